From an optimization exercise on the open Yosys and OpenROAD flow, aimed at small area; shortcuts taken in it are not production practice. At most, simulation tests tie the RTL to the original design; equivalence was not proved. Runs are listed by start time; runs that overlapped did not see each other's results, and the first one shown may already differ from the original design. Some runs may be left out. An edit can pass the tests and still lose a function that they never use. Function not checked in runs 2 and 8: the RTL went through the layout flow alone. Power and IR drop assume default switching activity.

==> flow/run.sh <==
#!/bin/bash
# synth_recipe.tcl (not shown) runs the flow's synth.tcl, then flattens the netlist and writes it again
# the make line also repeats each setting of config.mk as NAME=value (left out here)
make -C /OpenROAD-flow-scripts/flow DESIGN_CONFIG=/design/flow/config.mk WORK_HOME=/design/flow/orfs CLKGATE_MAP_FILE= SYNTH_SCRIPT=/design/flow/synth_recipe.tcl finish
==> flow/config.mk <==
export PLATFORM = sky130hd
export DESIGN_NAME = Too_Much_Cake
export DESIGN_NICKNAME = Too_Much_Cake
export VERILOG_FILES = /design/flow/design.v
export SDC_FILE = /design/flow/constraint.sdc
export NUM_CORES = 4
export LEC_CHECK = 0
export CAP_MARGIN = 20
export CORE_MARGIN = 2
export CORE_UTILIZATION = 40
export SLEW_MARGIN = 20
==> flow/constraint.sdc <==
create_clock -name core_clock -period 10.0 [get_ports {clk}]
set_input_delay 2.0000 -clock core_clock [delete_from_list [all_inputs] [get_ports {clk}]]
set_output_delay 2.0000 -clock core_clock [all_outputs]
set_load 0.01 [all_outputs]
==> flow/design.v <==
module Lab_4_1(a,b,c,d,o1,o2,o3,o4,o5,o6,o7);
input a,b,c,d;
output o1,o2,o3,o4,o5,o6,o7;
assign o1 = (!((!a&b&d) | (a&!b&!c) | (a&!d) | (c&b) | (!b&!d) | (!a&c)));
assign o2 = (!((!a&!b) | (!b&!d) | (!a&c&d) | (!a&!c&!d) | (a&!c&d)));
assign o3 = (!((!a&!c) | (!a&d) | (!a&b) | (!c&d) | (a&!b)));
assign o4 = (!((!a&!b&c) | (!a&!b&!d) | (b&c&!d) | (!b&c&d) | (b&!c&d) | (a&!c&!d)));
assign o5 = (!((!b&!d) | (a&b) | (c&!d) | (a&c)));
assign o6 = (!((!a&b&!c) | (b&!d) | (a&c) | (a&!b) | (!c&!d)));
assign o7 = (!((!a&b&!c) | (!a&!b&c) | (c&!d) | (a&d) | (a&!b)));
endmodule 
module VGA_Controller(clk, rst, xLength, yLength, ScreenArea, hsync, vsync, blank_n);
input clk, rst;
output reg [9:0]xLength, yLength; 
output reg ScreenArea;  
output hsync, vsync, blank_n;
reg p_hSync, p_vSync; 
localparam [9:0] porchHF = 10'd640;  
localparam [9:0] syncH = 10'd655; 
localparam [9:0] porchHB = 10'd747;  
localparam [9:0] maxH = 10'd793;  
localparam [9:0] porchVF = 10'd480;  
localparam [9:0] syncV = 10'd490;  
localparam [9:0] porchVB = 10'd492;  
localparam [9:0] maxV = 10'd525;  
always@(posedge clk)
	begin
		if(rst == 1'b1)
			xLength <= 10'd0;
		else if(xLength == maxH)
			xLength <= 10'd0;
		else
			xLength <= xLength + 10'd1;
	end
always@(posedge clk)
	begin
		if(rst == 1'b1)
			yLength <= 10'd0;
		else if(xLength == maxH)
			begin
				if(yLength == maxV)
					yLength <= 10'd0;
				else
					yLength <= yLength + 10'd1;
			end
	end
always@(posedge clk)  
	begin
		ScreenArea <= ((xLength < porchHF) && (yLength < porchVF)); 
	end
always@(posedge clk)  
	begin
		p_hSync <= ((xLength >= syncH) && (xLength < porchHB)); 
		p_vSync <= ((yLength >= syncV) && (yLength < porchVB)); 
	end
assign vsync = ~p_vSync; 
assign hsync = ~p_hSync;
assign blank_n = ScreenArea;
endmodule
module Guy(clk, rst, up, down, left, right, update, xLength, yLength, Guy);
input clk, rst;
input up, down, left, right, update;
input [9:0] xLength;
input [9:0] yLength;
output Guy;
reg Guy;
wire rst;
reg [9:0] GuyX;
reg [8:0] GuyY;
wire [9:0] xLength;
wire [9:0] yLength;
always@(posedge clk)
	begin
		Guy <= (xLength > GuyX && xLength < (GuyX+10'd15)) && (yLength > GuyY && yLength < (GuyY+10'd15));
	end	
reg [2:0]S;
reg [2:0]NS;
parameter Go_up = 3'd0,
		Go_down = 3'd1,
		Go_left = 3'd2,
		Go_right = 3'd3,
		Stay = 3'hF;
always @(posedge clk) if (rst == 1'b1 || update == 1'b1)
begin
	if (rst ==1'b1)
		S <= Stay;
	else
		S <= NS;
end
always@(*)
		case(S)
			Go_up:
				begin
					if (up == 1'b0)
						NS = Go_up;
					else
						NS = Stay;
				end
			Go_down:
				begin
					if (down == 1'b0)
						NS = Go_down;
					else
						NS = Stay;
				end
			Go_left:
				begin
					if (left == 1'b0)
						NS = Go_left;
					else
						NS = Stay;
				end
			Go_right:
				begin
					if (right == 1'b0)
						NS = Go_right;
					else
						NS = Stay;
				end
			Stay:
				begin
					if (up == 1'b0)
						NS = Go_up;
					else if (down == 1'b0)
						NS = Go_down;
					else if (left == 1'b0)
						NS = Go_left;
					else if (right == 1'b0)
						NS = Go_right;
					else
						NS = Stay;
				end
			default:
				NS = Stay;
		endcase
always @(posedge clk) if (rst == 1'b1 || update == 1'b1)
		begin
			if (rst == 1'b1)
				begin
					GuyX <= 10'd305;
					GuyY <= 9'd200;
				end
			else
				case(S)
					Go_up:
						GuyY <= (GuyY-9'd3);
					Go_down:
						GuyY <= (GuyY+9'd3);
					Go_left:
						GuyX <= (GuyX-10'd3);
					Go_right:
						GuyX <= (GuyX+10'd3);
					Stay:
						begin
							GuyY <= GuyY;
							GuyX <= GuyX;
						end
				endcase
		end
endmodule 
module Apple(clk, update, rst, xLength, yLength, apple);
input clk, update, rst;
input [9:0] xLength;
input [9:0] yLength;
output reg [4:0] apple;
always @(posedge clk)
	begin
		apple[2] <= (xLength >= 10'd205 && xLength < 10'd220) && (yLength >= 10'd400 && yLength < 10'd415);
		apple[1] <= (xLength >= 10'd135 && xLength < 10'd150) && (yLength >= 10'd300 && yLength < 10'd315);
		apple[0] <= (xLength >= 10'd35  && xLength < 10'd50 ) && (yLength >= 10'd80  && yLength < 10'd95 );
		apple[3] <= (xLength >= 10'd440 && xLength < 10'd455) && (yLength >= 10'd290 && yLength < 10'd305);
		apple[4] <= (xLength >= 10'd600 && xLength < 10'd615) && (yLength >= 10'd50  && yLength < 10'd65 );
	end
endmodule
module Truck (clk,update,rst,xLength,yLength,truck);	
input clk,rst,update;
input [9:0]xLength;
input [9:0]yLength;
wire [9:0] xLength;
wire [9:0] yLength;
output [14:0]truck;
assign truck[0] = slot0;
assign truck[1] = slot1;
assign truck[2] = slot2;
assign truck[3] = slot3;
assign truck[4] = slot4;
assign truck[5] = slot5;
assign truck[6] = slot6;
assign truck[7] = slot7;
assign truck[8] = slot8;
assign truck[9] = slot9;
assign truck[10] = slot10;
assign truck[11] = slot11;
assign truck[12] = slot12;
assign truck[13] = slot13;
assign truck[14] = slot14;
reg slot0;
reg slot1;
reg slot2;
reg slot3;
reg slot4;
reg slot5;
reg slot6;
reg slot7;
reg slot8;
reg slot9;
reg slot10;
reg slot11;
reg slot12;
reg slot13;
reg slot14;
reg [9:0] slot0X;
reg [9:0] slot1X;
reg [9:0] slot2X;
reg [9:0] slot3X;
reg [9:0] slot4X;
reg [9:0] slot5X;
reg [9:0] slot6X;
reg [9:0] slot7X;
reg [9:0] slot8X;
reg [9:0] slot9X;
reg [9:0] slot10X;
reg [9:0] slot11X;
reg [9:0] slot12X;
reg [9:0] slot13X;
reg [9:0] slot14X;
reg [8:0] slot0Y;
reg [8:0] slot1Y;
reg [8:0] slot2Y;
reg [8:0] slot3Y;
reg [8:0] slot4Y;
reg [8:0] slot5Y;
reg [8:0] slot6Y;
reg [8:0] slot7Y;
reg [8:0] slot8Y;
reg [8:0] slot9Y;
reg [8:0] slot10Y;
reg [8:0] slot11Y;
reg [8:0] slot12Y;
reg [8:0] slot13Y;
reg [8:0] slot14Y;
always@(posedge clk) 
	begin	 
		slot0 <= (xLength > slot0X && xLength < (slot0X+10'd30)) && (yLength > slot0Y && yLength < (slot0Y+10'd30));
		slot1 <= (xLength > slot1X && xLength < (slot1X+10'd30)) && (yLength > slot1Y && yLength < (slot1Y+10'd30));
		slot2 <= (xLength > slot2X && xLength < (slot2X+10'd30)) && (yLength > slot2Y && yLength < (slot2Y+10'd30));
		slot3 <= (xLength > slot3X && xLength < (slot3X+10'd30)) && (yLength > slot3Y && yLength < (slot3Y+10'd30));
		slot4 <= (xLength > slot4X && xLength < (slot4X+10'd30)) && (yLength > slot4Y && yLength < (slot4Y+10'd30));
		slot5 <= (xLength > slot5X && xLength < (slot5X+10'd30)) && (yLength > slot5Y && yLength < (slot5Y+10'd30));
		slot6 <= (xLength > slot6X && xLength < (slot6X+10'd30)) && (yLength > slot6Y && yLength < (slot6Y+10'd30));
		slot7 <= (xLength > slot7X && xLength < (slot7X+10'd30)) && (yLength > slot7Y && yLength < (slot7Y+10'd30));
		slot8 <= (xLength > slot8X && xLength < (slot8X+10'd30)) && (yLength > slot8Y && yLength < (slot8Y+10'd30));
		slot9 <= (xLength > slot9X && xLength < (slot9X+10'd30)) && (yLength > slot9Y && yLength < (slot9Y+10'd30));
		slot10 <= (xLength > slot10X && xLength < (slot10X+10'd30)) && (yLength > slot10Y && yLength < (slot10Y+10'd30));
		slot11 <= (xLength > slot11X && xLength < (slot11X+10'd30)) && (yLength > slot11Y && yLength < (slot11Y+10'd30));
		slot12 <= (xLength > slot12X && xLength < (slot12X+10'd30)) && (yLength > slot12Y && yLength < (slot12Y+10'd30));
		slot13 <= (xLength > slot13X && xLength < (slot13X+10'd30)) && (yLength > slot13Y && yLength < (slot13Y+10'd30));
		slot14 <= (xLength > slot14X && xLength < (slot14X+10'd30)) && (yLength > slot14Y && yLength < (slot14Y+10'd30));
	end
	always @(posedge clk) if (rst == 1'b1 || update == 1'b1)
	begin
		if (rst == 1'b1)
			begin  
				slot0X <= 10'd60;
				slot0Y <= 9'd0;
				slot1X <= 10'd95;
				slot1Y <= 9'd450;
				slot2X <= 10'd130;
				slot2Y <= 9'd450;
				slot3X <= 10'd165;
				slot3Y <= 9'd0;
				slot4X <= 10'd200;
				slot4Y <= 9'd0;
				slot5X <= 10'd235;
				slot5Y <= 9'd450;
				slot6X <= 10'd270;
				slot6Y <= 9'd450;
				slot7X <= 10'd330;
				slot7Y <= 9'd450;
				slot8X <= 10'd365;
				slot8Y <= 9'd0;
				slot9X <= 10'd400;
				slot9Y <= 9'd0;
				slot10X <= 10'd435;
				slot10Y <= 9'd450;
				slot11X <= 10'd470;
				slot11Y <= 9'd450;
				slot12X <= 10'd505;
				slot12Y <= 9'd0;
				slot13X <= 10'd540;
				slot13Y <= 9'd0;
				slot14X <= 10'd575;
				slot14Y <= 9'd450;
			end
		else
			begin
				slot0X <= 10'd60;
				slot0Y <= 9'd0;
				slot1X <= 10'd95;
				slot1Y <= 9'd450;
				slot2X <= 10'd130;
				slot2Y <= 9'd450;
				slot3X <= 10'd165;
				slot3Y <= 9'd0;
				slot4X <= 10'd200;
				slot4Y <= 9'd0;
				slot5X <= 10'd235;
				slot5Y <= 9'd450;
				slot6X <= 10'd270;
				slot6Y <= 9'd450;
				slot7X <= 10'd330;
				slot7Y <= 9'd450;
				slot8X <= 10'd365;
				slot8Y <= 9'd0;
				slot9X <= 10'd400;
				slot9Y <= 9'd0;
				slot10X <= 10'd435;
				slot10Y <= 9'd450;
				slot11X <= 10'd470;
				slot11Y <= 9'd450;
				slot12X <= 10'd505;
				slot12Y <= 9'd0;
				slot13X <= 10'd540;
				slot13Y <= 9'd0;
				slot14X <= 10'd575;
				slot14Y <= 9'd450;
			end
	end	
endmodule 
module Easy (clk,update,rst,xLength,yLength,cake);	
input clk,rst,update;
input [9:0]xLength;
input [9:0]yLength;
wire [9:0] xLength;
wire [9:0] yLength;
output [100:0]cake;
assign cake[0] = truck1c0;
assign cake[1] = truck1c1;
assign cake[2] = truck1c2;
assign cake[3] = truck1c3;
assign cake[4] = truck1c4;
assign cake[5] = truck1c5;
assign cake[6] = truck2c0;
assign cake[7] = truck2c1;
assign cake[8] = truck2c2;
assign cake[9] = truck2c3;
assign cake[10] = truck2c4;
assign cake[11] = truck2c5;
assign cake[12] = 1'b0;
assign cake[13] = 1'b0;
assign cake[14] = 1'b0;
assign cake[15] = 1'b0;
assign cake[16] = 1'b0;
assign cake[17] = 1'b0;
assign cake[18] = truck4c0;
assign cake[19] = truck4c1;
assign cake[20] = truck4c2;
assign cake[21] = truck4c3;
assign cake[22] = truck4c4;
assign cake[23] = truck4c5;
assign cake[24] = 1'b0;
assign cake[25] = 1'b0;
assign cake[26] = 1'b0;
assign cake[27] = 1'b0;
assign cake[28] = 1'b0;
assign cake[29] = 1'b0;
assign cake[30] = truck6c0;
assign cake[31] = truck6c1;
assign cake[32] = truck6c2;
assign cake[33] = truck6c3;
assign cake[34] = truck6c4;
assign cake[35] = truck6c5;
assign cake[36] = truck6c6;
assign cake[37] = truck6c7;
assign cake[38] = truck7c0;
assign cake[39] = truck7c1;
assign cake[40] = truck7c2;
assign cake[41] = truck7c3;
assign cake[42] = truck7c4;
assign cake[43] = truck7c5;
assign cake[44] = 1'b0;
assign cake[45] = 1'b0;
assign cake[46] = 1'b0;
assign cake[47] = 1'b0;
assign cake[48] = 1'b0;
assign cake[49] = 1'b0;
assign cake[50] = truck9c0;
assign cake[51] = truck9c1;
assign cake[52] = truck9c2;
assign cake[53] = truck9c3;
assign cake[54] = truck9c4;
assign cake[55] = truck9c5;
assign cake[56] = 1'b0;
assign cake[57] = 1'b0;
assign cake[58] = 1'b0;
assign cake[59] = 1'b0;
assign cake[60] = 1'b0;
assign cake[61] = 1'b0;
assign cake[62] = truck11c0;
assign cake[63] = truck11c1;
assign cake[64] = truck11c2;
assign cake[65] = truck11c3;
assign cake[66] = truck11c4;
assign cake[67] = truck11c5;
assign cake[68] = 1'b0;
assign cake[69] = 1'b0;
assign cake[70] = 1'b0;
assign cake[71] = 1'b0;
assign cake[72] = 1'b0;
assign cake[73] = 1'b0;
assign cake[74] = 1'b0;
assign cake[75] = truck13c0;
assign cake[76] = truck13c1;
assign cake[77] = truck13c2;
assign cake[78] = truck13c3;
assign cake[79] = truck13c4;
assign cake[80] = truck13c5;
assign cake[81] = truck14c0;
assign cake[82] = truck14c1;
assign cake[83] = truck14c2;
assign cake[84] = truck14c3;
assign cake[85] = truck14c4;
assign cake[86] = truck14c5;
assign cake[87] = truck14c6;
assign cake[88] = 1'b0;
assign cake[89] = 1'b0;
assign cake[90] = 1'b0;
assign cake[91] = 1'b0;
assign cake[92] = 1'b0;
assign cake[93] = 1'b0;
assign cake[94] = 1'b0;
assign cake[95] = truck16c0;
assign cake[96] = truck16c1;
assign cake[97] = truck16c2;
assign cake[98] = truck16c3;
assign cake[99] = truck16c4;
assign cake[100] = truck16c5;
reg truck1c0;
reg truck1c1;
reg truck1c2;
reg truck1c3;
reg truck1c4;
reg truck1c5;
reg truck2c0;
reg truck2c1;
reg truck2c2;
reg truck2c3;
reg truck2c4;
reg truck2c5;
reg truck4c0;
reg truck4c1;
reg truck4c2;
reg truck4c3;
reg truck4c4;
reg truck4c5;
reg truck6c0;
reg truck6c1;
reg truck6c2;
reg truck6c3;
reg truck6c4;
reg truck6c5;
reg truck6c6;
reg truck6c7;
reg truck7c0;
reg truck7c1;
reg truck7c2;
reg truck7c3;
reg truck7c4;
reg truck7c5;
reg truck9c0;
reg truck9c1;
reg truck9c2;
reg truck9c3;
reg truck9c4;
reg truck9c5;
reg truck11c0;
reg truck11c1;
reg truck11c2;
reg truck11c3;
reg truck11c4;
reg truck11c5;
reg truck13c0;
reg truck13c1;
reg truck13c2;
reg truck13c3;
reg truck13c4;
reg truck13c5;
reg truck14c0;
reg truck14c1;
reg truck14c2;
reg truck14c3;
reg truck14c4;
reg truck14c5;
reg truck14c6;
reg truck16c0;
reg truck16c1;
reg truck16c2;
reg truck16c3;
reg truck16c4;
reg truck16c5;
reg [9:0] truck1c0X;
reg [9:0] truck1c1X;
reg [9:0] truck1c2X;
reg [9:0] truck1c3X;
reg [9:0] truck1c4X;
reg [9:0] truck1c5X;
reg [9:0] truck2c0X;
reg [9:0] truck2c1X;
reg [9:0] truck2c2X;
reg [9:0] truck2c3X;
reg [9:0] truck2c4X;
reg [9:0] truck2c5X;
reg [9:0] truck4c0X;
reg [9:0] truck4c1X;
reg [9:0] truck4c2X;
reg [9:0] truck4c3X;
reg [9:0] truck4c4X;
reg [9:0] truck4c5X;
reg [9:0] truck6c0X;
reg [9:0] truck6c1X;
reg [9:0] truck6c2X;
reg [9:0] truck6c3X;
reg [9:0] truck6c4X;
reg [9:0] truck6c5X;
reg [9:0] truck6c6X;
reg [9:0] truck6c7X;
reg [9:0] truck7c0X;
reg [9:0] truck7c1X;
reg [9:0] truck7c2X;
reg [9:0] truck7c3X;
reg [9:0] truck7c4X;
reg [9:0] truck7c5X;
reg [9:0] truck9c0X;
reg [9:0] truck9c1X;
reg [9:0] truck9c2X;
reg [9:0] truck9c3X;
reg [9:0] truck9c4X;
reg [9:0] truck9c5X;
reg [9:0] truck11c0X;
reg [9:0] truck11c1X;
reg [9:0] truck11c2X;
reg [9:0] truck11c3X;
reg [9:0] truck11c4X;
reg [9:0] truck11c5X;
reg [9:0] truck13c0X;
reg [9:0] truck13c1X;
reg [9:0] truck13c2X;
reg [9:0] truck13c3X;
reg [9:0] truck13c4X;
reg [9:0] truck13c5X;
reg [9:0] truck14c0X;
reg [9:0] truck14c1X;
reg [9:0] truck14c2X;
reg [9:0] truck14c3X;
reg [9:0] truck14c4X;
reg [9:0] truck14c5X;
reg [9:0] truck14c6X;
reg [9:0] truck16c0X;
reg [9:0] truck16c1X;
reg [9:0] truck16c2X;
reg [9:0] truck16c3X;
reg [9:0] truck16c4X;
reg [9:0] truck16c5X;
reg [8:0] truck1c0Y;
reg [8:0] truck1c1Y;
reg [8:0] truck1c2Y;
reg [8:0] truck1c3Y;
reg [8:0] truck1c4Y;
reg [8:0] truck1c5Y;
reg [8:0] truck2c0Y;
reg [8:0] truck2c1Y;
reg [8:0] truck2c2Y;
reg [8:0] truck2c3Y;
reg [8:0] truck2c4Y;
reg [8:0] truck2c5Y;
reg [8:0] truck4c0Y;
reg [8:0] truck4c1Y;
reg [8:0] truck4c2Y;
reg [8:0] truck4c3Y;
reg [8:0] truck4c4Y;
reg [8:0] truck4c5Y;
reg [8:0] truck6c0Y;
reg [8:0] truck6c1Y;
reg [8:0] truck6c2Y;
reg [8:0] truck6c3Y;
reg [8:0] truck6c4Y;
reg [8:0] truck6c5Y;
reg [8:0] truck6c6Y;
reg [8:0] truck6c7Y;
reg [8:0] truck7c0Y;
reg [8:0] truck7c1Y;
reg [8:0] truck7c2Y;
reg [8:0] truck7c3Y;
reg [8:0] truck7c4Y;
reg [8:0] truck7c5Y;
reg [8:0] truck9c0Y;
reg [8:0] truck9c1Y;
reg [8:0] truck9c2Y;
reg [8:0] truck9c3Y;
reg [8:0] truck9c4Y;
reg [8:0] truck9c5Y;
reg [8:0] truck11c0Y;
reg [8:0] truck11c1Y;
reg [8:0] truck11c2Y;
reg [8:0] truck11c3Y;
reg [8:0] truck11c4Y;
reg [8:0] truck11c5Y;
reg [8:0] truck13c0Y;
reg [8:0] truck13c1Y;
reg [8:0] truck13c2Y;
reg [8:0] truck13c3Y;
reg [8:0] truck13c4Y;
reg [8:0] truck13c5Y;
reg [8:0] truck14c0Y;
reg [8:0] truck14c1Y;
reg [8:0] truck14c2Y;
reg [8:0] truck14c3Y;
reg [8:0] truck14c4Y;
reg [8:0] truck14c5Y;
reg [8:0] truck14c6Y;
reg [8:0] truck16c0Y;
reg [8:0] truck16c1Y;
reg [8:0] truck16c2Y;
reg [8:0] truck16c3Y;
reg [8:0] truck16c4Y;
reg [8:0] truck16c5Y;
always@(posedge clk) 
	begin	
		truck1c0 <= (xLength > truck1c0X && xLength < (truck1c0X+10'd20)) && (yLength > truck1c0Y && yLength < (truck1c0Y+10'd20));
		truck1c1 <= (xLength > truck1c1X && xLength < (truck1c1X+10'd20)) && (yLength > truck1c1Y && yLength < (truck1c1Y+10'd20));
		truck1c2 <= (xLength > truck1c2X && xLength < (truck1c2X+10'd20)) && (yLength > truck1c2Y && yLength < (truck1c2Y+10'd20));
		truck1c3 <= (xLength > truck1c3X && xLength < (truck1c3X+10'd20)) && (yLength > truck1c3Y && yLength < (truck1c3Y+10'd20));
		truck1c4 <= (xLength > truck1c4X && xLength < (truck1c4X+10'd20)) && (yLength > truck1c4Y && yLength < (truck1c4Y+10'd20));
		truck1c5 <= (xLength > truck1c5X && xLength < (truck1c5X+10'd20)) && (yLength > truck1c5Y && yLength < (truck1c5Y+10'd20));
		truck2c0 <= (xLength > truck2c0X && xLength < (truck2c0X+10'd20)) && (yLength > truck2c0Y && yLength < (truck2c0Y+10'd20));
		truck2c1 <= (xLength > truck2c1X && xLength < (truck2c1X+10'd20)) && (yLength > truck2c1Y && yLength < (truck2c1Y+10'd20));
		truck2c2 <= (xLength > truck2c2X && xLength < (truck2c2X+10'd20)) && (yLength > truck2c2Y && yLength < (truck2c2Y+10'd20));
		truck2c3 <= (xLength > truck2c3X && xLength < (truck2c3X+10'd20)) && (yLength > truck2c3Y && yLength < (truck2c3Y+10'd20));
		truck2c4 <= (xLength > truck2c4X && xLength < (truck2c4X+10'd20)) && (yLength > truck2c4Y && yLength < (truck2c4Y+10'd20));
		truck2c5 <= (xLength > truck2c5X && xLength < (truck2c5X+10'd20)) && (yLength > truck2c5Y && yLength < (truck2c5Y+10'd20));
		truck4c0 <= (xLength > truck4c0X && xLength < (truck4c0X+10'd20)) && (yLength > truck4c0Y && yLength < (truck4c0Y+10'd20));
		truck4c1 <= (xLength > truck4c1X && xLength < (truck4c1X+10'd20)) && (yLength > truck4c1Y && yLength < (truck4c1Y+10'd20));
		truck4c2 <= (xLength > truck4c2X && xLength < (truck4c2X+10'd20)) && (yLength > truck4c2Y && yLength < (truck4c2Y+10'd20));
		truck4c3 <= (xLength > truck4c3X && xLength < (truck4c3X+10'd20)) && (yLength > truck4c3Y && yLength < (truck4c3Y+10'd20));
		truck4c4 <= (xLength > truck4c4X && xLength < (truck4c4X+10'd20)) && (yLength > truck4c4Y && yLength < (truck4c4Y+10'd20));
		truck4c5 <= (xLength > truck4c5X && xLength < (truck4c5X+10'd20)) && (yLength > truck4c5Y && yLength < (truck4c5Y+10'd20));
		truck6c0 <= (xLength > truck6c0X && xLength < (truck6c0X+10'd20)) && (yLength > truck6c0Y && yLength < (truck6c0Y+10'd20));
		truck6c1 <= (xLength > truck6c1X && xLength < (truck6c1X+10'd20)) && (yLength > truck6c1Y && yLength < (truck6c1Y+10'd20));
		truck6c2 <= (xLength > truck6c2X && xLength < (truck6c2X+10'd20)) && (yLength > truck6c2Y && yLength < (truck6c2Y+10'd20));
		truck6c3 <= (xLength > truck6c3X && xLength < (truck6c3X+10'd20)) && (yLength > truck6c3Y && yLength < (truck6c3Y+10'd20));
		truck6c4 <= (xLength > truck6c4X && xLength < (truck6c4X+10'd20)) && (yLength > truck6c4Y && yLength < (truck6c4Y+10'd20));
		truck6c5 <= (xLength > truck6c5X && xLength < (truck6c5X+10'd20)) && (yLength > truck6c5Y && yLength < (truck6c5Y+10'd20));
		truck6c6 <= (xLength > truck6c6X && xLength < (truck6c6X+10'd20)) && (yLength > truck6c6Y && yLength < (truck6c6Y+10'd20));
		truck6c7 <= (xLength > truck6c7X && xLength < (truck6c7X+10'd20)) && (yLength > truck6c7Y && yLength < (truck6c7Y+10'd20));
		truck7c0 <= (xLength > truck7c0X && xLength < (truck7c0X+10'd20)) && (yLength > truck7c0Y && yLength < (truck7c0Y+10'd20));
		truck7c1 <= (xLength > truck7c1X && xLength < (truck7c1X+10'd20)) && (yLength > truck7c1Y && yLength < (truck7c1Y+10'd20));
		truck7c2 <= (xLength > truck7c2X && xLength < (truck7c2X+10'd20)) && (yLength > truck7c2Y && yLength < (truck7c2Y+10'd20));
		truck7c3 <= (xLength > truck7c3X && xLength < (truck7c3X+10'd20)) && (yLength > truck7c3Y && yLength < (truck7c3Y+10'd20));
		truck7c4 <= (xLength > truck7c4X && xLength < (truck7c4X+10'd20)) && (yLength > truck7c4Y && yLength < (truck7c4Y+10'd20));
		truck7c5 <= (xLength > truck7c5X && xLength < (truck7c5X+10'd20)) && (yLength > truck7c5Y && yLength < (truck7c5Y+10'd20));
		truck9c0 <= (xLength > truck9c0X && xLength < (truck9c0X+10'd20)) && (yLength > truck9c0Y && yLength < (truck9c0Y+10'd20));
		truck9c1 <= (xLength > truck9c1X && xLength < (truck9c1X+10'd20)) && (yLength > truck9c1Y && yLength < (truck9c1Y+10'd20));
		truck9c2 <= (xLength > truck9c2X && xLength < (truck9c2X+10'd20)) && (yLength > truck9c2Y && yLength < (truck9c2Y+10'd20));
		truck9c3 <= (xLength > truck9c3X && xLength < (truck9c3X+10'd20)) && (yLength > truck9c3Y && yLength < (truck9c3Y+10'd20));
		truck9c4 <= (xLength > truck9c4X && xLength < (truck9c4X+10'd20)) && (yLength > truck9c4Y && yLength < (truck9c4Y+10'd20));
		truck9c5 <= (xLength > truck9c5X && xLength < (truck9c5X+10'd20)) && (yLength > truck9c5Y && yLength < (truck9c5Y+10'd20));
		truck11c0 <= (xLength > truck11c0X && xLength < (truck11c0X+10'd20)) && (yLength > truck11c0Y && yLength < (truck11c0Y+10'd20));
		truck11c1 <= (xLength > truck11c1X && xLength < (truck11c1X+10'd20)) && (yLength > truck11c1Y && yLength < (truck11c1Y+10'd20));
		truck11c2 <= (xLength > truck11c2X && xLength < (truck11c2X+10'd20)) && (yLength > truck11c2Y && yLength < (truck11c2Y+10'd20));
		truck11c3 <= (xLength > truck11c3X && xLength < (truck11c3X+10'd20)) && (yLength > truck11c3Y && yLength < (truck11c3Y+10'd20));
		truck11c4 <= (xLength > truck11c4X && xLength < (truck11c4X+10'd20)) && (yLength > truck11c4Y && yLength < (truck11c4Y+10'd20));
		truck11c5 <= (xLength > truck11c5X && xLength < (truck11c5X+10'd20)) && (yLength > truck11c5Y && yLength < (truck11c5Y+10'd20));
		truck13c0 <= (xLength > truck13c0X && xLength < (truck13c0X+10'd20)) && (yLength > truck13c0Y && yLength < (truck13c0Y+10'd20));
		truck13c1 <= (xLength > truck13c1X && xLength < (truck13c1X+10'd20)) && (yLength > truck13c1Y && yLength < (truck13c1Y+10'd20));
		truck13c2 <= (xLength > truck13c2X && xLength < (truck13c2X+10'd20)) && (yLength > truck13c2Y && yLength < (truck13c2Y+10'd20));
		truck13c3 <= (xLength > truck13c3X && xLength < (truck13c3X+10'd20)) && (yLength > truck13c3Y && yLength < (truck13c3Y+10'd20));
		truck13c4 <= (xLength > truck13c4X && xLength < (truck13c4X+10'd20)) && (yLength > truck13c4Y && yLength < (truck13c4Y+10'd20));
		truck13c5 <= (xLength > truck13c5X && xLength < (truck13c5X+10'd20)) && (yLength > truck13c5Y && yLength < (truck13c5Y+10'd20));
		truck14c0 <= (xLength > truck14c0X && xLength < (truck14c0X+10'd20)) && (yLength > truck14c0Y && yLength < (truck14c0Y+10'd20));
		truck14c1 <= (xLength > truck14c1X && xLength < (truck14c1X+10'd20)) && (yLength > truck14c1Y && yLength < (truck14c1Y+10'd20));
		truck14c2 <= (xLength > truck14c2X && xLength < (truck14c2X+10'd20)) && (yLength > truck14c2Y && yLength < (truck14c2Y+10'd20));
		truck14c3 <= (xLength > truck14c3X && xLength < (truck14c3X+10'd20)) && (yLength > truck14c3Y && yLength < (truck14c3Y+10'd20));
		truck14c4 <= (xLength > truck14c4X && xLength < (truck14c4X+10'd20)) && (yLength > truck14c4Y && yLength < (truck14c4Y+10'd20));
		truck14c5 <= (xLength > truck14c5X && xLength < (truck14c5X+10'd20)) && (yLength > truck14c5Y && yLength < (truck14c5Y+10'd20));
		truck14c6 <= (xLength > truck14c6X && xLength < (truck14c6X+10'd20)) && (yLength > truck14c6Y && yLength < (truck14c6Y+10'd20));
		truck16c0 <= (xLength > truck16c0X && xLength < (truck16c0X+10'd20)) && (yLength > truck16c0Y && yLength < (truck16c0Y+10'd20));
		truck16c1 <= (xLength > truck16c1X && xLength < (truck16c1X+10'd20)) && (yLength > truck16c1Y && yLength < (truck16c1Y+10'd20));
		truck16c2 <= (xLength > truck16c2X && xLength < (truck16c2X+10'd20)) && (yLength > truck16c2Y && yLength < (truck16c2Y+10'd20));
		truck16c3 <= (xLength > truck16c3X && xLength < (truck16c3X+10'd20)) && (yLength > truck16c3Y && yLength < (truck16c3Y+10'd20));
		truck16c4 <= (xLength > truck16c4X && xLength < (truck16c4X+10'd20)) && (yLength > truck16c4Y && yLength < (truck16c4Y+10'd20));
		truck16c5 <= (xLength > truck16c5X && xLength < (truck16c5X+10'd20)) && (yLength > truck16c5Y && yLength < (truck16c5Y+10'd20));
	end
always @(posedge clk) if (rst == 1'b1 || update == 1'b1)
	begin
		if (rst == 1'b1)
			begin  
				truck1c0X <= 10'd65;
				truck1c0Y <= 9'd70;
				truck1c1X <= 10'd65;
				truck1c1Y <= 9'd150;
				truck1c2X <= 10'd65;
				truck1c2Y <= 9'd200;
				truck1c3X <= 10'd65;
				truck1c3Y <= 9'd290;
				truck1c4X <= 10'd65;
				truck1c4Y <= 9'd370;
				truck1c5X <= 10'd65;
				truck1c5Y <= 9'd450;
			end
		else if (truck1c0Y >= 9'd480)
			truck1c0Y <= 9'd0;
		else if (truck1c1Y >= 9'd480)
			truck1c1Y <= 9'd0;
		else if (truck1c2Y >= 9'd480)
			truck1c2Y <= 9'd0;
		else if (truck1c3Y >= 9'd480)
			truck1c3Y <= 9'd0;
		else if (truck1c4Y >= 9'd480)
			truck1c4Y <= 9'd0;
		else if (truck1c5Y >= 9'd480)
			truck1c5Y <= 9'd0;
		else
			begin  
				truck1c0Y <= truck1c0Y + 9'd1;
				truck1c1Y <= truck1c1Y + 9'd1;
				truck1c2Y <= truck1c2Y + 9'd1;
				truck1c3Y <= truck1c3Y + 9'd1;
				truck1c4Y <= truck1c4Y + 9'd1;
				truck1c5Y <= truck1c5Y + 9'd1;	
			end
	end
always @(posedge clk) if (rst == 1'b1 || update == 1'b1)
	begin
		if (rst == 1'b1)
			begin  
				truck2c0X <= 10'd100;
				truck2c0Y <= 9'd50;
				truck2c1X <= 10'd100;
				truck2c1Y <= 9'd150;
				truck2c2X <= 10'd100;
				truck2c2Y <= 9'd220;
				truck2c3X <= 10'd100;
				truck2c3Y <= 9'd290;
				truck2c4X <= 10'd100;
				truck2c4Y <= 9'd340;
				truck2c5X <= 10'd100;
				truck2c5Y <= 9'd440;
			end
		else if (truck2c0Y == 9'd0)
			truck2c0Y <= 9'd480;
		else if (truck2c1Y == 9'd0)
			truck2c1Y <= 9'd480;
		else if (truck2c2Y == 9'd0)
			truck2c2Y <= 9'd480;
		else if (truck2c3Y == 9'd0)
			truck2c3Y <= 9'd480;
		else if (truck2c4Y == 9'd0)
			truck2c4Y <= 9'd480;
		else if (truck2c5Y == 9'd0)
			truck2c5Y <= 9'd480;
		else
			begin  
				truck2c0Y <= truck2c0Y - 9'd1;
				truck2c1Y <= truck2c1Y - 9'd1;
				truck2c2Y <= truck2c2Y - 9'd1;
				truck2c3Y <= truck2c3Y - 9'd1;
				truck2c4Y <= truck2c4Y - 9'd1;
				truck2c5Y <= truck2c5Y - 9'd1;	
			end
	end
always @(posedge clk) if (rst == 1'b1 || update == 1'b1)
	begin
		if (rst == 1'b1)
			begin  
				truck4c0X <= 10'd170;
				truck4c0Y <= 9'd16;
				truck4c1X <= 10'd170;
				truck4c1Y <= 9'd69;
				truck4c2X <= 10'd170;
				truck4c2Y <= 9'd145;
				truck4c3X <= 10'd170;
				truck4c3Y <= 9'd215;
				truck4c4X <= 10'd170;
				truck4c4Y <= 9'd375;
				truck4c5X <= 10'd170;
				truck4c5Y <= 9'd420;
			end
		else if (truck4c0Y >= 9'd480)
			truck4c0Y <= 9'd0;
		else if (truck4c1Y >= 9'd480)
			truck4c1Y <= 9'd0;
		else if (truck4c2Y >= 9'd480)
			truck4c2Y <= 9'd0;
		else if (truck4c3Y >= 9'd480)
			truck4c3Y <= 9'd0;
		else if (truck4c4Y >= 9'd480)
			truck4c4Y <= 9'd0;
		else if (truck4c5Y >= 9'd480)
			truck4c5Y <= 9'd0;
		else
			begin  
				truck4c0Y <= truck4c0Y + 9'd1;
				truck4c1Y <= truck4c1Y + 9'd1;
				truck4c2Y <= truck4c2Y + 9'd1;
				truck4c3Y <= truck4c3Y + 9'd1;
				truck4c4Y <= truck4c4Y + 9'd1;
				truck4c5Y <= truck4c5Y + 9'd1;	
			end
	end
always @(posedge clk) if (rst == 1'b1 || update == 1'b1)
	begin
		if (rst == 1'b1)
			begin  
				truck6c0X <= 10'd240;
				truck6c0Y <= 9'd25;
				truck6c1X <= 10'd240;
				truck6c1Y <= 9'd75;
				truck6c2X <= 10'd240;
				truck6c2Y <= 9'd180;
				truck6c3X <= 10'd240;
				truck6c3Y <= 9'd210;
				truck6c4X <= 10'd240;
				truck6c4Y <= 9'd350;
				truck6c5X <= 10'd240;
				truck6c5Y <= 9'd375;
				truck6c6X <= 10'd240;
				truck6c6Y <= 9'd415;
				truck6c7X <= 10'd240;
				truck6c7Y <= 9'd460;
			end
		else if (truck6c0Y == 9'd0)
			truck6c0Y <= 9'd480;
		else if (truck6c1Y == 9'd0)
			truck6c1Y <= 9'd480;
		else if (truck6c2Y == 9'd0)
			truck6c2Y <= 9'd480;
		else if (truck6c3Y == 9'd0)
			truck6c3Y <= 9'd480;
		else if (truck6c4Y == 9'd0)
			truck6c4Y <= 9'd480;
		else if (truck6c5Y == 9'd0)
			truck6c5Y <= 9'd480;
		else if (truck6c6Y == 9'd0)
			truck6c6Y <= 9'd480;
		else if (truck6c7Y == 9'd0)
			truck6c7Y <= 9'd480;
		else
			begin  
				truck6c0Y <= truck6c0Y - 9'd2;
				truck6c1Y <= truck6c1Y - 9'd2;
				truck6c2Y <= truck6c2Y - 9'd2;
				truck6c3Y <= truck6c3Y - 9'd2;
				truck6c4Y <= truck6c4Y - 9'd2;
				truck6c5Y <= truck6c5Y - 9'd2;
				truck6c6Y <= truck6c6Y - 9'd2;
				truck6c7Y <= truck6c7Y - 9'd2;	
			end
	end
always @(posedge clk) if (rst == 1'b1 || update == 1'b1)
	begin
		if (rst == 1'b1)
			begin  
				truck7c0X <= 10'd275;
				truck7c0Y <= 9'd55;
				truck7c1X <= 10'd275;
				truck7c1Y <= 9'd155;
				truck7c2X <= 10'd275;
				truck7c2Y <= 9'd225;
				truck7c3X <= 10'd275;
				truck7c3Y <= 9'd296;
				truck7c4X <= 10'd275;
				truck7c4Y <= 9'd348;
				truck7c5X <= 10'd275;
				truck7c5Y <= 9'd451;
			end
		else if (truck7c0Y == 9'd0)
			truck7c0Y <= 9'd480;
		else if (truck7c1Y == 9'd0)
			truck7c1Y <= 9'd480;
		else if (truck7c2Y == 9'd0)
			truck7c2Y <= 9'd480;
		else if (truck7c3Y == 9'd0)
			truck7c3Y <= 9'd480;
		else if (truck7c4Y == 9'd0)
			truck7c4Y <= 9'd480;
		else if (truck7c5Y == 9'd0)
			truck7c5Y <= 9'd480;
		else
			begin  
				truck7c0Y <= truck7c0Y - 9'd1;
				truck7c1Y <= truck7c1Y - 9'd1;
				truck7c2Y <= truck7c2Y - 9'd1;
				truck7c3Y <= truck7c3Y - 9'd1;
				truck7c4Y <= truck7c4Y - 9'd1;
				truck7c5Y <= truck7c5Y - 9'd1;	
			end
	end
always @(posedge clk) if (rst == 1'b1 || update == 1'b1)
	begin
		if (rst == 1'b1)
			begin  
				truck9c0X <= 10'd335;
				truck9c0Y <= 9'd70;
				truck9c1X <= 10'd335;
				truck9c1Y <= 9'd160;
				truck9c2X <= 10'd335;
				truck9c2Y <= 9'd220;
				truck9c3X <= 10'd335;
				truck9c3Y <= 9'd255;
				truck9c4X <= 10'd335;
				truck9c4Y <= 9'd315;
				truck9c5X <= 10'd335;
				truck9c5Y <= 9'd420;
			end
		else if (truck9c0Y == 9'd0)
			truck9c0Y <= 9'd480;
		else if (truck9c1Y == 9'd0)
			truck9c1Y <= 9'd480;
		else if (truck9c2Y == 9'd0)
			truck9c2Y <= 9'd480;
		else if (truck9c3Y == 9'd0)
			truck9c3Y <= 9'd480;
		else if (truck9c4Y == 9'd0)
			truck9c4Y <= 9'd480;
		else if (truck9c5Y == 9'd0)
			truck9c5Y <= 9'd480;
		else
			begin  
				truck9c0Y <= truck9c0Y - 9'd1;
				truck9c1Y <= truck9c1Y - 9'd1;
				truck9c2Y <= truck9c2Y - 9'd1;
				truck9c3Y <= truck9c3Y - 9'd1;
				truck9c4Y <= truck9c4Y - 9'd1;
				truck9c5Y <= truck9c5Y - 9'd1;	
			end
	end
always @(posedge clk) if (rst == 1'b1 || update == 1'b1)
	begin
		if (rst == 1'b1)
			begin  
				truck11c0X <= 10'd405;
				truck11c0Y <= 9'd60;
				truck11c1X <= 10'd405;
				truck11c1Y <= 9'd190;
				truck11c2X <= 10'd405;
				truck11c2Y <= 9'd235;
				truck11c3X <= 10'd405;
				truck11c3Y <= 9'd280;
				truck11c4X <= 10'd405;
				truck11c4Y <= 9'd370;
				truck11c5X <= 10'd405;
				truck11c5Y <= 9'd445;
			end
		else if (truck11c0Y >= 9'd480)
			truck11c0Y <= 9'd0;
		else if (truck11c1Y >= 9'd480)
			truck11c1Y <= 9'd0;
		else if (truck11c2Y >= 9'd480)
			truck11c2Y <= 9'd0;
		else if (truck11c3Y >= 9'd480)
			truck11c3Y <= 9'd0;
		else if (truck11c4Y >= 9'd480)
			truck11c4Y <= 9'd0;
		else if (truck11c5Y >= 9'd480)
			truck11c5Y <= 9'd0;
		else
			begin  
				truck11c0Y <= truck11c0Y + 9'd1;
				truck11c1Y <= truck11c1Y + 9'd1;
				truck11c2Y <= truck11c2Y + 9'd1;
				truck11c3Y <= truck11c3Y + 9'd1;
				truck11c4Y <= truck11c4Y + 9'd1;
				truck11c5Y <= truck11c5Y + 9'd1;	
			end
	end		
always @(posedge clk) if (rst == 1'b1 || update == 1'b1)
	begin
		if (rst == 1'b1)
			begin  
				truck13c0X <= 10'd475;
				truck13c0Y <= 9'd50;
				truck13c1X <= 10'd475;
				truck13c1Y <= 9'd160;
				truck13c2X <= 10'd475;
				truck13c2Y <= 9'd220;
				truck13c3X <= 10'd475;
				truck13c3Y <= 9'd255;
				truck13c4X <= 10'd475;
				truck13c4Y <= 9'd335;
				truck13c5X <= 10'd475;
				truck13c5Y <= 9'd430;
			end
		else if (truck13c0Y == 9'd0)
			truck13c0Y <= 9'd480;
		else if (truck13c1Y == 9'd0)
			truck13c1Y <= 9'd480;
		else if (truck13c2Y == 9'd0)
			truck13c2Y <= 9'd480;
		else if (truck13c3Y == 9'd0)
			truck13c3Y <= 9'd480;
		else if (truck13c4Y == 9'd0)
			truck13c4Y <= 9'd480;
		else if (truck13c5Y == 9'd0)
			truck13c5Y <= 9'd480;
		else
			begin  
				truck13c0Y <= truck13c0Y - 9'd1;
				truck13c1Y <= truck13c1Y - 9'd1;
				truck13c2Y <= truck13c2Y - 9'd1;
				truck13c3Y <= truck13c3Y - 9'd1;
				truck13c4Y <= truck13c4Y - 9'd1;
				truck13c5Y <= truck13c5Y - 9'd1;	
			end
	end	
always @(posedge clk) if (rst == 1'b1 || update == 1'b1)
	begin
		if (rst == 1'b1)
			begin  
				truck14c0X <= 10'd510;
				truck14c0Y <= 9'd20;
				truck14c1X <= 10'd510;
				truck14c1Y <= 9'd100;
				truck14c2X <= 10'd510;
				truck14c2Y <= 9'd200;
				truck14c3X <= 10'd510;
				truck14c3Y <= 9'd255;
				truck14c4X <= 10'd510;
				truck14c4Y <= 9'd330;
				truck14c5X <= 10'd510;
				truck14c5Y <= 9'd400;
				truck14c6X <= 10'd510;
				truck14c6Y <= 9'd430;
			end
		else if (truck14c0Y >= 9'd480)
			truck14c0Y <= 9'd0;
		else if (truck14c1Y >= 9'd480)
			truck14c1Y <= 9'd0;
		else if (truck14c2Y >= 9'd480)
			truck14c2Y <= 9'd0;
		else if (truck14c3Y >= 9'd480)
			truck14c3Y <= 9'd0;
		else if (truck14c4Y >= 9'd480)
			truck14c4Y <= 9'd0;
		else if (truck14c5Y >= 9'd480)
			truck14c5Y <= 9'd0;
		else if (truck14c6Y >= 9'd480)
			truck14c6Y <= 9'd0;
		else
			begin  
				truck14c0Y <= truck14c0Y + 9'd1;
				truck14c1Y <= truck14c1Y + 9'd1;
				truck14c2Y <= truck14c2Y + 9'd1;
				truck14c3Y <= truck14c3Y + 9'd1;
				truck14c4Y <= truck14c4Y + 9'd1;
				truck14c5Y <= truck14c5Y + 9'd1;
				truck14c6Y <= truck14c6Y + 9'd1;		
			end
	end	
always @(posedge clk) if (rst == 1'b1 || update == 1'b1)
	begin
		if (rst == 1'b1)
			begin  
				truck16c0X <= 10'd580;
				truck16c0Y <= 9'd100;
				truck16c1X <= 10'd580;
				truck16c1Y <= 9'd150;
				truck16c2X <= 10'd580;
				truck16c2Y <= 9'd220;
				truck16c3X <= 10'd580;
				truck16c3Y <= 9'd300;
				truck16c4X <= 10'd580;
				truck16c4Y <= 9'd340;
				truck16c5X <= 10'd580;
				truck16c5Y <= 9'd430;
			end
		else if (truck16c0Y == 9'd0)
			truck16c0Y <= 9'd480;
		else if (truck16c1Y == 9'd0)
			truck16c1Y <= 9'd480;
		else if (truck16c2Y == 9'd0)
			truck16c2Y <= 9'd480;
		else if (truck16c3Y == 9'd0)
			truck16c3Y <= 9'd480;
		else if (truck16c4Y == 9'd0)
			truck16c4Y <= 9'd480;
		else if (truck16c5Y == 9'd0)
			truck16c5Y <= 9'd480;
		else
			begin  
				truck16c0Y <= truck16c0Y - 9'd1;
				truck16c1Y <= truck16c1Y - 9'd1;
				truck16c2Y <= truck16c2Y - 9'd1;
				truck16c3Y <= truck16c3Y - 9'd1;
				truck16c4Y <= truck16c4Y - 9'd1;
				truck16c5Y <= truck16c5Y - 9'd1;	
			end
	end	
endmodule 
module Hard (clk,update,rst,xLength,yLength,cake);	
input clk,rst,update;
input [9:0]xLength;
input [9:0]yLength;
wire [9:0] xLength;
wire [9:0] yLength;
output [100:0]cake;
assign cake[0] = truck1c0;
assign cake[1] = truck1c1;
assign cake[2] = truck1c2;
assign cake[3] = truck1c3;
assign cake[4] = truck1c4;
assign cake[5] = truck1c5;
assign cake[6] = truck2c0;
assign cake[7] = truck2c1;
assign cake[8] = truck2c2;
assign cake[9] = truck2c3;
assign cake[10] = truck2c4;
assign cake[11] = truck2c5;
assign cake[12] = truck3c0;
assign cake[13] = truck3c1;
assign cake[14] = truck3c2;
assign cake[15] = truck3c3;
assign cake[16] = truck3c4;
assign cake[17] = truck3c5;
assign cake[18] = truck4c0;
assign cake[19] = truck4c1;
assign cake[20] = truck4c2;
assign cake[21] = truck4c3;
assign cake[22] = truck4c4;
assign cake[23] = truck4c5;
assign cake[24] = truck5c0;
assign cake[25] = truck5c1;
assign cake[26] = truck5c2;
assign cake[27] = truck5c3;
assign cake[28] = truck5c4;
assign cake[29] = truck5c5;
assign cake[30] = truck6c0;
assign cake[31] = truck6c1;
assign cake[32] = truck6c2;
assign cake[33] = truck6c3;
assign cake[34] = truck6c4;
assign cake[35] = truck6c5;
assign cake[36] = truck6c6;
assign cake[37] = truck6c7;
assign cake[38] = truck7c0;
assign cake[39] = truck7c1;
assign cake[40] = truck7c2;
assign cake[41] = truck7c3;
assign cake[42] = truck7c4;
assign cake[43] = truck7c5;
assign cake[44] = 1'b0;
assign cake[45] = 1'b0;
assign cake[46] = 1'b0;
assign cake[47] = 1'b0;
assign cake[48] = 1'b0;
assign cake[49] = 1'b0;
assign cake[50] = truck9c0;
assign cake[51] = truck9c1;
assign cake[52] = truck9c2;
assign cake[53] = truck9c3;
assign cake[54] = truck9c4;
assign cake[55] = truck9c5;
assign cake[56] = truck10c0;
assign cake[57] = truck10c1;
assign cake[58] = truck10c2;
assign cake[59] = truck10c3;
assign cake[60] = truck10c4;
assign cake[61] = truck10c5;
assign cake[62] = truck11c0;
assign cake[63] = truck11c1;
assign cake[64] = truck11c2;
assign cake[65] = truck11c3;
assign cake[66] = truck11c4;
assign cake[67] = truck11c5;
assign cake[68] = truck12c0;
assign cake[69] = truck12c1;
assign cake[70] = truck12c2;
assign cake[71] = truck12c3;
assign cake[72] = truck12c4;
assign cake[73] = truck12c5;
assign cake[74] = truck12c6;
assign cake[75] = truck13c0;
assign cake[76] = truck13c1;
assign cake[77] = truck13c2;
assign cake[78] = truck13c3;
assign cake[79] = truck13c4;
assign cake[80] = truck13c5;
assign cake[81] = truck14c0;
assign cake[82] = truck14c1;
assign cake[83] = truck14c2;
assign cake[84] = truck14c3;
assign cake[85] = truck14c4;
assign cake[86] = truck14c5;
assign cake[87] = truck14c6;
assign cake[88] = truck15c0;
assign cake[89] = truck15c1;
assign cake[90] = truck15c2;
assign cake[91] = truck15c3;
assign cake[92] = truck15c4;
assign cake[93] = truck15c5;
assign cake[94] = truck15c6;
assign cake[95] = truck16c0;
assign cake[96] = truck16c1;
assign cake[97] = truck16c2;
assign cake[98] = truck16c3;
assign cake[99] = truck16c4;
assign cake[100] = truck16c5;
reg truck1c0;
reg truck1c1;
reg truck1c2;
reg truck1c3;
reg truck1c4;
reg truck1c5;
reg truck2c0;
reg truck2c1;
reg truck2c2;
reg truck2c3;
reg truck2c4;
reg truck2c5;
reg truck3c0;
reg truck3c1;
reg truck3c2;
reg truck3c3;
reg truck3c4;
reg truck3c5;
reg truck4c0;
reg truck4c1;
reg truck4c2;
reg truck4c3;
reg truck4c4;
reg truck4c5;
reg truck5c0;
reg truck5c1;
reg truck5c2;
reg truck5c3;
reg truck5c4;
reg truck5c5;
reg truck6c0;
reg truck6c1;
reg truck6c2;
reg truck6c3;
reg truck6c4;
reg truck6c5;
reg truck6c6;
reg truck6c7;
reg truck7c0;
reg truck7c1;
reg truck7c2;
reg truck7c3;
reg truck7c4;
reg truck7c5;
reg truck9c0;
reg truck9c1;
reg truck9c2;
reg truck9c3;
reg truck9c4;
reg truck9c5;
reg truck10c0;
reg truck10c1;
reg truck10c2;
reg truck10c3;
reg truck10c4;
reg truck10c5;
reg truck11c0;
reg truck11c1;
reg truck11c2;
reg truck11c3;
reg truck11c4;
reg truck11c5;
reg truck12c0;
reg truck12c1;
reg truck12c2;
reg truck12c3;
reg truck12c4;
reg truck12c5;
reg truck12c6;
reg truck13c0;
reg truck13c1;
reg truck13c2;
reg truck13c3;
reg truck13c4;
reg truck13c5;
reg truck14c0;
reg truck14c1;
reg truck14c2;
reg truck14c3;
reg truck14c4;
reg truck14c5;
reg truck14c6;
reg truck15c0;
reg truck15c1;
reg truck15c2;
reg truck15c3;
reg truck15c4;
reg truck15c5;
reg truck15c6;
reg truck16c0;
reg truck16c1;
reg truck16c2;
reg truck16c3;
reg truck16c4;
reg truck16c5;
reg [9:0] truck1c0X;
reg [9:0] truck1c1X;
reg [9:0] truck1c2X;
reg [9:0] truck1c3X;
reg [9:0] truck1c4X;
reg [9:0] truck1c5X;
reg [9:0] truck2c0X;
reg [9:0] truck2c1X;
reg [9:0] truck2c2X;
reg [9:0] truck2c3X;
reg [9:0] truck2c4X;
reg [9:0] truck2c5X;
reg [9:0] truck3c0X;
reg [9:0] truck3c1X;
reg [9:0] truck3c2X;
reg [9:0] truck3c3X;
reg [9:0] truck3c4X;
reg [9:0] truck3c5X;
reg [9:0] truck4c0X;
reg [9:0] truck4c1X;
reg [9:0] truck4c2X;
reg [9:0] truck4c3X;
reg [9:0] truck4c4X;
reg [9:0] truck4c5X;
reg [9:0] truck5c0X;
reg [9:0] truck5c1X;
reg [9:0] truck5c2X;
reg [9:0] truck5c3X;
reg [9:0] truck5c4X;
reg [9:0] truck5c5X;
reg [9:0] truck6c0X;
reg [9:0] truck6c1X;
reg [9:0] truck6c2X;
reg [9:0] truck6c3X;
reg [9:0] truck6c4X;
reg [9:0] truck6c5X;
reg [9:0] truck6c6X;
reg [9:0] truck6c7X;
reg [9:0] truck7c0X;
reg [9:0] truck7c1X;
reg [9:0] truck7c2X;
reg [9:0] truck7c3X;
reg [9:0] truck7c4X;
reg [9:0] truck7c5X;
reg [9:0] truck9c0X;
reg [9:0] truck9c1X;
reg [9:0] truck9c2X;
reg [9:0] truck9c3X;
reg [9:0] truck9c4X;
reg [9:0] truck9c5X;
reg [9:0] truck10c0X;
reg [9:0] truck10c1X;
reg [9:0] truck10c2X;
reg [9:0] truck10c3X;
reg [9:0] truck10c4X;
reg [9:0] truck10c5X;
reg [9:0] truck11c0X;
reg [9:0] truck11c1X;
reg [9:0] truck11c2X;
reg [9:0] truck11c3X;
reg [9:0] truck11c4X;
reg [9:0] truck11c5X;
reg [9:0] truck12c0X;
reg [9:0] truck12c1X;
reg [9:0] truck12c2X;
reg [9:0] truck12c3X;
reg [9:0] truck12c4X;
reg [9:0] truck12c5X;
reg [9:0] truck12c6X;
reg [9:0] truck13c0X;
reg [9:0] truck13c1X;
reg [9:0] truck13c2X;
reg [9:0] truck13c3X;
reg [9:0] truck13c4X;
reg [9:0] truck13c5X;
reg [9:0] truck14c0X;
reg [9:0] truck14c1X;
reg [9:0] truck14c2X;
reg [9:0] truck14c3X;
reg [9:0] truck14c4X;
reg [9:0] truck14c5X;
reg [9:0] truck14c6X;
reg [9:0] truck15c0X;
reg [9:0] truck15c1X;
reg [9:0] truck15c2X;
reg [9:0] truck15c3X;
reg [9:0] truck15c4X;
reg [9:0] truck15c5X;
reg [9:0] truck15c6X;
reg [9:0] truck16c0X;
reg [9:0] truck16c1X;
reg [9:0] truck16c2X;
reg [9:0] truck16c3X;
reg [9:0] truck16c4X;
reg [9:0] truck16c5X;
reg [8:0] truck1c0Y;
reg [8:0] truck1c1Y;
reg [8:0] truck1c2Y;
reg [8:0] truck1c3Y;
reg [8:0] truck1c4Y;
reg [8:0] truck1c5Y;
reg [8:0] truck2c0Y;
reg [8:0] truck2c1Y;
reg [8:0] truck2c2Y;
reg [8:0] truck2c3Y;
reg [8:0] truck2c4Y;
reg [8:0] truck2c5Y;
reg [8:0] truck3c0Y;
reg [8:0] truck3c1Y;
reg [8:0] truck3c2Y;
reg [8:0] truck3c3Y;
reg [8:0] truck3c4Y;
reg [8:0] truck3c5Y;
reg [8:0] truck4c0Y;
reg [8:0] truck4c1Y;
reg [8:0] truck4c2Y;
reg [8:0] truck4c3Y;
reg [8:0] truck4c4Y;
reg [8:0] truck4c5Y;
reg [8:0] truck5c0Y;
reg [8:0] truck5c1Y;
reg [8:0] truck5c2Y;
reg [8:0] truck5c3Y;
reg [8:0] truck5c4Y;
reg [8:0] truck5c5Y;
reg [8:0] truck6c0Y;
reg [8:0] truck6c1Y;
reg [8:0] truck6c2Y;
reg [8:0] truck6c3Y;
reg [8:0] truck6c4Y;
reg [8:0] truck6c5Y;
reg [8:0] truck6c6Y;
reg [8:0] truck6c7Y;
reg [8:0] truck7c0Y;
reg [8:0] truck7c1Y;
reg [8:0] truck7c2Y;
reg [8:0] truck7c3Y;
reg [8:0] truck7c4Y;
reg [8:0] truck7c5Y;
reg [8:0] truck9c0Y;
reg [8:0] truck9c1Y;
reg [8:0] truck9c2Y;
reg [8:0] truck9c3Y;
reg [8:0] truck9c4Y;
reg [8:0] truck9c5Y;
reg [8:0] truck10c0Y;
reg [8:0] truck10c1Y;
reg [8:0] truck10c2Y;
reg [8:0] truck10c3Y;
reg [8:0] truck10c4Y;
reg [8:0] truck10c5Y;
reg [8:0] truck11c0Y;
reg [8:0] truck11c1Y;
reg [8:0] truck11c2Y;
reg [8:0] truck11c3Y;
reg [8:0] truck11c4Y;
reg [8:0] truck11c5Y;
reg [8:0] truck12c0Y;
reg [8:0] truck12c1Y;
reg [8:0] truck12c2Y;
reg [8:0] truck12c3Y;
reg [8:0] truck12c4Y;
reg [8:0] truck12c5Y;
reg [8:0] truck12c6Y;
reg [8:0] truck13c0Y;
reg [8:0] truck13c1Y;
reg [8:0] truck13c2Y;
reg [8:0] truck13c3Y;
reg [8:0] truck13c4Y;
reg [8:0] truck13c5Y;
reg [8:0] truck14c0Y;
reg [8:0] truck14c1Y;
reg [8:0] truck14c2Y;
reg [8:0] truck14c3Y;
reg [8:0] truck14c4Y;
reg [8:0] truck14c5Y;
reg [8:0] truck14c6Y;
reg [8:0] truck15c0Y;
reg [8:0] truck15c1Y;
reg [8:0] truck15c2Y;
reg [8:0] truck15c3Y;
reg [8:0] truck15c4Y;
reg [8:0] truck15c5Y;
reg [8:0] truck15c6Y;
reg [8:0] truck16c0Y;
reg [8:0] truck16c1Y;
reg [8:0] truck16c2Y;
reg [8:0] truck16c3Y;
reg [8:0] truck16c4Y;
reg [8:0] truck16c5Y;
always@(posedge clk) 
	begin	
		truck1c0 <= (xLength > truck1c0X && xLength < (truck1c0X+10'd20)) && (yLength > truck1c0Y && yLength < (truck1c0Y+10'd20));
		truck1c1 <= (xLength > truck1c1X && xLength < (truck1c1X+10'd20)) && (yLength > truck1c1Y && yLength < (truck1c1Y+10'd20));
		truck1c2 <= (xLength > truck1c2X && xLength < (truck1c2X+10'd20)) && (yLength > truck1c2Y && yLength < (truck1c2Y+10'd20));
		truck1c3 <= (xLength > truck1c3X && xLength < (truck1c3X+10'd20)) && (yLength > truck1c3Y && yLength < (truck1c3Y+10'd20));
		truck1c4 <= (xLength > truck1c4X && xLength < (truck1c4X+10'd20)) && (yLength > truck1c4Y && yLength < (truck1c4Y+10'd20));
		truck1c5 <= (xLength > truck1c5X && xLength < (truck1c5X+10'd20)) && (yLength > truck1c5Y && yLength < (truck1c5Y+10'd20));
		truck2c0 <= (xLength > truck2c0X && xLength < (truck2c0X+10'd20)) && (yLength > truck2c0Y && yLength < (truck2c0Y+10'd20));
		truck2c1 <= (xLength > truck2c1X && xLength < (truck2c1X+10'd20)) && (yLength > truck2c1Y && yLength < (truck2c1Y+10'd20));
		truck2c2 <= (xLength > truck2c2X && xLength < (truck2c2X+10'd20)) && (yLength > truck2c2Y && yLength < (truck2c2Y+10'd20));
		truck2c3 <= (xLength > truck2c3X && xLength < (truck2c3X+10'd20)) && (yLength > truck2c3Y && yLength < (truck2c3Y+10'd20));
		truck2c4 <= (xLength > truck2c4X && xLength < (truck2c4X+10'd20)) && (yLength > truck2c4Y && yLength < (truck2c4Y+10'd20));
		truck2c5 <= (xLength > truck2c5X && xLength < (truck2c5X+10'd20)) && (yLength > truck2c5Y && yLength < (truck2c5Y+10'd20));
		truck3c0 <= (xLength > truck3c0X && xLength < (truck3c0X+10'd20)) && (yLength > truck3c0Y && yLength < (truck3c0Y+10'd20));
		truck3c1 <= (xLength > truck3c1X && xLength < (truck3c1X+10'd20)) && (yLength > truck3c1Y && yLength < (truck3c1Y+10'd20));
		truck3c2 <= (xLength > truck3c2X && xLength < (truck3c2X+10'd20)) && (yLength > truck3c2Y && yLength < (truck3c2Y+10'd20));
		truck3c3 <= (xLength > truck3c3X && xLength < (truck3c3X+10'd20)) && (yLength > truck3c3Y && yLength < (truck3c3Y+10'd20));
		truck3c4 <= (xLength > truck3c4X && xLength < (truck3c4X+10'd20)) && (yLength > truck3c4Y && yLength < (truck3c4Y+10'd20));
		truck3c5 <= (xLength > truck3c5X && xLength < (truck3c5X+10'd20)) && (yLength > truck3c5Y && yLength < (truck3c5Y+10'd20));
		truck4c0 <= (xLength > truck4c0X && xLength < (truck4c0X+10'd20)) && (yLength > truck4c0Y && yLength < (truck4c0Y+10'd20));
		truck4c1 <= (xLength > truck4c1X && xLength < (truck4c1X+10'd20)) && (yLength > truck4c1Y && yLength < (truck4c1Y+10'd20));
		truck4c2 <= (xLength > truck4c2X && xLength < (truck4c2X+10'd20)) && (yLength > truck4c2Y && yLength < (truck4c2Y+10'd20));
		truck4c3 <= (xLength > truck4c3X && xLength < (truck4c3X+10'd20)) && (yLength > truck4c3Y && yLength < (truck4c3Y+10'd20));
		truck4c4 <= (xLength > truck4c4X && xLength < (truck4c4X+10'd20)) && (yLength > truck4c4Y && yLength < (truck4c4Y+10'd20));
		truck4c5 <= (xLength > truck4c5X && xLength < (truck4c5X+10'd20)) && (yLength > truck4c5Y && yLength < (truck4c5Y+10'd20));
		truck5c0 <= (xLength > truck5c0X && xLength < (truck5c0X+10'd20)) && (yLength > truck5c0Y && yLength < (truck5c0Y+10'd20));
		truck5c1 <= (xLength > truck5c1X && xLength < (truck5c1X+10'd20)) && (yLength > truck5c1Y && yLength < (truck5c1Y+10'd20));
		truck5c2 <= (xLength > truck5c2X && xLength < (truck5c2X+10'd20)) && (yLength > truck5c2Y && yLength < (truck5c2Y+10'd20));
		truck5c3 <= (xLength > truck5c3X && xLength < (truck5c3X+10'd20)) && (yLength > truck5c3Y && yLength < (truck5c3Y+10'd20));
		truck5c4 <= (xLength > truck5c4X && xLength < (truck5c4X+10'd20)) && (yLength > truck5c4Y && yLength < (truck5c4Y+10'd20));
		truck5c5 <= (xLength > truck5c5X && xLength < (truck5c5X+10'd20)) && (yLength > truck5c5Y && yLength < (truck5c5Y+10'd20));
		truck6c0 <= (xLength > truck6c0X && xLength < (truck6c0X+10'd20)) && (yLength > truck6c0Y && yLength < (truck6c0Y+10'd20));
		truck6c1 <= (xLength > truck6c1X && xLength < (truck6c1X+10'd20)) && (yLength > truck6c1Y && yLength < (truck6c1Y+10'd20));
		truck6c2 <= (xLength > truck6c2X && xLength < (truck6c2X+10'd20)) && (yLength > truck6c2Y && yLength < (truck6c2Y+10'd20));
		truck6c3 <= (xLength > truck6c3X && xLength < (truck6c3X+10'd20)) && (yLength > truck6c3Y && yLength < (truck6c3Y+10'd20));
		truck6c4 <= (xLength > truck6c4X && xLength < (truck6c4X+10'd20)) && (yLength > truck6c4Y && yLength < (truck6c4Y+10'd20));
		truck6c5 <= (xLength > truck6c5X && xLength < (truck6c5X+10'd20)) && (yLength > truck6c5Y && yLength < (truck6c5Y+10'd20));
		truck6c6 <= (xLength > truck6c6X && xLength < (truck6c6X+10'd20)) && (yLength > truck6c6Y && yLength < (truck6c6Y+10'd20));
		truck6c7 <= (xLength > truck6c7X && xLength < (truck6c7X+10'd20)) && (yLength > truck6c7Y && yLength < (truck6c7Y+10'd20));
		truck7c0 <= (xLength > truck7c0X && xLength < (truck7c0X+10'd20)) && (yLength > truck7c0Y && yLength < (truck7c0Y+10'd20));
		truck7c1 <= (xLength > truck7c1X && xLength < (truck7c1X+10'd20)) && (yLength > truck7c1Y && yLength < (truck7c1Y+10'd20));
		truck7c2 <= (xLength > truck7c2X && xLength < (truck7c2X+10'd20)) && (yLength > truck7c2Y && yLength < (truck7c2Y+10'd20));
		truck7c3 <= (xLength > truck7c3X && xLength < (truck7c3X+10'd20)) && (yLength > truck7c3Y && yLength < (truck7c3Y+10'd20));
		truck7c4 <= (xLength > truck7c4X && xLength < (truck7c4X+10'd20)) && (yLength > truck7c4Y && yLength < (truck7c4Y+10'd20));
		truck7c5 <= (xLength > truck7c5X && xLength < (truck7c5X+10'd20)) && (yLength > truck7c5Y && yLength < (truck7c5Y+10'd20));
		truck9c0 <= (xLength > truck9c0X && xLength < (truck9c0X+10'd20)) && (yLength > truck9c0Y && yLength < (truck9c0Y+10'd20));
		truck9c1 <= (xLength > truck9c1X && xLength < (truck9c1X+10'd20)) && (yLength > truck9c1Y && yLength < (truck9c1Y+10'd20));
		truck9c2 <= (xLength > truck9c2X && xLength < (truck9c2X+10'd20)) && (yLength > truck9c2Y && yLength < (truck9c2Y+10'd20));
		truck9c3 <= (xLength > truck9c3X && xLength < (truck9c3X+10'd20)) && (yLength > truck9c3Y && yLength < (truck9c3Y+10'd20));
		truck9c4 <= (xLength > truck9c4X && xLength < (truck9c4X+10'd20)) && (yLength > truck9c4Y && yLength < (truck9c4Y+10'd20));
		truck9c5 <= (xLength > truck9c5X && xLength < (truck9c5X+10'd20)) && (yLength > truck9c5Y && yLength < (truck9c5Y+10'd20));
		truck10c0 <= (xLength > truck10c0X && xLength < (truck10c0X+10'd20)) && (yLength > truck10c0Y && yLength < (truck10c0Y+10'd20));
		truck10c1 <= (xLength > truck10c1X && xLength < (truck10c1X+10'd20)) && (yLength > truck10c1Y && yLength < (truck10c1Y+10'd20));
		truck10c2 <= (xLength > truck10c2X && xLength < (truck10c2X+10'd20)) && (yLength > truck10c2Y && yLength < (truck10c2Y+10'd20));
		truck10c3 <= (xLength > truck10c3X && xLength < (truck10c3X+10'd20)) && (yLength > truck10c3Y && yLength < (truck10c3Y+10'd20));
		truck10c4 <= (xLength > truck10c4X && xLength < (truck10c4X+10'd20)) && (yLength > truck10c4Y && yLength < (truck10c4Y+10'd20));
		truck10c5 <= (xLength > truck10c5X && xLength < (truck10c5X+10'd20)) && (yLength > truck10c5Y && yLength < (truck10c5Y+10'd20));
		truck11c0 <= (xLength > truck11c0X && xLength < (truck11c0X+10'd20)) && (yLength > truck11c0Y && yLength < (truck11c0Y+10'd20));
		truck11c1 <= (xLength > truck11c1X && xLength < (truck11c1X+10'd20)) && (yLength > truck11c1Y && yLength < (truck11c1Y+10'd20));
		truck11c2 <= (xLength > truck11c2X && xLength < (truck11c2X+10'd20)) && (yLength > truck11c2Y && yLength < (truck11c2Y+10'd20));
		truck11c3 <= (xLength > truck11c3X && xLength < (truck11c3X+10'd20)) && (yLength > truck11c3Y && yLength < (truck11c3Y+10'd20));
		truck11c4 <= (xLength > truck11c4X && xLength < (truck11c4X+10'd20)) && (yLength > truck11c4Y && yLength < (truck11c4Y+10'd20));
		truck11c5 <= (xLength > truck11c5X && xLength < (truck11c5X+10'd20)) && (yLength > truck11c5Y && yLength < (truck11c5Y+10'd20));
		truck12c0 <= (xLength > truck12c0X && xLength < (truck12c0X+10'd20)) && (yLength > truck12c0Y && yLength < (truck12c0Y+10'd20));
		truck12c1 <= (xLength > truck12c1X && xLength < (truck12c1X+10'd20)) && (yLength > truck12c1Y && yLength < (truck12c1Y+10'd20));
		truck12c2 <= (xLength > truck12c2X && xLength < (truck12c2X+10'd20)) && (yLength > truck12c2Y && yLength < (truck12c2Y+10'd20));
		truck12c3 <= (xLength > truck12c3X && xLength < (truck12c3X+10'd20)) && (yLength > truck12c3Y && yLength < (truck12c3Y+10'd20));
		truck12c4 <= (xLength > truck12c4X && xLength < (truck12c4X+10'd20)) && (yLength > truck12c4Y && yLength < (truck12c4Y+10'd20));
		truck12c5 <= (xLength > truck12c5X && xLength < (truck12c5X+10'd20)) && (yLength > truck12c5Y && yLength < (truck12c5Y+10'd20));
		truck12c6 <= (xLength > truck12c6X && xLength < (truck12c6X+10'd20)) && (yLength > truck12c6Y && yLength < (truck12c6Y+10'd20));
		truck13c0 <= (xLength > truck13c0X && xLength < (truck13c0X+10'd20)) && (yLength > truck13c0Y && yLength < (truck13c0Y+10'd20));
		truck13c1 <= (xLength > truck13c1X && xLength < (truck13c1X+10'd20)) && (yLength > truck13c1Y && yLength < (truck13c1Y+10'd20));
		truck13c2 <= (xLength > truck13c2X && xLength < (truck13c2X+10'd20)) && (yLength > truck13c2Y && yLength < (truck13c2Y+10'd20));
		truck13c3 <= (xLength > truck13c3X && xLength < (truck13c3X+10'd20)) && (yLength > truck13c3Y && yLength < (truck13c3Y+10'd20));
		truck13c4 <= (xLength > truck13c4X && xLength < (truck13c4X+10'd20)) && (yLength > truck13c4Y && yLength < (truck13c4Y+10'd20));
		truck13c5 <= (xLength > truck13c5X && xLength < (truck13c5X+10'd20)) && (yLength > truck13c5Y && yLength < (truck13c5Y+10'd20));
		truck14c0 <= (xLength > truck14c0X && xLength < (truck14c0X+10'd20)) && (yLength > truck14c0Y && yLength < (truck14c0Y+10'd20));
		truck14c1 <= (xLength > truck14c1X && xLength < (truck14c1X+10'd20)) && (yLength > truck14c1Y && yLength < (truck14c1Y+10'd20));
		truck14c2 <= (xLength > truck14c2X && xLength < (truck14c2X+10'd20)) && (yLength > truck14c2Y && yLength < (truck14c2Y+10'd20));
		truck14c3 <= (xLength > truck14c3X && xLength < (truck14c3X+10'd20)) && (yLength > truck14c3Y && yLength < (truck14c3Y+10'd20));
		truck14c4 <= (xLength > truck14c4X && xLength < (truck14c4X+10'd20)) && (yLength > truck14c4Y && yLength < (truck14c4Y+10'd20));
		truck14c5 <= (xLength > truck14c5X && xLength < (truck14c5X+10'd20)) && (yLength > truck14c5Y && yLength < (truck14c5Y+10'd20));
		truck14c6 <= (xLength > truck14c6X && xLength < (truck14c6X+10'd20)) && (yLength > truck14c6Y && yLength < (truck14c6Y+10'd20));
		truck15c0 <= (xLength > truck15c0X && xLength < (truck15c0X+10'd20)) && (yLength > truck15c0Y && yLength < (truck15c0Y+10'd20));
		truck15c1 <= (xLength > truck15c1X && xLength < (truck15c1X+10'd20)) && (yLength > truck15c1Y && yLength < (truck15c1Y+10'd20));
		truck15c2 <= (xLength > truck15c2X && xLength < (truck15c2X+10'd20)) && (yLength > truck15c2Y && yLength < (truck15c2Y+10'd20));
		truck15c3 <= (xLength > truck15c3X && xLength < (truck15c3X+10'd20)) && (yLength > truck15c3Y && yLength < (truck15c3Y+10'd20));
		truck15c4 <= (xLength > truck15c4X && xLength < (truck15c4X+10'd20)) && (yLength > truck15c4Y && yLength < (truck15c4Y+10'd20));
		truck15c5 <= (xLength > truck15c5X && xLength < (truck15c5X+10'd20)) && (yLength > truck15c5Y && yLength < (truck15c5Y+10'd20));
		truck15c6 <= (xLength > truck15c6X && xLength < (truck15c6X+10'd20)) && (yLength > truck15c6Y && yLength < (truck15c6Y+10'd20));
		truck16c0 <= (xLength > truck16c0X && xLength < (truck16c0X+10'd20)) && (yLength > truck16c0Y && yLength < (truck16c0Y+10'd20));
		truck16c1 <= (xLength > truck16c1X && xLength < (truck16c1X+10'd20)) && (yLength > truck16c1Y && yLength < (truck16c1Y+10'd20));
		truck16c2 <= (xLength > truck16c2X && xLength < (truck16c2X+10'd20)) && (yLength > truck16c2Y && yLength < (truck16c2Y+10'd20));
		truck16c3 <= (xLength > truck16c3X && xLength < (truck16c3X+10'd20)) && (yLength > truck16c3Y && yLength < (truck16c3Y+10'd20));
		truck16c4 <= (xLength > truck16c4X && xLength < (truck16c4X+10'd20)) && (yLength > truck16c4Y && yLength < (truck16c4Y+10'd20));
		truck16c5 <= (xLength > truck16c5X && xLength < (truck16c5X+10'd20)) && (yLength > truck16c5Y && yLength < (truck16c5Y+10'd20));
	end
always @(posedge clk) if (rst == 1'b1 || update == 1'b1)
	begin
		if (rst == 1'b1)
			begin  
				truck1c0X <= 10'd65;
				truck1c0Y <= 9'd70;
				truck1c1X <= 10'd65;
				truck1c1Y <= 9'd150;
				truck1c2X <= 10'd65;
				truck1c2Y <= 9'd200;
				truck1c3X <= 10'd65;
				truck1c3Y <= 9'd290;
				truck1c4X <= 10'd65;
				truck1c4Y <= 9'd370;
				truck1c5X <= 10'd65;
				truck1c5Y <= 9'd450;
			end
		else if (truck1c0Y >= 9'd480)
			truck1c0Y <= 9'd0;
		else if (truck1c1Y >= 9'd480)
			truck1c1Y <= 9'd0;
		else if (truck1c2Y >= 9'd480)
			truck1c2Y <= 9'd0;
		else if (truck1c3Y >= 9'd480)
			truck1c3Y <= 9'd0;
		else if (truck1c4Y >= 9'd480)
			truck1c4Y <= 9'd0;
		else if (truck1c5Y >= 9'd480)
			truck1c5Y <= 9'd0;
		else
			begin  
				truck1c0Y <= truck1c0Y + 9'd1;
				truck1c1Y <= truck1c1Y + 9'd1;
				truck1c2Y <= truck1c2Y + 9'd1;
				truck1c3Y <= truck1c3Y + 9'd1;
				truck1c4Y <= truck1c4Y + 9'd1;
				truck1c5Y <= truck1c5Y + 9'd1;	
			end
	end
always @(posedge clk) if (rst == 1'b1 || update == 1'b1)
	begin
		if (rst == 1'b1)
			begin  
				truck2c0X <= 10'd100;
				truck2c0Y <= 9'd50;
				truck2c1X <= 10'd100;
				truck2c1Y <= 9'd150;
				truck2c2X <= 10'd100;
				truck2c2Y <= 9'd220;
				truck2c3X <= 10'd100;
				truck2c3Y <= 9'd290;
				truck2c4X <= 10'd100;
				truck2c4Y <= 9'd340;
				truck2c5X <= 10'd100;
				truck2c5Y <= 9'd440;
			end
		else if (truck2c0Y == 9'd0)
			truck2c0Y <= 9'd480;
		else if (truck2c1Y == 9'd0)
			truck2c1Y <= 9'd480;
		else if (truck2c2Y == 9'd0)
			truck2c2Y <= 9'd480;
		else if (truck2c3Y == 9'd0)
			truck2c3Y <= 9'd480;
		else if (truck2c4Y == 9'd0)
			truck2c4Y <= 9'd480;
		else if (truck2c5Y == 9'd0)
			truck2c5Y <= 9'd480;
		else
			begin  
				truck2c0Y <= truck2c0Y - 9'd1;
				truck2c1Y <= truck2c1Y - 9'd1;
				truck2c2Y <= truck2c2Y - 9'd1;
				truck2c3Y <= truck2c3Y - 9'd1;
				truck2c4Y <= truck2c4Y - 9'd1;
				truck2c5Y <= truck2c5Y - 9'd1;	
			end
	end
always @(posedge clk) if (rst == 1'b1 || update == 1'b1)
	begin
		if (rst == 1'b1)
			begin  
				truck3c0X <= 10'd135;
				truck3c0Y <= 9'd20;
				truck3c1X <= 10'd135;
				truck3c1Y <= 9'd90;
				truck3c2X <= 10'd135;
				truck3c2Y <= 9'd160;
				truck3c3X <= 10'd135;
				truck3c3Y <= 9'd190;
				truck3c4X <= 10'd135;
				truck3c4Y <= 9'd300;
				truck3c5X <= 10'd135;
				truck3c5Y <= 9'd410;
			end
		else if (truck3c0Y == 9'd0)
			truck3c0Y <= 9'd480;
		else if (truck3c1Y == 9'd0)
			truck3c1Y <= 9'd480;
		else if (truck3c2Y == 9'd0)
			truck3c2Y <= 9'd480;
		else if (truck3c3Y == 9'd0)
			truck3c3Y <= 9'd480;
		else if (truck3c4Y == 9'd0)
			truck3c4Y <= 9'd480;
		else if (truck3c5Y == 9'd0)
			truck3c5Y <= 9'd480;
		else
			begin  
				truck3c0Y <= truck3c0Y - 9'd2;
				truck3c1Y <= truck3c1Y - 9'd2;
				truck3c2Y <= truck3c2Y - 9'd2;
				truck3c3Y <= truck3c3Y - 9'd2;
				truck3c4Y <= truck3c4Y - 9'd2;
				truck3c5Y <= truck3c5Y - 9'd2;	
			end
	end
always @(posedge clk) if (rst == 1'b1 || update == 1'b1)
	begin
		if (rst == 1'b1)
			begin  
				truck4c0X <= 10'd170;
				truck4c0Y <= 9'd16;
				truck4c1X <= 10'd170;
				truck4c1Y <= 9'd69;
				truck4c2X <= 10'd170;
				truck4c2Y <= 9'd145;
				truck4c3X <= 10'd170;
				truck4c3Y <= 9'd215;
				truck4c4X <= 10'd170;
				truck4c4Y <= 9'd375;
				truck4c5X <= 10'd170;
				truck4c5Y <= 9'd420;
			end
		else if (truck4c0Y >= 9'd480)
			truck4c0Y <= 9'd0;
		else if (truck4c1Y >= 9'd480)
			truck4c1Y <= 9'd0;
		else if (truck4c2Y >= 9'd480)
			truck4c2Y <= 9'd0;
		else if (truck4c3Y >= 9'd480)
			truck4c3Y <= 9'd0;
		else if (truck4c4Y >= 9'd480)
			truck4c4Y <= 9'd0;
		else if (truck4c5Y >= 9'd480)
			truck4c5Y <= 9'd0;
		else
			begin  
				truck4c0Y <= truck4c0Y + 9'd1;
				truck4c1Y <= truck4c1Y + 9'd1;
				truck4c2Y <= truck4c2Y + 9'd1;
				truck4c3Y <= truck4c3Y + 9'd1;
				truck4c4Y <= truck4c4Y + 9'd1;
				truck4c5Y <= truck4c5Y + 9'd1;	
			end
	end
always @(posedge clk) if (rst == 1'b1 || update == 1'b1)
	begin
		if (rst == 1'b1)
			begin  
				truck5c0X <= 10'd205;
				truck5c0Y <= 9'd20;
				truck5c1X <= 10'd205;
				truck5c1Y <= 9'd60;
				truck5c2X <= 10'd205;
				truck5c2Y <= 9'd120;
				truck5c3X <= 10'd205;
				truck5c3Y <= 9'd190;
				truck5c4X <= 10'd205;
				truck5c4Y <= 9'd350;
				truck5c5X <= 10'd205;
				truck5c5Y <= 9'd460;
			end
		else if (truck5c0Y >= 9'd480)
			truck5c0Y <= 9'd0;
		else if (truck5c1Y >= 9'd480)
			truck5c1Y <= 9'd0;
		else if (truck5c2Y >= 9'd480)
			truck5c2Y <= 9'd0;
		else if (truck5c3Y >= 9'd480)
			truck5c3Y <= 9'd0;
		else if (truck5c4Y >= 9'd480)
			truck5c4Y <= 9'd0;
		else if (truck5c5Y >= 9'd480)
			truck5c5Y <= 9'd0;
		else
			begin  
				truck5c0Y <= truck5c0Y + 9'd1;
				truck5c1Y <= truck5c1Y + 9'd1;
				truck5c2Y <= truck5c2Y + 9'd1;
				truck5c3Y <= truck5c3Y + 9'd1;
				truck5c4Y <= truck5c4Y + 9'd1;
				truck5c5Y <= truck5c5Y + 9'd1;	
			end
	end
always @(posedge clk) if (rst == 1'b1 || update == 1'b1)
	begin
		if (rst == 1'b1)
			begin  
				truck6c0X <= 10'd240;
				truck6c0Y <= 9'd25;
				truck6c1X <= 10'd240;
				truck6c1Y <= 9'd75;
				truck6c2X <= 10'd240;
				truck6c2Y <= 9'd180;
				truck6c3X <= 10'd240;
				truck6c3Y <= 9'd210;
				truck6c4X <= 10'd240;
				truck6c4Y <= 9'd350;
				truck6c5X <= 10'd240;
				truck6c5Y <= 9'd375;
				truck6c6X <= 10'd240;
				truck6c6Y <= 9'd415;
				truck6c7X <= 10'd240;
				truck6c7Y <= 9'd460;
			end
		else if (truck6c0Y == 9'd0)
			truck6c0Y <= 9'd480;
		else if (truck6c1Y == 9'd0)
			truck6c1Y <= 9'd480;
		else if (truck6c2Y == 9'd0)
			truck6c2Y <= 9'd480;
		else if (truck6c3Y == 9'd0)
			truck6c3Y <= 9'd480;
		else if (truck6c4Y == 9'd0)
			truck6c4Y <= 9'd480;
		else if (truck6c5Y == 9'd0)
			truck6c5Y <= 9'd480;
		else if (truck6c6Y == 9'd0)
			truck6c6Y <= 9'd480;
		else if (truck6c7Y == 9'd0)
			truck6c7Y <= 9'd480;
		else
			begin  
				truck6c0Y <= truck6c0Y - 9'd2;
				truck6c1Y <= truck6c1Y - 9'd2;
				truck6c2Y <= truck6c2Y - 9'd2;
				truck6c3Y <= truck6c3Y - 9'd2;
				truck6c4Y <= truck6c4Y - 9'd2;
				truck6c5Y <= truck6c5Y - 9'd2;
				truck6c6Y <= truck6c6Y - 9'd2;
				truck6c7Y <= truck6c7Y - 9'd2;	
			end
	end
always @(posedge clk) if (rst == 1'b1 || update == 1'b1)
	begin
		if (rst == 1'b1)
			begin  
				truck7c0X <= 10'd275;
				truck7c0Y <= 9'd55;
				truck7c1X <= 10'd275;
				truck7c1Y <= 9'd155;
				truck7c2X <= 10'd275;
				truck7c2Y <= 9'd225;
				truck7c3X <= 10'd275;
				truck7c3Y <= 9'd296;
				truck7c4X <= 10'd275;
				truck7c4Y <= 9'd348;
				truck7c5X <= 10'd275;
				truck7c5Y <= 9'd451;
			end
		else if (truck7c0Y == 9'd0)
			truck7c0Y <= 9'd480;
		else if (truck7c1Y == 9'd0)
			truck7c1Y <= 9'd480;
		else if (truck7c2Y == 9'd0)
			truck7c2Y <= 9'd480;
		else if (truck7c3Y == 9'd0)
			truck7c3Y <= 9'd480;
		else if (truck7c4Y == 9'd0)
			truck7c4Y <= 9'd480;
		else if (truck7c5Y == 9'd0)
			truck7c5Y <= 9'd480;
		else
			begin  
				truck7c0Y <= truck7c0Y - 9'd1;
				truck7c1Y <= truck7c1Y - 9'd1;
				truck7c2Y <= truck7c2Y - 9'd1;
				truck7c3Y <= truck7c3Y - 9'd1;
				truck7c4Y <= truck7c4Y - 9'd1;
				truck7c5Y <= truck7c5Y - 9'd1;	
			end
	end
always @(posedge clk) if (rst == 1'b1 || update == 1'b1)
	begin
		if (rst == 1'b1)
			begin  
				truck9c0X <= 10'd335;
				truck9c0Y <= 9'd70;
				truck9c1X <= 10'd335;
				truck9c1Y <= 9'd160;
				truck9c2X <= 10'd335;
				truck9c2Y <= 9'd220;
				truck9c3X <= 10'd335;
				truck9c3Y <= 9'd255;
				truck9c4X <= 10'd335;
				truck9c4Y <= 9'd315;
				truck9c5X <= 10'd335;
				truck9c5Y <= 9'd420;
			end
		else if (truck9c0Y == 9'd0)
			truck9c0Y <= 9'd480;
		else if (truck9c1Y == 9'd0)
			truck9c1Y <= 9'd480;
		else if (truck9c2Y == 9'd0)
			truck9c2Y <= 9'd480;
		else if (truck9c3Y == 9'd0)
			truck9c3Y <= 9'd480;
		else if (truck9c4Y == 9'd0)
			truck9c4Y <= 9'd480;
		else if (truck9c5Y == 9'd0)
			truck9c5Y <= 9'd480;
		else
			begin  
				truck9c0Y <= truck9c0Y - 9'd1;
				truck9c1Y <= truck9c1Y - 9'd1;
				truck9c2Y <= truck9c2Y - 9'd1;
				truck9c3Y <= truck9c3Y - 9'd1;
				truck9c4Y <= truck9c4Y - 9'd1;
				truck9c5Y <= truck9c5Y - 9'd1;	
			end
	end
always @(posedge clk) if (rst == 1'b1 || update == 1'b1)
	begin
		if (rst == 1'b1)
			begin  
				truck10c0X <= 10'd370;
				truck10c0Y <= 9'd90;
				truck10c1X <= 10'd370;
				truck10c1Y <= 9'd150;
				truck10c2X <= 10'd370;
				truck10c2Y <= 9'd190;
				truck10c3X <= 10'd370;
				truck10c3Y <= 9'd240;
				truck10c4X <= 10'd370;
				truck10c4Y <= 9'd325;
				truck10c5X <= 10'd370;
				truck10c5Y <= 9'd410;
			end
		else if (truck10c0Y >= 9'd480)
			truck10c0Y <= 9'd0;
		else if (truck10c1Y >= 9'd480)
			truck10c1Y <= 9'd0;
		else if (truck10c2Y >= 9'd480)
			truck10c2Y <= 9'd0;
		else if (truck10c3Y >= 9'd480)
			truck10c3Y <= 9'd0;
		else if (truck10c4Y >= 9'd480)
			truck10c4Y <= 9'd0;
		else if (truck10c5Y >= 9'd480)
			truck10c5Y <= 9'd0;
		else
			begin  
				truck10c0Y <= truck10c0Y + 9'd1;
				truck10c1Y <= truck10c1Y + 9'd1;
				truck10c2Y <= truck10c2Y + 9'd1;
				truck10c3Y <= truck10c3Y + 9'd1;
				truck10c4Y <= truck10c4Y + 9'd1;
				truck10c5Y <= truck10c5Y + 9'd1;	
			end
	end	
always @(posedge clk) if (rst == 1'b1 || update == 1'b1)
	begin
		if (rst == 1'b1)
			begin  
				truck11c0X <= 10'd405;
				truck11c0Y <= 9'd60;
				truck11c1X <= 10'd405;
				truck11c1Y <= 9'd190;
				truck11c2X <= 10'd405;
				truck11c2Y <= 9'd235;
				truck11c3X <= 10'd405;
				truck11c3Y <= 9'd280;
				truck11c4X <= 10'd405;
				truck11c4Y <= 9'd370;
				truck11c5X <= 10'd405;
				truck11c5Y <= 9'd445;
			end
		else if (truck11c0Y >= 9'd480)
			truck11c0Y <= 9'd0;
		else if (truck11c1Y >= 9'd480)
			truck11c1Y <= 9'd0;
		else if (truck11c2Y >= 9'd480)
			truck11c2Y <= 9'd0;
		else if (truck11c3Y >= 9'd480)
			truck11c3Y <= 9'd0;
		else if (truck11c4Y >= 9'd480)
			truck11c4Y <= 9'd0;
		else if (truck11c5Y >= 9'd480)
			truck11c5Y <= 9'd0;
		else
			begin  
				truck11c0Y <= truck11c0Y + 9'd1;
				truck11c1Y <= truck11c1Y + 9'd1;
				truck11c2Y <= truck11c2Y + 9'd1;
				truck11c3Y <= truck11c3Y + 9'd1;
				truck11c4Y <= truck11c4Y + 9'd1;
				truck11c5Y <= truck11c5Y + 9'd1;	
			end
	end		
always @(posedge clk) if (rst == 1'b1 || update == 1'b1)
	begin
		if (rst == 1'b1)
			begin  
				truck12c0X <= 10'd440;
				truck12c0Y <= 9'd20;
				truck12c1X <= 10'd440;
				truck12c1Y <= 9'd100;
				truck12c2X <= 10'd440;
				truck12c2Y <= 9'd200;
				truck12c3X <= 10'd440;
				truck12c3Y <= 9'd255;
				truck12c4X <= 10'd440;
				truck12c4Y <= 9'd330;
				truck12c5X <= 10'd440;
				truck12c5Y <= 9'd400;
				truck12c6X <= 10'd440;
				truck12c6Y <= 9'd430;
			end
		else if (truck12c0Y == 9'd0)
			truck12c0Y <= 9'd480;
		else if (truck12c1Y == 9'd0)
			truck12c1Y <= 9'd480;
		else if (truck12c2Y == 9'd0)
			truck12c2Y <= 9'd480;
		else if (truck12c3Y == 9'd0)
			truck12c3Y <= 9'd480;
		else if (truck12c4Y == 9'd0)
			truck12c4Y <= 9'd480;
		else if (truck12c5Y == 9'd0)
			truck12c5Y <= 9'd480;
		else if (truck12c6Y == 9'd0)
			truck12c6Y <= 9'd480;
		else
			begin  
				truck12c0Y <= truck12c0Y - 9'd2;
				truck12c1Y <= truck12c1Y - 9'd2;
				truck12c2Y <= truck12c2Y - 9'd2;
				truck12c3Y <= truck12c3Y - 9'd2;
				truck12c4Y <= truck12c4Y - 9'd2;
				truck12c5Y <= truck12c5Y - 9'd2;
				truck12c6Y <= truck12c6Y - 9'd2;		
			end
	end	
always @(posedge clk) if (rst == 1'b1 || update == 1'b1)
	begin
		if (rst == 1'b1)
			begin  
				truck13c0X <= 10'd475;
				truck13c0Y <= 9'd50;
				truck13c1X <= 10'd475;
				truck13c1Y <= 9'd160;
				truck13c2X <= 10'd475;
				truck13c2Y <= 9'd220;
				truck13c3X <= 10'd475;
				truck13c3Y <= 9'd255;
				truck13c4X <= 10'd475;
				truck13c4Y <= 9'd335;
				truck13c5X <= 10'd475;
				truck13c5Y <= 9'd430;
			end
		else if (truck13c0Y == 9'd0)
			truck13c0Y <= 9'd480;
		else if (truck13c1Y == 9'd0)
			truck13c1Y <= 9'd480;
		else if (truck13c2Y == 9'd0)
			truck13c2Y <= 9'd480;
		else if (truck13c3Y == 9'd0)
			truck13c3Y <= 9'd480;
		else if (truck13c4Y == 9'd0)
			truck13c4Y <= 9'd480;
		else if (truck13c5Y == 9'd0)
			truck13c5Y <= 9'd480;
		else
			begin  
				truck13c0Y <= truck13c0Y - 9'd1;
				truck13c1Y <= truck13c1Y - 9'd1;
				truck13c2Y <= truck13c2Y - 9'd1;
				truck13c3Y <= truck13c3Y - 9'd1;
				truck13c4Y <= truck13c4Y - 9'd1;
				truck13c5Y <= truck13c5Y - 9'd1;	
			end
	end	
always @(posedge clk) if (rst == 1'b1 || update == 1'b1)
	begin
		if (rst == 1'b1)
			begin  
				truck14c0X <= 10'd510;
				truck14c0Y <= 9'd20;
				truck14c1X <= 10'd510;
				truck14c1Y <= 9'd100;
				truck14c2X <= 10'd510;
				truck14c2Y <= 9'd200;
				truck14c3X <= 10'd510;
				truck14c3Y <= 9'd255;
				truck14c4X <= 10'd510;
				truck14c4Y <= 9'd330;
				truck14c5X <= 10'd510;
				truck14c5Y <= 9'd400;
				truck14c6X <= 10'd510;
				truck14c6Y <= 9'd430;
			end
		else if (truck14c0Y >= 9'd480)
			truck14c0Y <= 9'd0;
		else if (truck14c1Y >= 9'd480)
			truck14c1Y <= 9'd0;
		else if (truck14c2Y >= 9'd480)
			truck14c2Y <= 9'd0;
		else if (truck14c3Y >= 9'd480)
			truck14c3Y <= 9'd0;
		else if (truck14c4Y >= 9'd480)
			truck14c4Y <= 9'd0;
		else if (truck14c5Y >= 9'd480)
			truck14c5Y <= 9'd0;
		else if (truck14c6Y >= 9'd480)
			truck14c6Y <= 9'd0;
		else
			begin  
				truck14c0Y <= truck14c0Y + 9'd1;
				truck14c1Y <= truck14c1Y + 9'd1;
				truck14c2Y <= truck14c2Y + 9'd1;
				truck14c3Y <= truck14c3Y + 9'd1;
				truck14c4Y <= truck14c4Y + 9'd1;
				truck14c5Y <= truck14c5Y + 9'd1;
				truck14c6Y <= truck14c6Y + 9'd1;		
			end
	end	
always @(posedge clk) if (rst == 1'b1 || update == 1'b1)
	begin
		if (rst == 1'b1)
			begin  
				truck15c0X <= 10'd545;
				truck15c0Y <= 9'd30;
				truck15c1X <= 10'd545;
				truck15c1Y <= 9'd120;
				truck15c2X <= 10'd545;
				truck15c2Y <= 9'd220;
				truck15c3X <= 10'd545;
				truck15c3Y <= 9'd255;
				truck15c4X <= 10'd545;
				truck15c4Y <= 9'd350;
				truck15c5X <= 10'd545;
				truck15c5Y <= 9'd410;
				truck15c6X <= 10'd545;
				truck15c6Y <= 9'd440;
			end
		else if (truck15c0Y >= 9'd480)
			truck15c0Y <= 9'd0;
		else if (truck15c1Y >= 9'd480)
			truck15c1Y <= 9'd0;
		else if (truck15c2Y >= 9'd480)
			truck15c2Y <= 9'd0;
		else if (truck15c3Y >= 9'd480)
			truck15c3Y <= 9'd0;
		else if (truck15c4Y >= 9'd480)
			truck15c4Y <= 9'd0;
		else if (truck15c5Y >= 9'd480)
			truck15c5Y <= 9'd0;
		else if (truck15c6Y >= 9'd480)
			truck15c6Y <= 9'd0;
		else
			begin  
				truck15c0Y <= truck15c0Y + 9'd1;
				truck15c1Y <= truck15c1Y + 9'd1;
				truck15c2Y <= truck15c2Y + 9'd1;
				truck15c3Y <= truck15c3Y + 9'd1;
				truck15c4Y <= truck15c4Y + 9'd1;
				truck15c5Y <= truck15c5Y + 9'd1;
				truck15c6Y <= truck15c6Y + 9'd1;		
			end
	end	
always @(posedge clk) if (rst == 1'b1 || update == 1'b1)
	begin
		if (rst == 1'b1)
			begin  
				truck16c0X <= 10'd580;
				truck16c0Y <= 9'd100;
				truck16c1X <= 10'd580;
				truck16c1Y <= 9'd150;
				truck16c2X <= 10'd580;
				truck16c2Y <= 9'd220;
				truck16c3X <= 10'd580;
				truck16c3Y <= 9'd300;
				truck16c4X <= 10'd580;
				truck16c4Y <= 9'd340;
				truck16c5X <= 10'd580;
				truck16c5Y <= 9'd430;
			end
		else if (truck16c0Y == 9'd0)
			truck16c0Y <= 9'd480;
		else if (truck16c1Y == 9'd0)
			truck16c1Y <= 9'd480;
		else if (truck16c2Y == 9'd0)
			truck16c2Y <= 9'd480;
		else if (truck16c3Y == 9'd0)
			truck16c3Y <= 9'd480;
		else if (truck16c4Y == 9'd0)
			truck16c4Y <= 9'd480;
		else if (truck16c5Y == 9'd0)
			truck16c5Y <= 9'd480;
		else
			begin  
				truck16c0Y <= truck16c0Y - 9'd1;
				truck16c1Y <= truck16c1Y - 9'd1;
				truck16c2Y <= truck16c2Y - 9'd1;
				truck16c3Y <= truck16c3Y - 9'd1;
				truck16c4Y <= truck16c4Y - 9'd1;
				truck16c5Y <= truck16c5Y - 9'd1;	
			end
	end	
endmodule 
module collision (clk,rst,Guy,cake,border,apple,xLength,yLength,win,game_over, score); 
input clk, rst, Guy, border;  
input [4:0] apple;
input [100:0]cake;
input [9:0]xLength;
input [9:0]yLength;
output win, game_over;  
output [3:0] score;  
wire Guy;
wire [4:0] apple;
wire border;
wire [100:0]cake;
wire [9:0] xLength;
wire [9:0] yLength;
reg game_over; 
reg win;
reg [3:0] score;
wire [4:0]eat; 
wire hit;  
assign eat[0] = (Guy && apple[0]);
assign eat[1] = (Guy && apple[1]);
assign eat[2] = (Guy && apple[2]);
assign eat[3] = (Guy && apple[3]);
assign eat[4] = (Guy && apple[4]);
assign hit = (Guy && border) || (Guy && (cake[0] || cake[1] || cake[2] || cake[3] || cake[4] || cake[5] || cake[6] || cake[7] || cake[8] || cake[9] || cake[10] || cake [11] || cake[12] || cake[13] || cake[14] || cake[15] || cake[16] || cake[17] || cake[18] || cake[19] || cake[20] || cake[21] || cake[22] || cake[23] || cake[24] || cake[25] || cake[26] || cake[27] || cake[28] || cake[29] || cake[30] || cake[31] || cake[32] || cake[33] || cake[34] || cake[35] || cake[36] || cake[37] || cake[38] || cake[39] || cake[40] || cake[41] || cake[42] || cake[43] || cake[44] || cake[45] || cake[46] || cake[47] || cake[48] || cake[49] || cake[50] || cake[51] || cake[52] || cake[53] || cake[54] || cake[55] || cake [56] || cake[57] || cake[58] || cake[59] || cake[60] || cake[61] || cake[62] || cake[63] || cake[64] || cake[65] || cake[66] || cake[67] || cake[68] || cake[69] || cake[70] || cake[71] || cake[72] || cake[73] || cake[74] || cake[75] || cake[76] || cake[77] || cake[78] || cake[79] || cake[80] || cake[81] || cake[82] || cake[83] || cake[84] || cake[85] || cake[86] || cake[87] || cake[88] || cake[89] || cake[90] || cake[91] || cake[92] || cake[93] || cake[94] || cake[95] || cake[96] || cake[97] || cake[98] || cake[99] || cake[100] ));
localparam alive1 = 3'd0,
				alive2 = 3'd1,
				alive3 = 3'd2,
				alive4 = 3'd3,
				alive5 = 3'd4,
				winner = 3'd5,
				loser = 3'd6;
reg [2:0]S;
reg [2:0]NS;
always @(posedge clk)
	begin
		if (rst == 1'b1)
			begin
			S <= alive1;
			end
		else
			begin
			S <= NS;
			end
	end
always @(*) 
	case (S)
		alive1: 
			begin
				if (hit == 1'b1)
					NS = loser;
				else if(eat[2] == 1'b1)
					NS = alive2;
				else
					NS = alive1;
			end
			alive2: 
			begin
				if (hit == 1'b1)
					NS = loser;
				else if(eat[1] == 1'b1)
					NS = alive3;
				else
					NS = alive2;
			end
			alive3: 
			begin
				if (hit == 1'b1)
					NS = loser;
				else if(eat[0] == 1'b1)
					NS = alive4;
				else
					NS = alive3;
			end
			alive4: 
			begin
				if (hit == 1'b1)
					NS = loser;
				else if(eat[3] == 1'b1)
					NS = alive5;
				else
					NS = alive4;
			end
			alive5: 
			begin
				if (hit == 1'b1)
					NS = loser;
				else if(eat[4] == 1'b1)
					NS = winner;
				else
					NS = alive5;
			end
		winner:	 
			NS = winner;
		loser:   
			NS = loser;
		default:
			NS = S;
	endcase
always @(posedge clk) 
	begin
		if (rst == 1'b1)
			begin
				win <= 1'b0;
				game_over <= 1'b0;
				score <= 4'b0001;
			end
		else
			begin
				case (S)
					alive1:
						begin
							win <= 1'b0;
							game_over <= 1'b0;
							score <= 4'b0001;
						end
					alive2:
						begin
							win <= 1'b0;
							game_over <= 1'b0;
							score <= 4'b0010;
						end
					alive3:
						begin
							win <= 1'b0;
							game_over <= 1'b0;
							score <= 4'b0011;
						end
					alive4:
						begin
							win <= 1'b0;
							game_over <= 1'b0;
							score <= 4'b0100;
						end
					alive5:
						begin
							win <= 1'b0;
							game_over <= 1'b0;
							score <= 4'b0101;
						end
					winner:
						begin
						win <= 1'b1;
						score <= 4'b0000;
						end
					loser:
						begin
						game_over <= 1'b1;
						score <= 4'b0000;
						end
				endcase
			end
	end
endmodule
module text(clk,rst,xLength,yLength,game_over_text,win_text,level_num1_text,level_num2_text, apple1_text, apple2_text, apple3_text, apple4_text, apple5_text); 
input clk,rst;
input [9:0]xLength;
input [9:0] yLength;
wire [9:0] xLength;
wire [9:0] yLength;
output game_over_text;
output win_text;
output level_num1_text;
output level_num2_text;
wire game_over_text;
assign game_over_text = (go1 || go2 || go3 || go4 || go5 || go6 || go7 || go8 || go9 || go10);
reg [9:0] game_overX;
reg [8:0] game_overY;
reg go1, go2, go3, go4, go5;
reg go6, go7, go8, go9, go10;
always@(posedge clk) 
	begin	
			if (rst == 1'b1)
				begin
					game_overX = 10'd100;
					game_overY = 9'd200;
				end
			else
				begin
					go1 <= ((yLength >= (game_overY + 9'd0))  && (yLength < (game_overY + 9'd10)))  &&  ( ( (xLength >= (game_overX + 10'd0)) && (xLength < (game_overX + 10'd50)) ) || ( (xLength >= (game_overX + 10'd70)) && (xLength < (game_overX + 10'd100)) ) || ( (xLength >= (game_overX + 10'd130)) && (xLength < (game_overX + 10'd160)) ) || ( (xLength >= (game_overX + 10'd190)) && (xLength < (game_overX + 10'd200)) ) || ( (xLength >= (game_overX + 10'd230)) && (xLength < (game_overX + 10'd240)) ) || ( (xLength >= (game_overX + 10'd250)) && (xLength < (game_overX + 10'd260)) ) || ( (xLength >= (game_overX + 10'd290)) && (xLength < (game_overX + 10'd300)) ) || ( (xLength >= (game_overX + 10'd320)) && (xLength < (game_overX + 10'd360)) ) || ( (xLength >= (game_overX + 10'd370)) && (xLength < (game_overX + 10'd380)) ) || ( (xLength >= (game_overX + 10'd410)) && (xLength < (game_overX + 10'd420)) ));
					go2 <= ((yLength >= (game_overY + 9'd10)) && (yLength < (game_overY + 9'd20)))  &&  ( ( (xLength >= (game_overX + 10'd20)) && (xLength < (game_overX + 10'd30)) ) || ( (xLength >= (game_overX + 10'd60)) && (xLength < (game_overX + 10'd70)) ) || ( (xLength >= (game_overX + 10'd100)) && (xLength < (game_overX + 10'd110)) ) || ( (xLength >= (game_overX + 10'd120)) && (xLength < (game_overX + 10'd130)) ) || ( (xLength >= (game_overX + 10'd160)) && (xLength < (game_overX + 10'd170)) ) || ( (xLength >= (game_overX + 10'd190)) && (xLength < (game_overX + 10'd210)) ) || ( (xLength >= (game_overX + 10'd220)) && (xLength < (game_overX + 10'd240)) ) || ( (xLength >= (game_overX + 10'd250)) && (xLength < (game_overX + 10'd260)) ) || ( (xLength >= (game_overX + 10'd290)) && (xLength < (game_overX + 10'd300)) ) || ( (xLength >= (game_overX + 10'd310)) && (xLength < (game_overX + 10'd320)) ) || ( (xLength >= (game_overX + 10'd370)) && (xLength < (game_overX + 10'd380)) ) || ( (xLength >= (game_overX + 10'd410)) && (xLength < (game_overX + 10'd420)) ));
					go3 <= ((yLength >= (game_overY + 9'd20)) && (yLength < (game_overY + 9'd30)))  &&  ( ( (xLength >= (game_overX + 10'd20)) && (xLength < (game_overX + 10'd30)) ) || ( (xLength >= (game_overX + 10'd60)) && (xLength < (game_overX + 10'd70)) ) || ( (xLength >= (game_overX + 10'd100)) && (xLength < (game_overX + 10'd110)) ) || ( (xLength >= (game_overX + 10'd120)) && (xLength < (game_overX + 10'd130)) ) || ( (xLength >= (game_overX + 10'd160)) && (xLength < (game_overX + 10'd170)) ) || ( (xLength >= (game_overX + 10'd190)) && (xLength < (game_overX + 10'd200)) ) || ( (xLength >= (game_overX + 10'd210)) && (xLength < (game_overX + 10'd220)) ) || ( (xLength >= (game_overX + 10'd230)) && (xLength < (game_overX + 10'd240)) ) || ( (xLength >= (game_overX + 10'd250)) && (xLength < (game_overX + 10'd260)) ) || ( (xLength >= (game_overX + 10'd290)) && (xLength < (game_overX + 10'd300)) ) || ( (xLength >= (game_overX + 10'd310)) && (xLength < (game_overX + 10'd320)) ) || ( (xLength >= (game_overX + 10'd370)) && (xLength < (game_overX + 10'd420)) ));
					go4 <= ((yLength >= (game_overY + 9'd30)) && (yLength < (game_overY + 9'd40)))  &&  ( ( (xLength >= (game_overX + 10'd20)) && (xLength < (game_overX + 10'd30)) ) || ( (xLength >= (game_overX + 10'd60)) && (xLength < (game_overX + 10'd70)) ) || ( (xLength >= (game_overX + 10'd100)) && (xLength < (game_overX + 10'd110)) ) || ( (xLength >= (game_overX + 10'd120)) && (xLength < (game_overX + 10'd130)) ) || ( (xLength >= (game_overX + 10'd160)) && (xLength < (game_overX + 10'd170)) ) || ( (xLength >= (game_overX + 10'd190)) && (xLength < (game_overX + 10'd200)) ) || ( (xLength >= (game_overX + 10'd230)) && (xLength < (game_overX + 10'd240)) ) || ( (xLength >= (game_overX + 10'd250)) && (xLength < (game_overX + 10'd260)) ) || ( (xLength >= (game_overX + 10'd290)) && (xLength < (game_overX + 10'd300)) ) || ( (xLength >= (game_overX + 10'd310)) && (xLength < (game_overX + 10'd320)) ) || ( (xLength >= (game_overX + 10'd370)) && (xLength < (game_overX + 10'd380)) ) || ( (xLength >= (game_overX + 10'd410)) && (xLength < (game_overX + 10'd420)) ));
					go5 <= ((yLength >= (game_overY + 9'd40)) && (yLength < (game_overY + 9'd50)))  &&  ( ( (xLength >= (game_overX + 10'd20)) && (xLength < (game_overX + 10'd30)) ) || ( (xLength >= (game_overX + 10'd70)) && (xLength < (game_overX + 10'd100)) ) || ( (xLength >= (game_overX + 10'd130)) && (xLength < (game_overX + 10'd160)) ) || ( (xLength >= (game_overX + 10'd190)) && (xLength < (game_overX + 10'd200)) ) || ( (xLength >= (game_overX + 10'd230)) && (xLength < (game_overX + 10'd240)) ) || ( (xLength >= (game_overX + 10'd260)) && (xLength < (game_overX + 10'd290)) ) || ( (xLength >= (game_overX + 10'd320)) && (xLength < (game_overX + 10'd360)) ) || ( (xLength >= (game_overX + 10'd370)) && (xLength < (game_overX + 10'd380)) ) || ( (xLength >= (game_overX + 10'd410)) && (xLength < (game_overX + 10'd420)) ));
					go6 <= ((yLength >= (game_overY + 9'd60))  && (yLength < (game_overY + 9'd70)))  &&  ( ( (xLength >= (game_overX + 10'd105)) && (xLength < (game_overX + 10'd145)) ) || ( (xLength >= (game_overX + 10'd175)) && (xLength < (game_overX + 10'd185)) ) || ( (xLength >= (game_overX + 10'd215)) && (xLength < (game_overX + 10'd225)) ) || ( (xLength >= (game_overX + 10'd255)) && (xLength < (game_overX + 10'd265)) ) || ( (xLength >= (game_overX + 10'd275)) && (xLength < (game_overX + 10'd325)) ) );
					go7 <= ((yLength >= (game_overY + 9'd70))  && (yLength < (game_overY + 9'd80)))  &&  ( ( (xLength >= (game_overX + 10'd95)) && (xLength < (game_overX + 10'd105)) ) || ( (xLength >= (game_overX + 10'd165)) && (xLength < (game_overX + 10'd175)) ) || ( (xLength >= (game_overX + 10'd185)) && (xLength < (game_overX + 10'd195)) ) || ( (xLength >= (game_overX + 10'd215)) && (xLength < (game_overX + 10'd225)) ) || ( (xLength >= (game_overX + 10'd245)) && (xLength < (game_overX + 10'd255)) ) || ( (xLength >= (game_overX + 10'd275)) && (xLength < (game_overX + 10'd285)) ));
					go8 <= ((yLength >= (game_overY + 9'd80))  && (yLength < (game_overY + 9'd90)))  &&  ( ( (xLength >= (game_overX + 10'd95)) && (xLength < (game_overX + 10'd105)) ) || ( (xLength >= (game_overX + 10'd155)) && (xLength < (game_overX + 10'd205)) ) || ( (xLength >= (game_overX + 10'd215)) && (xLength < (game_overX + 10'd245)) ) || ( (xLength >= (game_overX + 10'd275)) && (xLength < (game_overX + 10'd305)) ));
					go9 <= ((yLength >= (game_overY + 9'd90))  && (yLength < (game_overY + 9'd100))) &&  ( ( (xLength >= (game_overX + 10'd95)) && (xLength < (game_overX + 10'd105)) ) || ( (xLength >= (game_overX + 10'd155)) && (xLength < (game_overX + 10'd165)) ) || ( (xLength >= (game_overX + 10'd195)) && (xLength < (game_overX + 10'd205)) ) || ( (xLength >= (game_overX + 10'd215)) && (xLength < (game_overX + 10'd225)) ) || ( (xLength >= (game_overX + 10'd245)) && (xLength < (game_overX + 10'd255)) ) || ( (xLength >= (game_overX + 10'd275)) && (xLength < (game_overX + 10'd285)) ));
					go10 <= ((yLength >= (game_overY + 9'd100)) && (yLength < (game_overY + 9'd110))) &&  ( ( (xLength >= (game_overX + 10'd105)) && (xLength < (game_overX + 10'd145)) ) || ( (xLength >= (game_overX + 10'd155)) && (xLength < (game_overX + 10'd165)) ) || ( (xLength >= (game_overX + 10'd195)) && (xLength < (game_overX + 10'd205)) ) || ( (xLength >= (game_overX + 10'd215)) && (xLength < (game_overX + 10'd225)) ) || ( (xLength >= (game_overX + 10'd255)) && (xLength < (game_overX + 10'd265)) ) || ( (xLength >= (game_overX + 10'd275)) && (xLength < (game_overX + 10'd325)) ));
				end
	end
wire win_text;
assign win_text = (win1 || win2 || win3 || win4 || win5);
reg [9:0] wt_X;
reg [8:0] wt_Y;
reg win1, win2, win3, win4, win5;
always @(posedge clk)
	begin
		if (rst == 1'b1)
			begin
				wt_X = 10'd230;
				wt_Y = 9'd230;
			end
		else
			begin
			win1 <= ((yLength >= (wt_Y + 9'd0))  && (yLength < (wt_Y + 9'd10)))  && ( ( (xLength >= (wt_X + 10'd0)) && (xLength < (wt_X + 10'd10)) ) || ( (xLength >= (wt_X + 10'd40)) && (xLength < (wt_X + 10'd50)) ) || ( (xLength >= (wt_X + 10'd60)) && (xLength < (wt_X + 10'd90)) ) || ( (xLength >= (wt_X + 10'd110)) && (xLength < (wt_X + 10'd150)) ) || ((xLength >= (wt_X + 10'd160)) && (xLength < (wt_X + 10'd210)) ) );
			win2 <= ((yLength >= (wt_Y + 9'd10)) && (yLength < (wt_Y + 9'd20)))  && ( ( (xLength >= (wt_X + 10'd0)) && (xLength < (wt_X + 10'd20)) ) || ( (xLength >= (wt_X + 10'd40)) && (xLength < (wt_X + 10'd50)) ) || ( (xLength >= (wt_X + 10'd70)) && (xLength < (wt_X + 10'd80)) ) || ( (xLength >= (wt_X + 10'd100)) && (xLength < (wt_X + 10'd110)) ) || ((xLength >= (wt_X + 10'd160)) && (xLength < (wt_X + 10'd170)) ) );
			win3 <= ((yLength >= (wt_Y + 9'd20)) && (yLength < (wt_Y + 9'd30)))  && ( ( (xLength >= (wt_X + 10'd0)) && (xLength < (wt_X + 10'd10)) ) || ( (xLength >= (wt_X + 10'd20)) && (xLength < (wt_X + 10'd30)) ) || ( (xLength >= (wt_X + 10'd40)) && (xLength < (wt_X + 10'd50)) ) || ( (xLength >= (wt_X + 10'd70)) && (xLength < (wt_X + 10'd80)) ) || ( (xLength >= (wt_X + 10'd100)) && (xLength < (wt_X + 10'd110)) ) || ((xLength >= (wt_X + 10'd160)) && (xLength < (wt_X + 10'd190)) ));
			win4 <= ((yLength >= (wt_Y + 9'd30)) && (yLength < (wt_Y + 9'd40)))  && ( ( (xLength >= (wt_X + 10'd0)) && (xLength < (wt_X + 10'd10)) ) || ( (xLength >= (wt_X + 10'd30)) && (xLength < (wt_X + 10'd50)) ) || ( (xLength >= (wt_X + 10'd70)) && (xLength < (wt_X + 10'd80)) ) || ( (xLength >= (wt_X + 10'd100)) && (xLength < (wt_X + 10'd110)) ) || ((xLength >= (wt_X + 10'd160)) && (xLength < (wt_X + 10'd170)) ) );
			win5 <= ((yLength >= (wt_Y + 9'd40)) && (yLength < (wt_Y + 9'd50)))  && ( ( (xLength >= (wt_X + 10'd0)) && (xLength < (wt_X + 10'd10)) ) || ( (xLength >= (wt_X + 10'd40)) && (xLength < (wt_X + 10'd50)) ) || ( (xLength >= (wt_X + 10'd60)) && (xLength < (wt_X + 10'd90)) ) || ( (xLength >= (wt_X + 10'd110)) && (xLength < (wt_X + 10'd150)) ) || ((xLength >= (wt_X + 10'd160)) && (xLength < (wt_X + 10'd210)) ) );
			end
	end
wire level_num1_text;
wire level_num2_text;
reg [9:0] level_X;
reg [8:0] level_Y;
assign level_num1_text = (lvone1 || lvone2 || lvone3 || lvone4 || lvone5);
assign level_num2_text = (lvtwo1 || lvtwo2 || lvtwo3 || lvtwo4 || lvtwo5);
reg lvone1, lvone2, lvone3, lvone4, lvone5;
reg lvtwo1, lvtwo2, lvtwo3, lvtwo4, lvtwo5;
always @(posedge clk)
	begin
		level_X = 10'd15;
		level_Y = 9'd3;
		lvone1 <= ((yLength >= (level_Y + 9'd0))  && (yLength < (level_Y + 9'd2)))  && ( ( (xLength >= (level_X + 10'd0)) && (xLength < (level_X + 10'd10)) )  || ( (xLength >= (level_X + 10'd16)) && (xLength < (level_X + 10'd18)) ) || ( (xLength >= (level_X + 10'd24)) && (xLength < (level_X + 10'd34)) ) || ( (xLength >= (level_X + 10'd36)) && (xLength < (level_X + 10'd38)) ) || ( (xLength >= (level_X + 10'd44)) && (xLength < (level_X + 10'd46)) ));
		lvone2 <= ((yLength >= (level_Y + 9'd2))  && (yLength < (level_Y + 9'd4)))  && ( ( (xLength >= (level_X + 10'd0)) && (xLength < (level_X + 10'd2)) )  || ( (xLength >= (level_X + 10'd14)) && (xLength < (level_X + 10'd16)) ) || ( (xLength >= (level_X + 10'd18)) && (xLength < (level_X + 10'd20)) ) || ( (xLength >= (level_X + 10'd24)) && (xLength < (level_X + 10'd26)) ) || ( (xLength >= (level_X + 10'd36)) && (xLength < (level_X + 10'd38)) ) || ( (xLength >= (level_X + 10'd44)) && (xLength < (level_X + 10'd46)) ) );
		lvone3 <= ((yLength >= (level_Y + 9'd4))  && (yLength < (level_Y + 9'd6)))  && ( ( (xLength >= (level_X + 10'd0)) && (xLength < (level_X + 10'd6)) )  || ( (xLength >= (level_X + 10'd12)) && (xLength < (level_X + 10'd22)) ) || ( (xLength >= (level_X + 10'd24)) && (xLength < (level_X + 10'd34)) ) || ( (xLength >= (level_X + 10'd38)) && (xLength < (level_X + 10'd40)) ) || ( (xLength >= (level_X + 10'd42)) && (xLength < (level_X + 10'd44)) ));
		lvone4 <= ((yLength >= (level_Y + 9'd6))  && (yLength < (level_Y + 9'd8)))  && ( ( (xLength >= (level_X + 10'd0)) && (xLength < (level_X + 10'd2)) )  || ( (xLength >= (level_X + 10'd12)) && (xLength < (level_X + 10'd14)) ) || ( (xLength >= (level_X + 10'd20)) && (xLength < (level_X + 10'd22)) ) || ( (xLength >= (level_X + 10'd32)) && (xLength < (level_X + 10'd34)) ) || ( (xLength >= (level_X + 10'd40)) && (xLength < (level_X + 10'd42)) ));
		lvone5 <= ((yLength >= (level_Y + 9'd8))  && (yLength < (level_Y + 9'd10))) && ( ( (xLength >= (level_X + 10'd0)) && (xLength < (level_X + 10'd10)) ) || ( (xLength >= (level_X + 10'd12)) && (xLength < (level_X + 10'd14)) ) || ( (xLength >= (level_X + 10'd20)) && (xLength < (level_X + 10'd22)) ) || ( (xLength >= (level_X + 10'd24)) && (xLength < (level_X + 10'd34)) ) || ( (xLength >= (level_X + 10'd40)) && (xLength < (level_X + 10'd42)) )  );
		lvtwo1 <= ((yLength >= (level_Y + 9'd0))  && (yLength < (level_Y + 9'd2)))  && ( ( (xLength >= (level_X + 10'd0)) && (xLength < (level_X + 10'd2)) )  || ( (xLength >= (level_X + 10'd8)) && (xLength < (level_X + 10'd10)) ) || ( (xLength >= (level_X + 10'd16)) && (xLength < (level_X + 10'd18)) ) || ( (xLength >= (level_X + 10'd26)) && (xLength < (level_X + 10'd32)) ) || ( (xLength >= (level_X + 10'd36)) && (xLength < (level_X + 10'd44)) ));
		lvtwo2 <= ((yLength >= (level_Y + 9'd2))  && (yLength < (level_Y + 9'd4)))  && ( ( (xLength >= (level_X + 10'd0)) && (xLength < (level_X + 10'd2)) )  || ( (xLength >= (level_X + 10'd8)) && (xLength < (level_X + 10'd10)) ) || ( (xLength >= (level_X + 10'd14)) && (xLength < (level_X + 10'd16)) ) || ( (xLength >= (level_X + 10'd18)) && (xLength < (level_X + 10'd20)) ) || ( (xLength >= (level_X + 10'd24)) && (xLength < (level_X + 10'd26)) ) || ( (xLength >= (level_X + 10'd32)) && (xLength < (level_X + 10'd34)) ) || ( (xLength >= (level_X + 10'd36)) && (xLength < (level_X + 10'd38)) ) || ( (xLength >= (level_X + 10'd44)) && (xLength < (level_X + 10'd46)) ));
		lvtwo3 <= ((yLength >= (level_Y + 9'd4))  && (yLength < (level_Y + 9'd6)))  && ( ( (xLength >= (level_X + 10'd0)) && (xLength < (level_X + 10'd10)) )  || ( (xLength >= (level_X + 10'd12)) && (xLength < (level_X + 10'd22)) ) || ( (xLength >= (level_X + 10'd24)) && (xLength < (level_X + 10'd34)) ) || ( (xLength >= (level_X + 10'd36)) && (xLength < (level_X + 10'd38)) ) || ( (xLength >= (level_X + 10'd44)) && (xLength < (level_X + 10'd46)) ));
		lvtwo4 <= ((yLength >= (level_Y + 9'd6))  && (yLength < (level_Y + 9'd8)))  && ( ( (xLength >= (level_X + 10'd0)) && (xLength < (level_X + 10'd2)) )  || ( (xLength >= (level_X + 10'd8)) && (xLength < (level_X + 10'd10)) ) || ( (xLength >= (level_X + 10'd12)) && (xLength < (level_X + 10'd14)) ) || ( (xLength >= (level_X + 10'd20)) && (xLength < (level_X + 10'd22)) ) || ( (xLength >= (level_X + 10'd24)) && (xLength < (level_X + 10'd26)) ) || ( (xLength >= (level_X + 10'd30)) && (xLength < (level_X + 10'd32)) ) || ( (xLength >= (level_X + 10'd36)) && (xLength < (level_X + 10'd38)) ) || ( (xLength >= (level_X + 10'd44)) && (xLength < (level_X + 10'd46)) ));
		lvtwo5 <= ((yLength >= (level_Y + 9'd8))  && (yLength < (level_Y + 9'd10))) && ( ( (xLength >= (level_X + 10'd0)) && (xLength < (level_X + 10'd2)) ) || ( (xLength >= (level_X + 10'd8)) && (xLength < (level_X + 10'd10)) ) || ( (xLength >= (level_X + 10'd12)) && (xLength < (level_X + 10'd14)) ) || ( (xLength >= (level_X + 10'd20)) && (xLength < (level_X + 10'd22)) ) || ( (xLength >= (level_X + 10'd24)) && (xLength < (level_X + 10'd26)) )  || ( (xLength >= (level_X + 10'd32)) && (xLength < (level_X + 10'd34)) ) || ( (xLength >= (level_X + 10'd36)) && (xLength < (level_X + 10'd44)) ));
		end
output apple1_text;
output apple2_text;
output apple3_text;
output apple4_text;
output apple5_text;
wire apple1_text;
wire apple2_text;
wire apple3_text;
wire apple4_text;
wire apple5_text;
reg [9:0] apple1_X;
reg [8:0] apple1_Y;
reg [9:0] apple2_X;
reg [8:0] apple2_Y;
reg [9:0] apple3_X;
reg [8:0] apple3_Y;
reg [9:0] apple4_X;
reg [8:0] apple4_Y;
reg [9:0] apple5_X;
reg [8:0] apple5_Y;
assign apple1_text = (app11 || app12 || app13 || app14 || app15);
assign apple2_text = (app21 || app22 || app23 || app24 || app25);
assign apple3_text = (app31 || app32 || app33 || app34 || app35);
assign apple4_text = (app41 || app42 || app43 || app44 || app45);
assign apple5_text = (app51 || app52 || app53 || app54 || app55);
reg app11, app12, app13, app14, app15;
reg app21, app22, app23, app24, app25;
reg app31, app32, app33, app34, app35;
reg app41, app42, app43, app44, app45;
reg app51, app52, app53, app54, app55;
always @(posedge clk)
	begin
		apple1_X = 10'd205;
		apple1_Y = 9'd400;
		app11 <= ((yLength >= (apple1_Y + 9'd2))  && (yLength < (apple1_Y + 9'd4)))  && ( ( (xLength >= (apple1_X + 10'd4)) && (xLength < (apple1_X + 10'd8)) )  );
		app12 <= ((yLength >= (apple1_Y + 9'd4))  && (yLength < (apple1_Y + 9'd6)))  && ( ( (xLength >= (apple1_X + 10'd6)) && (xLength < (apple1_X + 10'd8)) ) );
		app13 <= ((yLength >= (apple1_Y + 9'd6))  && (yLength < (apple1_Y + 9'd8)))  && ( ( (xLength >= (apple1_X + 10'd6)) && (xLength < (apple1_X + 10'd8)) ) );
		app14 <= ((yLength >= (apple1_Y + 9'd8))  && (yLength < (apple1_Y + 9'd10)))  && ( ( (xLength >= (apple1_X + 10'd6)) && (xLength < (apple1_X + 10'd8)) ) );
		app15 <= ((yLength >= (apple1_Y + 9'd10))  && (yLength < (apple1_Y + 9'd12))) && ( ( (xLength >= (apple1_X + 10'd4)) && (xLength < (apple1_X + 10'd10)) ));
		apple2_X = 10'd135;
		apple2_Y = 9'd300;
		app21 <= ((yLength >= (apple2_Y + 9'd2))  && (yLength < (apple2_Y + 9'd4)))  && ( ( (xLength >= (apple2_X + 10'd2)) && (xLength < (apple2_X + 10'd10)) )  );
		app22 <= ((yLength >= (apple2_Y + 9'd4))  && (yLength < (apple2_Y + 9'd6)))  && ( ( (xLength >= (apple2_X + 10'd10)) && (xLength < (apple2_X + 10'd12)) ) );
		app23 <= ((yLength >= (apple2_Y + 9'd6))  && (yLength < (apple2_Y + 9'd8)))  && ( ( (xLength >= (apple2_X + 10'd4)) && (xLength < (apple2_X + 10'd10)) ) );
		app24 <= ((yLength >= (apple2_Y + 9'd8))  && (yLength < (apple2_Y + 9'd10)))  && ( ( (xLength >= (apple2_X + 10'd2)) && (xLength < (apple2_X + 10'd4)) ) );
		app25 <= ((yLength >= (apple2_Y + 9'd10))  && (yLength < (apple2_Y + 9'd12))) && ( ( (xLength >= (apple2_X + 10'd2)) && (xLength < (apple2_X + 10'd12)) ));
		apple3_X = 10'd35;
		apple3_Y = 9'd80;
		app31 <= ((yLength >= (apple3_Y + 9'd2))  && (yLength < (apple3_Y + 9'd4)))  && ( ( (xLength >= (apple3_X + 10'd2)) && (xLength < (apple3_X + 10'd10)) )  );
		app32 <= ((yLength >= (apple3_Y + 9'd4))  && (yLength < (apple3_Y + 9'd6)))  && ( ( (xLength >= (apple3_X + 10'd10)) && (xLength < (apple3_X + 10'd12)) ) );
		app33 <= ((yLength >= (apple3_Y + 9'd6))  && (yLength < (apple3_Y + 9'd8)))  && ( ( (xLength >= (apple3_X + 10'd6)) && (xLength < (apple3_X + 10'd10)) ) );
		app34 <= ((yLength >= (apple3_Y + 9'd8))  && (yLength < (apple3_Y + 9'd10)))  && ( ( (xLength >= (apple3_X + 10'd10)) && (xLength < (apple3_X + 10'd12)) ) );
		app35 <= ((yLength >= (apple3_Y + 9'd10))  && (yLength < (apple3_Y + 9'd12))) && ( ( (xLength >= (apple3_X + 10'd2)) && (xLength < (apple3_X + 10'd10)) ));
		apple4_X = 10'd440;
		apple4_Y = 9'd290;
		app41 <= ((yLength >= (apple4_Y + 9'd2))  && (yLength < (apple4_Y + 9'd4)))  && ( ( (xLength >= (apple4_X + 10'd2)) && (xLength < (apple4_X + 10'd4)) )  || ( (xLength >= (apple4_X + 10'd10)) && (xLength < (apple4_X + 10'd12)) ) );
		app42 <= ((yLength >= (apple4_Y + 9'd4))  && (yLength < (apple4_Y + 9'd6)))  && ( ( (xLength >= (apple4_X + 10'd2)) && (xLength < (apple4_X + 10'd4)) ) || ( (xLength >= (apple4_X + 10'd10)) && (xLength < (apple4_X + 10'd12)) ) );
		app43 <= ((yLength >= (apple4_Y + 9'd6))  && (yLength < (apple4_Y + 9'd8)))  && ( ( (xLength >= (apple4_X + 10'd4)) && (xLength < (apple4_X + 10'd12)) ) );
		app44 <= ((yLength >= (apple4_Y + 9'd8))  && (yLength < (apple4_Y + 9'd10)))  && ( ( (xLength >= (apple4_X + 10'd10)) && (xLength < (apple4_X + 10'd12)) ) );
		app45 <= ((yLength >= (apple4_Y + 9'd10))  && (yLength < (apple4_Y + 9'd12))) && ( ( (xLength >= (apple4_X + 10'd10)) && (xLength < (apple4_X + 10'd12)) ));
		apple5_X = 10'd600;
		apple5_Y = 9'd50;
		app51 <= ((yLength >= (apple5_Y + 9'd2))  && (yLength < (apple5_Y + 9'd4)))  && ( ( (xLength >= (apple5_X + 10'd2)) && (xLength < (apple5_X + 10'd12)) )  );
		app52 <= ((yLength >= (apple5_Y + 9'd4))  && (yLength < (apple5_Y + 9'd6)))  && ( ( (xLength >= (apple5_X + 10'd2)) && (xLength < (apple5_X + 10'd4)) ) );
		app53 <= ((yLength >= (apple5_Y + 9'd6))  && (yLength < (apple5_Y + 9'd8)))  && ( ( (xLength >= (apple5_X + 10'd2)) && (xLength < (apple5_X + 10'd10)) ) );
		app54 <= ((yLength >= (apple5_Y + 9'd8))  && (yLength < (apple5_Y + 9'd10)))  && ( ( (xLength >= (apple5_X + 10'd10)) && (xLength < (apple5_X + 10'd12)) ) );
		app55 <= ((yLength >= (apple5_Y + 9'd10))  && (yLength < (apple5_Y + 9'd12))) && ( ( (xLength >= (apple5_X + 10'd2)) && (xLength < (apple5_X + 10'd10)) ));
	end
endmodule
module Too_Much_Cake(clk, rst, tick, up, down, left, right, VGA_R, VGA_G, VGA_B, hsync, vsync, blank_n, difficulty, o1,o2,o3,o4,o5,o6,o7);
input clk, rst;
input tick;
input difficulty;
input up, down, left, right;
output hsync, vsync, blank_n;
output o1,o2,o3,o4,o5,o6,o7;
wire update = tick;
Guy Guy1(clk, rst, up, down, left, right, update, xLength, yLength, Guy);
wire Guy;
Apple app(clk,update,rst,xLength,yLength,apple);
wire [4:0] apple;
Truck tru(clk,update,rst,xLength,yLength,truck);
wire [14:0] truck;
Easy Cake1(clk,update,rst,xLength,yLength,cake1);
Hard Cake2(clk,update,rst,xLength,yLength,cake2);
wire [100:0]cake1;
wire [100:0]cake2;
reg [100:0]cake;
always @(posedge clk)
		begin
			if (difficulty == 1'b0)
				cake <= cake1;
			else
				cake <=cake2;
		end
collision WL(clk,rst,Guy,cake,border,apple,xLength,yLength,win,game_over, score); 
wire game_over;
wire win;
wire [3:0] score;
Lab_4_1 Lab4(score[3],score[2],score[1],score[0],o1,o2,o3,o4,o5,o6,o7);
reg border;
always @(posedge clk)
	begin
		border <= (((xLength >= 0) && (xLength < 15) || (xLength >= 630) && (xLength < 641)) || ((yLength >= 0) && (yLength < 15) || (yLength >= 465) && (yLength < 481)));
	end
wire game_over_text;
wire win_text;
wire level_num1_text;
wire level_num2_text;
wire apple1_text;
wire apple2_text;
wire apple3_text;
wire apple4_text;
wire apple5_text;
text txt(clk,rst,xLength,yLength,game_over_text,win_text,level_num1_text,level_num2_text, apple1_text, apple2_text, apple3_text, apple4_text, apple5_text);
wire [9:0] xLength; 
wire [9:0] yLength;
wire ScreenArea;
VGA_Controller VGA(clk, rst, xLength, yLength, ScreenArea, hsync, vsync, blank_n);
output reg [7:0]VGA_R, VGA_G, VGA_B;
reg R;
reg G;
reg B;
always @(posedge clk)
	begin
		if (game_over == 1'b0)
			begin
				if (win == 1'b0)
					begin
						if (difficulty == 1'b0)
							begin
								R <= (((border && !level_num1_text) || (apple && !apple1_text && !apple2_text && !apple3_text && !apple4_text && !apple5_text)  ||Guy || cake[0] || cake[1] || cake[2] || cake[3] || cake[4] || cake[5] || cake[6] || cake[7] || cake[8] || cake[9] || cake[10] || cake[11] || cake[12] || cake[13] || cake[14] || cake[15] || cake[16] || cake[17] || cake[18] || cake[19] || cake[20] || cake[21] || cake[22] || cake[23] || cake[24] || cake[25] || cake[26] || cake[27] || cake[28] || cake[29] || cake[30] || cake[31] || cake[32] || cake[33] || cake[34] || cake[35] || cake[36] || cake[37] || cake[38] || cake[39] || cake[40] || cake[41] || cake[42] || cake[43] || cake[44] || cake[45] || cake[46] || cake[47] || cake[48] || cake[49] || cake[50] || cake[51] || cake[52] || cake[53] || cake[54] || cake[55] || cake[56] || cake[57] || cake[58] || cake[59] || cake[60] || cake[61] || cake[62] || cake[63] || cake[64] || cake[65] || cake[66] || cake[67] || cake[68] || cake[69] || cake[70] || cake[71] || cake[72] || cake[73] || cake[74] || cake[75] || cake[76] || cake[77] || cake[78] || cake[79] || cake[80] || cake[81] || cake[82] || cake[83] || cake[84] || cake[85] || cake[86] || cake[87] || cake[88] || cake[89] || cake[90] || cake[91] || cake[92] || cake[93] || cake[94] || cake[95] || cake[96] || cake[97] || cake[98] || cake[99] || cake[100]));
								G <= (((border && !level_num1_text) || cake[0] || cake[1] || cake[2] || cake[3] || cake[4] || cake[5] || cake[6] || cake[7] || cake[8] || cake[9] || cake[10] || cake[11] || cake[12] || cake[13] || cake[14] || cake[15] || cake[16] || cake[17] || cake[18] || cake[19] || cake[20] || cake[21] || cake[22] || cake[23] || cake[24] || cake[25] || cake[26] || cake[27] || cake[28] || cake[29] || cake[30] || cake[31] || cake[32] || cake[33] || cake[34] || cake[35] || cake[36] || cake[37] || cake[38] || cake[39] || cake[40] || cake[41] || cake[42] || cake[43] || cake[44] || cake[45] || cake[46] || cake[47] || cake[48] || cake[49] || cake[50] || cake[51] || cake[52] || cake[53] || cake[54] || cake[55] || cake[56] || cake[57] || cake[58] || cake[59] || cake[60] || cake[61] || cake[62] || cake[63] || cake[64] || cake[65] || cake[66] || cake[67] || cake[68] || cake[69] || cake[70] || cake[71] || cake[72] || cake[73] || cake[74] || cake[75] || cake[76] || cake[77] || cake[78] || cake[79] || cake[80] || cake[81] || cake[82] || cake[83] || cake[84] || cake[85] || cake[86] || cake[87] || cake[88] || cake[89] || cake[90] || cake[91] || cake[92] || cake[93] || cake[94] || cake[95] || cake[96] || cake[97] || cake[98] || cake[99] || cake[100] || truck[0] || truck[1] || truck[2] || truck[3] || truck[4] || truck[5] || truck[6] || truck[7] || truck[8] || truck[9] || truck[10] || truck[11] || truck[12] || truck[13] || truck[14]));
								B <= (((border && !level_num1_text) || Guy));
							end
						else
							begin
								R <= (((border && !level_num2_text) || (apple && !apple1_text && !apple2_text && !apple3_text && !apple4_text && !apple5_text) || Guy || cake[0] || cake[1] || cake[2] || cake[3] || cake[4] || cake[5] || cake[6] || cake[7] || cake[8] || cake[9] || cake[10] || cake[11] || cake[12] || cake[13] || cake[14] || cake[15] || cake[16] || cake[17] || cake[18] || cake[19] || cake[20] || cake[21] || cake[22] || cake[23] || cake[24] || cake[25] || cake[26] || cake[27] || cake[28] || cake[29] || cake[30] || cake[31] || cake[32] || cake[33] || cake[34] || cake[35] || cake[36] || cake[37] || cake[38] || cake[39] || cake[40] || cake[41] || cake[42] || cake[43] || cake[44] || cake[45] || cake[46] || cake[47] || cake[48] || cake[49] || cake[50] || cake[51] || cake[52] || cake[53] || cake[54] || cake[55] || cake[56] || cake[57] || cake[58] || cake[59] || cake[60] || cake[61] || cake[62] || cake[63] || cake[64] || cake[65] || cake[66] || cake[67] || cake[68] || cake[69] || cake[70] || cake[71] || cake[72] || cake[73] || cake[74] || cake[75] || cake[76] || cake[77] || cake[78] || cake[79] || cake[80] || cake[81] || cake[82] || cake[83] || cake[84] || cake[85] || cake[86] || cake[87] || cake[88] || cake[89] || cake[90] || cake[91] || cake[92] || cake[93] || cake[94] || cake[95] || cake[96] || cake[97] || cake[98] || cake[99] || cake[100]));
								G <= (((border && !level_num2_text) || cake[0] || cake[1] || cake[2] || cake[3] || cake[4] || cake[5] || cake[6] || cake[7] || cake[8] || cake[9] || cake[10] || cake[11] || cake[12] || cake[13] || cake[14] || cake[15] || cake[16] || cake[17] || cake[18] || cake[19] || cake[20] || cake[21] || cake[22] || cake[23] || cake[24] || cake[25] || cake[26] || cake[27] || cake[28] || cake[29] || cake[30] || cake[31] || cake[32] || cake[33] || cake[34] || cake[35] || cake[36] || cake[37] || cake[38] || cake[39] || cake[40] || cake[41] || cake[42] || cake[43] || cake[44] || cake[45] || cake[46] || cake[47] || cake[48] || cake[49] || cake[50] || cake[51] || cake[52] || cake[53] || cake[54] || cake[55] || cake[56] || cake[57] || cake[58] || cake[59] || cake[60] || cake[61] || cake[62] || cake[63] || cake[64] || cake[65] || cake[66] || cake[67] || cake[68] || cake[69] || cake[70] || cake[71] || cake[72] || cake[73] || cake[74] || cake[75] || cake[76] || cake[77] || cake[78] || cake[79] || cake[80] || cake[81] || cake[82] || cake[83] || cake[84] || cake[85] || cake[86] || cake[87] || cake[88] || cake[89] || cake[90] || cake[91] || cake[92] || cake[93] || cake[94] || cake[95] || cake[96] || cake[97] || cake[98] || cake[99] || cake[100] || truck[0] || truck[1] || truck[2] || truck[3] || truck[4] || truck[5] || truck[6] || truck[7] || truck[8] || truck[9] || truck[10] || truck[11] || truck[12] || truck[13] || truck[14]));
								B <= (((border && !level_num2_text) || Guy));
							end
					end
				else
					begin
						R <= 1'b0;
						G <= win_text;
						B <= 1'b0;
					end
			end
		else
			begin
				R <= game_over_text;
				G <= 1'b0;
				B <= 1'b0;
			end
	end
always@(posedge clk)
	begin
		VGA_R <= {8{R}};
		VGA_G <= {8{G}};
		VGA_B <= {8{B}};
	end 
endmodule
==> flow_metrics.tcl, run 1 <==
set metrics [dict create \
    netlist_top_cells_area "edfxtp_1 (26%), ha_1 (25%), xnor2_1 (7.8%)" \
    holdPathEnd "VGA_B[0]" \
    drtIter0Drc 9154 \
    hp-class "register to register" \
    place_congestion 0.942 \
    worstSkewPairLatency_ns 0.94 \
    reg2regPathDepth 10 \
    grt_max_degree 114 \
    rows 237 \
    rrSetupSlack_ns 5.95 \
    synth_area_per_cell_um2 9.03 \
    tritoncts "built" \
    synth_xor_area_share_pct 8.76 \
    slew_headroom_pct 18.5 \
    grt_pass1_vias 131000 \
    cp-end-kind "primary output" \
    numCtsBuffers 220 \
    grt_setup_unrepaired "no" \
    power_density_mw_per_mm2 159 \
    drt-wirelength-per-cell_um 18.3 \
    die_y_um 652 \
    tightest_slew_ns 1.21 \
    drt_pass1_iterations 7 \
    ys_warn_count 10 \
    port_buffers 41 \
    initial_core_util_pct 40.2 \
    dieArea_mm2 0.425 \
    status "complete, no violations" \
    yosys.area_share.simple_pct 16.2 \
    cts_max_level 4 \
    hold_viol 0 \
    max_freq_mhz 215 \
    async_flop_share_pct 0 \
    via_per_inst 5.54 \
    synth.area.mux_share_pct 0.483 \
    setup_viol 0 \
    routed_wl_um 444000 \
    core-area_mm2 0.417 \
    yosysSeqAreaShare_pct 30.2 \
    clk_pin_slew_ns 0.06 \
    cts_resized 0 \
    synth_top_cell_by_area "edfxtp_1" \
    synth-compound-area-share_pct 14.5 \
    crit_type "register to primary output" \
    clk_path_buf_depth 4 \
    ir_worst_vdd_v 0.000127 \
    maxCapViolations 0 \
    clock_sinks 1804 \
    arrival_ns 2.64 \
    dpl.hpwl_um 303000 \
    required_ns 8.00 \
    cts_setup_buffers 0 \
    ctsHoldBuffers 0 \
    cts-root-buf "clkbuf_16" \
    synthCells 18600 \
    grt_pass1_wl_um 713000 \
    fp.dieW_um 652 \
    synth_top_family_by_area "adder cells" \
    power.leakage_nw 80.7 \
    final_util_pct 43.7 \
    area_growth_pct 8.68 \
    vias 134000 \
    fin_tns_setup_ns 0 \
    drc 0 \
    period_share_pct 46.4 \
    final_layout_size_suffix_gt1_share_pct 3.59 \
    slew_viol_final 0 \
    fin_crit_ns 4.64 \
    power_mw 29.0 \
    synth_edf_count 1457 \
    worstHoldPathCells 0 \
    holdCritStartpoint "B" \
    ys_types 89 \
    synth_seq_cells 1804 \
    r2r_start "VGA.yLength[6]" \
    skew_ns 0.0617 \
    io_pins 42 \
    cp_max_fo 7 \
    fin_cells 24300 \
    synth_fa_ha_area_share_pct 24.9 \
    worstReg2RegEnd "Cake1.truck7c2" \
    final_antenna_net_count 0 \
    synth_top_area_share_pct 26.1 \
    worstSetupStartpointType "register" \
    antenna_found_initial 7 \
    nets 21900 \
    gr-usage-all-layers_pct 20.3 \
    synthFlopType "edfxtp_1" \
    syn_area_mm2 0.168 \
    grt-ovfl-total 0 \
    dp_cells 23800 \
]
metrics by stage:
| stage | instance area (µm²) | hold WS [ns] | setup slack (ns) |
|---|---|---|---|
| final | 182000 | 0.325 | 5.36 |
| after global routing | 182000 | 0.328 | 5.20 |
| after CTS | 182000 | 0.326 | 5.25 |
| after detailed placement | 175000 | 0.312 | 4.72 |
| after global placement | 175000 | 0.312 | 4.78 |
| after floorplan | 168000 | 0.310 | 0.890 |
per-layer routing:
layer | global-route usage, % | share of wire, %
met5 | 0 | 0.0059
met1 | 28.0 | 48
met2 | 33.6 | 45
met4 | 5.53 | 2.8
met3 | 1.95 | 4.2
layout make-up:
type	count	area, µm²
Antenna cell	2	5.00
Clock buffer	280	6060
Clock inverter	127	1460
Fill cell	40500	235000
Inverter	1739	6550
Multi-Input combinational cell	14600	109000
Sequential cell	1804	50700
Tap cell	5497	6880
Timing Repair Buffer	178	1770
kinds of logic after synthesis:
kind of cell               after synthesis
AOI/OAI and AO/OA                     4010
adders and majority gates             3342
xor gates and xnor gates              1680
DFF                                   1804
muxes                                   73
buffers and inverters                 2158
and+or+nand+nor                       5520
cell usage after synthesis (22+ instances only):
cell type / n
or4_1: 31
or2_2: 56
o21ai_0: 1245
dfxtp_1: 347
or3_1: 99
a2111oi_0: 150
o21bai_1: 121
buf_4: 23
a211oi_1: 109
mux2_2: 64
a211o_1: 24
buf_1: 22
ha_1: 3340
nor4b_1: 34
a31oi_1: 67
xnor2_1: 1489
nand3_1: 458
clkbuf_1: 336
and4_1: 122
nor3_1: 740
nand2b_1: 159
nor2b_1: 266
nand4_1: 448
a311oi_1: 36
o311ai_0: 90
inv_1: 1726
a21oi_1: 1260
nor4_1: 214
a21o_1: 292
o31ai_1: 86
nand2_1: 1142
o211ai_1: 59
o2111ai_1: 82
edfxtp_1: 1457
a2bb2oi_1: 39
o21a_1: 163
and2_1: 58
a21boi_0: 86
and3_1: 90
nor2_1: 1458
buf_2: 37
nand3b_1: 92
xor2_1: 191
registers in the layout (all words and copies together), names as in the netlist, 10 cells and up:
name and count:
cake 95, VGA.xLength 10, VGA.yLength 10, Guy1.GuyX 10
placed cells by master, fill, tap and decap left out, drive strengths merged, types with 110 or more instances in the layout:
master   Yosys  layout
nor4       222     222
o21ai     1252    1252
xor2       191     191
inv       1726    1733
nor2      1463    1463
a21o       292     292
a21oi     1262    1262
edfxtp    1457    1457
nor2b      266     266
clkbuf     336     282
a211oi     110     110
o21a       163     163
dfxtp      347     347
nand3      458     458
nand4      448     448
ha        3340    3340
a2111oi    151     151
xnor2     1489    1489
nand2     1144    1144
and4       122     122
nor3       742     742
buf         83     138
o21bai     121     121
nand2b     159     159
power breakdown:
| part | leakage (nW) | internal (mW) | switching [mW] |
|---|---|---|---|
| clock | 3.65 | 5.00 | 3.46 |
| sequential | 16.7 | 9.69 | 1.44 |
| combinational | 60.3 | 3.97 | 5.42 |
how the worst max path moves through the flow:
stage,from,to,cells after the start
6_report,WL.score[1],o4,6
5_1_grt,WL.score[1],o4,6
4_1_cts,WL.score[1],o4,6
3_5_place_dp,rst,Cake2.truck4c2Y[0],6
3_3_place_gp,rst,Cake2.truck11c3Y[3],7
2_1_floorplan,VGA.yLength[4],txt.win3,7
worst max-delay path, cell delays in order, from the launching register on:
cell             delay, ns
dfxtp_1               0.44
inv_1                 0.11
ha_1                  0.22
nand2b_1              0.14
o31a_1                0.11
nor2_1                0.13
clkdlybuf4s50_1       0.56
==> inputs of run 2 (changes only) <==
==> flow/design.v (replaced) <==
module Lab_4_1(a,b,c,d,o1,o2,o3,o4,o5,o6,o7);
input a,b,c,d;
output o1,o2,o3,o4,o5,o6,o7;
assign o1 = (!((!a&b&d) | (a&!b&!c) | (a&!d) | (c&b) | (!b&!d) | (!a&c)));
assign o2 = (!((!a&!b) | (!b&!d) | (!a&c&d) | (!a&!c&!d) | (a&!c&d)));
assign o3 = (!((!a&!c) | (!a&d) | (!a&b) | (!c&d) | (a&!b)));
assign o4 = (!((!a&!b&c) | (!a&!b&!d) | (b&c&!d) | (!b&c&d) | (b&!c&d) | (a&!c&!d)));
assign o5 = (!((!b&!d) | (a&b) | (c&!d) | (a&c)));
assign o6 = (!((!a&b&!c) | (b&!d) | (a&c) | (a&!b) | (!c&!d)));
assign o7 = (!((!a&b&!c) | (!a&!b&c) | (c&!d) | (a&d) | (a&!b)));
endmodule 
module VGA_Controller(clk, rst, xLength, yLength, ScreenArea, hsync, vsync, blank_n);
input clk, rst;
output reg [9:0]xLength, yLength; 
output reg ScreenArea;  
output hsync, vsync, blank_n;
reg p_hSync, p_vSync; 
localparam [9:0] porchHF = 10'd640;  
localparam [9:0] syncH = 10'd655; 
localparam [9:0] porchHB = 10'd747;  
localparam [9:0] maxH = 10'd793;  
localparam [9:0] porchVF = 10'd480;  
localparam [9:0] syncV = 10'd490;  
localparam [9:0] porchVB = 10'd492;  
localparam [9:0] maxV = 10'd525;  
always@(posedge clk)
	begin
		if(rst == 1'b1)
			xLength <= 10'd0;
		else if(xLength == maxH)
			xLength <= 10'd0;
		else
			xLength <= xLength + 10'd1;
	end
always@(posedge clk)
	begin
		if(rst == 1'b1)
			yLength <= 10'd0;
		else if(xLength == maxH)
			begin
				if(yLength == maxV)
					yLength <= 10'd0;
				else
					yLength <= yLength + 10'd1;
			end
	end
always@(posedge clk)  
	begin
		ScreenArea <= ((xLength < porchHF) && (yLength < porchVF)); 
	end
always@(posedge clk)  
	begin
		p_hSync <= ((xLength >= syncH) && (xLength < porchHB)); 
		p_vSync <= ((yLength >= syncV) && (yLength < porchVB)); 
	end
assign vsync = ~p_vSync; 
assign hsync = ~p_hSync;
assign blank_n = ScreenArea;
endmodule
module Guy(clk, rst, up, down, left, right, update, xLength, yLength, Guy);
input clk, rst;
input up, down, left, right, update;
input [9:0] xLength;
input [9:0] yLength;
output reg Guy;
reg [9:0] GuyX;
reg [8:0] GuyY;
wire [10:0] dx = {1'b0, xLength} - {1'b0, GuyX};
wire [9:0] dy = yLength - {1'b0, GuyY};
always@(posedge clk)
	begin
		Guy <= (dx >= 11'd1 && dx <= 11'd14) && (dy >= 10'd1 && dy <= 10'd14);
	end
reg [2:0]S;
reg [2:0]NS;
parameter Go_up = 3'd0,
		Go_down = 3'd1,
		Go_left = 3'd2,
		Go_right = 3'd3,
		Stay = 3'd7;
always @(posedge clk) if (rst == 1'b1 || update == 1'b1)
begin
	if (rst ==1'b1)
		S <= Stay;
	else
		S <= NS;
end
always@(*)
		case(S)
			Go_up:    NS = (up == 1'b0) ? Go_up : Stay;
			Go_down:  NS = (down == 1'b0) ? Go_down : Stay;
			Go_left:  NS = (left == 1'b0) ? Go_left : Stay;
			Go_right: NS = (right == 1'b0) ? Go_right : Stay;
			Stay:
				begin
					if (up == 1'b0)
						NS = Go_up;
					else if (down == 1'b0)
						NS = Go_down;
					else if (left == 1'b0)
						NS = Go_left;
					else if (right == 1'b0)
						NS = Go_right;
					else
						NS = Stay;
				end
			default:
				NS = Stay;
		endcase
wire moving = (S[2] == 1'b0);
wire vertical = (S[1] == 1'b0);
wire [9:0] pos = vertical ? {1'b0, GuyY} : GuyX;
wire [9:0] moved = pos + (S[0] ? 10'd3 : 10'h3FD);
always @(posedge clk) if (rst == 1'b1 || update == 1'b1)
		begin
			if (rst == 1'b1)
				begin
					GuyX <= 10'd305;
					GuyY <= 9'd200;
				end
			else if (moving)
				begin
					if (vertical)
						GuyY <= moved[8:0];
					else
						GuyX <= moved;
				end
		end
endmodule
module Apple(clk, xLength, yLength, apple, apple_shown);
input clk;
input [9:0] xLength;
input [9:0] yLength;
output reg [4:0] apple;
output reg apple_shown;
wire [9:0] x = xLength;
wire [9:0] y = yLength;
wire [4:0] a;
assign a[2] = (x >= 10'd205 && x < 10'd220) && (y >= 10'd400 && y < 10'd415);
assign a[1] = (x >= 10'd135 && x < 10'd150) && (y >= 10'd300 && y < 10'd315);
assign a[0] = (x >= 10'd35  && x < 10'd50 ) && (y >= 10'd80  && y < 10'd95 );
assign a[3] = (x >= 10'd440 && x < 10'd455) && (y >= 10'd290 && y < 10'd305);
assign a[4] = (x >= 10'd600 && x < 10'd615) && (y >= 10'd50  && y < 10'd65 );
wire n1 = ((y >= 10'd402 && y < 10'd404) && (x >= 10'd209 && x < 10'd213)) ||
          ((y >= 10'd404 && y < 10'd410) && (x >= 10'd211 && x < 10'd213)) ||
          ((y >= 10'd410 && y < 10'd412) && (x >= 10'd209 && x < 10'd215));
wire n2 = ((y >= 10'd302 && y < 10'd304) && (x >= 10'd137 && x < 10'd145)) ||
          ((y >= 10'd304 && y < 10'd306) && (x >= 10'd145 && x < 10'd147)) ||
          ((y >= 10'd306 && y < 10'd308) && (x >= 10'd139 && x < 10'd145)) ||
          ((y >= 10'd308 && y < 10'd310) && (x >= 10'd137 && x < 10'd139)) ||
          ((y >= 10'd310 && y < 10'd312) && (x >= 10'd137 && x < 10'd147));
wire n3 = ((y >= 10'd82 && y < 10'd84) && (x >= 10'd37 && x < 10'd45)) ||
          ((y >= 10'd84 && y < 10'd86) && (x >= 10'd45 && x < 10'd47)) ||
          ((y >= 10'd86 && y < 10'd88) && (x >= 10'd41 && x < 10'd45)) ||
          ((y >= 10'd88 && y < 10'd90) && (x >= 10'd45 && x < 10'd47)) ||
          ((y >= 10'd90 && y < 10'd92) && (x >= 10'd37 && x < 10'd45));
wire n4 = ((y >= 10'd292 && y < 10'd296) && ((x >= 10'd442 && x < 10'd444) || (x >= 10'd450 && x < 10'd452))) ||
          ((y >= 10'd296 && y < 10'd298) && (x >= 10'd444 && x < 10'd452)) ||
          ((y >= 10'd298 && y < 10'd302) && (x >= 10'd450 && x < 10'd452));
wire n5 = ((y >= 10'd52 && y < 10'd54) && (x >= 10'd602 && x < 10'd612)) ||
          ((y >= 10'd54 && y < 10'd56) && (x >= 10'd602 && x < 10'd604)) ||
          ((y >= 10'd56 && y < 10'd58) && (x >= 10'd602 && x < 10'd610)) ||
          ((y >= 10'd58 && y < 10'd60) && (x >= 10'd610 && x < 10'd612)) ||
          ((y >= 10'd60 && y < 10'd62) && (x >= 10'd602 && x < 10'd610));
always @(posedge clk)
	begin
		apple <= a;
		apple_shown <= (|a) && !(n1 || n2 || n3 || n4 || n5);
	end
endmodule
module Truck(clk, xLength, yLength, truck);
input clk;
input [9:0] xLength;
input [9:0] yLength;
output reg truck;
wire [9:0] x = xLength;
wire [9:0] y = yLength;
wire top = (x > 10'd60  && x < 10'd90 ) || (x > 10'd165 && x < 10'd195) || (x > 10'd200 && x < 10'd230) ||
           (x > 10'd365 && x < 10'd395) || (x > 10'd400 && x < 10'd430) || (x > 10'd505 && x < 10'd535) ||
           (x > 10'd540 && x < 10'd570);
wire bot = (x > 10'd95  && x < 10'd125) || (x > 10'd130 && x < 10'd160) || (x > 10'd235 && x < 10'd265) ||
           (x > 10'd270 && x < 10'd300) || (x > 10'd330 && x < 10'd360) || (x > 10'd435 && x < 10'd465) ||
           (x > 10'd470 && x < 10'd500) || (x > 10'd575 && x < 10'd605);
always @(posedge clk)
	truck <= (top && y > 10'd0 && y < 10'd30) || (bot && y > 10'd450 && y < 10'd480);
endmodule
module Easy(clk, rst, update, xLength, yLength, hit, hard_only);
input clk, rst, update;
input [9:0] xLength;
input [9:0] yLength;
output reg hit;        
output reg hard_only;  
reg [8:0] n486, n487;
reg [7:0] n246, n244;
reg [7:0] a6, a12;
wire rec6 = (n244 == 8'd90) || (n244 == 8'd106) || (n244 == 8'd177) || (n244 == 8'd233);  
wire rec12 = (n246 == 8'd10) || (n246 == 8'd51) || (n246 == 8'd102) || (n246 == 8'd168) || (n246 == 8'd204) || (n246 == 8'd220);
wire [8:0] n486_nx = rst ? 9'd0 : !update ? n486 : (n486 == 9'd485) ? 9'd0 : n486 + 9'd1;
wire [8:0] n487_nx = rst ? 9'd0 : !update ? n487 : (n487 == 9'd486) ? 9'd0 : n487 + 9'd1;
wire [7:0] n246_nx = rst ? 8'd0 : !update ? n246 : (n246 == 8'd245) ? 8'd0 : n246 + 8'd1;
wire [7:0] n244_nx = rst ? 8'd0 : !update ? n244 : (n244 == 8'd243) ? 8'd0 : n244 + 8'd1;
wire [7:0] a6_nx = rst ? 8'd0 : (update && !rec6) ? a6 + 8'd1 : a6;
wire [7:0] a12_nx = rst ? 8'd0 : (update && !rec12) ? a12 + 8'd1 : a12;
always @(posedge clk) begin
	n486 <= n486_nx;
	n487 <= n487_nx;
	n246 <= n246_nx;
	n244 <= n244_nx;
	a6 <= a6_nx;
	a12 <= a12_nx;
end
reg [3:0] kn; reg inln;
always @(*) begin
	kn = 4'd0; inln = 1'b0;
	if (xLength >= 10'd65 && xLength <= 10'd83) begin kn = 4'd0; inln = 1'b1; end
	if (xLength >= 10'd100 && xLength <= 10'd118) begin kn = 4'd1; inln = 1'b1; end
	if (xLength >= 10'd135 && xLength <= 10'd153) begin kn = 4'd2; inln = 1'b1; end
	if (xLength >= 10'd170 && xLength <= 10'd188) begin kn = 4'd3; inln = 1'b1; end
	if (xLength >= 10'd205 && xLength <= 10'd223) begin kn = 4'd4; inln = 1'b1; end
	if (xLength >= 10'd240 && xLength <= 10'd258) begin kn = 4'd5; inln = 1'b1; end
	if (xLength >= 10'd275 && xLength <= 10'd293) begin kn = 4'd6; inln = 1'b1; end
	if (xLength >= 10'd335 && xLength <= 10'd353) begin kn = 4'd8; inln = 1'b1; end
	if (xLength >= 10'd370 && xLength <= 10'd388) begin kn = 4'd9; inln = 1'b1; end
	if (xLength >= 10'd405 && xLength <= 10'd423) begin kn = 4'd10; inln = 1'b1; end
	if (xLength >= 10'd440 && xLength <= 10'd458) begin kn = 4'd11; inln = 1'b1; end
	if (xLength >= 10'd475 && xLength <= 10'd493) begin kn = 4'd12; inln = 1'b1; end
	if (xLength >= 10'd510 && xLength <= 10'd528) begin kn = 4'd13; inln = 1'b1; end
	if (xLength >= 10'd545 && xLength <= 10'd563) begin kn = 4'd14; inln = 1'b1; end
	if (xLength >= 10'd580 && xLength <= 10'd598) begin kn = 4'd15; inln = 1'b1; end
end
reg [8:0] nn;
reg [8:0] r0, r1, r2, r3, r4, r5, r6;
always @(*) begin
	case (kn)
		4'd0: begin nn = n486_nx; r0 = 9'd30; r1 = 9'd111; r2 = 9'd192; r3 = 9'd283; r4 = 9'd334; r5 = 9'd415; r6 = 9'd511; end
		4'd1: begin nn = n486_nx; r0 = 9'd50; r1 = 9'd151; r2 = 9'd222; r3 = 9'd293; r4 = 9'd344; r5 = 9'd445; r6 = 9'd511; end
		4'd2: begin nn = {1'b0,n246_nx}; r0 = 9'd10; r1 = 9'd46; r2 = 9'd82; r3 = 9'd98; r4 = 9'd154; r5 = 9'd210; r6 = 9'd511; end
		4'd3: begin nn = n486_nx; r0 = 9'd60; r1 = 9'd106; r2 = 9'd267; r3 = 9'd338; r4 = 9'd415; r5 = 9'd469; r6 = 9'd511; end
		4'd4: begin nn = n486_nx; r0 = 9'd20; r1 = 9'd131; r2 = 9'd292; r3 = 9'd363; r4 = 9'd424; r5 = 9'd465; r6 = 9'd511; end
		4'd5: begin nn = {1'b0,n244_nx}; r0 = 9'd90; r1 = 9'd106; r2 = 9'd177; r3 = 9'd233; r4 = 9'd511; r5 = 9'd511; r6 = 9'd511; end
		4'd6: begin nn = n486_nx; r0 = 9'd55; r1 = 9'd156; r2 = 9'd227; r3 = 9'd299; r4 = 9'd352; r5 = 9'd456; r6 = 9'd511; end
		4'd8: begin nn = n486_nx; r0 = 9'd70; r1 = 9'd161; r2 = 9'd222; r3 = 9'd258; r4 = 9'd319; r5 = 9'd425; r6 = 9'd511; end
		4'd9: begin nn = n486_nx; r0 = 9'd70; r1 = 9'd156; r2 = 9'd242; r3 = 9'd293; r4 = 9'd334; r5 = 9'd395; r6 = 9'd511; end
		4'd10: begin nn = n486_nx; r0 = 9'd35; r1 = 9'd111; r2 = 9'd202; r3 = 9'd248; r4 = 9'd294; r5 = 9'd425; r6 = 9'd511; end
		4'd11: begin nn = {1'b0,n246_nx}; r0 = 9'd10; r1 = 9'd51; r2 = 9'd102; r3 = 9'd168; r4 = 9'd204; r5 = 9'd220; r6 = 9'd511; end
		4'd12: begin nn = n486_nx; r0 = 9'd50; r1 = 9'd161; r2 = 9'd222; r3 = 9'd258; r4 = 9'd339; r5 = 9'd435; r6 = 9'd511; end
		4'd13: begin nn = n487_nx; r0 = 9'd50; r1 = 9'd81; r2 = 9'd152; r3 = 9'd228; r4 = 9'd284; r5 = 9'd385; r6 = 9'd466; end
		4'd14: begin nn = n487_nx; r0 = 9'd40; r1 = 9'd71; r2 = 9'd132; r3 = 9'd228; r4 = 9'd264; r5 = 9'd365; r6 = 9'd456; end
		4'd15: begin nn = n486_nx; r0 = 9'd100; r1 = 9'd151; r2 = 9'd222; r3 = 9'd303; r4 = 9'd344; r5 = 9'd435; r6 = 9'd511; end
		default: begin nn = 9'd0; r0 = 9'd511; r1 = 9'd511; r2 = 9'd511; r3 = 9'd511; r4 = 9'd511; r5 = 9'd511; r6 = 9'd511; end
	endcase
end
reg [3:0] k;
reg inl;
reg [6:0] b;  
always @(posedge clk) begin
	k <= kn;
	inl <= inln;
	b <= {nn > r6, nn > r5, nn > r4, nn > r3, nn > r2, nn > r1, nn > r0};
end
reg [8:0] n; reg [1:0] typ; reg ho; reg [6:0] sv;
reg [9:0] c0, c1, c2, c3, c4, c5, c6;
always @(*) begin
	case (k)
		4'd0: begin n = n486; typ = 2'd0; ho = 1'b0; sv = 7'b0111111; c0 = 10'd450; c1 = 10'd370; c2 = 10'd290; c3 = 10'd200; c4 = 10'd150; c5 = 10'd70; c6 = 10'd0; end
		4'd1: begin n = n486; typ = 2'd1; ho = 1'b0; sv = 7'b0111111; c0 = 10'd50; c1 = 10'd150; c2 = 10'd220; c3 = 10'd290; c4 = 10'd340; c5 = 10'd440; c6 = 10'd0; end
		4'd2: begin n = {1'b0,n246}; typ = 2'd2; ho = 1'b1; sv = 7'b0111111; c0 = 10'd20; c1 = 10'd90; c2 = 10'd160; c3 = 10'd190; c4 = 10'd300; c5 = 10'd410; c6 = 10'd0; end
		4'd3: begin n = n486; typ = 2'd0; ho = 1'b0; sv = 7'b0111111; c0 = 10'd420; c1 = 10'd375; c2 = 10'd215; c3 = 10'd145; c4 = 10'd69; c5 = 10'd16; c6 = 10'd0; end
		4'd4: begin n = n486; typ = 2'd0; ho = 1'b1; sv = 7'b0111111; c0 = 10'd460; c1 = 10'd350; c2 = 10'd190; c3 = 10'd120; c4 = 10'd60; c5 = 10'd20; c6 = 10'd0; end
		4'd5: begin n = {1'b0,n244}; typ = 2'd2; ho = 1'b0; sv = 7'b0001111; c0 = 10'd180; c1 = 10'd210; c2 = 10'd350; c3 = 10'd460; c4 = 10'd0; c5 = 10'd0; c6 = 10'd0; end
		4'd6: begin n = n486; typ = 2'd1; ho = 1'b0; sv = 7'b0111111; c0 = 10'd55; c1 = 10'd155; c2 = 10'd225; c3 = 10'd296; c4 = 10'd348; c5 = 10'd451; c6 = 10'd0; end
		4'd8: begin n = n486; typ = 2'd1; ho = 1'b0; sv = 7'b0111111; c0 = 10'd70; c1 = 10'd160; c2 = 10'd220; c3 = 10'd255; c4 = 10'd315; c5 = 10'd420; c6 = 10'd0; end
		4'd9: begin n = n486; typ = 2'd0; ho = 1'b1; sv = 7'b0111111; c0 = 10'd410; c1 = 10'd325; c2 = 10'd240; c3 = 10'd190; c4 = 10'd150; c5 = 10'd90; c6 = 10'd0; end
		4'd10: begin n = n486; typ = 2'd0; ho = 1'b0; sv = 7'b0111111; c0 = 10'd445; c1 = 10'd370; c2 = 10'd280; c3 = 10'd235; c4 = 10'd190; c5 = 10'd60; c6 = 10'd0; end
		4'd11: begin n = {1'b0,n246}; typ = 2'd2; ho = 1'b1; sv = 7'b0111111; c0 = 10'd20; c1 = 10'd100; c2 = 10'd200; c3 = 10'd330; c4 = 10'd400; c5 = 10'd430; c6 = 10'd0; end
		4'd12: begin n = n486; typ = 2'd1; ho = 1'b0; sv = 7'b0111111; c0 = 10'd50; c1 = 10'd160; c2 = 10'd220; c3 = 10'd255; c4 = 10'd335; c5 = 10'd430; c6 = 10'd0; end
		4'd13: begin n = n487; typ = 2'd0; ho = 1'b0; sv = 7'b1111111; c0 = 10'd430; c1 = 10'd400; c2 = 10'd330; c3 = 10'd255; c4 = 10'd200; c5 = 10'd100; c6 = 10'd20; end
		4'd14: begin n = n487; typ = 2'd0; ho = 1'b1; sv = 7'b1111111; c0 = 10'd440; c1 = 10'd410; c2 = 10'd350; c3 = 10'd255; c4 = 10'd220; c5 = 10'd120; c6 = 10'd30; end
		4'd15: begin n = n486; typ = 2'd1; ho = 1'b0; sv = 7'b0111111; c0 = 10'd100; c1 = 10'd150; c2 = 10'd220; c3 = 10'd300; c4 = 10'd340; c5 = 10'd430; c6 = 10'd0; end
		default: begin n = 9'd0; typ = 2'd0; ho = 1'b0; sv = 7'b0; c0 = 10'd0; c1 = 10'd0; c2 = 10'd0; c3 = 10'd0; c4 = 10'd0; c5 = 10'd0; c6 = 10'd0; end
	endcase
end
wire [2:0] m;
assign m[2] = b[3];
assign m[1] = b[1] && !b[3] || b[5];
assign m[0] = b[0] && !b[1] || b[2] && !b[3] || b[4] && !b[5] || b[6];
wire [9:0] u = {1'b0, n} - {7'b0, m};  
wire [9:0] v = (typ == 2'd0) ? yLength - u : (typ == 2'd1) ? yLength + u : yLength + {u[8:0], 1'b0};
wire [6:0] sh;
wire [9:0] d0 = v - c0;
assign sh[0] = sv[0] && (!b[0] ? (d0 >= 10'd1 && d0 <= 10'd19) : (typ == 2'd0) ? (d0 >= 10'd545 && d0 <= 10'd563) : (d0 >= 10'd481 && d0 <= 10'd499));
wire [9:0] d1 = v - c1;
assign sh[1] = sv[1] && (!b[1] ? (d1 >= 10'd1 && d1 <= 10'd19) : (typ == 2'd0) ? (d1 >= 10'd545 && d1 <= 10'd563) : (d1 >= 10'd481 && d1 <= 10'd499));
wire [9:0] d2 = v - c2;
assign sh[2] = sv[2] && (!b[2] ? (d2 >= 10'd1 && d2 <= 10'd19) : (typ == 2'd0) ? (d2 >= 10'd545 && d2 <= 10'd563) : (d2 >= 10'd481 && d2 <= 10'd499));
wire [9:0] d3 = v - c3;
assign sh[3] = sv[3] && (!b[3] ? (d3 >= 10'd1 && d3 <= 10'd19) : (typ == 2'd0) ? (d3 >= 10'd545 && d3 <= 10'd563) : (d3 >= 10'd481 && d3 <= 10'd499));
wire [9:0] d4 = v - c4;
assign sh[4] = sv[4] && (!b[4] ? (d4 >= 10'd1 && d4 <= 10'd19) : (typ == 2'd0) ? (d4 >= 10'd545 && d4 <= 10'd563) : (d4 >= 10'd481 && d4 <= 10'd499));
wire [9:0] d5 = v - c5;
assign sh[5] = sv[5] && (!b[5] ? (d5 >= 10'd1 && d5 <= 10'd19) : (typ == 2'd0) ? (d5 >= 10'd545 && d5 <= 10'd563) : (d5 >= 10'd481 && d5 <= 10'd499));
wire [9:0] d6 = v - c6;
assign sh[6] = sv[6] && (!b[6] ? (d6 >= 10'd1 && d6 <= 10'd19) : (typ == 2'd0) ? (d6 >= 10'd545 && d6 <= 10'd563) : (d6 >= 10'd481 && d6 <= 10'd499));
wire [10:0] z6 = {1'b0, yLength} + {2'b0, a6, 1'b0};
wire [10:0] z12 = {1'b0, yLength} + {2'b0, a12, 1'b0};
wire oh5 = (k == 4'd5) && ((z6[8:0] > 9'd25 && z6[8:0] < 9'd45 && z6[10:9] == ((a6 > 8'd12) ? 2'd1 : 2'd0)) || (z6[8:0] > 9'd75 && z6[8:0] < 9'd95 && z6[10:9] == ((a6 > 8'd37) ? 2'd1 : 2'd0)) || (z6[8:0] > 9'd375 && z6[8:0] < 9'd395 && z6[10:9] == ((a6 > 8'd187) ? 2'd1 : 2'd0)) || (z6[8:0] > 9'd415 && z6[8:0] < 9'd435 && z6[10:9] == ((a6 > 8'd207) ? 2'd1 : 2'd0)));
wire oh11 = (k == 4'd11) && ((z12[8:0] > 9'd255 && z12[8:0] < 9'd275 && z12[10:9] == ((a12 > 8'd127) ? 2'd1 : 2'd0)));
always @(posedge clk) begin
	hit <= inl && ((|sh) || oh5 || oh11);
	hard_only <= ho;
end
endmodule
module collision (clk,rst,Guy,cake,border,apple,win,game_over, score); 
input clk, rst, Guy, border;  
input [4:0] apple;
input cake;  
output win, game_over;  
output [3:0] score;  
wire Guy;
wire [4:0] apple;
wire border;
wire cake;
wire [4:0]eat; 
wire hit;  
assign eat[0] = (Guy && apple[0]);
assign eat[1] = (Guy && apple[1]);
assign eat[2] = (Guy && apple[2]);
assign eat[3] = (Guy && apple[3]);
assign eat[4] = (Guy && apple[4]);
assign hit = (Guy && border) || (Guy && cake);
localparam alive1 = 3'd0,
				alive2 = 3'd1,
				alive3 = 3'd2,
				alive4 = 3'd3,
				alive5 = 3'd4,
				winner = 3'd5,
				loser = 3'd6;
reg [2:0]S;
reg [2:0]NS;
always @(posedge clk)
	begin
		if (rst == 1'b1)
			begin
			S <= alive1;
			end
		else
			begin
			S <= NS;
			end
	end
always @(*) 
	case (S)
		alive1: 
			begin
				if (hit == 1'b1)
					NS = loser;
				else if(eat[2] == 1'b1)
					NS = alive2;
				else
					NS = alive1;
			end
			alive2: 
			begin
				if (hit == 1'b1)
					NS = loser;
				else if(eat[1] == 1'b1)
					NS = alive3;
				else
					NS = alive2;
			end
			alive3: 
			begin
				if (hit == 1'b1)
					NS = loser;
				else if(eat[0] == 1'b1)
					NS = alive4;
				else
					NS = alive3;
			end
			alive4: 
			begin
				if (hit == 1'b1)
					NS = loser;
				else if(eat[3] == 1'b1)
					NS = alive5;
				else
					NS = alive4;
			end
			alive5: 
			begin
				if (hit == 1'b1)
					NS = loser;
				else if(eat[4] == 1'b1)
					NS = winner;
				else
					NS = alive5;
			end
		winner:	 
			NS = winner;
		loser:   
			NS = loser;
		default:
			NS = S;
	endcase
reg [2:0] S_d;
always @(posedge clk)
	begin
		if (rst == 1'b1)
			S_d <= alive1;
		else
			S_d <= S;
	end
assign win = (S_d == winner);
assign game_over = (S_d == loser);
assign score = (S_d == alive1) ? 4'b0001 :
               (S_d == alive2) ? 4'b0010 :
               (S_d == alive3) ? 4'b0011 :
               (S_d == alive4) ? 4'b0100 :
               (S_d == alive5) ? 4'b0101 : 4'b0000;
endmodule
module text(clk, xLength, yLength, game_over_text, win_text, level_num1_text, level_num2_text);
input clk;
input [9:0] xLength;
input [9:0] yLength;
output reg game_over_text, win_text, level_num1_text, level_num2_text;
wire go1 = ((yLength >= 10'd200)  && (yLength < 10'd210))  &&  ( ( (xLength >= 10'd100) && (xLength < 10'd150) ) || ( (xLength >= 10'd170) && (xLength < 10'd200) ) || ( (xLength >= 10'd230) && (xLength < 10'd260) ) || ( (xLength >= 10'd290) && (xLength < 10'd300) ) || ( (xLength >= 10'd330) && (xLength < 10'd340) ) || ( (xLength >= 10'd350) && (xLength < 10'd360) ) || ( (xLength >= 10'd390) && (xLength < 10'd400) ) || ( (xLength >= 10'd420) && (xLength < 10'd460) ) || ( (xLength >= 10'd470) && (xLength < 10'd480) ) || ( (xLength >= 10'd510) && (xLength < 10'd520) ));
wire go2 = ((yLength >= 10'd210) && (yLength < 10'd220))  &&  ( ( (xLength >= 10'd120) && (xLength < 10'd130) ) || ( (xLength >= 10'd160) && (xLength < 10'd170) ) || ( (xLength >= 10'd200) && (xLength < 10'd210) ) || ( (xLength >= 10'd220) && (xLength < 10'd230) ) || ( (xLength >= 10'd260) && (xLength < 10'd270) ) || ( (xLength >= 10'd290) && (xLength < 10'd310) ) || ( (xLength >= 10'd320) && (xLength < 10'd340) ) || ( (xLength >= 10'd350) && (xLength < 10'd360) ) || ( (xLength >= 10'd390) && (xLength < 10'd400) ) || ( (xLength >= 10'd410) && (xLength < 10'd420) ) || ( (xLength >= 10'd470) && (xLength < 10'd480) ) || ( (xLength >= 10'd510) && (xLength < 10'd520) ));
wire go3 = ((yLength >= 10'd220) && (yLength < 10'd230))  &&  ( ( (xLength >= 10'd120) && (xLength < 10'd130) ) || ( (xLength >= 10'd160) && (xLength < 10'd170) ) || ( (xLength >= 10'd200) && (xLength < 10'd210) ) || ( (xLength >= 10'd220) && (xLength < 10'd230) ) || ( (xLength >= 10'd260) && (xLength < 10'd270) ) || ( (xLength >= 10'd290) && (xLength < 10'd300) ) || ( (xLength >= 10'd310) && (xLength < 10'd320) ) || ( (xLength >= 10'd330) && (xLength < 10'd340) ) || ( (xLength >= 10'd350) && (xLength < 10'd360) ) || ( (xLength >= 10'd390) && (xLength < 10'd400) ) || ( (xLength >= 10'd410) && (xLength < 10'd420) ) || ( (xLength >= 10'd470) && (xLength < 10'd520) ));
wire go4 = ((yLength >= 10'd230) && (yLength < 10'd240))  &&  ( ( (xLength >= 10'd120) && (xLength < 10'd130) ) || ( (xLength >= 10'd160) && (xLength < 10'd170) ) || ( (xLength >= 10'd200) && (xLength < 10'd210) ) || ( (xLength >= 10'd220) && (xLength < 10'd230) ) || ( (xLength >= 10'd260) && (xLength < 10'd270) ) || ( (xLength >= 10'd290) && (xLength < 10'd300) ) || ( (xLength >= 10'd330) && (xLength < 10'd340) ) || ( (xLength >= 10'd350) && (xLength < 10'd360) ) || ( (xLength >= 10'd390) && (xLength < 10'd400) ) || ( (xLength >= 10'd410) && (xLength < 10'd420) ) || ( (xLength >= 10'd470) && (xLength < 10'd480) ) || ( (xLength >= 10'd510) && (xLength < 10'd520) ));
wire go5 = ((yLength >= 10'd240) && (yLength < 10'd250))  &&  ( ( (xLength >= 10'd120) && (xLength < 10'd130) ) || ( (xLength >= 10'd170) && (xLength < 10'd200) ) || ( (xLength >= 10'd230) && (xLength < 10'd260) ) || ( (xLength >= 10'd290) && (xLength < 10'd300) ) || ( (xLength >= 10'd330) && (xLength < 10'd340) ) || ( (xLength >= 10'd360) && (xLength < 10'd390) ) || ( (xLength >= 10'd420) && (xLength < 10'd460) ) || ( (xLength >= 10'd470) && (xLength < 10'd480) ) || ( (xLength >= 10'd510) && (xLength < 10'd520) ));
wire go6 = ((yLength >= 10'd260)  && (yLength < 10'd270))  &&  ( ( (xLength >= 10'd205) && (xLength < 10'd245) ) || ( (xLength >= 10'd275) && (xLength < 10'd285) ) || ( (xLength >= 10'd315) && (xLength < 10'd325) ) || ( (xLength >= 10'd355) && (xLength < 10'd365) ) || ( (xLength >= 10'd375) && (xLength < 10'd425) ) );
wire go7 = ((yLength >= 10'd270)  && (yLength < 10'd280))  &&  ( ( (xLength >= 10'd195) && (xLength < 10'd205) ) || ( (xLength >= 10'd265) && (xLength < 10'd275) ) || ( (xLength >= 10'd285) && (xLength < 10'd295) ) || ( (xLength >= 10'd315) && (xLength < 10'd325) ) || ( (xLength >= 10'd345) && (xLength < 10'd355) ) || ( (xLength >= 10'd375) && (xLength < 10'd385) ));
wire go8 = ((yLength >= 10'd280)  && (yLength < 10'd290))  &&  ( ( (xLength >= 10'd195) && (xLength < 10'd205) ) || ( (xLength >= 10'd255) && (xLength < 10'd305) ) || ( (xLength >= 10'd315) && (xLength < 10'd345) ) || ( (xLength >= 10'd375) && (xLength < 10'd405) ));
wire go9 = ((yLength >= 10'd290)  && (yLength < 10'd300)) &&  ( ( (xLength >= 10'd195) && (xLength < 10'd205) ) || ( (xLength >= 10'd255) && (xLength < 10'd265) ) || ( (xLength >= 10'd295) && (xLength < 10'd305) ) || ( (xLength >= 10'd315) && (xLength < 10'd325) ) || ( (xLength >= 10'd345) && (xLength < 10'd355) ) || ( (xLength >= 10'd375) && (xLength < 10'd385) ));
wire go10 = ((yLength >= 10'd300) && (yLength < 10'd310)) &&  ( ( (xLength >= 10'd205) && (xLength < 10'd245) ) || ( (xLength >= 10'd255) && (xLength < 10'd265) ) || ( (xLength >= 10'd295) && (xLength < 10'd305) ) || ( (xLength >= 10'd315) && (xLength < 10'd325) ) || ( (xLength >= 10'd355) && (xLength < 10'd365) ) || ( (xLength >= 10'd375) && (xLength < 10'd425) ));
wire win1 = ((yLength >= 10'd230)  && (yLength < 10'd240))  && ( ( (xLength >= 10'd230) && (xLength < 10'd240) ) || ( (xLength >= 10'd270) && (xLength < 10'd280) ) || ( (xLength >= 10'd290) && (xLength < 10'd320) ) || ( (xLength >= 10'd340) && (xLength < 10'd380) ) || ((xLength >= 10'd390) && (xLength < 10'd440) ) );
wire win2 = ((yLength >= 10'd240) && (yLength < 10'd250))  && ( ( (xLength >= 10'd230) && (xLength < 10'd250) ) || ( (xLength >= 10'd270) && (xLength < 10'd280) ) || ( (xLength >= 10'd300) && (xLength < 10'd310) ) || ( (xLength >= 10'd330) && (xLength < 10'd340) ) || ((xLength >= 10'd390) && (xLength < 10'd400) ) );
wire win3 = ((yLength >= 10'd250) && (yLength < 10'd260))  && ( ( (xLength >= 10'd230) && (xLength < 10'd240) ) || ( (xLength >= 10'd250) && (xLength < 10'd260) ) || ( (xLength >= 10'd270) && (xLength < 10'd280) ) || ( (xLength >= 10'd300) && (xLength < 10'd310) ) || ( (xLength >= 10'd330) && (xLength < 10'd340) ) || ((xLength >= 10'd390) && (xLength < 10'd420) ));
wire win4 = ((yLength >= 10'd260) && (yLength < 10'd270))  && ( ( (xLength >= 10'd230) && (xLength < 10'd240) ) || ( (xLength >= 10'd260) && (xLength < 10'd280) ) || ( (xLength >= 10'd300) && (xLength < 10'd310) ) || ( (xLength >= 10'd330) && (xLength < 10'd340) ) || ((xLength >= 10'd390) && (xLength < 10'd400) ) );
wire win5 = ((yLength >= 10'd270) && (yLength < 10'd280))  && ( ( (xLength >= 10'd230) && (xLength < 10'd240) ) || ( (xLength >= 10'd270) && (xLength < 10'd280) ) || ( (xLength >= 10'd290) && (xLength < 10'd320) ) || ( (xLength >= 10'd340) && (xLength < 10'd380) ) || ((xLength >= 10'd390) && (xLength < 10'd440) ) );
wire lvone1 = ((yLength >= 10'd3)  && (yLength < 10'd5))  && ( ( (xLength >= 10'd15) && (xLength < 10'd25) )  || ( (xLength >= 10'd31) && (xLength < 10'd33) ) || ( (xLength >= 10'd39) && (xLength < 10'd49) ) || ( (xLength >= 10'd51) && (xLength < 10'd53) ) || ( (xLength >= 10'd59) && (xLength < 10'd61) ));
wire lvone2 = ((yLength >= 10'd5)  && (yLength < 10'd7))  && ( ( (xLength >= 10'd15) && (xLength < 10'd17) )  || ( (xLength >= 10'd29) && (xLength < 10'd31) ) || ( (xLength >= 10'd33) && (xLength < 10'd35) ) || ( (xLength >= 10'd39) && (xLength < 10'd41) ) || ( (xLength >= 10'd51) && (xLength < 10'd53) ) || ( (xLength >= 10'd59) && (xLength < 10'd61) ) );
wire lvone3 = ((yLength >= 10'd7)  && (yLength < 10'd9))  && ( ( (xLength >= 10'd15) && (xLength < 10'd21) )  || ( (xLength >= 10'd27) && (xLength < 10'd37) ) || ( (xLength >= 10'd39) && (xLength < 10'd49) ) || ( (xLength >= 10'd53) && (xLength < 10'd55) ) || ( (xLength >= 10'd57) && (xLength < 10'd59) ));
wire lvone4 = ((yLength >= 10'd9)  && (yLength < 10'd11))  && ( ( (xLength >= 10'd15) && (xLength < 10'd17) )  || ( (xLength >= 10'd27) && (xLength < 10'd29) ) || ( (xLength >= 10'd35) && (xLength < 10'd37) ) || ( (xLength >= 10'd47) && (xLength < 10'd49) ) || ( (xLength >= 10'd55) && (xLength < 10'd57) ));
wire lvone5 = ((yLength >= 10'd11)  && (yLength < 10'd13)) && ( ( (xLength >= 10'd15) && (xLength < 10'd25) ) || ( (xLength >= 10'd27) && (xLength < 10'd29) ) || ( (xLength >= 10'd35) && (xLength < 10'd37) ) || ( (xLength >= 10'd39) && (xLength < 10'd49) ) || ( (xLength >= 10'd55) && (xLength < 10'd57) )  );
wire lvtwo1 = ((yLength >= 10'd3)  && (yLength < 10'd5))  && ( ( (xLength >= 10'd15) && (xLength < 10'd17) )  || ( (xLength >= 10'd23) && (xLength < 10'd25) ) || ( (xLength >= 10'd31) && (xLength < 10'd33) ) || ( (xLength >= 10'd41) && (xLength < 10'd47) ) || ( (xLength >= 10'd51) && (xLength < 10'd59) ));
wire lvtwo2 = ((yLength >= 10'd5)  && (yLength < 10'd7))  && ( ( (xLength >= 10'd15) && (xLength < 10'd17) )  || ( (xLength >= 10'd23) && (xLength < 10'd25) ) || ( (xLength >= 10'd29) && (xLength < 10'd31) ) || ( (xLength >= 10'd33) && (xLength < 10'd35) ) || ( (xLength >= 10'd39) && (xLength < 10'd41) ) || ( (xLength >= 10'd47) && (xLength < 10'd49) ) || ( (xLength >= 10'd51) && (xLength < 10'd53) ) || ( (xLength >= 10'd59) && (xLength < 10'd61) ));
wire lvtwo3 = ((yLength >= 10'd7)  && (yLength < 10'd9))  && ( ( (xLength >= 10'd15) && (xLength < 10'd25) )  || ( (xLength >= 10'd27) && (xLength < 10'd37) ) || ( (xLength >= 10'd39) && (xLength < 10'd49) ) || ( (xLength >= 10'd51) && (xLength < 10'd53) ) || ( (xLength >= 10'd59) && (xLength < 10'd61) ));
wire lvtwo4 = ((yLength >= 10'd9)  && (yLength < 10'd11))  && ( ( (xLength >= 10'd15) && (xLength < 10'd17) )  || ( (xLength >= 10'd23) && (xLength < 10'd25) ) || ( (xLength >= 10'd27) && (xLength < 10'd29) ) || ( (xLength >= 10'd35) && (xLength < 10'd37) ) || ( (xLength >= 10'd39) && (xLength < 10'd41) ) || ( (xLength >= 10'd45) && (xLength < 10'd47) ) || ( (xLength >= 10'd51) && (xLength < 10'd53) ) || ( (xLength >= 10'd59) && (xLength < 10'd61) ));
wire lvtwo5 = ((yLength >= 10'd11)  && (yLength < 10'd13)) && ( ( (xLength >= 10'd15) && (xLength < 10'd17) ) || ( (xLength >= 10'd23) && (xLength < 10'd25) ) || ( (xLength >= 10'd27) && (xLength < 10'd29) ) || ( (xLength >= 10'd35) && (xLength < 10'd37) ) || ( (xLength >= 10'd39) && (xLength < 10'd41) )  || ( (xLength >= 10'd47) && (xLength < 10'd49) ) || ( (xLength >= 10'd51) && (xLength < 10'd59) ));
always @(posedge clk)
	begin
		game_over_text <= go1 || go2 || go3 || go4 || go5 || go6 || go7 || go8 || go9 || go10;
		win_text <= win1 || win2 || win3 || win4 || win5;
		level_num1_text <= lvone1 || lvone2 || lvone3 || lvone4 || lvone5;
		level_num2_text <= lvtwo1 || lvtwo2 || lvtwo3 || lvtwo4 || lvtwo5;
	end
endmodule
module Too_Much_Cake(clk, rst, tick, up, down, left, right, VGA_R, VGA_G, VGA_B, hsync, vsync, blank_n, difficulty, o1,o2,o3,o4,o5,o6,o7);
input clk, rst;
input tick;
input difficulty;
input up, down, left, right;
output hsync, vsync, blank_n;
output o1,o2,o3,o4,o5,o6,o7;
output [7:0] VGA_R, VGA_G, VGA_B;
wire update = tick;
wire [9:0] xLength;
wire [9:0] yLength;
wire ScreenArea;
VGA_Controller VGA(clk, rst, xLength, yLength, ScreenArea, hsync, vsync, blank_n);
wire Guy;
Guy Guy1(clk, rst, up, down, left, right, update, xLength, yLength, Guy);
wire [4:0] apple;
wire apple_shown;
Apple app(clk, xLength, yLength, apple, apple_shown);
wire truck;
Truck tru(clk, xLength, yLength, truck);
wire lane_hit, lane_hard_only;
Easy Cakes(clk, rst, update, xLength, yLength, lane_hit, lane_hard_only);
reg cake;
always @(posedge clk)
	cake <= lane_hit && (difficulty || !lane_hard_only);
reg border;
always @(posedge clk)
	border <= (xLength < 15) || (xLength >= 630 && xLength < 641) || (yLength < 15) || (yLength >= 465 && yLength < 481);
wire game_over;
wire win;
wire [3:0] score;
collision WL(clk, rst, Guy, cake, border, apple, win, game_over, score);
Lab_4_1 Lab4(score[3],score[2],score[1],score[0],o1,o2,o3,o4,o5,o6,o7);
wire game_over_text, win_text, level_num1_text, level_num2_text;
text txt(clk, xLength, yLength, game_over_text, win_text, level_num1_text, level_num2_text);
reg R, G, B;
wire edge_ = border && !(difficulty ? level_num2_text : level_num1_text);
always @(posedge clk)
	begin
		if (game_over)
			begin
				R <= game_over_text;
				G <= 1'b0;
				B <= 1'b0;
			end
		else if (win)
			begin
				R <= 1'b0;
				G <= win_text;
				B <= 1'b0;
			end
		else
			begin
				R <= edge_ || apple_shown || Guy || cake;
				G <= edge_ || cake || truck;
				B <= edge_ || Guy;
			end
	end
reg r_q, g_q, b_q;
always @(posedge clk)
	begin
		r_q <= R;
		g_q <= G;
		b_q <= B;
	end
assign VGA_R = {8{r_q}};
assign VGA_G = {8{g_q}};
assign VGA_B = {8{b_q}};
endmodule
--- a/flow/config.mk
+++ b/flow/config.mk
@@ -7,5 +7,6 @@
 export LEC_CHECK = 0
 export CAP_MARGIN = 20
 export CORE_MARGIN = 2
-export CORE_UTILIZATION = 40
+export CORE_UTILIZATION = 45
+export GPL_TIMING_DRIVEN = 0
 export SLEW_MARGIN = 20
==> run 2 against run 1 <==
Effect of this change:
- global-route usage grew 15 points
- synthesized area decreased by 89%
- routed wire length shrank 82%
- worst setup slack got worse by 3.8 ns
- synthesized cell count fell by 86%
- first-iteration DRC count shrank 75%
- die area down 90%
- utilization rose by 5.9 points
- critical path type is now register to register
- via count is 84% lower
- maximum frequency shrank 45%
- sequential power decreased by 95%
- largest cell class unchanged
- highest routed layer is now met4
==> flow_metrics.tcl, run 2 <==
set metrics [dict create \
    area_growth_pct 9.17 \
    ir_worst_vdd_v 0.000126 \
    worstReg2RegEnd "Cakes.hit" \
    maxCapViolations 0 \
    initial_core_util_pct 45.4 \
    cp_top_family "compound AO/OA/AOI/OAI gates" \
    core-area_mm2 0.0418 \
    synthCells 2648 \
    cts_setup_buffers 0 \
    period_share_pct 84.1 \
    worstSetupStartpointType "register" \
    status "complete, no violations" \
    routed_wl_um 78500 \
    reg2regPathDepth 29 \
    rrSetupSlack_ns 1.59 \
    via_per_inst 6.46 \
    worstSkewPairLatency_ns 0.46 \
    whs_ns 0.328 \
    async_flop_share_pct 0 \
    antenna_found_initial 1 \
    synth_area_per_cell_um2 7.16 \
    largest_registers "Guy1.GuyX (10), VGA.xLength (10), VGA.yLength (10)" \
    final_util_pct 49.6 \
    drc 0 \
    power_density_mw_per_mm2 103 \
    yosysSeqAreaShare_pct 15.4 \
    ys_types 92 \
    drt-wirelength-per-cell_um 24.0 \
    power_mw 2.13 \
    arrival_ns 8.76 \
    clk_pin_slew_ns 0.06 \
    path_depth 29 \
    grt_setup_unrepaired "no" \
    synth_top_cell_by_area "ha_1" \
    netlist_top_cells_area "ha_1 (14%), dfxtp_1 (12%), nor2_1 (6.3%)" \
    grt_max_degree 17 \
    max_freq_mhz 119 \
    path_buf_inv 2 \
    slew_headroom_pct 17.1 \
    cp-end-kind "register" \
    cts-root-buf "clkbuf_16" \
    cpPeakStageDelay_ns 0.80 \
    final_cell_mix "nor2_1 (316), nand2_1 (225), ha_1 (219)" \
    drt_pass1_iterations 7 \
    final_antenna_net_count 0 \
    grt_pass1_vias 20400 \
    crit_start "Cakes.k[3]" \
    tightest_slew_ns 1.23 \
    synth_top_area_share_pct 14.4 \
    fin_tns_setup_ns 0 \
    fin_crit_ns 8.41 \
    crit_type "register to register" \
    ys_warn_count 8 \
    fp.dieW_um 209 \
    drtIter0Drc 2307 \
    slew_viol_final 0 \
    final_layout_size_suffix_gt1_share_pct 4.44 \
    setup_viol 0 \
    critPathCapture "Cakes.hit" \
    syn_area_mm2 0.0190 \
    yosysMostFrequentCell "nor2_1" \
    tritoncts "built" \
    slowest_stage "a22oi_1" \
    die_y_um 209 \
    required_ns 10.34 \
    synth_edf_count 22 \
    grt_pass1_wl_um 120000 \
    r2r_start "Cakes.k[3]" \
    synth_commonest_cells "nor2_1 (316), nand2_1 (225), ha_1 (219), a21oi_1 (201), o21ai_0 (169)" \
    power.leakage_nw 8.52 \
    gr-usage-all-layers_pct 35.6 \
    synthFlopType "dfxtp_1" \
    cts_max_level 4 \
    postPlaceCellArea_mm2 0.0201 \
    hold_viol 0 \
    synth_seq_cells 135 \
    dpl.hpwl_um 61300 \
    skew_ns 0.0124 \
    clk_path_buf_depth 2 \
    hp-class "register to register" \
    port_buffers 40 \
    post-route-cell-area_mm2 0.0207 \
    rows 75 \
    clock_sinks 135 \
    grt-ovfl-total 0 \
    cp_max_fo 10 \
    numCtsBuffers 17 \
    vias 21100 \
    nets 2956 \
    place_congestion 1.14 \
    io_pins 42 \
    cts_resized 0 \
    ctsHoldBuffers 0 \
    dieArea_mm2 0.0438 \
    layout_commonest_cell "nor2_1" \
]
==> run 2: cell count changes after synthesis, sizes merged, moves of 1060 or more <==
cell    delta
edfxtp  -1435
a21oi   -1060
nor2    -1146
o21ai   -1081
inv     -1594
xnor2   -1400
ha      -3121
==> run 2: cell families after synthesis <==
logic type | after synthesis | synth area share, %
mux | 22 | 1.19
simple gates | 1052 | 27.2
fa+ha+maj | 238 | 16.3
flops | 135 | 15.4
compound gates | 758 | 26.2
other cells | 1 | 0.0198
xor+xnor | 158 | 7.30
buf+inv | 284 | 6.33
==> run 2: metal layers <==
layer  global-route usage (%)  routed length [µm]  vias up
li1                         -                   -     9752
met1                     45.3               32500     9918
met2                     56.2               34400     1109
met3                     6.66                6530      310
met4                     21.4                5110        0
met5                        0                   0        -
==> run 2: cell type report <==
type / count / area (µm²)
clock inverter: 10 / 120
sequential: 135 / 2920
multi-input combinational: 2231 / 14900
antenna: 2 / 5.00
fill: 4253 / 21100
timing repair buffer: 44 / 435
inverter: 136 / 510
buffer: 148 / 689
clock buffer: 22 / 454
tap: 539 / 674
==> run 2: metrics by stage <==
| step | cells | setup WS (ns) |
|---|---|---|
| 6_report | 3267 | 1.59 |
| 5_1_grt | 3265 | 1.09 |
| 4_1_cts | 3265 | 1.72 |
| 3_5_place_dp | 3233 | 1.78 |
| 3_3_place_gp | 3229 | 1.19 |
| 2_1_floorplan | 2650 | 3.07 |
==> run 2: where the power goes <==
part | switching, mW | internal (mW) | total, mW
clock network | 0.266 | 0.375 | 0.641
logic | 0.522 | 0.353 | 0.875
registers | 0.0252 | 0.585 | 0.610
total | 0.814 | 1.31 | 2.13
==> run 2: how the worst min path moves through the flow <==
stage,startpoint,to,slack (ns),depth (start not counted)
3_3_place_gp,G,g_q,0.31,0
6_report,B,b_q,0.33,0
3_5_place_dp,G,g_q,0.32,0
2_1_floorplan,B,b_q,0.31,0
4_1_cts,G,g_q,0.33,0
5_1_grt,B,b_q,0.34,0
==> inputs of run 3 (changes only) <==
--- a/flow/design.v
+++ b/flow/design.v
@@ -192,22 +192,20 @@
 output reg hard_only;  
 reg [8:0] n486, n487;
 reg [7:0] n246, n244;
-reg [7:0] a6, a12;
-wire rec6 = (n244 == 8'd90) || (n244 == 8'd106) || (n244 == 8'd177) || (n244 == 8'd233);  
-wire rec12 = (n246 == 8'd10) || (n246 == 8'd51) || (n246 == 8'd102) || (n246 == 8'd168) || (n246 == 8'd204) || (n246 == 8'd220);
+reg [3:0] q6, q12;
 wire [8:0] n486_nx = rst ? 9'd0 : !update ? n486 : (n486 == 9'd485) ? 9'd0 : n486 + 9'd1;
 wire [8:0] n487_nx = rst ? 9'd0 : !update ? n487 : (n487 == 9'd486) ? 9'd0 : n487 + 9'd1;
 wire [7:0] n246_nx = rst ? 8'd0 : !update ? n246 : (n246 == 8'd245) ? 8'd0 : n246 + 8'd1;
 wire [7:0] n244_nx = rst ? 8'd0 : !update ? n244 : (n244 == 8'd243) ? 8'd0 : n244 + 8'd1;
-wire [7:0] a6_nx = rst ? 8'd0 : (update && !rec6) ? a6 + 8'd1 : a6;
-wire [7:0] a12_nx = rst ? 8'd0 : (update && !rec12) ? a12 + 8'd1 : a12;
+wire [3:0] q6_nx = rst ? 4'd0 : (update && n244 == 8'd243) ? q6 + 4'd1 : q6;
+wire [3:0] q12_nx = rst ? 4'd0 : (update && n246 == 8'd245) ? q12 + 4'd1 : q12;
 always @(posedge clk) begin
 	n486 <= n486_nx;
 	n487 <= n487_nx;
 	n246 <= n246_nx;
 	n244 <= n244_nx;
-	a6 <= a6_nx;
-	a12 <= a12_nx;
+	q6 <= q6_nx;
+	q12 <= q12_nx;
 end
 reg [3:0] kn; reg inln;
 always @(*) begin
@@ -301,10 +299,26 @@
 assign sh[5] = sv[5] && (!b[5] ? (d5 >= 10'd1 && d5 <= 10'd19) : (typ == 2'd0) ? (d5 >= 10'd545 && d5 <= 10'd563) : (d5 >= 10'd481 && d5 <= 10'd499));
 wire [9:0] d6 = v - c6;
 assign sh[6] = sv[6] && (!b[6] ? (d6 >= 10'd1 && d6 <= 10'd19) : (typ == 2'd0) ? (d6 >= 10'd545 && d6 <= 10'd563) : (d6 >= 10'd481 && d6 <= 10'd499));
-wire [10:0] z6 = {1'b0, yLength} + {2'b0, a6, 1'b0};
-wire [10:0] z12 = {1'b0, yLength} + {2'b0, a12, 1'b0};
-wire oh5 = (k == 4'd5) && ((z6[8:0] > 9'd25 && z6[8:0] < 9'd45 && z6[10:9] == ((a6 > 8'd12) ? 2'd1 : 2'd0)) || (z6[8:0] > 9'd75 && z6[8:0] < 9'd95 && z6[10:9] == ((a6 > 8'd37) ? 2'd1 : 2'd0)) || (z6[8:0] > 9'd375 && z6[8:0] < 9'd395 && z6[10:9] == ((a6 > 8'd187) ? 2'd1 : 2'd0)) || (z6[8:0] > 9'd415 && z6[8:0] < 9'd435 && z6[10:9] == ((a6 > 8'd207) ? 2'd1 : 2'd0)));
-wire oh11 = (k == 4'd11) && ((z12[8:0] > 9'd255 && z12[8:0] < 9'd275 && z12[10:9] == ((a12 > 8'd127) ? 2'd1 : 2'd0)));
+wire [8:0] z = v[8:0] - {((k == 4'd5) ? q6 : q12), 5'b0};
+wire top = (yLength <= 10'd18);
+wire bot = (yLength >= 10'd513);
+wire [4:0] wo25 = z[4:0] - 5'd25;
+wire go25 = (wo25 > yLength[4:0]);
+wire ho25 = (z > 9'd25) && (z < 9'd45) && !(top && go25 || bot && !go25);
+wire [4:0] wo75 = z[4:0] - 5'd11;
+wire go75 = (wo75 > yLength[4:0]);
+wire ho75 = (z > 9'd75) && (z < 9'd95) && !(top && go75 || bot && !go75);
+wire [4:0] wo375 = z[4:0] - 5'd23;
+wire go375 = (wo375 > yLength[4:0]);
+wire ho375 = (z > 9'd375) && (z < 9'd395) && !(top && go375 || bot && !go375);
+wire [4:0] wo415 = z[4:0] - 5'd31;
+wire go415 = (wo415 > yLength[4:0]);
+wire ho415 = (z > 9'd415) && (z < 9'd435) && !(top && go415 || bot && !go415);
+wire oh5 = (k == 4'd5) && (ho25 || ho75 || ho375 || ho415);
+wire [4:0] wo255 = z[4:0] - 5'd31;
+wire go255 = (wo255 > yLength[4:0]);
+wire ho255 = (z > 9'd255) && (z < 9'd275) && !(top && go255 || bot && !go255);
+wire oh11 = (k == 4'd11) && (ho255);
 always @(posedge clk) begin
 	hit <= inl && ((|sh) || oh5 || oh11);
 	hard_only <= ho;
==> run 3 against run 2 <==
Effect of this change:
- still clean on timing, DRC and antenna
- utilization grew 0.58 points
- clock power is 9.7% higher
- design area decreased by 0.41%
- critical path type unchanged
- largest power group unchanged
==> flow_metrics.tcl, run 3 <==
set metrics [dict create \
    clock_sinks 127 \
    async_flop_share_pct 0 \
    antenna_found_initial 0 \
    status "complete, no violations" \
    synth_top_cell_by_area "ha_1" \
    grt_pass1_vias 20200 \
    cp_max_fo 11 \
    netlist_top_cells_area "ha_1 (14%), dfxtp_1 (11%), nor2_1 (5.6%)" \
    reg2regPathDepth 33 \
    syn_area_mm2 0.0188 \
    setup_viol 0 \
    initial_core_util_pct 45.8 \
    num_antenna_cells 0 \
    fin_crit_ns 9.35 \
    ir_worst_vdd_v 0.000142 \
    drt_pass1_iterations 6 \
    worst_slack_ns 0.645 \
    ys_types 89 \
    period_share_pct 93.5 \
    skew_ns 0.0193 \
    synth_top_area_share_pct 14.4 \
    cpPeakStageDelay_ns 0.60 \
    pre_cts_ws_ns 0.325 \
    postPlaceCellArea_mm2 0.0199 \
    tightest_slew_ns 1.26 \
    hp-class "register to register" \
    rows 74 \
    synth_area_per_cell_um2 7.12 \
    worstHoldPathCells 0 \
    drc 0 \
    nets 2952 \
    synth_edf_count 22 \
    required_ns 10.25 \
    path_depth 33 \
    slew_headroom_pct 15.6 \
    routed_wl_um 80500 \
    synth_commonest_cells "nor2_1 (282), nand2_1 (272), ha_1 (217), a21oi_1 (202), o21ai_0 (162)" \
    power_density_mw_per_mm2 112 \
    grt_max_degree 17 \
    hold_viol 0 \
    power.leakage_nw 8.51 \
    crit_type "register to register" \
    io_pins 42 \
    vias 21500 \
    arrival_ns 9.60 \
    numCtsBuffers 17 \
    cp_top_family "compound AO/OA/AOI/OAI gates" \
    port_buffers 39 \
    die_y_um 209 \
    synthCells 2646 \
    drt-wirelength-per-cell_um 24.7 \
    final_util_pct 50.2 \
    slew_viol_final 0 \
    fp.dieW_um 209 \
    cp-end-kind "register" \
    yosysMostFrequentCell "nor2_1" \
    worstSetupStartpointType "register" \
    fin_tns_setup_ns 0 \
    tritoncts "built" \
    dpl.hpwl_um 63000 \
    place_congestion 1.06 \
    yosysSeqAreaShare_pct 14.7 \
    ys_warn_count 8 \
    cts-root-buf "clkbuf_16" \
    gr-usage-all-layers_pct 36.1 \
    via_per_inst 6.59 \
    core-area_mm2 0.0411 \
    largest_registers "Guy1.GuyX (10), VGA.xLength (10), VGA.yLength (10)" \
    drtIter0Drc 2812 \
    grt_pass1_wl_um 121000 \
    final_antenna_net_count 0 \
    fin_cells 3257 \
    post-route-cell-area_mm2 0.0206 \
    final_layout_size_suffix_gt1_share_pct 4.66 \
    final_cell_mix "nor2_1 (281), nand2_1 (272), ha_1 (217)" \
    grt-ovfl-total 0 \
    slowest_stage "xnor2_1" \
    path_buf_inv 8 \
    area_growth_pct 9.49 \
    dp_cells 3223 \
    clk_path_buf_depth 2 \
    layout_commonest_cell "nor2_1" \
    maxCapViolations 0 \
    clk_pin_slew_ns 0.07 \
    grt_setup_unrepaired "no" \
    synth_seq_cells 127 \
    synthFlopType "dfxtp_1" \
    worstSkewPairLatency_ns 0.45 \
    dieArea_mm2 0.0435 \
    cts_max_level 4 \
    max_freq_mhz 107 \
]
run 3: path summary, 6_finish.rpt:
| check | end | startpoint | slack (ns) |
|---|---|---|---|
| min reg2reg | b_q | B | 0.33 |
| max reg2reg | Cakes.hit | Cakes.k[2] | 0.65 |
| min | b_q | B | 0.33 |
| max | Cakes.hit | Cakes.k[2] | 0.65 |
run 3: logic make-up (layout without fill, tap and decap cells):
kind of cell / Yosys count / in the layout / share of synthesized area, %
AND/OR/NAND/NOR: 1089 / 1089 / 28.6
AO/OA/AOI/OAI: 748 / 748 / 26.1
buffers and inverters: 272 / 349 / 6.02
adder cells (fa/ha/maj): 233 / 233 / 16.1
XOR/XNOR: 146 / 146 / 6.86
flip-flops: 127 / 127 / 14.7
multiplexers: 30 / 30 / 1.63
other: 1 / 3 / 0.0199
run 3: what timing repair did:
item                       in CTS  in global routing
setup endpoints to repair       0                  1
gates resized for setup         0                  3
buffers inserted                0                  3
hold buffers                    0                  0
run 3: through the flow:
| stage | total power, mW | hold slack (ns) |
|---|---|---|
| after global placement | 1.54 | 0.318 |
| after detailed placement | 1.58 | 0.318 |
| after CTS | 2.28 | 0.333 |
| after floorplan | 1.34 | 0.310 |
| after global routing | 2.43 | 0.342 |
| final | 2.30 | 0.328 |
run 3: area by class of cell:
type | count | area [µm²]
clock buffer | 17 | 425
buffer | 149 | 672
tap | 532 | 666
timing repair buffer | 46 | 438
clock inverter | 15 | 213
inverter | 122 | 462
multi-input combinational | 2249 | 15000
fill | 4139 | 20500
sequential | 127 | 2760
run 3: power breakdown:
group | total (mW) | internal, mW | switching [mW]
clock network | 0.703 | 0.408 | 0.295
registers | 0.571 | 0.550 | 0.0205
logic | 1.03 | 0.420 | 0.609
run 3: per-layer routing:
metal  vias to the layer above  track usage [%]  routed length [µm]
met4                         0             19.7                4870
li1                       9777                -                   -
met2                      1217             57.7               35400
met1                     10200             46.4               33300
met5                         -                0                   0
met3                       268             5.89                6970
==> inputs of run 4 (changes only) <==
--- a/flow/design.v
+++ b/flow/design.v
@@ -227,25 +227,25 @@
 	if (xLength >= 10'd580 && xLength <= 10'd598) begin kn = 4'd15; inln = 1'b1; end
 end
 reg [8:0] nn;
-reg [8:0] r0, r1, r2, r3, r4, r5, r6;
+reg [8:0] r0, r1, r2, r3, r4, r5;
 always @(*) begin
 	case (kn)
-		4'd0: begin nn = n486_nx; r0 = 9'd30; r1 = 9'd111; r2 = 9'd192; r3 = 9'd283; r4 = 9'd334; r5 = 9'd415; r6 = 9'd511; end
-		4'd1: begin nn = n486_nx; r0 = 9'd50; r1 = 9'd151; r2 = 9'd222; r3 = 9'd293; r4 = 9'd344; r5 = 9'd445; r6 = 9'd511; end
-		4'd2: begin nn = {1'b0,n246_nx}; r0 = 9'd10; r1 = 9'd46; r2 = 9'd82; r3 = 9'd98; r4 = 9'd154; r5 = 9'd210; r6 = 9'd511; end
-		4'd3: begin nn = n486_nx; r0 = 9'd60; r1 = 9'd106; r2 = 9'd267; r3 = 9'd338; r4 = 9'd415; r5 = 9'd469; r6 = 9'd511; end
-		4'd4: begin nn = n486_nx; r0 = 9'd20; r1 = 9'd131; r2 = 9'd292; r3 = 9'd363; r4 = 9'd424; r5 = 9'd465; r6 = 9'd511; end
-		4'd5: begin nn = {1'b0,n244_nx}; r0 = 9'd90; r1 = 9'd106; r2 = 9'd177; r3 = 9'd233; r4 = 9'd511; r5 = 9'd511; r6 = 9'd511; end
-		4'd6: begin nn = n486_nx; r0 = 9'd55; r1 = 9'd156; r2 = 9'd227; r3 = 9'd299; r4 = 9'd352; r5 = 9'd456; r6 = 9'd511; end
-		4'd8: begin nn = n486_nx; r0 = 9'd70; r1 = 9'd161; r2 = 9'd222; r3 = 9'd258; r4 = 9'd319; r5 = 9'd425; r6 = 9'd511; end
-		4'd9: begin nn = n486_nx; r0 = 9'd70; r1 = 9'd156; r2 = 9'd242; r3 = 9'd293; r4 = 9'd334; r5 = 9'd395; r6 = 9'd511; end
-		4'd10: begin nn = n486_nx; r0 = 9'd35; r1 = 9'd111; r2 = 9'd202; r3 = 9'd248; r4 = 9'd294; r5 = 9'd425; r6 = 9'd511; end
-		4'd11: begin nn = {1'b0,n246_nx}; r0 = 9'd10; r1 = 9'd51; r2 = 9'd102; r3 = 9'd168; r4 = 9'd204; r5 = 9'd220; r6 = 9'd511; end
-		4'd12: begin nn = n486_nx; r0 = 9'd50; r1 = 9'd161; r2 = 9'd222; r3 = 9'd258; r4 = 9'd339; r5 = 9'd435; r6 = 9'd511; end
-		4'd13: begin nn = n487_nx; r0 = 9'd50; r1 = 9'd81; r2 = 9'd152; r3 = 9'd228; r4 = 9'd284; r5 = 9'd385; r6 = 9'd466; end
-		4'd14: begin nn = n487_nx; r0 = 9'd40; r1 = 9'd71; r2 = 9'd132; r3 = 9'd228; r4 = 9'd264; r5 = 9'd365; r6 = 9'd456; end
-		4'd15: begin nn = n486_nx; r0 = 9'd100; r1 = 9'd151; r2 = 9'd222; r3 = 9'd303; r4 = 9'd344; r5 = 9'd435; r6 = 9'd511; end
-		default: begin nn = 9'd0; r0 = 9'd511; r1 = 9'd511; r2 = 9'd511; r3 = 9'd511; r4 = 9'd511; r5 = 9'd511; r6 = 9'd511; end
+		4'd0: begin nn = n486_nx; r0 = 9'd30; r1 = 9'd111; r2 = 9'd192; r3 = 9'd283; r4 = 9'd334; r5 = 9'd415; end
+		4'd1: begin nn = n486_nx; r0 = 9'd50; r1 = 9'd151; r2 = 9'd222; r3 = 9'd293; r4 = 9'd344; r5 = 9'd445; end
+		4'd2: begin nn = {1'b0,n246_nx}; r0 = 9'd10; r1 = 9'd46; r2 = 9'd82; r3 = 9'd98; r4 = 9'd154; r5 = 9'd210; end
+		4'd3: begin nn = n486_nx; r0 = 9'd60; r1 = 9'd106; r2 = 9'd267; r3 = 9'd338; r4 = 9'd415; r5 = 9'd469; end
+		4'd4: begin nn = n486_nx; r0 = 9'd20; r1 = 9'd131; r2 = 9'd292; r3 = 9'd363; r4 = 9'd424; r5 = 9'd465; end
+		4'd5: begin nn = {1'b0,n244_nx}; r0 = 9'd90; r1 = 9'd106; r2 = 9'd177; r3 = 9'd233; r4 = 9'd511; r5 = 9'd511; end
+		4'd6: begin nn = n486_nx; r0 = 9'd55; r1 = 9'd156; r2 = 9'd227; r3 = 9'd299; r4 = 9'd352; r5 = 9'd456; end
+		4'd8: begin nn = n486_nx; r0 = 9'd70; r1 = 9'd161; r2 = 9'd222; r3 = 9'd258; r4 = 9'd319; r5 = 9'd425; end
+		4'd9: begin nn = n486_nx; r0 = 9'd70; r1 = 9'd156; r2 = 9'd242; r3 = 9'd293; r4 = 9'd334; r5 = 9'd395; end
+		4'd10: begin nn = n486_nx; r0 = 9'd35; r1 = 9'd111; r2 = 9'd202; r3 = 9'd248; r4 = 9'd294; r5 = 9'd425; end
+		4'd11: begin nn = {1'b0,n246_nx}; r0 = 9'd10; r1 = 9'd51; r2 = 9'd102; r3 = 9'd168; r4 = 9'd204; r5 = 9'd220; end
+		4'd12: begin nn = n486_nx; r0 = 9'd50; r1 = 9'd161; r2 = 9'd222; r3 = 9'd258; r4 = 9'd339; r5 = 9'd435; end
+		4'd13: begin nn = n487_nx; r0 = 9'd50; r1 = 9'd81; r2 = 9'd152; r3 = 9'd228; r4 = 9'd284; r5 = 9'd385; end
+		4'd14: begin nn = n487_nx; r0 = 9'd40; r1 = 9'd71; r2 = 9'd132; r3 = 9'd228; r4 = 9'd264; r5 = 9'd365; end
+		4'd15: begin nn = n486_nx; r0 = 9'd100; r1 = 9'd151; r2 = 9'd222; r3 = 9'd303; r4 = 9'd344; r5 = 9'd435; end
+		default: begin nn = 9'd0; r0 = 9'd511; r1 = 9'd511; r2 = 9'd511; r3 = 9'd511; r4 = 9'd511; r5 = 9'd511; end
 	endcase
 end
 reg [3:0] k;
@@ -254,28 +254,28 @@
 always @(posedge clk) begin
 	k <= kn;
 	inl <= inln;
-	b <= {nn > r6, nn > r5, nn > r4, nn > r3, nn > r2, nn > r1, nn > r0};
+	b <= {(kn == 4'd13 && n487_nx > 9'd466) || (kn == 4'd14 && n487_nx > 9'd456), nn > r5, nn > r4, nn > r3, nn > r2, nn > r1, nn > r0};
 end
-reg [8:0] n; reg [1:0] typ; reg ho; reg [6:0] sv;
-reg [9:0] c0, c1, c2, c3, c4, c5, c6;
+reg [8:0] n; reg [1:0] typ; reg ho; reg [5:0] sv;
+reg [9:0] c0, c1, c2, c3, c4, c5;
 always @(*) begin
 	case (k)
-		4'd0: begin n = n486; typ = 2'd0; ho = 1'b0; sv = 7'b0111111; c0 = 10'd450; c1 = 10'd370; c2 = 10'd290; c3 = 10'd200; c4 = 10'd150; c5 = 10'd70; c6 = 10'd0; end
-		4'd1: begin n = n486; typ = 2'd1; ho = 1'b0; sv = 7'b0111111; c0 = 10'd50; c1 = 10'd150; c2 = 10'd220; c3 = 10'd290; c4 = 10'd340; c5 = 10'd440; c6 = 10'd0; end
-		4'd2: begin n = {1'b0,n246}; typ = 2'd2; ho = 1'b1; sv = 7'b0111111; c0 = 10'd20; c1 = 10'd90; c2 = 10'd160; c3 = 10'd190; c4 = 10'd300; c5 = 10'd410; c6 = 10'd0; end
-		4'd3: begin n = n486; typ = 2'd0; ho = 1'b0; sv = 7'b0111111; c0 = 10'd420; c1 = 10'd375; c2 = 10'd215; c3 = 10'd145; c4 = 10'd69; c5 = 10'd16; c6 = 10'd0; end
-		4'd4: begin n = n486; typ = 2'd0; ho = 1'b1; sv = 7'b0111111; c0 = 10'd460; c1 = 10'd350; c2 = 10'd190; c3 = 10'd120; c4 = 10'd60; c5 = 10'd20; c6 = 10'd0; end
-		4'd5: begin n = {1'b0,n244}; typ = 2'd2; ho = 1'b0; sv = 7'b0001111; c0 = 10'd180; c1 = 10'd210; c2 = 10'd350; c3 = 10'd460; c4 = 10'd0; c5 = 10'd0; c6 = 10'd0; end
-		4'd6: begin n = n486; typ = 2'd1; ho = 1'b0; sv = 7'b0111111; c0 = 10'd55; c1 = 10'd155; c2 = 10'd225; c3 = 10'd296; c4 = 10'd348; c5 = 10'd451; c6 = 10'd0; end
-		4'd8: begin n = n486; typ = 2'd1; ho = 1'b0; sv = 7'b0111111; c0 = 10'd70; c1 = 10'd160; c2 = 10'd220; c3 = 10'd255; c4 = 10'd315; c5 = 10'd420; c6 = 10'd0; end
-		4'd9: begin n = n486; typ = 2'd0; ho = 1'b1; sv = 7'b0111111; c0 = 10'd410; c1 = 10'd325; c2 = 10'd240; c3 = 10'd190; c4 = 10'd150; c5 = 10'd90; c6 = 10'd0; end
-		4'd10: begin n = n486; typ = 2'd0; ho = 1'b0; sv = 7'b0111111; c0 = 10'd445; c1 = 10'd370; c2 = 10'd280; c3 = 10'd235; c4 = 10'd190; c5 = 10'd60; c6 = 10'd0; end
-		4'd11: begin n = {1'b0,n246}; typ = 2'd2; ho = 1'b1; sv = 7'b0111111; c0 = 10'd20; c1 = 10'd100; c2 = 10'd200; c3 = 10'd330; c4 = 10'd400; c5 = 10'd430; c6 = 10'd0; end
-		4'd12: begin n = n486; typ = 2'd1; ho = 1'b0; sv = 7'b0111111; c0 = 10'd50; c1 = 10'd160; c2 = 10'd220; c3 = 10'd255; c4 = 10'd335; c5 = 10'd430; c6 = 10'd0; end
-		4'd13: begin n = n487; typ = 2'd0; ho = 1'b0; sv = 7'b1111111; c0 = 10'd430; c1 = 10'd400; c2 = 10'd330; c3 = 10'd255; c4 = 10'd200; c5 = 10'd100; c6 = 10'd20; end
-		4'd14: begin n = n487; typ = 2'd0; ho = 1'b1; sv = 7'b1111111; c0 = 10'd440; c1 = 10'd410; c2 = 10'd350; c3 = 10'd255; c4 = 10'd220; c5 = 10'd120; c6 = 10'd30; end
-		4'd15: begin n = n486; typ = 2'd1; ho = 1'b0; sv = 7'b0111111; c0 = 10'd100; c1 = 10'd150; c2 = 10'd220; c3 = 10'd300; c4 = 10'd340; c5 = 10'd430; c6 = 10'd0; end
-		default: begin n = 9'd0; typ = 2'd0; ho = 1'b0; sv = 7'b0; c0 = 10'd0; c1 = 10'd0; c2 = 10'd0; c3 = 10'd0; c4 = 10'd0; c5 = 10'd0; c6 = 10'd0; end
+		4'd0: begin n = n486; typ = 2'd0; ho = 1'b0; sv = 6'b111111; c0 = 10'd450; c1 = 10'd370; c2 = 10'd290; c3 = 10'd200; c4 = 10'd150; c5 = 10'd70; end
+		4'd1: begin n = n486; typ = 2'd1; ho = 1'b0; sv = 6'b111111; c0 = 10'd50; c1 = 10'd150; c2 = 10'd220; c3 = 10'd290; c4 = 10'd340; c5 = 10'd440; end
+		4'd2: begin n = {1'b0,n246}; typ = 2'd2; ho = 1'b1; sv = 6'b111111; c0 = 10'd20; c1 = 10'd90; c2 = 10'd160; c3 = 10'd190; c4 = 10'd300; c5 = 10'd410; end
+		4'd3: begin n = n486; typ = 2'd0; ho = 1'b0; sv = 6'b111111; c0 = 10'd420; c1 = 10'd375; c2 = 10'd215; c3 = 10'd145; c4 = 10'd69; c5 = 10'd16; end
+		4'd4: begin n = n486; typ = 2'd0; ho = 1'b1; sv = 6'b111111; c0 = 10'd460; c1 = 10'd350; c2 = 10'd190; c3 = 10'd120; c4 = 10'd60; c5 = 10'd20; end
+		4'd5: begin n = {1'b0,n244}; typ = 2'd2; ho = 1'b0; sv = 6'b001111; c0 = 10'd180; c1 = 10'd210; c2 = 10'd350; c3 = 10'd460; c4 = 10'd0; c5 = 10'd0; end
+		4'd6: begin n = n486; typ = 2'd1; ho = 1'b0; sv = 6'b111111; c0 = 10'd55; c1 = 10'd155; c2 = 10'd225; c3 = 10'd296; c4 = 10'd348; c5 = 10'd451; end
+		4'd8: begin n = n486; typ = 2'd1; ho = 1'b0; sv = 6'b111111; c0 = 10'd70; c1 = 10'd160; c2 = 10'd220; c3 = 10'd255; c4 = 10'd315; c5 = 10'd420; end
+		4'd9: begin n = n486; typ = 2'd0; ho = 1'b1; sv = 6'b111111; c0 = 10'd410; c1 = 10'd325; c2 = 10'd240; c3 = 10'd190; c4 = 10'd150; c5 = 10'd90; end
+		4'd10: begin n = n486; typ = 2'd0; ho = 1'b0; sv = 6'b111111; c0 = 10'd445; c1 = 10'd370; c2 = 10'd280; c3 = 10'd235; c4 = 10'd190; c5 = 10'd60; end
+		4'd11: begin n = {1'b0,n246}; typ = 2'd2; ho = 1'b1; sv = 6'b111111; c0 = 10'd20; c1 = 10'd100; c2 = 10'd200; c3 = 10'd330; c4 = 10'd400; c5 = 10'd430; end
+		4'd12: begin n = n486; typ = 2'd1; ho = 1'b0; sv = 6'b111111; c0 = 10'd50; c1 = 10'd160; c2 = 10'd220; c3 = 10'd255; c4 = 10'd335; c5 = 10'd430; end
+		4'd13: begin n = n487; typ = 2'd0; ho = 1'b0; sv = 6'b111111; c0 = 10'd430; c1 = 10'd400; c2 = 10'd330; c3 = 10'd255; c4 = 10'd200; c5 = 10'd100; end
+		4'd14: begin n = n487; typ = 2'd0; ho = 1'b1; sv = 6'b111111; c0 = 10'd440; c1 = 10'd410; c2 = 10'd350; c3 = 10'd255; c4 = 10'd220; c5 = 10'd120; end
+		4'd15: begin n = n486; typ = 2'd1; ho = 1'b0; sv = 6'b111111; c0 = 10'd100; c1 = 10'd150; c2 = 10'd220; c3 = 10'd300; c4 = 10'd340; c5 = 10'd430; end
+		default: begin n = 9'd0; typ = 2'd0; ho = 1'b0; sv = 6'b0; c0 = 10'd0; c1 = 10'd0; c2 = 10'd0; c3 = 10'd0; c4 = 10'd0; c5 = 10'd0; end
 	endcase
 end
 wire [2:0] m;
@@ -297,28 +297,11 @@
 assign sh[4] = sv[4] && (!b[4] ? (d4 >= 10'd1 && d4 <= 10'd19) : (typ == 2'd0) ? (d4 >= 10'd545 && d4 <= 10'd563) : (d4 >= 10'd481 && d4 <= 10'd499));
 wire [9:0] d5 = v - c5;
 assign sh[5] = sv[5] && (!b[5] ? (d5 >= 10'd1 && d5 <= 10'd19) : (typ == 2'd0) ? (d5 >= 10'd545 && d5 <= 10'd563) : (d5 >= 10'd481 && d5 <= 10'd499));
-wire [9:0] d6 = v - c6;
-assign sh[6] = sv[6] && (!b[6] ? (d6 >= 10'd1 && d6 <= 10'd19) : (typ == 2'd0) ? (d6 >= 10'd545 && d6 <= 10'd563) : (d6 >= 10'd481 && d6 <= 10'd499));
-wire [8:0] z = v[8:0] - {((k == 4'd5) ? q6 : q12), 5'b0};
-wire top = (yLength <= 10'd18);
-wire bot = (yLength >= 10'd513);
-wire [4:0] wo25 = z[4:0] - 5'd25;
-wire go25 = (wo25 > yLength[4:0]);
-wire ho25 = (z > 9'd25) && (z < 9'd45) && !(top && go25 || bot && !go25);
-wire [4:0] wo75 = z[4:0] - 5'd11;
-wire go75 = (wo75 > yLength[4:0]);
-wire ho75 = (z > 9'd75) && (z < 9'd95) && !(top && go75 || bot && !go75);
-wire [4:0] wo375 = z[4:0] - 5'd23;
-wire go375 = (wo375 > yLength[4:0]);
-wire ho375 = (z > 9'd375) && (z < 9'd395) && !(top && go375 || bot && !go375);
-wire [4:0] wo415 = z[4:0] - 5'd31;
-wire go415 = (wo415 > yLength[4:0]);
-wire ho415 = (z > 9'd415) && (z < 9'd435) && !(top && go415 || bot && !go415);
-wire oh5 = (k == 4'd5) && (ho25 || ho75 || ho375 || ho415);
-wire [4:0] wo255 = z[4:0] - 5'd31;
-wire go255 = (wo255 > yLength[4:0]);
-wire ho255 = (z > 9'd255) && (z < 9'd275) && !(top && go255 || bot && !go255);
-wire oh11 = (k == 4'd11) && (ho255);
+assign sh[6] = ((k == 4'd13) && (b[6] ? (v >= 10'd565 && v <= 10'd583) : (v >= 10'd21 && v <= 10'd39))) || ((k == 4'd14) && (b[6] ? (v >= 10'd575 && v <= 10'd593) : (v >= 10'd31 && v <= 10'd49)));
+wire [7:0] eh = u[7:0] - {((k == 4'd5) ? q6 : q12), 4'b0};  
+wire [9:0] z = yLength + {1'b0, eh, 1'b0};
+wire oh5 = (k == 4'd5) && ((z[8:0] > 9'd25 && z[8:0] < 9'd45 && z[9] == (eh > 8'd12)) || (z[8:0] > 9'd75 && z[8:0] < 9'd95 && z[9] == (eh > 8'd37)) || (z[8:0] > 9'd375 && z[8:0] < 9'd395 && z[9] == (eh > 8'd187)) || (z[8:0] > 9'd415 && z[8:0] < 9'd435 && z[9] == (eh > 8'd207)));
+wire oh11 = (k == 4'd11) && ((z[8:0] > 9'd255 && z[8:0] < 9'd275 && z[9] == (eh > 8'd127)));
 always @(posedge clk) begin
 	hit <= inl && ((|sh) || oh5 || oh11);
 	hard_only <= ho;
--- a/flow/config.mk
+++ b/flow/config.mk
@@ -7,6 +7,9 @@
 export LEC_CHECK = 0
 export CAP_MARGIN = 20
 export CORE_MARGIN = 2
-export CORE_UTILIZATION = 45
+export CORE_UTILIZATION = 50
+export CTS_BUF_LIST = sky130_fd_sc_hd__clkbuf_8 sky130_fd_sc_hd__clkbuf_16
+export CTS_CLUSTER_DIAMETER = 120
+export CTS_CLUSTER_SIZE = 30
 export GPL_TIMING_DRIVEN = 0
 export SLEW_MARGIN = 20
==> run 4 against run 3 <==
Effect of this change:
- cell count shrank 8.0%
- clock-buffer cell count stayed put
- largest power group unchanged
- sequential power hardly changed
- utilization grew 5.5 points
- total power shrank 12%
- critical path type unchanged
- synthesized cell count is 7.0% lower
- largest cell class unchanged
- non-clock buffer count fell by 17
==> flow_metrics.tcl, run 4 <==
set metrics [dict create \
    cp-end-kind "register" \
    holdCritStartpoint "R" \
    reg2regPathDepth 28 \
    grt_pass1_wl_um 113000 \
    layout_commonest_cell "nor2_1" \
    slew_headroom_pct 16.3 \
    period_share_pct 81.4 \
    largest_registers "Guy1.GuyX (10), VGA.xLength (10), VGA.yLength (10)" \
    fin_tns_setup_ns 0 \
    async_flop_share_pct 0 \
    required_ns 10.37 \
    whs_ns 0.328 \
    multiInputGateArea_mm2 0.0138 \
    grt_pass1_vias 19100 \
    synth_area_per_cell_um2 7.12 \
    final_cell_mix "nor2_1 (295), nand2_1 (248), ha_1 (195)" \
    grt_max_degree 17 \
    routed_wl_um 75800 \
    ir_worst_vdd_v 0.000106 \
    dpl.hpwl_um 58400 \
    power_density_mw_per_mm2 106 \
    ys_types 86 \
    drt_pass1_iterations 6 \
    netlist_top_cells_area "ha_1 (14%), dfxtp_1 (12%), nor2_1 (6.3%)" \
    initial_core_util_pct 50.7 \
    clk_pin_slew_ns 0.07 \
    gr-usage-all-layers_pct 40.6 \
    hold_viol 0 \
    setup_viol 0 \
    power.leakage_nw 7.90 \
    maxCapViolations 0 \
    dieArea_mm2 0.0366 \
    cp_top_family "compound AO/OA/AOI/OAI gates" \
    fp.dieW_um 191 \
    cts_max_level 4 \
    status "complete, no violations" \
    core-area_mm2 0.0345 \
    grt-ovfl-total 0 \
    area_growth_pct 9.68 \
    antenna_found_initial 2 \
    nets 2746 \
    syn_area_mm2 0.0175 \
    drc 0 \
    slowest_stage "or4b_2" \
    path_buf_inv 5 \
    cts-root-buf "clkbuf_16" \
    rrSetupSlack_ns 1.86 \
    tritoncts "built" \
    cts_resized 0 \
    yosysMostFrequentCell "nor2_1" \
    drt-wirelength-per-cell_um 25.3 \
    arrival_ns 8.51 \
    vias 20500 \
    num_antenna_cells 0 \
    worstSetupStartpointType "register" \
    final_layout_size_suffix_gt1_share_pct 5.35 \
    power_mw 2.03 \
    synthCells 2461 \
    place_congestion 1.09 \
    clk_path_buf_depth 2 \
    worstReg2RegEnd "Cakes.hit" \
    synth_seq_cells 127 \
    holdPathEnd "r_q" \
    cpPeakStageDelay_ns 0.60 \
    fin_crit_ns 8.14 \
    cp_max_fo 10 \
    port_buffers 40 \
    synth_edf_count 22 \
    drtIter0Drc 2919 \
    ctsHoldBuffers 0 \
    seq_area_mm2 0.00276 \
    ys_warn_count 8 \
    skew_ns 0.0193 \
    crit_type "register to register" \
    die_y_um 191 \
    slew_viol_final 0 \
    final_antenna_net_count 0 \
    worstSkewPairLatency_ns 0.46 \
    rows 68 \
    io_pins 42 \
    cts_setup_buffers 0 \
    hp-class "register to register" \
    synthFlopType "dfxtp_1" \
    worstHoldPathCells 0 \
    synth_top_cell_by_area "ha_1" \
    yosysSeqAreaShare_pct 15.8 \
    numCtsBuffers 17 \
    max_freq_mhz 123 \
    tightest_slew_ns 1.24 \
    synth_top_area_share_pct 13.9 \
    via_per_inst 6.84 \
    clock_sinks 127 \
    nFillCells 3322 \
    r2r_start "Cakes.k[3]" \
    synth_commonest_cells "nor2_1 (295), nand2_1 (248), ha_1 (195), a21oi_1 (192), o21ai_0 (164)" \
    grt_setup_unrepaired "no" \
]
[run 4: cell families after synthesis]
kind of cell	Yosys count	synth area share, %
simple gates	1014	28.1
fa+ha+maj	210	15.6
flops	127	15.8
buf+inv	243	5.96
xor+xnor	154	7.78
compound gates	683	25.1
other cells	1	0.0214
mux	29	1.70
[run 4: layer usage]
layer | part of all wire (%) | GRT usage, % | wire length, µm
met5 | 0 | 0 | 0
met1 | 39 | 51.2 | 29400
met4 | 6.7 | 24.1 | 5050
met2 | 43 | 63.9 | 32700
met3 | 11 | 8.33 | 8650
[run 4: worst max path at each step]
| stage | startpoint | end | slack (ns) | cells past startpoint |
|---|---|---|---|---|
| after floorplan | Cakes.k[1] | Cakes.hit | 3.56 | 27 |
| after global placement | Cakes.k[3] | Cakes.hit | 1.65 | 27 |
| after detailed placement | Cakes.k[3] | Cakes.hit | 2.16 | 28 |
| after CTS | Cakes.k[3] | Cakes.hit | 2.12 | 28 |
| after global routing | Cakes.k[3] | Cakes.hit | 1.50 | 28 |
| final | Cakes.k[3] | Cakes.hit | 1.86 | 28 |
[run 4: where the power goes]
group	switching [mW]	total, mW	internal, mW
logic	0.465	0.793	0.327
registers	0.0236	0.574	0.551
clock network	0.286	0.661	0.375
[run 4: final cells by class]
class	count	area share, %
inverters	112	2.19
clock buffers	17	2.21
repair buffers	47	2.37
plain buffers	131	3.24
multi-input cells	2093	71.7
clock inverters	15	0.905
flip-flops and latches	127	14.4
well taps	455	2.96
[run 4: worst reg2reg max path: cells and delay by family, from the launching register on]
family | cells | cell delay (ns)
compound gates | 12 | 3.02
xor+xnor | 2 | 0.66
fa+ha+maj | 3 | 0.96
buf+inv | 5 | 1.55
flops | 1 | 0.43
mux | 1 | 0.16
simple gates | 5 | 1.26
[run 4: stage by stage]
stage	util [%]	area (µm²)	setup WS (ns)	cells
2_1_floorplan	-	17500	3.56	2463
3_3_place_gp	53.5	18500	1.65	2958
3_5_place_dp	53.8	18600	2.16	2964
4_1_cts	55.5	19200	2.12	2996
5_1_grt	55.6	19200	1.50	2997
6_report	55.6	19200	1.86	2997
==> inputs of run 5 (changes only) <==
--- a/flow/config.mk
+++ b/flow/config.mk
@@ -8,8 +8,6 @@
 export CAP_MARGIN = 20
 export CORE_MARGIN = 2
 export CORE_UTILIZATION = 50
-export CTS_BUF_LIST = sky130_fd_sc_hd__clkbuf_8 sky130_fd_sc_hd__clkbuf_16
-export CTS_CLUSTER_DIAMETER = 120
-export CTS_CLUSTER_SIZE = 30
+export CTS_BUF_LIST = sky130_fd_sc_hd__clkbuf_4 sky130_fd_sc_hd__clkbuf_8
 export GPL_TIMING_DRIVEN = 0
 export SLEW_MARGIN = 20
==> run 5 against run 4 <==
Effect of this change:
- still clean
- critical path type unchanged
- sequential share of layout area is 0.14 points higher
- worst setup slack worse by 0.028 ns
- maximum frequency is 0.35% lower
- flip-flop and latch count stayed put
- clock power is 26% lower
==> flow_metrics.tcl, run 5 <==
set metrics [dict create \
    status "complete, no violations" \
    yosysSeqAreaShare_pct 15.8 \
    fin_crit_ns 8.17 \
    worstReg2RegEnd "Cakes.hit" \
    grt_setup_unrepaired "no" \
    drt-wirelength-per-cell_um 25.2 \
    nets 2747 \
    ctsHoldBuffers 0 \
    ys_warn_count 8 \
    cpPeakStageDelay_ns 0.60 \
    seq_area_mm2 0.00276 \
    cts_max_level 4 \
    async_flop_share_pct 0 \
    initial_core_util_pct 50.7 \
    final_antenna_net_count 0 \
    grt_pass1_wl_um 112000 \
    crit_start "Cakes.k[3]" \
    gr-usage-all-layers_pct 40.3 \
    p_clk_share_pct 26.4 \
    worstHoldPathCells 0 \
    arrival_ns 8.58 \
    clock_sinks 127 \
    multiInputGateArea_mm2 0.0138 \
    rrSetupSlack_ns 1.83 \
    dp_cells 2964 \
    synth_top_area_share_pct 13.9 \
    drt_pass1_iterations 8 \
    die_y_um 191 \
    io_pins 42 \
    grt-ovfl-total 0 \
    cts_setup_buffers 0 \
    synth_seq_cells 127 \
    drc 0 \
    worst_slack_ns 1.83 \
    tightest_slew_ns 1.18 \
    fin_cells 2999 \
    p_seq_share_pct 30.9 \
    hold_viol 0 \
    max_freq_mhz 122 \
    area_growth_pct 8.61 \
    maxCapViolations 0 \
    place_congestion 1.09 \
    slew_viol_final 0 \
    dieArea_mm2 0.0366 \
    via_per_inst 6.82 \
    antenna_found_initial 2 \
    pre_cts_ws_ns 2.16 \
    cts_resized 0 \
    worstSetupStartpointType "register" \
    synthFlopType "dfxtp_1" \
    rows 68 \
    core-area_mm2 0.0345 \
    final_util_pct 55.1 \
    skew_ns 0.0329 \
    numCtsBuffers 17 \
    worstSkewPairLatency_ns 0.50 \
    power.leakage_nw 7.82 \
    clk_path_buf_depth 2 \
    crit_type "register to register" \
    switching_share_pct 40.4 \
    synthCells 2461 \
    holdCritStartpoint "G" \
    routed_wl_um 75500 \
    p_sw_uw 749 \
    p_int_mw 1.11 \
    required_ns 10.41 \
    whs_ns 0.333 \
    final_cell_mix "nor2_1 (295), nand2_1 (248), ha_1 (195)" \
    cts-root-buf "clkbuf_8" \
    ys_types 86 \
    drtIter0Drc 2700 \
    reg2regPathDepth 28 \
    period_share_pct 81.7 \
    power_mw 1.86 \
    fin_tns_setup_ns 0 \
    synth_commonest_cells "nor2_1 (295), nand2_1 (248), ha_1 (195), a21oi_1 (192), o21ai_0 (164)" \
    cp-end-kind "register" \
    clk_pin_slew_ns 0.09 \
    grt_pass1_vias 19000 \
    largest_registers "Guy1.GuyX (10), VGA.xLength (10), VGA.yLength (10)" \
    dpl.hpwl_um 58400 \
    postPlaceCellArea_mm2 0.0186 \
    yosysMostFrequentCell "nor2_1" \
    grt_max_degree 17 \
    tritoncts "built" \
    synth_edf_count 22 \
    synth_area_per_cell_um2 7.12 \
    nFillCells 3343 \
    netlist_top_cells_area "ha_1 (14%), dfxtp_1 (12%), nor2_1 (6.3%)" \
    syn_area_mm2 0.0175 \
    hp-class "register to register" \
    layout_commonest_cell "nor2_1" \
    setup_viol 0 \
    r2r_start "Cakes.k[3]" \
    vias 20400 \
    post-route-cell-area_mm2 0.0190 \
    combPwrFrac_pct 42.7 \
    ir_worst_vdd_v 0.0000748 \
    power_density_mw_per_mm2 97.5 \
    slew_headroom_pct 20.7 \
    port_buffers 40 \
    final_layout_size_suffix_gt1_share_pct 5.35 \
    cp_max_fo 10 \
    holdPathEnd "g_q" \
    synth_top_cell_by_area "ha_1" \
    fp.dieW_um 191 \
    slowest_stage "or4b_2" \
]
-- run 5: cell counts after synthesis --
Identical to the previous run, type by type.
-- run 5: final cells by class --
type                       instances  area share [%]
sequential                       127            14.5
antenna                            1          0.0132
timing repair buffer              48            2.42
tap                              455            2.99
multi-input combinational       2093            72.4
clock buffer                      17            1.23
inverter                         112            2.21
buffer                           131            3.27
clock inverter                    15           0.914
-- run 5: power groups by stage --
stage / registers [mW] / clock network [mW] / logic (mW)
final: 0.573 / 0.490 / 0.792
after global routing: 0.577 / 0.507 / 0.866
after CTS: 0.573 / 0.487 / 0.771
after detailed placement: 0.583 / 0 / 0.765
after global placement: 0.583 / 0 / 0.720
after floorplan: 0.573 / 0 / 0.593
-- run 5: how the worst max path moves through the flow --
stage / endpoint / cells after the start / slack [ns]
floorplan: Cakes.hit / 27 / 3.56
detailed placement: Cakes.hit / 28 / 2.16
global placement: Cakes.hit / 27 / 1.65
finish: Cakes.hit / 28 / 1.83
CTS: Cakes.hit / 28 / 2.11
global route: Cakes.hit / 28 / 1.45
-- run 5: critical path: cells and delay by family (launching register included) --
family                     cells  cell delay, ns
xor gates and xnor gates       2            0.64
buffers and inverters          5            1.54
and+or+nand+nor                5            1.27
AOI/OAI and AO/OA             12            3.04
adders and majority gates      3            0.96
muxes                          1            0.15
DFF                            1            0.45
-- run 5: logic make-up (layout without fill, tap and decap cells) --
group	after synthesis	count (layout)	synth area share (%)
simple gates	1014	1014	28.1
other cells	1	4	0.0214
flops	127	127	15.8
compound gates	683	683	25.1
xor+xnor	154	154	7.78
fa+ha+maj	210	210	15.6
buf+inv	243	323	5.96
mux	29	29	1.70
-- run 5: per-layer routing --
metal / share of wire [%] / global-route usage (%)
met1: 39 / 51.0
met2: 44 / 63.4
met3: 11 / 8.41
met4: 6.3 / 23.7
met5: 0 / 0
==> inputs of run 6 (changes only) <==
--- a/flow/config.mk
+++ b/flow/config.mk
@@ -9,5 +9,5 @@
 export CORE_MARGIN = 2
 export CORE_UTILIZATION = 50
 export CTS_BUF_LIST = sky130_fd_sc_hd__clkbuf_4 sky130_fd_sc_hd__clkbuf_8
-export GPL_TIMING_DRIVEN = 0
+export GPL_TIMING_DRIVEN = 1
 export SLEW_MARGIN = 20
==> run 6 against run 5 <==
Effect of this change:
- die area is the same
- clock skew shrank 0.010 ns
- cell count decreased by 3.2%
- via count shrank 4.7%
- flip-flop and latch count is the same
- worst setup slack improved by 0.36 ns
- largest power group unchanged
- clock-buffer cell count is the same
- still clean on timing, DRC and antenna
- synthesized cell count stayed put
- combinational power fell by 2%
- highest routed layer unchanged
- synthesized area stayed put
==> flow_metrics.tcl, run 6 <==
set metrics [dict create \
    grt_pass1_wl_um 105000 \
    synth.area.mux_share_pct 1.70 \
    final_layout_size_suffix_gt1_share_pct 5.07 \
    vias 19500 \
    power_mw 1.80 \
    worstReg2RegEnd "Cakes.hit" \
    required_ns 10.44 \
    nets 2652 \
    period_share_pct 78.1 \
    cpPeakStageDelay_ns 0.81 \
    crit_type "register to register" \
    cp_max_fo 40 \
    cts_setup_buffers 0 \
    port_buffers 41 \
    pre_cts_ws_ns 2.40 \
    place_congestion 1.04 \
    holdCritStartpoint "B" \
    skew_ns 0.0227 \
    syn_area_mm2 0.0175 \
    clock_sinks 127 \
    worstSkewPairLatency_ns 0.50 \
    synth_xor_area_share_pct 7.78 \
    synthCells 2461 \
    largest_registers "Guy1.GuyX (10), VGA.xLength (10), VGA.yLength (10)" \
    setup_viol 0 \
    cts_resized 0 \
    synth_top_cell_by_area "ha_1" \
    arrival_ns 8.24 \
    holdPathEnd "b_q" \
    initial_core_util_pct 50.7 \
    final_cell_mix "nor2_1 (295), nand2_1 (248), ha_1 (195)" \
    drt_pass1_iterations 8 \
    hold_viol 0 \
    yosys.area_share.simple_pct 28.1 \
    reg2regPathDepth 26 \
    ctsHoldBuffers 0 \
    ys_warn_count 8 \
    clk_pin_slew_ns 0.09 \
    cts_max_level 4 \
    ys_types 86 \
    grt-ovfl-total 0 \
    grt_setup_unrepaired "no" \
    slew_viol_final 0 \
    synth_area_per_cell_um2 7.12 \
    drt-wirelength-per-cell_um 23.7 \
    status "complete, no violations" \
    routed_wl_um 68700 \
    grt_pass1_vias 17900 \
    synth_top_area_share_pct 13.9 \
    cp_top_family "compound AO/OA/AOI/OAI gates" \
    ir_worst_vdd_v 0.0000724 \
    power.leakage_nw 7.68 \
    gr-usage-all-layers_pct 37.0 \
    area_growth_pct 6.09 \
    nFillCells 3419 \
    r2r_start "Cakes.k[0]" \
    fin_tns_setup_ns 0 \
    rrSetupSlack_ns 2.19 \
    io_pins 42 \
    slowest_stage "a22oi_1" \
    netlist_top_cells_area "ha_1 (14%), dfxtp_1 (12%), nor2_1 (6.3%)" \
    synth-compound-area-share_pct 25.1 \
    synth_fa_ha_area_share_pct 15.6 \
    max_freq_mhz 128 \
    antenna_found_initial 0 \
    tritoncts "built" \
    cp-end-kind "register" \
    dpl.hpwl_um 52000 \
    tightest_slew_ns 1.21 \
    layout_commonest_cell "nor2_1" \
    via_per_inst 6.71 \
    num_antenna_cells 0 \
    drtIter0Drc 3057 \
    die_y_um 191 \
    synth_seq_cells 127 \
    synth_commonest_cells "nor2_1 (295), nand2_1 (248), ha_1 (195), a21oi_1 (192), o21ai_0 (164)" \
    maxCapViolations 0 \
    rows 68 \
    hp-class "register to register" \
    core-area_mm2 0.0345 \
    async_flop_share_pct 0 \
    numCtsBuffers 17 \
    synthFlopType "dfxtp_1" \
    path_buf_inv 3 \
    clk_path_buf_depth 2 \
    yosysMostFrequentCell "nor2_1" \
    fin_crit_ns 7.81 \
    synth_edf_count 22 \
    drc 0 \
    worstHoldPathCells 0 \
    yosysSeqAreaShare_pct 15.8 \
    power_density_mw_per_mm2 96.9 \
    dieArea_mm2 0.0366 \
    fp.dieW_um 191 \
    synth_top_family_by_area "simple AND/OR/NAND/NOR gates" \
    worst_slack_ns 2.19 \
    fin_cells 2903 \
    worstSetupStartpointType "register" \
    final_antenna_net_count 0 \
    cts-root-buf "clkbuf_8" \
    slew_headroom_pct 18.9 \
    dp_cells 2871 \
    grt_max_degree 53 \
]
[run 6: worst max path at each step]
stage                     from   endpoint  slack [ns]  cells after the start
global route        Cakes.k[0]  Cakes.hit        1.59                     26
finish              Cakes.k[0]  Cakes.hit        2.19                     26
global placement    Cakes.k[0]  Cakes.hit        2.69                     26
detailed placement  Cakes.k[0]  Cakes.hit        2.40                     27
floorplan           Cakes.k[1]  Cakes.hit        3.56                     27
CTS                 Cakes.k[0]  Cakes.hit        2.37                     26
[run 6: worst reg2reg max path: stages (launching register included)]
cell and delay, ns:
dfxtp_2 0.62, buf_4 0.45, nand2_1 0.24, o22ai_2 0.43, a22oi_1 0.19, o21ai_0 0.21, ha_1 0.31, a21o_1 0.18
a21oi_1 0.30, xor2_1 0.43, inv_1 0.16, ha_1 0.37, inv_1 0.07, a21o_1 0.20, a221oi_1 0.39, o21ai_0 0.13
a21o_1 0.20, a22oi_1 0.81, ha_1 0.39, a21oi_1 0.20, xnor2_1 0.12, nor3b_1 0.26, or4b_2 0.60, a21boi_0 0.19
mux2i_1 0.09, nand4_1 0.11, o2bb2ai_1 0.11
[run 6: cells by family (layout without fill, tap and decap cells)]
logic type | after synthesis | after routing
DFF | 127 | 127
other | 1 | 3
buffers and inverters | 243 | 228
and+or+nand+nor | 1014 | 1014
AOI/OAI and AO/OA | 683 | 683
xor gates and xnor gates | 154 | 154
muxes | 29 | 29
adders and majority gates | 210 | 210
[run 6: routing by layer]
metal	up-vias	share of wire [%]	GRT usage (%)
met5	-	0	0
met4	0	5.3	18.2
met3	246	9.0	4.96
met2	1184	44	58.6
met1	9179	42	49.5
li1	8881	-	-
[run 6: area by class of cell]
| cell class | count | area, µm² | area share, % |
|---|---|---|---|
| Multi-Input combinational cell | 2093 | 13700 | 73.9 |
| Sequential cell | 127 | 2770 | 14.9 |
| Timing Repair Buffer | 84 | 733 | 3.94 |
| Tap cell | 455 | 569 | 3.06 |
| Inverter | 112 | 420 | 2.26 |
| Clock buffer | 17 | 234 | 1.26 |
| Clock inverter | 15 | 138 | 0.740 |
[run 6: stage by stage]
step                      util [%]  area, µm²  hold WS [ns]
after floorplan                  -      17500         0.310
after global placement        52.7      18200         0.311
after detailed placement      52.7      18200         0.317
after CTS                     53.8      18600         0.338
after global routing          53.8      18600         0.348
final                         53.8      18600         0.334
[run 6: power breakdown]
part / total (mW) / internal, mW / switching (mW)
clock: 0.458 / 0.199 / 0.259
combinational: 0.774 / 0.323 / 0.451
sequential: 0.569 / 0.550 / 0.0191
==> inputs of run 7 (changes only) <==
--- a/flow/config.mk
+++ b/flow/config.mk
@@ -5,9 +5,9 @@
 export SDC_FILE = /design/flow/constraint.sdc
 export NUM_CORES = 4
 export LEC_CHECK = 0
-export CAP_MARGIN = 20
+export CAP_MARGIN = 10
 export CORE_MARGIN = 2
 export CORE_UTILIZATION = 50
 export CTS_BUF_LIST = sky130_fd_sc_hd__clkbuf_4 sky130_fd_sc_hd__clkbuf_8
 export GPL_TIMING_DRIVEN = 1
-export SLEW_MARGIN = 20
+export SLEW_MARGIN = 10
==> run 7 against run 6 <==
Effect of this change:
- utilization unchanged
- die area unchanged
- via count unchanged
- clock-buffer cell count unchanged
- sequential power hardly changed
- cell count unchanged
- combinational power about the same
- non-clock buffer count unchanged
==> flow_metrics.tcl, run 7 <==
set metrics [dict create \
    status "complete, no violations" \
    dp_cells 2871 \
    p_seq_share_pct 31.6 \
    cp-end-kind "register" \
    tritoncts "built" \
    synthFlopType "dfxtp_1" \
    fin_tns_setup_ns 0 \
    hp-class "register to register" \
    drc 0 \
    final_util_pct 53.8 \
    rrSetupSlack_ns 2.19 \
    nFillCells 3419 \
    fin_crit_ns 7.81 \
    fin_cells 2903 \
    largest_registers "Guy1.GuyX (10), VGA.xLength (10), VGA.yLength (10)" \
    cts-root-buf "clkbuf_8" \
    syn_area_mm2 0.0175 \
    clock_sinks 127 \
    yosysMostFrequentCell "nor2_1" \
    maxCapViolations 0 \
    switching_share_pct 40.5 \
    synth_seq_cells 127 \
    drtIter0Drc 3057 \
    synth_area_per_cell_um2 7.12 \
    crit_type "register to register" \
    synthCells 2461 \
    p_clk_share_pct 25.4 \
    num_antenna_cells 0 \
    cts_resized 0 \
    core-area_mm2 0.0345 \
    p_int_mw 1.07 \
    via_per_inst 6.71 \
    synth_top_area_share_pct 13.9 \
    period_share_pct 78.1 \
    worstSkewPairLatency_ns 0.50 \
    grt_setup_unrepaired "no" \
    tightest_slew_ns 1.21 \
    vias 19500 \
    layout_commonest_cell "nor2_1" \
    worstReg2RegEnd "Cakes.hit" \
    worstSetupStartpointType "register" \
    holdPathEnd "b_q" \
    r2r_start "Cakes.k[0]" \
    final_cell_mix "nor2_1 (295), nand2_1 (248), ha_1 (195)" \
    numCtsBuffers 17 \
    grt_pass1_vias 17900 \
    cts_max_level 4 \
    yosysSeqAreaShare_pct 15.8 \
    clk_path_buf_depth 2 \
    drt_pass1_iterations 8 \
    cts_setup_buffers 0 \
    place_congestion 1.04 \
    slew_viol_final 0 \
    synth_edf_count 22 \
    worstHoldPathCells 0 \
    required_ns 10.44 \
    async_flop_share_pct 0 \
    slew_headroom_pct 18.9 \
    p_sw_uw 730 \
    dieArea_mm2 0.0366 \
    setup_viol 0 \
    max_freq_mhz 128 \
    grt-ovfl-total 0 \
    arrival_ns 8.24 \
    synth_commonest_cells "nor2_1 (295), nand2_1 (248), ha_1 (195), a21oi_1 (192), o21ai_0 (164)" \
    antenna_found_initial 0 \
    ys_types 86 \
    clk_pin_slew_ns 0.09 \
    holdCritStartpoint "B" \
    skew_ns 0.0227 \
    grt_max_degree 53 \
    io_pins 42 \
    ctsHoldBuffers 0 \
    final_layout_size_suffix_gt1_share_pct 5.07 \
    routed_wl_um 68700 \
    nets 2652 \
    combPwrFrac_pct 43.0 \
    fp.dieW_um 191 \
    cp_max_fo 40 \
    final_antenna_net_count 0 \
    power.leakage_nw 7.68 \
    dpl.hpwl_um 52000 \
    ys_warn_count 8 \
    power_density_mw_per_mm2 96.9 \
    die_y_um 191 \
    port_buffers 41 \
    area_growth_pct 6.09 \
    drt-wirelength-per-cell_um 23.7 \
    grt_pass1_wl_um 105000 \
    reg2regPathDepth 26 \
    ir_worst_vdd_v 0.0000724 \
    netlist_top_cells_area "ha_1 (14%), dfxtp_1 (12%), nor2_1 (6.3%)" \
    initial_core_util_pct 50.7 \
    gr-usage-all-layers_pct 37.0 \
    synth_top_cell_by_area "ha_1" \
    rows 68 \
    hold_viol 0 \
]
run 7: cell counts in the layout (fill, tap and decap cells not counted):
No cell type changed its count.
run 7: routing by layer:
layer,GRT usage (%),vias to the layer above,routed length (µm)
met5,0,-,0
met4,18.2,0,3630
met3,4.96,246,6190
met2,58.6,1184,30100
met1,49.5,9179,28800
li1,-,8881,-
run 7: power groups by stage:
stage	clock network, mW	logic (mW)	registers [mW]
final	0.458	0.774	0.569
after global routing	0.481	0.848	0.573
after CTS	0.460	0.761	0.569
after detailed placement	0	0.757	0.581
after global placement	0	0.729	0.580
after floorplan	0	0.593	0.573
run 7: kinds of logic (layout without fill, tap and decap cells):
logic type	count (synthesis)	after routing	share of synthesized area, %
mux	29	29	1.70
compound gates	683	683	25.1
simple gates	1014	1014	28.1
buf+inv	243	228	5.96
other cells	1	3	0.0214
fa+ha+maj	210	210	15.6
xor+xnor	154	154	7.78
flops	127	127	15.8
run 7: worst max-delay path: stages (launching register included):
cell and delay (ns):
dfxtp_2 0.62, buf_4 0.44, nand2_1 0.23, o22ai_2 0.43
a22oi_1 0.18, o21ai_0 0.21, ha_1 0.31, a21o_1 0.18
a21oi_1 0.30, xor2_1 0.43, inv_1 0.16, ha_1 0.37
inv_1 0.07, a21o_1 0.20, a221oi_1 0.39, o21ai_0 0.13
a21o_1 0.20, a22oi_1 0.81, ha_1 0.39, a21oi_1 0.20
xnor2_1 0.12, nor3b_1 0.26, or4b_2 0.60, a21boi_0 0.19
mux2i_1 0.09, nand4_1 0.11, o2bb2ai_1 0.11
run 7: metrics by stage:
step | power [mW] | hold WS, ns | setup WS, ns | cell area [µm²]
floorplan | 1.17 | 0.310 | 3.56 | 17500
global placement | 1.31 | 0.311 | 2.69 | 18200
detailed placement | 1.34 | 0.317 | 2.40 | 18200
CTS | 1.79 | 0.338 | 2.37 | 18600
global route | 1.90 | 0.348 | 1.59 | 18600
finish | 1.80 | 0.334 | 2.19 | 18600
run 7: how the worst max path moves through the flow:
| stage | cells after the start | endpoint | startpoint |
|---|---|---|---|
| floorplan | 27 | Cakes.hit | Cakes.k[1] |
| global placement | 26 | Cakes.hit | Cakes.k[0] |
| detailed placement | 27 | Cakes.hit | Cakes.k[0] |
| CTS | 26 | Cakes.hit | Cakes.k[0] |
| global route | 26 | Cakes.hit | Cakes.k[0] |
| finish | 26 | Cakes.hit | Cakes.k[0] |
run 7: final cells by class:
| cell class | instances | area, µm² | area share [%] |
|---|---|---|---|
| multi-input combinational | 2093 | 13700 | 73.9 |
| sequential | 127 | 2770 | 14.9 |
| timing repair buffer | 84 | 733 | 3.94 |
| tap | 455 | 569 | 3.06 |
| inverter | 112 | 420 | 2.26 |
| clock buffer | 17 | 234 | 1.26 |
| clock inverter | 15 | 138 | 0.740 |
==> inputs of run 8 (changes only) <==
--- a/flow/design.v
+++ b/flow/design.v
@@ -131,58 +131,54 @@
 input clk;
 input [9:0] xLength;
 input [9:0] yLength;
-output reg [4:0] apple;
-output reg apple_shown;
+output [4:0] apple;
+output apple_shown;
 wire [9:0] x = xLength;
 wire [9:0] y = yLength;
 wire [4:0] a;
-assign a[2] = (x >= 10'd205 && x < 10'd220) && (y >= 10'd400 && y < 10'd415);
-assign a[1] = (x >= 10'd135 && x < 10'd150) && (y >= 10'd300 && y < 10'd315);
-assign a[0] = (x >= 10'd35  && x < 10'd50 ) && (y >= 10'd80  && y < 10'd95 );
-assign a[3] = (x >= 10'd440 && x < 10'd455) && (y >= 10'd290 && y < 10'd305);
-assign a[4] = (x >= 10'd600 && x < 10'd615) && (y >= 10'd50  && y < 10'd65 );
-wire n1 = ((y >= 10'd402 && y < 10'd404) && (x >= 10'd209 && x < 10'd213)) ||
-          ((y >= 10'd404 && y < 10'd410) && (x >= 10'd211 && x < 10'd213)) ||
-          ((y >= 10'd410 && y < 10'd412) && (x >= 10'd209 && x < 10'd215));
-wire n2 = ((y >= 10'd302 && y < 10'd304) && (x >= 10'd137 && x < 10'd145)) ||
-          ((y >= 10'd304 && y < 10'd306) && (x >= 10'd145 && x < 10'd147)) ||
-          ((y >= 10'd306 && y < 10'd308) && (x >= 10'd139 && x < 10'd145)) ||
-          ((y >= 10'd308 && y < 10'd310) && (x >= 10'd137 && x < 10'd139)) ||
-          ((y >= 10'd310 && y < 10'd312) && (x >= 10'd137 && x < 10'd147));
-wire n3 = ((y >= 10'd82 && y < 10'd84) && (x >= 10'd37 && x < 10'd45)) ||
-          ((y >= 10'd84 && y < 10'd86) && (x >= 10'd45 && x < 10'd47)) ||
-          ((y >= 10'd86 && y < 10'd88) && (x >= 10'd41 && x < 10'd45)) ||
-          ((y >= 10'd88 && y < 10'd90) && (x >= 10'd45 && x < 10'd47)) ||
-          ((y >= 10'd90 && y < 10'd92) && (x >= 10'd37 && x < 10'd45));
-wire n4 = ((y >= 10'd292 && y < 10'd296) && ((x >= 10'd442 && x < 10'd444) || (x >= 10'd450 && x < 10'd452))) ||
-          ((y >= 10'd296 && y < 10'd298) && (x >= 10'd444 && x < 10'd452)) ||
-          ((y >= 10'd298 && y < 10'd302) && (x >= 10'd450 && x < 10'd452));
-wire n5 = ((y >= 10'd52 && y < 10'd54) && (x >= 10'd602 && x < 10'd612)) ||
-          ((y >= 10'd54 && y < 10'd56) && (x >= 10'd602 && x < 10'd604)) ||
-          ((y >= 10'd56 && y < 10'd58) && (x >= 10'd602 && x < 10'd610)) ||
-          ((y >= 10'd58 && y < 10'd60) && (x >= 10'd610 && x < 10'd612)) ||
-          ((y >= 10'd60 && y < 10'd62) && (x >= 10'd602 && x < 10'd610));
-always @(posedge clk)
-	begin
-		apple <= a;
-		apple_shown <= (|a) && !(n1 || n2 || n3 || n4 || n5);
-	end
+assign a[2] = (x >= 10'd206 && x < 10'd221) && (y >= 10'd400 && y < 10'd415);
+assign a[1] = (x >= 10'd136 && x < 10'd151) && (y >= 10'd300 && y < 10'd315);
+assign a[0] = (x >= 10'd36  && x < 10'd51 ) && (y >= 10'd80  && y < 10'd95 );
+assign a[3] = (x >= 10'd441 && x < 10'd456) && (y >= 10'd290 && y < 10'd305);
+assign a[4] = (x >= 10'd601 && x < 10'd616) && (y >= 10'd50  && y < 10'd65 );
+wire n1 = ((y >= 10'd402 && y < 10'd404) && (x >= 10'd210 && x < 10'd214)) ||
+          ((y >= 10'd404 && y < 10'd410) && (x >= 10'd212 && x < 10'd214)) ||
+          ((y >= 10'd410 && y < 10'd412) && (x >= 10'd210 && x < 10'd216));
+wire n2 = ((y >= 10'd302 && y < 10'd304) && (x >= 10'd138 && x < 10'd146)) ||
+          ((y >= 10'd304 && y < 10'd306) && (x >= 10'd146 && x < 10'd148)) ||
+          ((y >= 10'd306 && y < 10'd308) && (x >= 10'd140 && x < 10'd146)) ||
+          ((y >= 10'd308 && y < 10'd310) && (x >= 10'd138 && x < 10'd140)) ||
+          ((y >= 10'd310 && y < 10'd312) && (x >= 10'd138 && x < 10'd148));
+wire n3 = ((y >= 10'd82 && y < 10'd84) && (x >= 10'd38 && x < 10'd46)) ||
+          ((y >= 10'd84 && y < 10'd86) && (x >= 10'd46 && x < 10'd48)) ||
+          ((y >= 10'd86 && y < 10'd88) && (x >= 10'd42 && x < 10'd46)) ||
+          ((y >= 10'd88 && y < 10'd90) && (x >= 10'd46 && x < 10'd48)) ||
+          ((y >= 10'd90 && y < 10'd92) && (x >= 10'd38 && x < 10'd46));
+wire n4 = ((y >= 10'd292 && y < 10'd296) && ((x >= 10'd443 && x < 10'd445) || (x >= 10'd451 && x < 10'd453))) ||
+          ((y >= 10'd296 && y < 10'd298) && (x >= 10'd445 && x < 10'd453)) ||
+          ((y >= 10'd298 && y < 10'd302) && (x >= 10'd451 && x < 10'd453));
+wire n5 = ((y >= 10'd52 && y < 10'd54) && (x >= 10'd603 && x < 10'd613)) ||
+          ((y >= 10'd54 && y < 10'd56) && (x >= 10'd603 && x < 10'd605)) ||
+          ((y >= 10'd56 && y < 10'd58) && (x >= 10'd603 && x < 10'd611)) ||
+          ((y >= 10'd58 && y < 10'd60) && (x >= 10'd611 && x < 10'd613)) ||
+          ((y >= 10'd60 && y < 10'd62) && (x >= 10'd603 && x < 10'd611));
+assign apple = a;
+assign apple_shown = (|a) && !(n1 || n2 || n3 || n4 || n5);
 endmodule
 module Truck(clk, xLength, yLength, truck);
 input clk;
 input [9:0] xLength;
 input [9:0] yLength;
-output reg truck;
+output truck;
 wire [9:0] x = xLength;
 wire [9:0] y = yLength;
-wire top = (x > 10'd60  && x < 10'd90 ) || (x > 10'd165 && x < 10'd195) || (x > 10'd200 && x < 10'd230) ||
-           (x > 10'd365 && x < 10'd395) || (x > 10'd400 && x < 10'd430) || (x > 10'd505 && x < 10'd535) ||
-           (x > 10'd540 && x < 10'd570);
-wire bot = (x > 10'd95  && x < 10'd125) || (x > 10'd130 && x < 10'd160) || (x > 10'd235 && x < 10'd265) ||
-           (x > 10'd270 && x < 10'd300) || (x > 10'd330 && x < 10'd360) || (x > 10'd435 && x < 10'd465) ||
-           (x > 10'd470 && x < 10'd500) || (x > 10'd575 && x < 10'd605);
-always @(posedge clk)
-	truck <= (top && y > 10'd0 && y < 10'd30) || (bot && y > 10'd450 && y < 10'd480);
+wire top = (x > 10'd61  && x < 10'd91 ) || (x > 10'd166 && x < 10'd196) || (x > 10'd201 && x < 10'd231) ||
+           (x > 10'd366 && x < 10'd396) || (x > 10'd401 && x < 10'd431) || (x > 10'd506 && x < 10'd536) ||
+           (x > 10'd541 && x < 10'd571);
+wire bot = (x > 10'd96  && x < 10'd126) || (x > 10'd131 && x < 10'd161) || (x > 10'd236 && x < 10'd266) ||
+           (x > 10'd271 && x < 10'd301) || (x > 10'd331 && x < 10'd361) || (x > 10'd436 && x < 10'd466) ||
+           (x > 10'd471 && x < 10'd501) || (x > 10'd576 && x < 10'd606);
+assign truck = (top && y > 10'd0 && y < 10'd30) || (bot && y > 10'd450 && y < 10'd480);
 endmodule
 module Easy(clk, rst, update, xLength, yLength, hit, hard_only);
 input clk, rst, update;
@@ -419,39 +415,36 @@
 input clk;
 input [9:0] xLength;
 input [9:0] yLength;
-output reg game_over_text, win_text, level_num1_text, level_num2_text;
-wire go1 = ((yLength >= 10'd200)  && (yLength < 10'd210))  &&  ( ( (xLength >= 10'd100) && (xLength < 10'd150) ) || ( (xLength >= 10'd170) && (xLength < 10'd200) ) || ( (xLength >= 10'd230) && (xLength < 10'd260) ) || ( (xLength >= 10'd290) && (xLength < 10'd300) ) || ( (xLength >= 10'd330) && (xLength < 10'd340) ) || ( (xLength >= 10'd350) && (xLength < 10'd360) ) || ( (xLength >= 10'd390) && (xLength < 10'd400) ) || ( (xLength >= 10'd420) && (xLength < 10'd460) ) || ( (xLength >= 10'd470) && (xLength < 10'd480) ) || ( (xLength >= 10'd510) && (xLength < 10'd520) ));
-wire go2 = ((yLength >= 10'd210) && (yLength < 10'd220))  &&  ( ( (xLength >= 10'd120) && (xLength < 10'd130) ) || ( (xLength >= 10'd160) && (xLength < 10'd170) ) || ( (xLength >= 10'd200) && (xLength < 10'd210) ) || ( (xLength >= 10'd220) && (xLength < 10'd230) ) || ( (xLength >= 10'd260) && (xLength < 10'd270) ) || ( (xLength >= 10'd290) && (xLength < 10'd310) ) || ( (xLength >= 10'd320) && (xLength < 10'd340) ) || ( (xLength >= 10'd350) && (xLength < 10'd360) ) || ( (xLength >= 10'd390) && (xLength < 10'd400) ) || ( (xLength >= 10'd410) && (xLength < 10'd420) ) || ( (xLength >= 10'd470) && (xLength < 10'd480) ) || ( (xLength >= 10'd510) && (xLength < 10'd520) ));
-wire go3 = ((yLength >= 10'd220) && (yLength < 10'd230))  &&  ( ( (xLength >= 10'd120) && (xLength < 10'd130) ) || ( (xLength >= 10'd160) && (xLength < 10'd170) ) || ( (xLength >= 10'd200) && (xLength < 10'd210) ) || ( (xLength >= 10'd220) && (xLength < 10'd230) ) || ( (xLength >= 10'd260) && (xLength < 10'd270) ) || ( (xLength >= 10'd290) && (xLength < 10'd300) ) || ( (xLength >= 10'd310) && (xLength < 10'd320) ) || ( (xLength >= 10'd330) && (xLength < 10'd340) ) || ( (xLength >= 10'd350) && (xLength < 10'd360) ) || ( (xLength >= 10'd390) && (xLength < 10'd400) ) || ( (xLength >= 10'd410) && (xLength < 10'd420) ) || ( (xLength >= 10'd470) && (xLength < 10'd520) ));
-wire go4 = ((yLength >= 10'd230) && (yLength < 10'd240))  &&  ( ( (xLength >= 10'd120) && (xLength < 10'd130) ) || ( (xLength >= 10'd160) && (xLength < 10'd170) ) || ( (xLength >= 10'd200) && (xLength < 10'd210) ) || ( (xLength >= 10'd220) && (xLength < 10'd230) ) || ( (xLength >= 10'd260) && (xLength < 10'd270) ) || ( (xLength >= 10'd290) && (xLength < 10'd300) ) || ( (xLength >= 10'd330) && (xLength < 10'd340) ) || ( (xLength >= 10'd350) && (xLength < 10'd360) ) || ( (xLength >= 10'd390) && (xLength < 10'd400) ) || ( (xLength >= 10'd410) && (xLength < 10'd420) ) || ( (xLength >= 10'd470) && (xLength < 10'd480) ) || ( (xLength >= 10'd510) && (xLength < 10'd520) ));
-wire go5 = ((yLength >= 10'd240) && (yLength < 10'd250))  &&  ( ( (xLength >= 10'd120) && (xLength < 10'd130) ) || ( (xLength >= 10'd170) && (xLength < 10'd200) ) || ( (xLength >= 10'd230) && (xLength < 10'd260) ) || ( (xLength >= 10'd290) && (xLength < 10'd300) ) || ( (xLength >= 10'd330) && (xLength < 10'd340) ) || ( (xLength >= 10'd360) && (xLength < 10'd390) ) || ( (xLength >= 10'd420) && (xLength < 10'd460) ) || ( (xLength >= 10'd470) && (xLength < 10'd480) ) || ( (xLength >= 10'd510) && (xLength < 10'd520) ));
-wire go6 = ((yLength >= 10'd260)  && (yLength < 10'd270))  &&  ( ( (xLength >= 10'd205) && (xLength < 10'd245) ) || ( (xLength >= 10'd275) && (xLength < 10'd285) ) || ( (xLength >= 10'd315) && (xLength < 10'd325) ) || ( (xLength >= 10'd355) && (xLength < 10'd365) ) || ( (xLength >= 10'd375) && (xLength < 10'd425) ) );
-wire go7 = ((yLength >= 10'd270)  && (yLength < 10'd280))  &&  ( ( (xLength >= 10'd195) && (xLength < 10'd205) ) || ( (xLength >= 10'd265) && (xLength < 10'd275) ) || ( (xLength >= 10'd285) && (xLength < 10'd295) ) || ( (xLength >= 10'd315) && (xLength < 10'd325) ) || ( (xLength >= 10'd345) && (xLength < 10'd355) ) || ( (xLength >= 10'd375) && (xLength < 10'd385) ));
-wire go8 = ((yLength >= 10'd280)  && (yLength < 10'd290))  &&  ( ( (xLength >= 10'd195) && (xLength < 10'd205) ) || ( (xLength >= 10'd255) && (xLength < 10'd305) ) || ( (xLength >= 10'd315) && (xLength < 10'd345) ) || ( (xLength >= 10'd375) && (xLength < 10'd405) ));
-wire go9 = ((yLength >= 10'd290)  && (yLength < 10'd300)) &&  ( ( (xLength >= 10'd195) && (xLength < 10'd205) ) || ( (xLength >= 10'd255) && (xLength < 10'd265) ) || ( (xLength >= 10'd295) && (xLength < 10'd305) ) || ( (xLength >= 10'd315) && (xLength < 10'd325) ) || ( (xLength >= 10'd345) && (xLength < 10'd355) ) || ( (xLength >= 10'd375) && (xLength < 10'd385) ));
-wire go10 = ((yLength >= 10'd300) && (yLength < 10'd310)) &&  ( ( (xLength >= 10'd205) && (xLength < 10'd245) ) || ( (xLength >= 10'd255) && (xLength < 10'd265) ) || ( (xLength >= 10'd295) && (xLength < 10'd305) ) || ( (xLength >= 10'd315) && (xLength < 10'd325) ) || ( (xLength >= 10'd355) && (xLength < 10'd365) ) || ( (xLength >= 10'd375) && (xLength < 10'd425) ));
-wire win1 = ((yLength >= 10'd230)  && (yLength < 10'd240))  && ( ( (xLength >= 10'd230) && (xLength < 10'd240) ) || ( (xLength >= 10'd270) && (xLength < 10'd280) ) || ( (xLength >= 10'd290) && (xLength < 10'd320) ) || ( (xLength >= 10'd340) && (xLength < 10'd380) ) || ((xLength >= 10'd390) && (xLength < 10'd440) ) );
-wire win2 = ((yLength >= 10'd240) && (yLength < 10'd250))  && ( ( (xLength >= 10'd230) && (xLength < 10'd250) ) || ( (xLength >= 10'd270) && (xLength < 10'd280) ) || ( (xLength >= 10'd300) && (xLength < 10'd310) ) || ( (xLength >= 10'd330) && (xLength < 10'd340) ) || ((xLength >= 10'd390) && (xLength < 10'd400) ) );
-wire win3 = ((yLength >= 10'd250) && (yLength < 10'd260))  && ( ( (xLength >= 10'd230) && (xLength < 10'd240) ) || ( (xLength >= 10'd250) && (xLength < 10'd260) ) || ( (xLength >= 10'd270) && (xLength < 10'd280) ) || ( (xLength >= 10'd300) && (xLength < 10'd310) ) || ( (xLength >= 10'd330) && (xLength < 10'd340) ) || ((xLength >= 10'd390) && (xLength < 10'd420) ));
-wire win4 = ((yLength >= 10'd260) && (yLength < 10'd270))  && ( ( (xLength >= 10'd230) && (xLength < 10'd240) ) || ( (xLength >= 10'd260) && (xLength < 10'd280) ) || ( (xLength >= 10'd300) && (xLength < 10'd310) ) || ( (xLength >= 10'd330) && (xLength < 10'd340) ) || ((xLength >= 10'd390) && (xLength < 10'd400) ) );
-wire win5 = ((yLength >= 10'd270) && (yLength < 10'd280))  && ( ( (xLength >= 10'd230) && (xLength < 10'd240) ) || ( (xLength >= 10'd270) && (xLength < 10'd280) ) || ( (xLength >= 10'd290) && (xLength < 10'd320) ) || ( (xLength >= 10'd340) && (xLength < 10'd380) ) || ((xLength >= 10'd390) && (xLength < 10'd440) ) );
-wire lvone1 = ((yLength >= 10'd3)  && (yLength < 10'd5))  && ( ( (xLength >= 10'd15) && (xLength < 10'd25) )  || ( (xLength >= 10'd31) && (xLength < 10'd33) ) || ( (xLength >= 10'd39) && (xLength < 10'd49) ) || ( (xLength >= 10'd51) && (xLength < 10'd53) ) || ( (xLength >= 10'd59) && (xLength < 10'd61) ));
-wire lvone2 = ((yLength >= 10'd5)  && (yLength < 10'd7))  && ( ( (xLength >= 10'd15) && (xLength < 10'd17) )  || ( (xLength >= 10'd29) && (xLength < 10'd31) ) || ( (xLength >= 10'd33) && (xLength < 10'd35) ) || ( (xLength >= 10'd39) && (xLength < 10'd41) ) || ( (xLength >= 10'd51) && (xLength < 10'd53) ) || ( (xLength >= 10'd59) && (xLength < 10'd61) ) );
-wire lvone3 = ((yLength >= 10'd7)  && (yLength < 10'd9))  && ( ( (xLength >= 10'd15) && (xLength < 10'd21) )  || ( (xLength >= 10'd27) && (xLength < 10'd37) ) || ( (xLength >= 10'd39) && (xLength < 10'd49) ) || ( (xLength >= 10'd53) && (xLength < 10'd55) ) || ( (xLength >= 10'd57) && (xLength < 10'd59) ));
-wire lvone4 = ((yLength >= 10'd9)  && (yLength < 10'd11))  && ( ( (xLength >= 10'd15) && (xLength < 10'd17) )  || ( (xLength >= 10'd27) && (xLength < 10'd29) ) || ( (xLength >= 10'd35) && (xLength < 10'd37) ) || ( (xLength >= 10'd47) && (xLength < 10'd49) ) || ( (xLength >= 10'd55) && (xLength < 10'd57) ));
-wire lvone5 = ((yLength >= 10'd11)  && (yLength < 10'd13)) && ( ( (xLength >= 10'd15) && (xLength < 10'd25) ) || ( (xLength >= 10'd27) && (xLength < 10'd29) ) || ( (xLength >= 10'd35) && (xLength < 10'd37) ) || ( (xLength >= 10'd39) && (xLength < 10'd49) ) || ( (xLength >= 10'd55) && (xLength < 10'd57) )  );
-wire lvtwo1 = ((yLength >= 10'd3)  && (yLength < 10'd5))  && ( ( (xLength >= 10'd15) && (xLength < 10'd17) )  || ( (xLength >= 10'd23) && (xLength < 10'd25) ) || ( (xLength >= 10'd31) && (xLength < 10'd33) ) || ( (xLength >= 10'd41) && (xLength < 10'd47) ) || ( (xLength >= 10'd51) && (xLength < 10'd59) ));
-wire lvtwo2 = ((yLength >= 10'd5)  && (yLength < 10'd7))  && ( ( (xLength >= 10'd15) && (xLength < 10'd17) )  || ( (xLength >= 10'd23) && (xLength < 10'd25) ) || ( (xLength >= 10'd29) && (xLength < 10'd31) ) || ( (xLength >= 10'd33) && (xLength < 10'd35) ) || ( (xLength >= 10'd39) && (xLength < 10'd41) ) || ( (xLength >= 10'd47) && (xLength < 10'd49) ) || ( (xLength >= 10'd51) && (xLength < 10'd53) ) || ( (xLength >= 10'd59) && (xLength < 10'd61) ));
-wire lvtwo3 = ((yLength >= 10'd7)  && (yLength < 10'd9))  && ( ( (xLength >= 10'd15) && (xLength < 10'd25) )  || ( (xLength >= 10'd27) && (xLength < 10'd37) ) || ( (xLength >= 10'd39) && (xLength < 10'd49) ) || ( (xLength >= 10'd51) && (xLength < 10'd53) ) || ( (xLength >= 10'd59) && (xLength < 10'd61) ));
-wire lvtwo4 = ((yLength >= 10'd9)  && (yLength < 10'd11))  && ( ( (xLength >= 10'd15) && (xLength < 10'd17) )  || ( (xLength >= 10'd23) && (xLength < 10'd25) ) || ( (xLength >= 10'd27) && (xLength < 10'd29) ) || ( (xLength >= 10'd35) && (xLength < 10'd37) ) || ( (xLength >= 10'd39) && (xLength < 10'd41) ) || ( (xLength >= 10'd45) && (xLength < 10'd47) ) || ( (xLength >= 10'd51) && (xLength < 10'd53) ) || ( (xLength >= 10'd59) && (xLength < 10'd61) ));
-wire lvtwo5 = ((yLength >= 10'd11)  && (yLength < 10'd13)) && ( ( (xLength >= 10'd15) && (xLength < 10'd17) ) || ( (xLength >= 10'd23) && (xLength < 10'd25) ) || ( (xLength >= 10'd27) && (xLength < 10'd29) ) || ( (xLength >= 10'd35) && (xLength < 10'd37) ) || ( (xLength >= 10'd39) && (xLength < 10'd41) )  || ( (xLength >= 10'd47) && (xLength < 10'd49) ) || ( (xLength >= 10'd51) && (xLength < 10'd59) ));
-always @(posedge clk)
-	begin
-		game_over_text <= go1 || go2 || go3 || go4 || go5 || go6 || go7 || go8 || go9 || go10;
-		win_text <= win1 || win2 || win3 || win4 || win5;
-		level_num1_text <= lvone1 || lvone2 || lvone3 || lvone4 || lvone5;
-		level_num2_text <= lvtwo1 || lvtwo2 || lvtwo3 || lvtwo4 || lvtwo5;
-	end
+output game_over_text, win_text, level_num1_text, level_num2_text;
+wire go1 = ((yLength >= 10'd200)  && (yLength < 10'd210))  &&  ( ( (xLength >= 10'd101) && (xLength < 10'd151) ) || ( (xLength >= 10'd171) && (xLength < 10'd201) ) || ( (xLength >= 10'd231) && (xLength < 10'd261) ) || ( (xLength >= 10'd291) && (xLength < 10'd301) ) || ( (xLength >= 10'd331) && (xLength < 10'd341) ) || ( (xLength >= 10'd351) && (xLength < 10'd361) ) || ( (xLength >= 10'd391) && (xLength < 10'd401) ) || ( (xLength >= 10'd421) && (xLength < 10'd461) ) || ( (xLength >= 10'd471) && (xLength < 10'd481) ) || ( (xLength >= 10'd511) && (xLength < 10'd521) ));
+wire go2 = ((yLength >= 10'd210) && (yLength < 10'd220))  &&  ( ( (xLength >= 10'd121) && (xLength < 10'd131) ) || ( (xLength >= 10'd161) && (xLength < 10'd171) ) || ( (xLength >= 10'd201) && (xLength < 10'd211) ) || ( (xLength >= 10'd221) && (xLength < 10'd231) ) || ( (xLength >= 10'd261) && (xLength < 10'd271) ) || ( (xLength >= 10'd291) && (xLength < 10'd311) ) || ( (xLength >= 10'd321) && (xLength < 10'd341) ) || ( (xLength >= 10'd351) && (xLength < 10'd361) ) || ( (xLength >= 10'd391) && (xLength < 10'd401) ) || ( (xLength >= 10'd411) && (xLength < 10'd421) ) || ( (xLength >= 10'd471) && (xLength < 10'd481) ) || ( (xLength >= 10'd511) && (xLength < 10'd521) ));
+wire go3 = ((yLength >= 10'd220) && (yLength < 10'd230))  &&  ( ( (xLength >= 10'd121) && (xLength < 10'd131) ) || ( (xLength >= 10'd161) && (xLength < 10'd171) ) || ( (xLength >= 10'd201) && (xLength < 10'd211) ) || ( (xLength >= 10'd221) && (xLength < 10'd231) ) || ( (xLength >= 10'd261) && (xLength < 10'd271) ) || ( (xLength >= 10'd291) && (xLength < 10'd301) ) || ( (xLength >= 10'd311) && (xLength < 10'd321) ) || ( (xLength >= 10'd331) && (xLength < 10'd341) ) || ( (xLength >= 10'd351) && (xLength < 10'd361) ) || ( (xLength >= 10'd391) && (xLength < 10'd401) ) || ( (xLength >= 10'd411) && (xLength < 10'd421) ) || ( (xLength >= 10'd471) && (xLength < 10'd521) ));
+wire go4 = ((yLength >= 10'd230) && (yLength < 10'd240))  &&  ( ( (xLength >= 10'd121) && (xLength < 10'd131) ) || ( (xLength >= 10'd161) && (xLength < 10'd171) ) || ( (xLength >= 10'd201) && (xLength < 10'd211) ) || ( (xLength >= 10'd221) && (xLength < 10'd231) ) || ( (xLength >= 10'd261) && (xLength < 10'd271) ) || ( (xLength >= 10'd291) && (xLength < 10'd301) ) || ( (xLength >= 10'd331) && (xLength < 10'd341) ) || ( (xLength >= 10'd351) && (xLength < 10'd361) ) || ( (xLength >= 10'd391) && (xLength < 10'd401) ) || ( (xLength >= 10'd411) && (xLength < 10'd421) ) || ( (xLength >= 10'd471) && (xLength < 10'd481) ) || ( (xLength >= 10'd511) && (xLength < 10'd521) ));
+wire go5 = ((yLength >= 10'd240) && (yLength < 10'd250))  &&  ( ( (xLength >= 10'd121) && (xLength < 10'd131) ) || ( (xLength >= 10'd171) && (xLength < 10'd201) ) || ( (xLength >= 10'd231) && (xLength < 10'd261) ) || ( (xLength >= 10'd291) && (xLength < 10'd301) ) || ( (xLength >= 10'd331) && (xLength < 10'd341) ) || ( (xLength >= 10'd361) && (xLength < 10'd391) ) || ( (xLength >= 10'd421) && (xLength < 10'd461) ) || ( (xLength >= 10'd471) && (xLength < 10'd481) ) || ( (xLength >= 10'd511) && (xLength < 10'd521) ));
+wire go6 = ((yLength >= 10'd260)  && (yLength < 10'd270))  &&  ( ( (xLength >= 10'd206) && (xLength < 10'd246) ) || ( (xLength >= 10'd276) && (xLength < 10'd286) ) || ( (xLength >= 10'd316) && (xLength < 10'd326) ) || ( (xLength >= 10'd356) && (xLength < 10'd366) ) || ( (xLength >= 10'd376) && (xLength < 10'd426) ) );
+wire go7 = ((yLength >= 10'd270)  && (yLength < 10'd280))  &&  ( ( (xLength >= 10'd196) && (xLength < 10'd206) ) || ( (xLength >= 10'd266) && (xLength < 10'd276) ) || ( (xLength >= 10'd286) && (xLength < 10'd296) ) || ( (xLength >= 10'd316) && (xLength < 10'd326) ) || ( (xLength >= 10'd346) && (xLength < 10'd356) ) || ( (xLength >= 10'd376) && (xLength < 10'd386) ));
+wire go8 = ((yLength >= 10'd280)  && (yLength < 10'd290))  &&  ( ( (xLength >= 10'd196) && (xLength < 10'd206) ) || ( (xLength >= 10'd256) && (xLength < 10'd306) ) || ( (xLength >= 10'd316) && (xLength < 10'd346) ) || ( (xLength >= 10'd376) && (xLength < 10'd406) ));
+wire go9 = ((yLength >= 10'd290)  && (yLength < 10'd300)) &&  ( ( (xLength >= 10'd196) && (xLength < 10'd206) ) || ( (xLength >= 10'd256) && (xLength < 10'd266) ) || ( (xLength >= 10'd296) && (xLength < 10'd306) ) || ( (xLength >= 10'd316) && (xLength < 10'd326) ) || ( (xLength >= 10'd346) && (xLength < 10'd356) ) || ( (xLength >= 10'd376) && (xLength < 10'd386) ));
+wire go10 = ((yLength >= 10'd300) && (yLength < 10'd310)) &&  ( ( (xLength >= 10'd206) && (xLength < 10'd246) ) || ( (xLength >= 10'd256) && (xLength < 10'd266) ) || ( (xLength >= 10'd296) && (xLength < 10'd306) ) || ( (xLength >= 10'd316) && (xLength < 10'd326) ) || ( (xLength >= 10'd356) && (xLength < 10'd366) ) || ( (xLength >= 10'd376) && (xLength < 10'd426) ));
+wire win1 = ((yLength >= 10'd230)  && (yLength < 10'd240))  && ( ( (xLength >= 10'd231) && (xLength < 10'd241) ) || ( (xLength >= 10'd271) && (xLength < 10'd281) ) || ( (xLength >= 10'd291) && (xLength < 10'd321) ) || ( (xLength >= 10'd341) && (xLength < 10'd381) ) || ((xLength >= 10'd391) && (xLength < 10'd441) ) );
+wire win2 = ((yLength >= 10'd240) && (yLength < 10'd250))  && ( ( (xLength >= 10'd231) && (xLength < 10'd251) ) || ( (xLength >= 10'd271) && (xLength < 10'd281) ) || ( (xLength >= 10'd301) && (xLength < 10'd311) ) || ( (xLength >= 10'd331) && (xLength < 10'd341) ) || ((xLength >= 10'd391) && (xLength < 10'd401) ) );
+wire win3 = ((yLength >= 10'd250) && (yLength < 10'd260))  && ( ( (xLength >= 10'd231) && (xLength < 10'd241) ) || ( (xLength >= 10'd251) && (xLength < 10'd261) ) || ( (xLength >= 10'd271) && (xLength < 10'd281) ) || ( (xLength >= 10'd301) && (xLength < 10'd311) ) || ( (xLength >= 10'd331) && (xLength < 10'd341) ) || ((xLength >= 10'd391) && (xLength < 10'd421) ));
+wire win4 = ((yLength >= 10'd260) && (yLength < 10'd270))  && ( ( (xLength >= 10'd231) && (xLength < 10'd241) ) || ( (xLength >= 10'd261) && (xLength < 10'd281) ) || ( (xLength >= 10'd301) && (xLength < 10'd311) ) || ( (xLength >= 10'd331) && (xLength < 10'd341) ) || ((xLength >= 10'd391) && (xLength < 10'd401) ) );
+wire win5 = ((yLength >= 10'd270) && (yLength < 10'd280))  && ( ( (xLength >= 10'd231) && (xLength < 10'd241) ) || ( (xLength >= 10'd271) && (xLength < 10'd281) ) || ( (xLength >= 10'd291) && (xLength < 10'd321) ) || ( (xLength >= 10'd341) && (xLength < 10'd381) ) || ((xLength >= 10'd391) && (xLength < 10'd441) ) );
+wire lvone1 = ((yLength >= 10'd3)  && (yLength < 10'd5))  && ( ( (xLength >= 10'd16) && (xLength < 10'd26) )  || ( (xLength >= 10'd32) && (xLength < 10'd34) ) || ( (xLength >= 10'd40) && (xLength < 10'd50) ) || ( (xLength >= 10'd52) && (xLength < 10'd54) ) || ( (xLength >= 10'd60) && (xLength < 10'd62) ));
+wire lvone2 = ((yLength >= 10'd5)  && (yLength < 10'd7))  && ( ( (xLength >= 10'd16) && (xLength < 10'd18) )  || ( (xLength >= 10'd30) && (xLength < 10'd32) ) || ( (xLength >= 10'd34) && (xLength < 10'd36) ) || ( (xLength >= 10'd40) && (xLength < 10'd42) ) || ( (xLength >= 10'd52) && (xLength < 10'd54) ) || ( (xLength >= 10'd60) && (xLength < 10'd62) ) );
+wire lvone3 = ((yLength >= 10'd7)  && (yLength < 10'd9))  && ( ( (xLength >= 10'd16) && (xLength < 10'd22) )  || ( (xLength >= 10'd28) && (xLength < 10'd38) ) || ( (xLength >= 10'd40) && (xLength < 10'd50) ) || ( (xLength >= 10'd54) && (xLength < 10'd56) ) || ( (xLength >= 10'd58) && (xLength < 10'd60) ));
+wire lvone4 = ((yLength >= 10'd9)  && (yLength < 10'd11))  && ( ( (xLength >= 10'd16) && (xLength < 10'd18) )  || ( (xLength >= 10'd28) && (xLength < 10'd30) ) || ( (xLength >= 10'd36) && (xLength < 10'd38) ) || ( (xLength >= 10'd48) && (xLength < 10'd50) ) || ( (xLength >= 10'd56) && (xLength < 10'd58) ));
+wire lvone5 = ((yLength >= 10'd11)  && (yLength < 10'd13)) && ( ( (xLength >= 10'd16) && (xLength < 10'd26) ) || ( (xLength >= 10'd28) && (xLength < 10'd30) ) || ( (xLength >= 10'd36) && (xLength < 10'd38) ) || ( (xLength >= 10'd40) && (xLength < 10'd50) ) || ( (xLength >= 10'd56) && (xLength < 10'd58) )  );
+wire lvtwo1 = ((yLength >= 10'd3)  && (yLength < 10'd5))  && ( ( (xLength >= 10'd16) && (xLength < 10'd18) )  || ( (xLength >= 10'd24) && (xLength < 10'd26) ) || ( (xLength >= 10'd32) && (xLength < 10'd34) ) || ( (xLength >= 10'd42) && (xLength < 10'd48) ) || ( (xLength >= 10'd52) && (xLength < 10'd60) ));
+wire lvtwo2 = ((yLength >= 10'd5)  && (yLength < 10'd7))  && ( ( (xLength >= 10'd16) && (xLength < 10'd18) )  || ( (xLength >= 10'd24) && (xLength < 10'd26) ) || ( (xLength >= 10'd30) && (xLength < 10'd32) ) || ( (xLength >= 10'd34) && (xLength < 10'd36) ) || ( (xLength >= 10'd40) && (xLength < 10'd42) ) || ( (xLength >= 10'd48) && (xLength < 10'd50) ) || ( (xLength >= 10'd52) && (xLength < 10'd54) ) || ( (xLength >= 10'd60) && (xLength < 10'd62) ));
+wire lvtwo3 = ((yLength >= 10'd7)  && (yLength < 10'd9))  && ( ( (xLength >= 10'd16) && (xLength < 10'd26) )  || ( (xLength >= 10'd28) && (xLength < 10'd38) ) || ( (xLength >= 10'd40) && (xLength < 10'd50) ) || ( (xLength >= 10'd52) && (xLength < 10'd54) ) || ( (xLength >= 10'd60) && (xLength < 10'd62) ));
+wire lvtwo4 = ((yLength >= 10'd9)  && (yLength < 10'd11))  && ( ( (xLength >= 10'd16) && (xLength < 10'd18) )  || ( (xLength >= 10'd24) && (xLength < 10'd26) ) || ( (xLength >= 10'd28) && (xLength < 10'd30) ) || ( (xLength >= 10'd36) && (xLength < 10'd38) ) || ( (xLength >= 10'd40) && (xLength < 10'd42) ) || ( (xLength >= 10'd46) && (xLength < 10'd48) ) || ( (xLength >= 10'd52) && (xLength < 10'd54) ) || ( (xLength >= 10'd60) && (xLength < 10'd62) ));
+wire lvtwo5 = ((yLength >= 10'd11)  && (yLength < 10'd13)) && ( ( (xLength >= 10'd16) && (xLength < 10'd18) ) || ( (xLength >= 10'd24) && (xLength < 10'd26) ) || ( (xLength >= 10'd28) && (xLength < 10'd30) ) || ( (xLength >= 10'd36) && (xLength < 10'd38) ) || ( (xLength >= 10'd40) && (xLength < 10'd42) )  || ( (xLength >= 10'd48) && (xLength < 10'd50) ) || ( (xLength >= 10'd52) && (xLength < 10'd60) ));
+assign game_over_text = go1 || go2 || go3 || go4 || go5 || go6 || go7 || go8 || go9 || go10;
+assign win_text = win1 || win2 || win3 || win4 || win5;
+assign level_num1_text = lvone1 || lvone2 || lvone3 || lvone4 || lvone5;
+assign level_num2_text = lvtwo1 || lvtwo2 || lvtwo3 || lvtwo4 || lvtwo5;
 endmodule
 module Too_Much_Cake(clk, rst, tick, up, down, left, right, VGA_R, VGA_G, VGA_B, hsync, vsync, blank_n, difficulty, o1,o2,o3,o4,o5,o6,o7);
 input clk, rst;
@@ -478,9 +471,10 @@
 reg cake;
 always @(posedge clk)
 	cake <= lane_hit && (difficulty || !lane_hard_only);
-reg border;
-always @(posedge clk)
-	border <= (xLength < 15) || (xLength >= 630 && xLength < 641) || (yLength < 15) || (yLength >= 465 && yLength < 481);
+wire border_col = (xLength >= 10'd1 && xLength < 10'd16) || (xLength >= 10'd631 && xLength < 10'd642);
+wire border_row = (xLength == 10'd0) ? ((yLength >= 10'd1 && yLength <= 10'd15) || (yLength >= 10'd466 && yLength <= 10'd481))
+                                     : ((yLength < 10'd15) || (yLength >= 10'd465 && yLength < 10'd481));
+wire border = border_col || border_row;
 wire game_over;
 wire win;
 wire [3:0] score;
--- a/flow/config.mk
+++ b/flow/config.mk
@@ -5,9 +5,9 @@
 export SDC_FILE = /design/flow/constraint.sdc
 export NUM_CORES = 4
 export LEC_CHECK = 0
-export CAP_MARGIN = 10
+export CAP_MARGIN = 20
 export CORE_MARGIN = 2
 export CORE_UTILIZATION = 50
 export CTS_BUF_LIST = sky130_fd_sc_hd__clkbuf_4 sky130_fd_sc_hd__clkbuf_8
 export GPL_TIMING_DRIVEN = 1
-export SLEW_MARGIN = 10
+export SLEW_MARGIN = 20
==> run 8 against run 7 <==
Effect of this change:
- design area up 1.6%
- synthesized area up 2.0%
- clock power about the same
- routed wire length up 2.9%
- critical path depth up 3
- non-clock buffer count up 2
- utilization down 0.46 points
- flip-flop and latch count down 12
- clock skew up 0.018 ns
- worst setup slack worse by 0.31 ns
- via count up 3.0%
- maximum frequency down 3.8%
- critical endpoint unchanged
==> flow_metrics.tcl, run 8 <==
set metrics [dict create \
    layout_commonest_cell "nand2_1" \
    ys_types 96 \
    worstSkewPairLatency_ns 0.52 \
    clk_pin_slew_ns 0.11 \
    vias 20100 \
    drc 0 \
    cts_max_level 4 \
    crit_top_cell "a21oi_1" \
    period_share_pct 81.2 \
    drt_pass1_iterations 7 \
    clk_path_buf_depth 2 \
    slowest_stage "dfxtp_1" \
    hp-class "register to register" \
    fin_cells 2988 \
    yosysMostFrequentCell "nand2_1" \
    cts_setup_buffers 0 \
    synth_top_area_share_pct 13.6 \
    grt_max_degree 56 \
    power_density_mw_per_mm2 99.9 \
    cts-root-buf "clkbuf_8" \
    required_ns 10.41 \
    synth_top_cell_by_area "ha_1" \
    io_pins 42 \
    final_cell_mix "nand2_1 (285), nor2_1 (280), a21oi_1 (195)" \
    hold_viol 0 \
    dieArea_mm2 0.0373 \
    dpl.hpwl_um 54000 \
    initial_core_util_pct 50.5 \
    arrival_ns 8.52 \
    power_mw 1.89 \
    synth_seq_cells 115 \
    grt_pass1_vias 18400 \
    port_buffers 41 \
    worst_slack_ns 1.88 \
    via_per_inst 6.72 \
    antenna_found_initial 4 \
    maxCapViolations 0 \
    cp_max_fo 32 \
    clock_sinks 115 \
    cpPeakStageDelay_ns 1.08 \
    area_growth_pct 5.71 \
    largest_registers "Guy1.GuyX (10), VGA.xLength (10), VGA.yLength (10)" \
    synthFlopType "dfxtp_1" \
    ctsHoldBuffers 0 \
    pre_cts_ws_ns 2.15 \
    fin_crit_ns 8.12 \
    yosysSeqAreaShare_pct 14.1 \
    status "complete, no violations" \
    fp.dieW_um 193 \
    grt_setup_unrepaired "no" \
    crit_type "register to register" \
    post-route-cell-area_mm2 0.0189 \
    skew_ns 0.0410 \
    cp-end-kind "register" \
    grt_pass1_wl_um 107000 \
    num_antenna_cells 0 \
    fin_tns_setup_ns 0 \
    setup_viol 0 \
    ys_warn_count 5 \
    gr-usage-all-layers_pct 37.5 \
    numCtsBuffers 17 \
    slew_viol_final 0 \
    die_y_um 193 \
    tritoncts "built" \
    core-area_mm2 0.0354 \
    power.leakage_nw 7.89 \
    synth_edf_count 22 \
    synthCells 2555 \
    netlist_top_cells_area "ha_1 (14%), dfxtp_1 (10%), nand2_1 (6.0%)" \
    nets 2730 \
    synth_commonest_cells "nand2_1 (285), nor2_1 (280), a21oi_1 (195), ha_1 (194), o21ai_0 (171)" \
    async_flop_share_pct 0 \
    final_layout_size_suffix_gt1_share_pct 5.18 \
    syn_area_mm2 0.0179 \
    routed_wl_um 70700 \
    dp_cells 2956 \
    drt-wirelength-per-cell_um 23.7 \
    tightest_slew_ns 1.12 \
    cts_resized 0 \
    rows 69 \
    max_freq_mhz 123 \
    place_congestion 0.999 \
    final_antenna_net_count 0 \
    worstSetupStartpointType "register" \
    drtIter0Drc 2694 \
    slew_headroom_pct 25.2 \
    ir_worst_vdd_v 0.0000985 \
    grt-ovfl-total 0 \
    synth_area_per_cell_um2 6.99 \
    postPlaceCellArea_mm2 0.0185 \
]
## run 8: logic make-up after synthesis
logic type,share of synthesized area (%)
and+or+nand+nor,29.2
AOI/OAI and AO/OA,26.6
xor gates and xnor gates,6.86
buffers and inverters,6.23
DFF,14.1
muxes,1.81
other,0.0210
adders and majority gates,15.2
## run 8: final cells by class
class                   count  area (µm²)
well taps                 461         577
flip-flops and latches    115        2520
multi-input cells        2182       14200
inverters                 112         420
clock buffers              18         241
repair buffers             86         743
fillers                  3527       16500
clock inverters            14         129
## run 8: per-stage QoR
step                      hold WS (ns)  util (%)
after floorplan                  0.310         -
after global placement           0.316      52.3
after detailed placement         0.319      52.3
after CTS                        0.341      53.3
after global routing             0.337      53.3
final                            0.325      53.3
## run 8: critical path, delay by kind of cell (launching register included)
kind | cells | cell delay [ns]
AOI/OAI and AO/OA | 14 | 3.60
buffers and inverters | 2 | 0.41
and+or+nand+nor | 8 | 0.99
xor gates and xnor gates | 1 | 0.52
DFF | 1 | 1.08
adders and majority gates | 4 | 1.41
## run 8: where the power goes
group          total, mW  switching, mW  internal (mW)  leakage (nW)
Clock              0.455          0.254          0.201         0.184
Sequential         0.523         0.0214          0.502         0.967
Combinational      0.908          0.536          0.372          6.74
Total               1.89          0.811           1.07          7.89
## run 8: worst paths after layout
check,startpoint,endpoint,slack [ns],cells past startpoint
worst max-delay path,Cakes.k[3],Cakes.hit,1.88,29
worst min register to register,G,g_q,0.33,0
worst max register to register,Cakes.k[3],Cakes.hit,1.88,29
worst min-delay path,G,g_q,0.33,0
## run 8: per-layer routing
layer / GRT usage [%] / part of all wire, %
met1: 50.8 / 42
met2: 57.1 / 42
met3: 8.34 / 11
met4: 16.4 / 4.7
met5: 0 / 0.045

## re-timing with driven ports
The flow's constraints put no driver on any port. The routed layouts listed below were extracted and timed again, unchanged, in two steps. Step 1: set_driving_cell puts a clkbuf_16 on clk and a buf_2 on each other input, an assumption about the parent block. Step 2 times the ports against the registers' clock, not the clock port: input delays grow and output delays shrink by t, the midpoint of the rising clock arrivals with the driver on. a / b / c = ideal ports / drivers / drivers and shift; a / b = the first two.
run | shift t [ns] | setup WS [ns] | latest minus earliest clock arrival (ns)
run 1 | 1.026 | 5.358 / 5.243 / 4.684 | 0.063 / 0.063
run 2 | 0.504 | 1.589 / 1.589 / 1.589 | 0.013 / 0.013
run 3 | 0.508 | 0.645 / 0.645 / 0.645 | 0.019 / 0.019
run 4 | 0.504 | 1.860 / 1.860 / 1.860 | 0.022 / 0.021
run 5 | 0.534 | 1.832 / 1.832 / 1.832 | 0.036 / 0.035
run 6 | 0.544 | 2.192 / 2.192 / 2.192 | 0.023 / 0.022
run 7 | 0.544 | 2.192 / 2.192 / 2.192 | 0.023 / 0.022
run 8 | 0.545 | 1.885 / 1.885 / 1.885 | 0.041 / 0.042
After both steps setup and hold are still met in every run listed. The setup slack of run 1, which loses most, moves by -0.115 ns with the drivers and by -0.674 ns with both steps.
